This is an optimization exercise on Yosys and OpenROAD, whose aim is small area, not a production implementation.
Where RTL was checked, it was by simulation tests only, not by an equivalence proof against the original.
Order is by start time. A run may have started before the one above it ended, and the first run may already hold edits.
The series may have gaps, and a smaller design here may also do less where the tests do not look.
For runs 28 and 29, only the layout was checked, not whether the RTL still works.
The flow treats the clock pin as an ideal source, which a real chip does not have.

$ cat design/flow/constraint.sdc
create_clock -name core_clock -period 10.0 [get_ports {HCLK}]
set_input_delay 2.0000 -clock core_clock [delete_from_list [all_inputs] [get_ports {HCLK}]]
set_output_delay 2.0000 -clock core_clock [all_outputs]
set_load 0.01 [all_outputs]
$ cat design/flow/config.mk
export PLATFORM = sky130hd
export DESIGN_NAME = apb_convolver
export DESIGN_NICKNAME = apb_convolver
export VERILOG_FILES = /design/flow/design.v
export SDC_FILE = /design/flow/constraint.sdc
export NUM_CORES = 4
export LEC_CHECK = 0
export CAP_MARGIN = 20
export CORE_MARGIN = 2
export CORE_UTILIZATION = 40
export SLEW_MARGIN = 20
$ cat design/flow/run.sh
#!/bin/bash
# synth_recipe.tcl (not shown) runs the flow's synth.tcl, then flattens the netlist and writes it again
# the make line also repeats each setting of config.mk as NAME=value (left out here)
make -C /OpenROAD-flow-scripts/flow DESIGN_CONFIG=/design/flow/config.mk WORK_HOME=/design/flow/orfs CLKGATE_MAP_FILE= SYNTH_SCRIPT=/design/flow/synth_recipe.tcl finish
$ cat design/flow/design.v
module kernel(
    input  logic            CLK,
    input  logic            RESETn,
    input  logic            shift,
    input  logic     [7:0]  wa,wb,wc, wd,we,wf, wg,wh,wi, in_a, in_b, in_c,
    output logic     [15:0] out_val        
    );
    logic [7:0] d_0,q_0, d_1,q_1, d_2,q_2, d_3,q_3, d_4,q_4, d_5,q_5;
    logic [17:0] n0,n1,n2;
    logic [18:0] n3;
    logic [19:0] n4;
    always_ff @(posedge CLK, negedge RESETn)
    begin
        if(~RESETn)
            begin
            q_0  <= 8'b0;
            q_1  <= 8'b0;
            q_2  <= 8'b0;
            q_3  <= 8'b0;
            q_4  <= 8'b0;
            q_5  <= 8'b0;
            end
        else
            begin
            q_0  <= d_0;
            q_1  <= d_1;
            q_2  <= d_2;
            q_3  <= d_3;
            q_4  <= d_4;
            q_5  <= d_5;
            end
    end
    always_comb begin
       d_0 = q_0;
       d_1 = q_1;
       d_2 = q_2;
       d_3 = q_3;
       d_4 = q_4;
       d_5 = q_5;
       if (shift == 1'b1)
       begin
           d_0 = in_a;
           d_1 = q_0;
           d_2 = in_b;
           d_3 = q_2;
           d_4 = in_c;
           d_5 = q_4;
       end
    end
    always_comb begin
       n0 = wc*in_a + wb*q_0 + wa*q_1;
       n1 = wf*in_b + we*q_2 + wd*q_3;
       n2 = wi*in_c + wh*q_4 + wg*q_5;
    end
    assign n3 = n0 +n1;
    assign n4 = n3 +n2;
    assign out_val = n4[19:4];
endmodule
module control_signals(
    input  logic            CLK,
    input  logic            RESETn,
    input  logic            W,
    input  logic            EN,
    input  logic            SEL,
    input  logic     [2:0]  rel_addr,
    input  logic            pwdt0,
    input  logic     [4:0]  counter,
    output  logic           shift,
    output  logic           shift_out,
    output  logic           wr_n,
    output  logic           display,
    output  logic           clc,
    output  logic           final_shift,
    output  logic           addr_increment
    );
    logic wensel,shift_sig,shift_out_sig;
    logic d_0,q_0, d_1,q_1, d_2,q_2, d_3,q_3, d_4,q_4;
    assign wensel = W & EN & SEL;
    always_ff @(posedge CLK, negedge RESETn)
    begin
        if(~RESETn)
            begin
            q_0  <= 1'b0;
            q_1  <= 1'b0;
            q_2  <= 1'b0;
            q_3  <= 1'b0;
            q_4  <= 1'b0;
            end
        else
            begin
            q_0  <= d_0;
            q_1  <= d_1;
            q_2  <= d_2;
            q_3  <= d_3;
            q_4  <= d_4;
            end
    end
    always_comb begin
       display = 1'b0;
       clc = 1'b0;
       if (wensel && (rel_addr == 3'b100))
       begin
           if(pwdt0)begin
            display = 1'b1;
            end
        else begin
            clc = 1'b1;
            end
       end
    end
    always_comb begin
       d_3 = rel_addr[2];
       d_4 = q_3;
       d_0 = shift_sig;
       d_1 = q_0;
       d_2 = shift_out_sig;
       final_shift = q_4;
       shift = shift_sig;
       shift_out = shift_out_sig;
       wr_n = ~q_2;
    end
    always_comb begin
       shift_sig = 1'b0;
       if (wensel && (rel_addr == 3'b011)) begin
          shift_sig = 1'b1;
       end
    end
    always_comb begin
       shift_out_sig = 1'b0;
       if (q_1 && ((counter >= 5'b00011)&&(counter <= 5'b11100))) begin
          shift_out_sig = 1'b1;
       end
    end
    always_comb begin
       addr_increment = 1'b0;
       if ((!W) && EN && SEL && (rel_addr[2])) begin
          addr_increment = 1'b1;
       end
    end
endmodule
module control_unit(
    input  logic            CLK,
    input  logic            RESETn,
    input  logic            wr_n,
    input  logic            display,
    input  logic            clc,
    input  logic            shift,
    input  logic            shift_out,
    input  logic            addr_increment,
    output logic            WRITEn,
    output logic      [4:0] counter,
    output logic     [10:0] ADDR
    );
    enum {RESET,CALC,DISPLAY} next_state,curr_state;
    logic [10:0] next_address,curr_address;
    logic [4:0] next_counter,curr_counter;
    always_ff @(posedge CLK, negedge RESETn)
    begin
        if(~RESETn)
            begin
            curr_state   <= RESET;
            curr_address <= 11'b0;
            curr_counter <= 5'b0;
            end
        else
            begin
            curr_state   <= next_state;
            curr_address <= next_address;
            curr_counter <= next_counter;
            end
    end
    always_comb begin
       WRITEn = 1'b1;
       next_address = curr_address;
       next_counter = curr_counter;
       next_state =curr_state;
       case (curr_state)          
           RESET:begin
                 WRITEn = 1'b0;
                 next_address = curr_address + 1;
               if (curr_address == 338)begin
                        next_state = CALC;
                        next_address = 11'b0;
                    end
                 end      
           CALC:begin
                   WRITEn = wr_n;
                      if(~wr_n)begin
                         next_address = curr_address + 1;
                      end
                      else if(shift)begin
                         next_counter = curr_counter + 1;
                         if(curr_counter == 5'b11100)begin
                         next_counter = 5'b00001;
                         end
                      end 
                      else if(display)begin
                         next_address = 11'b0;
                         next_state = DISPLAY;
                         next_counter = 5'b0;
                      end
                   end       
           DISPLAY:begin
                      WRITEn = 1'b1;
                      if(addr_increment)begin
                         next_address = curr_address + 1;
                      end
                      else if(clc)begin
                         next_address = 11'b0;
                         next_state = CALC;
                      end
                   end     
       endcase
    end
    assign counter = curr_counter;
    assign ADDR    = curr_address;
endmodule
module result_register(
    input  logic            CLK,
    input  logic            RESETn,
    input  logic            shift_out,
    input  logic     [15:0] res_a,res_b,
    output logic     [31:0] to_sram   
    );
    logic [31:0] d_res,q_res;
    always_ff @(posedge CLK, negedge RESETn)
    begin
        if(~RESETn)
            begin
            q_res <= 32'b0;
            end
        else
            begin
            q_res <= d_res;
            end
    end
    always_comb begin
       d_res <= q_res;
       if (shift_out == 1'b1)
       begin
          d_res <= {res_a ,res_b};
       end
    end
    assign to_sram = q_res;
endmodule
module main_module_c(
    input  logic            CLK,
    input  logic            RESETn,
    input  logic     [7:0]  wa,wb,wc, wd,we,wf, wg,wh,wi, in1, in2, in3, in4,
    input  logic            W,
    input  logic            EN,
    input  logic            SEL,
    input  logic     [2:0]  rel_addr,
    input  logic            pwdt0,
    output logic            final_shift,
    output logic     [31:0] two_results,
    output logic            mem_wen_n,
    output logic     [10:0] mem_addr,
    output logic     [31:0] mem_wdata,
    input  logic     [31:0] mem_rdata
    );
    logic shift,WRITEn,shift_out,wr_n,display,clc,addr_increment;
    logic  [4:0] counter;
    logic [15:0] outa,outb;
    logic [10:0] address;
    logic [31:0] WDATA;
    kernel
    first
    (
    .CLK      (CLK   ),
    .RESETn   (RESETn),
    .shift    (shift ),
    .wa       (wa    ),
    .wb       (wb    ),
    .wc       (wc    ),
    .wd       (wd    ),
    .we       (we    ),
    .wf       (wf    ),
    .wg       (wg    ),
    .wh       (wh    ),
    .wi       (wi    ),
    .in_a     (in1   ),
    .in_b     (in2   ),
    .in_c     (in3   ),
    .out_val  (outa  )
    );
    kernel
    second
    (
    .CLK      (CLK   ),
    .RESETn   (RESETn),
    .shift    (shift ),
    .wa       (wa    ),
    .wb       (wb    ),
    .wc       (wc    ),
    .wd       (wd    ),
    .we       (we    ),
    .wf       (wf    ),
    .wg       (wg    ),
    .wh       (wh    ),
    .wi       (wi    ),
    .in_a     (in2   ),
    .in_b     (in3   ),
    .in_c     (in4   ),
    .out_val  (outb  )
    );
    result_register
    before_sram
    (
    .CLK      (CLK   ),
    .RESETn   (RESETn),
    .shift_out(shift_out ),
    .res_a    (outa  ),
    .res_b    (outb  ),
    .to_sram  (WDATA )
    );
    assign mem_wen_n   = WRITEn;
    assign mem_addr    = address;
    assign mem_wdata   = WDATA;
    assign two_results = mem_rdata;
    control_signals
    gen_signals
    (
    .CLK      (CLK   ),
    .RESETn   (RESETn),
    .W        (W      ),
    .EN       (EN     ),
    .SEL      (SEL    ),
    .rel_addr (rel_addr),
    .pwdt0    (pwdt0  ),
    .counter  (counter),
    .shift    (shift  ),
    .shift_out(shift_out),
    .wr_n     (wr_n   ),
    .display  (display),
    .clc  (clc),
    .final_shift (final_shift),
    .addr_increment (addr_increment)
    );
    control_unit
    fsm
    (
    .CLK      (CLK   ),
    .RESETn   (RESETn),
    .wr_n     (wr_n   ),
    .display  (display),
    .clc  (clc),
    .shift    (shift  ),
    .shift_out(shift_out),
    .addr_increment (addr_increment),
    .WRITEn   (WRITEn ),
    .ADDR     (address),
    .counter   (counter)
    );
endmodule
module apb_convolver(
    input  logic                      HCLK,
    input  logic                      HRESETn,
    input  logic               [11:0] PADDR,
    input  logic               [31:0] PWDATA,
    input  logic                      PWRITE,
    input  logic                      PSEL,
    input  logic                      PENABLE,
    output logic               [31:0] PRDATA,
    output logic                      PREADY,
    output logic                      PSLVERR,
    output logic               [3:0]  irq_o,
    output logic                      mem_wen_n,
    output logic               [10:0] mem_addr,
    output logic               [31:0] mem_wdata,
    input  logic               [31:0] mem_rdata
    );
    logic final_shift;
    logic [2:0]   rel_addr;
    assign rel_addr = PADDR[4:2];
    assign PREADY  = 1'b1;
    assign PSLVERR = 1'b0;
    assign irq_o   = 4'b0;
    logic [31:0] dw1, qw1, dw2, qw2, dw3, qw3, d_inp, q_inp, d_out, q_out, two_results;
        always_ff @(posedge HCLK, negedge HRESETn)
    begin
        if(~HRESETn)
            begin
            qw1    <= 32'b0;
            qw2    <= 32'b0;
            qw3    <= 32'b0;
            q_inp  <= 32'b0;
            q_out  <= 32'b0;
            end
        else
            begin
            qw1    <= dw1  ;
            qw2    <= dw2  ;
            qw3    <= dw3  ;
            q_inp  <= d_inp;
            q_out  <= d_out;
            end
    end
    always_comb 
    begin
       PRDATA = 32'b0;
       if (PSEL && PENABLE && !PWRITE)
        begin
            case (rel_addr)
                3'b000:
                    PRDATA = qw1;
                3'b001:
                    PRDATA = qw2;
                3'b010:
                    PRDATA = qw3;
                3'b011:
                    PRDATA = q_inp;
                3'b101:
                    PRDATA = q_out;
            endcase
        end
    end
    always_comb 
    begin
           dw1 = qw1;
           dw2 = qw2;
           dw3 = qw3;
           d_inp = q_inp;
       if (PSEL && PENABLE && PWRITE)
        begin
            case (rel_addr)
                3'b000:
                    dw1 = PWDATA;
                3'b001:
                    dw2 = PWDATA;
                3'b010:
                    dw3 = PWDATA;
                3'b011:
                    d_inp = PWDATA;
            endcase
        end
    end
    always_comb 
    begin
       d_out = q_out;
           if(final_shift)begin
              d_out =  two_results;
           end
    end
    main_module_c
    convolver
    (
    .CLK      (HCLK   ),
    .RESETn   (HRESETn),
    .wa       (qw1[23:16]),
    .wb       (qw1[15:8] ),
    .wc       (qw1[7:0]  ),
    .wd       (qw2[23:16]),
    .we       (qw2[15:8] ),
    .wf       (qw2[7:0]  ),
    .wg       (qw3[23:16]),
    .wh       (qw3[15:8] ),
    .wi       (qw3[7:0]  ),
    .in1      (q_inp[31:24]),
    .in2      (q_inp[23:16]),
    .in3      (q_inp[15:8]),
    .in4      (q_inp[7:0]),
    .W        (PWRITE   ),
    .EN       (PENABLE  ),
    .SEL      (PSEL     ),
    .rel_addr (rel_addr ),
    .pwdt0    (PWDATA[0]),
    .final_shift (final_shift),
    .two_results(two_results),
    .mem_wen_n   (mem_wen_n),
    .mem_addr    (mem_addr ),
    .mem_wdata   (mem_wdata),
    .mem_rdata   (mem_rdata)
    );
endmodule
==> impl_results.md, run 1 <==
* Headroom to the max-slew limit at 0.2146
* Cell Rows at roughly 130
* Worst endpoint data arrival time at 9.23 ns
* Final Critical Period at 8.743 ns
* Vias in the first global route at 39,890
* TritonRoute pass-1 iters at 6
* Tcrit/Tclk final at 0.8743
* All-layer global routing usage at 0.2414
* Post-CTS Setup Repair Bufs at 0
* Final setup violation count at 0
* Status: complete, no violations
* Synth Flop Type: dfrtp_1
* Antenna viol nets, final at 0
* Worst setup SP type: register
* Crit. End Element: register
* Slew @ Worst Pin at 1.178 ns
* Critical Path RT at 10.49 ns
* Fraction of the yosys area taken by sequential cells at 0.1314
* Post-cts resize count at 0
* Port bufs at 147
* Horiz. Die Dim at 368.5 um
* Max-slew violation count at 0
* I/O pin total at ~160
* Clock transition at path regs at about 0.060 ns
* Cells after synthesis at between 5,000 and 6,000
* Top cells by area, synth: fa_1 (41%), dfrtp_1 (13%), ha_1 (12%)
* Critical path class: reg -> reg
* Setup Skew at 0.06167 ns
* Clock sinks at 279
* Share of cells above drive strength 1 at 0.07589
* Cts bufs inserted at 39
* Synth-to-Final Area Change at 9.589%
* MaxCap Viol Count at 0
* Total wire length at 157.7 mm
* First-pass GRT wire length at 245.2 mm
* Worst hold path class: reg -> reg
* Antenna violations before repair at 8
* Unrepaired setup endpoints after global routing: no
* Seq cells post-synth at 279
* Setup TNS Final at 0 ns
* Pin count of the biggest net entering global routing at 154
* Yosys warning total at 5
* Placer Congestion at between 0.9 and 1
* Clk Latency, worst-skew pair at 0.65 ns
* Post-synth top area cell: fa_1
* Number of synthesized flops with an enable pin at 0
* Synthesized area at 0.05313 mm^2
* Number of remaining DRC errors at 0
* Hold Violations, Final at 0
* Commonest non-fill, non-tap cell in the layout: inv_1
* CORE AREA at 0.1316 mm^2
* Clock buffer depth at 3
* Die area at around 0.14 mm^2
* Fmax at 114.4 MHz
* Final #Nets at ~7,200
* Area share of the largest cell type after synthesis at 0.4084
* Via-to-Cell Ratio at 5.015
* CTS tree: built
* Hold buffer count at cts at 0
* Clock Tree Root: clkbuf_16
* Via count at 36,500
* Crit path max fanout at 15
* Final HPWL DP at roughly 130 mm
* Max H-tree Level at 2
* Fraction of registers with async set/reset at 1.000
* Wire per inst at 21.67 um
* Unique masters post-synth at 63
* Initial DRC Count at 2,493
* Synth Area per Inst at 9.812 um^2
* GRT overflow at 0
* Initial Util at 0.4036
* Die H at 368.5 um
* Most frequent cells in the layout: inv_1 (1,447), fa_1 (1,084), and2_1 (715)
## cell families after synthesis
| family | after synthesis | synth area share |
|---|---|---|
| adders and majority gates | 1602 | 0.5304 |
| and+or+nand+nor | 1363 | 0.1334 |
| other | 2 | 0.0001413 |
| DFF | 279 | 0.1314 |
| xor gates and xnor gates | 34 | 0.005605 |
| AOI/OAI and AO/OA | 198 | 0.02482 |
| buffers and inverters | 1674 | 0.1191 |
| muxes | 263 | 0.05510 |
## registers in the layout (all words and copies together) (netlist names), 2 cells and up
name,cells
convolver.before_sram.q_res,32
convolver.first.q_0,8
convolver.first.q_1,8
convolver.first.q_2,8
convolver.first.q_3,8
convolver.first.q_4,8
convolver.fsm.curr_address,11
convolver.fsm.curr_counter,5
convolver.fsm.curr_state,2
convolver.second.q_3,8
convolver.second.q_4,8
convolver.second.q_5,8
q_inp,32
q_out,32
qw1,32
qw2,32
qw3,32
## stage by stage
step           instance area [um^2]  hold slack [ns]  instances    util  setup WS, ns
6_report                      58230           0.3467       7278  0.4424         1.257
5_1_grt                       58220           0.3663       7276  0.4423        0.9022
4_1_cts                       58220           0.3483       7276  0.4423         1.231
3_5_place_dp                  56800           0.3347       7205  0.4315         1.242
3_3_place_gp                  56800           0.3318       7205  0.4315         1.272
2_1_floorplan                 53150           0.3312       5419       -         1.919
## cells in the mapped netlist (5+ instances only)
library cell,count
nand4_1,5
nor2_1,51
mux2i_1,36
nor2b_1,9
buf_4,6
buf_2,18
o31ai_1,5
nand2_1,526
a21o_1,10
o21ai_0,85
and2_1,715
mux2_2,225
dfrtp_1,279
ha_1,518
nand2b_1,11
a21oi_1,26
inv_1,1447
clkbuf_1,192
buf_1,11
xor2_1,19
nand3_1,11
nor3_1,7
xnor2_1,15
nor4_1,6
fa_1,1084
a222oi_1,31
and3_1,8
o21bai_1,6
## worst paths after layout
check | startpoint | end | slack, ns | cells after the start
max in group asynchronous | HRESETn | convolver.before_sram.q_res[3] | 6.55 | 3
min | convolver.gen_signals.q_3 | convolver.gen_signals.q_4 | 0.35 | 0
min reg2reg | convolver.gen_signals.q_3 | convolver.gen_signals.q_4 | 0.35 | 0
min in group asynchronous | HRESETn | qw3[12] | 1.43 | 1
max reg2reg | q_inp[11] | convolver.before_sram.q_res[15] | 1.26 | 24
max | q_inp[11] | convolver.before_sram.q_res[15] | 1.26 | 24
## final cells by class
class / instances / area, um^2
timing repair buffer: 258 / 2312
multi-input combinational: 3466 / 39870
sequential: 279 / 6982
inverter: 1447 / 5431
clock buffer: 49 / 1094
fill: 12660 / 73400
clock inverter: 22 / 332.8
antenna: 2 / 5.005
tap: 1755 / 2196
## worst max-delay path: stages (launching register included)
cell and delay, ns:
dfrtp_1 1.00, nand2_1 0.17, fa_1 0.57, fa_1 0.44
fa_1 0.52, inv_1 0.06, fa_1 0.56, inv_1 0.06
fa_1 0.53, inv_1 0.05, fa_1 0.47, fa_1 0.64
fa_1 0.45, fa_1 0.55, inv_1 0.07, fa_1 0.47
inv_1 0.04, ha_1 0.38, o21a_1 0.15, o21ai_0 0.06
a31o_2 0.24, o21ai_0 0.49, o221ai_1 0.23, xnor2_1 0.26
o21ai_0 0.12
## per-layer routing
| layer | wire length [um] | part of all wire | GRT usage |
|---|---|---|---|
| met3 | 8578 | 0.054 | 0.03024 |
| met5 | 0 | 0 | 0 |
| met1 | 64420 | 0.41 | 0.3130 |
| met2 | 76170 | 0.48 | 0.4034 |
| met4 | 8527 | 0.054 | 0.1100 |
Power of run 1 is not shown: the default activity estimate is doubtful for this run.
==> run 2: changes to the inputs <==
==> design/flow/design.v (replaced) <==
module apb_convolver(
    input  logic                      HCLK,
    input  logic                      HRESETn,
    input  logic               [11:0] PADDR,
    input  logic               [31:0] PWDATA,
    input  logic                      PWRITE,
    input  logic                      PSEL,
    input  logic                      PENABLE,
    output logic               [31:0] PRDATA,
    output logic                      PREADY,
    output logic                      PSLVERR,
    output logic               [3:0]  irq_o,
    output logic                      mem_wen_n,
    output logic               [10:0] mem_addr,
    output logic               [31:0] mem_wdata,
    input  logic               [31:0] mem_rdata
    );
    logic [2:0] rel_addr;
    assign rel_addr = PADDR[4:2];
    assign PREADY  = 1'b1;
    assign PSLVERR = 1'b0;
    assign irq_o   = 4'b0;
    logic wensel, shift, setup_in, display, clc, addr_increment;
    assign wensel         = PWRITE & PENABLE & PSEL;
    assign shift          = wensel & (rel_addr == 3'd3);
    assign setup_in       = PSEL & ~PENABLE & PWRITE & (rel_addr == 3'd3);
    assign display        = wensel & (rel_addr == 3'd4) &  PWDATA[0];
    assign clc            = wensel & (rel_addr == 3'd4) & ~PWDATA[0];
    assign addr_increment = ~PWRITE & PENABLE & PSEL & rel_addr[2];
    logic [31:0] qw1, qw2, qw3, q_inp, h1, h2, q_out;
    logic        q_0, q_1, q_2, q_3, q_4, pa;
    always_ff @(posedge HCLK, negedge HRESETn)
        if (~HRESETn) begin
            qw1 <= '0; qw2 <= '0; qw3 <= '0;
            q_inp <= '0; h1 <= '0; h2 <= '0; q_out <= '0;
            q_0 <= 1'b0; q_1 <= 1'b0; q_2 <= 1'b0; q_3 <= 1'b0; q_4 <= 1'b0; pa <= 1'b0;
        end else begin
            if (wensel && rel_addr == 3'd0) qw1 <= PWDATA;
            if (wensel && rel_addr == 3'd1) qw2 <= PWDATA;
            if (wensel && rel_addr == 3'd2) qw3 <= PWDATA;
            if (shift) begin
                q_inp <= PWDATA;
                h1    <= q_inp;
                h2    <= h1;
            end
            if (q_4) q_out <= mem_rdata;
            q_0 <= shift;
            q_1 <= q_0;
            q_2 <= q_1 && (counter >= 5'd3) && (counter <= 5'd28);
            q_3 <= rel_addr[2];
            q_4 <= q_3;
            pa  <= setup_in;
        end
    always_comb begin
        case (rel_addr)
            3'd0: PRDATA = qw1;
            3'd1: PRDATA = qw2;
            3'd2: PRDATA = qw3;
            3'd3: PRDATA = q_inp;
            3'd5: PRDATA = q_out;
            default: PRDATA = 32'b0;
        endcase
    end
    localparam logic [1:0] RESET = 2'd0, CALC = 2'd1, DISPLAY = 2'd2;
    logic [1:0]  state, next_state;
    logic [10:0] address, next_address;
    logic [4:0]  counter, next_counter;
    logic        WRITEn;
    always_ff @(posedge HCLK, negedge HRESETn)
        if (~HRESETn) begin
            state   <= RESET;
            address <= '0;
            counter <= '0;
        end else begin
            state   <= next_state;
            address <= next_address;
            counter <= next_counter;
        end
    always_comb begin
        WRITEn       = 1'b1;
        next_address = address;
        next_counter = counter;
        next_state   = state;
        case (state)
            RESET: begin
                WRITEn = 1'b0;
                next_address = address + 1'b1;
                if (address == 11'd338) begin
                    next_state   = CALC;
                    next_address = '0;
                end
            end
            CALC: begin
                WRITEn = ~q_2;
                if (q_2)
                    next_address = address + 1'b1;
                else if (shift)
                    next_counter = (counter == 5'd28) ? 5'd1 : counter + 1'b1;
                else if (display) begin
                    next_address = '0;
                    next_state   = DISPLAY;
                    next_counter = '0;
                end
            end
            DISPLAY: begin
                if (addr_increment)
                    next_address = address + 1'b1;
                else if (clc) begin
                    next_address = '0;
                    next_state   = CALC;
                end
            end
            default: ;
        endcase
    end
    assign mem_wen_n = WRITEn;
    assign mem_addr  = address;
    logic [1:0] sel;
    assign sel = {q_0 | q_1, pa | q_1};
    logic [1:0] dC [4], dB [4], dA [4];    
    always_comb
        for (int k = 0; k < 4; k++) begin
            case (sel)
                2'd0: begin dC[k] = PWDATA[8*k+0 +: 2]; dB[k] = q_inp[8*k+0 +: 2]; dA[k] = h1[8*k+0 +: 2]; end
                2'd1: begin dC[k] = PWDATA[8*k+2 +: 2]; dB[k] = q_inp[8*k+2 +: 2]; dA[k] = h1[8*k+2 +: 2]; end
                2'd2: begin dC[k] = q_inp[8*k+4 +: 2];  dB[k] = h1[8*k+4 +: 2];    dA[k] = h2[8*k+4 +: 2]; end
                default: begin dC[k] = q_inp[8*k+6 +: 2]; dB[k] = h1[8*k+6 +: 2];  dA[k] = h2[8*k+6 +: 2]; end
            endcase
        end
    logic [12:0] p_up, p_lo;
    always_comb begin
        p_up = qw1[7:0]*dC[3] + qw1[15:8]*dB[3] + qw1[23:16]*dA[3]
             + qw2[7:0]*dC[2] + qw2[15:8]*dB[2] + qw2[23:16]*dA[2]
             + qw3[7:0]*dC[1] + qw3[15:8]*dB[1] + qw3[23:16]*dA[1];
        p_lo = qw1[7:0]*dC[2] + qw1[15:8]*dB[2] + qw1[23:16]*dA[2]
             + qw2[7:0]*dC[1] + qw2[15:8]*dB[1] + qw2[23:16]*dA[1]
             + qw3[7:0]*dC[0] + qw3[15:8]*dB[0] + qw3[23:16]*dA[0];
    end
    logic [13:0] acc_up, acc_lo;
    logic [1:0]  sv_up, sv_lo;
    logic        first;
    assign first = (sel == 2'd0);
    always_ff @(posedge HCLK, negedge HRESETn)
        if (~HRESETn) begin
            acc_up <= '0; acc_lo <= '0; sv_up <= '0; sv_lo <= '0;
        end else begin
            acc_up <= (first ? 14'd0 : {2'b0, acc_up[13:2]}) + p_up;
            acc_lo <= (first ? 14'd0 : {2'b0, acc_lo[13:2]}) + p_lo;
            sv_up  <= acc_up[1:0];
            sv_lo  <= acc_lo[1:0];
        end
    assign mem_wdata = {acc_up, sv_up, acc_lo, sv_lo};
endmodule
==> run 2 against run 1 <==
  * Maximum frequency shrank 0.64%
  * Highest routed layer is now met5
  * Largest cell class unchanged
  * Critical endpoint is now acc_up[10]
  * Core utilization grew 2.8 points
  * Routed wire length shrank 61%
  * First-iteration DRC count shrank 63%
  * Sequential cell count shrank 15
  * Global-route usage shrank 1.9 points
  * Setup slack lost 0.056 ns
  * Final cell count shrank 59%
==> impl_results.md, run 2 <==
* Number of remaining DRC errors at 0 (unchanged)
* Horiz. Die Dim at 238.4 um (-35%)
* Post-CTS Setup Repair Bufs at 0 (unchanged)
* Area share of the largest cell type after synthesis at 0.3005 (-0.1079)
* Clock transition at path regs at 0.06 ns (about the same)
* Most frequent cells in the layout: inv_1 (317), nand2_1 (274), dfrtp_1 (264)
* Die area at 0.05684 mm^2 (-58%)
* Setup Skew at 0.01660 ns (-0.04507 ns)
* Vias in the first global route at 16,770 (-58%)
* Crit path max fanout at 16 (+1)
* Share of cells above drive strength 1 at 0.1380 (+0.06210)
* MaxCap Viol Count at 0 (unchanged)
* TritonRoute pass-1 iters at 7 (+1)
* Total wire length at 62.24 mm (-61%)
* Synth Area per Inst at 10.23 um^2 (+4.2%)
* Antenna violations before repair at 4 (-4)
* Die H at 238.4 um (-35%)
* Synth-to-Final Area Change at 15.72%
* Top cells by count, synth: inv_1 (317), nand2_1 (274), dfrtp_1 (264), fa_1 (248), mux2_2 (204)
* Post-Synth XOR/XNOR Area at 0.01116 (+0.005552)
* Headroom to the max-slew limit at 0.3075 (+0.09291)
* Largest family of logic cells by synthesized area: adder cells
* Initial Util at 0.4069 (+0.003207)
* Seq cells post-synth at 264 (-5.4%)
* Largest stage delay, worst path at 0.66 ns (-0.34 ns)
* All-layer global routing usage at 0.2221 (-0.01928)
* Port bufs at 147 (unchanged)
* First-pass GRT wire length at 97.32 mm (-60%)
* Final HPWL DP at 46.90 mm (-64%)
* Hold buffer count at cts at 0 (unchanged)
* Cells after DPL at 2,957 (-59%)
* Final setup violation count at 0 (unchanged)
* Yosys warning total at 4 (-1)
* Clk Latency, worst-skew pair at 0.61 ns (-0.04 ns)
* Pin count of the biggest net entering global routing at 76 (-51%)
* Wire per inst at 20.63 um (-4.8%)
* Cts bufs inserted at 31 (-21%)
* Post-synthesis mux area share at 0.1462 (+0.09107)
* I/O pin total at 163 (unchanged)
* Via-to-Cell Ratio at 5.325 (+6.2%)
* CP most frequent cell: fa_1
* Synth Flop Type: dfrtp_1
* Critical Path RT at 10.48 ns (about the same)
* Status: complete, no violations
* Worst setup SP type: input port
* Max-slew violation count at 0 (unchanged)
* Crit. End Element: register
* Antenna viol nets, final at 0 (unchanged)
* Worst hold path class: reg -> reg
* Worst endpoint data arrival time at 9.28 ns (+0.05 ns)
* Fmax at 113.6 MHz (-0.64%)
* Fraction of registers with async set/reset at 1.000 (unchanged)
* Setup TNS Final at 0 ns (unchanged)
* Clock sinks at 264 (-5.4%)
* Clock buffer depth at 3 (unchanged)
* Top cells by area, synth: dfrtp_1 (30%), fa_1 (23%), mux2_2 (10%)
* Via count at 16,070 (-56%)
* GRT overflow at 0 (unchanged)
* Number of synthesized flops with an enable pin at 0 (unchanged)
* Hold-critical path depth at 0 (unchanged)
* Placer Congestion at 0.9502 (+3.5%)
* Post-cts resize count at 0 (unchanged)
* Util after Layout at 0.4708 (+0.02844)
* Max H-tree Level at 1 (-1)
* Critical path class: in -> reg
* Unrepaired setup endpoints after global routing: no
* Adder-Cell Fraction of Synth Area at 0.2771 (-0.2533)
* Commonest non-fill, non-tap cell in the layout: inv_1
* Initial DRC Count at 932 (-63%)
* Final Critical Period at 8.799 ns (+0.05605 ns)
* Unique masters post-synth at 61 (-3.2%)
* Post-synth top area cell: dfrtp_1
* Layout Cells excl Fill at 3,017 (-59%)
* Synth Area in Compound Gates at 0.06620 (+0.04138)
* CTS tree: built
* Fraction of the yosys area taken by sequential cells at 0.3005 (+0.1691)
* Slew @ Worst Pin at 1.037 ns (-0.1416 ns)
* Cells after synthesis at 2,149 (-60%)
* Cell Rows at 85 (-36%)
* Crit-path slowest cell: or4b_2
* Tcrit/Tclk final at 0.8799 (+0.005605)
* CORE AREA at 0.05403 mm^2 (-59%)
* Hold Violations, Final at 0 (unchanged)
* Worst R2R Path Depth at 23 (-4.2%)
* Synthesized area at 0.02198 mm^2 (-59%)
* Final #Nets at 2,713 (-62%)
* Count leader, synth: inv_1
* Simple-gate share of the synthesized area at 0.1273 (-0.006070)
* Dpl cell area at 0.02432 mm^2 (-57%)
* Final Cell Area at 0.02544 mm^2 (-56%)
* Clock Tree Root: clkbuf_16
-- run 2: logic make-up after synthesis --
family                     after synthesis
and+or+nand+nor                        569
buffers and inverters                  400
adders and majority gates              338
muxes                                  295
DFF                                    264
AOI/OAI and AO/OA                      253
xor gates and xnor gates                28
other                                    2
-- run 2: per-stage QoR --
step	setup WS [ns]	hold slack [ns]
after floorplan	1.658	0.3312
after global placement	0.7039	0.3316
after detailed placement	0.6234	0.3402
after CTS	1.231	0.3577
after global routing	0.8339	0.3661
final	1.201	0.3557
-- run 2: path summary, 6_finish.rpt --
path	startpoint	slack, ns	end
setup / recovery	PWDATA[9]	1.20	acc_up[10]
hold / removal	q_3	0.36	q_4
min in group asynchronous	HRESETn	1.35	sv_up[0]
hold reg to reg	q_3	0.36	q_4
max in group asynchronous	HRESETn	6.38	qw3[7]
setup reg to reg	q_0	1.73	acc_up[10]
-- run 2: area by class of cell --
class                   instances  area [um^2]
clock buffers                  39        855.8
flip-flops and latches        264         6606
repair buffers                191         1797
fillers                      5076        28590
diodes                          2        5.005
multi-input cells            1489        13860
clock inverters                19        255.2
well taps                     696        870.8
inverters                     317         1190
-- run 2: per-layer routing --
layer / global-route usage / vias to the layer above / wire (um)
li1: - / 7248 / -
met1: 0.2921 / 8314 / 26690
met2: 0.3782 / 394 / 30420
met3: 0.03424 / 104 / 3064
met4: 0.06723 / 6 / 2035
met5: 0 / - / 33
-- run 2: critical path: cells and delay by family --
kind | cells | cell delay, ns
simple gates | 5 | 1.29
xor+xnor | 1 | 0.08
buf+inv | 5 | 1.23
compound gates | 5 | 0.90
mux | 1 | 0.12
fa+ha+maj | 8 | 3.65
Power of run 2 is not shown: the default activity estimate is doubtful for this run.
==> run 3: changes to the inputs <==
--- a/design/flow/design.v
+++ b/design/flow/design.v
@@ -1 +1,936 @@
+module ksum(
+    input  logic [11:0] a,
+    input  logic [7:0] w0,
+    input  logic [1:0] d0,
+    input  logic [7:0] w1,
+    input  logic [1:0] d1,
+    input  logic [7:0] w2,
+    input  logic [1:0] d2,
+    input  logic [7:0] w3,
+    input  logic [1:0] d3,
+    input  logic [7:0] w4,
+    input  logic [1:0] d4,
+    input  logic [7:0] w5,
+    input  logic [1:0] d5,
+    input  logic [7:0] w6,
+    input  logic [1:0] d6,
+    input  logic [7:0] w7,
+    input  logic [1:0] d7,
+    input  logic [7:0] w8,
+    input  logic [1:0] d8,
+    output logic [13:0] s);
+    wire pp1;
+    assign pp1 = w1[0] & d1[0];
+    wire pp2;
+    assign pp2 = w1[0] & d1[1];
+    wire pp3;
+    assign pp3 = w1[1] & d1[0];
+    wire pp4;
+    assign pp4 = w1[1] & d1[1];
+    wire pp5;
+    assign pp5 = w1[2] & d1[0];
+    wire pp6;
+    assign pp6 = w1[2] & d1[1];
+    wire pp7;
+    assign pp7 = w1[3] & d1[0];
+    wire pp8;
+    assign pp8 = w1[3] & d1[1];
+    wire pp9;
+    assign pp9 = w1[4] & d1[0];
+    wire pp10;
+    assign pp10 = w1[4] & d1[1];
+    wire pp11;
+    assign pp11 = w1[5] & d1[0];
+    wire pp12;
+    assign pp12 = w1[5] & d1[1];
+    wire pp13;
+    assign pp13 = w1[6] & d1[0];
+    wire pp14;
+    assign pp14 = w1[6] & d1[1];
+    wire pp15;
+    assign pp15 = w1[7] & d1[0];
+    wire pp16;
+    assign pp16 = w1[7] & d1[1];
+    wire pp17;
+    assign pp17 = w2[0] & d2[0];
+    wire pp18;
+    assign pp18 = w2[0] & d2[1];
+    wire pp19;
+    assign pp19 = w2[1] & d2[0];
+    wire pp20;
+    assign pp20 = w2[1] & d2[1];
+    wire pp21;
+    assign pp21 = w2[2] & d2[0];
+    wire pp22;
+    assign pp22 = w2[2] & d2[1];
+    wire pp23;
+    assign pp23 = w2[3] & d2[0];
+    wire pp24;
+    assign pp24 = w2[3] & d2[1];
+    wire pp25;
+    assign pp25 = w2[4] & d2[0];
+    wire pp26;
+    assign pp26 = w2[4] & d2[1];
+    wire pp27;
+    assign pp27 = w2[5] & d2[0];
+    wire pp28;
+    assign pp28 = w2[5] & d2[1];
+    wire pp29;
+    assign pp29 = w2[6] & d2[0];
+    wire pp30;
+    assign pp30 = w2[6] & d2[1];
+    wire pp31;
+    assign pp31 = w2[7] & d2[0];
+    wire pp32;
+    assign pp32 = w2[7] & d2[1];
+    wire pp33;
+    assign pp33 = w4[0] & d4[0];
+    wire pp34;
+    assign pp34 = w4[0] & d4[1];
+    wire pp35;
+    assign pp35 = w4[1] & d4[0];
+    wire pp36;
+    assign pp36 = w4[1] & d4[1];
+    wire pp37;
+    assign pp37 = w4[2] & d4[0];
+    wire pp38;
+    assign pp38 = w4[2] & d4[1];
+    wire pp39;
+    assign pp39 = w4[3] & d4[0];
+    wire pp40;
+    assign pp40 = w4[3] & d4[1];
+    wire pp41;
+    assign pp41 = w4[4] & d4[0];
+    wire pp42;
+    assign pp42 = w4[4] & d4[1];
+    wire pp43;
+    assign pp43 = w4[5] & d4[0];
+    wire pp44;
+    assign pp44 = w4[5] & d4[1];
+    wire pp45;
+    assign pp45 = w4[6] & d4[0];
+    wire pp46;
+    assign pp46 = w4[6] & d4[1];
+    wire pp47;
+    assign pp47 = w4[7] & d4[0];
+    wire pp48;
+    assign pp48 = w4[7] & d4[1];
+    wire pp49;
+    assign pp49 = w5[0] & d5[0];
+    wire pp50;
+    assign pp50 = w5[0] & d5[1];
+    wire pp51;
+    assign pp51 = w5[1] & d5[0];
+    wire pp52;
+    assign pp52 = w5[1] & d5[1];
+    wire pp53;
+    assign pp53 = w5[2] & d5[0];
+    wire pp54;
+    assign pp54 = w5[2] & d5[1];
+    wire pp55;
+    assign pp55 = w5[3] & d5[0];
+    wire pp56;
+    assign pp56 = w5[3] & d5[1];
+    wire pp57;
+    assign pp57 = w5[4] & d5[0];
+    wire pp58;
+    assign pp58 = w5[4] & d5[1];
+    wire pp59;
+    assign pp59 = w5[5] & d5[0];
+    wire pp60;
+    assign pp60 = w5[5] & d5[1];
+    wire pp61;
+    assign pp61 = w5[6] & d5[0];
+    wire pp62;
+    assign pp62 = w5[6] & d5[1];
+    wire pp63;
+    assign pp63 = w5[7] & d5[0];
+    wire pp64;
+    assign pp64 = w5[7] & d5[1];
+    wire pp65;
+    assign pp65 = w7[0] & d7[0];
+    wire pp66;
+    assign pp66 = w7[0] & d7[1];
+    wire pp67;
+    assign pp67 = w7[1] & d7[0];
+    wire pp68;
+    assign pp68 = w7[1] & d7[1];
+    wire pp69;
+    assign pp69 = w7[2] & d7[0];
+    wire pp70;
+    assign pp70 = w7[2] & d7[1];
+    wire pp71;
+    assign pp71 = w7[3] & d7[0];
+    wire pp72;
+    assign pp72 = w7[3] & d7[1];
+    wire pp73;
+    assign pp73 = w7[4] & d7[0];
+    wire pp74;
+    assign pp74 = w7[4] & d7[1];
+    wire pp75;
+    assign pp75 = w7[5] & d7[0];
+    wire pp76;
+    assign pp76 = w7[5] & d7[1];
+    wire pp77;
+    assign pp77 = w7[6] & d7[0];
+    wire pp78;
+    assign pp78 = w7[6] & d7[1];
+    wire pp79;
+    assign pp79 = w7[7] & d7[0];
+    wire pp80;
+    assign pp80 = w7[7] & d7[1];
+    wire pp81;
+    assign pp81 = w8[0] & d8[0];
+    wire pp82;
+    assign pp82 = w8[0] & d8[1];
+    wire pp83;
+    assign pp83 = w8[1] & d8[0];
+    wire pp84;
+    assign pp84 = w8[1] & d8[1];
+    wire pp85;
+    assign pp85 = w8[2] & d8[0];
+    wire pp86;
+    assign pp86 = w8[2] & d8[1];
+    wire pp87;
+    assign pp87 = w8[3] & d8[0];
+    wire pp88;
+    assign pp88 = w8[3] & d8[1];
+    wire pp89;
+    assign pp89 = w8[4] & d8[0];
+    wire pp90;
+    assign pp90 = w8[4] & d8[1];
+    wire pp91;
+    assign pp91 = w8[5] & d8[0];
+    wire pp92;
+    assign pp92 = w8[5] & d8[1];
+    wire pp93;
+    assign pp93 = w8[6] & d8[0];
+    wire pp94;
+    assign pp94 = w8[6] & d8[1];
+    wire pp95;
+    assign pp95 = w8[7] & d8[0];
+    wire pp96;
+    assign pp96 = w8[7] & d8[1];
+    wire pp97;
+    assign pp97 = w0[0] & d0[0];
+    wire pp98;
+    assign pp98 = w0[0] & d0[1];
+    wire pp99;
+    assign pp99 = w0[1] & d0[0];
+    wire pp100;
+    assign pp100 = w0[1] & d0[1];
+    wire pp101;
+    assign pp101 = w0[2] & d0[0];
+    wire pp102;
+    assign pp102 = w0[2] & d0[1];
+    wire pp103;
+    assign pp103 = w0[3] & d0[0];
+    wire pp104;
+    assign pp104 = w0[3] & d0[1];
+    wire pp105;
+    assign pp105 = w0[4] & d0[0];
+    wire pp106;
+    assign pp106 = w0[4] & d0[1];
+    wire pp107;
+    assign pp107 = w0[5] & d0[0];
+    wire pp108;
+    assign pp108 = w0[5] & d0[1];
+    wire pp109;
+    assign pp109 = w0[6] & d0[0];
+    wire pp110;
+    assign pp110 = w0[6] & d0[1];
+    wire pp111;
+    assign pp111 = w0[7] & d0[0];
+    wire pp112;
+    assign pp112 = w0[7] & d0[1];
+    wire pp113;
+    assign pp113 = w3[0] & d3[0];
+    wire pp114;
+    assign pp114 = w3[0] & d3[1];
+    wire pp115;
+    assign pp115 = w3[1] & d3[0];
+    wire pp116;
+    assign pp116 = w3[1] & d3[1];
+    wire pp117;
+    assign pp117 = w3[2] & d3[0];
+    wire pp118;
+    assign pp118 = w3[2] & d3[1];
+    wire pp119;
+    assign pp119 = w3[3] & d3[0];
+    wire pp120;
+    assign pp120 = w3[3] & d3[1];
+    wire pp121;
+    assign pp121 = w3[4] & d3[0];
+    wire pp122;
+    assign pp122 = w3[4] & d3[1];
+    wire pp123;
+    assign pp123 = w3[5] & d3[0];
+    wire pp124;
+    assign pp124 = w3[5] & d3[1];
+    wire pp125;
+    assign pp125 = w3[6] & d3[0];
+    wire pp126;
+    assign pp126 = w3[6] & d3[1];
+    wire pp127;
+    assign pp127 = w3[7] & d3[0];
+    wire pp128;
+    assign pp128 = w3[7] & d3[1];
+    wire pp129;
+    assign pp129 = w6[0] & d6[0];
+    wire pp130;
+    assign pp130 = w6[0] & d6[1];
+    wire pp131;
+    assign pp131 = w6[1] & d6[0];
+    wire pp132;
+    assign pp132 = w6[1] & d6[1];
+    wire pp133;
+    assign pp133 = w6[2] & d6[0];
+    wire pp134;
+    assign pp134 = w6[2] & d6[1];
+    wire pp135;
+    assign pp135 = w6[3] & d6[0];
+    wire pp136;
+    assign pp136 = w6[3] & d6[1];
+    wire pp137;
+    assign pp137 = w6[4] & d6[0];
+    wire pp138;
+    assign pp138 = w6[4] & d6[1];
+    wire pp139;
+    assign pp139 = w6[5] & d6[0];
+    wire pp140;
+    assign pp140 = w6[5] & d6[1];
+    wire pp141;
+    assign pp141 = w6[6] & d6[0];
+    wire pp142;
+    assign pp142 = w6[6] & d6[1];
+    wire pp143;
+    assign pp143 = w6[7] & d6[0];
+    wire pp144;
+    assign pp144 = w6[7] & d6[1];
+    wire s145;
+    wire c146;
+    assign s145 = a[1] ^ pp2 ^ pp3;
+    assign c146 = (a[1] & pp2) | (pp3 & (a[1] ^ pp2));
+    wire s147;
+    wire c148;
+    assign s147 = pp18 ^ pp19 ^ pp34;
+    assign c148 = (pp18 & pp19) | (pp34 & (pp18 ^ pp19));
+    wire s149;
+    wire c150;
+    assign s149 = pp35 ^ pp50 ^ pp51;
+    assign c150 = (pp35 & pp50) | (pp51 & (pp35 ^ pp50));
+    wire s151;
+    wire c152;
+    assign s151 = a[2] ^ pp4 ^ pp5;
+    assign c152 = (a[2] & pp4) | (pp5 & (a[2] ^ pp4));
+    wire s153;
+    wire c154;
+    assign s153 = pp20 ^ pp21 ^ pp36;
+    assign c154 = (pp20 & pp21) | (pp36 & (pp20 ^ pp21));
+    wire s155;
+    wire c156;
+    assign s155 = pp37 ^ pp52 ^ pp53;
+    assign c156 = (pp37 & pp52) | (pp53 & (pp37 ^ pp52));
+    wire s157;
+    wire c158;
+    assign s157 = pp68 ^ pp69 ^ pp84;
+    assign c158 = (pp68 & pp69) | (pp84 & (pp68 ^ pp69));
+    wire s159;
+    wire c160;
+    assign s159 = pp85 ^ pp100;
+    assign c160 = pp85 & pp100;
+    wire s161;
+    wire c162;
+    assign s161 = a[3] ^ pp6 ^ pp7;
+    assign c162 = (a[3] & pp6) | (pp7 & (a[3] ^ pp6));
+    wire s163;
+    wire c164;
+    assign s163 = pp22 ^ pp23 ^ pp38;
+    assign c164 = (pp22 & pp23) | (pp38 & (pp22 ^ pp23));
+    wire s165;
+    wire c166;
+    assign s165 = pp39 ^ pp54 ^ pp55;
+    assign c166 = (pp39 & pp54) | (pp55 & (pp39 ^ pp54));
+    wire s167;
+    wire c168;
+    assign s167 = pp70 ^ pp71 ^ pp86;
+    assign c168 = (pp70 & pp71) | (pp86 & (pp70 ^ pp71));
+    wire s169;
+    wire c170;
+    assign s169 = pp87 ^ pp102 ^ pp103;
+    assign c170 = (pp87 & pp102) | (pp103 & (pp87 ^ pp102));
+    wire s171;
+    wire c172;
+    assign s171 = pp118 ^ pp119;
+    assign c172 = pp118 & pp119;
+    wire s173;
+    wire c174;
+    assign s173 = a[4] ^ pp8 ^ pp9;
+    assign c174 = (a[4] & pp8) | (pp9 & (a[4] ^ pp8));
+    wire s175;
+    wire c176;
+    assign s175 = pp24 ^ pp25 ^ pp40;
+    assign c176 = (pp24 & pp25) | (pp40 & (pp24 ^ pp25));
+    wire s177;
+    wire c178;
+    assign s177 = pp41 ^ pp56 ^ pp57;
+    assign c178 = (pp41 & pp56) | (pp57 & (pp41 ^ pp56));
+    wire s179;
+    wire c180;
+    assign s179 = pp72 ^ pp73 ^ pp88;
+    assign c180 = (pp72 & pp73) | (pp88 & (pp72 ^ pp73));
+    wire s181;
+    wire c182;
+    assign s181 = pp89 ^ pp104 ^ pp105;
+    assign c182 = (pp89 & pp104) | (pp105 & (pp89 ^ pp104));
+    wire s183;
+    wire c184;
+    assign s183 = pp120 ^ pp121 ^ pp136;
+    assign c184 = (pp120 & pp121) | (pp136 & (pp120 ^ pp121));
+    wire s185;
+    wire c186;
+    assign s185 = a[5] ^ pp10 ^ pp11;
+    assign c186 = (a[5] & pp10) | (pp11 & (a[5] ^ pp10));
+    wire s187;
+    wire c188;
+    assign s187 = pp26 ^ pp27 ^ pp42;
+    assign c188 = (pp26 & pp27) | (pp42 & (pp26 ^ pp27));
+    wire s189;
+    wire c190;
+    assign s189 = pp43 ^ pp58 ^ pp59;
+    assign c190 = (pp43 & pp58) | (pp59 & (pp43 ^ pp58));
+    wire s191;
+    wire c192;
+    assign s191 = pp74 ^ pp75 ^ pp90;
+    assign c192 = (pp74 & pp75) | (pp90 & (pp74 ^ pp75));
+    wire s193;
+    wire c194;
+    assign s193 = pp91 ^ pp106 ^ pp107;
+    assign c194 = (pp91 & pp106) | (pp107 & (pp91 ^ pp106));
+    wire s195;
+    wire c196;
+    assign s195 = pp122 ^ pp123 ^ pp138;
+    assign c196 = (pp122 & pp123) | (pp138 & (pp122 ^ pp123));
+    wire s197;
+    wire c198;
+    assign s197 = a[6] ^ pp12 ^ pp13;
+    assign c198 = (a[6] & pp12) | (pp13 & (a[6] ^ pp12));
+    wire s199;
+    wire c200;
+    assign s199 = pp28 ^ pp29 ^ pp44;
+    assign c200 = (pp28 & pp29) | (pp44 & (pp28 ^ pp29));
+    wire s201;
+    wire c202;
+    assign s201 = pp45 ^ pp60 ^ pp61;
+    assign c202 = (pp45 & pp60) | (pp61 & (pp45 ^ pp60));
+    wire s203;
+    wire c204;
+    assign s203 = pp76 ^ pp77 ^ pp92;
+    assign c204 = (pp76 & pp77) | (pp92 & (pp76 ^ pp77));
+    wire s205;
+    wire c206;
+    assign s205 = pp93 ^ pp108 ^ pp109;
+    assign c206 = (pp93 & pp108) | (pp109 & (pp93 ^ pp108));
+    wire s207;
+    wire c208;
+    assign s207 = pp124 ^ pp125 ^ pp140;
+    assign c208 = (pp124 & pp125) | (pp140 & (pp124 ^ pp125));
+    wire s209;
+    wire c210;
+    assign s209 = a[7] ^ pp14 ^ pp15;
+    assign c210 = (a[7] & pp14) | (pp15 & (a[7] ^ pp14));
+    wire s211;
+    wire c212;
+    assign s211 = pp30 ^ pp31 ^ pp46;
+    assign c212 = (pp30 & pp31) | (pp46 & (pp30 ^ pp31));
+    wire s213;
+    wire c214;
+    assign s213 = pp47 ^ pp62 ^ pp63;
+    assign c214 = (pp47 & pp62) | (pp63 & (pp47 ^ pp62));
+    wire s215;
+    wire c216;
+    assign s215 = pp78 ^ pp79 ^ pp94;
+    assign c216 = (pp78 & pp79) | (pp94 & (pp78 ^ pp79));
+    wire s217;
+    wire c218;
+    assign s217 = pp95 ^ pp110 ^ pp111;
+    assign c218 = (pp95 & pp110) | (pp111 & (pp95 ^ pp110));
+    wire s219;
+    wire c220;
+    assign s219 = pp126 ^ pp127 ^ pp142;
+    assign c220 = (pp126 & pp127) | (pp142 & (pp126 ^ pp127));
+    wire s221;
+    wire c222;
+    assign s221 = a[8] ^ pp16 ^ pp32;
+    assign c222 = (a[8] & pp16) | (pp32 & (a[8] ^ pp16));
+    wire s223;
+    wire c224;
+    assign s223 = pp48 ^ pp64;
+    assign c224 = pp48 & pp64;
+    wire s225;
+    wire c226;
+    assign s225 = a[0] ^ pp1;
+    assign c226 = a[0] & pp1;
+    wire s227;
+    wire c228;
+    assign s227 = pp66 ^ pp67 ^ pp82;
+    assign c228 = (pp66 & pp67) | (pp82 & (pp66 ^ pp67));
+    wire s229;
+    wire c230;
+    assign s229 = pp83 ^ pp98 ^ pp99;
+    assign c230 = (pp83 & pp98) | (pp99 & (pp83 ^ pp98));
+    wire s231;
+    wire c232;
+    assign s231 = pp114 ^ pp115;
+    assign c232 = pp114 & pp115;
+    wire s233;
+    wire c234;
+    assign s233 = pp101 ^ pp116 ^ pp117;
+    assign c234 = (pp101 & pp116) | (pp117 & (pp101 ^ pp116));
+    wire s235;
+    wire c236;
+    assign s235 = pp132 ^ pp133 ^ s151;
+    assign c236 = (pp132 & pp133) | (s151 & (pp132 ^ pp133));
+    wire s237;
+    wire c238;
+    assign s237 = s153 ^ s155 ^ s157;
+    assign c238 = (s153 & s155) | (s157 & (s153 ^ s155));
+    wire s239;
+    wire c240;
+    assign s239 = s159 ^ c146;
+    assign c240 = s159 & c146;
+    wire s241;
+    wire c242;
+    assign s241 = pp134 ^ pp135 ^ s161;
+    assign c242 = (pp134 & pp135) | (s161 & (pp134 ^ pp135));
+    wire s243;
+    wire c244;
+    assign s243 = s163 ^ s165 ^ s167;
+    assign c244 = (s163 & s165) | (s167 & (s163 ^ s165));
+    wire s245;
+    wire c246;
+    assign s245 = s169 ^ s171 ^ c152;
+    assign c246 = (s169 & s171) | (c152 & (s169 ^ s171));
+    wire s247;
+    wire c248;
+    assign s247 = c154 ^ c156 ^ c158;
+    assign c248 = (c154 & c156) | (c158 & (c154 ^ c156));
+    wire s249;
+    wire c250;
+    assign s249 = pp137 ^ s173 ^ s175;
+    assign c250 = (pp137 & s173) | (s175 & (pp137 ^ s173));
+    wire s251;
+    wire c252;
+    assign s251 = s177 ^ s179 ^ s181;
+    assign c252 = (s177 & s179) | (s181 & (s177 ^ s179));
+    wire s253;
+    wire c254;
+    assign s253 = s183 ^ c162 ^ c164;
+    assign c254 = (s183 & c162) | (c164 & (s183 ^ c162));
+    wire s255;
+    wire c256;
+    assign s255 = c166 ^ c168 ^ c170;
+    assign c256 = (c166 & c168) | (c170 & (c166 ^ c168));
+    wire s257;
+    wire c258;
+    assign s257 = pp139 ^ s185 ^ s187;
+    assign c258 = (pp139 & s185) | (s187 & (pp139 ^ s185));
+    wire s259;
+    wire c260;
+    assign s259 = s189 ^ s191 ^ s193;
+    assign c260 = (s189 & s191) | (s193 & (s189 ^ s191));
+    wire s261;
+    wire c262;
+    assign s261 = s195 ^ c174 ^ c176;
+    assign c262 = (s195 & c174) | (c176 & (s195 ^ c174));
+    wire s263;
+    wire c264;
+    assign s263 = c178 ^ c180 ^ c182;
+    assign c264 = (c178 & c180) | (c182 & (c178 ^ c180));
+    wire s265;
+    wire c266;
+    assign s265 = pp141 ^ s197 ^ s199;
+    assign c266 = (pp141 & s197) | (s199 & (pp141 ^ s197));
+    wire s267;
+    wire c268;
+    assign s267 = s201 ^ s203 ^ s205;
+    assign c268 = (s201 & s203) | (s205 & (s201 ^ s203));
+    wire s269;
+    wire c270;
+    assign s269 = s207 ^ c186 ^ c188;
+    assign c270 = (s207 & c186) | (c188 & (s207 ^ c186));
+    wire s271;
+    wire c272;
+    assign s271 = c190 ^ c192 ^ c194;
+    assign c272 = (c190 & c192) | (c194 & (c190 ^ c192));
+    wire s273;
+    wire c274;
+    assign s273 = pp143 ^ s209 ^ s211;
+    assign c274 = (pp143 & s209) | (s211 & (pp143 ^ s209));
+    wire s275;
+    wire c276;
+    assign s275 = s213 ^ s215 ^ s217;
+    assign c276 = (s213 & s215) | (s217 & (s213 ^ s215));
+    wire s277;
+    wire c278;
+    assign s277 = s219 ^ c198 ^ c200;
+    assign c278 = (s219 & c198) | (c200 & (s219 ^ c198));
+    wire s279;
+    wire c280;
+    assign s279 = c202 ^ c204 ^ c206;
+    assign c280 = (c202 & c204) | (c206 & (c202 ^ c204));
+    wire s281;
+    wire c282;
+    assign s281 = pp80 ^ pp96 ^ pp112;
+    assign c282 = (pp80 & pp96) | (pp112 & (pp80 ^ pp96));
+    wire s283;
+    wire c284;
+    assign s283 = pp128 ^ pp144 ^ s221;
+    assign c284 = (pp128 & pp144) | (s221 & (pp128 ^ pp144));
+    wire s285;
+    wire c286;
+    assign s285 = s223 ^ c210 ^ c212;
+    assign c286 = (s223 & c210) | (c212 & (s223 ^ c210));
+    wire s287;
+    wire c288;
+    assign s287 = c214 ^ c216 ^ c218;
+    assign c288 = (c214 & c216) | (c218 & (c214 ^ c216));
+    wire s289;
+    wire c290;
+    assign s289 = pp17 ^ pp33 ^ pp49;
+    assign c290 = (pp17 & pp33) | (pp49 & (pp17 ^ pp33));
+    wire s291;
+    wire c292;
+    assign s291 = pp65 ^ pp81;
+    assign c292 = pp65 & pp81;
+    wire s293;
+    wire c294;
+    assign s293 = pp130 ^ pp131 ^ s145;
+    assign c294 = (pp130 & pp131) | (s145 & (pp130 ^ pp131));
+    wire s295;
+    wire c296;
+    assign s295 = s147 ^ s149 ^ s227;
+    assign c296 = (s147 & s149) | (s227 & (s147 ^ s149));
+    wire s297;
+    wire c298;
+    assign s297 = s229 ^ s231;
+    assign c298 = s229 & s231;
+    wire s299;
+    wire c300;
+    assign s299 = c148 ^ c150 ^ s233;
+    assign c300 = (c148 & c150) | (s233 & (c148 ^ c150));
+    wire s301;
+    wire c302;
+    assign s301 = s235 ^ s237 ^ s239;
+    assign c302 = (s235 & s237) | (s239 & (s235 ^ s237));
+    wire s303;
+    wire c304;
+    assign s303 = c228 ^ c230 ^ c232;
+    assign c304 = (c228 & c230) | (c232 & (c228 ^ c230));
+    wire s305;
+    wire c306;
+    assign s305 = c160 ^ s241 ^ s243;
+    assign c306 = (c160 & s241) | (s243 & (c160 ^ s241));
+    wire s307;
+    wire c308;
+    assign s307 = s245 ^ s247 ^ c234;
+    assign c308 = (s245 & s247) | (c234 & (s245 ^ s247));
+    wire s309;
+    wire c310;
+    assign s309 = c236 ^ c238 ^ c240;
+    assign c310 = (c236 & c238) | (c240 & (c236 ^ c238));
+    wire s311;
+    wire c312;
+    assign s311 = c172 ^ s249 ^ s251;
+    assign c312 = (c172 & s249) | (s251 & (c172 ^ s249));
+    wire s313;
+    wire c314;
+    assign s313 = s253 ^ s255 ^ c242;
+    assign c314 = (s253 & s255) | (c242 & (s253 ^ s255));
+    wire s315;
+    wire c316;
+    assign s315 = c244 ^ c246 ^ c248;
+    assign c316 = (c244 & c246) | (c248 & (c244 ^ c246));
+    wire s317;
+    wire c318;
+    assign s317 = c184 ^ s257 ^ s259;
+    assign c318 = (c184 & s257) | (s259 & (c184 ^ s257));
+    wire s319;
+    wire c320;
+    assign s319 = s261 ^ s263 ^ c250;
+    assign c320 = (s261 & s263) | (c250 & (s261 ^ s263));
+    wire s321;
+    wire c322;
+    assign s321 = c252 ^ c254 ^ c256;
+    assign c322 = (c252 & c254) | (c256 & (c252 ^ c254));
+    wire s323;
+    wire c324;
+    assign s323 = c196 ^ s265 ^ s267;
+    assign c324 = (c196 & s265) | (s267 & (c196 ^ s265));
+    wire s325;
+    wire c326;
+    assign s325 = s269 ^ s271 ^ c258;
+    assign c326 = (s269 & s271) | (c258 & (s269 ^ s271));
+    wire s327;
+    wire c328;
+    assign s327 = c260 ^ c262 ^ c264;
+    assign c328 = (c260 & c262) | (c264 & (c260 ^ c262));
+    wire s329;
+    wire c330;
+    assign s329 = c208 ^ s273 ^ s275;
+    assign c330 = (c208 & s273) | (s275 & (c208 ^ s273));
+    wire s331;
+    wire c332;
+    assign s331 = s277 ^ s279 ^ c266;
+    assign c332 = (s277 & s279) | (c266 & (s277 ^ s279));
+    wire s333;
+    wire c334;
+    assign s333 = c268 ^ c270 ^ c272;
+    assign c334 = (c268 & c270) | (c272 & (c268 ^ c270));
+    wire s335;
+    wire c336;
+    assign s335 = c220 ^ s281 ^ s283;
+    assign c336 = (c220 & s281) | (s283 & (c220 ^ s281));
+    wire s337;
+    wire c338;
+    assign s337 = s285 ^ s287 ^ c274;
+    assign c338 = (s285 & s287) | (c274 & (s285 ^ s287));
+    wire s339;
+    wire c340;
+    assign s339 = c276 ^ c278 ^ c280;
+    assign c340 = (c276 & c278) | (c280 & (c276 ^ c278));
+    wire s341;
+    wire c342;
+    assign s341 = a[9] ^ c222 ^ c224;
+    assign c342 = (a[9] & c222) | (c224 & (a[9] ^ c222));
+    wire s343;
+    wire c344;
+    assign s343 = c282 ^ c284 ^ c286;
+    assign c344 = (c282 & c284) | (c286 & (c282 ^ c284));
+    wire s345;
+    wire c346;
+    assign s345 = pp97 ^ pp113 ^ pp129;
+    assign c346 = (pp97 & pp113) | (pp129 & (pp97 ^ pp113));
+    wire s347;
+    wire c348;
+    assign s347 = c226 ^ s293 ^ s295;
+    assign c348 = (c226 & s293) | (s295 & (c226 ^ s293));
+    wire s349;
+    wire c350;
+    assign s349 = s297 ^ c290;
+    assign c350 = s297 & c290;
+    wire s351;
+    wire c352;
+    assign s351 = s299 ^ s301 ^ s303;
+    assign c352 = (s299 & s301) | (s303 & (s299 ^ s301));
+    wire s353;
+    wire c354;
+    assign s353 = c294 ^ c296 ^ c298;
+    assign c354 = (c294 & c296) | (c298 & (c294 ^ c296));
+    wire s355;
+    wire c356;
+    assign s355 = s305 ^ s307 ^ s309;
+    assign c356 = (s305 & s307) | (s309 & (s305 ^ s307));
+    wire s357;
+    wire c358;
+    assign s357 = c300 ^ c302 ^ c304;
+    assign c358 = (c300 & c302) | (c304 & (c300 ^ c302));
+    wire s359;
+    wire c360;
+    assign s359 = s311 ^ s313 ^ s315;
+    assign c360 = (s311 & s313) | (s315 & (s311 ^ s313));
+    wire s361;
+    wire c362;
+    assign s361 = c306 ^ c308 ^ c310;
+    assign c362 = (c306 & c308) | (c310 & (c306 ^ c308));
+    wire s363;
+    wire c364;
+    assign s363 = s317 ^ s319 ^ s321;
+    assign c364 = (s317 & s319) | (s321 & (s317 ^ s319));
+    wire s365;
+    wire c366;
+    assign s365 = c312 ^ c314 ^ c316;
+    assign c366 = (c312 & c314) | (c316 & (c312 ^ c314));
+    wire s367;
+    wire c368;
+    assign s367 = s323 ^ s325 ^ s327;
+    assign c368 = (s323 & s325) | (s327 & (s323 ^ s325));
+    wire s369;
+    wire c370;
+    assign s369 = c318 ^ c320 ^ c322;
+    assign c370 = (c318 & c320) | (c322 & (c318 ^ c320));
+    wire s371;
+    wire c372;
+    assign s371 = s329 ^ s331 ^ s333;
+    assign c372 = (s329 & s331) | (s333 & (s329 ^ s331));
+    wire s373;
+    wire c374;
+    assign s373 = c324 ^ c326 ^ c328;
+    assign c374 = (c324 & c326) | (c328 & (c324 ^ c326));
+    wire s375;
+    wire c376;
+    assign s375 = s335 ^ s337 ^ s339;
+    assign c376 = (s335 & s337) | (s339 & (s335 ^ s337));
+    wire s377;
+    wire c378;
+    assign s377 = c330 ^ c332 ^ c334;
+    assign c378 = (c330 & c332) | (c334 & (c330 ^ c332));
+    wire s379;
+    wire c380;
+    assign s379 = c288 ^ s341 ^ s343;
+    assign c380 = (c288 & s341) | (s343 & (c288 ^ s341));
+    wire s381;
+    wire c382;
+    assign s381 = c336 ^ c338 ^ c340;
+    assign c382 = (c336 & c338) | (c340 & (c336 ^ c338));
+    wire s383;
+    wire c384;
+    assign s383 = a[10] ^ c342;
+    assign c384 = a[10] & c342;
+    wire s385;
+    wire c386;
+    assign s385 = s225 ^ s289;
+    assign c386 = s225 & s289;
+    wire s387;
+    wire c388;
+    assign s387 = c292 ^ s347 ^ s349;
+    assign c388 = (c292 & s347) | (s349 & (c292 ^ s347));
+    wire s389;
+    wire c390;
+    assign s389 = s351 ^ s353 ^ c348;
+    assign c390 = (s351 & s353) | (c348 & (s351 ^ s353));
+    wire s391;
+    wire c392;
+    assign s391 = s355 ^ s357 ^ c352;
+    assign c392 = (s355 & s357) | (c352 & (s355 ^ s357));
+    wire s393;
+    wire c394;
+    assign s393 = s359 ^ s361 ^ c356;
+    assign c394 = (s359 & s361) | (c356 & (s359 ^ s361));
+    wire s395;
+    wire c396;
+    assign s395 = s363 ^ s365 ^ c360;
+    assign c396 = (s363 & s365) | (c360 & (s363 ^ s365));
+    wire s397;
+    wire c398;
+    assign s397 = s367 ^ s369 ^ c364;
+    assign c398 = (s367 & s369) | (c364 & (s367 ^ s369));
+    wire s399;
+    wire c400;
+    assign s399 = s371 ^ s373 ^ c368;
+    assign c400 = (s371 & s373) | (c368 & (s371 ^ s373));
+    wire s401;
+    wire c402;
+    assign s401 = s375 ^ s377 ^ c372;
+    assign c402 = (s375 & s377) | (c372 & (s375 ^ s377));
+    wire s403;
+    wire c404;
+    assign s403 = s379 ^ s381 ^ c376;
+    assign c404 = (s379 & s381) | (c376 & (s379 ^ s381));
+    wire s405;
+    wire c406;
+    assign s405 = c344 ^ s383 ^ c380;
+    assign c406 = (c344 & s383) | (c380 & (c344 ^ s383));
+    wire s407;
+    wire c408;
+    assign s407 = s291 ^ s345;
+    assign c408 = s291 & s345;
+    wire s409;
+    wire c410;
+    assign s409 = c346 ^ s387 ^ c386;
+    assign c410 = (c346 & s387) | (c386 & (c346 ^ s387));
+    wire s411;
+    wire c412;
+    assign s411 = c350 ^ s389 ^ c388;
+    assign c412 = (c350 & s389) | (c388 & (c350 ^ s389));
+    wire s413;
+    wire c414;
+    assign s413 = c354 ^ s391 ^ c390;
+    assign c414 = (c354 & s391) | (c390 & (c354 ^ s391));
+    wire s415;
+    wire c416;
+    assign s415 = c358 ^ s393 ^ c392;
+    assign c416 = (c358 & s393) | (c392 & (c358 ^ s393));
+    wire s417;
+    wire c418;
+    assign s417 = c362 ^ s395 ^ c394;
+    assign c418 = (c362 & s395) | (c394 & (c362 ^ s395));
+    wire s419;
+    wire c420;
+    assign s419 = c366 ^ s397 ^ c396;
+    assign c420 = (c366 & s397) | (c396 & (c366 ^ s397));
+    wire s421;
+    wire c422;
+    assign s421 = c370 ^ s399 ^ c398;
+    assign c422 = (c370 & s399) | (c398 & (c370 ^ s399));
+    wire s423;
+    wire c424;
+    assign s423 = c374 ^ s401 ^ c400;
+    assign c424 = (c374 & s401) | (c400 & (c374 ^ s401));
+    wire s425;
+    wire c426;
+    assign s425 = c378 ^ s403 ^ c402;
+    assign c426 = (c378 & s403) | (c402 & (c378 ^ s403));
+    wire s427;
+    wire c428;
+    assign s427 = c382 ^ s405 ^ c404;
+    assign c428 = (c382 & s405) | (c404 & (c382 ^ s405));
+    wire s429;
+    wire c430;
+    assign s429 = a[11] ^ c384 ^ c406;
+    assign c430 = (a[11] & c384) | (c406 & (a[11] ^ c384));
+    wire s431;
+    wire c432;
+    assign s431 = s385 ^ s407;
+    assign c432 = s385 & s407;
+    wire s433;
+    wire c434;
+    assign s433 = s409 ^ c408 ^ c432;
+    assign c434 = (s409 & c408) | (c432 & (s409 ^ c408));
+    wire s435;
+    wire c436;
+    assign s435 = s411 ^ c410 ^ c434;
+    assign c436 = (s411 & c410) | (c434 & (s411 ^ c410));
+    wire s437;
+    wire c438;
+    assign s437 = s413 ^ c412 ^ c436;
+    assign c438 = (s413 & c412) | (c436 & (s413 ^ c412));
+    wire s439;
+    wire c440;
+    assign s439 = s415 ^ c414 ^ c438;
+    assign c440 = (s415 & c414) | (c438 & (s415 ^ c414));
+    wire s441;
+    wire c442;
+    assign s441 = s417 ^ c416 ^ c440;
+    assign c442 = (s417 & c416) | (c440 & (s417 ^ c416));
+    wire s443;
+    wire c444;
+    assign s443 = s419 ^ c418 ^ c442;
+    assign c444 = (s419 & c418) | (c442 & (s419 ^ c418));
+    wire s445;
+    wire c446;
+    assign s445 = s421 ^ c420 ^ c444;
+    assign c446 = (s421 & c420) | (c444 & (s421 ^ c420));
+    wire s447;
+    wire c448;
+    assign s447 = s423 ^ c422 ^ c446;
+    assign c448 = (s423 & c422) | (c446 & (s423 ^ c422));
+    wire s449;
+    wire c450;
+    assign s449 = s425 ^ c424 ^ c448;
+    assign c450 = (s425 & c424) | (c448 & (s425 ^ c424));
+    wire s451;
+    wire c452;
+    assign s451 = s427 ^ c426 ^ c450;
+    assign c452 = (s427 & c426) | (c450 & (s427 ^ c426));
+    wire s453;
+    wire c454;
+    assign s453 = s429 ^ c428 ^ c452;
+    assign c454 = (s429 & c428) | (c452 & (s429 ^ c428));
+    wire s455;
+    wire c456;
+    assign s455 = c430 ^ c454;
+    assign c456 = c430 & c454;
+    assign s = {c456, s455, s453, s451, s449, s447, s445, s443, s441, s439, s437, s435, s433, s431};
+endmodule
 module apb_convolver(
@@ -34,3 +969,3 @@
             qw1 <= '0; qw2 <= '0; qw3 <= '0;
-            q_inp <= '0; h1 <= '0; h2 <= '0; q_out <= '0;
+            q_inp <= '0; q_out <= '0;
             q_0 <= 1'b0; q_1 <= 1'b0; q_2 <= 1'b0; q_3 <= 1'b0; q_4 <= 1'b0; pa <= 1'b0;
@@ -40,7 +975,3 @@
             if (wensel && rel_addr == 3'd2) qw3 <= PWDATA;
-            if (shift) begin
-                q_inp <= PWDATA;
-                h1    <= q_inp;
-                h2    <= h1;
-            end
+            if (shift) q_inp <= PWDATA;
             if (q_4) q_out <= mem_rdata;
@@ -63,2 +994,7 @@
     end
+    always_ff @(posedge HCLK)
+        if (shift) begin
+            h1 <= q_inp;
+            h2 <= h1;
+        end
     localparam logic [1:0] RESET = 2'd0, CALC = 2'd1, DISPLAY = 2'd2;
@@ -129,15 +1065,15 @@
         end
-    logic [12:0] p_up, p_lo;
-    always_comb begin
-        p_up = qw1[7:0]*dC[3] + qw1[15:8]*dB[3] + qw1[23:16]*dA[3]
-             + qw2[7:0]*dC[2] + qw2[15:8]*dB[2] + qw2[23:16]*dA[2]
-             + qw3[7:0]*dC[1] + qw3[15:8]*dB[1] + qw3[23:16]*dA[1];
-        p_lo = qw1[7:0]*dC[2] + qw1[15:8]*dB[2] + qw1[23:16]*dA[2]
-             + qw2[7:0]*dC[1] + qw2[15:8]*dB[1] + qw2[23:16]*dA[1]
-             + qw3[7:0]*dC[0] + qw3[15:8]*dB[0] + qw3[23:16]*dA[0];
-    end
-    logic [13:0] acc_up, acc_lo;
+    logic [13:0] acc_up, acc_lo, nx_up, nx_lo;
     logic [1:0]  sv_up, sv_lo;
-    logic        first;
-    assign first = (sel == 2'd0);
+    logic [11:0] fb_up, fb_lo;
+    assign fb_up = (sel == 2'd0) ? 12'd0 : acc_up[13:2];
+    assign fb_lo = (sel == 2'd0) ? 12'd0 : acc_lo[13:2];
+    ksum k_up (.a(fb_up), .s(nx_up),
+        .w0(qw1[7:0]), .d0(dC[3]), .w1(qw1[15:8]), .d1(dB[3]), .w2(qw1[23:16]), .d2(dA[3]),
+        .w3(qw2[7:0]), .d3(dC[2]), .w4(qw2[15:8]), .d4(dB[2]), .w5(qw2[23:16]), .d5(dA[2]),
+        .w6(qw3[7:0]), .d6(dC[1]), .w7(qw3[15:8]), .d7(dB[1]), .w8(qw3[23:16]), .d8(dA[1]));
+    ksum k_lo (.a(fb_lo), .s(nx_lo),
+        .w0(qw1[7:0]), .d0(dC[2]), .w1(qw1[15:8]), .d1(dB[2]), .w2(qw1[23:16]), .d2(dA[2]),
+        .w3(qw2[7:0]), .d3(dC[1]), .w4(qw2[15:8]), .d4(dB[1]), .w5(qw2[23:16]), .d5(dA[1]),
+        .w6(qw3[7:0]), .d6(dC[0]), .w7(qw3[15:8]), .d7(dB[0]), .w8(qw3[23:16]), .d8(dA[0]));
     always_ff @(posedge HCLK, negedge HRESETn)
@@ -146,4 +1082,4 @@
         end else begin
-            acc_up <= (first ? 14'd0 : {2'b0, acc_up[13:2]}) + p_up;
-            acc_lo <= (first ? 14'd0 : {2'b0, acc_lo[13:2]}) + p_lo;
+            acc_up <= nx_up;
+            acc_lo <= nx_lo;
             sv_up  <= acc_up[1:0];
==> run 3 against run 2 <==
  * Still clean
  * Clock skew fell by 0.0033 ns
  * Critical path depth rose by 2
  * Global-route usage rose by 1.2 points
  * Count of clock-buffer cells in the layout fell by 4
  * Core utilization rose by 0.49 points
  * Hold slack got worse by 0.0062 ns
  * Routed wire length fell by 3.2%
  * Sequential share of layout area rose by 2.8 points
  * Sequential cell count did not move
  * Via count fell by 13%
  * Critical endpoint is now acc_lo[12]
  * Largest cell class unchanged
==> impl_results.md, run 3 <==
* Top cells by area, synth: fa_1 (28%), dfrtp_1 (27%), mux2_2 (8.8%)
* Count leader, synth: fa_1
* Worst setup SP type: input port
* Horiz. Die Dim at 229.2 um (-3.9%)
* CORE AREA at 0.05007 mm^2 (-7.3%)
* Wire per inst at 22.53 um (+9.2%)
* Tcrit/Tclk final at 0.9312 (+0.05126)
* Most frequent cells in the layout: fa_1 (284), nand2_1 (283), inv_1 (250)
* Critical path class: in -> reg
* Synth Flop Type: dfrtp_1
* FF-to-FF setup slack at 1.09 ns (-0.64 ns)
* Port bufs at 147 (unchanged)
* Fraction of the yosys area taken by sequential cells at 0.3375 (+0.03698)
* Crit. End Element: register
* Setup TNS Final at 0 ns (unchanged)
* Synth Area per Inst at 11.21 um^2 (+9.6%)
* Worst hold path class: reg -> reg
* Setup Skew at 0.01331 ns (-0.003285 ns)
* MaxCap Viol Count at 0 (unchanged)
* Vias in the first global route at 15,080 (-10%)
* Hold EP: q_4
* Hold Worst Slack at 0.3494 ns (-0.006232 ns)
* Final #Nets at 2,378 (-12%)
* Crit path buffers/inverters at 8 (+3)
* Area share of the largest cell type after synthesis at 0.2803 (-0.02026)
* Initial Util at 0.4051 (-0.001717)
* Fmax at 107.4 MHz (-5.5%)
* Final HPWL DP at 45.23 mm (-3.6%)
* Max-slew violation count at 0 (unchanged)
* Unique masters post-synth at 56 (-8.2%)
* Clock transition at path regs at 0.06 ns (about the same)
* Max H-tree Level at 1 (unchanged)
* Final worst setup slack at 0.6880 ns (-0.5126 ns)
* Antenna viol nets, final at 0 (unchanged)
* CP delay by family, top: adder cells
* Initial DRC Count at 947 (+1.6%)
* Reg-to-reg endpoint: acc_up[11]
* TritonRoute pass-1 iters at 6 (-1)
* Seq cells post-synth at 264 (unchanged)
* Fraction of registers with async set/reset at 0.8182 (-0.1818)
* Pin count of the biggest net entering global routing at 93 (+22%)
* Status: complete, no violations
* Headroom to the max-slew limit at 0.3156 (+0.008030)
* Post-cts resize count at 0 (unchanged)
* All-layer global routing usage at 0.2344 (+0.01236)
* Crit path max fanout at 9 (-7)
* Worst R2R Path Depth at 29 (+26%)
* Number of diodes at 0 (-2)
* Commonest non-fill, non-tap cell in the layout: fa_1
* Post-CTS Setup Repair Bufs at 0 (unchanged)
* Crit-path slowest cell: clkdlybuf4s50_1
* Hold Violations, Final at 0 (unchanged)
* Hold-critical path depth at 0 (unchanged)
* Clock Tree Root: clkbuf_16
* GRT overflow at 0 (unchanged)
* Slew @ Worst Pin at 1.027 ns (-0.009848 ns)
* Final Critical Period at 9.312 ns (+0.5126 ns)
* Clk Latency, worst-skew pair at 0.60 ns (about the same)
* Hold buffer count at cts at 0 (unchanged)
* Die area at 0.05253 mm^2 (-7.6%)
* Via-to-Cell Ratio at 5.211 (-2.2%)
* Post-Place Setup Slack at 0.03823 ns (-0.5852 ns)
* Antenna violations before repair at 5 (+1)
* Critical Path RT at 10.48 ns (about the same)
* Number of remaining DRC errors at 0 (unchanged)
* Unrepaired setup endpoints after global routing: no
* Final setup violation count at 0 (unchanged)
* Yosys warning total at 7 (+3)
* Largest stage delay, worst path at 0.58 ns (-0.08 ns)
* Clock buffer depth at 3 (unchanged)
* I/O pin total at 163 (unchanged)
* Cells after synthesis at 1,809 (-16%)
* CTS tree: built
* Via count at 13,930 (-13%)
* Placer Congestion at 0.9596 (+0.99%)
* HP Start: q_3
* Cell Rows at 82 (-3.5%)
* Die H at 229.2 um (-3.9%)
* Share of cells above drive strength 1 at 0.1449 (+0.006865)
* R2r startpoint: pa
* Synthesized area at 0.02028 mm^2 (-7.7%)
* Worst endpoint data arrival time at 9.79 ns (+0.51 ns)
* CP most frequent cell: fa_1
* Total wire length at 60.26 mm (-3.2%)
* Clock sinks at 264 (unchanged)
* Cts bufs inserted at 31 (unchanged)
* First-pass GRT wire length at 92.63 mm (-4.8%)
* Synth-to-Final Area Change at 17.41%
* Number of synthesized flops with an enable pin at 48 (+48)
* Top cells by count, synth: fa_1 (284), nand2_1 (283), inv_1 (250), dfrtp_1 (216), mux2_2 (158)
* Post-synth top area cell: fa_1
run 3: cell count changes in the layout (fill, tap and decap cells not counted), moves of 46 or more:
cell	before	now
mux2_2	204	158
dfrtp_1	264	214
inv_1	317	250
a21oi_1	65	19
ha_1	90	36
edfxtp_1	0	48
run 3: how the worst max path moves through the flow:
stage	from	to	slack [ns]	depth (start not counted)
after global routing	PWDATA[16]	acc_lo[12]	0.38	29
final	PWDATA[11]	acc_lo[12]	0.69	27
after CTS	PWDATA[16]	acc_lo[12]	0.64	29
after floorplan	PWDATA[19]	acc_lo[12]	0.87	28
after global placement	PWDATA[16]	acc_lo[12]	0.11	29
after detailed placement	PWDATA[11]	acc_lo[12]	0.04	27
run 3: worst register-to-register path: cells and delay by family (launching register included):
kind	cells	cell delay [ns]
multiplexers	1	0.23
AO/OA/AOI/OAI	2	0.23
adder cells (fa/ha/maj)	16	6.26
AND/OR/NAND/NOR	2	0.29
flip-flops	1	0.75
buffers and inverters	8	1.04
run 3: logic make-up (layout without fill, tap and decap cells):
group | Yosys count | after routing | share of synthesized area
flip-flops | 264 | 264 | 0.3375
other | 2 | 6 | 0.0003702
AND/OR/NAND/NOR | 497 | 497 | 0.1183
buffers and inverters | 326 | 515 | 0.06470
multiplexers | 251 | 251 | 0.1339
adder cells (fa/ha/maj) | 320 | 320 | 0.3025
AO/OA/AOI/OAI | 149 | 149 | 0.04275
run 3: per-stage QoR:
step / cells / utilization / instance area [um^2]
global placement: 2616 / 0.4537 / 22720
global route: 2674 / 0.4757 / 23820
detailed placement: 2616 / 0.4537 / 22720
CTS: 2674 / 0.4757 / 23820
floorplan: 1813 / - / 20300
finish: 2674 / 0.4757 / 23820
run 3: layer usage:
layer	routed length [um]	vias to the layer above	share of wire	GRT usage
met5	29	-	0.00048	0
met2	28440	504	0.47	0.3807
met1	25340	7225	0.42	0.3176
li1	-	6092	-	-
met3	4153	108	0.069	0.04519
met4	2294	4	0.038	0.07549
run 3: cell type report:
type                            count  area [um^2]
Clock inverter                     23        277.8
Multi-Input combinational cell   1223        12170
Tap cell                          672        840.8
Fill cell                        4687        26250
Sequential cell                   264         6849
Inverter                          250        938.4
Clock buffer                       35        822.0
Timing Repair Buffer              207         1919
Power of run 3 is not shown: the default activity estimate is doubtful for this run.
==> run 4: changes to the inputs <==
--- a/design/flow/config.mk
+++ b/design/flow/config.mk
@@ -10,2 +10,4 @@
 export CORE_UTILIZATION = 40
+export CTS_BUF_LIST = sky130_fd_sc_hd__clkbuf_2 sky130_fd_sc_hd__clkbuf_4
+export CTS_CLUSTER_SIZE = 30
 export SLEW_MARGIN = 20
==> run 4 against run 3 <==
  * Still clean
  * Via count is 2.8% higher
  * Final cell count up 3.5%
  * Design area about the same
  * Register-to-register slack hardly changed
  * Critical path type unchanged
  * Highest routed layer unchanged
==> impl_results.md, run 4 <==
* Status: complete, no violations
* Crit. End Element: register
* Area share of the largest cell type after synthesis at 0.2803 (unchanged)
* Sequential Area at 0.006849 mm^2 (unchanged)
* MaxCap Viol Count at 0 (unchanged)
* Most frequent cells in the layout: fa_1 (284), nand2_1 (283), inv_1 (250)
* Unrepaired setup endpoints after global routing: no
* Critical path origin: PWDATA[11]
* Cts bufs inserted at 80 (+160%)
* First-pass GRT wire length at 93.67 mm (+1.1%)
* Commonest non-fill, non-tap cell in the layout: fa_1
* GRT overflow at 0 (unchanged)
* Clock Tree Root: clkbuf_4
* Setup TNS Final at 0 ns (unchanged)
* Top cells by area, synth: fa_1 (28%), dfrtp_1 (27%), mux2_2 (8.8%)
* Clock sinks at 264 (unchanged)
* Post-CTS Setup Repair Bufs at 0 (unchanged)
* Seq cells post-synth at 264 (unchanged)
* Final setup violation count at 0 (unchanged)
* CTS tree: built
* Tcrit/Tclk final at 0.9078 (-0.02342)
* Met2 WL at 28.94 mm (+1.8%)
* Via count at 14,330 (+2.8%)
* Fraction of registers with async set/reset at 0.8182 (unchanged)
* Antenna viol nets, final at 0 (unchanged)
* CORE AREA at 0.05007 mm^2 (unchanged)
* Final Critical Period at 9.078 ns (-0.2342 ns)
* Max-slew violation count at 0 (unchanged)
* Port bufs at 147 (unchanged)
* Unique masters post-synth at 56 (unchanged)
* Fraction of the yosys area taken by sequential cells at 0.3375 (unchanged)
* Synth Area per Inst at 11.21 um^2 (unchanged)
* Hold Violations, Final at 0 (unchanged)
* Post-cts resize count at 0 (unchanged)
* TritonRoute pass-1 iters at 5 (-1)
* Synth-to-Final Area Change at 17.40% (about the same)
* Initial Util at 0.4051 (unchanged)
* Max H-tree Level at 3 (+2)
* Share of cells above drive strength 1 at 0.1769 (+0.03201)
* Clock transition at path regs at 0.06 ns (about the same)
* Hold-critical path depth at 0 (unchanged)
* Cell Rows at 82 (unchanged)
* Number of synthesized flops with an enable pin at 48 (unchanged)
* Critical path class: in -> reg
* Slew @ Worst Pin at 1.044 ns (+0.01752 ns)
* I/O pin total at 163 (unchanged)
* Worst hold path class: reg -> reg
* Hold buffer count at cts at 0 (unchanged)
* All-layer global routing usage at 0.2392 (+0.004777)
* Largest stage delay, worst path at 0.58 ns (about the same)
* HP Start: q_3
* Synth Flop Type: dfrtp_1
* Headroom to the max-slew limit at 0.3039 (-0.01168)
* Placer Congestion at 0.9596 (unchanged)
* Via-to-Cell Ratio at 5.178 (-0.63%)
* Setup Skew at 0.08069 ns (+0.06737 ns)
* Fmax at 110.2 MHz (+2.6%)
* Pin count of the biggest net entering global routing at 93 (unchanged)
* R2r startpoint: pa
* Highest metal used: met5
* Met3 Routed Length at 4.529 mm (+9.1%)
* Clk Latency, worst-skew pair at 0.85 ns (+0.25 ns)
* Filler instances at 4,754 (+1.4%)
* Initial DRC Count at 998 (+5.4%)
* Yosys warning total at 7 (unchanged)
* Worst setup SP type: input port
* Total wire length at 61.10 mm (+1.4%)
* CP most frequent cell: fa_1
* Die H at 229.2 um (unchanged)
* Met1 wire length at 25.30 mm (-0.17%)
* Crit path max fanout at 9 (unchanged)
* Critical Path RT at 10.70 ns (+0.22 ns)
* Antenna violations before repair at 7 (+2)
* Worst endpoint data arrival time at 9.78 ns (about the same)
* Top cells by count, synth: fa_1 (284), nand2_1 (283), inv_1 (250), dfrtp_1 (216), mux2_2 (158)
* Final #Nets at 2,427 (+2.1%)
* Multi-input logic area at 0.01217 mm^2 (unchanged)
* Synthesized area at 0.02028 mm^2 (unchanged)
* Vias in the first global route at 15,640 (+3.8%)
* Final HPWL DP at 45.23 mm (unchanged)
* Wire per inst at 22.08 um (-2.0%)
* Worst R2R Path Depth at 29 (unchanged)
* Number of remaining DRC errors at 0 (unchanged)
* Die area at 0.05253 mm^2 (unchanged)
* Count leader, synth: fa_1
* Clock buffer depth at 3 (unchanged)
* Horiz. Die Dim at 229.2 um (unchanged)
* Cells after synthesis at 1,809 (unchanged)
* Crit-path slowest cell: fa_1
* Post-synth top area cell: fa_1
==> run 4: layer usage <==
layer / up-vias / GRT usage
li1: 6252 / -
met1: 7380 / 0.3102
met4: 6 / 0.09294
met2: 555 / 0.3847
met3: 134 / 0.06225
met5: - / 0
==> run 4: stage by stage <==
stage            util  instance area, um^2  cells  hold WS [ns]  setup WS [ns]
6_report       0.4756                23810   2767        0.3499         0.9222
5_1_grt        0.4756                23810   2766        0.3661         0.6561
4_1_cts        0.4755                23810   2764        0.3543         0.9517
3_5_place_dp   0.4537                22720   2616        0.3395        0.03823
3_3_place_gp   0.4537                22720   2616        0.3327         0.1145
2_1_floorplan       -                20300   1813        0.3312         0.8743
==> run 4: cell families (layout without fill, tap and decap cells) <==
family | after synthesis | in the layout | synth area share
buf+inv | 326 | 605 | 0.06470
mux | 251 | 251 | 0.1339
simple gates | 497 | 497 | 0.1183
other cells | 2 | 9 | 0.0003702
compound gates | 149 | 149 | 0.04275
fa+ha+maj | 320 | 320 | 0.3025
flops | 264 | 264 | 0.3375
==> run 4: final cells by class <==
cell class	instances	area share
clock inverters	25	0.006988
flip-flops and latches	264	0.2876
well taps	672	0.03531
clock buffers	123	0.03877
repair buffers	207	0.08060
diodes	3	0.0003152
multi-input cells	1223	0.5110
inverters	250	0.03941
==> run 4: path summary, 6_finish.rpt <==
kind                       slack (ns)          to
max                              0.92  acc_lo[12]
min                              0.35         q_4
max reg2reg                      1.10  acc_up[11]
min reg2reg                      0.35         q_4
max in group asynchronous        7.24          pa
min in group asynchronous        1.14   acc_lo[4]
==> run 4: critical path, delay by kind of cell <==
kind	cells	cell delay, ns
adder cells (fa/ha/maj)	14	5.73
buffers and inverters	8	1.34
AND/OR/NAND/NOR	2	0.20
AO/OA/AOI/OAI	2	0.39
multiplexers	1	0.12
Power of run 4 is not shown: the default activity estimate is doubtful for this run.
==> run 5: changes to the inputs <==
==> design/flow/flow/run.sh (new file) <==
#!/bin/bash
# Own layout flow: the standard ORFS flow (standard.sh, standard synthesis unchanged),
# with two placement/CTS arguments changed:
#  - port buffers are sky130_fd_sc_hd__buf_1 instead of the default clkdlybuf4s50_1;
#  - CTS uses clkbuf_4 buffers and no dummy loads.
# The full make output goes to flow_make.log in the work folder; ORFS's per-step logs are
# under orfs/logs/.
set -euo pipefail
bash standard.sh \
  "BUFFER_PORTS_ARGS=-buffer_cell sky130_fd_sc_hd__buf_1" \
  "CTS_ARGS=-sink_clustering_enable -repair_clock_nets -dont_use_dummy_load -buf_list sky130_fd_sc_hd__clkbuf_4" \
  finish > flow_make.log 2>&1
==> design/flow/standard.sh (new file) <==
#!/bin/bash
# synth_recipe.tcl (not shown) runs the flow's synth.tcl, then flattens the netlist and writes it again
# the make line also repeats each setting of config.mk as NAME=value (left out here)
make -C /OpenROAD-flow-scripts/flow DESIGN_CONFIG=/design/flow/config.mk WORK_HOME=/design/flow/orfs CLKGATE_MAP_FILE= SYNTH_SCRIPT=/design/flow/synth_recipe.tcl "${@:-finish}"
--- a/design/flow/config.mk
+++ b/design/flow/config.mk
@@ -10,4 +10,2 @@
 export CORE_UTILIZATION = 40
-export CTS_BUF_LIST = sky130_fd_sc_hd__clkbuf_2 sky130_fd_sc_hd__clkbuf_4
-export CTS_CLUSTER_SIZE = 30
 export SLEW_MARGIN = 20
removed: design/flow/run.sh
==> run 5 against run 4 <==
  * Routed wire length decreased by 0.26%
  * Sequential share of layout area rose by 1.8 points
  * Synthesized cell count unchanged
  * Critical endpoint is now acc_up[12]
  * Hold slack gained 0.0034 ns
==> impl_results.md, run 5 <==
* Status: complete, no violations
* Post-synth top area cell: fa_1
* Setup TNS Final at 0 ns (unchanged)
* Cts bufs inserted at 80 (unchanged)
* Worst hold path class: reg -> reg
* Final #Nets at 2,422 (-0.21%)
* Cell Rows at 82 (unchanged)
* First-pass GRT wire length at 93.92 mm (+0.26%)
* Post-CTS Setup Repair Bufs at 0 (unchanged)
* Synth Area per Inst at 11.21 um^2 (unchanged)
* Crit. End Element: register
* Via-to-Cell Ratio at 5.292 (+2.2%)
* Final HPWL DP at 45.33 mm (+0.22%)
* Top cells by area, synth: fa_1 (28%), dfrtp_1 (27%), mux2_2 (8.8%)
* Filler instances at 4,811 (+1.2%)
* Max-slew violation count at 0 (unchanged)
* TritonRoute pass-1 iters at 5 (unchanged)
* Max H-tree Level at 3 (unchanged)
* Final setup violation count at 0 (unchanged)
* Worst endpoint data arrival time at 9.63 ns (-0.15 ns)
* Hold Worst Slack at 0.3533 ns (+0.003427 ns)
* Placer Congestion at 0.9611 (+0.16%)
* Antenna viol nets, final at 0 (unchanged)
* Wire per inst at 22.64 um (+2.5%)
* GRT overflow at 0 (unchanged)
* Number of synthesized flops with an enable pin at 48 (unchanged)
* Hold buffer count at cts at 0 (unchanged)
* Fmax at 111.0 MHz (+0.77%)
* Commonest non-fill, non-tap cell in the layout: fa_1
* Fraction of the yosys area taken by sequential cells at 0.3375 (unchanged)
* Via count at 14,250 (-0.56%)
* Tcrit/Tclk final at 0.9008 (-0.006963)
* Critical Path RT at 10.63 ns (-0.07 ns)
* Crit-path slowest cell: dfrtp_1
* Critical path class: reg -> reg
* Worst setup SP type: register
* All-layer global routing usage at 0.2399 (+0.0007063)
* Unique masters post-synth at 56 (unchanged)
* Final Critical Period at 9.008 ns (-0.06963 ns)
* Port bufs at 147 (unchanged)
* Initial Util at 0.4051 (unchanged)
* Unrepaired setup endpoints after global routing: no
* Pin count of the biggest net entering global routing at 73 (-22%)
* Clock transition at path regs at 0.05 ns (about the same)
* FF-to-FF setup slack at 0.99 ns (-0.11 ns)
* Vias in the first global route at 15,420 (-1.4%)
* CTS tree: built
* Crit path max fanout at 15 (+6)
* Synthesized area at 0.02028 mm^2 (unchanged)
* Cells after synthesis at 1,809 (unchanged)
* Total wire length at 60.94 mm (-0.26%)
* Initial DRC Count at 940 (-5.8%)
* Area share of the largest cell type after synthesis at 0.2803 (unchanged)
* Util after Layout at 0.4471 (-0.02849)
* I/O pin total at 163 (unchanged)
* Clock buffer depth at 3 (unchanged)
* MaxCap Viol Count at 0 (unchanged)
* Post-cts resize count at 0 (unchanged)
* Die H at 229.2 um (unchanged)
* Horiz. Die Dim at 229.2 um (unchanged)
* Top cells by count, synth: fa_1 (284), nand2_1 (283), inv_1 (250), dfrtp_1 (216), mux2_2 (158)
* Fraction of registers with async set/reset at 0.8182 (unchanged)
* CP most frequent cell: fa_1
* Setup Skew at 0.1048 ns (+0.02406 ns)
* Yosys warning total at 7 (unchanged)
* Clk Latency, worst-skew pair at 0.83 ns (-0.02 ns)
* Synth-to-Final Area Change at 10.37%
* Die area at 0.05253 mm^2 (unchanged)
* Clock Tree Root: clkbuf_4
* Clock sinks at 264 (unchanged)
* Number of remaining DRC errors at 0 (unchanged)
* Hold Violations, Final at 0 (unchanged)
* Most frequent cells in the layout: fa_1 (284), nand2_1 (283), inv_1 (250)
* Antenna violations before repair at 6 (-1)
* Slew @ Worst Pin at 1.080 ns (+0.03537 ns)
* Largest stage delay, worst path at 0.70 ns (+0.12 ns)
* Headroom to the max-slew limit at 0.2771 (-0.02675)
* CORE AREA at 0.05007 mm^2 (unchanged)
* Share of cells above drive strength 1 at 0.1550 (-0.02184)
* Synth Flop Type: dfrtp_1
* Count leader, synth: fa_1
* Seq cells post-synth at 264 (unchanged)
[run 5: cell count changes in the layout (fill, tap and decap cells not counted), sizes merged]
cell           change
clkdlybuf4s50    -144
inv                -2
bufinv             -2
buf              +135
clkinv            -21
clkbuf            -39
diode              -2
[run 5: cell families after synthesis]
kind of cell	count (synthesis)	share of synthesized area
AO/OA/AOI/OAI	149	0.04275
adder cells (fa/ha/maj)	320	0.3025
buffers and inverters	326	0.06470
flip-flops	264	0.3375
multiplexers	251	0.1339
other	2	0.0003702
AND/OR/NAND/NOR	497	0.1183
[run 5: path summary, 6_finish.rpt]
path                         start    endpoint  cells past startpoint
setup reg to reg               q_0  acc_up[12]                     28
min in group asynchronous  HRESETn   acc_up[6]                      1
max in group asynchronous  HRESETn          pa                      2
hold / removal                 q_3         q_4                      0
setup / recovery               q_0  acc_up[12]                     28
hold reg to reg                q_3         q_4                      0
[run 5: area by class of cell]
cell class | instances | area, um^2 | area share
Inverter | 250 | 938.4 | 0.04192
Tap cell | 672 | 840.8 | 0.03756
Multi-Input combinational cell | 1223 | 12170 | 0.5436
Antenna cell | 1 | 2.502 | 0.0001118
Timing Repair Buffer | 202 | 987.2 | 0.04410
Clock buffer | 80 | 600.6 | 0.02683
Sequential cell | 264 | 6849 | 0.3059
[run 5: metrics by stage]
step	instance area, um^2	std cells	setup WS (ns)
6_report	22390	2692	0.9918
5_1_grt	22390	2692	0.5758
4_1_cts	22390	2691	1.013
3_5_place_dp	21780	2611	0.3830
3_3_place_gp	21780	2611	0.4347
2_1_floorplan	20300	1813	0.8743
[run 5: routing by layer]
layer,GRT usage,up-vias,wire length [um]
li1,-,6182,-
met1,0.3055,7400,24830
met2,0.3880,525,28990
met3,0.07196,130,5009
met4,0.08705,10,2048
met5,0,-,59
[run 5: critical path, delay by kind of cell (launching register included)]
| kind | cells | cell delay (ns) |
|---|---|---|
| compound gates | 2 | 0.41 |
| fa+ha+maj | 16 | 5.93 |
| buf+inv | 8 | 1.35 |
| flops | 1 | 0.70 |
| simple gates | 2 | 0.45 |
Power of run 5 is not shown: the default activity estimate is doubtful for this run.
==> run 6: changes to the inputs <==
==> design/flow/flow/run.sh (replaced) <==
#!/bin/bash
# Own layout flow, built on the standard ORFS flow (standard.sh):
#  1. the standard synthesis, unchanged (standard.sh synth);
#  2. flow/polarity.py rewrites the synthesised netlist's inverters: full adders are
#     self-dual and many gates have a complementary cell, so it picks their polarities to
#     need fewer inverters (registers and the logic function are unchanged);
#  3. the rest of the standard flow, with port buffers of sky130_fd_sc_hd__buf_1 (instead of
#     clkdlybuf4s50_1) and CTS with clkbuf_4 buffers and no dummy loads.
# Each tool's full output goes to a log in the work folder: flow_synth.log, flow_polarity.log,
# flow_layout.log (ORFS's per-step logs are under orfs/logs/).
set -euo pipefail
RES=orfs/results/${FLOW_PLATFORM}/apb_convolver/base
LIB=${FLOW_HOME}/platforms/${FLOW_PLATFORM}/lib/sky130_fd_sc_hd__tt_025C_1v80.lib
bash standard.sh synth > flow_synth.log 2>&1
cp ${RES}/1_2_yosys.v ${RES}/1_2_yosys.standard.v
python3 flow/polarity.py ${RES}/1_2_yosys.standard.v ${RES}/1_2_yosys.pol.v ${LIB} > flow_polarity.log 2>&1
cp ${RES}/1_2_yosys.pol.v ${RES}/1_2_yosys.v
rm -f ${RES}/1_synth.odb ${RES}/1_synth.sdc
bash standard.sh \
  "BUFFER_PORTS_ARGS=-buffer_cell sky130_fd_sc_hd__buf_1" \
  "CTS_ARGS=-sink_clustering_enable -repair_clock_nets -dont_use_dummy_load -buf_list sky130_fd_sc_hd__clkbuf_4" \
  finish > flow_layout.log 2>&1
==> design/flow/flow/polarity.py (new file) <==
#!/usr/bin/env python3
"""Inverter-polarity optimisation of a flat sky130hd gate netlist written by Yosys.

Two kinds of cell may change the polarity of what they drive:
  - a full adder (fa) is self-dual, FA(~a,~b,~c) = (~sum, ~cout), so it may be
    "flipped": fed the complements of its inputs it drives the complements of
    its outputs;
  - a simple gate may be swapped for its complementary cell (nand2 <-> and2,
    xnor2 <-> xor2, a21oi <-> a21o, mux2i <-> mux2, ...), which has the same
    inputs and drives the complement of the output.
All of the netlist's inverters (except any that drive an output port) are
removed, a polarity is chosen for every such cell by simulated annealing to
minimise (inverter area + swapped-cell area change), and one inverter is put
back for every signal whose complement is still needed. The function of every
output and register input is unchanged; registers are untouched.

usage: polarity2.py IN.v OUT.v [LIBERTY]
"""
import re, sys, random, math
from collections import defaultdict

P = "sky130_fd_sc_hd__"
INV = P + "inv_1"
LIB = sys.argv[3] if len(sys.argv) > 3 else \
    "/OpenROAD-flow-scripts/flow/platforms/sky130hd/lib/sky130_fd_sc_hd__tt_025C_1v80.lib"
PAIRS = [("nand2_1", "Y", "and2_1", "X"), ("nand2_1", "Y", "and2_0", "X"),
         ("nor2_1", "Y", "or2_1", "X"), ("nor2_1", "Y", "or2_0", "X"),
         ("nand3_1", "Y", "and3_1", "X"), ("nor3_1", "Y", "or3_1", "X"),
         ("nand4_1", "Y", "and4_1", "X"), ("nor4_1", "Y", "or4_1", "X"),
         ("xnor2_1", "Y", "xor2_1", "X"),
         ("a21oi_1", "Y", "a21o_1", "X"), ("o21ai_0", "Y", "o21a_1", "X"),
         ("o21ai_1", "Y", "o21a_1", "X"),
         ("a22oi_1", "Y", "a22o_1", "X"), ("o22ai_1", "Y", "o22a_1", "X"),
         ("a211oi_1", "Y", "a211o_1", "X"), ("o211ai_1", "Y", "o211a_1", "X"),
         ("a31oi_1", "Y", "a31o_1", "X"), ("o31ai_1", "Y", "o31a_1", "X"),
         ("a2bb2oi_1", "Y", "a2bb2o_1", "X"), ("o2bb2ai_1", "Y", "o2bb2a_1", "X"),
         ("a21boi_0", "Y", "a21bo_1", "X"), ("o21bai_1", "Y", "o21ba_1", "X"),
         ("mux2i_1", "Y", "mux2_1", "X")]
SWAP = {}
for a, pa, b, pb in PAIRS:
    SWAP.setdefault(P + a, (P + b, pa, pb))
    SWAP.setdefault(P + b, (P + a, pb, pa))
AREA = {}
_n = None
for l in open(LIB):
    mm = re.match(r'\s*cell\s*\(\s*"?(\w+)"?\s*\)', l)
    if mm:
        _n = mm.group(1)
    mm = re.match(r'\s*area\s*:\s*([\d.]+)', l)
    if mm and _n:
        AREA[_n] = float(mm.group(1)); _n = None
INV_AREA = AREA[INV]

src = open(sys.argv[1]).read()
m = re.search(r"^module\s+(\w+)\s*\((.*?)\);", src, re.S | re.M)
head_end = m.end()
endm = src.rindex("endmodule")
body = src[head_end:endm]
inst_re = re.compile(r"^\s*(sky130_fd_sc_hd__\w+)\s+(\S+)\s*\((.*?)\);\s*$", re.S | re.M)
pin_re = re.compile(r"\.(\w+)\(\s*(.*?)\s*\)\s*(?:,|$)", re.S)
cells = []
for im in inst_re.finditer(body):
    cells.append([im.group(1), im.group(2), [(p, n.strip()) for p, n in pin_re.findall(im.group(3))]])
first_inst = inst_re.search(body).start()
decls = body[:first_inst]
assert inst_re.sub("", body[first_inst:]).strip() == ""
port_dir = {}
for d, rng, names in re.findall(r"^\s*(input|output|inout)\s+(\[[^\]]*\])?\s*([^;]+);", decls, re.M):
    for n in names.split(","):
        port_dir[n.strip()] = d
def port_kind(net):
    return port_dir.get(net.split("[")[0].strip())

OUTPINS = {"X", "Y", "Q", "Q_N", "SUM", "COUT", "HI", "LO", "GCLK"}
def is_const(n):
    return n == "" or n.startswith("1'b") or n.startswith("'")

inv_of = {}
n_inv = 0
for c in cells:
    if c[0].startswith(P + "inv_"):
        n_inv += 1
        pins = dict(c[2])
        if port_kind(pins["Y"]) != "output":
            inv_of[pins["Y"]] = pins["A"]
def root(net):
    par = 0
    while net in inv_of:
        net = inv_of[net]; par ^= 1
    return net, par
def removed(c):
    return c[0].startswith(P + "inv_") and dict(c[2])["Y"] in inv_of

# nodes: fa cells (flip inputs and outputs) and swappable gates (flip output)
is_fa = {}
node_out = {}      # cell idx -> list of output nets
drv_node = {}      # net -> cell idx whose polarity sets it
swap_gain = {}     # cell idx -> area change when flipped
for i, c in enumerate(cells):
    typ = c[0]
    if typ.startswith(P + "fa_"):
        outs = [n for p, n in c[2] if p in ("SUM", "COUT")]
        if any(port_kind(n) == "output" for n in outs):
            continue
        is_fa[i] = True
        node_out[i] = outs
        swap_gain[i] = 0.0
    elif typ in SWAP:
        outs = [n for p, n in c[2] if p in OUTPINS]
        if len(outs) != 1 or port_kind(outs[0]) == "output":
            continue
        is_fa[i] = False
        node_out[i] = outs
        swap_gain[i] = AREA[SWAP[typ][0]] - AREA[typ]
    else:
        continue
    for n in node_out[i]:
        drv_node[n] = i
nodes = list(node_out)

uses = defaultdict(list)    # root -> [(cell idx, parity)]
in_roots = defaultdict(set)
for i, c in enumerate(cells):
    if removed(c):
        continue
    for p, n in c[2]:
        if p in OUTPINS or is_const(n):
            continue
        r, par = root(n)
        uses[r].append((i, par))
        if is_fa.get(i):
            in_roots[i].add(r)
flip = defaultdict(int)
def need(r):
    ph = flip[drv_node[r]] if r in drv_node else 0
    for i, par in uses[r]:
        if par ^ (flip[i] if is_fa.get(i) else 0) ^ ph:
            return 1
    return 0
touch = {i: set(node_out[i]) | in_roots[i] for i in nodes}
def local(i):
    return sum(need(r) for r in touch[i]) * INV_AREA + (swap_gain[i] if flip[i] else 0.0)
cost = sum(need(r) for r in uses) * INV_AREA
start = cost
random.seed(1)
best = cost; best_flip = dict(flip)
T = 2.0
steps = 200 * len(nodes)
for s in range(steps):
    T = 2.0 * (1 - s / steps) + 0.01
    i = random.choice(nodes)
    c0 = local(i)
    flip[i] ^= 1
    d = local(i) - c0
    if d <= 0 or random.random() < math.exp(-d / T):
        cost += d
        if cost < best - 1e-9:
            best = cost; best_flip = dict(flip)
    else:
        flip[i] ^= 1
flip = defaultdict(int, best_flip)
improved = True
while improved:
    improved = False
    for i in nodes:
        c0 = local(i); flip[i] ^= 1
        if local(i) < c0 - 1e-9:
            improved = True
        else:
            flip[i] ^= 1
ninv = sum(need(r) for r in uses)
dswap = sum(swap_gain[i] for i in nodes if flip[i])
sys.stderr.write(f"polarity: {n_inv} inverters in, {ninv} out; {sum(1 for i in nodes if flip[i] and is_fa[i])} fa flipped, "
                 f"{sum(1 for i in nodes if flip[i] and not is_fa[i])} gates swapped (area {dswap:+.1f}); "
                 f"net area change {(ninv - n_inv) * INV_AREA + dswap:+.1f} um2\n")

newdecl, inv_net = [], {}
def comp_net(r):
    if r not in inv_net:
        nn = f"_pol{len(inv_net) + 1}_"
        inv_net[r] = nn
        newdecl.append(f"  wire {nn};\n")
    return inv_net[r]
out_cells = []
for i, c in enumerate(cells):
    if removed(c):
        continue
    typ, name, pl = c
    if flip[i] and not is_fa.get(i, True):
        newtyp, oldpin, newpin = SWAP[typ]
        typ = newtyp
        pl = [(newpin if p == oldpin else p, n) for p, n in pl]
    npl = []
    for p, n in pl:
        if p in OUTPINS or is_const(n):
            npl.append((p, n)); continue
        r, par = root(n)
        ph = flip[drv_node[r]] if r in drv_node else 0
        q = par ^ (flip[i] if is_fa.get(i) else 0) ^ ph
        npl.append((p, comp_net(r) if q else r))
    out_cells.append((typ, name, npl))
for k, (r, nn) in enumerate(inv_net.items()):
    ph = flip[drv_node[r]] if r in drv_node else 0
    out_cells.append((INV, f"_polinv{k + 1}_", [("A", r), ("Y", nn)]))
def esc(n):
    return n + " " if n.startswith("\\") else n
def fmt(c):
    typ, name, pl = c
    return f"  {typ} {esc(name)} (\n" + ",\n".join(f"    .{p}({esc(n)})" for p, n in pl) + "\n  );\n"
open(sys.argv[2], "w").write(src[:head_end] + decls + "".join(newdecl) + "".join(fmt(c) for c in out_cells) + src[endm:])
==> run 6 against run 5 <==
  * Still clean on timing, DRC and antenna
  * Area after synthesis decreased by 3.4%
  * Count of clock-buffer cells in the layout fell by 3
  * Via count fell by 4.1%
  * Largest cell class unchanged
  * Highest routed layer unchanged
==> impl_results.md, run 6 <==
* CP most frequent cell: fa_1
* Crit path buffers/inverters at 1 (-7)
* Yosys warning total at 7 (unchanged)
* Cells after DPL at 2,438 (-6.6%)
* Headroom to the max-slew limit at 0.3932 (+0.1161)
* Antenna viol nets, final at 0 (unchanged)
* Crit. End Element: register
* Hold Violations, Final at 0 (unchanged)
* Crit path max fanout at 22 (+7)
* Via count at 13,660 (-4.1%)
* Critical path endpoint: acc_lo[12]
* Worst R2R Path Depth at 23 (-18%)
* Die area at 0.05077 mm^2 (-3.3%)
* Cts bufs inserted at 77 (-3.8%)
* Largest stage delay, worst path at 0.65 ns (-0.05 ns)
* Via-to-Cell Ratio at 5.425 (+2.5%)
* Cells after synthesis at 1,660 (-8.2%)
* CORE AREA at 0.04865 mm^2 (-2.8%)
* Initial DRC Count at 817 (-13%)
* R2r startpoint: pa
* Max-slew violation count at 0 (unchanged)
* Dpl cell area at 0.02124 mm^2 (-2.5%)
* Total wire length at 57.98 mm (-4.9%)
* Max H-tree Level at 3 (unchanged)
* Cells along the critical path: buf_12, mux2i_1, nor2_1, a21oi_1, o21ai_0, and2_1, fa_1, fa_1, fa_1, fa_1, fa_1, fa_1, fa_1, fa_1, fa_1, fa_1, fa_1, fa_1, fa_1, fa_1, fa_1, fa_1, ha_1
* Initial Util at 0.4028 (-0.002334)
* Most frequent cells in the layout: nand2_1 (335), fa_1 (284), dfrtp_1 (215)
* Worst hold path class: reg -> reg
* Reg-to-reg endpoint: acc_lo[12]
* Port bufs at 147 (unchanged)
* All-layer global routing usage at 0.2369 (-0.002992)
* Filler instances at 4,628 (-3.8%)
* Fmax at 102.9 MHz (-7.3%)
* Antenna violations before repair at 5 (-1)
* CTS tree: built
* Slew @ Worst Pin at 0.9102 ns (-0.1693 ns)
* Tcrit/Tclk final at 0.9722 (+0.07140)
* First-pass GRT wire length at 88.40 mm (-5.9%)
* Wire per inst at 23.03 um (+1.7%)
* Final #Nets at 2,297 (-5.2%)
* Critical Path RT at 10.66 ns (+0.03 ns)
* GRT overflow at 0 (unchanged)
* Status: complete, no violations
* Commonest non-fill, non-tap cell in the layout: nand2_1
* Pin count of the biggest net entering global routing at 79 (+8.2%)
* Synthesized area at 0.01960 mm^2 (-3.4%)
* I/O pin total at 163 (unchanged)
* Clock Tree Root: clkbuf_4
* Clk Latency, worst-skew pair at 0.80 ns (-0.03 ns)
* Critical path class: reg -> reg
* Layout Cells excl Fill at 2,518 (-6.5%)
* Clock transition at path regs at 0.07 ns (+0.02 ns)
* Worst endpoint data arrival time at 10.38 ns (+0.75 ns)
* Final HPWL DP at 44.95 mm (-0.84%)
* Post-CTS Setup Repair Bufs at 0 (unchanged)
* Number of remaining DRC errors at 0 (unchanged)
* Vias in the first global route at 14,930 (-3.2%)
* Worst setup SP type: register
* Crit-path slowest cell: dfrtp_2
* Horiz. Die Dim at 225.3 um (-1.7%)
* Clock sinks at 264 (unchanged)
* Cell Rows at 81 (-1.2%)
* CP delay by family, top: adder cells
* Share of cells above drive strength 1 at 0.1774 (+0.02238)
* Setup TNS Final at 0 ns (unchanged)
* Final setup violation count at 0 (unchanged)
* Critical path origin: pa
* Clock buffer depth at 3 (unchanged)
* Final Critical Period at 9.722 ns (+0.7140 ns)
* Post-cts resize count at 0 (unchanged)
* MaxCap Viol Count at 0 (unchanged)
* FF-to-FF setup slack at 0.28 ns (-0.71 ns)
* Unrepaired setup endpoints after global routing: no
* Die H at 225.3 um (-1.7%)
* Setup Skew at 0.1012 ns (-0.003587 ns)
* Synth-to-Final Area Change at 11.44%
* Hold buffer count at cts at 0 (unchanged)
* Worst path depth at 23 (-18%)
* Synth Area per Inst at 11.80 um^2 (+5.3%)
* Placer Congestion at 0.9474 (-1.4%)
* Util after Layout at 0.4489 (+0.001748)
* Final Cell Area at 0.02184 mm^2 (-2.5%)
* TritonRoute pass-1 iters at 5 (unchanged)
run 6: worst min-delay path by stage:
stage / startpoint / slack [ns] / to / depth (start not counted)
final: q_3 / 0.35 / q_4 / 0
after global routing: acc_lo[1] / 0.37 / sv_lo[1] / 0
after CTS: q_3 / 0.35 / q_4 / 0
after detailed placement: q_3 / 0.34 / q_4 / 0
after global placement: q_3 / 0.33 / q_4 / 0
after floorplan: q_3 / 0.33 / q_4 / 0
run 6: area by class of cell:
type / count / area, um^2 / area share
clock buffer: 77 / 578.1 / 0.02647
antenna: 2 / 5.005 / 0.0002292
multi-input combinational: 1223 / 12040 / 0.5513
timing repair buffer: 229 / 1210 / 0.05541
tap: 622 / 778.2 / 0.03564
sequential: 264 / 6848 / 0.3136
inverter: 101 / 379.1 / 0.01736
run 6: metal layers:
metal / GRT usage / wire length, um / up-vias / part of all wire
met3: 0.05372 / 3967 / 122 / 0.068
met4: 0.1083 / 2506 / 4 / 0.043
met2: 0.3814 / 27910 / 489 / 0.48
met5: 0 / 33 / - / 0.00057
met1: 0.3057 / 23560 / 7124 / 0.41
li1: - / - / 5920 / -
run 6: metrics by stage:
step | worst slack (ns) | hold slack [ns]
after floorplan | 0.1583 | 0.3312
after global routing | 0.03211 | 0.3657
after detailed placement | -0.1489 | 0.3362
after global placement | -0.09461 | 0.3321
final | 0.2778 | 0.3454
after CTS | 0.2865 | 0.3481
Power of run 6 is not shown: the default activity estimate is doubtful for this run.
==> run 7: changes to the inputs <==
==> design/flow/flow/run.sh (replaced) <==
#!/bin/bash
# Own layout flow, built on the standard ORFS flow (standard.sh):
#  1. the standard synthesis, unchanged (standard.sh synth);
#  2. flow/polarity.py rewrites the synthesised netlist's inverters: full adders are
#     self-dual and many gates have a complementary cell, so it picks their polarities to
#     need fewer inverters (registers and the logic function are unchanged);
#  3. the standard floorplan and placement, with port buffers of sky130_fd_sc_hd__buf_1
#     (instead of clkdlybuf4s50_1);
#  5. the rest of the standard flow.
# Each tool's full output goes to a log file of its own in the work folder (flow_*.log);
# ORFS's per-step logs are under orfs/logs/.
set -euo pipefail
RES=orfs/results/${FLOW_PLATFORM}/apb_convolver/base
LIB=${FLOW_HOME}/platforms/${FLOW_PLATFORM}/lib/sky130_fd_sc_hd__tt_025C_1v80.lib
BP="BUFFER_PORTS_ARGS=-buffer_cell sky130_fd_sc_hd__buf_1"

bash standard.sh synth > flow_synth.log 2>&1
cp ${RES}/1_2_yosys.v ${RES}/1_2_yosys.standard.v
python3 flow/polarity.py ${RES}/1_2_yosys.standard.v ${RES}/1_2_yosys.pol.v ${LIB} > flow_polarity.log 2>&1
cp ${RES}/1_2_yosys.pol.v ${RES}/1_2_yosys.v
rm -f ${RES}/1_synth.odb ${RES}/1_synth.sdc

bash standard.sh "$BP" place > flow_place.log 2>&1

BASE="-sink_clustering_enable -repair_clock_nets -dont_use_dummy_load"
TRIALS=(
  "-buf_list sky130_fd_sc_hd__clkbuf_4 -sink_clustering_size 8 -sink_clustering_max_diameter 80"
  "-buf_list sky130_fd_sc_hd__clkbuf_4 -sink_clustering_size 10 -sink_clustering_max_diameter 60"
  "-buf_list sky130_fd_sc_hd__clkbuf_4 -sink_clustering_size 8 -sink_clustering_max_diameter 60"
  "-buf_list sky130_fd_sc_hd__clkbuf_8 -sink_clustering_size 14 -sink_clustering_max_diameter 60"
  "-buf_list sky130_fd_sc_hd__clkbuf_4 -sink_clustering_size 10 -sink_clustering_max_diameter 35"
  "-buf_list sky130_fd_sc_hd__clkbuf_8 -sink_clustering_size 10 -sink_clustering_max_diameter 60"
)
best_args="$BASE -buf_list sky130_fd_sc_hd__clkbuf_4"
best_area=1e9
: > flow_cts_trials.log
for i in "${!TRIALS[@]}"; do
  args="$BASE ${TRIALS[$i]}"
  line=$(CTS_TRY_ARGS="$args" CTS_TRY_ODB=${RES}/3_place.odb CTS_TRY_SDC=${RES}/3_place.sdc \
         openroad -no_init -exit flow/cts_trial.tcl 2>&1 | tee -a flow_cts_trials.log | grep CTS_TRIAL || true)
  echo "trial $i: $args -> $line" >> flow_cts_trials.log
  area=$(echo "$line" | awk '{print $3}'); slew=$(echo "$line" | awk '{print $5}')
  if [[ -n "$area" && -n "$slew" ]] && awk -v s="$slew" -v a="$area" -v b="$best_area" 'BEGIN{exit !(s < 0.112 && a < b)}'; then
    best_area=$area; best_args="$args"
  fi
done
echo "chosen: $best_args (clock cells $best_area um2)" >> flow_cts_trials.log

bash standard.sh "$BP" "CTS_ARGS=$best_args" finish > flow_layout.log 2>&1
==> design/flow/flow/cts_trial.tcl (new file) <==
# Trial clock tree on the placed design: prints the clock cells' area and the largest
# slew at a register clock pin. Reads CTS_TRY_ARGS, CTS_TRY_ODB, CTS_TRY_SDC from the environment.
set P $::env(FLOW_HOME)/platforms/$::env(FLOW_PLATFORM)
read_lef $P/lef/sky130_fd_sc_hd.tlef
read_lef $P/lef/sky130_fd_sc_hd_merged.lef
read_liberty $P/lib/sky130_fd_sc_hd__tt_025C_1v80.lib
read_db $::env(CTS_TRY_ODB)
read_sdc $::env(CTS_TRY_SDC)
source $P/setRC.tcl
clock_tree_synthesis {*}$::env(CTS_TRY_ARGS)
set_propagated_clock [all_clocks]
estimate_parasitics -placement
set a 0
foreach inst [get_cells *] {
  set m [get_property $inst ref_name]
  if {[string match "*clkbuf*" $m] || [string match "*clkinv*" $m]} {
    set a [expr {$a + [get_property [get_lib_cells */$m] area]}]
  }
}
set mx 0
foreach pin [get_pins -hierarchical */CLK] {
  set s [get_property $pin slew_max]
  if {$s > $mx} { set mx $s }
}
puts "CTS_TRIAL area $a slew $mx"
==> run 7 against run 6 <==
  * Core utilization decreased by 0.59 points
  * Non-clock buffer count unchanged
  * Register-to-register slack improved by 0.07 ns
  * Largest cell class unchanged
  * Highest routed layer unchanged
  * Die area unchanged
  * Hold slack improved by 0.010 ns
  * First-iteration DRC count increased by 16%
  * Final cell count decreased by 1.5%
  * Critical path depth unchanged
==> impl_results.md, run 7 <==
* FF-to-FF setup slack at 0.35 ns (+0.07 ns)
* CP most frequent cell: fa_1
* Multi-input logic area at 0.01204 mm^2 (unchanged)
* First-pass GRT wire length at 88.11 mm (-0.33%)
* Headroom to the max-slew limit at 0.4180 (+0.02482)
* Via count at 13,450 (-1.5%)
* Cells after synthesis at 1,660 (unchanged)
* Largest stage delay, worst path at 0.67 ns (+0.02 ns)
* Pin count of the biggest net entering global routing at 79 (unchanged)
* Max-slew violation count at 0 (unchanged)
* Crit-path slowest cell: dfrtp_2
* Critical path class: reg -> reg
* Worst endpoint data arrival time at 10.30 ns (-0.08 ns)
* Antenna violations before repair at 4 (-1)
* Worst R2R Path Depth at 23 (unchanged)
* Antenna viol nets, final at 0 (unchanged)
* Status: complete, no violations
* Commonest non-fill, non-tap cell in the layout: nand2_1
* Hold-critical path depth at 0 (unchanged)
* Final Critical Period at 9.654 ns (-0.06784 ns)
* Final #Nets at 2,259 (-1.7%)
* Setup Skew at 0.08557 ns (-0.01560 ns)
* CP delay by family, top: adder cells
* Wire per inst at 23.27 um (+1.1%)
* Synth Area per Inst at 11.80 um^2 (unchanged)
* Critical path origin: pa
* Most frequent cells in the layout: nand2_1 (335), fa_1 (284), dfrtp_1 (215)
* Via-to-Cell Ratio at 5.423 (about the same)
* Horiz. Die Dim at 225.3 um (unchanged)
* Vias in the first global route at 14,600 (-2.2%)
* TritonRoute pass-1 iters at 6 (+1)
* Hold buffer count at cts at 0 (unchanged)
* R2r startpoint: pa
* MaxCap Viol Count at 0 (unchanged)
* Die H at 225.3 um (unchanged)
* Tcrit/Tclk final at 0.9654 (-0.006784)
* Critical path endpoint: acc_lo[12]
* Slew @ Worst Pin at 0.8730 ns (-0.03723 ns)
* Sequential Area at 0.006848 mm^2 (unchanged)
* Hold Violations, Final at 0 (unchanged)
* Clock transition at path regs at 0.10 ns (+0.03 ns)
* Filler instances at 4,628 (unchanged)
* Final HPWL DP at 44.95 mm (unchanged)
* Reg-to-reg endpoint: acc_lo[12]
* I/O pin total at 163 (unchanged)
* Total wire length at 57.71 mm (-0.47%)
* Number of remaining DRC errors at 0 (unchanged)
* Critical Path RT at 10.65 ns (about the same)
* Synth-to-Final Area Change at 9.986%
* Fmax at 103.6 MHz (+0.70%)
* Clock sinks at 264 (unchanged)
* Crit path buffers/inverters at 1 (unchanged)
* CORE AREA at 0.04865 mm^2 (unchanged)
* Initial Util at 0.4028 (unchanged)
* Placer Congestion at 0.9474 (unchanged)
* Crit path max fanout at 22 (unchanged)
* Share of cells above drive strength 1 at 0.1606 (-0.01684)
* Clk Latency, worst-skew pair at 0.75 ns (-0.05 ns)
* Worst path depth at 23 (unchanged)
* Cell Rows at 81 (unchanged)
* Final setup violation count at 0 (unchanged)
* Synthesized area at 0.01960 mm^2 (unchanged)
* Worst setup SP type: register
* Crit. End Element: register
* Cells along the critical path: buf_12, mux2i_1, nor2_1, a21oi_1, o21ai_0, and2_1, fa_1, fa_1, fa_1, fa_1, fa_1, fa_1, fa_1, fa_1, fa_1, fa_1, fa_1, fa_1, fa_1, fa_1, fa_1, fa_1, ha_1
* Cts bufs inserted at 39 (-49%)
* CTS tree: built
* Yosys warning total at 7 (unchanged)
* Initial DRC Count at 944 (+16%)
* Util after Layout at 0.4430 (-0.005864)
* GRT overflow at 0 (unchanged)
* All-layer global routing usage at 0.2344 (-0.002484)
* Worst hold path class: reg -> reg
* Post-cts resize count at 0 (unchanged)
* Unrepaired setup endpoints after global routing: no
* Die area at 0.05077 mm^2 (unchanged)
* Port bufs at 147 (unchanged)
* Post-CTS Setup Repair Bufs at 0 (unchanged)
-- run 7: changes by cell type in the layout (fill, tap and decap cells not counted), sizes merged --
| cell | delta |
|---|---|
| clkbuf | -38 |
-- run 7: how the worst min path moves through the flow --
stage                     start  endpoint  slack [ns]
after floorplan             q_3       q_4        0.33
after global placement      q_3       q_4        0.33
after detailed placement    q_3       q_4        0.34
after CTS                   q_3       q_4        0.36
after global routing        q_3       q_4        0.39
final                       q_3       q_4        0.36
-- run 7: layout make-up --
class / instances / area share
well taps: 622 / 0.03611
clock buffers: 39 / 0.01358
multi-input cells: 1223 / 0.5586
flip-flops and latches: 264 / 0.3177
inverters: 101 / 0.01759
diodes: 2 / 0.0002322
repair buffers: 229 / 0.05614
-- run 7: metrics by stage --
| stage | hold WS (ns) | area, um^2 | setup TNS, ns | setup slack (ns) | instances |
|---|---|---|---|---|---|
| floorplan | 0.3312 | 19610 | 0 | 0.1583 | 1664 |
| global placement | 0.3321 | 21240 | -0.1721 | -0.09461 | 2438 |
| detailed placement | 0.3362 | 21240 | -0.2822 | -0.1489 | 2438 |
| CTS | 0.3594 | 21530 | 0 | 0.3160 | 2477 |
| global route | 0.3915 | 21550 | 0 | 0.07402 | 2480 |
| finish | 0.3559 | 21550 | 0 | 0.3456 | 2480 |
-- run 7: per-layer routing --
| metal | routed length, um | global-route usage |
|---|---|---|
| met4 | 2394 | 0.09378 |
| met1 | 23830 | 0.3088 |
| met3 | 3550 | 0.04615 |
| met5 | 33 | 0 |
| met2 | 27900 | 0.3817 |
Power of run 7 is not shown: the default activity estimate is doubtful for this run.
==> run 8: changes to the inputs <==
--- a/design/flow/config.mk
+++ b/design/flow/config.mk
@@ -7,2 +7,3 @@
 export LEC_CHECK = 0
+export ABC_AREA = 1
 export CAP_MARGIN = 20
==> run 8 against run 7 <==
  * Still clean
  * Core utilization up 0.068 points
  * Final cell count up 9.4%
  * First-iteration DRC count up 20%
  * Sequential share of layout area up 0.55 points
  * Via count up 6.3%
  * Setup slack worse by 0.058 ns
  * Count of clock-buffer cells in the layout up 1
  * Area after synthesis down 1.4%
  * Design area down 1.7%
  * Sequential cell count unchanged
  * Critical path depth up 4
  * Routed wire length up 2.0%
  * Critical path type unchanged
==> impl_results.md, run 8 <==
* Status: complete, no violations
* Final HPWL DP at 46.55 mm (+3.6%)
* Fmax at 103.0 MHz (-0.60%)
* TritonRoute pass-1 iters at 5 (-1)
* MaxCap Viol Count at 0 (unchanged)
* Wire per inst at 21.68 um (-6.8%)
* Slew @ Worst Pin at 1.032 ns (+0.1591 ns)
* Via count at 14,290 (+6.3%)
* Clk Latency, worst-skew pair at 0.78 ns (+0.03 ns)
* Tcrit/Tclk final at 0.9712 (+0.005805)
* Most frequent cells in the layout: nand2_1 (327), fa_1 (284), inv_1 (231)
* Placer Congestion at 0.8940 (-5.6%)
* Cts bufs inserted at 40 (+2.6%)
* GRT overflow at 0 (unchanged)
* Hold Violations, Final at 0 (unchanged)
* Hold buffer count at cts at 0 (unchanged)
* Clock sinks at 264 (unchanged)
* Final #Nets at 2,500 (+11%)
* Antenna violations before repair at 4 (unchanged)
* Critical path class: reg -> reg
* Util after Layout at 0.4437 (+0.0006810)
* Worst setup SP type: register
* Worst endpoint data arrival time at 10.35 ns (+0.05 ns)
* Initial DRC Count at 1,134 (+20%)
* R2r startpoint: q_1
* Synth-to-Final Area Change at 9.656%
* CTS tree: built
* Via-to-Cell Ratio at 5.267 (-2.9%)
* Filler instances at 4,623 (-0.11%)
* Total wire length at 58.85 mm (+2.0%)
* Clock transition at path regs at 0.10 ns (about the same)
* Number of remaining DRC errors at 0 (unchanged)
* Final Critical Period at 9.712 ns (+0.05805 ns)
* CORE AREA at 0.04775 mm^2 (-1.9%)
* Antenna viol nets, final at 0 (unchanged)
* Pin count of the biggest net entering global routing at 93 (+18%)
* Die area at 0.05007 mm^2 (-1.4%)
* Share of cells above drive strength 1 at 0.06867 (-0.09189)
* Post-CTS Setup Repair Bufs at 0 (unchanged)
* Synth Area per Inst at 10.11 um^2 (-14%)
* Crit path max fanout at 9 (-59%)
* Max-slew violation count at 0 (unchanged)
* Setup Skew at 0.09982 ns (+0.01426 ns)
* I/O pin total at 163 (unchanged)
* Port bufs at 147 (unchanged)
* Yosys warning total at 7 (unchanged)
* Initial Util at 0.4046 (+0.001835)
* FF-to-FF setup slack at 0.29 ns (-0.06 ns)
* Unrepaired setup endpoints after global routing: no
* Headroom to the max-slew limit at 0.3119 (-0.1061)
* Reg-to-reg endpoint: acc_up[12]
* Vias in the first global route at 15,240 (+4.4%)
* Critical Path RT at 10.64 ns (about the same)
* Critical path origin: q_1
* Final setup violation count at 0 (unchanged)
* Cell Rows at 80 (-1.2%)
* Horiz. Die Dim at 223.8 um (-0.69%)
* Die H at 223.8 um (-0.69%)
* Worst R2R Path Depth at 27 (+17%)
* First-pass GRT wire length at 92.04 mm (+4.5%)
* Critical path endpoint: acc_up[12]
* Crit. End Element: register
* Synthesized area at 0.01932 mm^2 (-1.4%)
* All-layer global routing usage at 0.2462 (+0.01174)
* Commonest non-fill, non-tap cell in the layout: nand2_1
* Cells after synthesis at 1,911 (+15%)
* Worst hold path class: reg -> reg
[run 8: what timing repair did]
item	in CTS	in global routing
hold endpoints to repair	0	0
setup endpoints to repair	0	1
gates resized for setup	0	1
[run 8: layout make-up]
class / count / area (um^2) / area share
clock buffer: 40 / 300.3 / 0.01417
sequential: 264 / 6848 / 0.3232
tap: 615 / 769.5 / 0.03632
antenna: 2 / 5.005 / 0.0002362
inverter: 231 / 867.1 / 0.04093
multi-input combinational: 1351 / 11320 / 0.5345
timing repair buffer: 211 / 1072 / 0.05061
[run 8: worst max-delay path: stages (launching register included)]
cell,delay [ns]
dfrtp_1,0.37
inv_1,0.18
nand2_4,0.12
nor2_8,0.20
inv_1,0.20
buf_4,0.24
o211ai_1,0.35
o21ai_4,0.23
inv_1,0.11
buf_4,0.21
and2_1,0.18
fa_1,0.42
fa_1,0.55
fa_1,0.44
fa_1,0.54
fa_1,0.44
fa_1,0.45
fa_1,0.39
fa_1,0.39
fa_1,0.44
fa_1,0.41
fa_1,0.41
fa_1,0.46
fa_1,0.42
fa_1,0.39
fa_1,0.38
fa_1,0.38
ha_1,0.27
[run 8: stage by stage]
stage,hold WS [ns],instances,setup slack (ns),setup TNS (ns),cell area (um^2)
2_1_floorplan,0.3312,1915,0.5713,0,19330
3_3_place_gp,0.3325,2671,-0.1062,-0.1394,20850
3_5_place_dp,0.3354,2671,-0.1853,-0.3575,20850
4_1_cts,0.3606,2711,0.2737,0,21150
5_1_grt,0.3618,2714,0.01023,0,21190
6_report,0.3579,2714,0.2876,0,21190
[run 8: per-layer routing]
layer / part of all wire / GRT usage / vias to the layer above
li1: - / - / 6407
met1: 0.42 / 0.3244 / 7314
met2: 0.49 / 0.4153 / 467
met3: 0.051 / 0.03227 / 104
met4: 0.039 / 0.09613 / 2
met5: 0.00027 / 0 / -
[run 8: worst min-delay path by stage]
stage | start | endpoint | cells past startpoint
floorplan | q_3 | q_4 | 0
global placement | q_3 | q_4 | 0
detailed placement | q_3 | q_4 | 0
CTS | q_3 | q_4 | 0
global route | q_3 | q_4 | 0
finish | q_3 | q_4 | 0
Power of run 8 is not shown: the default activity estimate is doubtful for this run.
==> run 9: changes to the inputs <==
--- a/design/flow/flow/run.sh
+++ b/design/flow/flow/run.sh
@@ -15,2 +15,3 @@
 BP="BUFFER_PORTS_ARGS=-buffer_cell sky130_fd_sc_hd__buf_1"
+RB="REMOVE_ABC_BUFFERS=1"
 
@@ -22,3 +23,3 @@
 
-bash standard.sh "$BP" place > flow_place.log 2>&1
+bash standard.sh "$BP" "$RB" place > flow_place.log 2>&1
 
@@ -48,2 +49,2 @@
 
-bash standard.sh "$BP" "CTS_ARGS=$best_args" finish > flow_layout.log 2>&1
+bash standard.sh "$BP" "$RB" "CTS_ARGS=$best_args" finish > flow_layout.log 2>&1
--- a/design/flow/config.mk
+++ b/design/flow/config.mk
@@ -7,6 +7,5 @@
 export LEC_CHECK = 0
-export ABC_AREA = 1
-export CAP_MARGIN = 20
+export CAP_MARGIN = 5
 export CORE_MARGIN = 2
 export CORE_UTILIZATION = 40
-export SLEW_MARGIN = 20
+export SLEW_MARGIN = 5
==> run 9 against run 8 <==
  * Setup slack improved by 0.10 ns
  * Sequential share of layout area fell by 0.56 points
  * Clock skew fell by 0.026 ns
  * Critical path depth fell by 4
  * Via count fell by 6.1%
  * Sequential cell count did not move
  * Final cell count fell by 8.5%
  * Critical endpoint unchanged
==> impl_results.md, run 9 <==
* Status: complete, no violations
* Hold buffer count at cts at 0 (unchanged)
* Initial Util at 0.4028 (-0.001835)
* I/O pin total at 163 (unchanged)
* Cts bufs inserted at 42 (+5.0%)
* Worst setup SP type: register
* CORE AREA at 0.04865 mm^2 (+1.9%)
* Final HPWL DP at 42.39 mm (-8.9%)
* Reg-to-reg endpoint: acc_up[12]
* Critical path endpoint: acc_up[12]
* Cell Rows at 81 (+1.3%)
* Crit. End Element: register
* Unrepaired setup endpoints after global routing: no
* Placer Congestion at 0.8776 (-1.8%)
* Commonest non-fill, non-tap cell in the layout: nand2_1
* Port bufs at 147 (unchanged)
* Most frequent cells in the layout: nand2_1 (335), fa_1 (284), dfrtp_1 (215)
* Synth-to-Final Area Change at 10.01%
* Worst hold path class: reg -> reg
* Cells after synthesis at 1,660 (-13%)
* Hold Violations, Final at 0 (unchanged)
* R2r startpoint: pa
* Post-cts resize count at 0 (unchanged)
* First-pass GRT wire length at 87.03 mm (-5.4%)
* Final #Nets at 2,258 (-9.7%)
* Die H at 225.3 um (+0.70%)
* Crit path max fanout at 15 (+6)
* Worst endpoint data arrival time at 10.28 ns (-0.07 ns)
* Die area at 0.05077 mm^2 (+1.4%)
* Clk Latency, worst-skew pair at 0.80 ns (+0.02 ns)
* Post-CTS Setup Repair Bufs at 0 (unchanged)
* Filler instances at 4,663 (+0.87%)
* FF-to-FF setup slack at 0.39 ns (+0.10 ns)
* Synthesized area at 0.01960 mm^2 (+1.4%)
* CTS tree: built
* Final Critical Period at 9.611 ns (-0.1015 ns)
* Setup Skew at 0.07356 ns (-0.02626 ns)
* Via-to-Cell Ratio at 5.407 (+2.7%)
* Headroom to the max-slew limit at 0.2747 (-0.03727)
* GRT overflow at 0 (unchanged)
* Horiz. Die Dim at 225.3 um (+0.70%)
* Antenna violations before repair at 6 (+2)
* Synth Area per Inst at 11.80 um^2 (+17%)
* Number of remaining DRC errors at 0 (unchanged)
* Via count at 13,420 (-6.1%)
* Max-slew violation count at 0 (unchanged)
* Vias in the first global route at 14,370 (-5.7%)
* MaxCap Viol Count at 0 (unchanged)
* Tcrit/Tclk final at 0.9611 (-0.01015)
* Antenna viol nets, final at 0 (unchanged)
* Final setup violation count at 0 (unchanged)
* Critical path class: reg -> reg
* Wire per inst at 22.70 um (+4.7%)
* TritonRoute pass-1 iters at 8 (+3)
* Critical Path RT at 10.67 ns (+0.03 ns)
* Hold Worst Slack at 0.3607 ns (+0.002769 ns)
* Clock sinks at 264 (unchanged)
* All-layer global routing usage at 0.2305 (-0.01565)
* Yosys warning total at 7 (unchanged)
* Pin count of the biggest net entering global routing at 144 (+55%)
* Total wire length at 56.34 mm (-4.3%)
* Initial DRC Count at 941 (-17%)
* Share of cells above drive strength 1 at 0.1601 (+0.09144)
* Worst R2R Path Depth at 23 (-15%)
* Slew @ Worst Pin at 1.088 ns (+0.05591 ns)
* Fmax at 104.0 MHz (+1.1%)
* Critical path origin: pa
* Clock transition at path regs at 0.09 ns (about the same)
==> run 9: worst min path at each step <==
stage,from,cells after the start,to,slack (ns)
after floorplan,q_3,0,q_4,0.33
after detailed placement,q_3,0,q_4,0.35
after global placement,q_3,0,q_4,0.33
final,q_3,0,q_4,0.36
after CTS,q_3,0,q_4,0.37
after global routing,q_3,0,q_4,0.37
==> run 9: worst max-delay path, stage by stage (launching register included) <==
cell and delay [ns]:
dfrtp_2 0.59, nor2b_1 0.43, buf_4 0.23, a21oi_1 0.07, o21ai_1 0.53, nand2_1 0.18
fa_1 0.50, fa_1 0.51, inv_1 0.07, fa_1 0.54, fa_1 0.45, fa_1 0.58
fa_1 0.45, fa_1 0.44, fa_1 0.40, fa_1 0.42, fa_1 0.42, fa_1 0.40
fa_1 0.40, fa_1 0.41, fa_1 0.42, fa_1 0.41, fa_1 0.38, ha_1 0.28
==> run 9: metrics by stage <==
step | util | setup WS [ns] | setup TNS, ns | instances | instance area, um^2
after floorplan | - | -0.1341 | -0.2602 | 1588 | 19240
after global placement | 0.4364 | -0.2417 | -0.6096 | 2435 | 21230
after detailed placement | 0.4364 | -0.3088 | -0.9048 | 2435 | 21230
after CTS | 0.4429 | 0.3113 | 0 | 2477 | 21540
after global routing | 0.4430 | 0.03792 | 0 | 2480 | 21550
final | 0.4431 | 0.3891 | 0 | 2482 | 21560
==> run 9: routing by layer <==
metal / track usage / wire, um / up-vias
li1: - / - / 5826
met1: 0.3133 / 24170 / 7011
met2: 0.3707 / 26640 / 473
met3: 0.04316 / 3556 / 103
met4: 0.08182 / 1932 / 6
met5: 0 / 38 / -
==> run 9: final cells by class <==
cell class / instances / area [um^2] / share of cell area
inverter: 101 / 379.1 / 0.01759
antenna: 5 / 12.51 / 0.0005804
timing repair buffer: 225 / 1185 / 0.05497
sequential: 264 / 6848 / 0.3177
tap: 622 / 778.2 / 0.03610
multi-input combinational: 1223 / 12040 / 0.5585
clock buffer: 42 / 315.3 / 0.01463
Power of run 9 is not shown: the default activity estimate is doubtful for this run.
==> run 10: changes to the inputs <==
--- a/design/flow/flow/run.sh
+++ b/design/flow/flow/run.sh
@@ -15,3 +15,2 @@
 BP="BUFFER_PORTS_ARGS=-buffer_cell sky130_fd_sc_hd__buf_1"
-RB="REMOVE_ABC_BUFFERS=1"
 
@@ -23,3 +22,3 @@
 
-bash standard.sh "$BP" "$RB" place > flow_place.log 2>&1
+bash standard.sh "$BP" place > flow_place.log 2>&1
 
@@ -49,2 +48,2 @@
 
-bash standard.sh "$BP" "$RB" "CTS_ARGS=$best_args" finish > flow_layout.log 2>&1
+bash standard.sh "$BP" "CTS_ARGS=$best_args" finish > flow_layout.log 2>&1
--- a/design/flow/config.mk
+++ b/design/flow/config.mk
@@ -7,5 +7,6 @@
 export LEC_CHECK = 0
-export CAP_MARGIN = 5
+export ABC_AREA = 1
+export CAP_MARGIN = 20
 export CORE_MARGIN = 2
-export CORE_UTILIZATION = 40
-export SLEW_MARGIN = 5
+export CORE_UTILIZATION = 65
+export SLEW_MARGIN = 20
==> run 10 against run 9 <==
  * Register-to-register slack worse by 0.15 ns
  * First-iteration DRC count up 45%
  * Sequential cell count did not move
  * Core utilization rose by 26 points
  * Synthesized cell count up 15%
  * Die area down 39%
  * Critical path type unchanged
  * Highest routed layer unchanged
==> impl_results.md, run 10 <==
* Synthesized area at 0.01932 mm^2 (-1.4%)
* Wire per inst at 22.30 um (-1.7%)
* Slew @ Worst Pin at 1.101 ns (+0.01307 ns)
* Unrepaired setup endpoints after global routing: no
* Synth Area per Inst at 10.11 um^2 (-14%)
* Tcrit/Tclk final at 0.9758 (+0.01474)
* Worst endpoint data arrival time at 10.33 ns (+0.05 ns)
* Final HPWL DP at 42.82 mm (+1.0%)
* All-layer global routing usage at 0.3772 (+0.1466)
* Clock sinks at 264 (unchanged)
* Worst R2R Path Depth at 24 (+4.3%)
* Commonest non-fill, non-tap cell in the layout: nand2_1
* Crit path max fanout at 10 (-5)
* Final Critical Period at 9.758 ns (+0.1474 ns)
* GRT overflow at 0 (unchanged)
* CTS tree: built
* Critical path class: reg -> reg
* Initial DRC Count at 1,369 (+45%)
* Initial Util at 0.6553 (+0.2525)
* Via count at 14,530 (+8.3%)
* Synth-to-Final Area Change at 7.675%
* CP most frequent cell: fa_1
* Final setup violation count at 0 (unchanged)
* I/O pin total at 163 (unchanged)
* Cells after synthesis at 1,911 (+15%)
* Worst path depth at 24 (+4.3%)
* Clk Latency, worst-skew pair at 0.70 ns (-0.10 ns)
* Status: complete, no violations
* Hold-critical path depth at 0 (unchanged)
* R2r startpoint: pa
* Cts bufs inserted at 40 (-4.8%)
* Port bufs at 147 (unchanged)
* CORE AREA at 0.02948 mm^2 (-39%)
* Most frequent cells in the layout: nand2_1 (327), fa_1 (284), inv_1 (230)
* Setup Skew at 0.08098 ns (+0.007423 ns)
* Cells along the critical path: inv_1, o21ai_4, inv_1, buf_12, o21ai_4, inv_1, and2_1, fa_1, fa_1, fa_1, fa_1, fa_1, fa_1, fa_1, fa_1, fa_1, fa_1, fa_1, fa_1, fa_1, fa_1, fa_1, fa_1, ha_1
* Number of remaining DRC errors at 0 (unchanged)
* Die area at 0.03112 mm^2 (-39%)
* Pin count of the biggest net entering global routing at 152 (+5.6%)
* MaxCap Viol Count at 0 (unchanged)
* Clock transition at path regs at 0.10 ns (about the same)
* Cell Rows at 63 (-22%)
* Cells after DPL at 2,432 (-0.12%)
* Hold Violations, Final at 0 (unchanged)
* Vias in the first global route at 15,030 (+4.6%)
* Critical Path RT at 10.57 ns (-0.10 ns)
* Via-to-Cell Ratio at 5.873 (+8.6%)
* Critical path origin: pa
* Setup TNS Final at 0 ns (unchanged)
* Critical path endpoint: acc_lo[12]
* TritonRoute pass-1 iters at 6 (-2)
* First-pass GRT wire length at 86.33 mm (-0.81%)
* Layout Cells excl Fill at 2,474 (-0.32%)
* Headroom to the max-slew limit at 0.2660 (-0.008715)
* Largest stage delay, worst path at 0.60 ns (about the same)
* Final #Nets at 2,485 (+10%)
* Horiz. Die Dim at 176.4 um (-22%)
* Reg-to-reg endpoint: acc_lo[12]
* Worst hold path class: reg -> reg
* Filler instances at 2,297 (-51%)
* Fmax at 102.5 MHz (-1.5%)
* Share of cells above drive strength 1 at 0.06292 (-0.09719)
* CP delay by family, top: adder cells
* Crit path buffers/inverters at 4 (+2)
* Crit. End Element: register
* Hold buffer count at cts at 0 (unchanged)
* Crit-path slowest cell: fa_1
* Antenna violations before repair at 2 (-4)
* Yosys warning total at 7 (unchanged)
* Max-slew violation count at 0 (unchanged)
* Total wire length at 55.18 mm (-2.1%)
* Worst setup SP type: register
* Die H at 176.4 um (-22%)
* Placer Congestion at 0.9406 (+7.2%)
* Antenna viol nets, final at 0 (unchanged)
* FF-to-FF setup slack at 0.24 ns (-0.15 ns)
[run 10: layer usage]
layer | track usage | vias to the layer above | part of all wire
li1 | - | 6371 | -
met1 | 0.5134 | 7279 | 0.39
met2 | 0.5997 | 728 | 0.47
met3 | 0.07687 | 151 | 0.085
met4 | 0.1587 | 2 | 0.049
met5 | 0 | - | 0.00036
[run 10: repair_timing]
action	in CTS	in global routing
buffers inserted	0	0
resized for setup	0	3
endpoints found under the setup margin	0	2
[run 10: stage by stage]
stage | utilization | hold WS, ns | area (um^2) | setup slack [ns]
detailed placement | 0.6946 | 0.3455 | 20480 | -0.1270
finish | 0.7056 | 0.3602 | 20800 | 0.2417
global route | 0.7055 | 0.3706 | 20800 | 0.05927
floorplan | - | 0.3312 | 19330 | 0.5713
CTS | 0.7047 | 0.3604 | 20780 | 0.1335
global placement | 0.6944 | 0.3320 | 20470 | -0.02254
[run 10: final cells by class]
class | instances | area, um^2 | share of cell area
multi-input cells | 1351 | 11340 | 0.5452
flip-flops and latches | 264 | 6848 | 0.3292
repair buffers | 196 | 948.4 | 0.04559
diodes | 2 | 5.005 | 0.0002406
well taps | 390 | 488.0 | 0.02346
inverters | 231 | 870.8 | 0.04186
clock buffers | 40 | 300.3 | 0.01444
[run 10: worst min path at each step]
stage               start  endpoint  slack (ns)
floorplan             q_3       q_4        0.33
global placement      q_3       q_4        0.33
detailed placement    q_3       q_4        0.35
CTS                   q_3       q_4        0.36
global route          q_3       q_4        0.37
finish                q_3       q_4        0.36
Power of run 10 is not shown: the default activity estimate is doubtful for this run.
==> run 11: changes to the inputs <==
--- a/design/flow/design.v
+++ b/design/flow/design.v
@@ -968,10 +968,5 @@
         if (~HRESETn) begin
-            qw1 <= '0; qw2 <= '0; qw3 <= '0;
-            q_inp <= '0; q_out <= '0;
+            q_out <= '0;
             q_0 <= 1'b0; q_1 <= 1'b0; q_2 <= 1'b0; q_3 <= 1'b0; q_4 <= 1'b0; pa <= 1'b0;
         end else begin
-            if (wensel && rel_addr == 3'd0) qw1 <= PWDATA;
-            if (wensel && rel_addr == 3'd1) qw2 <= PWDATA;
-            if (wensel && rel_addr == 3'd2) qw3 <= PWDATA;
-            if (shift) q_inp <= PWDATA;
             if (q_4) q_out <= mem_rdata;
@@ -994,2 +989,10 @@
     end
+    logic [31:0] wdata;
+    assign wdata = PWDATA & {32{HRESETn}};
+    always_ff @(posedge HCLK) begin
+        if (~HRESETn || (wensel && rel_addr == 3'd0)) qw1 <= wdata;
+        if (~HRESETn || (wensel && rel_addr == 3'd1)) qw2 <= wdata;
+        if (~HRESETn || (wensel && rel_addr == 3'd2)) qw3 <= wdata;
+        if (~HRESETn || shift)                        q_inp <= wdata;
+    end
     always_ff @(posedge HCLK)
--- a/design/flow/config.mk
+++ b/design/flow/config.mk
@@ -10,3 +10,3 @@
 export CORE_MARGIN = 2
-export CORE_UTILIZATION = 65
+export CORE_UTILIZATION = 40
 export SLEW_MARGIN = 20
==> run 11 against run 10 <==
  * Design area decreased by 0.62%
  * Final cell count decreased by 0.53%
  * Area after synthesis decreased by 2.3%
  * Largest cell class unchanged
==> impl_results.md, run 11 <==
* Worst hold path class: reg -> reg
* Commonest non-fill, non-tap cell in the layout: fa_1
* Final #Nets at 2,254 (-9.3%)
* Hold buffer count at cts at 0 (unchanged)
* Post-cts resize count at 0 (unchanged)
* Fmax at 103.8 MHz (+1.3%)
* HP Start: q_3
* Synthesized area at 0.01888 mm^2 (-2.3%)
* Total wire length at 59.87 mm (+8.5%)
* Unrepaired setup endpoints after global routing: no
* Synth-to-Final Area Change at 9.518%
* FF-to-FF setup slack at 0.36 ns (+0.12 ns)
* Die H at 221.2 um (+25%)
* Worst endpoint data arrival time at 10.27 ns (-0.06 ns)
* Reg-to-reg endpoint: acc_up[12]
* Yosys warning total at 7 (unchanged)
* Hold EP: q_4
* Share of cells above drive strength 1 at 0.07293 (+0.01001)
* Final worst setup slack at 0.3644 ns (+0.1227 ns)
* Clock sinks at 264 (unchanged)
* Max-slew violation count at 0 (unchanged)
* Placer Congestion at 0.9303 (-1.1%)
* Critical Path RT at 10.64 ns (+0.07 ns)
* Cells after synthesis at 1,659 (-13%)
* Port bufs at 147 (unchanged)
* Headroom to the max-slew limit at 0.2954 (+0.02941)
* Clk Latency, worst-skew pair at 0.81 ns (+0.11 ns)
* Hold-critical path depth at 0 (unchanged)
* Final setup violation count at 0 (unchanged)
* Post-CTS Setup Repair Bufs at 0 (unchanged)
* Status: complete, no violations
* Hold Worst Slack at 0.3579 ns (-0.002308 ns)
* Synth Area per Inst at 11.38 um^2 (+13%)
* Number of remaining DRC errors at 0 (unchanged)
* Via-to-Cell Ratio at 5.273 (-10%)
* GRT overflow at 0 (unchanged)
* Pin count of the biggest net entering global routing at 65 (-57%)
* Vias in the first global route at 14,020 (-6.7%)
* CTS tree: built
* I/O pin total at 163 (unchanged)
* Tcrit/Tclk final at 0.9636 (-0.01227)
* Slew @ Worst Pin at 1.057 ns (-0.04411 ns)
* Die area at 0.04894 mm^2 (+57%)
* Final Critical Period at 9.636 ns (-0.1227 ns)
* Worst setup SP type: register
* Critical path class: reg -> reg
* Post-Place Setup Slack at -0.03011 ns (+0.09685 ns)
* Most frequent cells in the layout: fa_1 (284), nand2_1 (225), inv_1 (224)
* Horiz. Die Dim at 221.2 um (+25%)
* Antenna viol nets, final at 0 (unchanged)
* CORE AREA at 0.04656 mm^2 (+58%)
* Worst R2R Path Depth at 24 (unchanged)
* Cell Rows at 79 (+25%)
* MaxCap Viol Count at 0 (unchanged)
* Clock transition at path regs at 0.10 ns (about the same)
* Final HPWL DP at 47.58 mm (+11%)
* Cts bufs inserted at 39 (-2.5%)
* TritonRoute pass-1 iters at 5 (-1)
* Crit path max fanout at 15 (+5)
* Initial DRC Count at 1,097 (-20%)
* R2r startpoint: q_0
* Setup Skew at 0.1052 ns (+0.02424 ns)
* Crit. End Element: register
* Wire per inst at 24.33 um (+9.1%)
* Initial Util at 0.4055 (-0.2499)
* Antenna violations before repair at 6 (+4)
* All-layer global routing usage at 0.2546 (-0.1226)
* First-pass GRT wire length at 90.34 mm (+4.7%)
* Hold Violations, Final at 0 (unchanged)
* Via count at 12,980 (-11%)
[run 11: cell type report]
cell class / instances / area (um^2)
clock buffer: 39 / 292.8
tap: 607 / 759.5
fill: 4436 / 25880
multi-input combinational: 1125 / 10340
inverter: 225 / 844.6
timing repair buffer: 198 / 938.4
sequential: 264 / 7488
antenna: 3 / 7.507
[run 11: worst max path at each step]
| stage | cells after the start | to | startpoint |
|---|---|---|---|
| 2_1_floorplan | 21 | acc_up[12] | PWDATA[11] |
| 3_3_place_gp | 23 | acc_up[12] | PWDATA[27] |
| 3_5_place_dp | 23 | acc_up[12] | PWDATA[25] |
| 4_1_cts | 24 | acc_up[12] | q_0 |
| 5_1_grt | 24 | acc_up[12] | q_0 |
| 6_report | 24 | acc_up[12] | q_0 |
[run 11: routing by layer]
layer / up-vias / track usage / wire (um)
li1: 5675 / - / -
met1: 6653 / 0.3403 / 24540
met2: 515 / 0.4112 / 28360
met3: 133 / 0.04900 / 4329
met4: 2 / 0.1007 / 2628
met5: - / 0 / 9
[run 11: critical path, stage by stage, from the launching register on]
cell     delay (ns)
dfrtp_1        0.39
inv_1          0.28
o21ai_4        0.11
inv_2          0.39
buf_4          0.26
nor2_1         0.07
a31oi_2        0.35
and2_1         0.22
fa_1           0.43
fa_1           0.59
fa_1           0.45
fa_1           0.51
fa_1           0.57
fa_1           0.45
fa_1           0.44
fa_1           0.40
fa_1           0.43
fa_1           0.43
fa_1           0.41
fa_1           0.47
fa_1           0.43
fa_1           0.39
fa_1           0.40
fa_1           0.37
ha_1           0.27
[run 11: metrics by stage]
stage / setup TNS [ns] / cell area, um^2 / utilization / std cells
3_5_place_dp: -0.03011 / 20370 / 0.4376 / 2419
4_1_cts: 0 / 20670 / 0.4439 / 2458
5_1_grt: 0 / 20670 / 0.4441 / 2461
6_report: 0 / 20670 / 0.4441 / 2461
3_3_place_gp: 0 / 20370 / 0.4376 / 2419
2_1_floorplan: 0 / 18890 / - / 1663
Power of run 11 is not shown: the default activity estimate is doubtful for this run.
==> run 12: changes to the inputs <==
--- a/design/flow/flow/run.sh
+++ b/design/flow/flow/run.sh
@@ -16,3 +16,9 @@
 
-bash standard.sh synth > flow_synth.log 2>&1
+# synthesis: the standard synthesis script, with only its ABC mapping script replaced
+# by flow/abc.script (area-oriented mapping); registers are mapped before ABC runs, so they
+# are the standard synthesis's registers.
+sed "s#log_cmd abc {\*}\$abc_args#lset abc_args [expr {[lsearch \$abc_args -script] + 1}] $PWD/flow/abc.script\n  log_cmd abc {*}\$abc_args#" \
+  ${FLOW_HOME}/scripts/synth.tcl > synth_own.tcl
+sed "s#source \$::env(SCRIPTS_DIR)/synth.tcl#source $PWD/synth_own.tcl#" synth_recipe.tcl > synth_recipe_own.tcl
+bash standard.sh "SYNTH_SCRIPT=$PWD/synth_recipe_own.tcl" synth > flow_synth.log 2>&1
 cp ${RES}/1_2_yosys.v ${RES}/1_2_yosys.standard.v
==> design/flow/flow/abc.script (new file) <==
strash
&get -n
&dch -f
&nf -R 1000
&put
topo
--- a/design/flow/flow/polarity.py
+++ b/design/flow/flow/polarity.py
@@ -80,3 +80,3 @@
 for c in cells:
-    if c[0].startswith(P + "inv_"):
+    if c[0].startswith(P + "inv_") or c[0].startswith(P + "clkinv_"):
         n_inv += 1
@@ -91,3 +91,3 @@
 def removed(c):
-    return c[0].startswith(P + "inv_") and dict(c[2])["Y"] in inv_of
+    return (c[0].startswith(P + "inv_") or c[0].startswith(P + "clkinv_")) and dict(c[2])["Y"] in inv_of
 
==> run 12 against run 11 <==
  * Clock skew decreased by 0.028 ns
  * Register-to-register slack gained 0.07 ns
  * Setup slack improved by 0.073 ns
  * Largest cell class unchanged
  * Sequential share of layout area up 1.6 points
  * Core utilization is 1.3 points higher
  * Highest routed layer unchanged
  * Final cell count is 12% lower
==> impl_results.md, run 12 <==
* Unrepaired setup endpoints after global routing: no
* Initial DRC Count at 1,351 (+23%)
* Status: complete, no violations
* Final Critical Period at 9.563 ns (-0.07263 ns)
* Headroom to the max-slew limit at 0.3909 (+0.09552)
* I/O pin total at 163 (unchanged)
* Port bufs at 147 (unchanged)
* Setup Skew at 0.07731 ns (-0.02791 ns)
* Crit. End Element: register
* Wire per inst at 24.18 um (-0.59%)
* Antenna violations before repair at 3 (-3)
* Critical path origin: q_0
* Max-slew violation count at 0 (unchanged)
* Cell Rows at 76 (-3.8%)
* Layout Cells excl Fill at 2,155 (-12%)
* Final #Nets at 1,972 (-13%)
* Hold-critical path depth at 0 (unchanged)
* Number of remaining DRC errors at 0 (unchanged)
* Yosys warning total at 7 (unchanged)
* CORE AREA at 0.04327 mm^2 (-7.1%)
* Slew @ Worst Pin at 0.9137 ns (-0.1433 ns)
* TritonRoute pass-1 iters at 9 (+4)
* Fmax at 104.6 MHz (+0.76%)
* Post-CTS Setup Repair Bufs at 0 (unchanged)
* Final worst setup slack at 0.4370 ns (+0.07263 ns)
* FF-to-FF setup slack at 0.44 ns (+0.07 ns)
* Worst setup SP type: register
* Clock sinks at 264 (unchanged)
* Total wire length at 52.11 mm (-13%)
* Filler instances at 3,997 (-9.9%)
* Via-to-Cell Ratio at 5.556 (+5.4%)
* Crit path max fanout at 20 (+5)
* Placer Congestion at 0.8831 (-5.1%)
* Setup TNS Final at 0 ns (unchanged)
* Via count at 11,970 (-7.7%)
* Hold Violations, Final at 0 (unchanged)
* Hold buffer count at cts at 0 (unchanged)
* Final setup violation count at 0 (unchanged)
* Post-Place Setup Slack at -0.1649 ns (-0.1347 ns)
* Reg-to-reg endpoint: acc_lo[12]
* Clock transition at path regs at 0.08 ns (-0.02 ns)
* Cells after DPL at 2,113 (-13%)
* Pin count of the biggest net entering global routing at 63 (-3.1%)
* Worst R2R Path Depth at 26 (+8.3%)
* Share of cells above drive strength 1 at 0.07330 (+0.0003615)
* Die H at 214.0 um (-3.3%)
* First-pass GRT wire length at 79.03 mm (-13%)
* Horiz. Die Dim at 214.0 um (-3.3%)
* Synthesized area at 0.01764 mm^2 (-6.5%)
* Clk Latency, worst-skew pair at 0.76 ns (-0.05 ns)
* Tcrit/Tclk final at 0.9563 (-0.007263)
* Most frequent cells in the layout: nand2_1 (294), fa_1 (284), edfxtp_1 (176)
* Worst hold path class: reg -> reg
* Die area at 0.04581 mm^2 (-6.4%)
* Critical Path RT at 10.62 ns (-0.02 ns)
* MaxCap Viol Count at 0 (unchanged)
* Hold EP: q_4
* Commonest non-fill, non-tap cell in the layout: nand2_1
* HP Start: q_3
* Cts bufs inserted at 40 (+2.6%)
* Vias in the first global route at 12,520 (-11%)
* Initial Util at 0.4078 (+0.002342)
* Worst endpoint data arrival time at 10.18 ns (-0.09 ns)
* Synth-to-Final Area Change at 12.10%
* R2r startpoint: q_0
* CTS tree: built
* Post-cts resize count at 0 (unchanged)
* Final HPWL DP at 39.56 mm (-17%)
* Critical path class: reg -> reg
* Util after Layout at 0.4572 (+0.01311)
* GRT overflow at 0 (unchanged)
* All-layer global routing usage at 0.2323 (-0.02224)
* Cells after synthesis at 1,319 (-20%)
* Antenna viol nets, final at 0 (unchanged)
* Synth Area per Inst at 13.38 um^2 (+18%)
[run 12: worst max-delay path by stage]
stage	endpoint	slack, ns	depth (start not counted)
floorplan	acc_lo[12]	0.03	19
global placement	acc_lo[12]	-0.10	21
detailed placement	acc_lo[12]	-0.16	23
CTS	acc_lo[12]	0.39	26
global route	acc_lo[12]	0.03	26
finish	acc_lo[12]	0.44	26
[run 12: metal layers]
layer	vias to the layer above	track usage	wire (um)
met4	2	0.09627	2161
met5	-	0	7
met3	110	0.04993	4565
met2	642	0.3637	24420
li1	5045	-	-
met1	6174	0.3161	20960
[run 12: worst max-delay path: stages (launching register included)]
cell     delay, ns
dfrtp_1       0.60
buf_4         0.36
nor2_1        0.11
nor2_2        0.19
buf_4         0.25
nand2_1       0.07
o21ai_1       0.14
buf_12        0.15
nand2_1       0.07
fa_1          0.47
fa_1          0.55
inv_1         0.08
fa_1          0.54
fa_1          0.46
fa_1          0.57
fa_1          0.44
fa_1          0.45
fa_1          0.39
fa_1          0.42
fa_1          0.41
fa_1          0.41
fa_1          0.42
fa_1          0.41
fa_1          0.41
fa_1          0.39
fa_1          0.38
ha_1          0.27
[run 12: stage by stage]
| stage | hold slack [ns] | instance area [um^2] |
|---|---|---|
| finish | 0.3543 | 19780 |
| global route | 0.3637 | 19780 |
| CTS | 0.3557 | 19760 |
| detailed placement | 0.3371 | 19460 |
| global placement | 0.3405 | 19460 |
| floorplan | 0.3312 | 17680 |
[run 12: area by class of cell]
class	count	area, um^2	area share
antenna	1	2.502	0.0001265
clock buffer	40	300.3	0.01518
inverter	79	296.5	0.01499
multi-input combinational	974	9868	0.4989
sequential	264	7487	0.3785
tap	585	732.0	0.03700
timing repair buffer	212	1094	0.05529
Power of run 12 is not shown: the default activity estimate is doubtful for this run.
==> run 13: changes to the inputs <==
==> design/flow/flow/abc.script (replaced) <==
strash
dch -f
amap
topo
==> run 13 against run 12 <==
  * Routed wire length grew 2.7%
  * Still clean on timing, DRC and antenna
  * Clock skew fell by 0.0038 ns
  * Largest cell class unchanged
  * First-iteration DRC count fell by 21%
==> impl_results.md, run 13 <==
* Die area at 0.04585 mm^2 (about the same)
* Port bufs at 147 (unchanged)
* Hold buffer count at cts at 0 (unchanged)
* Critical Path RT at 10.65 ns (+0.03 ns)
* CTS tree: built
* All-layer global routing usage at 0.2417 (+0.009343)
* Cells along the critical path: or2_0, nor2_4, buf_4, a222oi_1, nand2_1, o21ai_1, nor2_1, fa_1, fa_1, fa_1, fa_1, fa_1, fa_1, fa_1, fa_1, fa_1, fa_1, fa_1, fa_1, fa_1, fa_1, fa_1, fa_1, ha_1
* CP delay by family, top: adder cells
* Crit-path slowest cell: fa_1
* Cts bufs inserted at 42 (+5.0%)
* FF-to-FF setup slack at 0.35 ns (-0.09 ns)
* Worst endpoint data arrival time at 10.30 ns (+0.12 ns)
* Layout Cells excl Fill at 2,286 (+6.1%)
* Worst setup SP type: register
* First-pass GRT wire length at 82.46 mm (+4.3%)
* TritonRoute pass-1 iters at 6 (-3)
* Hold-critical path depth at 0 (unchanged)
* Worst R2R Path Depth at 24 (-7.7%)
* CORE AREA at 0.04336 mm^2 (+0.22%)
* Largest stage delay, worst path at 0.58 ns (-0.02 ns)
* Vias in the first global route at 13,210 (+5.5%)
* Synth-to-Final Area Change at 12.30%
* Fmax at 103.6 MHz (-0.93%)
* Hold Violations, Final at 0 (unchanged)
* R2r startpoint: q_1
* I/O pin total at 163 (unchanged)
* HP Start: acc_up[0]
* Worst hold path class: reg -> reg
* Horiz. Die Dim at 214.1 um (about the same)
* Share of cells above drive strength 1 at 0.07126 (-0.002035)
* Final setup violation count at 0 (unchanged)
* Hold Worst Slack at 0.3575 ns (+0.003177 ns)
* Clock sinks at 264 (unchanged)
* Synth Area per Inst at 12.21 um^2 (-8.8%)
* Final HPWL DP at 41.26 mm (+4.3%)
* Crit path buffers/inverters at 1 (-3)
* Cells after DPL at 2,241 (+6.1%)
* Cells after synthesis at 1,447 (+9.7%)
* Placer Congestion at 0.8879 (+0.54%)
* Crit. End Element: register
* Wire per inst at 23.41 um (-3.2%)
* Headroom to the max-slew limit at 0.2639 (-0.1270)
* Total wire length at 53.52 mm (+2.7%)
* Crit path max fanout at 7 (-65%)
* Via-to-Cell Ratio at 5.378 (-3.2%)
* MaxCap Viol Count at 0 (unchanged)
* Pin count of the biggest net entering global routing at 65 (+3.2%)
* Via count at 12,300 (+2.7%)
* Status: complete, no violations
* Final worst setup slack at 0.3472 ns (-0.08975 ns)
* Filler instances at 4,100 (+2.6%)
* Cell Rows at 76 (unchanged)
* Antenna violations before repair at 2 (-1)
* Initial Util at 0.4073 (-0.0005192)
* Tcrit/Tclk final at 0.9653 (+0.008975)
* Antenna viol nets, final at 0 (unchanged)
* Unrepaired setup endpoints after global routing: no
* Slew @ Worst Pin at 1.093 ns (+0.1790 ns)
* CP most frequent cell: fa_1
* Die H at 214.1 um (about the same)
* Final #Nets at 2,101 (+6.5%)
* GRT overflow at 0 (unchanged)
* Initial DRC Count at 1,068 (-21%)
* Clk Latency, worst-skew pair at 0.78 ns (+0.02 ns)
* Hold EP: sv_up[0]
* Critical path class: reg -> reg
* Synthesized area at 0.01766 mm^2 (about the same)
* Clock transition at path regs at 0.09 ns (about the same)
* Final Critical Period at 9.653 ns (+0.08975 ns)
* Reg-to-reg endpoint: acc_up[12]
* Max-slew violation count at 0 (unchanged)
* Commonest non-fill, non-tap cell in the layout: nor2_1
* Setup Skew at 0.07351 ns (-0.003800 ns)
* Most frequent cells in the layout: nor2_1 (351), fa_1 (284), edfxtp_1 (176)
* Yosys warning total at 7 (unchanged)
* Post-Place Setup Slack at -0.03921 ns (+0.1256 ns)
* Number of remaining DRC errors at 0 (unchanged)
-- run 13: changes by cell type in the layout (fill, tap and decap cells not counted), moves of 33 or more --
cell / change
nor2_1: +336
nand2_1: -261
inv_1: +96
and2_0: -92
a222oi_1: -40
a221oi_1: +34
o22ai_1: +34
a22oi_1: -33
-- run 13: routing by layer --
| layer | vias to the layer above | share of wire | track usage |
|---|---|---|---|
| met3 | 77 | 0.077 | 0.04936 |
| met1 | 6379 | 0.41 | 0.3286 |
| li1 | 5329 | - | - |
| met4 | 0 | 0.029 | 0.06944 |
| met5 | - | 0 | 0 |
| met2 | 510 | 0.48 | 0.3952 |
-- run 13: timing repair --
item                       in CTS  in global routing
setup endpoints to repair       0                  1
gates resized for setup         0                  1
setup buffers                   0                  0
-- run 13: layout make-up --
class / instances / area (um^2) / area share
Multi-Input combinational cell: 1006 / 9572 / 0.4826
Sequential cell: 264 / 7487 / 0.3775
Timing Repair Buffer: 211 / 1061 / 0.05350
Tap cell: 585 / 732.0 / 0.03691
Inverter: 175 / 658.1 / 0.03318
Clock buffer: 42 / 315.3 / 0.01590
Antenna cell: 3 / 7.507 / 0.0003785
-- run 13: how the worst max path moves through the flow --
stage               depth (start not counted)       start  slack, ns    endpoint
detailed placement                         24  PWDATA[19]      -0.04  acc_lo[12]
global placement                           22  PWDATA[27]       0.02  acc_up[12]
floorplan                                  21         q_1       0.11  acc_lo[12]
global route                               24         q_1       0.04  acc_lo[12]
CTS                                        23         q_1       0.23  acc_lo[12]
finish                                     24         q_1       0.35  acc_up[12]
-- run 13: worst reg2reg max path, delay by kind of cell (launching register included) --
family / cells / cell delay [ns]
adders and majority gates: 17 / 7.53
and+or+nand+nor: 4 / 0.73
AOI/OAI and AO/OA: 2 / 0.69
DFF: 1 / 0.39
buffers and inverters: 1 / 0.20
-- run 13: metrics by stage --
step	area, um^2	utilization	TNS (ns)
global placement	19510	0.4498	0
CTS	19820	0.4571	0
detailed placement	19510	0.4498	-0.07253
finish	19830	0.4574	0
global route	19830	0.4574	0
floorplan	17700	-	0
Power of run 13 is not shown: the default activity estimate is doubtful for this run.
==> run 14: changes to the inputs <==
--- a/design/flow/design.v
+++ b/design/flow/design.v
@@ -968,5 +968,10 @@
         if (~HRESETn) begin
-            q_out <= '0;
+            qw1 <= '0; qw2 <= '0; qw3 <= '0;
+            q_inp <= '0; q_out <= '0;
             q_0 <= 1'b0; q_1 <= 1'b0; q_2 <= 1'b0; q_3 <= 1'b0; q_4 <= 1'b0; pa <= 1'b0;
         end else begin
+            if (wensel && rel_addr == 3'd0) qw1 <= PWDATA;
+            if (wensel && rel_addr == 3'd1) qw2 <= PWDATA;
+            if (wensel && rel_addr == 3'd2) qw3 <= PWDATA;
+            if (shift) q_inp <= PWDATA;
             if (q_4) q_out <= mem_rdata;
@@ -989,10 +994,2 @@
     end
-    logic [31:0] wdata;
-    assign wdata = PWDATA & {32{HRESETn}};
-    always_ff @(posedge HCLK) begin
-        if (~HRESETn || (wensel && rel_addr == 3'd0)) qw1 <= wdata;
-        if (~HRESETn || (wensel && rel_addr == 3'd1)) qw2 <= wdata;
-        if (~HRESETn || (wensel && rel_addr == 3'd2)) qw3 <= wdata;
-        if (~HRESETn || shift)                        q_inp <= wdata;
-    end
     always_ff @(posedge HCLK)
==> run 14 against run 13 <==
  * Still clean
  * Core utilization fell by 0.18 points
  * Routed wire length rose by 4.4%
  * Clock skew rose by 0.0051 ns
  * Sequential cell count did not move
  * Global-route usage rose by 0.36 points
  * Synthesized cell count rose by 14%
  * Maximum frequency rose by 1.2%
  * First-iteration DRC count rose by 3.7%
  * Die area rose by 1.5%
==> impl_results.md, run 14 <==
* Cts bufs inserted at 40 (-4.8%)
* Via count at 13,680 (+11%)
* Worst endpoint data arrival time at 10.15 ns (-0.15 ns)
* Met2 WL at 26.01 mm (+1.2%)
* Met1 wire length at 23.19 mm (+4.7%)
* Critical Path RT at 10.60 ns (-0.05 ns)
* Clk Latency, worst-skew pair at 0.77 ns (about the same)
* Highest metal used: met5
* Hold buffer count at cts at 0 (unchanged)
* Cells after DPL at 2,460 (+9.8%)
* Most frequent cells in the layout: nor2_1 (457), fa_1 (284), dfrtp_1 (216)
* Max-slew violation count at 0 (unchanged)
* Worst setup SP type: register
* CTS tree: built
* All-layer global routing usage at 0.2452 (+0.003564)
* Slew @ Worst Pin at 1.116 ns (+0.02299 ns)
* CORE AREA at 0.04422 mm^2 (+2.0%)
* Headroom to the max-slew limit at 0.2484 (-0.01549)
* Setup TNS Final at 0 ns (unchanged)
* Post-CTS Setup Repair Bufs at 0 (unchanged)
* Reg-to-reg endpoint: acc_up[12]
* Synth Area per Inst at 10.88 um^2 (-11%)
* Worst R2R Path Depth at 25 (+4.2%)
* Largest stage delay, worst path at 0.58 ns (about the same)
* Setup Skew at 0.07864 ns (+0.005132 ns)
* Synthesized area at 0.01793 mm^2 (+1.5%)
* Tcrit/Tclk final at 0.9541 (-0.01114)
* Layout Cells excl Fill at 2,502 (+9.4%)
* Die H at 215.7 um (+0.75%)
* Number of remaining DRC errors at 0 (unchanged)
* Status: complete, no violations
* Final HPWL DP at 42.24 mm (+2.4%)
* Port bufs at 147 (unchanged)
* Worst hold path class: reg -> reg
* Unrepaired setup endpoints after global routing: no
* Antenna viol nets, final at 0 (unchanged)
* Final setup violation count at 0 (unchanged)
* CP delay by family, top: adder cells
* Yosys warning total at 7 (unchanged)
* R2r startpoint: q_1
* Cell Rows at 77 (+1.3%)
* Antenna violations before repair at 2 (unchanged)
* GRT overflow at 0 (unchanged)
* Share of cells above drive strength 1 at 0.06709 (-0.004174)
* Clock sinks at 264 (unchanged)
* MaxCap Viol Count at 0 (unchanged)
* TritonRoute pass-1 iters at 5 (-1)
* Hold EP: q_4
* Post-cts resize count at 0 (unchanged)
* Final #Nets at 2,311 (+10%)
* First-pass GRT wire length at 85.14 mm (+3.3%)
* FF-to-FF setup slack at 0.46 ns (+0.11 ns)
* Hold Violations, Final at 0 (unchanged)
* Via-to-Cell Ratio at 5.468 (+1.7%)
* Initial DRC Count at 1,107 (+3.7%)
* CP most frequent cell: fa_1
* Crit path max fanout at 26 (+19)
* Fmax at 104.8 MHz (+1.2%)
* Die area at 0.04654 mm^2 (+1.5%)
* Final Critical Period at 9.541 ns (-0.1114 ns)
* Crit. End Element: register
* Wire per inst at 22.34 um (-4.6%)
* Met3 Routed Length at 4.616 mm (+12%)
* Crit-path slowest cell: fa_1
* Placer Congestion at 0.8829 (-0.56%)
* I/O pin total at 163 (unchanged)
* Commonest non-fill, non-tap cell in the layout: nor2_1
* Pin count of the biggest net entering global routing at 174 (+170%)
* Critical path class: reg -> reg
* Horiz. Die Dim at 215.7 um (+0.75%)
* Filler instances at 4,243 (+3.5%)
* Hold-critical path depth at 0 (unchanged)
* Clock transition at path regs at 0.10 ns (about the same)
* Initial Util at 0.4055 (-0.001749)
* Vias in the first global route at 14,110 (+6.8%)
* Cells after synthesis at 1,648 (+14%)
* Crit path buffers/inverters at 2 (+1)
* Total wire length at 55.90 mm (+4.4%)
* Synth-to-Final Area Change at 12.35% (about the same)
* HP Start: q_3
[run 14: cell count changes in the layout (fill, tap and decap cells not counted), moves of 10 or more]
cell,change
dfrtp_1,+128
edfxtp_1,-128
a21oi_1,+109
nor2_1,+106
nor2b_1,-30
o22a_1,+16
buf_4,+10
[run 14: worst max-delay path by stage]
| stage | from | endpoint | cells past startpoint |
|---|---|---|---|
| final | q_1 | acc_up[12] | 25 |
| after global routing | q_1 | acc_up[12] | 25 |
| after CTS | q_1 | acc_up[12] | 25 |
| after detailed placement | PWDATA[27] | acc_up[12] | 22 |
| after global placement | PWDATA[27] | acc_up[12] | 22 |
| after floorplan | q_0 | acc_lo[12] | 23 |
[run 14: final cells by class]
type | instances | area (um^2) | share of cell area
antenna | 2 | 5.005 | 0.0002484
inverter | 174 | 654.4 | 0.03248
timing repair buffer | 222 | 1156 | 0.05738
multi-input combinational | 1208 | 10450 | 0.5184
clock buffer | 40 | 300.3 | 0.01490
tap | 592 | 740.7 | 0.03676
sequential | 264 | 6847 | 0.3398
[run 14: worst reg2reg max path: stages, from the launching register on]
cell and delay (ns):
dfrtp_1 0.39, or2_0 0.28, nor2_2 0.11, buf_12 0.19, a222oi_1 0.35, nand2_1 0.08, o21ai_1 0.17, buf_4 0.34
nor2_1 0.10, fa_1 0.47, fa_1 0.55, fa_1 0.45, fa_1 0.52, fa_1 0.58, fa_1 0.45, fa_1 0.44
fa_1 0.38, fa_1 0.44, fa_1 0.43, fa_1 0.41, fa_1 0.40, fa_1 0.43, fa_1 0.40, fa_1 0.39
fa_1 0.37, ha_1 0.28
[run 14: metrics by stage]
| step | hold WS [ns] | setup slack, ns | cell area (um^2) | util |
|---|---|---|---|---|
| 6_report | 0.3598 | 0.4586 | 20150 | 0.4556 |
| 5_1_grt | 0.3648 | 0.1651 | 20150 | 0.4556 |
| 4_1_cts | 0.3639 | 0.4044 | 20140 | 0.4555 |
| 3_5_place_dp | 0.3397 | 0.0004707 | 19840 | 0.4487 |
| 3_3_place_gp | 0.3338 | 0.02823 | 19840 | 0.4487 |
| 2_1_floorplan | 0.3312 | 0.1041 | 17970 | - |
[run 14: metal layers]
layer	GRT usage	vias to the layer above
met2	0.3856	615
met5	0	-
met3	0.04426	103
met1	0.3416	6978
met4	0.09080	2
li1	-	5983
Power of run 14 is left out: the tool's default activity adds up to more than one toggle a clock period on the data nets, which glitch-free logic cannot reach.
==> run 15: changes to the inputs <==
--- a/design/flow/design.v
+++ b/design/flow/design.v
@@ -968,10 +968,5 @@
         if (~HRESETn) begin
-            qw1 <= '0; qw2 <= '0; qw3 <= '0;
-            q_inp <= '0; q_out <= '0;
+            q_out <= '0;
             q_0 <= 1'b0; q_1 <= 1'b0; q_2 <= 1'b0; q_3 <= 1'b0; q_4 <= 1'b0; pa <= 1'b0;
         end else begin
-            if (wensel && rel_addr == 3'd0) qw1 <= PWDATA;
-            if (wensel && rel_addr == 3'd1) qw2 <= PWDATA;
-            if (wensel && rel_addr == 3'd2) qw3 <= PWDATA;
-            if (shift) q_inp <= PWDATA;
             if (q_4) q_out <= mem_rdata;
@@ -994,2 +989,10 @@
     end
+    logic [31:0] wdata;
+    assign wdata = PWDATA & {32{HRESETn}};
+    always_ff @(posedge HCLK) begin
+        if (~HRESETn || (wensel && rel_addr == 3'd0)) qw1 <= wdata;
+        if (~HRESETn || (wensel && rel_addr == 3'd1)) qw2 <= wdata;
+        if (~HRESETn || (wensel && rel_addr == 3'd2)) qw3 <= wdata;
+        if (~HRESETn || shift)                        q_inp <= wdata;
+    end
     always_ff @(posedge HCLK)
==> design/flow/flow/abc.script (replaced) <==
strash
ifraig
dch -f
amap -m
topo
--- a/design/flow/config.mk
+++ b/design/flow/config.mk
@@ -10,3 +10,3 @@
 export CORE_MARGIN = 2
-export CORE_UTILIZATION = 40
+export CORE_UTILIZATION = 60
 export SLEW_MARGIN = 20
==> run 15 against run 14 <==
  * Critical path depth down 2
  * Still clean on timing, DRC and antenna
  * Routed wire length shrank 13%
  * Synthesized cell count decreased by 20%
  * Setup slack got worse by 0.051 ns
  * Global-route usage grew 9.3 points
  * Final cell count decreased by 22%
  * Hold slack improved by 0.0047 ns
  * Maximum frequency is 0.54% lower
  * Area after synthesis decreased by 2.8%
==> impl_results.md, run 15 <==
* CP delay by family, top: adder cells
* Crit-path slowest cell: a21oi_1
* Largest stage delay, worst path at 0.62 ns (+0.04 ns)
* Placer Congestion at 0.9308 (+5.4%)
* Antenna viol nets, final at 0 (unchanged)
* Vias in the first global route at 12,920 (-8.4%)
* TritonRoute pass-1 iters at 7 (+2)
* Die area at 0.03043 mm^2 (-35%)
* Cells after synthesis at 1,321 (-20%)
* Cells along the critical path: nor3b_2, buf_12, a222oi_1, nor2_1, a21oi_1, nor2_1, fa_1, fa_1, fa_1, fa_1, fa_1, fa_1, fa_1, fa_1, fa_1, fa_1, fa_1, fa_1, fa_1, fa_1, fa_1, fa_1, ha_1
* Tcrit/Tclk final at 0.9593 (+0.005135)
* Clock transition at path regs at 0.09 ns (about the same)
* Synth Area per Inst at 13.20 um^2 (+21%)
* Util after Layout at 0.6739 (+0.2183)
* Slew @ Worst Pin at 0.9012 ns (-0.2144 ns)
* Worst hold path class: reg -> reg
* Initial DRC Count at 1,355 (+22%)
* Synthesized area at 0.01743 mm^2 (-2.8%)
* Clk Latency, worst-skew pair at 0.68 ns (-0.09 ns)
* Crit path max fanout at 24 (-7.7%)
* CTS tree: built
* CP most frequent cell: fa_1
* Status: complete, no violations
* Synth-to-Final Area Change at 10.67%
* Post-Place Setup Slack at -0.1224 ns (-0.1229 ns)
* Worst endpoint data arrival time at 10.11 ns (-0.04 ns)
* Cell Rows at 62 (-19%)
* R2r startpoint: pa
* Clock sinks at 264 (unchanged)
* Yosys warning total at 7 (unchanged)
* I/O pin total at 163 (unchanged)
* Via count at 12,070 (-12%)
* Critical Path RT at 10.52 ns (-0.08 ns)
* Max-slew violation count at 0 (unchanged)
* Headroom to the max-slew limit at 0.3992 (+0.1508)
* Critical path class: reg -> reg
* Total wire length at 48.48 mm (-13%)
* Hold Violations, Final at 0 (unchanged)
* Number of remaining DRC errors at 0 (unchanged)
* Final #Nets at 1,965 (-15%)
* Final Critical Period at 9.593 ns (+0.05135 ns)
* Unrepaired setup endpoints after global routing: no
* Port bufs at 147 (unchanged)
* Critical path origin: pa
* Final HPWL DP at 35.73 mm (-15%)
* Final setup violation count at 0 (unchanged)
* All-layer global routing usage at 0.3383 (+0.09306)
* Most frequent cells in the layout: nor2_1 (329), fa_1 (284), edfxtp_1 (176)
* Setup Skew at 0.09023 ns (+0.01159 ns)
* Hold buffer count at cts at 0 (unchanged)
* Dpl cell area at 0.01899 mm^2 (-4.3%)
* Via-to-Cell Ratio at 6.197 (+13%)
* Post-cts resize count at 0 (unchanged)
* Hold Worst Slack at 0.3645 ns (+0.004697 ns)
* GRT overflow at 0 (unchanged)
* CORE AREA at 0.02863 mm^2 (-35%)
* Antenna violations before repair at 2 (unchanged)
* Crit path buffers/inverters at 1 (-1)
* Horiz. Die Dim at 174.5 um (-19%)
* Worst setup SP type: register
* Final worst setup slack at 0.4073 ns (-0.05135 ns)
* Pin count of the biggest net entering global routing at 54 (-69%)
* Post-CTS Setup Repair Bufs at 0 (unchanged)
* Wire per inst at 24.90 um (+11%)
* Initial Util at 0.6090 (+0.2034)
* Share of cells above drive strength 1 at 0.06850 (+0.001416)
* Final Cell Area at 0.01929 mm^2 (-4.3%)
* HP Start: q_3
* Commonest non-fill, non-tap cell in the layout: nor2_1
* First-pass GRT wire length at 75.29 mm (-12%)
* Crit. End Element: register
* Die H at 174.5 um (-19%)
* Cts bufs inserted at 40 (unchanged)
* Fmax at 104.2 MHz (-0.54%)
* MaxCap Viol Count at 0 (unchanged)
run 15: worst register-to-register path, stage by stage (launching register included):
cell      delay [ns]
dfrtp_1         0.42
nor3b_2         0.19
buf_12          0.17
a222oi_1        0.37
nor2_1          0.07
a21oi_1         0.62
nor2_1          0.13
fa_1            0.52
fa_1            0.59
fa_1            0.45
fa_1            0.51
fa_1            0.58
fa_1            0.45
fa_1            0.45
fa_1            0.38
fa_1            0.42
fa_1            0.42
fa_1            0.41
fa_1            0.41
fa_1            0.40
fa_1            0.42
fa_1            0.41
fa_1            0.38
ha_1            0.27
run 15: cell type report:
| class | count | area (um^2) |
|---|---|---|
| multi-input combinational | 935 | 9532 |
| antenna | 1 | 2.502 |
| inverter | 120 | 450.4 |
| sequential | 264 | 7487 |
| tap | 384 | 480.5 |
| timing repair buffer | 203 | 1039 |
| fill | 2220 | 9334 |
| clock buffer | 40 | 300.3 |
run 15: path summary, 6_finish.rpt:
check                      slack, ns         end  depth (start not counted)
min in group asynchronous       1.35    state[0]                          1
hold / removal                  0.36         q_4                          0
setup reg to reg                0.41  acc_up[12]                         23
hold reg to reg                 0.36         q_4                          0
max in group asynchronous       7.41    sv_up[1]                          2
setup / recovery                0.41  acc_up[12]                         23
run 15: through the flow:
step	cells	setup TNS, ns
2_1_floorplan	1325	0
3_3_place_gp	1906	-0.06767
3_5_place_dp	1906	-0.2262
4_1_cts	1946	0
5_1_grt	1947	0
6_report	1947	0
run 15: per-layer routing:
metal	share of wire	track usage
met1	0.37	0.4564
met2	0.47	0.5413
met3	0.10	0.06212
met4	0.053	0.1583
met5	0.00010	0
Power of run 15 is not shown: the default activity estimate is doubtful for this run.
==> run 16: changes to the inputs <==
--- a/design/flow/design.v
+++ b/design/flow/design.v
@@ -968,5 +968,10 @@
         if (~HRESETn) begin
-            q_out <= '0;
+            qw1 <= '0; qw2 <= '0; qw3 <= '0;
+            q_inp <= '0; q_out <= '0;
             q_0 <= 1'b0; q_1 <= 1'b0; q_2 <= 1'b0; q_3 <= 1'b0; q_4 <= 1'b0; pa <= 1'b0;
         end else begin
+            if (wensel && rel_addr == 3'd0) qw1 <= PWDATA;
+            if (wensel && rel_addr == 3'd1) qw2 <= PWDATA;
+            if (wensel && rel_addr == 3'd2) qw3 <= PWDATA;
+            if (shift) q_inp <= PWDATA;
             if (q_4) q_out <= mem_rdata;
@@ -989,10 +994,2 @@
     end
-    logic [31:0] wdata;
-    assign wdata = PWDATA & {32{HRESETn}};
-    always_ff @(posedge HCLK) begin
-        if (~HRESETn || (wensel && rel_addr == 3'd0)) qw1 <= wdata;
-        if (~HRESETn || (wensel && rel_addr == 3'd1)) qw2 <= wdata;
-        if (~HRESETn || (wensel && rel_addr == 3'd2)) qw3 <= wdata;
-        if (~HRESETn || shift)                        q_inp <= wdata;
-    end
     always_ff @(posedge HCLK)
@@ -1056,4 +1053,4 @@
     assign mem_addr  = address;
-    logic [1:0] sel;
-    assign sel = {q_0 | q_1, pa | q_1};
+    logic ph0;
+    assign ph0 = ~(pa | q_0 | q_1);
     logic [1:0] dC [4], dB [4], dA [4];    
@@ -1061,8 +1058,8 @@
         for (int k = 0; k < 4; k++) begin
-            case (sel)
-                2'd0: begin dC[k] = PWDATA[8*k+0 +: 2]; dB[k] = q_inp[8*k+0 +: 2]; dA[k] = h1[8*k+0 +: 2]; end
-                2'd1: begin dC[k] = PWDATA[8*k+2 +: 2]; dB[k] = q_inp[8*k+2 +: 2]; dA[k] = h1[8*k+2 +: 2]; end
-                2'd2: begin dC[k] = q_inp[8*k+4 +: 2];  dB[k] = h1[8*k+4 +: 2];    dA[k] = h2[8*k+4 +: 2]; end
-                default: begin dC[k] = q_inp[8*k+6 +: 2]; dB[k] = h1[8*k+6 +: 2];  dA[k] = h2[8*k+6 +: 2]; end
-            endcase
+            dC[k] = ({2{ph0}} & PWDATA[8*k+0 +: 2]) | ({2{pa}} & PWDATA[8*k+2 +: 2])
+                  | ({2{q_0}} & q_inp[8*k+4 +: 2])  | ({2{q_1}} & q_inp[8*k+6 +: 2]);
+            dB[k] = ({2{ph0}} & q_inp[8*k+0 +: 2])  | ({2{pa}} & q_inp[8*k+2 +: 2])
+                  | ({2{q_0}} & h1[8*k+4 +: 2])     | ({2{q_1}} & h1[8*k+6 +: 2]);
+            dA[k] = ({2{ph0}} & h1[8*k+0 +: 2])     | ({2{pa}} & h1[8*k+2 +: 2])
+                  | ({2{q_0}} & h2[8*k+4 +: 2])     | ({2{q_1}} & h2[8*k+6 +: 2]);
         end
@@ -1071,4 +1068,4 @@
     logic [11:0] fb_up, fb_lo;
-    assign fb_up = (sel == 2'd0) ? 12'd0 : acc_up[13:2];
-    assign fb_lo = (sel == 2'd0) ? 12'd0 : acc_lo[13:2];
+    assign fb_up = ph0 ? 12'd0 : acc_up[13:2];
+    assign fb_lo = ph0 ? 12'd0 : acc_lo[13:2];
     ksum k_up (.a(fb_up), .s(nx_up),
==> design/flow/flow/abc.script (replaced) <==
strash
dch -f
amap
topo
--- a/design/flow/config.mk
+++ b/design/flow/config.mk
@@ -10,3 +10,3 @@
 export CORE_MARGIN = 2
-export CORE_UTILIZATION = 60
+export CORE_UTILIZATION = 40
 export SLEW_MARGIN = 20
==> run 16 against run 15 <==
  * Area after synthesis grew 2.3%
  * First-iteration DRC count shrank 4.8%
  * Clock skew decreased by 0.029 ns
  * Synthesized cell count increased by 22%
  * Maximum frequency shrank 0.12%
  * Hold slack lost 0.0039 ns
  * Register-to-register slack barely moved
  * Still clean
==> impl_results.md, run 16 <==
* Pin count of the biggest net entering global routing at 73 (+35%)
* Number of remaining DRC errors at 0 (unchanged)
* Status: complete, no violations
* Unrepaired setup endpoints after global routing: no
* Initial Util at 0.4040 (-0.2050)
* Final #Nets at 2,275 (+16%)
* Cts bufs inserted at 40 (unchanged)
* Dpl cell area at 0.01971 mm^2 (+3.8%)
* Clock transition at path regs at 0.10 ns (about the same)
* First-pass GRT wire length at 85.93 mm (+14%)
* Wire per inst at 22.69 um (-8.9%)
* HP Start: q_3
* Final setup violation count at 0 (unchanged)
* CORE AREA at 0.04412 mm^2 (+54%)
* TritonRoute pass-1 iters at 6 (-1)
* Hold EP: q_4
* Worst R2R Path Depth at 23 (unchanged)
* Layout Cells excl Fill at 2,466 (+27%)
* Antenna viol nets, final at 0 (unchanged)
* Most frequent cells in the layout: nor2_1 (455), fa_1 (284), dfrtp_1 (216)
* Final Cell Area at 0.02002 mm^2 (+3.8%)
* Vias in the first global route at 14,130 (+9.4%)
* GRT overflow at 0 (unchanged)
* Horiz. Die Dim at 215.1 um (+23%)
* Headroom to the max-slew limit at 0.3798 (-0.01941)
* FF-to-FF setup slack at 0.40 ns (about the same)
* Slew @ Worst Pin at 0.9304 ns (+0.02911 ns)
* MaxCap Viol Count at 0 (unchanged)
* Post-CTS Setup Repair Bufs at 0 (unchanged)
* Setup TNS Final at 0 ns (unchanged)
* Synthesized area at 0.01783 mm^2 (+2.3%)
* Cells after synthesis at 1,613 (+22%)
* Max-slew violation count at 0 (unchanged)
* Clock sinks at 264 (unchanged)
* Port bufs at 147 (unchanged)
* All-layer global routing usage at 0.2491 (-0.08917)
* Synth-to-Final Area Change at 12.28%
* Initial DRC Count at 1,290 (-4.8%)
* Fmax at 104.1 MHz (-0.12%)
* Worst endpoint data arrival time at 10.21 ns (+0.10 ns)
* Critical Path RT at 10.60 ns (+0.08 ns)
* R2r startpoint: pa
* Total wire length at 55.95 mm (+15%)
* Via count at 13,460 (+12%)
* Largest stage delay, worst path at 0.70 ns (+0.08 ns)
* Reg-to-reg endpoint: acc_lo[12]
* Clk Latency, worst-skew pair at 0.77 ns (+0.09 ns)
* Crit path max fanout at 16 (-33%)
* Final HPWL DP at 42.71 mm (+20%)
* Cell Rows at 77 (+24%)
* Crit. End Element: register
* Hold-critical path depth at 0 (unchanged)
* Tcrit/Tclk final at 0.9604 (+0.001099)
* Setup Skew at 0.06119 ns (-0.02904 ns)
* Worst setup SP type: register
* Share of cells above drive strength 1 at 0.06784 (-0.0006600)
* Cells along the critical path: nor3_4, inv_1, o22ai_1, a221oi_1, buf_4, nor2_1, fa_1, fa_1, fa_1, fa_1, fa_1, fa_1, fa_1, fa_1, fa_1, fa_1, fa_1, fa_1, fa_1, fa_1, fa_1, fa_1, ha_1
* I/O pin total at 163 (unchanged)
* Placer Congestion at 0.8977 (-3.6%)
* Synth Area per Inst at 11.05 um^2 (-16%)
* Crit-path slowest cell: dfrtp_1
* Final Critical Period at 9.604 ns (+0.01098 ns)
* Post-cts resize count at 0 (unchanged)
* Antenna violations before repair at 5 (+3)
* Worst hold path class: reg -> reg
* Critical path class: reg -> reg
* CP most frequent cell: fa_1
* Yosys warning total at 7 (unchanged)
* Via-to-Cell Ratio at 5.460 (-12%)
* Die H at 215.1 um (+23%)
* CTS tree: built
* Commonest non-fill, non-tap cell in the layout: nor2_1
* Hold buffer count at cts at 0 (unchanged)
* Hold Violations, Final at 0 (unchanged)
* Die area at 0.04627 mm^2 (+52%)
* Util after Layout at 0.4536 (-0.2203)
* Cells after DPL at 2,424 (+27%)
## run 16: critical path: cells and delay by family, from the launching register on
kind | cells | cell delay, ns
adder cells (fa/ha/maj) | 17 | 7.47
flip-flops | 1 | 0.70
buffers and inverters | 2 | 0.68
AO/OA/AOI/OAI | 2 | 0.41
AND/OR/NAND/NOR | 2 | 0.19
## run 16: how the worst max path moves through the flow
stage                 end  startpoint  cells after the start  slack, ns
3_3_place_gp   acc_up[12]  PWDATA[17]                     20       0.02
2_1_floorplan  acc_up[12]  PWDATA[10]                     18       0.03
6_report       acc_lo[12]          pa                     23       0.40
4_1_cts        acc_lo[12]          pa                     23       0.29
3_5_place_dp   acc_up[12]  PWDATA[17]                     20      -0.03
5_1_grt        acc_lo[12]          pa                     23       0.04
## run 16: area by class of cell
| type | instances | area [um^2] |
|---|---|---|
| diodes | 2 | 5.005 |
| clock buffers | 40 | 300.3 |
| fillers | 4348 | 24110 |
| inverters | 171 | 643.1 |
| multi-input cells | 1176 | 10370 |
| flip-flops and latches | 264 | 6847 |
| well taps | 592 | 740.7 |
| repair buffers | 221 | 1111 |
## run 16: through the flow
| stage | hold WS, ns | setup WS [ns] |
|---|---|---|
| 4_1_cts | 0.3594 | 0.2929 |
| 3_5_place_dp | 0.3394 | -0.02781 |
| 5_1_grt | 0.3545 | 0.04305 |
| 3_3_place_gp | 0.3321 | 0.01935 |
| 2_1_floorplan | 0.3312 | 0.03314 |
| 6_report | 0.3606 | 0.3963 |
## run 16: per-layer routing
layer  wire, um  track usage  up-vias
li1           -            -     5877
met1      23030       0.3449     6877
met2      25670       0.3835      590
met3       4594      0.04657      116
met4       2634       0.1140        4
met5         23            0        -
Power of run 16 is not shown: default switching activity piles up to over one toggle a cycle in this logic, so the estimate is an artifact.
==> run 17: changes to the inputs <==
==> design/flow/flow/abc.script (replaced) <==
strash
ifraig
dch -f
amap -m
topo
--- a/design/flow/config.mk
+++ b/design/flow/config.mk
@@ -10,3 +10,3 @@
 export CORE_MARGIN = 2
-export CORE_UTILIZATION = 40
+export CORE_UTILIZATION = 60
 export SLEW_MARGIN = 20
==> run 17 against run 16 <==
  * Hold slack gained 0.010 ns
  * Still clean
  * Sequential cell count is the same
  * Final cell count is 7.0% lower
  * Largest cell class unchanged
==> impl_results.md, run 17 <==
* Initial DRC Count at 1,220 (-5.4%)
* Final Critical Period at 9.518 ns (-0.08561 ns)
* All-layer global routing usage at 0.3567 (+0.1076)
* Hold Worst Slack at 0.3710 ns (+0.01039 ns)
* Via count at 13,830 (+2.7%)
* Unrepaired setup endpoints after global routing: no
* Clock sinks at 264 (unchanged)
* Critical path origin: pa
* Hold Violations, Final at 0 (unchanged)
* Layout Cells excl Fill at 2,293 (-7.0%)
* FF-to-FF setup slack at 0.48 ns (+0.09 ns)
* Final HPWL DP at 38.78 mm (-9.2%)
* Clock transition at path regs at 0.10 ns (about the same)
* I/O pin total at 163 (unchanged)
* Post-CTS Setup Repair Bufs at 0 (unchanged)
* Initial Util at 0.6073 (+0.2033)
* Worst setup SP type: register
* CORE AREA at 0.02948 mm^2 (-33%)
* First-pass GRT wire length at 81.73 mm (-4.9%)
* Status: complete, no violations
* Yosys warning total at 7 (unchanged)
* Commonest non-fill, non-tap cell in the layout: nor2_1
* Worst endpoint data arrival time at 10.08 ns (-0.13 ns)
* Most frequent cells in the layout: nor2_1 (459), fa_1 (284), dfrtp_1 (216)
* CTS tree: built
* Port bufs at 147 (unchanged)
* Wire per inst at 23.00 um (+1.4%)
* Pin count of the biggest net entering global routing at 78 (+6.8%)
* Share of cells above drive strength 1 at 0.06839 (+0.0005432)
* Worst R2R Path Depth at 23 (unchanged)
* Critical path class: reg -> reg
* GRT overflow at 0 (unchanged)
* Sequential Area at 0.006847 mm^2 (unchanged)
* Cells after synthesis at 1,642 (+1.8%)
* Setup TNS Final at 0 ns (unchanged)
* Multi-input logic area at 0.01039 mm^2 (+0.18%)
* Slew @ Worst Pin at 0.9225 ns (-0.007842 ns)
* Placer Congestion at 0.9206 (+2.6%)
* Via-to-Cell Ratio at 6.031 (+10%)
* MaxCap Viol Count at 0 (unchanged)
* Post-cts resize count at 0 (unchanged)
* Total wire length at 52.74 mm (-5.7%)
* Horiz. Die Dim at 176.7 um (-18%)
* Tcrit/Tclk final at 0.9518 (-0.008561)
* Cts bufs inserted at 40 (unchanged)
* Hold buffer count at cts at 0 (unchanged)
* Reg-to-reg endpoint: acc_up[12]
* TritonRoute pass-1 iters at 6 (unchanged)
* Cells after DPL at 2,250 (-7.2%)
* Crit. End Element: register
* Filler instances at 2,374 (-45%)
* R2r startpoint: pa
* Synthesized area at 0.01790 mm^2 (+0.44%)
* Crit path max fanout at 16 (unchanged)
* Cell Rows at 63 (-18%)
* Critical Path RT at 10.56 ns (-0.04 ns)
* Final Cell Area at 0.01989 mm^2 (-0.61%)
* Final setup violation count at 0 (unchanged)
* Die area at 0.03124 mm^2 (-32%)
* Vias in the first global route at 14,410 (+1.9%)
* Number of remaining DRC errors at 0 (unchanged)
* Antenna viol nets, final at 0 (unchanged)
* Headroom to the max-slew limit at 0.3850 (+0.005228)
* Setup Skew at 0.09684 ns (+0.03566 ns)
* Final #Nets at 2,304 (+1.3%)
* Fmax at 105.1 MHz (+0.90%)
* Die H at 176.7 um (-18%)
* Worst hold path class: reg -> reg
* Antenna violations before repair at 3 (-2)
* Clk Latency, worst-skew pair at 0.73 ns (-0.04 ns)
* Dpl cell area at 0.01956 mm^2 (-0.76%)
* Critical path endpoint: acc_up[12]
* Synth Area per Inst at 10.90 um^2 (-1.3%)
* Max-slew violation count at 0 (unchanged)
* Synth-to-Final Area Change at 11.10%
-- run 17: worst min-delay path by stage --
| stage | start | endpoint | slack [ns] | depth (start not counted) |
|---|---|---|---|---|
| 2_1_floorplan | q_3 | q_4 | 0.33 | 0 |
| 3_3_place_gp | q_3 | q_4 | 0.33 | 0 |
| 3_5_place_dp | q_3 | q_4 | 0.35 | 0 |
| 4_1_cts | q_3 | q_4 | 0.37 | 0 |
| 5_1_grt | acc_up[0] | sv_up[0] | 0.39 | 0 |
| 6_report | q_3 | q_4 | 0.37 | 0 |
-- run 17: area by class of cell --
cell class              count  area share
flip-flops and latches    264      0.3442
diodes                      2   0.0002516
repair buffers            221     0.05793
inverters                 189     0.03585
well taps                 390     0.02453
multi-input cells        1187      0.5222
clock buffers              40     0.01510
-- run 17: worst max-delay path, stage by stage, from the launching register on --
cell	delay, ns
dfrtp_1	0.52
buf_4	0.27
inv_1	0.33
o22ai_1	0.16
a221oi_2	0.21
buf_4	0.35
nor2_1	0.11
fa_1	0.56
fa_1	0.43
fa_1	0.54
fa_1	0.45
fa_1	0.58
fa_1	0.45
fa_1	0.44
fa_1	0.39
fa_1	0.43
fa_1	0.42
fa_1	0.41
fa_1	0.41
fa_1	0.43
fa_1	0.40
fa_1	0.39
fa_1	0.37
ha_1	0.28
-- run 17: through the flow --
step | worst slack (ns) | util
floorplan | 0.2401 | -
detailed placement | -0.05639 | 0.6635
finish | 0.4819 | 0.6748
global placement | -0.03369 | 0.6628
global route | 0.2592 | 0.6748
CTS | 0.4767 | 0.6737
-- run 17: metal layers --
layer / up-vias / wire length (um) / track usage
met5: - / 13 / 0
met4: 2 / 2672 / 0.1525
met3: 153 / 5495 / 0.07882
met2: 828 / 24150 / 0.5540
met1: 6890 / 20410 / 0.4920
li1: 5956 / - / -
Power of run 17 is left out for the same reason.
==> run 18: changes to the inputs <==
==> design/flow/flow/abc.script (replaced) <==
strash
ifraig
dch -f
amap -m -F 4 -A 8
topo
--- a/design/flow/config.mk
+++ b/design/flow/config.mk
@@ -11,2 +11,3 @@
 export CORE_UTILIZATION = 60
+export GPL_TIMING_DRIVEN = 0
 export SLEW_MARGIN = 20
==> run 18 against run 17 <==
  * Routed wire length is 3.2% lower
  * Area after synthesis decreased by 1.3%
  * Critical path depth down 3
  * Design area shrank 0.52%
  * Core utilization increased by 1.1 points
  * Die area fell by 1.3%
  * Critical endpoint unchanged
  * Highest routed layer unchanged
==> impl_results.md, run 18 <==
* Status: complete, no violations
* Placer Congestion at 0.8819 (-4.2%)
* Vias in the first global route at 13,930 (-3.3%)
* Commonest non-fill, non-tap cell in the layout: nor2_1
* Initial Util at 0.6122 (+0.004876)
* I/O pin total at 163 (unchanged)
* Initial DRC Count at 1,625 (+33%)
* Crit. End Element: register
* GRT overflow at 0 (unchanged)
* Unrepaired setup endpoints after global routing: no
* Crit-path slowest cell: a21boi_2
* Wire per inst at 24.38 um (+6.0%)
* All-layer global routing usage at 0.3502 (-0.006438)
* Setup Skew at 0.07593 ns (-0.02091 ns)
* Clock sinks at 264 (unchanged)
* Headroom to the max-slew limit at 0.3208 (-0.06420)
* Via-to-Cell Ratio at 6.349 (+5.3%)
* Number of remaining DRC errors at 0 (unchanged)
* Final setup violation count at 0 (unchanged)
* Most frequent cells in the layout: nor2_1 (387), fa_1 (284), dfrtp_1 (212)
* First-pass GRT wire length at 80.32 mm (-1.7%)
* Largest stage delay, worst path at 0.67 ns (+0.09 ns)
* Share of cells above drive strength 1 at 0.07490 (+0.006513)
* Crit path max fanout at 8 (-8)
* Antenna violations before repair at 4 (+1)
* CP delay by family, top: adder cells
* Clock transition at path regs at 0.10 ns (about the same)
* MaxCap Viol Count at 0 (unchanged)
* Pin count of the biggest net entering global routing at 64 (-18%)
* Max-slew violation count at 0 (unchanged)
* Horiz. Die Dim at 175.6 um (-0.65%)
* Crit path buffers/inverters at 1 (-2)
* Die H at 175.6 um (-0.65%)
* CTS tree: built
* Cts bufs inserted at 39 (-2.5%)
* Slew @ Worst Pin at 1.013 ns (+0.09018 ns)
* Synth Area per Inst at 11.99 um^2 (+9.9%)
* Clk Latency, worst-skew pair at 0.70 ns (-0.03 ns)
* Final #Nets at 2,112 (-8.3%)
* TritonRoute pass-1 iters at 10 (+4)
* Worst setup SP type: input port
* Filler instances at 2,257 (-4.9%)
* Worst endpoint data arrival time at 10.34 ns (+0.26 ns)
* Die area at 0.03083 mm^2 (-1.3%)
* Critical path class: in -> reg
* Hold Violations, Final at 0 (unchanged)
* Synth-to-Final Area Change at 12.02%
* CORE AREA at 0.02886 mm^2 (-2.1%)
* Util after Layout at 0.6858 (+0.01101)
* Sequential Area at 0.006852 mm^2 (about the same)
* Port bufs at 147 (unchanged)
* Cells along the critical path: buf_1, a222oi_1, a21boi_2, nor2_1, fa_1, fa_1, fa_1, fa_1, fa_1, fa_1, fa_1, fa_1, fa_1, fa_1, fa_1, fa_1, fa_1, fa_1, fa_1, ha_1
* Synthesized area at 0.01767 mm^2 (-1.3%)
* Tcrit/Tclk final at 0.9792 (+0.02743)
* Cells after synthesis at 1,474 (-10%)
* Yosys warning total at 7 (unchanged)
* CP most frequent cell: fa_1
* Total wire length at 51.06 mm (-3.2%)
* Final HPWL DP at 38.89 mm (+0.29%)
* Fmax at 102.1 MHz (-2.8%)
* Cell Rows at 62 (-1.6%)
* Critical Path RT at 10.54 ns (-0.02 ns)
* Via count at 13,300 (-3.9%)
* Multi-input logic area at 0.01046 mm^2 (+0.71%)
* Worst hold path class: reg -> reg
* Antenna viol nets, final at 0 (unchanged)
* Final Critical Period at 9.792 ns (+0.2743 ns)
==> run 18: cell type report <==
type	instances	share of cell area
multi-input combinational	1085	0.5286
sequential	264	0.3462
timing repair buffer	192	0.06025
tap	384	0.02428
inverter	123	0.02346
clock buffer	39	0.01479
buffer	6	0.002276
antenna	1	0.0001264
==> run 18: final timing paths <==
check	from	endpoint	slack [ns]	cells past startpoint
worst max-delay path	PWDATA[27]	acc_up[12]	0.21	20
worst min-delay path	q_3	q_4	0.37	0
worst max register to register	q_1	acc_lo[12]	0.37	21
worst min register to register	q_3	q_4	0.37	0
max in group asynchronous	HRESETn	q_out[28]	7.77	3
min in group asynchronous	HRESETn	qw3[16]	1.36	1
==> run 18: through the flow <==
stage / instance area (um^2) / setup WS [ns] / hold WS (ns) / instances / TNS, ns
finish: 19790 / 0.2076 / 0.3700 / 2094 / 0
global route: 19790 / 0.006561 / 0.3743 / 2094 / 0
CTS: 19760 / 0.1363 / 0.3677 / 2092 / 0
detailed placement: 19460 / -0.5753 / 0.3455 / 2053 / -2.665
global placement: 18720 / -4.803 / 0.3332 / 2009 / -1109.75
floorplan: 17690 / 0.07620 / 0.3312 / 1478 / 0
==> run 18: routing by layer <==
| metal | share of wire | track usage | up-vias | routed length, um |
|---|---|---|---|---|
| li1 | - | - | 5586 | - |
| met1 | 0.37 | 0.4886 | 6769 | 19130 |
| met2 | 0.46 | 0.5413 | 775 | 23730 |
| met3 | 0.11 | 0.07814 | 159 | 5737 |
| met4 | 0.047 | 0.1463 | 6 | 2415 |
| met5 | 0.00076 | 0 | - | 39 |
==> run 18: timing repair <==
item,4_1_cts,5_1_grt
buffers inserted,0,1
gates resized for setup,3,4
pin swaps,0,2
setup endpoints to repair,2,3
hold buffers,0,0
Power of run 18 is left out for the same reason.
==> run 19: changes to the inputs <==
==> design/flow/flow/abc.script (replaced) <==
strash
dch -f
amap
topo
--- a/design/flow/config.mk
+++ b/design/flow/config.mk
@@ -10,3 +10,3 @@
 export CORE_MARGIN = 2
-export CORE_UTILIZATION = 60
+export CORE_UTILIZATION = 40
 export GPL_TIMING_DRIVEN = 0
==> run 19 against run 18 <==
  * Still clean
  * Routed wire length up 9.6%
  * Global-route usage down 10 points
  * Design area up 3.6%
  * Critical path depth up 4
  * Sequential cell count unchanged
  * Critical endpoint unchanged
==> impl_results.md, run 19 <==
* Initial Util at 0.4040 (-0.2082)
* Worst endpoint data arrival time at 10.40 ns (+0.06 ns)
* Largest stage delay, worst path at 0.67 ns (about the same)
* Critical Path RT at 10.61 ns (+0.07 ns)
* TritonRoute pass-1 iters at 6 (-4)
* Cells along the critical path: nor3_4, buf_8, inv_6, o22ai_1, a221oi_4, buf_8, nor2_1, fa_1, fa_1, fa_1, fa_1, fa_1, fa_1, fa_1, fa_1, fa_1, fa_1, fa_1, fa_1, fa_1, fa_1, fa_1, fa_1, ha_1
* Tcrit/Tclk final at 0.9796 (about the same)
* Crit path buffers/inverters at 3 (+2)
* Cell Rows at 77 (+24%)
* CP most frequent cell: fa_1
* Crit path max fanout at 24 (+16)
* Final HPWL DP at 43.23 mm (+11%)
* Fmax at 102.1 MHz (about the same)
* Clock sinks at 264 (unchanged)
* Cells after synthesis at 1,613 (+9.4%)
* Antenna violations before repair at 6 (+2)
* R2r startpoint: q_0
* Vias in the first global route at 14,270 (+2.4%)
* Hold buffer count at cts at 0 (unchanged)
* Critical path class: reg -> reg
* Headroom to the max-slew limit at 0.3073 (-0.01354)
* Die H at 215.1 um (+23%)
* Final Critical Period at 9.796 ns (+0.003719 ns)
* Die area at 0.04627 mm^2 (+50%)
* HP Start: q_3
* Crit. End Element: register
* Synth-to-Final Area Change at 15.00%
* Setup Skew at 0.05294 ns (-0.02299 ns)
* Worst hold path class: reg -> reg
* Status: complete, no violations
* Total wire length at 55.97 mm (+9.6%)
* CTS tree: built
* Antenna viol nets, final at 0 (unchanged)
* Max-slew violation count at 0 (unchanged)
* I/O pin total at 163 (unchanged)
* Util after Layout at 0.4646 (-0.2212)
* Worst setup SP type: register
* Most frequent cells in the layout: nor2_1 (455), fa_1 (284), dfrtp_1 (213)
* Final #Nets at 2,265 (+7.2%)
* Unrepaired setup endpoints after global routing: no
* GRT overflow at 0 (unchanged)
* Initial DRC Count at 1,272 (-22%)
* Crit-path slowest cell: dfrtp_4
* Number of remaining DRC errors at 0 (unchanged)
* Clk Latency, worst-skew pair at 0.76 ns (+0.06 ns)
* Final setup violation count at 0 (unchanged)
* Yosys warning total at 7 (unchanged)
* All-layer global routing usage at 0.2475 (-0.1028)
* Via count at 13,770 (+3.6%)
* Port bufs at 147 (unchanged)
* Horiz. Die Dim at 215.1 um (+23%)
* Synth Area per Inst at 11.05 um^2 (-7.8%)
* First-pass GRT wire length at 86.26 mm (+7.4%)
* Cts bufs inserted at 39 (unchanged)
* Placer Congestion at 0.9024 (+2.3%)
* Wire per inst at 22.78 um (-6.6%)
* MaxCap Viol Count at 0 (unchanged)
* CP delay by family, top: adder cells
* Slew @ Worst Pin at 1.037 ns (+0.02428 ns)
* Critical path origin: q_0
* Hold Violations, Final at 0 (unchanged)
* Pin count of the biggest net entering global routing at 66 (+3.1%)
* Share of cells above drive strength 1 at 0.07680 (+0.001902)
* CORE AREA at 0.04412 mm^2 (+53%)
* Synthesized area at 0.01783 mm^2 (+0.91%)
* Via-to-Cell Ratio at 5.604 (-12%)
* Clock transition at path regs at 0.10 ns (about the same)
* Commonest non-fill, non-tap cell in the layout: nor2_1
* FF-to-FF setup slack at 0.20 ns (-0.17 ns)
run 19: final cells by class:
cell class,count,area [um^2]
Fill cell,4208,23620
Multi-Input combinational cell,1176,10590
Sequential cell,264,6858
Timing Repair Buffer,206,1318
Tap cell,592,740.7
Inverter,171,649.4
Clock buffer,39,292.8
Buffer,6,45.04
Antenna cell,3,7.507
run 19: stage by stage:
stage	worst slack, ns	hold slack (ns)	setup TNS [ns]	instances	area, um^2
finish	0.2039	0.3647	0	2457	20500
CTS	0.08959	0.3678	0	2440	20390
global placement	-4.407	0.3317	-1011.81	2356	19160
detailed placement	-0.8139	0.3373	-4.598	2398	20050
floorplan	0.03314	0.3312	0	1617	17870
global route	0.009885	0.3788	0	2456	20500
run 19: repair_timing:
item,4_1_cts,5_1_grt
endpoints found under the setup margin,8,4
pin swaps,1,0
buffers inserted,3,13
resized for setup,8,1
run 19: final timing paths:
kind / to / cells past startpoint
worst max-delay path: acc_up[12] / 24
worst min-delay path: q_4 / 0
worst max register to register: acc_up[12] / 24
worst min register to register: q_4 / 0
max in group asynchronous: sv_up[0] / 7
min in group asynchronous: acc_up[8] / 2
run 19: worst reg2reg max path: stages (launching register included):
cell      delay [ns]
dfrtp_4         0.67
nor3_4          0.10
buf_8           0.17
inv_6           0.26
o22ai_1         0.18
a221oi_4        0.46
buf_8           0.26
nor2_1          0.09
fa_1            0.57
fa_1            0.44
fa_1            0.51
fa_1            0.51
fa_1            0.58
fa_1            0.45
fa_1            0.46
fa_1            0.43
fa_1            0.41
fa_1            0.43
fa_1            0.41
fa_1            0.43
fa_1            0.43
fa_1            0.41
fa_1            0.39
fa_1            0.38
ha_1            0.28
run 19: layer usage:
metal  global-route usage  part of all wire  up-vias
met1               0.3485              0.42     7015
li1                     -                 -     5855
met5                    0           0.00086        -
met4              0.09080             0.038        8
met2               0.3745              0.45      758
met3              0.05959             0.097      134
Power of run 19 is left out for the same reason.
==> run 20: changes to the inputs <==
--- a/design/flow/design.v
+++ b/design/flow/design.v
@@ -968,10 +968,5 @@
         if (~HRESETn) begin
-            qw1 <= '0; qw2 <= '0; qw3 <= '0;
-            q_inp <= '0; q_out <= '0;
+            q_out <= '0;
             q_0 <= 1'b0; q_1 <= 1'b0; q_2 <= 1'b0; q_3 <= 1'b0; q_4 <= 1'b0; pa <= 1'b0;
         end else begin
-            if (wensel && rel_addr == 3'd0) qw1 <= PWDATA;
-            if (wensel && rel_addr == 3'd1) qw2 <= PWDATA;
-            if (wensel && rel_addr == 3'd2) qw3 <= PWDATA;
-            if (shift) q_inp <= PWDATA;
             if (q_4) q_out <= mem_rdata;
@@ -994,2 +989,10 @@
     end
+    logic [31:0] wdata;
+    assign wdata = PWDATA & {32{HRESETn}};
+    always_ff @(posedge HCLK) begin
+        if (~HRESETn || (wensel && rel_addr == 3'd0)) qw1 <= wdata;
+        if (~HRESETn || (wensel && rel_addr == 3'd1)) qw2 <= wdata;
+        if (~HRESETn || (wensel && rel_addr == 3'd2)) qw3 <= wdata;
+        if (~HRESETn || shift)                        q_inp <= wdata;
+    end
     always_ff @(posedge HCLK)
--- a/design/flow/flow/run.sh
+++ b/design/flow/flow/run.sh
@@ -48,3 +48,3 @@
   area=$(echo "$line" | awk '{print $3}'); slew=$(echo "$line" | awk '{print $5}')
-  if [[ -n "$area" && -n "$slew" ]] && awk -v s="$slew" -v a="$area" -v b="$best_area" 'BEGIN{exit !(s < 0.112 && a < b)}'; then
+  if [[ -n "$area" && -n "$slew" ]] && awk -v s="$slew" -v a="$area" -v b="$best_area" 'BEGIN{exit !(s < 0.108 && a < b)}'; then
     best_area=$area; best_args="$args"
==> design/flow/flow/abc.script (replaced) <==
strash
ifraig
dch -f
amap -m
topo
--- a/design/flow/config.mk
+++ b/design/flow/config.mk
@@ -10,4 +10,3 @@
 export CORE_MARGIN = 2
-export CORE_UTILIZATION = 40
-export GPL_TIMING_DRIVEN = 0
+export CORE_UTILIZATION = 60
 export SLEW_MARGIN = 20
==> run 20 against run 19 <==
  * Clock skew down 0.021 ns
  * Register-to-register slack improved by 0.36 ns
  * Design area shrank 5.8%
  * Die area shrank 34%
  * Global-route usage up 9.5 points
  * Area after synthesis decreased by 2.2%
  * Setup slack gained 0.36 ns
  * Highest routed layer is now met4
==> impl_results.md, run 20 <==
* Via count at 12,050 (-13%)
* Synth-to-Final Area Change at 10.71%
* Hold Violations, Final at 0 (unchanged)
* Worst setup SP type: register
* Total wire length at 48.68 mm (-13%)
* Yosys warning total at 7 (unchanged)
* Slew @ Worst Pin at 0.9037 ns (-0.1332 ns)
* Final Critical Period at 9.432 ns (-0.3637 ns)
* Status: complete, no violations
* Tcrit/Tclk final at 0.9432 (-0.03637)
* Fmax at 106.0 MHz (+3.9%)
* First-pass GRT wire length at 76.27 mm (-12%)
* Crit. End Element: register
* Initial Util at 0.6091 (+0.2051)
* Filler instances at 2,220 (-47%)
* CTS tree: built
* Most frequent cells in the layout: nor2_1 (310), fa_1 (284), edfxtp_1 (176)
* Final Cell Area at 0.01930 mm^2 (-5.8%)
* Dpl cell area at 0.01898 mm^2 (-5.3%)
* Die H at 174.5 um (-19%)
* Unrepaired setup endpoints after global routing: no
* Number of remaining DRC errors at 0 (unchanged)
* I/O pin total at 163 (unchanged)
* HP Start: acc_lo[0]
* Die area at 0.03044 mm^2 (-34%)
* Post-cts resize count at 0 (-8)
* Antenna viol nets, final at 0 (unchanged)
* CP delay by family, top: adder cells
* Critical Path RT at 10.54 ns (-0.07 ns)
* Antenna violations before repair at 2 (-4)
* Setup Skew at 0.03178 ns (-0.02116 ns)
* Cells after synthesis at 1,327 (-18%)
* Critical path class: reg -> reg
* Crit path buffers/inverters at 1 (-2)
* Horiz. Die Dim at 174.5 um (-19%)
* Worst endpoint data arrival time at 9.97 ns (-0.43 ns)
* Cts bufs inserted at 39 (unchanged)
* Pin count of the biggest net entering global routing at 54 (-18%)
* Cells after DPL at 1,916 (-20%)
* MaxCap Viol Count at 0 (unchanged)
* Worst hold path class: reg -> reg
* Layout Cells excl Fill at 1,958 (-20%)
* Wire per inst at 24.86 um (+9.1%)
* Headroom to the max-slew limit at 0.3968 (+0.08955)
* Largest stage delay, worst path at 0.70 ns (+0.03 ns)
* Max-slew violation count at 0 (unchanged)
* Synth Area per Inst at 13.14 um^2 (+19%)
* Hold buffer count at cts at 0 (unchanged)
* Crit path max fanout at 10 (-58%)
* Crit-path slowest cell: a21boi_2
* Post-CTS Setup Repair Bufs at 0 (-3)
* Placer Congestion at 0.9291 (+3.0%)
* Clk Latency, worst-skew pair at 0.67 ns (-0.09 ns)
* Vias in the first global route at 13,050 (-8.5%)
* Port bufs at 147 (unchanged)
* CP most frequent cell: fa_1
* All-layer global routing usage at 0.3427 (+0.09520)
* Clock sinks at 264 (unchanged)
* Critical path origin: q_1
* R2r startpoint: q_1
* Cells along the critical path: buf_4, a222oi_1, a21boi_2, nor2_1, fa_1, fa_1, fa_1, fa_1, fa_1, fa_1, fa_1, fa_1, fa_1, fa_1, fa_1, fa_1, fa_1, fa_1, fa_1, fa_1, ha_1
* CORE AREA at 0.02863 mm^2 (-35%)
* Clock transition at path regs at 0.10 ns (about the same)
* Cell Rows at 62 (-19%)
* Final HPWL DP at 36.42 mm (-16%)
* Commonest non-fill, non-tap cell in the layout: nor2_1
* Via-to-Cell Ratio at 6.152 (+9.8%)
* Final setup violation count at 0 (unchanged)
* GRT overflow at 0 (unchanged)
* Final #Nets at 1,975 (-13%)
* Share of cells above drive strength 1 at 0.06997 (-0.006825)
* Initial DRC Count at 1,311 (+3.1%)
* TritonRoute pass-1 iters at 6 (unchanged)
* Synthesized area at 0.01744 mm^2 (-2.2%)
## run 20: final cells by class
| class | instances | area [um^2] | share of cell area |
|---|---|---|---|
| Antenna cell | 2 | 5.005 | 0.0002593 |
| Clock buffer | 39 | 292.8 | 0.01517 |
| Inverter | 134 | 503.0 | 0.02606 |
| Multi-Input combinational cell | 927 | 9488 | 0.4915 |
| Sequential cell | 264 | 7487 | 0.3879 |
| Tap cell | 384 | 480.5 | 0.02489 |
| Timing Repair Buffer | 208 | 1046 | 0.05419 |
## run 20: path summary, 6_finish.rpt
kind	end	slack (ns)	cells past startpoint
setup reg to reg	acc_up[12]	0.57	21
hold / removal	sv_lo[0]	0.37	0
min in group asynchronous	q_out[31]	1.42	1
hold reg to reg	sv_lo[0]	0.37	0
setup / recovery	acc_up[12]	0.57	21
max in group asynchronous	q_out[23]	7.40	2
## run 20: through the flow
| stage | hold slack, ns | util | setup TNS, ns | setup WS [ns] |
|---|---|---|---|---|
| CTS | 0.3740 | 0.6732 | 0 | 0.5672 |
| detailed placement | 0.3484 | 0.6630 | -0.2617 | -0.1362 |
| finish | 0.3717 | 0.6743 | 0 | 0.5676 |
| global route | 0.3918 | 0.6742 | 0 | 0.2660 |
| global placement | 0.3400 | 0.6630 | -0.04851 | -0.04505 |
| floorplan | 0.3312 | - | -0.04154 | -0.04154 |
## run 20: per-layer routing
| metal | part of all wire | vias up | track usage |
|---|---|---|---|
| li1 | - | 5067 | - |
| met5 | 0 | - | 0 |
| met3 | 0.091 | 138 | 0.06190 |
| met2 | 0.47 | 638 | 0.5486 |
| met4 | 0.047 | 0 | 0.1432 |
| met1 | 0.39 | 6203 | 0.4705 |
Power of run 20 is not shown: the default activity estimate is doubtful for this run.
==> run 21: changes to the inputs <==
--- a/design/flow/design.v
+++ b/design/flow/design.v
@@ -968,5 +968,10 @@
         if (~HRESETn) begin
-            q_out <= '0;
+            qw1 <= '0; qw2 <= '0; qw3 <= '0;
+            q_inp <= '0; q_out <= '0;
             q_0 <= 1'b0; q_1 <= 1'b0; q_2 <= 1'b0; q_3 <= 1'b0; q_4 <= 1'b0; pa <= 1'b0;
         end else begin
+            if (wensel && rel_addr == 3'd0) qw1 <= PWDATA;
+            if (wensel && rel_addr == 3'd1) qw2 <= PWDATA;
+            if (wensel && rel_addr == 3'd2) qw3 <= PWDATA;
+            if (shift) q_inp <= PWDATA;
             if (q_4) q_out <= mem_rdata;
@@ -989,10 +994,2 @@
     end
-    logic [31:0] wdata;
-    assign wdata = PWDATA & {32{HRESETn}};
-    always_ff @(posedge HCLK) begin
-        if (~HRESETn || (wensel && rel_addr == 3'd0)) qw1 <= wdata;
-        if (~HRESETn || (wensel && rel_addr == 3'd1)) qw2 <= wdata;
-        if (~HRESETn || (wensel && rel_addr == 3'd2)) qw3 <= wdata;
-        if (~HRESETn || shift)                        q_inp <= wdata;
-    end
     always_ff @(posedge HCLK)
==> design/flow/flow/abc.script (replaced) <==
strash
ifraig
dch -f
amap -m -F 4 -A 8
topo
==> run 21 against run 20 <==
  * Still clean
  * Count of clock-buffer cells in the layout shrank 1
  * Non-clock buffer count increased by 16
  * Area after synthesis is 1.3% higher
  * Die area up 1.3%
  * Routed wire length grew 4.8%
  * Sequential cell count unchanged
  * Largest cell class unchanged
==> impl_results.md, run 21 <==
* FF-to-FF setup slack at 0.45 ns (-0.12 ns)
* Vias in the first global route at 13,870 (+6.2%)
* Hold buffer count at cts at 0 (unchanged)
* Initial Util at 0.6122 (+0.003109)
* Status: complete, no violations
* Critical Path RT at 10.55 ns (about the same)
* All-layer global routing usage at 0.3497 (+0.007015)
* Critical path class: reg -> reg
* Final HPWL DP at 37.55 mm (+3.1%)
* Cts bufs inserted at 38 (-2.6%)
* Tcrit/Tclk final at 0.9554 (+0.01214)
* MaxCap Viol Count at 0 (unchanged)
* R2r startpoint: q_1
* HP Start: acc_up[1]
* Horiz. Die Dim at 175.6 um (+0.65%)
* Final Critical Period at 9.554 ns (+0.1214 ns)
* Clock sinks at 264 (unchanged)
* Cells after DPL at 2,080 (+8.6%)
* Total wire length at 51.04 mm (+4.8%)
* Cells after synthesis at 1,474 (+11%)
* Share of cells above drive strength 1 at 0.07151 (+0.001536)
* Post-CTS Setup Repair Bufs at 0 (unchanged)
* Pin count of the biggest net entering global routing at 182 (+240%)
* Final #Nets at 2,137 (+8.2%)
* Worst setup SP type: register
* TritonRoute pass-1 iters at 10 (+4)
* GRT overflow at 0 (unchanged)
* Clk Latency, worst-skew pair at 0.68 ns (about the same)
* Via count at 13,350 (+11%)
* Crit. End Element: register
* Fmax at 104.7 MHz (-1.3%)
* Number of remaining DRC errors at 0 (unchanged)
* Max-slew violation count at 0 (unchanged)
* Hold Violations, Final at 0 (unchanged)
* CTS tree: built
* Worst R2R Path Depth at 22 (+4.8%)
* Yosys warning total at 7 (unchanged)
* Reg-to-reg endpoint: acc_up[12]
* Die area at 0.03083 mm^2 (+1.3%)
* Initial DRC Count at 1,549 (+18%)
* Setup Skew at 0.07513 ns (+0.04335 ns)
* Hold EP: sv_up[1]
* Antenna viol nets, final at 0 (unchanged)
* Commonest non-fill, non-tap cell in the layout: nor2_1
* Synth Area per Inst at 11.99 um^2 (-8.8%)
* Cell Rows at 62 (unchanged)
* Port bufs at 147 (unchanged)
* Via-to-Cell Ratio at 6.296 (+2.3%)
* First-pass GRT wire length at 80.49 mm (+5.5%)
* Layout Cells excl Fill at 2,120 (+8.3%)
* Synthesized area at 0.01767 mm^2 (+1.3%)
* Antenna violations before repair at 4 (+2)
* Slew @ Worst Pin at 1.137 ns (+0.2334 ns)
* Placer Congestion at 0.9101 (-2.0%)
* Post-cts resize count at 0 (unchanged)
* Clock transition at path regs at 0.10 ns (about the same)
* Final setup violation count at 0 (unchanged)
* Worst endpoint data arrival time at 10.11 ns (+0.14 ns)
* Headroom to the max-slew limit at 0.2419 (-0.1549)
* Synth-to-Final Area Change at 10.96%
* Hold-critical path depth at 0 (unchanged)
* Wire per inst at 24.07 um (-3.2%)
* Unrepaired setup endpoints after global routing: no
* Crit path max fanout at 18 (+8)
* Die H at 175.6 um (+0.65%)
* Worst hold path class: reg -> reg
* Most frequent cells in the layout: nor2_1 (387), fa_1 (284), dfrtp_1 (216)
* CORE AREA at 0.02886 mm^2 (+0.81%)
* I/O pin total at 163 (unchanged)
-- run 21: area by class of cell --
type	count	area, um^2
Multi-Input combinational cell	1085	10360
Fill cell	2300	9255
Sequential cell	264	6847
Timing Repair Buffer	224	1159
Tap cell	384	480.5
Inverter	123	464.2
Clock buffer	38	285.3
Antenna cell	2	5.005
-- run 21: worst max-delay path by stage --
stage / from / end / slack [ns]
2_1_floorplan: PWDATA[19] / acc_lo[12] / 0.08
3_3_place_gp: PWDATA[19] / acc_up[12] / -0.04
3_5_place_dp: PWDATA[19] / acc_up[12] / -0.16
4_1_cts: q_1 / acc_up[12] / 0.47
5_1_grt: q_1 / acc_lo[12] / 0.21
6_report: q_1 / acc_up[12] / 0.45
-- run 21: per-stage QoR --
stage                     setup TNS, ns  setup WS [ns]  hold WS, ns    util  instance area [um^2]
after floorplan                       0        0.07620       0.3312       -                 17690
after CTS                             0         0.4739       0.3688  0.6790                 19600
after detailed placement        -0.3304        -0.1573       0.3457  0.6691                 19310
final                                 0         0.4461       0.3601  0.6793                 19600
after global routing                  0         0.2135       0.3873  0.6793                 19600
after global placement         -0.07393       -0.04333       0.3352  0.6691                 19310
-- run 21: metal layers --
| layer | vias up | global-route usage | part of all wire |
|---|---|---|---|
| li1 | 5628 | - | - |
| met1 | 6795 | 0.5002 | 0.39 |
| met2 | 790 | 0.5400 | 0.47 |
| met3 | 130 | 0.06190 | 0.10 |
| met4 | 4 | 0.1446 | 0.045 |
| met5 | - | 0 | 0.00049 |
-- run 21: critical path: stages (launching register included) --
cell and delay [ns]:
dfrtp_1 0.56, buf_4 0.30, a222oi_1 0.46, a21boi_1 0.38
buf_12 0.23, nor2_1 0.07, fa_1 0.47, fa_1 0.59
fa_1 0.46, fa_1 0.52, fa_1 0.59, fa_1 0.45
fa_1 0.46, fa_1 0.44, fa_1 0.43, fa_1 0.39
fa_1 0.41, fa_1 0.41, fa_1 0.40, fa_1 0.42
fa_1 0.39, fa_1 0.37, ha_1 0.27
Power of run 21 is not shown: default switching activity piles up to over one toggle a cycle in this logic, so the estimate is an artifact.
==> run 22: changes to the inputs <==
--- a/design/flow/flow/run.sh
+++ b/design/flow/flow/run.sh
@@ -2,3 +2,5 @@
 # Own layout flow, built on the standard ORFS flow (standard.sh):
-#  1. the standard synthesis, unchanged (standard.sh synth);
+#  1. the standard synthesis (standard.sh synth, synth_recipe.tcl), with only the ABC
+#     mapping script replaced by flow/abc.script (area-oriented mapping); the registers are
+#     mapped before ABC runs, so they are the standard synthesis's registers;
 #  2. flow/polarity.py rewrites the synthesised netlist's inverters: full adders are
==> run 22 against run 21 <==
  * Hold slack did not move
  * Clock skew is the same
  * Global-route usage unchanged
  * Critical endpoint unchanged
  * Core utilization is the same
  * Highest routed layer unchanged
  * Die area did not move
  * Largest cell class unchanged
  * Count of clock-buffer cells in the layout unchanged
  * Design area is the same
  * Sequential cell count did not move
  * Area after synthesis is the same
==> impl_results.md, run 22 <==
* Status: complete, no violations
* Clock transition at path regs at 0.10 ns (about the same)
* Setup Skew at 0.07513 ns (unchanged)
* Via count at 13,350 (unchanged)
* Filler instances at 2,300 (unchanged)
* All-layer global routing usage at 0.3497 (unchanged)
* Tcrit/Tclk final at 0.9554 (unchanged)
* Pin count of the biggest net entering global routing at 182 (unchanged)
* Crit path buffers/inverters at 2 (unchanged)
* Via-to-Cell Ratio at 6.296 (unchanged)
* Die area at 0.03083 mm^2 (unchanged)
* Hold buffer count at cts at 0 (unchanged)
* I/O pin total at 163 (unchanged)
* Antenna viol nets, final at 0 (unchanged)
* Share of cells above drive strength 1 at 0.07151 (unchanged)
* Final Cell Area at 0.01960 mm^2 (unchanged)
* Worst hold path class: reg -> reg
* Dpl cell area at 0.01931 mm^2 (unchanged)
* Unrepaired setup endpoints after global routing: no
* Worst R2R Path Depth at 22 (unchanged)
* GRT overflow at 0 (unchanged)
* Final Critical Period at 9.554 ns (unchanged)
* Max-slew violation count at 0 (unchanged)
* Worst endpoint data arrival time at 10.11 ns (about the same)
* Initial DRC Count at 1,549 (unchanged)
* Hold Violations, Final at 0 (unchanged)
* Most frequent cells in the layout: nor2_1 (387), fa_1 (284), dfrtp_1 (216)
* Worst path depth at 22 (unchanged)
* Wire per inst at 24.07 um (unchanged)
* MaxCap Viol Count at 0 (unchanged)
* Critical path origin: q_1
* Critical path class: reg -> reg
* Cells after synthesis at 1,474 (unchanged)
* Port bufs at 147 (unchanged)
* Clock sinks at 264 (unchanged)
* Vias in the first global route at 13,870 (unchanged)
* Placer Congestion at 0.9101 (unchanged)
* Crit. End Element: register
* Number of remaining DRC errors at 0 (unchanged)
* Antenna violations before repair at 4 (unchanged)
* Cell Rows at 62 (unchanged)
* Headroom to the max-slew limit at 0.2419 (unchanged)
* Commonest non-fill, non-tap cell in the layout: nor2_1
* Cells along the critical path: buf_4, a222oi_1, a21boi_1, buf_12, nor2_1, fa_1, fa_1, fa_1, fa_1, fa_1, fa_1, fa_1, fa_1, fa_1, fa_1, fa_1, fa_1, fa_1, fa_1, fa_1, fa_1, ha_1
* Reg-to-reg endpoint: acc_up[12]
* Post-cts resize count at 0 (unchanged)
* Synthesized area at 0.01767 mm^2 (unchanged)
* Crit path max fanout at 18 (unchanged)
* Horiz. Die Dim at 175.6 um (unchanged)
* CP delay by family, top: adder cells
* Initial Util at 0.6122 (unchanged)
* R2r startpoint: q_1
* Synth-to-Final Area Change at 10.96% (unchanged)
* Crit-path slowest cell: fa_1
* Final #Nets at 2,137 (unchanged)
* First-pass GRT wire length at 80.49 mm (unchanged)
* Slew @ Worst Pin at 1.137 ns (unchanged)
* TritonRoute pass-1 iters at 10 (unchanged)
* Cts bufs inserted at 38 (unchanged)
* Die H at 175.6 um (unchanged)
* Largest stage delay, worst path at 0.59 ns (about the same)
* Critical path endpoint: acc_up[12]
* FF-to-FF setup slack at 0.45 ns (about the same)
* Worst setup SP type: register
* CTS tree: built
* Total wire length at 51.04 mm (unchanged)
* CORE AREA at 0.02886 mm^2 (unchanged)
* Clk Latency, worst-skew pair at 0.68 ns (about the same)
* CP most frequent cell: fa_1
* Synth Area per Inst at 11.99 um^2 (unchanged)
* Post-CTS Setup Repair Bufs at 0 (unchanged)
* Fmax at 104.7 MHz (unchanged)
* Yosys warning total at 7 (unchanged)
* Final setup violation count at 0 (unchanged)
* Critical Path RT at 10.55 ns (about the same)
* Final HPWL DP at 37.55 mm (unchanged)
run 22: cell type report:
| class | instances | area (um^2) | share of cell area |
|---|---|---|---|
| sequential | 264 | 6847 | 0.3493 |
| timing repair buffer | 224 | 1159 | 0.05910 |
| multi-input combinational | 1085 | 10360 | 0.5286 |
| inverter | 123 | 464.2 | 0.02368 |
| tap | 384 | 480.5 | 0.02451 |
| clock buffer | 38 | 285.3 | 0.01455 |
| antenna | 2 | 5.005 | 0.0002553 |
run 22: worst register-to-register path: stages (launching register included):
cell      delay, ns
dfrtp_1        0.56
buf_4          0.30
a222oi_1       0.47
a21boi_1       0.38
buf_12         0.23
nor2_1         0.07
fa_1           0.47
fa_1           0.59
fa_1           0.46
fa_1           0.52
fa_1           0.59
fa_1           0.45
fa_1           0.46
fa_1           0.44
fa_1           0.43
fa_1           0.39
fa_1           0.41
fa_1           0.41
fa_1           0.40
fa_1           0.42
fa_1           0.39
fa_1           0.37
ha_1           0.27
run 22: how the worst min path moves through the flow:
| stage | startpoint | to | slack, ns | depth (start not counted) |
|---|---|---|---|---|
| finish | acc_up[1] | sv_up[1] | 0.36 | 0 |
| floorplan | q_3 | q_4 | 0.33 | 0 |
| CTS | q_3 | q_4 | 0.37 | 0 |
| global route | q_3 | q_4 | 0.39 | 0 |
| global placement | q_3 | q_4 | 0.34 | 0 |
| detailed placement | q_3 | q_4 | 0.35 | 0 |
run 22: metrics by stage:
stage                     hold WS (ns)  instances  setup slack, ns  utilization  TNS (ns)
after floorplan                 0.3312       1478          0.07620            -         0
after global placement          0.3352       2080         -0.04333       0.6691  -0.07393
after detailed placement        0.3457       2080          -0.1573       0.6691   -0.3304
after CTS                       0.3688       2118           0.4739       0.6790         0
after global routing            0.3873       2120           0.2135       0.6793         0
final                           0.3601       2120           0.4461       0.6793         0
run 22: per-layer routing:
metal  vias up  global-route usage  part of all wire
li1       5628                   -                 -
met1      6795              0.5002              0.39
met2       790              0.5400              0.47
met3       130             0.06190              0.10
met4         4              0.1446             0.045
met5         -                   0           0.00049
Power of run 22 is left out for the same reason.
==> run 23: changes to the inputs <==
--- a/design/flow/design.v
+++ b/design/flow/design.v
@@ -968,10 +968,5 @@
         if (~HRESETn) begin
-            qw1 <= '0; qw2 <= '0; qw3 <= '0;
-            q_inp <= '0; q_out <= '0;
+            q_out <= '0;
             q_0 <= 1'b0; q_1 <= 1'b0; q_2 <= 1'b0; q_3 <= 1'b0; q_4 <= 1'b0; pa <= 1'b0;
         end else begin
-            if (wensel && rel_addr == 3'd0) qw1 <= PWDATA;
-            if (wensel && rel_addr == 3'd1) qw2 <= PWDATA;
-            if (wensel && rel_addr == 3'd2) qw3 <= PWDATA;
-            if (shift) q_inp <= PWDATA;
             if (q_4) q_out <= mem_rdata;
@@ -994,2 +989,10 @@
     end
+    logic [31:0] wdata;
+    assign wdata = PWDATA & {32{HRESETn}};
+    always_ff @(posedge HCLK) begin
+        if (~HRESETn || (wensel && rel_addr == 3'd0)) qw1 <= wdata;
+        if (~HRESETn || (wensel && rel_addr == 3'd1)) qw2 <= wdata;
+        if (~HRESETn || (wensel && rel_addr == 3'd2)) qw3 <= wdata;
+        if (~HRESETn || shift)                        q_inp <= wdata;
+    end
     always_ff @(posedge HCLK)
==> design/flow/flow/abc.script (replaced) <==
strash
ifraig
dch -f
amap -m
topo
==> run 23 against run 22 <==
  * Still clean on timing, DRC and antenna
  * Synthesized cell count is 10% lower
  * Register-to-register slack better by 0.12 ns
  * Count of clock-buffer cells in the layout is 1 higher
  * First-iteration DRC count is 15% lower
  * Critical path type unchanged
  * Largest cell class unchanged
==> impl_results.md, run 23 <==
* Status: complete, no violations
* Setup TNS Final at 0 ns (unchanged)
* Headroom to the max-slew limit at 0.3968 (+0.1549)
* Unrepaired setup endpoints after global routing: no
* GRT overflow at 0 (unchanged)
* All-layer global routing usage at 0.3427 (-0.007015)
* Die area at 0.03044 mm^2 (-1.3%)
* Final HPWL DP at 36.42 mm (-3.0%)
* Largest stage delay, worst path at 0.70 ns (+0.11 ns)
* TritonRoute pass-1 iters at 6 (-4)
* Hold Violations, Final at 0 (unchanged)
* Cell Rows at 62 (unchanged)
* Post-cts resize count at 0 (unchanged)
* Critical Path RT at 10.54 ns (about the same)
* Crit. End Element: register
* I/O pin total at 163 (unchanged)
* Critical path class: reg -> reg
* Worst hold path class: reg -> reg
* Wire per inst at 24.86 um (+3.3%)
* Cells after synthesis at 1,327 (-10%)
* Number of remaining DRC errors at 0 (unchanged)
* Yosys warning total at 7 (unchanged)
* Post-CTS Setup Repair Bufs at 0 (unchanged)
* Synth Area per Inst at 13.14 um^2 (+9.6%)
* Total wire length at 48.68 mm (-4.6%)
* Antenna viol nets, final at 0 (unchanged)
* Final #Nets at 1,975 (-7.6%)
* Most frequent cells in the layout: nor2_1 (310), fa_1 (284), edfxtp_1 (176)
* Initial Util at 0.6091 (-0.003109)
* Antenna violations before repair at 2 (-2)
* Cells along the critical path: buf_4, a222oi_1, a21boi_2, nor2_1, fa_1, fa_1, fa_1, fa_1, fa_1, fa_1, fa_1, fa_1, fa_1, fa_1, fa_1, fa_1, fa_1, fa_1, fa_1, fa_1, ha_1
* Final Critical Period at 9.432 ns (-0.1214 ns)
* Synth-to-Final Area Change at 10.71%
* Share of cells above drive strength 1 at 0.06997 (-0.001536)
* Crit-path slowest cell: a21boi_2
* Crit path buffers/inverters at 1 (-1)
* CP most frequent cell: fa_1
* Placer Congestion at 0.9291 (+2.1%)
* Initial DRC Count at 1,311 (-15%)
* Worst endpoint data arrival time at 9.97 ns (-0.14 ns)
* MaxCap Viol Count at 0 (unchanged)
* Hold buffer count at cts at 0 (unchanged)
* Horiz. Die Dim at 174.5 um (-0.64%)
* Pin count of the biggest net entering global routing at 54 (-70%)
* Port bufs at 147 (unchanged)
* Crit path max fanout at 10 (-8)
* Tcrit/Tclk final at 0.9432 (-0.01214)
* Max-slew violation count at 0 (unchanged)
* Clk Latency, worst-skew pair at 0.67 ns (about the same)
* CP delay by family, top: adder cells
* Clock sinks at 264 (unchanged)
* Final worst setup slack at 0.5676 ns (+0.1214 ns)
* Commonest non-fill, non-tap cell in the layout: nor2_1
* Worst setup SP type: register
* Synthesized area at 0.01744 mm^2 (-1.3%)
* Slew @ Worst Pin at 0.9037 ns (-0.2334 ns)
* Clock transition at path regs at 0.10 ns (about the same)
* Cts bufs inserted at 39 (+2.6%)
* First-pass GRT wire length at 76.27 mm (-5.2%)
* Setup Skew at 0.03178 ns (-0.04335 ns)
* Vias in the first global route at 13,050 (-5.9%)
* CTS tree: built
* Final setup violation count at 0 (unchanged)
* Via-to-Cell Ratio at 6.152 (-2.3%)
* Fmax at 106.0 MHz (+1.3%)
* CORE AREA at 0.02863 mm^2 (-0.81%)
* Die H at 174.5 um (-0.64%)
* Via count at 12,050 (-9.7%)
* Post-Place Setup Slack at -0.1362 ns (+0.02106 ns)
[run 23: cell count changes in the layout (fill, tap and decap cells not counted), sizes merged, moves of 13 or more]
| cell | delta |
|---|---|
| buf | -16 |
| a221oi | +14 |
| dfrtp | -128 |
| inv | +13 |
| edfxtp | +128 |
| a222oi | -17 |
| o22a | -45 |
| a21oi | -72 |
| nor2 | -77 |
| nor2b | +30 |
[run 23: per-layer routing]
metal,wire (um),vias to the layer above,global-route usage
li1,-,5067,-
met1,18860,6203,0.4705
met2,23090,638,0.5486
met3,4437,138,0.06190
met4,2299,0,0.1432
met5,0,-,0
[run 23: per-stage QoR]
step / cells / cell area (um^2) / hold WS, ns / util
final: 1958 / 19300 / 0.3717 / 0.6743
after detailed placement: 1916 / 18980 / 0.3484 / 0.6630
after global placement: 1916 / 18980 / 0.3400 / 0.6630
after CTS: 1955 / 19270 / 0.3740 / 0.6732
after floorplan: 1331 / 17460 / 0.3312 / -
after global routing: 1957 / 19300 / 0.3918 / 0.6742
[run 23: layout make-up]
cell class / count / area (um^2)
Fill cell: 2220 / 9323
Antenna cell: 2 / 5.005
Timing Repair Buffer: 208 / 1046
Tap cell: 384 / 480.5
Inverter: 134 / 503.0
Clock buffer: 39 / 292.8
Multi-Input combinational cell: 927 / 9488
Sequential cell: 264 / 7487
[run 23: final timing paths]
check	from	end	slack (ns)	cells after the start
max in group asynchronous	HRESETn	q_out[23]	7.40	2
min	acc_lo[0]	sv_lo[0]	0.37	0
max reg2reg	q_1	acc_up[12]	0.57	21
min reg2reg	acc_lo[0]	sv_lo[0]	0.37	0
max	q_1	acc_up[12]	0.57	21
min in group asynchronous	HRESETn	q_out[31]	1.42	1
[run 23: worst reg2reg max path: stages, from the launching register on]
cell and delay (ns):
dfrtp_1 0.56, buf_4 0.27, a222oi_1 0.23, a21boi_2 0.70, nor2_1 0.15, fa_1 0.58, fa_1 0.43, fa_1 0.50
fa_1 0.51, fa_1 0.59, fa_1 0.46, fa_1 0.45, fa_1 0.39, fa_1 0.42, fa_1 0.41, fa_1 0.41
fa_1 0.40, fa_1 0.42, fa_1 0.40, fa_1 0.39, fa_1 0.37, ha_1 0.27
Power of run 23 is not shown: the default activity estimate is doubtful for this run.
==> run 24: changes to the inputs <==
--- a/design/flow/design.v
+++ b/design/flow/design.v
@@ -991,6 +991,10 @@
     assign wdata = PWDATA & {32{HRESETn}};
+    logic [31:0] qw1n, qw2n, qw3n;
+    assign qw1 = ~qw1n;
+    assign qw2 = ~qw2n;
+    assign qw3 = ~qw3n;
     always_ff @(posedge HCLK) begin
-        if (~HRESETn || (wensel && rel_addr == 3'd0)) qw1 <= wdata;
-        if (~HRESETn || (wensel && rel_addr == 3'd1)) qw2 <= wdata;
-        if (~HRESETn || (wensel && rel_addr == 3'd2)) qw3 <= wdata;
+        if (~HRESETn || (wensel && rel_addr == 3'd0)) qw1n <= ~wdata;
+        if (~HRESETn || (wensel && rel_addr == 3'd1)) qw2n <= ~wdata;
+        if (~HRESETn || (wensel && rel_addr == 3'd2)) qw3n <= ~wdata;
         if (~HRESETn || shift)                        q_inp <= wdata;
==> design/flow/flow/abc.script (replaced) <==
strash
ifraig
dch -f
amap -m -F 4 -A 8
topo
==> run 24 against run 23 <==
  * Maximum frequency fell by 2.5%
  * Critical path type unchanged
  * Global-route usage fell by 0.58 points
  * Largest cell class unchanged
  * Area after synthesis fell by 1.6%
==> impl_results.md, run 24 <==
* Hold Worst Slack at 0.3631 ns (-0.008532 ns)
* Final worst setup slack at 0.3302 ns (-0.2374 ns)
* Worst setup SP type: register
* Via count at 11,960 (-0.76%)
* Critical Path RT at 10.48 ns (-0.06 ns)
* First-pass GRT wire length at 74.51 mm (-2.3%)
* Worst endpoint data arrival time at 10.15 ns (+0.18 ns)
* Setup TNS Final at 0 ns (unchanged)
* Crit. End Element: register
* GRT overflow at 0 (unchanged)
* Headroom to the max-slew limit at 0.4088 (+0.01200)
* Largest stage delay, worst path at 0.59 ns (-0.11 ns)
* Synth Area per Inst at 13.48 um^2 (+2.6%)
* Met1 Use GR at 0.4670 (-0.003484)
* Tcrit/Tclk final at 0.9670 (+0.02374)
* CTS tree: built
* Cell Rows at 61 (-1.6%)
* Status: complete, no violations
* I/O pin total at 163 (unchanged)
* Pin count of the biggest net entering global routing at 53 (-1.9%)
* MaxCap Viol Count at 0 (unchanged)
* CORE AREA at 0.02793 mm^2 (-2.4%)
* All-layer global routing usage at 0.3369 (-0.005774)
* Share of cells above drive strength 1 at 0.07373 (+0.003758)
* Port bufs at 147 (unchanged)
* Antenna viol nets, final at 0 (unchanged)
* Horiz. Die Dim at 173.1 um (-0.81%)
* M2 GR Usage at 0.5340 (-0.01461)
* Synth-to-Final Area Change at 10.81% (about the same)
* Hold buffer count at cts at 0 (unchanged)
* Cells along the critical path: buf_4, a222oi_1, a21boi_1, nor2_1, fa_1, fa_1, fa_1, fa_1, fa_1, fa_1, fa_1, fa_1, fa_1, fa_1, fa_1, fa_1, fa_1, fa_1, fa_1, fa_1, ha_1
* Number of remaining DRC errors at 0 (unchanged)
* Clock transition at path regs at 0.09 ns (about the same)
* Commonest non-fill, non-tap cell in the layout: nor2_1
* Die area at 0.02995 mm^2 (-1.6%)
* Final HPWL DP at 35.87 mm (-1.5%)
* Fmax at 103.4 MHz (-2.5%)
* Unrepaired setup endpoints after global routing: no
* Cells after synthesis at 1,272 (-4.1%)
* Cts bufs inserted at 39 (unchanged)
* Synthesized area at 0.01715 mm^2 (-1.6%)
* Final setup violation count at 0 (unchanged)
* Slew @ Worst Pin at 0.8858 ns (-0.01797 ns)
* Final #Nets at 1,922 (-2.7%)
* Initial Util at 0.6139 (+0.004803)
* Crit path buffers/inverters at 1 (unchanged)
* CP most frequent cell: fa_1
* Final Critical Period at 9.670 ns (+0.2374 ns)
* Critical path class: reg -> reg
* Initial DRC Count at 1,522 (+16%)
* CP delay by family, top: adder cells
* Most frequent cells in the layout: nor2_1 (310), fa_1 (284), edfxtp_1 (176)
* Post-Place Setup Slack at -0.2278 ns (-0.09151 ns)
* Clk Latency, worst-skew pair at 0.68 ns (about the same)
* Total wire length at 48.36 mm (-0.67%)
* Via-to-Cell Ratio at 6.299 (+2.4%)
* Antenna violations before repair at 1 (-1)
* Crit-path slowest cell: a21boi_1
* Max-slew violation count at 0 (unchanged)
* Post-CTS Setup Repair Bufs at 0 (unchanged)
* Clock sinks at 264 (unchanged)
* TritonRoute pass-1 iters at 8 (+2)
* Die H at 173.1 um (-0.81%)
* Post-cts resize count at 0 (unchanged)
* Most Used Layer, Global Route: met2
* Wire per inst at 25.48 um (+2.5%)
* Setup Skew at 0.09406 ns (+0.06229 ns)
* Crit path max fanout at 11 (+1)
* GRT met3 Usage at 0.06376 (+0.001866)
* Hold Violations, Final at 0 (unchanged)
* Worst hold path class: reg -> reg
* Yosys warning total at 7 (unchanged)
* Placer Congestion at 0.9397 (+1.1%)
* Vias in the first global route at 12,660 (-3.0%)
run 24: cell count changes in the layout (fill, tap and decap cells not counted), sizes merged, moves of 12 or more:
cell and change:
a21oi -12, a221oi +17, a222oi -14, inv -63, nand2 +20, nor2b -30
o21ai +22, o221ai -21, o22ai +20
run 24: path summary, 6_finish.rpt:
| check | startpoint | endpoint | slack [ns] | depth (start not counted) |
|---|---|---|---|---|
| min | q_3 | q_4 | 0.36 | 0 |
| max | q_1 | acc_up[12] | 0.33 | 21 |
| max in group asynchronous | HRESETn | pa | 7.61 | 2 |
| min in group asynchronous | HRESETn | sv_lo[1] | 1.25 | 1 |
| max reg2reg | q_1 | acc_up[12] | 0.33 | 21 |
| min reg2reg | q_3 | q_4 | 0.36 | 0 |
run 24: area by class of cell:
class                           instances  area (um^2)
Antenna cell                            1        2.502
Clock buffer                           39        292.8
Fill cell                            2173         8932
Inverter                               70        262.8
Multi-Input combinational cell        936         9430
Sequential cell                       264         7487
Tap cell                              378        473.0
Timing Repair Buffer                  210         1054
run 24: per-layer routing:
| metal | vias to the layer above | part of all wire |
|---|---|---|
| li1 | 4970 | - |
| met1 | 6090 | 0.38 |
| met2 | 753 | 0.47 |
| met3 | 142 | 0.097 |
| met4 | 0 | 0.047 |
| met5 | - | 0 |
run 24: through the flow:
stage                     utilization  area [um^2]  std cells
final                          0.6802        19000       1898
after global routing           0.6802        19000       1898
after CTS                      0.6801        19000       1897
after detailed placement       0.6697        18710       1858
after global placement         0.6697        18710       1858
after floorplan                     -        17160       1276
Power of run 24 is not shown: the default activity estimate is doubtful for this run.
==> run 25: changes to the inputs <==
--- a/design/flow/design.v
+++ b/design/flow/design.v
@@ -965,2 +965,6 @@
     logic [31:0] qw1, qw2, qw3, q_inp, h1, h2, q_out;
+    logic [31:0] qw1n, qw2n, qw3n;
+    assign qw1 = ~qw1n;
+    assign qw2 = ~qw2n;
+    assign qw3 = ~qw3n;
     logic        q_0, q_1, q_2, q_3, q_4, pa;
@@ -968,5 +972,10 @@
         if (~HRESETn) begin
-            q_out <= '0;
+            qw1n <= '1; qw2n <= '1; qw3n <= '1;
+            q_inp <= '0; q_out <= '0;
             q_0 <= 1'b0; q_1 <= 1'b0; q_2 <= 1'b0; q_3 <= 1'b0; q_4 <= 1'b0; pa <= 1'b0;
         end else begin
+            if (wensel && rel_addr == 3'd0) qw1n <= ~PWDATA;
+            if (wensel && rel_addr == 3'd1) qw2n <= ~PWDATA;
+            if (wensel && rel_addr == 3'd2) qw3n <= ~PWDATA;
+            if (shift) q_inp <= PWDATA;
             if (q_4) q_out <= mem_rdata;
@@ -989,14 +998,2 @@
     end
-    logic [31:0] wdata;
-    assign wdata = PWDATA & {32{HRESETn}};
-    logic [31:0] qw1n, qw2n, qw3n;
-    assign qw1 = ~qw1n;
-    assign qw2 = ~qw2n;
-    assign qw3 = ~qw3n;
-    always_ff @(posedge HCLK) begin
-        if (~HRESETn || (wensel && rel_addr == 3'd0)) qw1n <= ~wdata;
-        if (~HRESETn || (wensel && rel_addr == 3'd1)) qw2n <= ~wdata;
-        if (~HRESETn || (wensel && rel_addr == 3'd2)) qw3n <= ~wdata;
-        if (~HRESETn || shift)                        q_inp <= wdata;
-    end
     always_ff @(posedge HCLK)
==> run 25 against run 24 <==
  * Still clean
  * Hold slack worse by 0.0062 ns
  * Critical path depth down 1
  * Maximum frequency up 0.73%
  * Design area up 2.4%
  * Register-to-register slack better by 0.07 ns
  * Highest routed layer unchanged
==> impl_results.md, run 25 <==
* Total wire length at 49.80 mm (+3.0%)
* Largest stage delay, worst path at 0.70 ns (+0.11 ns)
* Post-cts resize count at 0 (unchanged)
* FF-to-FF setup slack at 0.40 ns (+0.07 ns)
* Via-to-Cell Ratio at 6.244 (-0.87%)
* Worst endpoint data arrival time at 10.14 ns (about the same)
* Slew @ Worst Pin at 1.112 ns (+0.2260 ns)
* Setup TNS Final at 0 ns (unchanged)
* First-pass GRT wire length at 77.42 mm (+3.9%)
* Cts bufs inserted at 40 (+2.6%)
* Initial DRC Count at 1,329 (-13%)
* Reg-to-reg endpoint: acc_up[12]
* Crit-path slowest cell: dfrtp_1
* Die area at 0.03054 mm^2 (+2.0%)
* Crit. End Element: register
* Final Critical Period at 9.600 ns (-0.06997 ns)
* Most frequent cells in the layout: nor2_1 (409), fa_1 (284), buf_1 (146)
* Crit path max fanout at 19 (+8)
* Clk Latency, worst-skew pair at 0.68 ns (about the same)
* Critical Path RT at 10.54 ns (+0.06 ns)
* Worst R2R Path Depth at 20 (-4.8%)
* CORE AREA at 0.02870 mm^2 (+2.8%)
* R2r startpoint: pa
* Final HPWL DP at 36.75 mm (+2.5%)
* Clock transition at path regs at 0.10 ns (about the same)
* Die H at 174.8 um (+0.98%)
* Fmax at 104.2 MHz (+0.73%)
* TritonRoute pass-1 iters at 10 (+2)
* Number of remaining DRC errors at 0 (unchanged)
* Headroom to the max-slew limit at 0.2588 (-0.1500)
* CP most frequent cell: fa_1
* Final #Nets at 2,100 (+9.3%)
* Status: complete, no violations
* Antenna viol nets, final at 0 (unchanged)
* Commonest non-fill, non-tap cell in the layout: nor2_1
* Hold EP: q_4
* Hold buffer count at cts at 0 (unchanged)
* Post-Place Setup Slack at -0.1238 ns (+0.1040 ns)
* Via count at 13,020 (+8.9%)
* Wire per inst at 23.89 um (-6.2%)
* Port bufs at 147 (unchanged)
* Hold Violations, Final at 0 (unchanged)
* Critical path origin: pa
* Worst hold path class: reg -> reg
* Yosys warning total at 7 (unchanged)
* Placer Congestion at 0.8998 (-4.2%)
* Setup Skew at 0.05244 ns (-0.04162 ns)
* Pin count of the biggest net entering global routing at 91 (+72%)
* MaxCap Viol Count at 0 (unchanged)
* CTS tree: built
* GRT overflow at 0 (unchanged)
* Final setup violation count at 0 (unchanged)
* Antenna violations before repair at 3 (+2)
* I/O pin total at 163 (unchanged)
* Tcrit/Tclk final at 0.9600 (-0.006997)
* All-layer global routing usage at 0.3402 (+0.003316)
* Max-slew violation count at 0 (unchanged)
* Final worst setup slack at 0.4001 ns (+0.06997 ns)
* Hold-critical path depth at 0 (unchanged)
* Share of cells above drive strength 1 at 0.1291 (+0.05532)
* Vias in the first global route at 13,350 (+5.4%)
* Critical path class: reg -> reg
* Post-CTS Setup Repair Bufs at 0 (unchanged)
* Cell Rows at 62 (+1.6%)
* HP Start: q_3
* Horiz. Die Dim at 174.8 um (+0.98%)
* Synthesized area at 0.01750 mm^2 (+2.0%)
* Unrepaired setup endpoints after global routing: no
* Cells along the critical path: a222oi_1, a21boi_1, nor2_1, fa_1, fa_1, fa_1, fa_1, fa_1, fa_1, fa_1, fa_1, fa_1, fa_1, fa_1, fa_1, fa_1, fa_1, fa_1, fa_1, ha_1
* Worst setup SP type: register
* Synth Area per Inst at 12.17 um^2 (-9.8%)
* Initial Util at 0.6095 (-0.004356)
* Synth-to-Final Area Change at 11.17%
* Clock sinks at 264 (unchanged)
* Cells after synthesis at 1,438 (+13%)
-- run 25: cell count changes in the layout (fill, tap and decap cells not counted), moves of 27 or more --
cell	before	now
nand2_1	33	6
edfxtp_1	176	48
dfstp_2	0	96
a21oi_1	4	107
inv_1	69	36
dfrtp_1	88	120
nor2_1	310	409
-- run 25: metrics by stage --
stage               hold slack [ns]  cells  cell area (um^2)  utilization
floorplan                    0.3312   1442             17510            -
global placement             0.3321   2040             19110       0.6659
detailed placement           0.3355   2041             19140       0.6668
CTS                          0.3581   2081             19440       0.6773
global route                 0.3629   2082             19440       0.6774
finish                       0.3569   2085             19450       0.6776
-- run 25: worst max path at each step --
stage | endpoint | cells after the start | slack [ns]
3_5_place_dp | acc_up[12] | 20 | -0.12
4_1_cts | acc_lo[12] | 20 | 0.44
5_1_grt | acc_up[12] | 20 | 0.18
3_3_place_gp | acc_up[12] | 20 | -0.03
2_1_floorplan | acc_lo[12] | 20 | 0.02
6_report | acc_up[12] | 20 | 0.40
-- run 25: layer usage --
metal | global-route usage | part of all wire | vias to the layer above
met3 | 0.05091 | 0.085 | 124
met2 | 0.5237 | 0.47 | 673
met4 | 0.1510 | 0.051 | 0
met5 | 0 | 0 | -
li1 | - | - | 5562
met1 | 0.4894 | 0.40 | 6659
-- run 25: final cells by class --
| type | count | area (um^2) |
|---|---|---|
| Inverter | 36 | 135.1 |
| Tap cell | 384 | 480.5 |
| Multi-Input combinational cell | 1136 | 10410 |
| Antenna cell | 4 | 10.01 |
| Timing Repair Buffer | 221 | 1144 |
| Fill cell | 2282 | 9253 |
| Clock buffer | 40 | 300.3 |
| Sequential cell | 264 | 6967 |
-- run 25: worst max-delay path, delay by kind of cell, from the launching register on --
family / cells / cell delay (ns)
and+or+nand+nor: 1 / 0.14
adders and majority gates: 17 / 7.40
DFF: 1 / 0.70
AOI/OAI and AO/OA: 2 / 1.18
Power of run 25 is left out: the tool's default activity adds up to more than one toggle a clock period on the data nets, which glitch-free logic cannot reach.
==> run 26: changes to the inputs <==
--- a/design/flow/config.mk
+++ b/design/flow/config.mk
@@ -10,3 +10,3 @@
 export CORE_MARGIN = 2
-export CORE_UTILIZATION = 60
+export CORE_UTILIZATION = 40
 export SLEW_MARGIN = 20
==> run 26 against run 25 <==
  * Global-route usage down 9.2 points
  * Via count up 0.52%
  * Critical path depth up 1
  * Count of clock-buffer cells in the layout up 3
  * Critical endpoint is now acc_lo[12]
==> impl_results.md, run 26 <==
* Synthesized area at 0.01750 mm^2 (unchanged)
* Via-to-Cell Ratio at 5.712 (-8.5%)
* Final setup violation count at 0 (unchanged)
* Via count at 13,090 (+0.52%)
* Unrepaired setup endpoints after global routing: no
* Synth Area per Inst at 12.17 um^2 (unchanged)
* Initial DRC Count at 1,301 (-2.1%)
* Share of cells above drive strength 1 at 0.1321 (+0.003069)
* Vias in the first global route at 13,670 (+2.4%)
* Worst setup SP type: register
* Commonest non-fill, non-tap cell in the layout: nor2_1
* Post-cts resize count at 0 (unchanged)
* CORE AREA at 0.04317 mm^2 (+50%)
* Multi-input logic area at 0.01041 mm^2 (unchanged)
* Headroom to the max-slew limit at 0.3784 (+0.1196)
* Worst hold path class: reg -> reg
* Final HPWL DP at 40.57 mm (+10%)
* TritonRoute pass-1 iters at 9 (-1)
* Hold buffer count at cts at 0 (unchanged)
* Final worst setup slack at 0.4957 ns (+0.09554 ns)
* Total wire length at 54.17 mm (+8.8%)
* Critical path class: reg -> reg
* Yosys warning total at 7 (unchanged)
* Hold Violations, Final at 0 (unchanged)
* Cells after synthesis at 1,438 (unchanged)
* Horiz. Die Dim at 213.1 um (+22%)
* Clock transition at path regs at 0.09 ns (about the same)
* Die H at 213.1 um (+22%)
* CTS tree: built
* Filler instances at 4,073 (+78%)
* Clock sinks at 264 (unchanged)
* Pin count of the biggest net entering global routing at 74 (-19%)
* Port bufs at 147 (unchanged)
* Cell Rows at 76 (+23%)
* Number of remaining DRC errors at 0 (unchanged)
* Util after Layout at 0.4572 (-0.2205)
* Initial Util at 0.4053 (-0.2043)
* Status: complete, no violations
* Max-slew violation count at 0 (unchanged)
* Final #Nets at 2,106 (+0.29%)
* First-pass GRT wire length at 82.65 mm (+6.7%)
* Post-CTS Setup Repair Bufs at 0 (unchanged)
* Crit. End Element: register
* Tcrit/Tclk final at 0.9504 (-0.009554)
* Wire per inst at 23.64 um (-1.0%)
* Critical Path RT at 10.65 ns (+0.11 ns)
* MaxCap Viol Count at 0 (unchanged)
* Sequential Area at 0.006967 mm^2 (unchanged)
* Post-Place Setup Slack at -0.1332 ns (-0.009439 ns)
* Worst endpoint data arrival time at 10.16 ns (+0.02 ns)
* Setup Skew at 0.06390 ns (+0.01146 ns)
* Most frequent cells in the layout: nor2_1 (409), fa_1 (284), buf_1 (146)
* Final Critical Period at 9.504 ns (-0.09554 ns)
* Synth-to-Final Area Change at 12.81%
* Fmax at 105.2 MHz (+1.0%)
* Crit path max fanout at 11 (-8)
* Antenna viol nets, final at 0 (unchanged)
* Slew @ Worst Pin at 0.9325 ns (-0.1794 ns)
* Clk Latency, worst-skew pair at 0.78 ns (+0.10 ns)
* Cts bufs inserted at 43 (+7.5%)
* Antenna violations before repair at 3 (unchanged)
* GRT overflow at 0 (unchanged)
* Placer Congestion at 0.8973 (-0.28%)
* All-layer global routing usage at 0.2481 (-0.09211)
* I/O pin total at 163 (unchanged)
* Die area at 0.04543 mm^2 (+49%)
-- run 26: final timing paths --
path | startpoint | to | slack [ns] | cells past startpoint
hold reg to reg | q_3 | q_4 | 0.36 | 0
setup reg to reg | q_0 | acc_lo[12] | 0.50 | 21
setup / recovery | q_0 | acc_lo[12] | 0.50 | 21
hold / removal | q_3 | q_4 | 0.36 | 0
max in group asynchronous | HRESETn | state[1] | 7.49 | 2
min in group asynchronous | HRESETn | q_out[18] | 1.19 | 1
-- run 26: layer usage --
metal,global-route usage,part of all wire,up-vias
met5,0,0.00030,-
met4,0.09219,0.038,2
met3,0.05280,0.083,116
met2,0.3950,0.48,604
met1,0.3358,0.40,6803
li1,-,-,5561
-- run 26: layout make-up --
type	count	share of cell area
Tap cell	585	0.03709
Timing Repair Buffer	224	0.05870
Antenna cell	3	0.0003804
Sequential cell	264	0.3530
Inverter	36	0.006847
Multi-Input combinational cell	1136	0.5276
Clock buffer	43	0.01636
-- run 26: critical path: stages, from the launching register on --
cell and delay (ns):
dfrtp_1 0.53, buf_4 0.23, a222oi_1 0.41, a21boi_1 0.58
nor2_1 0.14, fa_1 0.53, fa_1 0.66, fa_1 0.48
fa_1 0.50, fa_1 0.57, fa_1 0.44, fa_1 0.44
fa_1 0.40, fa_1 0.41, fa_1 0.41, fa_1 0.41
fa_1 0.40, fa_1 0.40, fa_1 0.40, fa_1 0.39
fa_1 0.38, ha_1 0.27
-- run 26: stage by stage --
| stage | hold WS (ns) | setup TNS, ns | std cells | cell area [um^2] |
|---|---|---|---|---|
| final | 0.3563 | 0 | 2291 | 19740 |
| after global routing | 0.3720 | 0 | 2291 | 19740 |
| after CTS | 0.3553 | 0 | 2288 | 19730 |
| after detailed placement | 0.3355 | -0.2417 | 2245 | 19410 |
| after global placement | 0.3337 | -0.08015 | 2245 | 19410 |
| after floorplan | 0.3312 | 0 | 1442 | 17510 |
Power of run 26 is not shown: the default activity estimate is doubtful for this run.
==> run 27: changes to the inputs <==
--- a/design/flow/design.v
+++ b/design/flow/design.v
@@ -965,6 +965,2 @@
     logic [31:0] qw1, qw2, qw3, q_inp, h1, h2, q_out;
-    logic [31:0] qw1n, qw2n, qw3n;
-    assign qw1 = ~qw1n;
-    assign qw2 = ~qw2n;
-    assign qw3 = ~qw3n;
     logic        q_0, q_1, q_2, q_3, q_4, pa;
@@ -972,10 +968,5 @@
         if (~HRESETn) begin
-            qw1n <= '1; qw2n <= '1; qw3n <= '1;
-            q_inp <= '0; q_out <= '0;
+            q_out <= '0;
             q_0 <= 1'b0; q_1 <= 1'b0; q_2 <= 1'b0; q_3 <= 1'b0; q_4 <= 1'b0; pa <= 1'b0;
         end else begin
-            if (wensel && rel_addr == 3'd0) qw1n <= ~PWDATA;
-            if (wensel && rel_addr == 3'd1) qw2n <= ~PWDATA;
-            if (wensel && rel_addr == 3'd2) qw3n <= ~PWDATA;
-            if (shift) q_inp <= PWDATA;
             if (q_4) q_out <= mem_rdata;
@@ -998,2 +989,18 @@
     end
+    logic stale;
+    always_ff @(posedge HCLK, negedge HRESETn)
+        if (~HRESETn) stale <= 1'b1;
+        else          stale <= 1'b0;
+    logic [31:0] wdata;
+    assign wdata = PWDATA & {32{~stale}};
+    logic [31:0] qw1n, qw2n, qw3n;
+    assign qw1 = ~qw1n;
+    assign qw2 = ~qw2n;
+    assign qw3 = ~qw3n;
+    always_ff @(posedge HCLK) begin
+        if (stale || (wensel && rel_addr == 3'd0)) qw1n <= ~wdata;
+        if (stale || (wensel && rel_addr == 3'd1)) qw2n <= ~wdata;
+        if (stale || (wensel && rel_addr == 3'd2)) qw3n <= ~wdata;
+        if (stale || shift)                        q_inp <= wdata;
+    end
     always_ff @(posedge HCLK)
@@ -1058,3 +1065,3 @@
     logic ph0;
-    assign ph0 = ~(pa | q_0 | q_1);
+    assign ph0 = ~(pa | q_0 | q_1 | stale);
     logic [1:0] dC [4], dB [4], dA [4];    
--- a/design/flow/config.mk
+++ b/design/flow/config.mk
@@ -10,3 +10,3 @@
 export CORE_MARGIN = 2
-export CORE_UTILIZATION = 40
+export CORE_UTILIZATION = 60
 export SLEW_MARGIN = 20
==> run 27 against run 26 <==
  * Still clean on timing, DRC and antenna
  * Sequential cell count rose by 1
  * Critical path depth increased by 1
  * Die area down 34%
  * Setup slack worse by 0.025 ns
  * Core utilization rose by 22 points
  * Count of clock-buffer cells in the layout down 3
  * Synthesized cell count shrank 12%
  * Critical path type is now in -> reg
  * Critical endpoint unchanged
  * Largest cell class unchanged
==> impl_results.md, run 27 <==
* Status: complete, no violations
* Largest stage delay, worst path at 0.58 ns (-0.08 ns)
* CP delay by family, top: adder cells
* Initial Util at 0.6133 (+0.2080)
* CTS tree: built
* Synthesized area at 0.01718 mm^2 (-1.8%)
* Headroom to the max-slew limit at 0.2052 (-0.1731)
* All-layer global routing usage at 0.3298 (+0.08167)
* Commonest non-fill, non-tap cell in the layout: nor2_1
* Cell Rows at 61 (-20%)
* Port bufs at 147 (unchanged)
* Critical Path RT at 10.54 ns (-0.11 ns)
* Synth-to-Final Area Change at 10.85%
* Clk Latency, worst-skew pair at 0.67 ns (-0.11 ns)
* Via count at 11,960 (-8.6%)
* CP most frequent cell: fa_1
* Cts bufs inserted at 40 (-7.0%)
* Post-CTS Setup Repair Bufs at 0 (unchanged)
* Crit path buffers/inverters at 3 (+2)
* Final HPWL DP at 35.36 mm (-13%)
* Hold buffer count at cts at 0 (unchanged)
* Worst setup SP type: input port
* Wire per inst at 25.08 um (+6.1%)
* Setup Skew at 0.03860 ns (-0.02530 ns)
* Unrepaired setup endpoints after global routing: no
* Util after Layout at 0.6799 (+0.2227)
* Most frequent cells in the layout: nor2_1 (308), fa_1 (284), edfxtp_1 (176)
* Share of cells above drive strength 1 at 0.07185 (-0.06027)
* Final #Nets at 1,920 (-8.8%)
* Number of remaining DRC errors at 0 (unchanged)
* Crit-path slowest cell: fa_1
* MaxCap Viol Count at 0 (unchanged)
* Antenna violations before repair at 1 (-2)
* Antenna viol nets, final at 0 (unchanged)
* Cells after synthesis at 1,272 (-12%)
* Tcrit/Tclk final at 0.9529 (+0.002495)
* Cells along the critical path: buf_1, a222oi_1, buf_4, o21a_1, buf_4, nor2_1, ha_1, fa_1, fa_1, fa_1, fa_1, fa_1, fa_1, fa_1, fa_1, fa_1, fa_1, fa_1, fa_1, fa_1, fa_1, ha_1
* Yosys warning total at 7 (unchanged)
* Final Critical Period at 9.529 ns (+0.02495 ns)
* GRT overflow at 0 (unchanged)
* CORE AREA at 0.02801 mm^2 (-35%)
* Slew @ Worst Pin at 1.190 ns (+0.2572 ns)
* Pin count of the biggest net entering global routing at 54 (-27%)
* Post-cts resize count at 0 (unchanged)
* First-pass GRT wire length at 73.30 mm (-11%)
* Total wire length at 47.56 mm (-12%)
* Final setup violation count at 0 (unchanged)
* Synth Area per Inst at 13.51 um^2 (+11%)
* Clock sinks at 265 (+0.38%)
* Crit. End Element: register
* I/O pin total at 163 (unchanged)
* Crit path max fanout at 12 (+1)
* Die area at 0.03000 mm^2 (-34%)
* Die H at 173.2 um (-19%)
* Placer Congestion at 0.9071 (+1.1%)
* Via-to-Cell Ratio at 6.309 (+10%)
* Clock transition at path regs at 0.09 ns (about the same)
* Critical path class: in -> reg
* Max-slew violation count at 0 (unchanged)
* Vias in the first global route at 12,380 (-9.4%)
* Initial DRC Count at 1,359 (+4.5%)
* Worst hold path class: reg -> reg
* Hold Violations, Final at 0 (unchanged)
* TritonRoute pass-1 iters at 8 (-1)
* Worst endpoint data arrival time at 10.07 ns (-0.09 ns)
* Horiz. Die Dim at 173.2 um (-19%)
* Fmax at 104.9 MHz (-0.26%)
run 27: cell types whose count changed in the layout (fill, tap and decap cells not counted), moves of 20 or more:
cell / delta
buf_4: -20
inv_1: +34
dfrtp_1: -32
a21oi_1: -104
nand2_1: +25
nor2_1: -101
dfstp_2: -95
o22a_1: -23
edfxtp_1: +128
run 27: worst paths after layout:
path | start | to | slack (ns) | cells past startpoint
max in group asynchronous | HRESETn | state[1] | 7.50 | 2
min in group asynchronous | HRESETn | acc_lo[0] | 1.33 | 1
max | PWDATA[11] | acc_lo[12] | 0.47 | 22
max reg2reg | q_0 | acc_lo[12] | 0.50 | 21
min | q_3 | q_4 | 0.36 | 0
min reg2reg | q_3 | q_4 | 0.36 | 0
run 27: area by class of cell:
type,count,area (um^2)
tap,378,473.0
multi-input combinational,936,9448
inverter,70,262.8
sequential,265,7513
clock buffer,40,300.3
timing repair buffer,206,1044
fill,2095,8967
antenna,1,2.502
run 27: layer usage:
layer | wire length (um) | vias to the layer above | part of all wire | global-route usage
li1 | - | 4970 | - | -
met1 | 17760 | 6108 | 0.37 | 0.4617
met2 | 23080 | 754 | 0.49 | 0.5308
met3 | 4562 | 129 | 0.096 | 0.05000
met4 | 2152 | 0 | 0.045 | 0.1299
met5 | 0 | - | 0 | 0
run 27: through the flow:
stage	TNS, ns	instance area [um^2]	worst slack (ns)	hold slack (ns)	cells
detailed placement	-0.5584	18740	-0.2190	0.3364	1855
global route	0	19040	0.2041	0.3718	1896
finish	0	19040	0.4707	0.3574	1896
CTS	0	19040	0.4538	0.3582	1895
floorplan	0	17200	0.2070	0.3312	1277
global placement	-0.2135	18730	-0.1065	0.3329	1854
run 27: worst register-to-register path, cell delays in order, from the launching register on:
cell and delay (ns):
dfrtp_1 0.48, buf_4 0.28, a222oi_1 0.48, a21boi_1 0.56, nor2_1 0.14, fa_1 0.53
fa_1 0.63, fa_1 0.46, fa_1 0.50, fa_1 0.57, fa_1 0.44, fa_1 0.45
fa_1 0.40, fa_1 0.40, fa_1 0.42, fa_1 0.40, fa_1 0.39, fa_1 0.41
fa_1 0.40, fa_1 0.39, fa_1 0.37, ha_1 0.27
Power of run 27 is not shown: the default activity estimate is doubtful for this run.
==> run 28: changes to the inputs <==
--- a/design/flow/design.v
+++ b/design/flow/design.v
@@ -965,3 +965,3 @@
     logic [31:0] qw1, qw2, qw3, q_inp, h1, h2, q_out;
-    logic        q_0, q_1, q_2, q_3, q_4, pa;
+    logic        q_0, q_1, q_2, q_3, q_4, pa, ph0;
     always_ff @(posedge HCLK, negedge HRESETn)
@@ -969,3 +969,3 @@
             q_out <= '0;
-            q_0 <= 1'b0; q_1 <= 1'b0; q_2 <= 1'b0; q_3 <= 1'b0; q_4 <= 1'b0; pa <= 1'b0;
+            q_0 <= 1'b0; q_1 <= 1'b0; q_2 <= 1'b0; q_3 <= 1'b0; q_4 <= 1'b0; pa <= 1'b0; ph0 <= 1'b0;
         end else begin
@@ -978,2 +978,3 @@
             pa  <= setup_in;
+            ph0 <= ~(setup_in | shift | q_0);    
         end
@@ -1064,4 +1065,2 @@
     assign mem_addr  = address;
-    logic ph0;
-    assign ph0 = ~(pa | q_0 | q_1 | stale);
     logic [1:0] dC [4], dB [4], dA [4];    
==> run 28 against run 27 <==
  * Still clean
  * Die area is 0.39% higher
  * Synthesized cell count increased by 1.0%
  * Area after synthesis grew 0.40%
  * First-iteration DRC count increased by 0.59%
  * Largest cell class unchanged
==> impl_results.md, run 28 <==
* Critical path origin: PWDATA[24]
* Post-cts resize count at 0 (unchanged)
* Filler instances at 2,253 (+7.5%)
* Horiz. Die Dim at 173.5 um (+0.19%)
* Synthesized area at 0.01725 mm^2 (+0.40%)
* Commonest non-fill, non-tap cell in the layout: nor2_1
* Worst setup SP type: input port
* Layout Cells excl Fill at 1,921 (+1.3%)
* Final Critical Period at 9.475 ns (-0.05468 ns)
* Max-slew violation count at 0 (unchanged)
* Total wire length at 48.12 mm (+1.2%)
* M2 GR Usage at 0.5338 (+0.003000)
* Met1 Use GR at 0.4676 (+0.005925)
* Status: complete, no violations
* Synth-to-Final Area Change at 10.98%
* Post-CTS Setup Repair Bufs at 0 (unchanged)
* Hold Worst Slack at 0.3666 ns (+0.009234 ns)
* Clk Latency, worst-skew pair at 0.66 ns (about the same)
* Cts bufs inserted at 39 (-2.5%)
* Crit path max fanout at 4 (-8)
* Most Used Layer, Global Route: met2
* HP Start: q_3
* Critical path class: in -> reg
* GRT overflow at 0 (unchanged)
* Reg-to-reg endpoint: acc_up[12]
* Worst endpoint data arrival time at 10.00 ns (-0.07 ns)
* GRT met3 Usage at 0.06206 (+0.01206)
* Tcrit/Tclk final at 0.9475 (-0.005468)
* Wire per inst at 25.05 um (-0.14%)
* Slew @ Worst Pin at 0.9702 ns (-0.2194 ns)
* FF-to-FF setup slack at 0.59 ns (+0.09 ns)
* Clock transition at path regs at 0.10 ns (about the same)
* Number of remaining DRC errors at 0 (unchanged)
* All-layer global routing usage at 0.3370 (+0.007198)
* Headroom to the max-slew limit at 0.3525 (+0.1472)
* Antenna violations before repair at 1 (unchanged)
* Cells after DPL at 1,881 (+1.4%)
* Hold buffer count at cts at 0 (unchanged)
* Clock sinks at 266 (+0.38%)
* Antenna viol nets, final at 0 (unchanged)
* Placer Congestion at 0.9444 (+4.1%)
* Die area at 0.03012 mm^2 (+0.39%)
* Pin count of the biggest net entering global routing at 57 (+5.6%)
* MaxCap Viol Count at 0 (unchanged)
* Die H at 173.5 um (+0.19%)
* First-pass GRT wire length at 74.15 mm (+1.2%)
* Via count at 11,990 (+0.23%)
* Most frequent cells in the layout: nor2_1 (299), fa_1 (284), edfxtp_1 (176)
* Yosys warning total at 7 (unchanged)
* Cell Rows at 62 (+1.6%)
* Share of cells above drive strength 1 at 0.07617 (+0.004320)
* Worst R2R Path Depth at 22 (+4.8%)
* Hold Violations, Final at 0 (unchanged)
* CORE AREA at 0.02847 mm^2 (+1.6%)
* Final setup violation count at 0 (unchanged)
* R2r startpoint: q_0
* Worst hold path class: reg -> reg
* Synth Area per Inst at 13.42 um^2 (-0.62%)
* Port bufs at 147 (unchanged)
* Fmax at 105.5 MHz (+0.58%)
* Post-Place Setup Slack at -0.1991 ns (+0.01988 ns)
* Setup Skew at 0.03077 ns (-0.007831 ns)
* Util after Layout at 0.6723 (-0.007538)
* Hold EP: q_4
* Final worst setup slack at 0.5254 ns (+0.05468 ns)
* Via-to-Cell Ratio at 6.240 (-1.1%)
* CTS tree: built
* Hold-critical path depth at 0 (unchanged)
* Initial DRC Count at 1,367 (+0.59%)
* Cells after synthesis at 1,285 (+1.0%)
* Final #Nets at 1,939 (+0.99%)
* I/O pin total at 163 (unchanged)
* Crit. End Element: register
* Unrepaired setup endpoints after global routing: no
* TritonRoute pass-1 iters at 5 (-3)
* Vias in the first global route at 12,550 (+1.3%)
* Final HPWL DP at 35.55 mm (+0.54%)
* Initial Util at 0.6058 (-0.007475)
* Critical Path RT at 10.52 ns (-0.02 ns)
## run 28: cell types whose count changed in the layout (fill, tap and decap cells not counted), moves of 4 or more
cell,previous run,this run
a31oi_1,1,6
o21a_1,10,1
nor2_1,308,299
a21boi_0,7,12
inv_1,70,80
a211oi_1,5,1
nand2b_1,0,17
and2_1,16,0
buf_4,55,64
nand2_1,31,40
## run 28: final cells by class
class	instances	area, um^2	share of cell area
Antenna cell	1	2.502	0.0001307
Sequential cell	266	7538	0.3938
Multi-Input combinational cell	938	9450	0.4937
Timing Repair Buffer	213	1076	0.05622
Inverter	80	300.3	0.01569
Tap cell	384	480.5	0.02510
Clock buffer	39	292.8	0.01530
## run 28: worst max-delay path, cell delays in order
cell and delay [ns]:
buf_1 0.08, a222oi_1 0.38, a21boi_0 0.23, buf_4 0.20
nor2_1 0.06, fa_1 0.48, fa_1 0.52, fa_1 0.57
fa_1 0.44, fa_1 0.59, fa_1 0.45, fa_1 0.44
fa_1 0.42, fa_1 0.42, fa_1 0.41, fa_1 0.40
fa_1 0.44, fa_1 0.40, fa_1 0.40, fa_1 0.38
ha_1 0.27
## run 28: layer usage
metal	wire, um	part of all wire
met1	18100	0.38
met2	22580	0.47
met3	4969	0.10
met4	2482	0.052
met5	0	0
## run 28: metrics by stage
stage	instance area (um^2)	TNS, ns
floorplan	17270	-0.001010
global placement	18850	-0.2262
detailed placement	18850	-0.3772
CTS	19140	0
global route	19140	0
finish	19140	0
## run 28: worst max-delay path by stage
| stage | cells past startpoint | endpoint |
|---|---|---|
| floorplan | 19 | acc_lo[12] |
| global placement | 21 | acc_up[12] |
| detailed placement | 21 | acc_up[12] |
| CTS | 21 | acc_up[12] |
| global route | 22 | acc_lo[12] |
| finish | 21 | acc_up[12] |
Power of run 28 is not shown: the default activity estimate is doubtful for this run.
==> run 29: changes to the inputs <==
--- a/design/flow/design.v
+++ b/design/flow/design.v
@@ -965,9 +965,9 @@
     logic [31:0] qw1, qw2, qw3, q_inp, h1, h2, q_out;
-    logic        q_0, q_1, q_2, q_3, q_4, pa, ph0;
+    logic        q_0, q_1, q_2, q_3, q_4, pa, qv, ph0;
     always_ff @(posedge HCLK, negedge HRESETn)
         if (~HRESETn) begin
-            q_out <= '0;
+            qv    <= 1'b0;
             q_0 <= 1'b0; q_1 <= 1'b0; q_2 <= 1'b0; q_3 <= 1'b0; q_4 <= 1'b0; pa <= 1'b0; ph0 <= 1'b0;
         end else begin
-            if (q_4) q_out <= mem_rdata;
+            if (q_4) qv <= 1'b1;
             q_0 <= shift;
@@ -986,3 +986,3 @@
             3'd3: PRDATA = q_inp;
-            3'd5: PRDATA = q_out;
+            3'd5: PRDATA = qv ? q_out : 32'b0;
             default: PRDATA = 32'b0;
@@ -1007,2 +1007,4 @@
     always_ff @(posedge HCLK)
+        if (q_4) q_out <= mem_rdata;
+    always_ff @(posedge HCLK)
         if (shift) begin
==> run 29 against run 28 <==
  * Hold slack worse by 0.011 ns
  * Via count down 0.58%
  * Register-to-register slack lost 0.29 ns
  * Core utilization rose by 1.3 points
  * Setup slack worse by 0.23 ns
  * First-iteration DRC count grew 11%
  * Die area fell by 0.62%
  * Design area is the same
  * Routed wire length increased by 6.0%
  * Sequential share of layout area up 0.97 points
==> impl_results.md, run 29 <==
* Worst endpoint data arrival time at 10.24 ns (+0.24 ns)
* Die area at 0.02993 mm^2 (-0.62%)
* Placer Congestion at 0.9691 (+2.6%)
* Cts bufs inserted at 40 (+2.6%)
* Share of cells above drive strength 1 at 0.08443 (+0.008261)
* Headroom to the max-slew limit at 0.2782 (-0.07426)
* Setup Skew at 0.08103 ns (+0.05026 ns)
* Crit. End Element: register
* Clock transition at path regs at 0.09 ns (about the same)
* Synth Area per Inst at 13.70 um^2 (+2.1%)
* Post-CTS Setup Repair Bufs at 0 (unchanged)
* Slew @ Worst Pin at 1.080 ns (+0.1095 ns)
* Port bufs at 147 (unchanged)
* Synth-to-Final Area Change at 11.69%
* Final #Nets at 1,919 (-1.0%)
* Worst hold path class: reg -> reg
* Critical Path RT at 10.54 ns (+0.02 ns)
* Initial DRC Count at 1,521 (+11%)
* TritonRoute pass-1 iters at 9 (+4)
* Final Critical Period at 9.702 ns (+0.2273 ns)
* Antenna viol nets, final at 0 (unchanged)
* Synthesized area at 0.01714 mm^2 (-0.64%)
* Total wire length at 51.00 mm (+6.0%)
* Initial Util at 0.6135 (+0.007672)
* Die H at 173.0 um (-0.31%)
* Cells after synthesis at 1,251 (-2.6%)
* I/O pin total at 163 (unchanged)
* Max-slew violation count at 0 (unchanged)
* Post-cts resize count at 0 (unchanged)
* Final HPWL DP at 38.32 mm (+7.8%)
* Number of remaining DRC errors at 0 (unchanged)
* Unrepaired setup endpoints after global routing: no
* Clk Latency, worst-skew pair at 0.69 ns (+0.03 ns)
* Fmax at 103.1 MHz (-2.3%)
* Hold Violations, Final at 0 (unchanged)
* Clock sinks at 267 (+0.38%)
* Antenna violations before repair at 3 (+2)
* Setup TNS Final at 0 ns (unchanged)
* CTS tree: built
* Tcrit/Tclk final at 0.9702 (+0.02273)
* GRT overflow at 0 (unchanged)
* Critical path class: reg -> reg
* Vias in the first global route at 12,850 (+2.4%)
* Pin count of the biggest net entering global routing at 52 (-8.8%)
* Yosys warning total at 7 (unchanged)
* Horiz. Die Dim at 173.0 um (-0.31%)
* Wire per inst at 26.89 um (+7.3%)
* Hold buffer count at cts at 0 (unchanged)
* CORE AREA at 0.02793 mm^2 (-1.9%)
* Crit path max fanout at 20 (+16)
* Final setup violation count at 0 (unchanged)
* Filler instances at 2,121 (-5.9%)
* First-pass GRT wire length at 77.90 mm (+5.1%)
* Via-to-Cell Ratio at 6.283 (+0.67%)
* All-layer global routing usage at 0.3563 (+0.01932)
* Via count at 11,920 (-0.58%)
* MaxCap Viol Count at 0 (unchanged)
* Status: complete, no violations
* Most frequent cells in the layout: nor2_1 (305), fa_1 (284), edfxtp_1 (208)
* Worst setup SP type: register
* Cell Rows at 61 (-1.6%)
* Commonest non-fill, non-tap cell in the layout: nor2_1
==> run 29: final cells by class <==
type	instances	area [um^2]	area share
antenna	3	7.507	0.0003922
inverter	76	285.3	0.01490
tap	378	473.0	0.02471
multi-input combinational	907	9154	0.4782
clock buffer	40	300.3	0.01569
timing repair buffer	226	1196	0.06249
sequential	267	7725	0.4036
==> run 29: path summary, 6_finish.rpt <==
kind | from | to | slack, ns | cells past startpoint
worst min-delay path | q_3 | q_4 | 0.36 | 0
worst max-delay path | pa | acc_lo[12] | 0.30 | 22
max in group asynchronous | HRESETn | acc_up[12] | 7.70 | 2
min in group asynchronous | HRESETn | acc_lo[7] | 1.27 | 1
worst max register to register | pa | acc_lo[12] | 0.30 | 22
worst min register to register | q_3 | q_4 | 0.36 | 0
==> run 29: worst max-delay path: stages (launching register included) <==
cell and delay [ns]:
dfrtp_1 0.70, buf_4 0.30, a222oi_1 0.31, a21boi_0 0.37, buf_4 0.22, nor2_1 0.06, fa_1 0.55, fa_1 0.44
fa_1 0.56, fa_1 0.45, fa_1 0.59, fa_1 0.45, fa_1 0.46, fa_1 0.42, fa_1 0.45, fa_1 0.42
fa_1 0.40, fa_1 0.39, fa_1 0.53, fa_1 0.45, fa_1 0.39, fa_1 0.38, ha_1 0.28
==> run 29: through the flow <==
stage               hold WS (ns)  setup WS, ns  cells  utilization  cell area [um^2]
floorplan                 0.3312     -0.001010   1256            -             17160
global placement          0.3339       -0.2984   1854       0.6742             18830
detailed placement        0.3347       -0.3989   1854       0.6742             18830
CTS                       0.3555        0.3269   1894       0.6849             19130
global route              0.3669      0.005922   1895       0.6850             19140
finish                    0.3553        0.2981   1897       0.6852             19140
==> run 29: metal layers <==
| metal | part of all wire | track usage | vias to the layer above |
|---|---|---|---|
| li1 | - | - | 4896 |
| met1 | 0.37 | 0.4833 | 6089 |
| met5 | 0 | 0 | - |
| met2 | 0.46 | 0.5438 | 780 |
| met4 | 0.049 | 0.1547 | 0 |
| met3 | 0.12 | 0.1055 | 153 |
Power of run 29 is not shown: the default activity estimate is doubtful for this run.
==> run 30: changes to the inputs <==
--- a/design/flow/design.v
+++ b/design/flow/design.v
@@ -965,3 +965,3 @@
     logic [31:0] qw1, qw2, qw3, q_inp, h1, h2, q_out;
-    logic        q_0, q_1, q_2, q_3, q_4, pa, qv, ph0;
+    logic        q_0, q_1, q_2, q_3, q_4, pa, qv;
     always_ff @(posedge HCLK, negedge HRESETn)
@@ -969,3 +969,3 @@
             qv    <= 1'b0;
-            q_0 <= 1'b0; q_1 <= 1'b0; q_2 <= 1'b0; q_3 <= 1'b0; q_4 <= 1'b0; pa <= 1'b0; ph0 <= 1'b0;
+            q_0 <= 1'b0; q_1 <= 1'b0; q_2 <= 1'b0; q_3 <= 1'b0; q_4 <= 1'b0; pa <= 1'b0;
         end else begin
@@ -978,3 +978,2 @@
             pa  <= setup_in;
-            ph0 <= ~(setup_in | shift | q_0);    
         end
@@ -1067,2 +1066,4 @@
     assign mem_addr  = address;
+    logic ph0;
+    assign ph0 = ~(pa | q_0 | q_1 | stale);
     logic [1:0] dC [4], dB [4], dA [4];    
==> run 30 against run 29 <==
  * Still clean on timing, DRC and antenna
  * First-iteration DRC count fell by 4.4%
  * Maximum frequency fell by 0.50%
  * Non-clock buffer count is 12 lower
  * Clock skew increased by 0.018 ns
  * Via count is 0.17% higher
  * Final cell count is 1.2% lower
  * Critical path type unchanged
  * Largest cell class unchanged
==> impl_results.md, run 30 <==
* Status: complete, no violations
* Antenna viol nets, final at 0 (unchanged)
* Pin count of the biggest net entering global routing at 59 (+13%)
* Wire per inst at 27.52 um (+2.4%)
* Cells along the critical path: buf_4, a222oi_1, a21boi_1, nor2_1, fa_1, fa_1, fa_1, fa_1, fa_1, fa_1, fa_1, fa_1, fa_1, fa_1, fa_1, fa_1, fa_1, fa_1, fa_1, fa_1, ha_1
* Cells after synthesis at 1,242 (-0.72%)
* Cts bufs inserted at 40 (unchanged)
* Final Critical Period at 9.751 ns (+0.04882 ns)
* Commonest non-fill, non-tap cell in the layout: nor2_1
* Clock sinks at 266 (-0.37%)
* Die H at 172.7 um (-0.15%)
* Horiz. Die Dim at 172.7 um (-0.15%)
* Crit. End Element: register
* Antenna violations before repair at 1 (-2)
* Setup Skew at 0.09900 ns (+0.01797 ns)
* Largest stage delay, worst path at 0.65 ns (-0.05 ns)
* Initial Util at 0.6116 (-0.001926)
* Most frequent cells in the layout: nor2_1 (309), fa_1 (284), edfxtp_1 (208)
* Worst endpoint data arrival time at 10.24 ns (about the same)
* Placer Congestion at 0.9630 (-0.63%)
* Cell Rows at 61 (unchanged)
* Share of cells above drive strength 1 at 0.08027 (-0.004165)
* CORE AREA at 0.02793 mm^2 (unchanged)
* Hold Violations, Final at 0 (unchanged)
* Crit path buffers/inverters at 1 (-1)
* Total wire length at 51.57 mm (+1.1%)
* Critical Path RT at 10.49 ns (-0.05 ns)
* GRT overflow at 0 (unchanged)
* Hold buffer count at cts at 0 (unchanged)
* Max-slew violation count at 0 (unchanged)
* Vias in the first global route at 12,320 (-4.1%)
* Clk Latency, worst-skew pair at 0.69 ns (about the same)
* I/O pin total at 163 (unchanged)
* TritonRoute pass-1 iters at 8 (-1)
* Via-to-Cell Ratio at 6.370 (+1.4%)
* Clock transition at path regs at 0.09 ns (about the same)
* Via count at 11,940 (+0.17%)
* Worst setup SP type: register
* Synth Area per Inst at 13.76 um^2 (+0.41%)
* Layout Cells excl Fill at 1,874 (-1.2%)
* Crit-path slowest cell: a21boi_1
* Tcrit/Tclk final at 0.9751 (+0.004882)
* Slew @ Worst Pin at 0.9619 ns (-0.1177 ns)
* Crit path max fanout at 20 (unchanged)
* Unrepaired setup endpoints after global routing: no
* CP most frequent cell: fa_1
* Number of remaining DRC errors at 0 (unchanged)
* Hold Worst Slack at 0.3752 ns (+0.01994 ns)
* Yosys warning total at 7 (unchanged)
* Final HPWL DP at 38.87 mm (+1.4%)
* Headroom to the max-slew limit at 0.3587 (+0.08050)
* Util after Layout at 0.6823 (-0.002956)
* Synth-to-Final Area Change at 11.56%
* Critical path class: reg -> reg
* Final #Nets at 1,898 (-1.1%)
* Cells after DPL at 1,833 (-1.1%)
* All-layer global routing usage at 0.3572 (+0.0009050)
* Port bufs at 147 (unchanged)
* Final setup violation count at 0 (unchanged)
* CTS tree: built
* Filler instances at 2,144 (+1.1%)
* Initial DRC Count at 1,454 (-4.4%)
* Post-CTS Setup Repair Bufs at 0 (unchanged)
* Fmax at 102.6 MHz (-0.50%)
* MaxCap Viol Count at 0 (unchanged)
* Die area at 0.02984 mm^2 (-0.31%)
* Worst hold path class: reg -> reg
* Synthesized area at 0.01708 mm^2 (-0.31%)
* First-pass GRT wire length at 77.72 mm (-0.23%)
* CP delay by family, top: adder cells
run 30: metrics by stage:
stage / setup WS, ns / instance area (um^2) / setup TNS, ns
2_1_floorplan: 0.2072 / 17110 / 0
3_3_place_gp: -0.3024 / 18730 / -0.7919
3_5_place_dp: -0.3110 / 18730 / -0.9471
4_1_cts: 0.2013 / 19040 / 0
5_1_grt: 0.007450 / 19060 / 0
6_report: 0.2493 / 19060 / 0
run 30: per-layer routing:
layer  global-route usage  up-vias  wire length (um)
met2               0.5656      782             24480
met3              0.06310      128              4956
met5                    0        -                 0
met1               0.5068     6168             19990
met4               0.1328        0              2154
li1                     -     4860                 -
run 30: timing repair:
action,CTS,global route
gates cloned,0,0
setup endpoints to repair,1,2
gates resized for setup,1,4
run 30: worst paths after layout:
kind | from | end | slack (ns) | cells after the start
worst max register to register | q_0 | acc_up[12] | 0.25 | 21
worst max-delay path | q_0 | acc_up[12] | 0.25 | 21
worst min-delay path | q_3 | q_4 | 0.38 | 0
max in group asynchronous | HRESETn | address[9] | 7.86 | 2
min in group asynchronous | HRESETn | counter[4] | 1.52 | 2
worst min register to register | q_3 | q_4 | 0.38 | 0
run 30: cell type report:
type / count / area, um^2 / area share
Multi-Input combinational cell: 907 / 9196 / 0.4825
Sequential cell: 266 / 7700 / 0.4040
Timing Repair Buffer: 214 / 1131 / 0.05935
Tap cell: 378 / 473.0 / 0.02482
Clock buffer: 40 / 300.3 / 0.01576
Inverter: 68 / 255.2 / 0.01339
Antenna cell: 1 / 2.502 / 0.0001313
Power of run 30 is not shown: the default activity estimate is doubtful for this run.
==> run 31: changes to the inputs <==
--- a/design/flow/design.v
+++ b/design/flow/design.v
@@ -964,10 +964,15 @@
     assign addr_increment = ~PWRITE & PENABLE & PSEL & rel_addr[2];
+    localparam logic [1:0] RESET = 2'd0, CALC = 2'd1, DISPLAY = 2'd2;
+    logic [1:0]  state, next_state;
+    logic [10:0] address, next_address;
+    logic [4:0]  counter, next_counter;
+    logic        WRITEn;
     logic [31:0] qw1, qw2, qw3, q_inp, h1, h2, q_out;
-    logic        q_0, q_1, q_2, q_3, q_4, pa, qv;
+    logic        q_0, q_1, q_2, q_3, q_4, pa;
     always_ff @(posedge HCLK, negedge HRESETn)
         if (~HRESETn) begin
-            qv    <= 1'b0;
+            q_out <= '0;
             q_0 <= 1'b0; q_1 <= 1'b0; q_2 <= 1'b0; q_3 <= 1'b0; q_4 <= 1'b0; pa <= 1'b0;
         end else begin
-            if (q_4) qv <= 1'b1;
+            if (q_4) q_out <= mem_rdata;
             q_0 <= shift;
@@ -985,3 +990,3 @@
             3'd3: PRDATA = q_inp;
-            3'd5: PRDATA = qv ? q_out : 32'b0;
+            3'd5: PRDATA = q_out;
             default: PRDATA = 32'b0;
@@ -1006,4 +1011,2 @@
     always_ff @(posedge HCLK)
-        if (q_4) q_out <= mem_rdata;
-    always_ff @(posedge HCLK)
         if (shift) begin
@@ -1012,7 +1015,2 @@
         end
-    localparam logic [1:0] RESET = 2'd0, CALC = 2'd1, DISPLAY = 2'd2;
-    logic [1:0]  state, next_state;
-    logic [10:0] address, next_address;
-    logic [4:0]  counter, next_counter;
-    logic        WRITEn;
     always_ff @(posedge HCLK, negedge HRESETn)
==> run 31 against run 30 <==
  * Area after synthesis rose by 0.55%
  * Design area fell by 0.18%
  * First-iteration DRC count down 12%
  * Highest routed layer is now met5
  * Count of clock-buffer cells in the layout stayed put
  * Die area up 0.53%
  * Register-to-register slack better by 0.35 ns
  * Sequential share of layout area is 0.91 points lower
  * Hold slack got worse by 0.0022 ns
  * Synthesized cell count rose by 2.6%
  * Sequential cell count fell by 1
  * Maximum frequency up 3.4%
==> impl_results.md, run 31 <==
* Status: complete, no violations
* Synth-to-Final Area Change at 10.75%
* Worst endpoint data arrival time at 9.97 ns (-0.27 ns)
* Worst setup SP type: input port
* Clock sinks at 265 (-0.38%)
* CTS tree: built
* Tcrit/Tclk final at 0.9429 (-0.03217)
* Max-slew violation count at 0 (unchanged)
* Cell Rows at 61 (unchanged)
* All-layer global routing usage at 0.3325 (-0.02462)
* TritonRoute pass-1 iters at 9 (+1)
* Most frequent cells in the layout: nor2_1 (311), fa_1 (284), edfxtp_1 (176)
* Final Critical Period at 9.429 ns (-0.3217 ns)
* Final setup violation count at 0 (unchanged)
* Die H at 173.2 um (+0.27%)
* Final #Nets at 1,922 (+1.3%)
* Final HPWL DP at 35.78 mm (-8.0%)
* Antenna violations before repair at 2 (+1)
* CP most frequent cell: fa_1
* Crit path buffers/inverters at 1 (unchanged)
* Critical Path RT at 10.54 ns (+0.05 ns)
* Slew @ Worst Pin at 0.7409 ns (-0.2210 ns)
* Vias in the first global route at 12,260 (-0.47%)
* Horiz. Die Dim at 173.2 um (+0.27%)
* Headroom to the max-slew limit at 0.5008 (+0.1421)
* Initial Util at 0.6133 (+0.001684)
* Number of remaining DRC errors at 0 (unchanged)
* Wire per inst at 25.26 um (-8.2%)
* Via-to-Cell Ratio at 6.286 (-1.3%)
* Synth Area per Inst at 13.48 um^2 (-2.0%)
* Crit. End Element: register
* Worst hold path class: reg -> reg
* Commonest non-fill, non-tap cell in the layout: nor2_1
* First-pass GRT wire length at 73.06 mm (-6.0%)
* Util after Layout at 0.6792 (-0.003065)
* Filler instances at 2,161 (+0.79%)
* Post-cts resize count at 0 (-1)
* Clk Latency, worst-skew pair at 0.66 ns (-0.03 ns)
* GRT overflow at 0 (unchanged)
* Unrepaired setup endpoints after global routing: no
* I/O pin total at 163 (unchanged)
* Via count at 11,930 (-0.067%)
* Clock transition at path regs at 0.09 ns (about the same)
* Total wire length at 47.94 mm (-7.1%)
* Port bufs at 147 (unchanged)
* Post-CTS Setup Repair Bufs at 0 (unchanged)
* Share of cells above drive strength 1 at 0.07110 (-0.009168)
* Cells along the critical path: buf_1, a222oi_1, o21a_1, nor2_1, fa_1, fa_1, fa_1, fa_1, fa_1, fa_1, fa_1, fa_1, fa_1, fa_1, fa_1, fa_1, fa_1, fa_1, fa_1, ha_1
* Hold Violations, Final at 0 (unchanged)
* Cts bufs inserted at 40 (unchanged)
* Crit path max fanout at 4 (-80%)
* Critical path class: in -> reg
* Setup Skew at 0.04300 ns (-0.05600 ns)
* Placer Congestion at 0.9192 (-4.5%)
* Die area at 0.03000 mm^2 (+0.53%)
* MaxCap Viol Count at 0 (unchanged)
* Synthesized area at 0.01718 mm^2 (+0.55%)
* Largest stage delay, worst path at 0.59 ns (-0.06 ns)
* CP delay by family, top: adder cells
* Crit-path slowest cell: fa_1
* CORE AREA at 0.02801 mm^2 (+0.27%)
* Fmax at 106.1 MHz (+3.4%)
* Antenna viol nets, final at 0 (unchanged)
* Pin count of the biggest net entering global routing at 52 (-12%)
* Hold buffer count at cts at 0 (unchanged)
* Initial DRC Count at 1,279 (-12%)
* Cells after synthesis at 1,274 (+2.6%)
* Yosys warning total at 7 (unchanged)
## run 31: routing by layer
metal | GRT usage | routed length [um]
met1 | 0.4639 | 18160
met2 | 0.5272 | 23010
met3 | 0.04837 | 4211
met4 | 0.1540 | 2551
met5 | 0 | 7
## run 31: path summary, 6_finish.rpt
path | start | endpoint | slack (ns) | cells after the start
min in group asynchronous | HRESETn | sv_lo[0] | 1.37 | 1
max in group asynchronous | HRESETn | q_out[18] | 7.47 | 2
setup reg to reg | stale | acc_lo[12] | 0.60 | 21
hold reg to reg | acc_up[1] | sv_up[1] | 0.37 | 0
hold / removal | acc_up[1] | sv_up[1] | 0.37 | 0
setup / recovery | PWDATA[18] | acc_lo[12] | 0.57 | 20
## run 31: final cells by class
class	count	area, um^2	area share
antenna	1	2.502	0.0001315
tap	378	473.0	0.02486
sequential	265	7513	0.3949
inverter	70	262.8	0.01381
clock buffer	40	300.3	0.01578
multi-input combinational	938	9442	0.4963
timing repair buffer	206	1031	0.05419
## run 31: through the flow
| step | hold WS (ns) | instances | setup TNS (ns) | worst slack [ns] | instance area (um^2) |
|---|---|---|---|---|---|
| 2_1_floorplan | 0.3312 | 1279 | 0 | 0.2066 | 17200 |
| 3_3_place_gp | 0.3332 | 1856 | -0.1265 | -0.07657 | 18710 |
| 3_5_place_dp | 0.3615 | 1857 | -0.4134 | -0.1601 | 18720 |
| 4_1_cts | 0.3774 | 1897 | 0 | 0.5573 | 19020 |
| 5_1_grt | 0.3925 | 1898 | 0 | 0.2924 | 19020 |
| 6_report | 0.3731 | 1898 | 0 | 0.5710 | 19020 |
Power of run 31 is not shown: the default activity estimate is doubtful for this run.
==> run 32: changes to the inputs <==
==> design/flow/flow/abc.script (replaced) <==
strash
&get -n
&dch -f
&nf -R 1000
&put
topo
==> run 32 against run 31 <==
  * Sequential cell count stayed put
  * Via count fell by 2.4%
  * Critical path type is now reg -> reg
  * Critical endpoint is now acc_up[12]
  * Synthesized cell count fell by 2.0%
  * Non-clock buffer count increased by 4
  * Still clean on timing, DRC and antenna
  * Hold slack better by 0.0051 ns
  * Setup slack worse by 0.10 ns
  * Count of clock-buffer cells in the layout did not move
  * Register-to-register slack got worse by 0.13 ns
==> impl_results.md, run 32 <==
* Clk Latency, worst-skew pair at 0.69 ns (+0.03 ns)
* Vias in the first global route at 12,340 (+0.60%)
* Fmax at 104.9 MHz (-1.1%)
* Worst hold path class: reg -> reg
* CORE AREA at 0.02855 mm^2 (+1.9%)
* Antenna violations before repair at 3 (+1)
* Filler instances at 2,244 (+3.8%)
* M2 GR Usage at 0.5417 (+0.01450)
* Post-CTS Setup Repair Bufs at 0 (unchanged)
* Synth-to-Final Area Change at 10.87%
* Worst setup SP type: register
* Total wire length at 47.49 mm (-0.92%)
* Commonest non-fill, non-tap cell in the layout: nor2_1
* Tcrit/Tclk final at 0.9530 (+0.01014)
* Die H at 173.6 um (+0.22%)
* Final HPWL DP at 35.52 mm (-0.72%)
* Setup Skew at 0.06219 ns (+0.01919 ns)
* Hold Violations, Final at 0 (unchanged)
* CTS tree: built
* Horiz. Die Dim at 173.6 um (+0.22%)
* Cell Rows at 62 (+1.6%)
* Clock transition at path regs at 0.08 ns (about the same)
* Number of remaining DRC errors at 0 (unchanged)
* Final #Nets at 1,900 (-1.1%)
* Wire per inst at 25.21 um (-0.19%)
* Critical Path RT at 10.56 ns (+0.02 ns)
* Dpl cell area at 0.01882 mm^2 (+0.51%)
* First-pass GRT wire length at 73.07 mm (about the same)
* Clock sinks at 265 (unchanged)
* Yosys warning total at 7 (unchanged)
* MaxCap Viol Count at 0 (unchanged)
* Worst endpoint data arrival time at 10.09 ns (+0.12 ns)
* Crit path max fanout at 14 (+10)
* Max-slew violation count at 0 (unchanged)
* Synth Area per Inst at 13.83 um^2 (+2.5%)
* Synthesized area at 0.01726 mm^2 (+0.45%)
* Status: complete, no violations
* Multi-input logic area at 0.009628 mm^2 (+2.0%)
* Via-to-Cell Ratio at 6.183 (-1.6%)
* Die area at 0.03013 mm^2 (+0.45%)
* Slew @ Worst Pin at 1.084 ns (+0.3429 ns)
* Post-cts resize count at 0 (unchanged)
* Initial Util at 0.6044 (-0.008813)
* Crit. End Element: register
* Most frequent cells in the layout: nor2_1 (299), fa_1 (284), edfxtp_1 (176)
* GRT overflow at 0 (unchanged)
* All-layer global routing usage at 0.3301 (-0.002463)
* Util after Layout at 0.6701 (-0.009045)
* Hold buffer count at cts at 0 (unchanged)
* Sequential Area at 0.007513 mm^2 (unchanged)
* Headroom to the max-slew limit at 0.2775 (-0.2234)
* Via count at 11,650 (-2.4%)
* Final setup violation count at 0 (unchanged)
* Met1 Use GR at 0.4514 (-0.01251)
* Unrepaired setup endpoints after global routing: no
* Placer Congestion at 0.9057 (-1.5%)
* Initial DRC Count at 1,329 (+3.9%)
* Share of cells above drive strength 1 at 0.07682 (+0.005721)
* Most Used Layer, Global Route: met2
* I/O pin total at 163 (unchanged)
* Cells after DPL at 1,841 (-0.86%)
* Cells after synthesis at 1,248 (-2.0%)
* Hold Worst Slack at 0.3782 ns (+0.005087 ns)
* GRT met3 Usage at 0.04539 (-0.002978)
* Final Critical Period at 9.530 ns (+0.1014 ns)
* Layout Cells excl Fill at 1,884 (-0.74%)
* Port bufs at 147 (unchanged)
* Pin count of the biggest net entering global routing at 52 (unchanged)
* Cts bufs inserted at 40 (unchanged)
* Critical path class: reg -> reg
* Antenna viol nets, final at 0 (unchanged)
* TritonRoute pass-1 iters at 6 (-3)
* Final Cell Area at 0.01913 mm^2 (+0.56%)
## run 32: final cells by class
class | instances | area share
multi-input cells | 943 | 0.5033
flip-flops and latches | 265 | 0.3927
repair buffers | 210 | 0.05507
well taps | 384 | 0.02511
clock buffers | 40 | 0.01570
inverters | 39 | 0.007718
diodes | 3 | 0.0003924
## run 32: worst max-delay path, cell delays in order, from the launching register on
cell and delay (ns):
dfrtp_1 0.61, buf_4 0.28, a222oi_1 0.31, a21boi_0 0.57
buf_4 0.30, nor2_1 0.08, fa_1 0.53, fa_1 0.44
fa_1 0.54, fa_1 0.45, fa_1 0.50, fa_1 0.46
fa_1 0.40, fa_1 0.39, fa_1 0.46, fa_1 0.41
fa_1 0.41, fa_1 0.41, fa_1 0.42, fa_1 0.40
fa_1 0.41, fa_1 0.38, ha_1 0.27
## run 32: final timing paths
path	to	startpoint	cells past startpoint	slack, ns
setup / recovery	acc_up[12]	pa	22	0.47
hold / removal	sv_up[0]	acc_up[0]	0	0.38
setup reg to reg	acc_up[12]	pa	22	0.47
hold reg to reg	sv_up[0]	acc_up[0]	0	0.38
max in group asynchronous	state[0]	HRESETn	2	7.52
min in group asynchronous	acc_up[5]	HRESETn	1	1.34
## run 32: per-layer routing
layer	vias to the layer above	part of all wire
li1	4890	-
met1	6003	0.38
met2	621	0.49
met3	133	0.078
met4	2	0.050
met5	-	0.00034
## run 32: stage by stage
stage          setup WS (ns)  setup TNS (ns)
6_report              0.4695               0
5_1_grt               0.1981               0
4_1_cts               0.4556               0
3_5_place_dp         -0.2277         -0.6714
3_3_place_gp         -0.1341         -0.3262
2_1_floorplan        0.04917               0
Power of run 32 is not shown: the default activity estimate is doubtful for this run.
==> run 33: changes to the inputs <==
==> design/flow/flow/abc.script (replaced) <==
strash
ifraig
dch -f
amap -m -F 4 -A 8
topo
--- a/design/flow/config.mk
+++ b/design/flow/config.mk
@@ -10,3 +10,3 @@
 export CORE_MARGIN = 2
-export CORE_UTILIZATION = 60
+export CORE_UTILIZATION = 75
 export SLEW_MARGIN = 20
==> run 33 against run 32 <==
  * Critical path type is now in -> reg
  * Global-route usage is 8.7 points higher
  * Critical endpoint is now acc_lo[12]
  * Final cell count down 3.8%
  * Register-to-register slack got worse by 0.14 ns
  * Synthesized cell count up 2.1%
  * Routed wire length grew 0.65%
  * Core utilization up 17 points
  * Non-clock buffer count increased by 3
  * Sequential cell count unchanged
==> impl_results.md, run 33 <==
* Wire per inst at 26.38 um (+4.6%)
* Antenna violations before repair at 1 (-2)
* CORE AREA at 0.02257 mm^2 (-21%)
* Fmax at 102.8 MHz (-2.0%)
* Worst path depth at 21 (-4.5%)
* Worst hold path class: reg -> reg
* Clk Latency, worst-skew pair at 0.65 ns (-0.04 ns)
* Final #Nets at 1,928 (+1.5%)
* Tcrit/Tclk final at 0.9728 (+0.01980)
* Post-cts resize count at 0 (unchanged)
* Via-to-Cell Ratio at 6.907 (+12%)
* Die area at 0.02413 mm^2 (-20%)
* Hold EP: q_4
* Status: complete, no violations
* FF-to-FF setup slack at 0.33 ns (-0.14 ns)
* Headroom to the max-slew limit at 0.4192 (+0.1418)
* TritonRoute pass-1 iters at 12 (+6)
* Met1 wire length at 15.51 mm (-14%)
* Dpl cell area at 0.01864 mm^2 (-0.92%)
* Final setup violation count at 0 (unchanged)
* Horiz. Die Dim at 155.3 um (-11%)
* Clock sinks at 265 (unchanged)
* Final Cell Area at 0.01897 mm^2 (-0.86%)
* Yosys warning total at 7 (unchanged)
* Crit-path slowest cell: fa_1
* Post-CTS Setup Repair Bufs at 0 (unchanged)
* Clock transition at path regs at 0.09 ns (about the same)
* Synth Area per Inst at 13.48 um^2 (-2.5%)
* Via count at 12,520 (+7.4%)
* Worst endpoint data arrival time at 10.22 ns (+0.13 ns)
* Commonest non-fill, non-tap cell in the layout: nor2_1
* MaxCap Viol Count at 0 (unchanged)
* Critical path origin: PWDATA[11]
* Synth-to-Final Area Change at 10.42%
* Crit path max fanout at 12 (-2)
* Reg-to-reg endpoint: acc_lo[12]
* First-pass GRT wire length at 73.20 mm (+0.17%)
* Initial DRC Count at 1,491 (+12%)
* Final HPWL DP at 35.62 mm (+0.29%)
* Crit path buffers/inverters at 2 (unchanged)
* Cells after synthesis at 1,274 (+2.1%)
* Met2 WL at 22.67 mm (-2.8%)
* Setup TNS Final at 0 ns (unchanged)
* Slew @ Worst Pin at 0.8621 ns (-0.2218 ns)
* Cell Rows at 55 (-11%)
* GRT overflow at 0 (unchanged)
* CP delay by family, top: adder cells
* Pin count of the biggest net entering global routing at 52 (unchanged)
* CP most frequent cell: fa_1
* Hold buffer count at cts at 0 (unchanged)
* Setup Skew at 0.04455 ns (-0.01764 ns)
* Max-slew violation count at 0 (unchanged)
* Cells along the critical path: buf_1, a222oi_1, o21a_1, buf_4, nor2_1, ha_1, fa_1, fa_1, fa_1, fa_1, fa_1, fa_1, fa_1, fa_1, fa_1, fa_1, fa_1, fa_1, fa_1, fa_1, ha_1
* Most frequent cells in the layout: nor2_1 (311), fa_1 (284), edfxtp_1 (176)
* Initial Util at 0.7610 (+0.1566)
* Antenna viol nets, final at 0 (unchanged)
* Highest metal used: met4
* Die H at 155.3 um (-11%)
* Critical path class: in -> reg
* Final Critical Period at 9.728 ns (+0.1980 ns)
* CTS tree: built
* Total wire length at 47.80 mm (+0.65%)
* Cts bufs inserted at 39 (-2.5%)
* Port bufs at 147 (unchanged)
* Crit. End Element: register
* HP Start: q_3
* Met3 Routed Length at 6.196 mm (+67%)
* Hold Violations, Final at 0 (unchanged)
* Critical Path RT at 10.49 ns (-0.07 ns)
* Synthesized area at 0.01718 mm^2 (-0.45%)
* Vias in the first global route at 13,250 (+7.4%)
* Largest stage delay, worst path at 0.58 ns (-0.03 ns)
* Util after Layout at 0.8403 (+0.1702)
* All-layer global routing usage at 0.4173 (+0.08726)
* I/O pin total at 163 (unchanged)
* R2r startpoint: q_0
* Share of cells above drive strength 1 at 0.07738 (+0.0005567)
* Hold-critical path depth at 0 (unchanged)
* Worst R2R Path Depth at 21 (-4.5%)
* Unrepaired setup endpoints after global routing: no
* Number of remaining DRC errors at 0 (unchanged)
* Placer Congestion at 0.9391 (+3.7%)
* Worst setup SP type: input port
run 33: cell types whose count changed in the layout (fill, tap and decap cells not counted), sizes merged, moves of 12 or more:
cell,delta
o22a,+34
mux2,-33
nand2b,-33
inv,+31
nand2,+18
nor2,+12
run 33: cell type report:
| cell class | instances | area, um^2 |
|---|---|---|
| inverter | 70 | 262.8 |
| antenna | 2 | 5.005 |
| multi-input combinational | 938 | 9443 |
| clock buffer | 39 | 292.8 |
| fill | 1229 | 3605 |
| tap | 285 | 356.6 |
| sequential | 265 | 7513 |
| timing repair buffer | 213 | 1094 |
run 33: metal layers:
metal	vias up	global-route usage
met1	6179	0.5490
li1	4969	-
met3	241	0.09109
met2	1127	0.6485
met5	-	0
met4	0	0.2626
run 33: worst max path at each step:
stage / end
3_3_place_gp: acc_lo[12]
6_report: acc_lo[12]
5_1_grt: acc_lo[12]
2_1_floorplan: acc_lo[12]
4_1_cts: acc_lo[12]
3_5_place_dp: acc_lo[12]
run 33: metrics by stage:
stage | hold WS, ns | setup WS (ns) | cells
detailed placement | 0.3451 | -0.2599 | 1770
finish | 0.3650 | 0.2715 | 1812
CTS | 0.3664 | 0.4101 | 1809
global placement | 0.3331 | -0.03490 | 1770
floorplan | 0.3312 | 0.2066 | 1279
global route | 0.3789 | 0.08189 | 1811
Power of run 33 is not shown: the default activity estimate is doubtful for this run.
==> run 34: changes to the inputs <==
--- a/design/flow/config.mk
+++ b/design/flow/config.mk
@@ -10,3 +10,3 @@
 export CORE_MARGIN = 2
-export CORE_UTILIZATION = 75
+export CORE_UTILIZATION = 50
 export SLEW_MARGIN = 20
==> run 34 against run 33 <==
  * Still clean
  * Synthesized cell count unchanged
  * Via count shrank 5.6%
  * Die area grew 49%
  * Count of clock-buffer cells in the layout stayed put
  * Final cell count is 8.8% higher
  * Critical path depth rose by 1
  * Clock skew grew 0.015 ns
  * Setup slack better by 0.023 ns
  * Sequential cell count is the same
  * First-iteration DRC count shrank 22%
  * Sequential share of layout area shrank 0.33 points
  * Highest routed layer unchanged
==> impl_results.md, run 34 <==
* Clk Latency, worst-skew pair at 0.66 ns (about the same)
* Critical Path RT at 10.55 ns (+0.06 ns)
* Worst hold path class: reg -> reg
* Commonest non-fill, non-tap cell in the layout: nor2_1
* Initial Util at 0.5097 (-0.2513)
* Via-to-Cell Ratio at 5.994 (-13%)
* Die H at 189.4 um (+22%)
* Worst setup SP type: register
* Crit path max fanout at 22 (+10)
* GRT overflow at 0 (unchanged)
* Fmax at 103.0 MHz (+0.24%)
* Antenna violations before repair at 1 (unchanged)
* Synth Area per Inst at 13.48 um^2 (unchanged)
* Crit. End Element: register
* Port bufs at 147 (unchanged)
* Synth-to-Final Area Change at 11.35%
* Unrepaired setup endpoints after global routing: no
* Headroom to the max-slew limit at 0.2950 (-0.1242)
* MaxCap Viol Count at 0 (unchanged)
* Synthesized area at 0.01718 mm^2 (unchanged)
* Initial DRC Count at 1,163 (-22%)
* CORE AREA at 0.03370 mm^2 (+49%)
* Cell Rows at 67 (+22%)
* Vias in the first global route at 12,360 (-6.7%)
* Final setup violation count at 0 (unchanged)
* Critical path class: reg -> reg
* Cells after synthesis at 1,274 (unchanged)
* Final Critical Period at 9.705 ns (-0.02334 ns)
* Worst endpoint data arrival time at 10.25 ns (+0.03 ns)
* Hold Worst Slack at 0.3634 ns (-0.001590 ns)
* Via count at 11,820 (-5.6%)
* Wire per inst at 24.65 um (-6.6%)
* Post-cts resize count at 0 (unchanged)
* Pin count of the biggest net entering global routing at 59 (+13%)
* Antenna viol nets, final at 0 (unchanged)
* Hold Violations, Final at 0 (unchanged)
* TritonRoute pass-1 iters at 10 (-2)
* Status: complete, no violations
* Share of cells above drive strength 1 at 0.07293 (-0.004447)
* Hold buffer count at cts at 0 (unchanged)
* Tcrit/Tclk final at 0.9705 (-0.002334)
* First-pass GRT wire length at 73.80 mm (+0.83%)
* Number of remaining DRC errors at 0 (unchanged)
* I/O pin total at 163 (unchanged)
* Setup Skew at 0.05992 ns (+0.01537 ns)
* Clock transition at path regs at 0.09 ns (about the same)
* Total wire length at 48.58 mm (+1.6%)
* Most frequent cells in the layout: nor2_1 (311), fa_1 (284), edfxtp_1 (176)
* Cts bufs inserted at 39 (unchanged)
* All-layer global routing usage at 0.2812 (-0.1361)
* Final HPWL DP at 36.70 mm (+3.0%)
* Final #Nets at 1,925 (-0.16%)
* Slew @ Worst Pin at 1.055 ns (+0.1932 ns)
* Placer Congestion at 0.9193 (-2.1%)
* Die area at 0.03585 mm^2 (+49%)
* Horiz. Die Dim at 189.4 um (+22%)
* Yosys warning total at 7 (unchanged)
* Filler instances at 2,900 (+140%)
* CTS tree: built
* Post-CTS Setup Repair Bufs at 0 (unchanged)
* Clock sinks at 265 (unchanged)
* Max-slew violation count at 0 (unchanged)
[run 34: changes by cell type in the layout (fill, tap and decap cells not counted), moves of 2 or more]
cell      before  now
a21boi_2       3    0
o21ai_4        1    3
buf_4         63   61
a21boi_1       5    9
o21ai_2        2    0
[run 34: metrics by stage]
step / worst slack [ns] / instance area, um^2 / util / setup TNS [ns] / std cells
2_1_floorplan: 0.2066 / 17200 / - / 0 / 1279
3_3_place_gp: -0.1459 / 18830 / 0.5588 / -0.3698 / 1931
3_5_place_dp: -0.2321 / 18830 / 0.5588 / -0.7103 / 1931
4_1_cts: 0.2910 / 19120 / 0.5675 / 0 / 1970
5_1_grt: 0.04398 / 19130 / 0.5676 / 0 / 1971
6_report: 0.2948 / 19130 / 0.5676 / 0 / 1971
[run 34: final cells by class]
cell class	instances	area, um^2	share of cell area
inverter	70	262.8	0.01374
sequential	265	7513	0.3928
tap	448	560.5	0.02931
multi-input combinational	938	9442	0.4936
antenna	1	2.502	0.0001308
clock buffer	39	292.8	0.01531
timing repair buffer	210	1054	0.05508
[run 34: per-layer routing]
layer  track usage  routed length (um)  vias up
li1              -                   -     4980
met1        0.3890               18890     6112
met2        0.4501               23260      622
met3       0.04411                4319      101
met4        0.1154                2112        0
met5             0                   0        -
[run 34: final timing paths]
kind	slack, ns	cells past startpoint	to	from
worst max register to register	0.29	22	acc_up[12]	pa
min in group asynchronous	1.28	1	acc_lo[2]	HRESETn
worst max-delay path	0.29	22	acc_up[12]	pa
worst min-delay path	0.36	0	q_4	q_3
max in group asynchronous	7.46	2	address[2]	HRESETn
worst min register to register	0.36	0	q_4	q_3
[run 34: worst max-delay path, stage by stage (launching register included)]
cell and delay, ns:
dfrtp_1 0.97, nor4_4 0.12, buf_4 0.26, a21boi_0 0.58
buf_4 0.31, nor2_1 0.08, fa_1 0.54, fa_1 0.45
fa_1 0.54, fa_1 0.44, fa_1 0.50, fa_1 0.44
fa_1 0.39, fa_1 0.39, fa_1 0.46, fa_1 0.40
fa_1 0.41, fa_1 0.40, fa_1 0.42, fa_1 0.42
fa_1 0.39, fa_1 0.41, ha_1 0.28
Power of run 34 is not shown: the default activity estimate is doubtful for this run.

==> re-timing with driven ports <==
The flow's constraints put no driver on any port. The routed layouts listed below were extracted and timed again, unchanged, in two steps.
Step 1 sets driving cells, clkbuf_16 on the clock port and buf_2 on the other inputs (assumed; they add their load-dependent delay and slew).
Step 2 moves the port delays by t, midway between the first and last clock arrival at a register: inputs arrive t later, outputs are due t later. That takes back most of the time a late clock gives input paths.
Slacks: ideal / step 1 / step 2; pairs: ideal / step 1.
run | t (ns) | setup WS [ns] | latest minus earliest clock arrival (ns)
run 1 | 0.691 | 1.257 / 1.257 / 1.257 | 0.061 / 0.062
run 2 | 0.659 | 1.201 / 1.238 / 0.579 | 0.019 / 0.020
run 3 | 0.653 | 0.688 / 0.719 / 0.066 | 0.014 / 0.014
run 4 | 0.859 | 0.922 / 0.948 / 0.090 | 0.080 / 0.081
run 5 | 0.834 | 0.992 / 0.992 / 0.309 | 0.119 / 0.118
run 6 | 0.803 | 0.278 / 0.278 / -0.055 | 0.101 / 0.101
run 7 | 0.764 | 0.346 / 0.346 / -0.043 | 0.086 / 0.085
run 8 | 0.781 | 0.288 / 0.288 / -0.122 | 0.100 / 0.100
run 9 | 0.816 | 0.389 / 0.389 / -0.205 | 0.074 / 0.073
run 10 | 0.710 | 0.242 / 0.242 / -0.116 | 0.085 / 0.085
run 11 | 0.809 | 0.364 / 0.364 / -0.013 | 0.105 / 0.106
run 12 | 0.774 | 0.437 / 0.437 / -0.065 | 0.083 / 0.084
run 13 | 0.783 | 0.347 / 0.347 / 0.007 | 0.086 / 0.086
run 14 | 0.781 | 0.459 / 0.459 / 0.019 | 0.080 / 0.079
run 15 | 0.684 | 0.407 / 0.407 / -0.084 | 0.091 / 0.091
run 16 | 0.787 | 0.396 / 0.396 / -0.005 | 0.061 / 0.061
run 17 | 0.736 | 0.482 / 0.482 / -0.001 | 0.099 / 0.099
run 18 | 0.716 | 0.208 / 0.236 / -0.480 | 0.076 / 0.076
run 19 | 0.784 | 0.204 / 0.204 / -0.421 | 0.053 / 0.053
run 20 | 0.701 | 0.568 / 0.568 / -0.058 | 0.032 / 0.033
run 21 | 0.695 | 0.446 / 0.446 / -0.145 | 0.076 / 0.076
run 22 | 0.695 | 0.446 / 0.446 / -0.145 | 0.076 / 0.076
run 23 | 0.701 | 0.568 / 0.568 / -0.058 | 0.032 / 0.033
run 24 | 0.677 | 0.330 / 0.330 / -0.262 | 0.094 / 0.094
run 25 | 0.702 | 0.400 / 0.400 / -0.137 | 0.052 / 0.053
run 26 | 0.793 | 0.496 / 0.496 / -0.101 | 0.075 / 0.075
run 27 | 0.701 | 0.471 / 0.471 / -0.230 | 0.052 / 0.052
run 28 | 0.698 | 0.525 / 0.551 / -0.146 | 0.031 / 0.031
run 29 | 0.694 | 0.298 / 0.298 / -0.355 | 0.081 / 0.081
run 30 | 0.694 | 0.249 / 0.249 / -0.319 | 0.101 / 0.101
run 31 | 0.689 | 0.571 / 0.589 / -0.099 | 0.045 / 0.045
run 32 | 0.707 | 0.470 / 0.470 / -0.184 | 0.062 / 0.063
run 33 | 0.672 | 0.272 / 0.277 / -0.396 | 0.045 / 0.045
run 34 | 0.696 | 0.295 / 0.295 / -0.182 | 0.082 / 0.082
With both steps, setup timing fails in 27 of these runs, where it was met with ideal ports. For run 4, which loses most, drivers alone change the setup slack by +0.026 ns; drivers and shift together by -0.832 ns.
